From an optimization exercise on the open Yosys and OpenROAD flow, aimed at small area and a short achievable clock period; shortcuts taken in it are not production practice. Where RTL was checked, it was by simulation tests only, not by an equivalence proof against the original. Runs are listed by start time; runs that overlapped did not see each other's results, and the first one shown may already differ from the original design. Some runs may be left out. An edit can pass the tests and still lose a function that they never use. Function not checked in runs 5, 7, 17 to 21, 26 to 28, 36 and 38: the RTL went through the layout flow alone. No activity file was given, so power comes from the tool's default toggle rates.

## flow/run.sh

```bash
#!/bin/bash
# synth_recipe.tcl (not shown) runs the flow's synth.tcl, then flattens the netlist and writes it again
# the make line also repeats each setting of config.mk as NAME=value (left out here)
make -C /OpenROAD-flow-scripts/flow DESIGN_CONFIG=/design/flow/config.mk WORK_HOME=/design/flow/orfs CLKGATE_MAP_FILE= SYNTH_SCRIPT=/design/flow/synth_recipe.tcl finish
```

## flow/config.mk

```make
export PLATFORM = sky130hd
export DESIGN_NAME = DataPath16BitCpu_Clean
export DESIGN_NICKNAME = DataPath16BitCpu_Clean
export VERILOG_FILES = /design/flow/design.v
export SDC_FILE = /design/flow/constraint.sdc
export NUM_CORES = 4
export LEC_CHECK = 0
export CAP_MARGIN = 20
export CORE_MARGIN = 2
export CORE_UTILIZATION = 40
export PLACE_DENSITY = 0.6
export SLEW_MARGIN = 20
```

## flow/constraint.sdc

```tcl
create_clock -name core_clock -period 14.0 [get_ports {Clk}]
set_input_delay 2.8000 -clock core_clock [delete_from_list [all_inputs] [get_ports {Clk}]]
set_output_delay 2.8000 -clock core_clock [all_outputs]
set_load 0.01 [all_outputs]
```

## flow/design.v

```verilog
`timescale 1ns / 1ps
module D_FF(Clk  , reset, D    , Q);
    input D, Clk, reset;
    output reg Q;
    always @(posedge Clk or negedge reset)
        if (~reset)
            begin
                Q <= 1'b0;
            end 
        else
            begin
                Q <= D;
            end
endmodule 
`timescale 1ns / 1ps
module Register16b(Clk  ,     reset,      In,Out);
    input [15:0] In;
    input Clk, reset;
    output [15:0] Out;
    D_FF     DFF [15:0] (Clk  , reset, In    , Out);
endmodule
`timescale 1ns / 1ps
module Decoder_3to8(E     ,X        ,Z);
    input E;
    input [2:0] X;
    output [7:0] Z;
    and A0(Z[0],E,~X[2],~X[1],~X[0]);
    and A1(Z[1],E,~X[2],~X[1], X[0]);
    and A2(Z[2],E,~X[2], X[1],~X[0]);
    and A3(Z[3],E,~X[2], X[1], X[0]);
    and A4(Z[4],E, X[2],~X[1],~X[0]);
    and A5(Z[5],E, X[2],~X[1], X[0]);
    and A6(Z[6],E, X[2], X[1],~X[0]);
    and A7(Z[7],E, X[2], X[1], X[0]);
endmodule
`timescale 1ns / 1ps
module Decoder_4to16(E,X,Z);
    input E;
    input [3:0] X;
    output [15:0] Z;  
    not(X3not,X[3]);
    and(E1,X3not,E);
    and(E2,X[3],E);
    Decoder_3to8        DEC1        (E1     ,X[2:0]        ,Z[7:0]);
    Decoder_3to8        DEC2        (E2      ,X[2:0]        ,Z[15:8]);
endmodule
`timescale 1ns / 1ps
module Mux16bit_2to1(E     ,   S  , X1   , X0   , Z);
    input E, S;
    input [15:0] X1;
    input [15:0] X0;
    output [15:0] Z;
    wire Snot; 
    wire [15:0] A1;
    wire [15:0] A2; 
    not            n1(Snot,S);
    genvar i_a2;
    generate for (i_a2 = 0; i_a2 <= 15; i_a2 = i_a2 + 1) begin : a2
        and g (A2[i_a2], E, Snot, X0[i_a2]);
    end endgenerate
    genvar i_a1;
    generate for (i_a1 = 0; i_a1 <= 15; i_a1 = i_a1 + 1) begin : a1
        and g (A1[i_a1], E, S, X1[i_a1]);
    end endgenerate
    genvar i_o1;
    generate for (i_o1 = 0; i_o1 <= 15; i_o1 = i_o1 + 1) begin : o1
        or g (Z[i_o1], A1[i_o1], A2[i_o1]);
    end endgenerate
endmodule
`timescale 1ns / 1ps
module Mux16bit_8to1(E     ,   S  , X0,X1,X2,X3,X4,X5,X6,X7, Z);
    input E;
    input [2:0] S;
    input [15:0] X0,X1,X2,X3,X4,X5,X6,X7;
    output [15:0] Z;
    wire [15:0] Z0,Z1, Z2, Z3, Z4,Z5;
    Mux16bit_2to1       MUX4        (E     ,   S[0]  , X1   , X0   , Z0); 
    Mux16bit_2to1       MUX3        (E     ,   S[0]  , X3   , X2   , Z1);
    Mux16bit_2to1       MUX2        (E     ,   S[0]  , X5   , X4   , Z2);     
    Mux16bit_2to1       MUX1        (E     ,   S[0]  , X7   , X6   , Z3);
    Mux16bit_2to1       MUX6        (E     ,   S[1]  , Z1   , Z0   , Z4);
    Mux16bit_2to1       MUX5        (E     ,   S[1]  , Z3   , Z2   , Z5);
    Mux16bit_2to1       MUX7        (E     ,   S[2]  , Z5   , Z4   , Z);        
endmodule
`timescale 1ns / 1ps
module Mux16bit_16to1(E,S,X0,X1,X2,X3,X4,X5,X6,X7,X8,X9,X10,X11,X12,X13,X14,X15,Z);
    input E;
    input [3:0] S;
    input [15:0] X0,X1,X2,X3,X4,X5,X6,X7,X8,X9,X10,X11,X12,X13,X14,X15;
    output [15:0] Z;
    wire [15:0] Z1, Z2;
    Mux16bit_8to1       MUX1        (E,S[2:0],X0,X1,X2,X3,X4,X5,X6,X7,Z1);
    Mux16bit_8to1       MUX2        (E,S[2:0],X8,X9,X10,X11,X12,X13,X14,X15,Z2);
    Mux16bit_2to1       MUX3        (E     ,   S[3]  ,  Z2  , Z1   , Z);    
endmodule
`timescale 1ns / 1ps
module Reg_File16b(A,B,C,Aaddr,Baddr,Caddr,Load,Clear,Clk);
    output [15:0] A,B;
    input [15:0] C;
    input [3:0] Aaddr,Baddr,Caddr;
    input Load,Clear,Clk;
    wire [255:0] In, Out;  
    wire [15:0] Zdec;     
    Register16b         REG0            (Clk  ,Clear      ,In[15:0]     ,Out[15:0]);
    Register16b         REG1            (Clk  ,Clear      ,In[31:16]    ,Out[31:16]);
    Register16b         REG2            (Clk  ,Clear      ,In[47:32]    ,Out[47:32]);
    Register16b         REG3            (Clk  ,Clear      ,In[63:48]    ,Out[63:48]);
    Register16b         REG4            (Clk  ,Clear      ,In[79:64]    ,Out[79:64]);
    Register16b         REG5            (Clk  ,Clear      ,In[95:80]    ,Out[95:80]);
    Register16b         REG6            (Clk  ,Clear      ,In[111:96]   ,Out[111:96]);
    Register16b         REG7            (Clk  ,Clear      ,In[127:112]  ,Out[127:112] );
    Register16b         REG8            (Clk  ,Clear      ,In[143:128]  ,Out[143:128]);
    Register16b         REG9            (Clk  ,Clear      ,In[159:144]  ,Out[159:144]);
    Register16b         REG10           (Clk  ,Clear      ,In[175:160]  ,Out[175:160]);
    Register16b         REG11           (Clk  ,Clear      ,In[191:176]  ,Out[191:176]);
    Register16b         REG12           (Clk  ,Clear      ,In[207:192]  ,Out[207:192]);
    Register16b         REG13           (Clk  ,Clear      ,In[223:208]  ,Out[223:208]);
    Register16b         REG14           (Clk  ,Clear      ,In[239:224]  ,Out[239:224]);
    Register16b         REG15           (Clk  ,Clear      ,In[255:240]  ,Out[255:240]);
    Mux16bit_16to1       MUX1        (1'b1,Aaddr,Out[15:0],Out[31:16],Out[47:32],Out[63:48],Out[79:64],Out[95:80],Out[111:96],Out[127:112],Out[143:128],Out[159:144],Out[175:160],Out[191:176],Out[207:192],Out[223:208],Out[239:224],Out[255:240],A);
    Mux16bit_16to1       MUX2        (1'b1,Baddr,Out[15:0],Out[31:16],Out[47:32],Out[63:48],Out[79:64],Out[95:80],Out[111:96],Out[127:112],Out[143:128],Out[159:144],Out[175:160],Out[191:176],Out[207:192],Out[223:208],Out[239:224],Out[255:240],B);
    Decoder_4to16         DECODER1            (Load     ,Caddr        ,Zdec);
    Mux16bit_2to1          MUX_0                (1'b1      ,Zdec[0]  ,C      , Out[15:0]    , In[15:0]);
    Mux16bit_2to1          MUX_1                (1'b1      ,Zdec[1]  ,C      , Out[31:16]   , In[31:16]);
    Mux16bit_2to1          MUX_2                (1'b1      ,Zdec[2]  ,C      , Out[47:32]   , In[47:32]);
    Mux16bit_2to1          MUX_3                (1'b1      ,Zdec[3]  ,C      , Out[63:48]   , In[63:48]);
    Mux16bit_2to1          MUX_4                (1'b1      ,Zdec[4]  ,C      , Out[79:64]   , In[79:64]);
    Mux16bit_2to1          MUX_5                (1'b1      ,Zdec[5]  ,C      , Out[95:80]   , In[95:80]);
    Mux16bit_2to1          MUX_6                (1'b1      ,Zdec[6]  ,C      , Out[111:96]  , In[111:96]);
    Mux16bit_2to1          MUX_7                (1'b1      ,Zdec[7]  ,C      , Out[127:112] , In[127:112]);
    Mux16bit_2to1          MUX_8                (1'b1      ,Zdec[8]  ,C      , Out[143:128] , In[143:128]);
    Mux16bit_2to1          MUX_9                (1'b1      ,Zdec[9]  ,C      , Out[159:144] , In[159:144]);
    Mux16bit_2to1          MUX_10               (1'b1     ,Zdec[10]  ,C      , Out[175:160] , In[175:160]);
    Mux16bit_2to1          MUX_11               (1'b1     ,Zdec[11]  ,C      , Out[191:176] , In[191:176]);
    Mux16bit_2to1          MUX_12               (1'b1     ,Zdec[12]  ,C      , Out[207:192] , In[207:192]);
    Mux16bit_2to1          MUX_13               (1'b1     ,Zdec[13]  ,C      , Out[223:208] , In[223:208]);
    Mux16bit_2to1          MUX_14               (1'b1     ,Zdec[14]  ,C      , Out[239:224] , In[239:224]);
    Mux16bit_2to1          MUX_15               (1'b1     ,Zdec[15]  ,C      , Out[255:240] , In[255:240]);
endmodule
`timescale 1ns / 1ps
module FullAdder_1Bit(x     ,y     ,Cin    ,Cout    ,s);
    input x,y,Cin;
    output Cout, s;
    wire s1,c1,c2;
    xor(s1,x,y);
    and(c1,x,y);
    xor(s,s1,Cin);
    and(c2,s1,Cin);
    or(Cout,c1,c2);
endmodule
`timescale 1ns / 1ps
module FullAdder2s_16bit(x          , y         ,Cin    ,Cout    , Ov        , s);
    input [15:0] x,y;
    input Cin;
    output [15:0]s;
    output Ov;
    output Cout;
    wire [14:0]c;
    wire [15:0]a;
    xor(a[0], y[0],Cin);
    xor(a[1], y[1],Cin);
    xor(a[2], y[2],Cin);
    xor(a[3], y[3],Cin);
    xor(a[4], y[4],Cin);
    xor(a[5], y[5],Cin);
    xor(a[6], y[6],Cin);
    xor(a[7], y[7],Cin);
    xor(a[8], y[8],Cin);
    xor(a[9], y[9],Cin);
    xor(a[10], y[10],Cin);
    xor(a[11], y[11],Cin);
    xor(a[12], y[12],Cin);
    xor(a[13], y[13],Cin);
    xor(a[14], y[14],Cin);
    xor(a[15], y[15],Cin);
    FullAdder_1Bit f1(x[0] , a[0] , Cin   , c[0]   , s[0]);
    FullAdder_1Bit f2(x[1], a[1], c[0], c[1], s[1]);
    FullAdder_1Bit f3(x[2], a[2], c[1], c[2], s[2]);
    FullAdder_1Bit f4(x[3], a[3], c[2], c[3], s[3]);
    FullAdder_1Bit f5(x[4], a[4], c[3], c[4], s[4]);
    FullAdder_1Bit f6(x[5], a[5], c[4], c[5], s[5]);
    FullAdder_1Bit f7(x[6], a[6], c[5], c[6], s[6]);
    FullAdder_1Bit f8(x[7],a[7], c[6], c[7], s[7]);
    FullAdder_1Bit f9(x[8], a[8], c[7], c[8], s[8]);
    FullAdder_1Bit f10(x[9], a[9], c[8], c[9], s[9]);
    FullAdder_1Bit f11(x[10], a[10], c[9], c[10], s[10]);
    FullAdder_1Bit f12(x[11], a[11], c[10], c[11], s[11]);
    FullAdder_1Bit f13(x[12],a[12], c[11], c[12], s[12]);
    FullAdder_1Bit f14(x[13], a[13], c[12], c[13], s[13]);
    FullAdder_1Bit f15(x[14], a[14], c[13], c[14], s[14]);
    FullAdder_1Bit f16(x[15],a[15], c[14], Cout, s[15]);
    xor(Ov,c[14],Cout);
endmodule
`timescale 1ns / 1ps
module AND_Bitwise(X          ,Y          ,Z);
    input [15:0] X, Y;
    output [15:0] Z;
    genvar i_and1;
    generate for (i_and1 = 0; i_and1 <= 15; i_and1 = i_and1 + 1) begin : and1
        and g (Z[i_and1], X[i_and1], Y[i_and1]);
    end endgenerate
endmodule
`timescale 1ns / 1ps
module OR_Bitwise(X          ,Y          ,Z);
    input [15:0] X, Y;
    output [15:0] Z;
    genvar i_or1;
    generate for (i_or1 = 0; i_or1 <= 15; i_or1 = i_or1 + 1) begin : or1
        or g (Z[i_or1], X[i_or1], Y[i_or1]);
    end endgenerate
endmodule
`timescale 1ns / 1ps
module Lt(X          ,Y          ,Z);
    input [15:0] X,Y;
    output [15:0] Z;
    wire TmpLt, nEq, TmpZ,CoutLt,OvLt;
    wire [15:0] Zeq,ZLt;
    FullAdder2s_16bit       FA_Lt           (X          ,Y          ,1'b1    ,CoutLt     , OvLt        ,ZLt);    
    or(TmpLt,1'b0,ZLt[15]);
    genvar i_AND_16flag;
    generate for (i_AND_16flag = 0; i_AND_16flag <= 15; i_AND_16flag = i_AND_16flag + 1) begin : AND_16flag
        and g (Z[i_AND_16flag], 1'b1, TmpLt);
    end endgenerate
endmodule
`timescale 1ns / 1ps
module BNE(X          ,Y          ,Z1, nEq);
    input [15:0] X,Y;
    output [15:0] Z1;
    output nEq;
    wire Cout, Ov_adders;
    FullAdder2s_16bit       Subtract_2s           (X          ,Y          ,1'b1    , Cout    ,Ov_adders ,Z1);
    or(nEq,Z1[0],Z1[1],Z1[2],Z1[3],Z1[4],Z1[5],Z1[6],Z1[7],Z1[8],Z1[9],Z1[10],Z1[11],Z1[12],Z1[13],Z1[14],Z1[15]);
endmodule
`timescale 1ns / 1ps
module ALU(X          ,Y          ,Out            ,Cout    ,Lt      ,nEq     ,Gt         ,Ov      ,Opcode);
    input [15:0] X,Y;
    input [2:0] Opcode;
    output Cout,Lt,nEq,Gt,Ov;
    output [15:0] Out;
    wire [15:0] Z0,Z1,Z2,Z3,Z4,Z5,Zeq,ZLt;  
    wire C1;  
    wire nSignBit, CoutLt,OvLt, TmpGt, TmpLt;
    wire [1:0] Ov_adders;  
    FullAdder2s_16bit         Add_2s         (X          ,Y          ,1'b0    ,C1      , Ov_adders[0] ,Z0);
    FullAdder2s_16bit       Sub_2s           (X          ,Y          ,1'b1    ,Cout     , Ov_adders[1],Z1);             
    AND_Bitwise             AND_B1          (X          ,Y          ,Z2);
    OR_Bitwise              OR_B1           (X          ,Y          ,Z3);
    Lt                      LT1             (X          ,Y          ,Z4);
    BNE                     BNE1            (X          ,Y          ,Z5, nEq);
    Mux16bit_8to1            MUX1           (1'b1,Opcode,Z0,Z1,Z2,Z3,Z4,Z5,16'b0,16'b0,Out);
endmodule
`timescale 1ns / 1ps
module Mux4bit_2to1(E     ,   S  , X1   , X0   , Z);
    input E, S;
    input [3:0] X1;
    input [3:0] X0;
    output [3:0] Z;
    wire Snot; 
    wire [3:0] A1;
    wire [3:0] A2; 
    not            n1(Snot,S);
    genvar i_a2;
    generate for (i_a2 = 0; i_a2 <= 3; i_a2 = i_a2 + 1) begin : a2
        and g (A2[i_a2], E, Snot, X0[i_a2]);
    end endgenerate
    genvar i_a1;
    generate for (i_a1 = 0; i_a1 <= 3; i_a1 = i_a1 + 1) begin : a1
        and g (A1[i_a1], E, S, X1[i_a1]);
    end endgenerate
    genvar i_o1;
    generate for (i_o1 = 0; i_o1 <= 3; i_o1 = i_o1 + 1) begin : o1
        or g (Z[i_o1], A1[i_o1], A2[i_o1]);
    end endgenerate
endmodule
`timescale 1ns / 1ps
module SignExtend_4to16(Data_In, Data_Out);
    input signed [3:0] Data_In;
    output signed [15:0] Data_Out;
    assign Data_Out = Data_In;
endmodule
`timescale 1ns / 1ps
module ControlUnit4bit(OPCODE, Control);
    input [3:0] OPCODE;
    output reg [10:0] Control;
    always @(*)
    case(OPCODE)
        0 :  Control = 11'b010_0010_0101;
        1 :  Control = 11'b010_0011_0101;
        2 :  Control = 11'b010_0000_0101;
        6 :  Control = 11'b010_0001_0101;
        7 :  Control = 11'b010_0100_0101;
        8 :  Control = 11'b011_0000_1100;
        10 :  Control = 11'b001_1000_1100;
        14 :  Control = 11'b000_0101_1110;
        15 :  Control = 11'b101_0001_1111;
        default : Control = 11'b000_0000_0000;
      endcase
endmodule
`timescale 1ns / 1ps
module DataPath16BitCpu_Clean(Clk,Reset,Restart,Ins,Mem_Out,PC,A,ALU_Out,B,MemWrite);
    input Clk;                           
    input Reset;                         
    input Restart;                       
    input [15:0] Ins;                    
    input [15:0] Mem_Out;                
    output [15:0] PC;                    
    output [15:0] A;                     
    output [15:0] ALU_Out;               
    output [15:0] B;                     
    output MemWrite;                     
    wire [15:0] PC;                          
    wire [3:0] Caddr;                        
    wire [15:0] A, B;                        
    wire [15:0] Offset;                      
    wire [15:0] ALUsrc_Out;                  
    wire [15:0] ALU_Out;                     
    wire [15:0] MemToReg_Out;                
    wire [15:0] PC_PlusONE_Out;              
    wire [15:0] PC_PlusOnePlusOFFSET_Out;    
    wire [15:0] PC_Branch_Out;               
    wire [15:0] PC_Next;                     
    wire [10:0] Control;                     
    assign MemWrite = Control[7];            
    wire BranchSelect;                       
    wire nEq;                                
    wire PlusONE_Cout,PlusONE_Ov,OFFSET_Cout,OFFSET_Ov,ALU_Cout,ALU_Lt,ALU_Gt,ALU_Ov;  
    Register16b             ProgramCounter          (Clk,Restart,PC_Next,PC);
    Mux4bit_2to1            RegDst_MUX   (1'b1,Control[0],Ins[3:0],Ins[7:4],Caddr);
    Reg_File16b             REG_FILE     (A,B,MemToReg_Out,Ins[11:8],Ins[7:4],Caddr,Control[9],Reset,Clk);
    ControlUnit4bit         ControlUnit    (Ins[15:12], Control);
    SignExtend_4to16        SIGN_EXTEND     (Ins[3:0], Offset);
    Mux16bit_2to1           ALUsrc_MUX   (1'b1,Control[8],Offset,B,ALUsrc_Out);
    ALU                     ALU1    (A ,ALUsrc_Out,ALU_Out,ALU_Cout,ALU_Lt ,nEq ,ALU_Gt ,ALU_Ov ,Control[6:4]);
    Mux16bit_2to1           MemToReg_MUX   (1'b1,Control[3],Mem_Out,ALU_Out,MemToReg_Out);
    FullAdder2s_16bit         PC_PlusONE         (PC  , 16'b0000_0000_0000_0001   ,1'b0  ,PlusONE_Cout,PlusONE_Ov , PC_PlusONE_Out);
    FullAdder2s_16bit         PC_OFFSET         (PC_PlusONE_Out  , Offset ,1'b0    ,OFFSET_Cout,OFFSET_Ov , PC_PlusOnePlusOFFSET_Out);
    and(BranchSelect,Control[1],nEq);
    Mux16bit_2to1           Branch_MUX   (1'b1,BranchSelect,PC_PlusOnePlusOFFSET_Out,PC_PlusONE_Out,PC_Branch_Out);
    Mux16bit_2to1           Jump_MUX   (1'b1,Control[10],Ins,PC_Branch_Out,PC_Next);
endmodule
```

==> reports/results.ini, run 1 <==
[outcome]
status = timing/DRC/antenna clean

[setup_path]
cp_max_fo = 8
cp_slowest_cell = fa_1
critical_path_class = input pin to output port
cp.required_ps = 11200
crit_path_start_kind = input pin
arrival_ps = 10910
cp-endpoint = ALU_Out[14]
r2r_slack_ps = 4900
r2r_cells = 26
max_stage_delay_ps = 540
end_kind = output port
crit_chain = buf_4 > mux4_2 > mux4_2 > ha_1 > fa_1 > fa_2 > fa_2 > fa_2 > fa_2 > fa_1 > fa_1 > fa_2 > fa_1 > fa_1 > fa_2 > fa_2 > fa_2 > fa_1 > inv_1 > o22ai_1 > a221oi_2 > a21oi_2 > clkdlybuf4s15_2
worst_path_most_repeated_cell = fa_2
crit_start = Ins[8]
timing.rr.end = ProgramCounter.DFF[0].Q

[synth]
async_reset_ff_share_pct = 100.0
syn-cell-area_um2 = 18260
synthAdderAreaFrac_pct = 7.893
synth.ff_latch_count = 272
yosysUniqueCellTypes = 68
synthFlopType = dfrtp_1
synth_common_cells = 272 x dfrtp_1, 176 x mux2_2, 144 x mux4_2
synth.largest_area_cell = dfrtp_1
synthSimpleGateAreaFrac_pct = 4.550
synth_cells = 1317
ys_seq_area_share_pct = 37.27
synth_top_family_by_area = multiplexers
syn_area_per_cell_um2 = 13.87
yosysWarnings = 5
synth_xor_xnor_area_share_pct = 0.2809
synth_nets = 1442
synth_compound_area_share_pct = 5.975
yosys.area.top_type_share_pct = 37.27
synthMuxAreaShare_pct = 37.99
post-synth-top-count-cell = dfrtp_1
ys_top_cells_by_area = dfrtp_1 37%, mux4_2 18%, mux2_2 11%
synth-edff-count = 0

[route]
viasPerCell = 5.760
antenna_left = 0
wirelength_um = 50700
drt-wirelength-per-cell_um = 25.04
first_pass_iters = 6
drt_iter0_markers = 868
met1_length_um = 23000
met2_length_um = 23920
met3_length_um = 2712
drc_errors = 0
highest_layer = met4
detailroute.via_count = 11660

[clock_network]
holdBufCountCts = 0
htree_num_levels = 1
cts_tree = built
cts.path.max_buffers = 3
clock-sinks = 272
clk_pin_slew_ps = 60
cts_root_buf = clkbuf_16
cts_buffers = 29
insertion_delay_ps = 560

[power]
irDropWorstVdd_mv = 0.1374
switching_share_pct = 37.75
power_frac_seq_pct = 30.4
p_sw_mw = 1.795
pwr-share-comb_pct = 54.1
pwr-share-clk_pct = 15.4
power_mw = 4.755
intPower_mw = 2.960
leakagePower_nw = 8.911
powerDensity_nw_per_um2 = 226.8

[floorplanning]
io_pins = 100
rows = 78
die_w_um = 217.7
core_area_um2 = 45190
dieArea_um2 = 47380
initial_core_util_pct = 40.41
die_h_um = 217.7

[sta]
skew_ps = 17.31
drv_slew = 0
worst_pin_slew_ps = 1066
rsz0062_at_grt = no
period_needed_ps = 13710
setup_viol = 0
hold_ws_ps = 511.7
finalHoldViolCount = 0
min_period_over_period_pct = 97.92
maxSlewHeadroom_pct = 28.54
fin_ws_ps = 290.7
fmax_mhz = 72.94

[hold_path]
hold_class = flip-flop to flip-flop

[cells_and_area]
syn_to_final_growth_pct = 14.80
final_nets = 1530
multiInputGateArea_um2 = 10530
layout-drive-gt1-share_pct = 43.19
num-fill-cells = 3952
regArea_um2 = 6807

[global_route]
grt.total_usage_pct = 22.05
grt_first_pass_wirelength_um = 79160
grt.overflow.total = 0
grt_max_degree = 113
antenna_found_initial = 1
grt_pass1_vias = 12390

[placed_design]
gp_congestion = 0.9231
io_buffers = 99
dp_slack_ps = -667.1
dp_hpwl_um = 34870

[flow_run]
maxCapViolCount = 0

[cell families after synthesis]
group,count (synthesis)
AND/OR/NAND/NOR,139
flip-flops,272
XOR/XNOR,5
buffers and inverters,204
AO/OA/AOI/OAI,160
multiplexers,447
adder cells (fa/ha/maj),90
[power by group through the flow]
stage | Clock [mW] | Combinational (mW) | Sequential, mW
floorplan | 0 | 1.76 | 1.34
global placement | 0 | 2.48 | 1.44
detailed placement | 0 | 2.53 | 1.45
CTS | 0.748 | 2.55 | 1.44
global route | 0.786 | 2.79 | 1.50
finish | 0.734 | 2.57 | 1.45
[per-stage QoR]
| step | utilization [%] | TNS [ps] | std cells | area [um^2] |
|---|---|---|---|---|
| finish | 46.39 | 0 | 2025 | 20960 |
| global route | 46.39 | 0 | 2025 | 20960 |
| CTS | 46.29 | 0 | 2023 | 20920 |
| detailed placement | 44.14 | -9020 | 1973 | 19950 |
| global placement | 44.14 | -7871 | 1973 | 19950 |
| floorplan | - | -10.64 | 1317 | 18350 |
[repair_timing]
action                     4_1_cts  5_1_grt
buffers inserted                 0        1
gates resized for setup         50       11
cloned                           0        0
pin swaps                        5        3
setup endpoints to repair       16       16
[per-layer routing]
layer | GRT usage [%] | vias to the layer above
li1 | - | 5071
met3 | 2.943 | 63
met1 | 31.86 | 6194
met2 | 35.45 | 335
met4 | 4.977 | 0
met5 | 0 | -
[cells in the final DEF (no fill, tap or decap), types with 10 or more instances in the layout]
cell	n
a21oi_1	36
buf_4	100
clkbuf_16	29
clkdlybuf4s50_1	76
dfrtp_1	272
fa_1	26
fa_2	16
ha_1	48
inv_1	59
mux2_1	34
mux2_2	176
mux2_4	72
mux2i_1	18
mux4_2	144
nand2_1	35
nand3_1	12
nor2_1	39
o21a_1	17
o21ai_0	35
o22ai_1	13
o311ai_0	10
[worst max-delay path: cells and delay by family]
kind / cells / cell delay [ps]
adders and majority gates: 15 / 6030
muxes: 2 / 1050
AOI/OAI and AO/OA: 3 / 530
buffers and inverters: 3 / 500
[how the worst min path moves through the flow]
stage	startpoint	to	slack, ps	cells past startpoint
6_report	flip-flop	flip-flop	510	1
5_1_grt	flip-flop	flip-flop	530	1
4_1_cts	flip-flop	flip-flop	510	1
3_5_place_dp	flip-flop	flip-flop	500	1
3_3_place_gp	flip-flop	flip-flop	490	1
2_1_floorplan	flip-flop	flip-flop	470	1
[cell type report]
| type | count | area share (%) |
|---|---|---|
| clock buffers | 38 | 3.766 |
| clock inverters | 12 | 0.4655 |
| repair buffers | 202 | 8.439 |
| inverters | 59 | 1.056 |
| multi-input cells | 841 | 50.21 |
| flip-flops and latches | 272 | 32.47 |
| well taps | 600 | 3.581 |
| diodes | 1 | 0.01194 |
==> inputs of run 2 (changes only) <==
==> flow/design.v (replaced) <==
`timescale 1ns / 1ps
module DataPath16BitCpu_Clean(Clk,Reset,Restart,Ins,Mem_Out,PC,A,ALU_Out,B,MemWrite);
    input Clk;                           
    input Reset;                         
    input Restart;                       
    input [15:0] Ins;                    
    input [15:0] Mem_Out;                
    output [15:0] PC;                    
    output [15:0] A;                     
    output [15:0] ALU_Out;               
    output [15:0] B;                     
    output MemWrite;                     
    wire [3:0] op = Ins[15:12];
    wire [3:0] rs = Ins[11:8];
    wire [3:0] rt = Ins[7:4];
    wire [3:0] rd = Ins[3:0];
    wire [15:0] off = {{12{Ins[3]}}, Ins[3:0]};
    wire is_lw  = (op == 4'd8);
    wire is_sw  = (op == 4'd10);
    wire is_bne = (op == 4'd14);
    wire is_jmp = (op == 4'd15);
    wire is_r   = (op == 4'd0) | (op == 4'd1) | (op == 4'd2) | (op == 4'd6) | (op == 4'd7);
    wire we     = is_r | is_lw;
    wire [3:0] wa = op[3] ? rt : rd;     
    wire use_off = op[3] & ~op[2];       
    wire sub     = op[2];                
    assign MemWrite = is_sw;
    wire [15:0] C;                       
    wire [255:0] Rf;
    reg  [15:0] V;                       
    genvar i;
    generate
        for (i = 0; i < 16; i = i + 1) begin : rf
            reg [15:0] q;
            always @(posedge Clk)
                if (we && wa == i) q <= C;
            assign Rf[i*16 +: 16] = q;
        end
    endgenerate
    always @(posedge Clk or negedge Reset)
        if (~Reset) V <= 16'd0;
        else if (we) V <= V | (16'd1 << wa);
    assign A = Rf[rs*16 +: 16] & {16{V[rs]}};
    assign B = Rf[rt*16 +: 16] & {16{V[rt]}};
    wire [15:0] Y = use_off ? off : (B ^ {16{sub}});
    wire [15:0] sum = A + Y + {15'd0, sub};
    assign ALU_Out = sum;
    reg [15:0] res;
    always @(*)
        case (op[2:0])
            3'd0: res = A & B;
            3'd1: res = A | B;
            3'd7: res = {16{sum[15]}};
            default: res = sum;          
        endcase
    assign C = op[3] ? Mem_Out : res;
    reg [15:0] PCr;
    wire ne = |sum;                      
    wire [15:0] inc = (is_bne & ne) ? off + 16'd1 : 16'd1;
    wire [15:0] PC_Next = is_jmp ? Ins : PCr + inc;
    always @(posedge Clk or negedge Restart)
        if (~Restart) PCr <= 16'd0;
        else PCr <= PC_Next;
    assign PC = PCr;
endmodule
==> run 2 against run 1 <==
Net effect: worst hold slack got worse by 27 ps; critical path depth fell by 9; synthesized area fell by 14%; still clean; clock skew fell by 2.6 ps; combinational power fell by 64%; sequential power fell by 26%; cell count fell by 19%; register-to-register slack improved by 1100 ps; global-route usage rose by 0.28 points; critical endpoint is now ALU_Out[10]; non-clock buffer count fell by 78; routed wire length fell by 11%.
==> reports/results.ini, run 2 <==
[sta]
tns_ps = 0  ; unchanged
hold_ws_ps = 484.9  ; -26.81 ps
rsz0062_at_grt = no
finalHoldViolCount = 0  ; unchanged
skew_ps = 14.71  ; -2.603 ps
setup_viol = 0  ; unchanged
worst_pin_slew_ps = 1031  ; -35.54 ps
period_needed_ps = 11310  ; -2404 ps
drv_slew = 0  ; unchanged
fmax_mhz = 88.45  ; +21%
maxSlewHeadroom_pct = 31.14  ; +2.6 points
min_period_over_period_pct = 80.75  ; -17 points

[clock_network]
clock-sinks = 288  ; +5.9%
insertion_delay_ps = 570  ; about the same
clk_pin_slew_ps = 60  ; about the same
cts_setup_buffers = 0  ; unchanged
cts_root_buf = clkbuf_16
cts_tree = built
cts.path.max_buffers = 3  ; unchanged
cts_buffers = 31  ; +6.9%
cts_resized = 0  ; -100%
htree_num_levels = 1  ; unchanged
holdBufCountCts = 0  ; unchanged

[setup_path]
crit_chain = buf_4 > mux4_2 > mux4_2 > and2_1 > mux2_2 > o21ai_0 > fa_1 > inv_1 > fa_1 > a21o_1 > a221oi_1 > a21oi_1 > o311ai_0 > clkdlybuf4s50_1
worstReg2RegStart = V[15]
r2r_cells = 24  ; -7.7%
cp_top_family = compound AO/OA/AOI/OAI gates
cp.required_ps = 11200  ; about the same
cp_num_buf_inv = 3  ; unchanged
crit_path_start_kind = input pin
r2r_slack_ps = 5960  ; +1060 ps
timing.rr.end = PCr[13]
arrival_ps = 8510  ; -2400 ps
max_stage_delay_ps = 710  ; +170 ps
end_kind = output port
cp_max_fo = 40  ; +32
critical_path_class = input pin to output port
cp_slowest_cell = mux4_2

[route]
met3_length_um = 4102  ; +51%
drc_errors = 0  ; unchanged
antenna_left = 0  ; unchanged
met1_length_um = 18950  ; -18%
drt_iter0_markers = 921  ; +6.1%
first_pass_iters = 5  ; -1
met2_length_um = 20830  ; -13%
viasPerCell = 6.117  ; +6.2%
wirelength_um = 45070  ; -11%
highest_layer = met5
drt-wirelength-per-cell_um = 27.33  ; +9.2%
detailroute.via_count = 10090  ; -14%

[power]
power_mw = 2.753  ; -42%
leakagePower_nw = 6.068  ; -32%
irDropWorstVdd_mv = 0.08931  ; -35%
powerDensity_nw_per_um2 = 150.1  ; -34%

[synth]
synth_nets = 1087  ; -25%
post-synth-top-count-cell = edfxtp_1
yosysUniqueCellTypes = 72  ; +5.9%
yosys.area.top_type_share_pct = 48.72  ; +11 points
ys_top_cells_by_area = edfxtp_1 49%, mux4_2 24%, dfrtp_1 5.1%
syn-cell-area_um2 = 15780  ; -14%
yosysWarnings = 1  ; -4
ys_seq_area_share_pct = 53.79  ; +17 points
synth-edff-count = 256  ; +256
syn_area_per_cell_um2 = 15.49  ; +12%
synth_common_cells = 256 x edfxtp_1, 168 x mux4_2, 58 x nor2_1
synth.largest_area_cell = edfxtp_1
async_reset_ff_share_pct = 11.11  ; -89 points
synth_cells = 1019  ; -23%
synth.ff_latch_count = 288  ; +5.9%
synthFlopType = edfxtp_1

[global_route]
grt.overflow.total = 0  ; unchanged
grt.total_usage_pct = 22.33  ; +0.28 points
antenna_found_initial = 2  ; +1
grt_pass1_vias = 10390  ; -16%
grt_first_pass_wirelength_um = 67900  ; -14%
grt_max_degree = 47  ; -58%

[cells_and_area]
final_cell_mix = 256 x edfxtp_1, 168 x mux4_2, 93 x clkdlybuf4s50_1
largest_reg_flops = 256
reg.largest.list = rf.q: 256 flops, PCr: 16 flops, V: 16 flops
largest_register = rf.q
syn_to_final_growth_pct = 16.24
final_nets = 1175  ; -23%
n_antenna_cell = 0  ; -1
layout-drive-gt1-share_pct = 25.73  ; -17 points
final_common_cell = edfxtp_1

[placed_design]
io_buffers = 99  ; unchanged
gp_congestion = 0.9397  ; +1.8%
dp_hpwl_um = 28120  ; -19%

[floorplanning]
die_w_um = 202.6  ; -6.9%
die_h_um = 202.6  ; -6.9%
dieArea_um2 = 41050  ; -13%
initial_core_util_pct = 40.64  ; +0.23 points
io_pins = 100  ; unchanged
core_area_um2 = 38830  ; -14%
rows = 72  ; -7.7%

[hold_path]
whs_endpoint = V[6]
hold_start = V[6]
whs_path_depth = 1  ; unchanged
hold_class = flip-flop to flip-flop

[outcome]
status = timing/DRC/antenna clean

[flow_run]
maxCapViolCount = 0  ; unchanged

[run 2: cell count changes after synthesis, moves of 34 or more]
cell,delta
dfrtp_1,-240
edfxtp_1,+256
mux2_2,-172
buf_4,-37
mux2_1,-34
fa_1,-39
mux2_4,-72
inv_1,-38
[run 2: final cells by class]
class                           instances  area (um^2)
Timing Repair Buffer                  124         1156
Inverter                               22        82.58
Tap cell                              518        648.1
Clock buffer                           42        837.1
Sequential cell                       288         8488
Multi-Input combinational cell        640         7043
Clock inverter                         15        87.58
Fill cell                            3332        20480
[run 2: layer usage]
| layer | track usage, % | vias to the layer above |
|---|---|---|
| met5 | 0 | - |
| met4 | 6.230 | 2 |
| met3 | 4.783 | 61 |
| met2 | 35.40 | 459 |
| met1 | 31.33 | 5237 |
| li1 | - | 4328 |
[run 2: power breakdown]
part           total, mW  internal (mW)  leakage, nW  switching [mW]
Combinational      0.922          0.412         2.96           0.510
Clock              0.760          0.419        0.446           0.341
Sequential          1.07           1.04         2.66          0.0296
Total               2.75           1.87         6.07           0.881
[run 2: how the worst max path moves through the flow]
stage	startpoint	to	slack [ps]	cells after the start
after floorplan	Ins[4]	ALU_Out[10]	3530	16
after global placement	Ins[4]	ALU_Out[10]	2750	14
after detailed placement	Ins[4]	ALU_Out[10]	2670	14
after CTS	Ins[4]	ALU_Out[10]	2660	14
after global routing	Ins[4]	ALU_Out[10]	2260	13
final	Ins[4]	ALU_Out[10]	2690	14
[run 2: worst reg2reg max path: stages, from the launching register on]
cell and delay (ps):
dfrtp_1 410, mux4_2 470, mux4_2 720, and2_1 300, mux2_2 270, o21ai_0 200
fa_1 240, inv_1 70, fa_1 460, a21o_1 220, a221oi_1 540, a21oi_1 200
o311ai_0 610, o21bai_1 220, nor4_1 110, a211oi_2 880, ha_1 420, or2_2 280
a21oi_1 210, a2111oi_0 130, o31a_1 320, o21a_1 180, o21ai_0 200, and3_1 170
o21ai_0 60
[run 2: cell families (layout without fill, tap and decap cells)]
| family | Yosys count | count (layout) | share of synthesized area (%) |
|---|---|---|---|
| flops | 288 | 288 | 53.79 |
| simple gates | 238 | 238 | 7.755 |
| mux | 173 | 173 | 24.33 |
| compound gates | 160 | 160 | 6.724 |
| buf+inv | 91 | 203 | 2.379 |
| fa+ha+maj | 49 | 49 | 3.774 |
| xor+xnor | 20 | 20 | 1.253 |
[run 2: through the flow]
step                worst slack, ps  std cells  instance area (um^2)  utilization [%]
floorplan                      3532       1019                 15780                -
global placement               2749       1592                 17410            44.84
detailed placement             2675       1592                 17410            44.84
CTS                            2660       1649                 18340            47.23
global route                   2259       1649                 18340            47.24
finish                         2694       1649                 18340            47.24
==> inputs of run 3 (changes only) <==
--- a/flow/config.mk
+++ b/flow/config.mk
@@ -5,8 +5,10 @@
 export SDC_FILE = /design/flow/constraint.sdc
 export NUM_CORES = 4
 export LEC_CHECK = 0
+export ABC_CLOCK_PERIOD_IN_PS = 2500
 export CAP_MARGIN = 20
 export CORE_MARGIN = 2
 export CORE_UTILIZATION = 40
 export PLACE_DENSITY = 0.6
+export SETUP_SLACK_MARGIN = 5
 export SLEW_MARGIN = 20
==> run 3 against run 2 <==
Net effect: critical path type unchanged; sequential power about the same; utilization grew 4.6 points; clock skew rose by 4.9 ps; die area unchanged; first-iteration DRC count grew 20%; synthesized area is the same; sequential share of layout area shrank 4.1 points; critical endpoint is now ALU_Out[14]; critical path depth up 2; global-route usage grew 0.98 points.
==> reports/results.ini, run 3 <==
[outcome]
status = timing/DRC/antenna clean

[setup_path]
cp.required_ps = 11200  ; about the same
worstReg2RegStart = V[7]
r2r_cells = 34  ; +42%
cp_max_fo = 6  ; -85%
cp_slowest_cell = mux4_2
critical_path_class = input pin to output port
r2r_slack_ps = 7040  ; +1080 ps
end_kind = output port
cp_num_buf_inv = 4  ; +1
cp_top_family = multiplexers
crit_chain = buf_16 > mux4_2 > mux4_2 > buf_12 > and2_4 > mux2_4 > o21ai_2 > fa_2 > inv_2 > fa_2 > a21o_4 > a221o_1 > a31oi_2 > or4b_4 > nand4_1 > buf_2
crit_path_start_kind = input pin
timing.rr.end = PCr[14]
arrival_ps = 6530  ; -1980 ps
max_stage_delay_ps = 500  ; -210 ps

[hold_path]
whs_path_depth = 1  ; unchanged
hold_class = flip-flop to flip-flop
whs_endpoint = V[6]
hold_start = V[6]

[clock_network]
htree_num_levels = 1  ; unchanged
cts.path.max_buffers = 3  ; unchanged
cts_root_buf = clkbuf_16
insertion_delay_ps = 580  ; about the same
cts_buffers = 30  ; -3.2%
clk_pin_slew_ps = 60  ; about the same
cts_tree = built
clock-sinks = 288  ; unchanged

[cells_and_area]
n_antenna_cell = 0  ; unchanged
fin_cells = 1740  ; +5.5%
final_common_cell = edfxtp_1
utilization_pct = 51.82  ; +4.6 points
num-fill-cells = 3139  ; -5.8%
final_cell_mix = 256 x edfxtp_1, 168 x mux4_2, 79 x buf_4
largest_register = rf.q
final_nets = 1267  ; +7.8%
layout-drive-gt1-share_pct = 39.36  ; +14 points
reg.largest.list = rf.q: 256 flops, PCr: 16 flops, V: 16 flops
syn_to_final_growth_pct = 27.51
largest_reg_flops = 256  ; unchanged

[placed_design]
io_buffers = 99  ; unchanged
gp_congestion = 0.9591  ; +2.1%
dp_hpwl_um = 28350  ; +0.82%
dp.cells = 1595  ; +0.19%

[route]
antenna_left = 0  ; unchanged
wirelength_um = 48240  ; +7.0%
met1_length_um = 19850  ; +4.8%
first_pass_iters = 5  ; unchanged
drt_iter0_markers = 1103  ; +20%
detailroute.via_count = 10750  ; +6.6%
drc_errors = 0  ; unchanged
drt-wirelength-per-cell_um = 27.72  ; +1.4%
met2_length_um = 22700  ; +8.9%
highest_layer = met4
viasPerCell = 6.179  ; +1.0%
met3_length_um = 4710  ; +15%

[global_route]
grt.overflow.total = 0  ; unchanged
antenna_found_initial = 1  ; -1
grt_first_pass_wirelength_um = 70810  ; +4.3%
grt_max_degree = 67  ; +43%
grt_pass1_vias = 10560  ; +1.6%
grt.total_usage_pct = 23.31  ; +0.98 points

[sta]
rsz0062_at_grt = yes
maxSlewHeadroom_pct = 34.68  ; +3.5 points
setup_viol = 0  ; unchanged
period_needed_ps = 9327  ; -1979 ps
tns_ps = 0  ; unchanged
min_period_over_period_pct = 66.62  ; -14 points
fmax_mhz = 107.2  ; +21%
skew_ps = 19.64  ; +4.932 ps
worst_pin_slew_ps = 977.5  ; -53.00 ps
finalHoldViolCount = 0  ; unchanged
drv_slew = 0  ; unchanged

[floorplanning]
initial_core_util_pct = 40.64  ; unchanged
die_w_um = 202.6  ; unchanged
rows = 72  ; unchanged
core_area_um2 = 38830  ; unchanged
die_h_um = 202.6  ; unchanged
dieArea_um2 = 41050  ; unchanged
io_pins = 100  ; unchanged

[synth]
post-synth-top-count-cell = edfxtp_1
async_reset_ff_share_pct = 11.11  ; unchanged
syn_area_per_cell_um2 = 15.49  ; unchanged
yosysUniqueCellTypes = 72  ; unchanged
synth-edff-count = 256  ; unchanged
synth_cells = 1019  ; unchanged
yosys.area.top_type_share_pct = 48.72  ; unchanged
yosysWarnings = 1  ; unchanged
synth_common_cells = 256 x edfxtp_1, 168 x mux4_2, 58 x nor2_1
synthFlopType = edfxtp_1
ys_seq_area_share_pct = 53.79  ; unchanged
ys_top_cells_by_area = edfxtp_1 49%, mux4_2 24%, dfrtp_1 5.1%
synth.largest_area_cell = edfxtp_1
synth.ff_latch_count = 288  ; unchanged
synth_nets = 1087  ; unchanged
syn-cell-area_um2 = 15780  ; unchanged

[power]
powerDensity_nw_per_um2 = 153.9  ; +2.5%
switching_share_pct = 32.14  ; +0.15 points
intPower_mw = 2.101  ; +12%
pwr-share-comb_pct = 39.3  ; +5.8 points
pwr-share-clk_pct = 26.0  ; -1.6 points
irDropWorstVdd_mv = 0.08572  ; -4.0%
p_sw_uw = 995.4  ; +13%
power_frac_seq_pct = 34.7  ; -4.2 points
leakagePower_nw = 6.892  ; +14%

[flow_run]
maxCapViolCount = 0  ; unchanged

## run 3: metrics by stage
| stage | hold slack [ps] | power, mW | instance area (um^2) | worst slack, ps |
|---|---|---|---|---|
| 3_3_place_gp | 467.1 | 2.015 | 17470 | 3006 |
| 5_1_grt | 501.5 | 3.219 | 20120 | 4552 |
| 2_1_floorplan | 451.5 | 1.638 | 15930 | 4661 |
| 6_report | 479.4 | 3.097 | 20120 | 4673 |
| 3_5_place_dp | 469.7 | 2.019 | 17470 | 2897 |
| 4_1_cts | 484.7 | 2.995 | 19690 | 4642 |
## run 3: worst max-delay path by stage
stage               slack (ps)  startpoint          end  cells after the start
CTS                       4640      Ins[4]  ALU_Out[10]                     15
finish                    4670      Ins[4]  ALU_Out[14]                     16
detailed placement        2900      Ins[4]  ALU_Out[10]                     15
global placement          3010      Ins[4]  ALU_Out[10]                     15
floorplan                 4660      Ins[4]  ALU_Out[14]                     17
global route              4550      Ins[4]  ALU_Out[14]                     16
## run 3: cell type report
type                    count  area, um^2  area share (%)
clock inverters            23       227.7           1.132
inverters                  22       85.08          0.4228
well taps                 518       648.1           3.221
clock buffers              32       758.2           3.768
repair buffers            217        2330           11.58
multi-input cells         640        7585           37.69
flip-flops and latches    288        8488           42.18
## run 3: cells by family after synthesis
kind of cell,share of synthesized area (%)
DFF,53.79
muxes,24.33
buffers and inverters,2.379
xor gates and xnor gates,1.253
adders and majority gates,3.774
AOI/OAI and AO/OA,6.724
and+or+nand+nor,7.755
## run 3: metal layers
metal	global-route usage (%)	vias to the layer above
met5	0	-
met4	4.875	0
met3	4.173	79
met2	36.79	562
met1	34.09	5569
li1	-	4541
## run 3: worst register-to-register path, delay by kind of cell (launching register included)
family	cells	cell delay, ps
AO/OA/AOI/OAI	11	2040
XOR/XNOR	1	150
AND/OR/NAND/NOR	7	980
adder cells (fa/ha/maj)	4	1170
buffers and inverters	8	870
multiplexers	3	1240
flip-flops	1	380
## run 3: repair_timing
action	CTS	global route
buffers inserted	65	15
gates resized for setup	144	69
endpoints found under the setup margin	30	23
pin swaps	44	32
gates cloned	8	2
hold buffers	0	0
## run 3: power groups by stage
stage | clock, mW | combinational (mW) | sequential [mW]
detailed placement | 0 | 0.930 | 1.09
floorplan | 0 | 0.545 | 1.09
global placement | 0 | 0.927 | 1.09
global route | 0.849 | 1.29 | 1.08
finish | 0.807 | 1.22 | 1.07
CTS | 0.817 | 1.11 | 1.07
==> inputs of run 4 (changes only) <==
--- a/flow/config.mk
+++ b/flow/config.mk
@@ -5,7 +5,6 @@
 export SDC_FILE = /design/flow/constraint.sdc
 export NUM_CORES = 4
 export LEC_CHECK = 0
-export ABC_CLOCK_PERIOD_IN_PS = 2500
 export CAP_MARGIN = 20
 export CORE_MARGIN = 2
 export CORE_UTILIZATION = 40
==> run 4 against run 3 <==
Net effect: first-iteration DRC count did not move; global-route usage did not move; non-clock buffer count did not move; combinational power barely moved; via count did not move; synthesized cell count did not move; critical path type unchanged; highest routed layer unchanged.
==> reports/results.ini, run 4 <==
[clock_network]
cts_root_buf = clkbuf_16
clk_pin_slew_ps = 60  ; about the same
clock-sinks = 288  ; unchanged
cts_tree = built
htree_num_levels = 1  ; unchanged
insertion_delay_ps = 580  ; about the same
cts.path.max_buffers = 3  ; unchanged
cts_buffers = 30  ; unchanged

[power]
power_mw = 3.097  ; unchanged
leakagePower_nw = 6.892  ; unchanged
irDropWorstVdd_mv = 0.08572  ; unchanged
power_frac_seq_pct = 34.7  ; about the same
powerDensity_nw_per_um2 = 153.9  ; unchanged
pwr-share-clk_pct = 26.0  ; about the same
switching_share_pct = 32.14  ; unchanged
pwr-share-comb_pct = 39.3  ; about the same
p_sw_uw = 995.4  ; unchanged
intPower_mw = 2.101  ; unchanged

[sta]
tns_ps = 0  ; unchanged
hold_ws_ps = 479.4  ; unchanged
rsz0062_at_grt = yes
maxSlewHeadroom_pct = 34.68  ; unchanged
fin_ws_ps = 4673  ; unchanged
skew_ps = 19.64  ; unchanged
min_period_over_period_pct = 66.62  ; unchanged
fmax_mhz = 107.2  ; unchanged
period_needed_ps = 9327  ; unchanged
finalHoldViolCount = 0  ; unchanged
worst_pin_slew_ps = 977.5  ; unchanged
setup_viol = 0  ; unchanged
drv_slew = 0  ; unchanged

[synth]
yosysWarnings = 1  ; unchanged
synth_compound_area_share_pct = 6.724  ; unchanged
synthSimpleGateAreaFrac_pct = 7.755  ; unchanged
syn-cell-area_um2 = 15780  ; unchanged
ys_seq_area_share_pct = 53.79  ; unchanged
syn_area_per_cell_um2 = 15.49  ; unchanged
synthAdderAreaFrac_pct = 3.774  ; unchanged
yosysUniqueCellTypes = 72  ; unchanged
synthFlopType = edfxtp_1
async_reset_ff_share_pct = 11.11  ; unchanged
synth_nets = 1087  ; unchanged
synth_xor_xnor_area_share_pct = 1.253  ; unchanged
synth_cells = 1019  ; unchanged
synthMuxAreaShare_pct = 24.33  ; unchanged
synth_top_family_by_area = multiplexers
ys_top_cells_by_area = edfxtp_1 49%, mux4_2 24%, dfrtp_1 5.1%
synth_common_cells = 256 x edfxtp_1, 168 x mux4_2, 58 x nor2_1
synth-edff-count = 256  ; unchanged
synth.ff_latch_count = 288  ; unchanged
yosys.area.top_type_share_pct = 48.72  ; unchanged
synth.largest_area_cell = edfxtp_1
post-synth-top-count-cell = edfxtp_1

[outcome]
status = timing/DRC/antenna clean

[cells_and_area]
n_antenna_cell = 0  ; unchanged
final_common_cell = edfxtp_1
num-fill-cells = 3139  ; unchanged
utilization_pct = 51.82  ; unchanged
largest_reg_flops = 256  ; unchanged
final_nets = 1267  ; unchanged
reg.largest.list = rf.q: 256 flops, PCr: 16 flops, V: 16 flops
layout-drive-gt1-share_pct = 39.36  ; unchanged
final_cell_mix = 256 x edfxtp_1, 168 x mux4_2, 79 x buf_4
syn_to_final_growth_pct = 27.51  ; unchanged
largest_register = rf.q

[route]
drc_errors = 0  ; unchanged
first_pass_iters = 5  ; unchanged
detailroute.via_count = 10750  ; unchanged
drt-wirelength-per-cell_um = 27.72  ; unchanged
drt_iter0_markers = 1103  ; unchanged
wirelength_um = 48240  ; unchanged
antenna_left = 0  ; unchanged
viasPerCell = 6.179  ; unchanged

[setup_path]
end_kind = output port
arrival_ps = 6530  ; about the same
cp_slowest_cell = mux4_2
crit_start = Ins[4]
max_stage_delay_ps = 500  ; about the same
crit_path_start_kind = input pin
cp.required_ps = 11200  ; about the same
cp_max_fo = 6  ; unchanged
critical_path_class = input pin to output port
crit_chain = buf_16 > mux4_2 > mux4_2 > buf_12 > and2_4 > mux2_4 > o21ai_2 > fa_2 > inv_2 > fa_2 > a21o_4 > a221o_1 > a31oi_2 > or4b_4 > nand4_1 > buf_2
worstReg2RegStart = V[7]

[placed_design]
dp_slack_ps = 2897  ; unchanged
dp_hpwl_um = 28350  ; unchanged
gp_congestion = 0.9591  ; unchanged
io_buffers = 99  ; unchanged

[floorplanning]
die_w_um = 202.6  ; unchanged
dieArea_um2 = 41050  ; unchanged
core_area_um2 = 38830  ; unchanged
initial_core_util_pct = 40.64  ; unchanged
rows = 72  ; unchanged
die_h_um = 202.6  ; unchanged
io_pins = 100  ; unchanged

[global_route]
grt_pass1_vias = 10560  ; unchanged
grt_max_degree = 67  ; unchanged
antenna_found_initial = 1  ; unchanged
grt.total_usage_pct = 23.31  ; unchanged
grt.overflow.total = 0  ; unchanged
grt_first_pass_wirelength_um = 70810  ; unchanged

[flow_run]
maxCapViolCount = 0  ; unchanged

[hold_path]
hold_start = V[6]
hold_class = flip-flop to flip-flop

[run 4: cell counts after synthesis]
No cell type changed its count.
[run 4: power by group through the flow]
stage	Combinational (mW)	Sequential (mW)	Clock, mW
CTS	1.11	1.07	0.817
floorplan	0.545	1.09	0
global route	1.29	1.08	0.849
global placement	0.927	1.09	0
finish	1.22	1.07	0.807
detailed placement	0.930	1.09	0
[run 4: cells by family (layout without fill, tap and decap cells)]
logic type      Yosys count  count (layout)
flops                   288             288
xor+xnor                 20              20
mux                     173             173
buf+inv                  91             294
fa+ha+maj                49              49
simple gates            238             238
compound gates          160             160
[run 4: layout make-up]
type	count	area, um^2	area share, %
sequential	288	8488	42.18
multi-input combinational	640	7585	37.69
timing repair buffer	217	2330	11.58
clock buffer	32	758.2	3.768
tap	518	648.1	3.221
clock inverter	23	227.7	1.132
inverter	22	85.08	0.4228
[run 4: path summary, 6_finish.rpt]
path | endpoint | slack (ps) | cells after the start
worst max-delay path | ALU_Out[14] | 4670 | 16
worst min-delay path | V[6] | 480 | 1
worst max register to register | PCr[14] | 7040 | 34
worst min register to register | V[6] | 480 | 1
max in group asynchronous | PCr[11] | 10830 | 1
min in group asynchronous | V[1] | 2670 | 1
[run 4: layer usage]
layer | part of all wire (%) | global-route usage (%)
met5 | 0 | 0
met2 | 47 | 36.79
met3 | 9.8 | 4.173
met1 | 41 | 34.09
met4 | 2.0 | 4.875
[run 4: critical path: cells and delay by family]
family	cells	cell delay [ps]
multiplexers	3	1260
AO/OA/AOI/OAI	4	930
AND/OR/NAND/NOR	3	430
buffers and inverters	4	490
adder cells (fa/ha/maj)	2	610
[run 4: what timing repair did]
action / CTS / global route
pin swaps: 44 / 32
setup endpoints to repair: 30 / 23
gates resized for setup: 144 / 69
hold buffers: 0 / 0
setup buffers: 65 / 15
cloned: 8 / 2
[run 4: per-stage QoR]
stage                     instance area [um^2]  cells
after floorplan                          15930   1019
after global placement                   17470   1595
after detailed placement                 17470   1595
after CTS                                19690   1723
after global routing                     20120   1740
final                                    20120   1740
==> inputs of run 5 (changes only) <==
--- a/flow/design.v
+++ b/flow/design.v
@@ -22,7 +22,6 @@
     wire is_r   = (op == 4'd0) | (op == 4'd1) | (op == 4'd2) | (op == 4'd6) | (op == 4'd7);
     wire we     = is_r | is_lw;
     wire [3:0] wa = op[3] ? rt : rd;     
-    wire use_off = op[3] & ~op[2];       
     wire sub     = op[2];                
     assign MemWrite = is_sw;
     wire [15:0] C;                       
@@ -40,11 +39,30 @@
     always @(posedge Clk or negedge Reset)
         if (~Reset) V <= 16'd0;
         else if (we) V <= V | (16'd1 << wa);
-    assign A = Rf[rs*16 +: 16] & {16{V[rs]}};
-    assign B = Rf[rt*16 +: 16] & {16{V[rt]}};
-    wire [15:0] Y = use_off ? off : (B ^ {16{sub}});
-    wire [15:0] sum = A + Y + {15'd0, sub};
-    assign ALU_Out = sum;
+    wire [15:0] sA, sB;
+    generate
+        for (i = 0; i < 16; i = i + 1) begin : dec
+            assign sA[i] = (rs == i) & V[i];
+            assign sB[i] = (rt == i) & V[i];
+        end
+    endgenerate
+    RdMux16 rdA (.s(sA), .d(Rf), .y(A));
+    RdMux16 rdB (.s(sB), .d(Rf), .y(B));
+    wire [4:0] lo = {1'b0, A[3:0]} + {1'b0, Ins[3:0]};
+    wire c4 = lo[4];
+    wire incr = c4 & ~Ins[3];
+    wire decr = ~c4 & Ins[3];
+    wire [15:4] ones, zeros;             
+    assign ones[4] = 1'b1;
+    assign zeros[4] = 1'b1;
+    generate
+        for (i = 5; i < 16; i = i + 1) begin : pfx
+            assign ones[i]  = &A[i-1:4];
+            assign zeros[i] = ~|A[i-1:4];
+        end
+    endgenerate
+    assign ALU_Out = {A[15:4] ^ (({12{incr}} & ones) | ({12{decr}} & zeros)), lo[3:0]};
+    wire [15:0] sum = A + (B ^ {16{sub}}) + {15'd0, sub};
     reg [15:0] res;
     always @(*)
         case (op[2:0])
@@ -63,3 +81,18 @@
         else PCr <= PC_Next;
     assign PC = PCr;
 endmodule
+module RdMux16(s, d, y);
+    input [15:0] s;
+    input [255:0] d;
+    output [15:0] y;
+    genvar b, k;
+    generate
+        for (b = 0; b < 16; b = b + 1) begin : bit_
+            wire [7:0] p;
+            for (k = 0; k < 8; k = k + 1) begin : pair
+                assign p[k] = (s[2*k] & d[(2*k)*16 + b]) | (s[2*k+1] & d[(2*k+1)*16 + b]);
+            end
+            assign y[b] = (p[0] | p[1] | p[2] | p[3]) | (p[4] | p[5] | p[6] | p[7]);
+        end
+    endgenerate
+endmodule
==> run 5 against run 4 <==
Net effect: non-clock buffer count is 81 higher; sequential power grew 6%; synthesized area is 1.3% lower; highest routed layer unchanged; sequential share of layout area down 0.83 points; cell count is 26% higher; critical path type unchanged.
==> reports/results.ini, run 5 <==
[synth]
async_reset_ff_share_pct = 11.11  ; unchanged
syn_area_per_cell_um2 = 11.07  ; -29%
yosys.area.top_type_share_pct = 49.37  ; +0.65 points
post-synth-top-count-cell = edfxtp_1
synth.ff_latch_count = 288  ; unchanged
syn-cell-area_um2 = 15570  ; -1.3%
ys_seq_area_share_pct = 54.51  ; +0.72 points
yosysUniqueCellTypes = 84  ; +17%
synth_common_cells = 256 x edfxtp_1, 196 x a22oi_1, 147 x nand2_1
synth-edff-count = 256  ; unchanged
synth_cells = 1407  ; +38%
synth.largest_area_cell = edfxtp_1
synth_nets = 1481  ; +36%
yosysWarnings = 1  ; unchanged
ys_top_cells_by_area = edfxtp_1 49%, a22oi_1 9.4%, dfrtp_1 5.1%
synthFlopType = edfxtp_1

[power]
powerDensity_nw_per_um2 = 139.6  ; -9.3%
power_mw = 2.866  ; -7.4%
leakagePower_nw = 7.869  ; +14%
irDropWorstVdd_mv = 0.09763  ; +14%

[floorplanning]
core_area_um2 = 38560  ; -0.70%
rows = 72  ; unchanged
io_pins = 100  ; unchanged
initial_core_util_pct = 40.39  ; -0.25 points
die_h_um = 201.3  ; -0.65%
dieArea_um2 = 40530  ; -1.3%
die_w_um = 201.3  ; -0.65%

[clock_network]
clk_pin_slew_ps = 60  ; about the same
clock-sinks = 288  ; unchanged
cts_root_buf = clkbuf_16
htree_num_levels = 1  ; unchanged
holdBufCountCts = 0  ; unchanged
cts_tree = built
cts_buffers = 29  ; -3.3%
cts.path.max_buffers = 3  ; unchanged
insertion_delay_ps = 580  ; about the same

[sta]
min_period_over_period_pct = 68.17  ; +1.6 points
period_needed_ps = 9544  ; +217.1 ps
fin_ws_ps = 4456  ; -217.1 ps
skew_ps = 15.25  ; -4.384 ps
setup_viol = 0  ; unchanged
drv_slew = 0  ; unchanged
maxSlewHeadroom_pct = 28.89  ; -5.8 points
tns_ps = 0  ; unchanged
worst_pin_slew_ps = 1063  ; +85.24 ps
fmax_mhz = 104.8  ; -2.3%
finalHoldViolCount = 0  ; unchanged
rsz0062_at_grt = yes

[setup_path]
worstReg2RegStart = V[2]
crit_path_start_kind = input pin
end_kind = output port
cp-endpoint = ALU_Out[15]
timing.rr.end = PCr[14]
cp_max_fo = 6  ; unchanged
cp.required_ps = 11200  ; about the same
crit_start = Ins[10]
arrival_ps = 6740  ; +210 ps
r2r_slack_ps = 6540  ; -500 ps
critical_path_class = input pin to output port
r2r_cells = 34  ; unchanged

[route]
drc_errors = 0  ; unchanged
first_pass_iters = 7  ; +2
drt-wirelength-per-cell_um = 29.96  ; +8.1%
wirelength_um = 65490  ; +36%
viasPerCell = 6.559  ; +6.2%
detailroute.via_count = 14340  ; +33%
drt_iter0_markers = 1840  ; +67%
antenna_left = 0  ; unchanged

[cells_and_area]
num-fill-cells = 3319  ; +5.7%
final_common_cell = edfxtp_1
n_antenna_cell = 0  ; unchanged
final_nets = 1721  ; +36%
largest_reg_flops = 256  ; unchanged
final_cell_mix = 256 x edfxtp_1, 179 x a22oi_1, 173 x buf_4
layout-drive-gt1-share_pct = 26.26  ; -13 points
syn_to_final_growth_pct = 31.79
multiInputGateArea_um2 = 7370  ; -2.8%
regArea_um2 = 8488  ; unchanged
largest_register = rf.q
reg.largest.list = rf.q: 256 flops, PCr: 16 flops, V: 16 flops

[hold_path]
whs_path_depth = 2  ; +1
hold_class = flip-flop to flip-flop

[placed_design]
dp_slack_ps = 2115  ; -782.1 ps
gp_congestion = 1.052  ; +9.7%
io_buffers = 99  ; unchanged
dp_hpwl_um = 40040  ; +41%

[global_route]
grt_pass1_vias = 13610  ; +29%
grt.total_usage_pct = 31.28  ; +8.0 points
antenna_found_initial = 0  ; -1
grt.overflow.total = 0  ; unchanged
grt_first_pass_wirelength_um = 93230  ; +32%
grt_max_degree = 35  ; -48%

[outcome]
status = timing/DRC/antenna clean

[flow_run]
maxCapViolCount = 0  ; unchanged

run 5: cell type report:
type | count | area share, %
sequential | 288 | 41.36
clock buffer | 33 | 3.609
timing repair buffer | 298 | 14.03
multi-input combinational | 982 | 35.91
inverter | 48 | 0.8901
tap | 518 | 3.158
clock inverter | 19 | 1.042
run 5: cell families (layout without fill, tap and decap cells):
kind of cell | Yosys count | after routing | share of synthesized area (%)
compound gates | 366 | 366 | 17.10
xor+xnor | 52 | 52 | 3.013
fa+ha+maj | 52 | 52 | 4.114
buf+inv | 137 | 398 | 3.471
flops | 288 | 288 | 54.51
mux | 10 | 10 | 0.6669
simple gates | 502 | 502 | 17.13
run 5: through the flow:
step                      std cells  utilization (%)  hold WS (ps)  cell area [um^2]
after floorplan                1407                -         552.7             15820
after global placement         1967            44.93         702.3             17320
after detailed placement       1967            44.93         711.1             17320
after CTS                      2146            51.97         714.8             20040
after global routing           2186            53.23         718.9             20520
final                          2186            53.23         695.5             20520
run 5: critical path, cell delays in order:
cell       delay (ps)
bufbuf_16         230
buf_4             120
nor4bb_4           60
and2_4            220
a22oi_2           150
nand2_1            80
or4_4             580
fa_2              390
a21o_1            180
a21o_1            190
inv_1              60
ha_2              140
and2_4            130
or4b_4            520
nor3_4            170
nand3_2           110
nor3_2            180
mux2i_1           120
xnor2_1           150
buf_2             150
run 5: repair_timing:
item                                    in CTS  in global routing
endpoints found under the setup margin     230                 18
buffers inserted                           121                 38
cloned                                       6                  2
pin swaps                                   57                 21
resized for setup                          260                 32
run 5: worst min-delay path by stage:
stage,startpoint,to,slack [ps]
CTS,PCr[0],PCr[0],710
global route,PCr[0],PCr[0],720
global placement,PCr[0],PCr[0],700
finish,PCr[0],PCr[0],700
detailed placement,PCr[0],PCr[0],710
floorplan,V[10],V[10],550
run 5: power breakdown:
| part | switching, mW | leakage [nW] | internal [mW] | total, mW |
|---|---|---|---|---|
| logic | 0.527 | 4.75 | 0.422 | 0.949 |
| registers | 0.0931 | 2.66 | 1.04 | 1.13 |
| clock network | 0.334 | 0.458 | 0.454 | 0.788 |
run 5: metal layers:
metal	global-route usage [%]	wire (um)	vias up
met2	47.01	27830	1270
met3	8.487	8662	310
met4	15.41	4147	0
met1	41.85	24850	6814
met5	0	0	-
li1	-	-	5945
==> inputs of run 6 (changes only) <==
--- a/flow/design.v
+++ b/flow/design.v
@@ -62,7 +62,9 @@
         end
     endgenerate
     assign ALU_Out = {A[15:4] ^ (({12{incr}} & ones) | ({12{decr}} & zeros)), lo[3:0]};
-    wire [15:0] sum = A + (B ^ {16{sub}}) + {15'd0, sub};
+    wire [15:0] y = B ^ {16{sub}};
+    wire [15:0] sum = A + y + {15'd0, sub};
+    wire ne = ~&(A ^ y);                 
     reg [15:0] res;
     always @(*)
         case (op[2:0])
@@ -73,9 +75,9 @@
         endcase
     assign C = op[3] ? Mem_Out : res;
     reg [15:0] PCr;
-    wire ne = |sum;                      
-    wire [15:0] inc = (is_bne & ne) ? off + 16'd1 : 16'd1;
-    wire [15:0] PC_Next = is_jmp ? Ins : PCr + inc;
+    wire [15:0] pc1 = PCr + 16'd1;
+    wire [15:0] pcb = pc1 + off;
+    wire [15:0] PC_Next = is_jmp ? Ins : (is_bne & ne) ? pcb : pc1;
     always @(posedge Clk or negedge Restart)
         if (~Restart) PCr <= 16'd0;
         else PCr <= PC_Next;
==> run 6 against run 5 <==
Net effect: still clean on timing, DRC and antenna; die area rose by 5.8%; non-clock buffer count fell by 75; synthesized area rose by 5.9%; worst hold slack got worse by 130 ps; sequential power barely moved; power rose by 4.8%; maximum frequency rose by 5.0%; cell count rose by 2.2%; global-route usage rose by 0.25 points; count of clock-buffer cells in the layout rose by 10; critical path type unchanged; critical endpoint is now ALU_Out[13]; largest cell class unchanged; largest power group unchanged.
==> reports/results.ini, run 6 <==
[outcome]
status = timing/DRC/antenna clean

[clock_network]
cts.path.max_buffers = 3  ; unchanged
cts_buffers = 31  ; +6.9%
clock-sinks = 288  ; unchanged
cts_root_buf = clkbuf_16
cts_tree = built
insertion_delay_ps = 600  ; +20 ps
clk_pin_slew_ps = 60  ; about the same
htree_num_levels = 1  ; unchanged

[synth]
synth.largest_area_cell = edfxtp_1
synthSimpleGateAreaFrac_pct = 20.07  ; +2.9 points
ys_top_cells_by_area = edfxtp_1 47%, a22oi_1 7.9%, dfrtp_1 4.9%
synth_xor_xnor_area_share_pct = 3.308  ; +0.30 points
synth_nets = 1598  ; +7.9%
synth_cells = 1524  ; +8.3%
synth_compound_area_share_pct = 16.71  ; -0.39 points
synth.ff_latch_count = 288  ; unchanged
synthAdderAreaFrac_pct = 3.703  ; -0.41 points
synthFlopType = edfxtp_1
async_reset_ff_share_pct = 11.11  ; unchanged
syn_area_per_cell_um2 = 10.82  ; -2.2%
post-synth-top-count-cell = edfxtp_1
synth_top_family_by_area = simple AND/OR/NAND/NOR gates
yosys.area.top_type_share_pct = 46.62  ; -2.7 points
synth-edff-count = 256  ; unchanged
yosysWarnings = 1  ; unchanged
synth_common_cells = 256 x edfxtp_1, 173 x a22oi_1, 144 x nand2_1
syn-cell-area_um2 = 16490  ; +5.9%
yosysUniqueCellTypes = 104  ; +24%
synthMuxAreaShare_pct = 0.7587  ; +0.092 points
ys_seq_area_share_pct = 51.47  ; -3.0 points

[power]
power_frac_seq_pct = 36.5  ; -2.9 points
intPower_mw = 1.950  ; +2.0%
pwr-share-clk_pct = 27.4  ; about the same
leakagePower_nw = 7.582  ; -3.6%
p_sw_mw = 1.053  ; +10%
irDropWorstVdd_mv = 0.1064  ; +9.0%
powerDensity_nw_per_um2 = 147.2  ; +5.4%
pwr-share-comb_pct = 36.1  ; +3.0 points
switching_share_pct = 35.08  ; +1.8 points

[setup_path]
crit_chain = buf_16 > and4b_2 > and2_4 > buf_4 > a22oi_1 > nand2_1 > nor4_4 > inv_2 > ha_4 > a21o_1 > a21o_1 > ha_2 > nor4b_4 > nor4b_4 > buf_4 > and3_4 > a31oi_4 > xnor2_1 > buf_2
end_kind = output port
cp.required_ps = 11200  ; about the same
critical_path_class = input pin to output port
r2r_slack_ps = 7490  ; +950 ps
crit_path_start_kind = input pin
max_stage_delay_ps = 320  ; -260 ps
arrival_ps = 6290  ; -450 ps
cp_max_fo = 7  ; +1
cp_slowest_cell = nor4b_4

[cells_and_area]
final_cell_mix = 256 x edfxtp_1, 163 x a22oi_1, 142 x nand2_1
largest_reg_flops = 256  ; unchanged
n_antenna_cell = 0  ; unchanged
largest_register = rf.q
reg.largest.list = rf.q: 256 flops, PCr: 16 flops, V: 16 flops
final_common_cell = edfxtp_1
layout-drive-gt1-share_pct = 19.67  ; -6.6 points
final_nets = 1752  ; +1.8%
syn_to_final_growth_pct = 23.69

[floorplanning]
die_w_um = 207.0  ; +2.8%
dieArea_um2 = 42870  ; +5.8%
initial_core_util_pct = 40.48  ; +0.091 points
io_pins = 100  ; unchanged
rows = 74  ; +2.8%
core_area_um2 = 40740  ; +5.7%
die_h_um = 207.0  ; +2.8%

[global_route]
grt.overflow.total = 0  ; unchanged
grt_max_degree = 30  ; -14%
grt_pass1_vias = 14310  ; +5.2%
antenna_found_initial = 0  ; unchanged
grt_first_pass_wirelength_um = 99790  ; +7.0%
grt.total_usage_pct = 31.53  ; +0.25 points

[sta]
drv_slew = 0  ; unchanged
maxSlewHeadroom_pct = 21.62  ; -7.3 points
rsz0062_at_grt = yes
hold_ws_ps = 561.1  ; -134.3 ps
tns_ps = 0  ; unchanged
period_needed_ps = 9087  ; -457.1 ps
fin_ws_ps = 4913  ; +457.0 ps
fmax_mhz = 110.0  ; +5.0%
setup_viol = 0  ; unchanged
skew_ps = 31.44  ; +16.19 ps
worst_pin_slew_ps = 1176  ; +112.9 ps
finalHoldViolCount = 0  ; unchanged
min_period_over_period_pct = 64.91  ; -3.3 points

[route]
wirelength_um = 70000  ; +6.9%
drt-wirelength-per-cell_um = 31.32  ; +4.5%
antenna_left = 0  ; unchanged
drt_iter0_markers = 2123  ; +15%
viasPerCell = 6.677  ; +1.8%
first_pass_iters = 9  ; +2
detailroute.via_count = 14920  ; +4.1%
drc_errors = 0  ; unchanged

[hold_path]
hold_class = flip-flop to flip-flop

[placed_design]
gp_congestion = 0.9710  ; -7.7%
dp_slack_ps = 2207  ; +91.90 ps
io_buffers = 99  ; unchanged
dp_hpwl_um = 45850  ; +15%

[flow_run]
maxCapViolCount = 0  ; unchanged

==> run 6: changes by cell type in the layout (fill, tap and decap cells not counted), moves of 12 or more <==
cell     change
nand3_1     +67
buf_4       -59
a22oi_1     -16
xnor2_1     +12
o21ai_0     +20
nand4_1     +17
a21oi_1     +16
buf_12      -12
==> run 6: final timing paths <==
check,startpoint,to,depth (start not counted)
worst max register to register,V[9],rf[3].q[5],18
worst min-delay path,V[0],V[0],1
max in group asynchronous,Reset,V[0],1
min in group asynchronous,Restart,PCr[13],1
worst max-delay path,Ins[9],ALU_Out[13],19
worst min register to register,V[0],V[0],1
==> run 6: what timing repair did <==
action,in CTS,in global routing
cloned,6,0
pin swaps,36,16
endpoints found under the setup margin,140,54
resized for setup,155,19
hold buffers,0,0
buffers inserted,56,10
==> run 6: cell type report <==
class | instances | area, um^2
clock inverters | 15 | 148.9
repair buffers | 223 | 2123
clock buffers | 43 | 860.8
flip-flops and latches | 288 | 8488
inverters | 48 | 182.7
multi-input cells | 1086 | 7929
fillers | 3647 | 20340
well taps | 532 | 665.6
==> run 6: cells by family after synthesis <==
family | Yosys count
simple gates | 595
fa+ha+maj | 49
mux | 12
flops | 288
buf+inv | 150
compound gates | 371
xor+xnor | 59
==> run 6: power groups by stage <==
stage | clock (mW) | combinational, mW | sequential [mW]
after floorplan | 0 | 0.627 | 1.09
after global placement | 0 | 1.00 | 1.11
after detailed placement | 0 | 1.02 | 1.11
after CTS | 0.825 | 1.06 | 1.09
after global routing | 0.860 | 1.16 | 1.10
final | 0.822 | 1.08 | 1.10
==> run 6: stage by stage <==
step / utilization (%) / power, mW / cells / cell area (um^2)
2_1_floorplan: - / 1.721 / 1524 / 16530
4_1_cts: 49.71 / 2.975 / 2225 / 20250
3_5_place_dp: 44.85 / 2.125 / 2105 / 18270
6_report: 50.07 / 3.003 / 2235 / 20400
3_3_place_gp: 44.82 / 2.115 / 2105 / 18260
5_1_grt: 50.07 / 3.126 / 2235 / 20400
==> run 6: metal layers <==
layer / global-route usage [%] / vias to the layer above / part of all wire, % / wire length [um]
li1: - / 6212 / - / -
met1: 42.69 / 7247 / 39 / 27470
met2: 47.32 / 1164 / 43 / 29910
met3: 7.823 / 300 / 12 / 8255
met4: 15.34 / 0 / 6.2 / 4355
met5: 0 / - / 0 / 0
==> run 6: critical path, delay by kind of cell <==
kind | cells | cell delay, ps
buffers and inverters | 5 | 710
adders and majority gates | 2 | 470
xor gates and xnor gates | 1 | 170
and+or+nand+nor | 7 | 1670
AOI/OAI and AO/OA | 4 | 460
==> inputs of run 7 (changes only) <==
--- a/flow/design.v
+++ b/flow/design.v
@@ -62,9 +62,7 @@
         end
     endgenerate
     assign ALU_Out = {A[15:4] ^ (({12{incr}} & ones) | ({12{decr}} & zeros)), lo[3:0]};
-    wire [15:0] y = B ^ {16{sub}};
-    wire [15:0] sum = A + y + {15'd0, sub};
-    wire ne = ~&(A ^ y);                 
+    wire [15:0] sum = A + (B ^ {16{sub}}) + {15'd0, sub};
     reg [15:0] res;
     always @(*)
         case (op[2:0])
@@ -75,9 +73,9 @@
         endcase
     assign C = op[3] ? Mem_Out : res;
     reg [15:0] PCr;
-    wire [15:0] pc1 = PCr + 16'd1;
-    wire [15:0] pcb = pc1 + off;
-    wire [15:0] PC_Next = is_jmp ? Ins : (is_bne & ne) ? pcb : pc1;
+    wire ne = |sum;                      
+    wire [15:0] inc = (is_bne & ne) ? off + 16'd1 : 16'd1;
+    wire [15:0] PC_Next = is_jmp ? Ins : PCr + inc;
     always @(posedge Clk or negedge Restart)
         if (~Restart) PCr <= 16'd0;
         else PCr <= PC_Next;
--- a/flow/config.mk
+++ b/flow/config.mk
@@ -5,6 +5,7 @@
 export SDC_FILE = /design/flow/constraint.sdc
 export NUM_CORES = 4
 export LEC_CHECK = 0
+export ABC_AREA = 1
 export CAP_MARGIN = 20
 export CORE_MARGIN = 2
 export CORE_UTILIZATION = 40
==> run 7 against run 6 <==
Net effect: cell count increased by 7.0%; first-iteration DRC count is 24% lower; power down 12%; synthesized area is 5.3% lower; worst hold slack worse by 76 ps; synthesized cell count rose by 9.8%; largest cell class unchanged.
==> reports/results.ini, run 7 <==
[outcome]
status = timing/DRC/antenna clean

[global_route]
grt_pass1_vias = 13930  ; -2.6%
antenna_found_initial = 3  ; +3
grt_max_degree = 28  ; -6.7%
grt_first_pass_wirelength_um = 93560  ; -6.2%
grt.overflow.total = 0  ; unchanged
grt.total_usage_pct = 31.72  ; +0.19 points

[sta]
skew_ps = 13.18  ; -18.26 ps
hold_ws_ps = 485.6  ; -75.54 ps
worst_pin_slew_ps = 1146  ; -29.31 ps
fmax_mhz = 111.0  ; +0.85%
period_needed_ps = 9010  ; -76.96 ps
min_period_over_period_pct = 64.36  ; -0.55 points
setup_viol = 0  ; unchanged
fin_ws_ps = 4990  ; +76.96 ps
maxSlewHeadroom_pct = 23.50  ; +1.9 points
tns_ps = 0  ; unchanged
drv_slew = 0  ; unchanged
rsz0062_at_grt = yes
finalHoldViolCount = 0  ; unchanged

[power]
switching_share_pct = 31.57  ; -3.5 points
powerDensity_nw_per_um2 = 136.4  ; -7.3%
power_frac_seq_pct = 40.0  ; +3.5 points
pwr-share-comb_pct = 26.9  ; -9.2 points
p_sw_uw = 838.8  ; -20%
irDropWorstVdd_mv = 0.08814  ; -17%
pwr-share-clk_pct = 33.1  ; +5.7 points
leakagePower_nw = 8.010  ; +5.6%
intPower_mw = 1.818  ; -6.8%

[cells_and_area]
utilization_pct = 50.51  ; +0.44 points
reg.largest.list = rf.q: 256 flops, PCr: 16 flops, V: 16 flops
largest_reg_flops = 256  ; unchanged
final_cell_mix = 315 x nand2_1, 256 x edfxtp_1, 228 x inv_1
final_common_cell = nand2_1
layout-drive-gt1-share_pct = 15.21  ; -4.5 points
design_area_um2 = 19470  ; -4.5%
final_nets = 1928  ; +10%
num-fill-cells = 3562  ; -2.3%
syn_to_final_growth_pct = 24.66
largest_register = rf.q
n_antenna_cell = 0  ; unchanged

[setup_path]
critical_path_depth = 18  ; -1
arrival_ps = 6210  ; -80 ps
cp_num_buf_inv = 5  ; unchanged
crit_path_start_kind = input pin
critical_path_class = input pin to output port
cp_top_family = buffers and inverters
cp_slowest_cell = clkdlybuf4s50_1
crit_chain = clkbuf_4 > nand2_4 > nor2_2 > nand2_4 > inv_4 > a22oi_1 > nand3_1 > nor4_4 > inv_2 > ha_4 > a21o_1 > a31oi_4 > inv_1 > ha_4 > nand3_1 > o21ai_0 > xor2_1 > clkdlybuf4s50_1
r2r_cells = 41  ; +23
cp.required_ps = 11200  ; about the same
cp_max_fo = 10  ; +3
max_stage_delay_ps = 560  ; +240 ps
end_kind = output port

[synth]
synth.largest_area_cell = edfxtp_1
yosysWarnings = 1  ; unchanged
syn_area_per_cell_um2 = 9.332  ; -14%
ys_top_cells_by_area = edfxtp_1 49%, nand2_1 7.9%, inv_1 5.8%
synth-edff-count = 256  ; unchanged
synthFlopType = edfxtp_1
post-synth-top-count-cell = nand2_1
syn-cell-area_um2 = 15620  ; -5.3%
async_reset_ff_share_pct = 11.11  ; unchanged
synth_common_cells = 327 x nand2_1, 256 x edfxtp_1, 242 x inv_1
ys_seq_area_share_pct = 54.34  ; +2.9 points
synth.ff_latch_count = 288  ; unchanged
yosys.area.top_type_share_pct = 49.21  ; +2.6 points
synth_nets = 1748  ; +9.4%
yosysUniqueCellTypes = 53  ; -49%
synth_cells = 1674  ; +9.8%

[floorplanning]
die_w_um = 201.6  ; -2.6%
initial_core_util_pct = 40.51  ; about the same
die_h_um = 201.6  ; -2.6%
dieArea_um2 = 40650  ; -5.2%
core_area_um2 = 38560  ; -5.4%
rows = 72  ; -2.7%
io_pins = 100  ; unchanged

[route]
wirelength_um = 65700  ; -6.1%
first_pass_iters = 7  ; -2
detailroute.via_count = 14400  ; -3.5%
drt_iter0_markers = 1614  ; -24%
viasPerCell = 6.018  ; -9.9%
antenna_left = 0  ; unchanged
drt-wirelength-per-cell_um = 27.47  ; -12%
drc_errors = 0  ; unchanged

[clock_network]
clk_pin_slew_ps = 60  ; about the same
clock-sinks = 288  ; unchanged
cts_buffers = 31  ; unchanged
cts_tree = built
cts.path.max_buffers = 3  ; unchanged
insertion_delay_ps = 580  ; -20 ps
htree_num_levels = 1  ; unchanged
holdBufCountCts = 0  ; unchanged
cts_root_buf = clkbuf_16

[flow_run]
maxCapViolCount = 0  ; unchanged

[placed_design]
dp_hpwl_um = 43060  ; -6.1%
placed_area_um2 = 17380  ; -4.9%
io_buffers = 99  ; unchanged
dp_slack_ps = 3423  ; +1216 ps
gp_congestion = 1.001  ; +3.1%

[hold_path]
hold_class = flip-flop to flip-flop
whs_path_depth = 2  ; +1

==> run 7: cell count changes after synthesis, moves of 29 or more <==
| cell | change |
|---|---|
| nand3_1 | -39 |
| nor2_1 | +69 |
| xnor2_1 | -41 |
| a22oi_1 | -156 |
| clkbuf_1 | -50 |
| inv_1 | +199 |
| and3_1 | -29 |
| o21ai_0 | +60 |
| o22ai_1 | +77 |
| nand2_1 | +183 |
==> run 7: cell type report <==
cell class / instances / area (um^2) / share of cell area, %
clock buffer: 34 / 787.0 / 4.041
tap: 518 / 648.1 / 3.328
inverter: 265 / 1064 / 5.461
clock inverter: 19 / 280.3 / 1.439
multi-input combinational: 1092 / 6586 / 33.82
sequential: 288 / 8488 / 43.59
timing repair buffer: 176 / 1620 / 8.320
==> run 7: worst paths after layout <==
kind | from | to | slack, ps
setup / recovery | Ins[9] | ALU_Out[7] | 4990
hold / removal | V[14] | V[14] | 490
setup reg to reg | V[12] | PCr[14] | 7490
hold reg to reg | V[14] | V[14] | 490
max in group asynchronous | Reset | V[13] | 10730
min in group asynchronous | Restart | PCr[1] | 2650
==> run 7: through the flow <==
step	cells	total power [mW]
2_1_floorplan	1674	1.434
3_3_place_gp	2281	1.729
3_5_place_dp	2281	1.732
4_1_cts	2370	2.618
5_1_grt	2392	2.748
6_report	2392	2.657
==> run 7: worst min-delay path: cells and delay by family (launching register included) <==
family,cells,cell delay [ps]
AO/OA/AOI/OAI,1,70
buffers and inverters,1,60
flip-flops,1,320
==> run 7: cell families (layout without fill, tap and decap cells) <==
logic type               after synthesis  count (layout)  share of synthesized area, %
XOR/XNOR                              40              40                         2.243
AO/OA/AOI/OAI                        335             335                         13.56
buffers and inverters                294             494                         7.241
flip-flops                           288             288                         54.34
adder cells (fa/ha/maj)               39              39                         3.268
AND/OR/NAND/NOR                      678             678                         19.35
==> run 7: layer usage <==
metal,GRT usage (%),part of all wire (%),routed length [um],vias to the layer above
met5,0,0.014,9,-
met2,48.78,43,28430,1097
met3,8.876,13,8833,272
met4,18.09,6.6,4311,2
li1,-,-,-,6244
met1,40.26,37,24110,6780
==> run 7: repair_timing <==
action                                 in CTS  in global routing
resized for setup                         115                 58
endpoints found under the hold margin       0                  0
pin swaps                                   6                 13
setup buffers                              36                 21
setup endpoints to repair                  40                 20
==> run 7: power groups by stage <==
stage | Sequential [mW] | Clock [mW] | Combinational [mW]
2_1_floorplan | 1.08 | 0 | 0.357
3_3_place_gp | 1.08 | 0 | 0.653
3_5_place_dp | 1.08 | 0 | 0.654
4_1_cts | 1.06 | 0.877 | 0.679
5_1_grt | 1.07 | 0.910 | 0.769
6_report | 1.06 | 0.878 | 0.715
==> inputs of run 8 (changes only) <==
--- a/flow/design.v
+++ b/flow/design.v
@@ -62,7 +62,9 @@
         end
     endgenerate
     assign ALU_Out = {A[15:4] ^ (({12{incr}} & ones) | ({12{decr}} & zeros)), lo[3:0]};
-    wire [15:0] sum = A + (B ^ {16{sub}}) + {15'd0, sub};
+    wire [15:0] y = B ^ {16{sub}};
+    wire [15:0] sum = A + y + {15'd0, sub};
+    wire ne = ~&(A ^ y);                 
     reg [15:0] res;
     always @(*)
         case (op[2:0])
@@ -73,9 +75,9 @@
         endcase
     assign C = op[3] ? Mem_Out : res;
     reg [15:0] PCr;
-    wire ne = |sum;                      
-    wire [15:0] inc = (is_bne & ne) ? off + 16'd1 : 16'd1;
-    wire [15:0] PC_Next = is_jmp ? Ins : PCr + inc;
+    wire [15:0] pc1 = PCr + 16'd1;
+    wire [15:0] pcb = pc1 + off;
+    wire [15:0] PC_Next = is_jmp ? Ins : (is_bne & ne) ? pcb : pc1;
     always @(posedge Clk or negedge Restart)
         if (~Restart) PCr <= 16'd0;
         else PCr <= PC_Next;
==> run 8 against run 7 <==
Net effect: sequential share of layout area is 0.20 points higher; synthesized area is 3.3% higher; clock skew rose by 16 ps; critical path depth fell by 8; non-clock buffer count shrank 26; worst hold slack gained 42 ps; count of clock-buffer cells in the layout rose by 1; die area grew 3.2%; combinational power increased by 12%; global-route usage decreased by 0.36 points.
==> reports/results.ini, run 8 <==
[sta]
fmax_mhz = 111.6  ; +0.58%
finalHoldViolCount = 0  ; unchanged
tns_ps = 0  ; unchanged
maxSlewHeadroom_pct = 28.39  ; +4.9 points
period_needed_ps = 8958  ; -51.87 ps
min_period_over_period_pct = 63.99  ; -0.37 points
drv_slew = 0  ; unchanged
skew_ps = 29.22  ; +16.04 ps
worst_pin_slew_ps = 1072  ; -74.77 ps
setup_viol = 0  ; unchanged
rsz0062_at_grt = no

[clock_network]
cts.path.max_buffers = 3  ; unchanged
cts_buffers = 31  ; unchanged
htree_num_levels = 1  ; unchanged
cts_tree = built
clk_pin_slew_ps = 60  ; about the same
holdBufCountCts = 0  ; unchanged
insertion_delay_ps = 590  ; about the same
cts_root_buf = clkbuf_16
clock-sinks = 288  ; unchanged

[global_route]
antenna_found_initial = 2  ; -1
grt_max_degree = 28  ; unchanged
grt_first_pass_wirelength_um = 95010  ; +1.5%
grt.total_usage_pct = 31.36  ; -0.36 points
grt.overflow.total = 0  ; unchanged
grt_pass1_vias = 14200  ; +1.9%

[synth]
synth_nets = 1856  ; +6.2%
async_reset_ff_share_pct = 11.11  ; unchanged
ys_seq_area_share_pct = 52.60  ; -1.7 points
synth_cells = 1782  ; +6.5%
yosysUniqueCellTypes = 51  ; -3.8%
synthFlopType = edfxtp_1
ys_top_cells_by_area = edfxtp_1 48%, nand2_1 9.7%, inv_1 5.5%
syn_area_per_cell_um2 = 9.056  ; -3.0%
synth.largest_area_cell = edfxtp_1
synth_common_cells = 418 x nand2_1, 256 x edfxtp_1, 235 x inv_1
syn-cell-area_um2 = 16140  ; +3.3%
yosys.area.top_type_share_pct = 47.64  ; -1.6 points
synth.ff_latch_count = 288  ; unchanged
yosysWarnings = 1  ; unchanged
synth-edff-count = 256  ; unchanged
post-synth-top-count-cell = nand2_1

[setup_path]
end_kind = output port
cp_max_fo = 8  ; -2
cp.required_ps = 11200  ; about the same
arrival_ps = 6160  ; -50 ps
critical_path_class = input pin to output port
crit_path_start_kind = input pin

[power]
powerDensity_nw_per_um2 = 143.1  ; +4.9%
irDropWorstVdd_mv = 0.1102  ; +25%
leakagePower_nw = 7.917  ; -1.2%

[placed_design]
gp_congestion = 1.044  ; +4.2%
dp_hpwl_um = 47010  ; +9.2%
io_buffers = 99  ; unchanged

[floorplanning]
dieArea_um2 = 41970  ; +3.2%
initial_core_util_pct = 40.52  ; about the same
die_w_um = 204.9  ; +1.6%
core_area_um2 = 39820  ; +3.3%
die_h_um = 204.9  ; +1.6%
io_pins = 100  ; unchanged
rows = 73  ; +1.4%

[outcome]
status = timing/DRC/antenna clean

[flow_run]
maxCapViolCount = 0  ; unchanged

[route]
wirelength_um = 66140  ; +0.67%
detailroute.via_count = 14710  ; +2.2%
antenna_left = 0  ; unchanged
first_pass_iters = 6  ; -1
drc_errors = 0  ; unchanged
drt-wirelength-per-cell_um = 26.72  ; -2.7%
drt_iter0_markers = 1778  ; +10%
viasPerCell = 5.943  ; -1.2%

[cells_and_area]
layout-drive-gt1-share_pct = 11.65  ; -3.6 points
final_common_cell = nand2_1
largest_register = rf.q
largest_reg_flops = 256  ; unchanged
reg.largest.list = rf.q: 256 flops, PCr: 16 flops, V: 16 flops
syn_to_final_growth_pct = 20.11
num-fill-cells = 3756  ; +5.4%
utilization_pct = 48.67  ; -1.8 points
final_nets = 1998  ; +3.6%
final_cell_mix = 415 x nand2_1, 256 x edfxtp_1, 230 x inv_1

[hold_path]
hold_class = flip-flop to flip-flop

-- run 8: changes by cell type after synthesis, sizes merged, moves of 9 or more --
cell,change
nand2,+95
o22ai,-21
nand3,-17
buf,+10
o211ai,+9
-- run 8: area by class of cell --
type	count	area (um^2)	area share [%]
diodes	1	2.502	0.01291
clock buffers	35	790.8	4.080
clock inverters	23	332.8	1.717
inverters	257	985.9	5.086
multi-input cells	1196	6760	34.88
flip-flops and latches	288	8488	43.79
well taps	525	656.9	3.389
repair buffers	150	1366	7.049
-- run 8: where the power goes --
part / internal (mW) / leakage, nW / switching [mW]
Sequential: 1.02 / 2.66 / 0.0467
Combinational: 0.300 / 4.71 / 0.501
Clock: 0.554 / 0.542 / 0.353
-- run 8: repair_timing --
| item | 4_1_cts | 5_1_grt |
|---|---|---|
| gates resized for setup | 58 | 28 |
| buffers inserted | 12 | 9 |
| pin swaps | 5 | 3 |
| setup endpoints to repair | 20 | 25 |
| cloned | 0 | 0 |
-- run 8: critical path, cell delays in order --
cell and delay (ps):
clkdlybuf4s50_1 730, nor2_2 210, nand2_1 530, clkinvlp_4 210
buf_4 220, a22oi_1 150, o2111ai_1 170, nor2_1 520
inv_1 100, clkdlybuf4s50_1 500
-- run 8: worst paths after layout --
| kind | from | endpoint | slack (ps) | cells past startpoint |
|---|---|---|---|---|
| setup reg to reg | V[12] | rf[1].q[14] | 8520 | 21 |
| hold reg to reg | V[13] | V[13] | 530 | 2 |
| max in group asynchronous | Restart | PCr[15] | 10870 | 1 |
| hold / removal | V[13] | V[13] | 530 | 2 |
| min in group asynchronous | Restart | PCr[9] | 2660 | 1 |
| setup / recovery | Ins[4] | B[10] | 5040 | 10 |
-- run 8: cell families after synthesis --
| kind of cell | synth area share [%] |
|---|---|
| xor gates and xnor gates | 2.985 |
| adders and majority gates | 3.163 |
| DFF | 52.60 |
| and+or+nand+nor | 20.95 |
| buffers and inverters | 7.280 |
| AOI/OAI and AO/OA | 13.03 |
-- run 8: metal layers --
layer | global-route usage [%] | routed length, um | part of all wire (%) | up-vias
li1 | - | - | - | 6477
met1 | 41.12 | 25730 | 39 | 6904
met2 | 49.11 | 28860 | 44 | 1068
met3 | 6.045 | 7405 | 11 | 261
met4 | 16.86 | 4138 | 6.3 | 0
met5 | 0 | 0 | 0 | -
-- run 8: stage by stage --
stage / hold WS (ps) / worst slack (ps) / instance area [um^2] / power (mW) / cells
2_1_floorplan: 439.5 / 5412 / 16140 / 1.550 / 1782
3_3_place_gp: 521.9 / 3528 / 17860 / 1.845 / 2395
3_5_place_dp: 525.5 / 3425 / 17860 / 1.854 / 2395
4_1_cts: 540.5 / 5004 / 19190 / 2.762 / 2465
5_1_grt: 563.6 / 5005 / 19380 / 2.900 / 2474
6_report: 527.5 / 5042 / 19380 / 2.773 / 2475
==> inputs of run 9 (changes only) <==
--- a/flow/config.mk
+++ b/flow/config.mk
@@ -8,7 +8,7 @@
 export ABC_AREA = 1
 export CAP_MARGIN = 20
 export CORE_MARGIN = 2
-export CORE_UTILIZATION = 40
-export PLACE_DENSITY = 0.6
+export CORE_UTILIZATION = 65
+export PLACE_DENSITY = 0.8
 export SETUP_SLACK_MARGIN = 5
 export SLEW_MARGIN = 20
==> run 9 against run 8 <==
Net effect: worst hold slack got worse by 6.2 ps; die area decreased by 38%; largest cell class unchanged; still clean on timing, DRC and antenna; power decreased by 3.1%; count of clock-buffer cells in the layout unchanged; setup slack got worse by 120 ps; sequential power about the same; critical path depth increased by 1; highest routed layer is now met5.
==> reports/results.ini, run 9 <==
[outcome]
status = timing/DRC/antenna clean

[route]
drt-wirelength-per-cell_um = 28.34  ; +6.0%
viasPerCell = 6.958  ; +17%
detailroute.via_count = 15700  ; +6.7%
drt_iter0_markers = 3075  ; +73%
first_pass_iters = 9  ; +3
antenna_left = 0  ; unchanged
drc_errors = 0  ; unchanged
wirelength_um = 63930  ; -3.3%

[synth]
syn_area_per_cell_um2 = 9.056  ; unchanged
synthFlopType = edfxtp_1
synth_cells = 1782  ; unchanged
synth-edff-count = 256  ; unchanged
ys_seq_area_share_pct = 52.60  ; unchanged
synth_compound_area_share_pct = 13.03  ; unchanged
synth.ff_latch_count = 288  ; unchanged
yosys.area.top_type_share_pct = 47.64  ; unchanged
async_reset_ff_share_pct = 11.11  ; unchanged
synth_top_family_by_area = simple AND/OR/NAND/NOR gates
synth.largest_area_cell = edfxtp_1
yosysWarnings = 1  ; unchanged
ys_top_cells_by_area = edfxtp_1 48%, nand2_1 9.7%, inv_1 5.5%
synth_common_cells = 418 x nand2_1, 256 x edfxtp_1, 235 x inv_1
syn-cell-area_um2 = 16140  ; unchanged
synthSimpleGateAreaFrac_pct = 20.95  ; unchanged
synthAdderAreaFrac_pct = 3.163  ; unchanged
post-synth-top-count-cell = nand2_1
synth_nets = 1856  ; unchanged
synth_xor_xnor_area_share_pct = 2.985  ; unchanged
synthMuxAreaShare_pct = 0  ; unchanged
yosysUniqueCellTypes = 51  ; unchanged

[sta]
period_needed_ps = 9080  ; +121.7 ps
fin_ws_ps = 4920  ; -121.7 ps
drv_slew = 0  ; unchanged
min_period_over_period_pct = 64.86  ; +0.87 points
skew_ps = 22.68  ; -6.544 ps
fmax_mhz = 110.1  ; -1.3%
worst_pin_slew_ps = 1106  ; +34.63 ps
maxSlewHeadroom_pct = 25.57  ; -2.8 points
setup_viol = 0  ; unchanged
rsz0062_at_grt = yes
finalHoldViolCount = 0  ; unchanged
tns_ps = 0  ; unchanged

[floorplanning]
io_pins = 100  ; unchanged
initial_core_util_pct = 66.36  ; +26 points
die_w_um = 161.6  ; -21%
die_h_um = 161.6  ; -21%
rows = 57  ; -22%
core_area_um2 = 24320  ; -39%
dieArea_um2 = 26100  ; -38%

[global_route]
met3_usage_pct = 17.23  ; +11 points
grt.total_usage_pct = 48.51  ; +17 points
antenna_found_initial = 3  ; +1
grt_util_met1_pct = 59.56  ; +18 points
grt_pass1_vias = 14840  ; +4.5%
top_usage_layer = met2
grt_first_pass_wirelength_um = 92010  ; -3.2%
grt.overflow.total = 0  ; unchanged
grt_use_met2_pct = 72.88  ; +24 points
grt_max_degree = 28  ; unchanged

[cells_and_area]
largest_reg_flops = 256  ; unchanged
largest_register = rf.q
reg.largest.list = rf.q: 256 flops, PCr: 16 flops, V: 16 flops
final_common_cell = nand2_1
regArea_um2 = 8488  ; unchanged
syn_to_final_growth_pct = 17.09
final_nets = 1983  ; -0.75%
final_cell_mix = 414 x nand2_1, 256 x edfxtp_1, 229 x inv_1
layout-drive-gt1-share_pct = 10.72  ; -0.93 points
fin_cells = 2256  ; -8.8%
multiInputGateArea_um2 = 6769  ; +0.13%
num-fill-cells = 1623  ; -57%

[setup_path]
crit_path_start_kind = input pin
cp_max_fo = 11  ; +3
critical_path_class = input pin to output port
end_kind = output port
timing.rr.end = rf[10].q[14]
max_stage_delay_ps = 600  ; -130 ps
cp.required_ps = 11200  ; about the same
worst_path_most_repeated_cell = nand2_1
crit_chain = clkdlybuf4s50_1 > nand2_1 > nor2_1 > nand2_1 > clkinvlp_4 > nand2_1 > o21ai_0 > a211oi_1 > and3_1 > inv_1 > clkdlybuf4s50_1
r2r_cells = 21  ; unchanged
r2r_slack_ps = 8370  ; -150 ps
cp_slowest_cell = clkdlybuf4s50_1
worstReg2RegStart = V[15]
arrival_ps = 6280  ; +120 ps

[power]
powerDensity_nw_per_um2 = 142.2  ; -0.61%
leakagePower_nw = 7.747  ; -2.1%
irDropWorstVdd_mv = 0.1710  ; +55%

[hold_path]
whs_endpoint = V[13]
hold_start = V[13]
hold_class = flip-flop to flip-flop
whs_path_depth = 2  ; unchanged

[placed_design]
dp_hpwl_um = 42770  ; -9.0%
gp_congestion = 1.015  ; -2.8%
dp.cells = 2191  ; -8.5%
io_buffers = 99  ; unchanged
dp_slack_ps = 3255  ; -170.7 ps

[clock_network]
clock-sinks = 288  ; unchanged
cts_buffers = 28  ; -9.7%
htree_num_levels = 1  ; unchanged
clk_pin_slew_ps = 60  ; about the same
insertion_delay_ps = 570  ; -20 ps
cts_root_buf = clkbuf_16
cts.path.max_buffers = 3  ; unchanged
cts_tree = built

[flow_run]
maxCapViolCount = 0  ; unchanged

[run 9: cell count changes in the layout (fill, tap and decap cells not counted), sizes merged]
cell | previous run | this run
clkdlybuf4s50 | 84 | 86
buf | 55 | 43
inv | 253 | 250
clkinvlp | 5 | 6
clkinv | 14 | 13
dlygate4sd2 | 6 | 8
bufinv | 8 | 5
dlymetal6s2s | 5 | 1
[run 9: worst max-delay path by stage]
stage	startpoint	endpoint
global placement	Ins[9]	ALU_Out[6]
floorplan	Ins[9]	ALU_Out[6]
global route	Ins[11]	ALU_Out[6]
detailed placement	Ins[8]	ALU_Out[6]
finish	Ins[6]	B[9]
CTS	Ins[11]	ALU_Out[6]
[run 9: cell type report]
class	count	share of cell area [%]
antenna	1	0.01324
inverter	257	5.258
sequential	288	44.92
multi-input combinational	1196	35.82
clock inverter	17	1.112
timing repair buffer	138	6.767
tap	324	2.145
clock buffer	35	3.960
[run 9: timing repair]
action,4_1_cts,5_1_grt
buffers inserted,9,3
pin swaps,7,3
gates cloned,0,0
hold buffers,0,0
setup endpoints to repair,21,21
gates resized for setup,70,19
hold endpoints to repair,0,0
[run 9: per-layer routing]
| metal | vias to the layer above | wire length [um] |
|---|---|---|
| met5 | - | 13 |
| met4 | 2 | 5875 |
| met3 | 489 | 10780 |
| met2 | 1557 | 26850 |
| met1 | 7194 | 20410 |
| li1 | 6456 | - |
[run 9: cells by family (layout without fill, tap and decap cells)]
family | after synthesis | after routing
and+or+nand+nor | 767 | 767
DFF | 288 | 288
buffers and inverters | 298 | 447
AOI/OAI and AO/OA | 335 | 335
other | 0 | 1
adders and majority gates | 39 | 39
xor gates and xnor gates | 55 | 55
[run 9: through the flow]
stage	hold slack [ps]	power (mW)	cell area [um^2]	utilization, %
2_1_floorplan	439.5	1.550	16140	-
3_3_place_gp	482.4	1.809	17580	72.28
3_5_place_dp	505.3	1.840	17580	72.31
4_1_cts	519.9	2.632	18770	77.19
5_1_grt	529.3	2.770	18890	77.69
6_report	521.3	2.687	18900	77.70
[run 9: worst max-delay path: cells and delay by family]
| kind | cells | cell delay (ps) |
|---|---|---|
| AO/OA/AOI/OAI | 2 | 350 |
| buffers and inverters | 4 | 1720 |
| AND/OR/NAND/NOR | 5 | 1410 |
[run 9: where the power goes]
part	internal, mW	total [mW]	switching, mW	leakage (nW)
logic	0.301	0.821	0.521	4.62
registers	1.02	1.06	0.0455	2.66
clock network	0.470	0.802	0.333	0.463
total	1.79	2.69	0.899	7.75
==> inputs of run 10 (changes only) <==
==> flow/flow/run.sh (new file) <==
#!/bin/bash
# Layout flow: the standard flow (standard.sh) with three changes:
#  - synthesis is the standard flow's synthesis script with an area-oriented ABC mapping
#    script (flow/area.abc) in place of ORFS's; registers are unchanged;
#  - port buffers are plain buf_4 cells;
#  - setup repair aims for a larger slack margin.
# Each step's full output goes to its own log file here.
set -euo pipefail
F=$(pwd)/flow
MY_ABC_SCRIPT=$F/area.abc bash standard.sh SYNTH_SCRIPT=$F/synth.tcl synth > synth.log 2>&1
bash standard.sh "BUFFER_PORTS_ARGS=-buffer_cell sky130_fd_sc_hd__buf_4" SETUP_SLACK_MARGIN=6  finish > layout.log 2>&1
==> flow/flow/area.abc (new file) <==
strash; dc2; &get -n; &dch -f; &nf -R 1000; &put
==> flow/flow/synth.tcl (new file) <==
proc synth {args} { yosys synth -nofsm -noshare {*}$args }
proc abc {args} {
  set i [lsearch -exact $args -script]
  if { $i >= 0 && [info exists ::env(MY_ABC_SCRIPT)] } { lset args [expr {$i + 1}] $::env(MY_ABC_SCRIPT) }
  yosys abc {*}$args
}
source $::env(SCRIPTS_DIR)/synth.tcl
# left out here: clear keep_hierarchy, flatten, clean up, hide names made inside functions, write 1_2_yosys.v
==> flow/standard.sh (new file) <==
#!/bin/bash
# synth_recipe.tcl (not shown) runs the flow's synth.tcl, then flattens the netlist and writes it again
# the make line also repeats each setting of config.mk as NAME=value (left out here)
make -C /OpenROAD-flow-scripts/flow DESIGN_CONFIG=/design/flow/config.mk WORK_HOME=/design/flow/orfs CLKGATE_MAP_FILE= SYNTH_SCRIPT=/design/flow/synth_recipe.tcl "${@:-finish}"
==> flow/config.mk (replaced) <==
export PLATFORM = sky130hd
export DESIGN_NAME = DataPath16BitCpu_Clean
export DESIGN_NICKNAME = DataPath16BitCpu_Clean
export VERILOG_FILES = /design/flow/design.v
export SDC_FILE = /design/flow/constraint.sdc
export NUM_CORES = 4
export LEC_CHECK = 0
export CAP_MARGIN = 20
export CORE_MARGIN = 2
export CORE_UTILIZATION = 40
export PLACE_DENSITY = 0.6
export SLEW_MARGIN = 20
removed: flow/run.sh
==> run 10 against run 9 <==
Net effect: setup slack worse by 510 ps; critical path depth rose by 11; routed wire length down 13%; via count shrank 23%; sequential share of layout area rose by 3.3 points; utilization down 27 points; synthesized cell count is 38% lower; combinational power about the same; flip-flop and latch count did not move; clock skew is 3.6 ps lower.
==> reports/results.ini, run 10 <==
[global_route]
grt_pass1_vias = 11580  ; -22%
grt_first_pass_wirelength_um = 77290  ; -16%
grt.overflow.total = 0  ; unchanged
grt_max_degree = 33  ; +18%
grt.total_usage_pct = 29.38  ; -19 points
antenna_found_initial = 0  ; -3

[route]
drc_errors = 0  ; unchanged
wirelength_um = 55370  ; -13%
first_pass_iters = 11  ; +2
drt_iter0_markers = 2194  ; -29%
viasPerCell = 6.797  ; -2.3%
antenna_left = 0  ; unchanged
detailroute.via_count = 12130  ; -23%
drt-wirelength-per-cell_um = 31.02  ; +9.5%

[sta]
min_period_over_period_pct = 68.48  ; +3.6 points
worst_pin_slew_ps = 1038  ; -67.75 ps
tns_ps = 0  ; unchanged
fmax_mhz = 104.3  ; -5.3%
hold_ws_ps = 520.0  ; -1.265 ps
period_needed_ps = 9588  ; +507.8 ps
fin_ws_ps = 4412  ; -507.8 ps
finalHoldViolCount = 0  ; unchanged
setup_viol = 0  ; unchanged
skew_ps = 19.11  ; -3.566 ps
drv_slew = 0  ; unchanged
rsz0062_at_grt = yes
maxSlewHeadroom_pct = 30.61  ; +5.0 points

[placed_design]
dp_slack_ps = 3955  ; +700.8 ps
dp_hpwl_um = 33220  ; -22%
io_buffers = 99  ; unchanged
placed_area_um2 = 15870  ; -9.8%
gp_congestion = 0.9031  ; -11%

[cells_and_area]
n_antenna_cell = 0  ; -1
num-fill-cells = 2905  ; +79%
syn_to_final_growth_pct = 25.19
largest_reg_flops = 256  ; unchanged
utilization_pct = 50.87  ; -27 points
final_nets = 1383  ; -30%
final_cell_mix = 256 x edfxtp_1, 172 x buf_4, 111 x a222oi_1
largest_register = rf.q
reg.largest.list = rf.q: 256 flops, PCr: 16 flops, V: 16 flops
layout-drive-gt1-share_pct = 23.98  ; +13 points
final_common_cell = edfxtp_1
design_area_um2 = 17610  ; -6.8%

[floorplanning]
initial_core_util_pct = 40.63  ; -26 points
rows = 68  ; +19%
die_w_um = 191.6  ; +19%
io_pins = 100  ; unchanged
die_h_um = 191.6  ; +19%
core_area_um2 = 34630  ; +42%
dieArea_um2 = 36690  ; +41%

[synth]
syn_area_per_cell_um2 = 12.81  ; +41%
synth_cells = 1098  ; -38%
yosysWarnings = 1  ; unchanged
syn-cell-area_um2 = 14070  ; -13%
synthFlopType = edfxtp_1
yosys.area.top_type_share_pct = 54.64  ; +7.0 points
async_reset_ff_share_pct = 11.11  ; unchanged
ys_seq_area_share_pct = 60.33  ; +7.7 points
synth.ff_latch_count = 288  ; unchanged
synth.largest_area_cell = edfxtp_1
synth_common_cells = 256 x edfxtp_1, 111 x a222oi_1, 78 x nand2_1
synth-edff-count = 256  ; unchanged
synth_nets = 1172  ; -37%
post-synth-top-count-cell = edfxtp_1
yosysUniqueCellTypes = 42  ; -18%
ys_top_cells_by_area = edfxtp_1 55%, a222oi_1 7.9%, dfrtp_1 5.7%

[setup_path]
cp.required_ps = 11200  ; about the same
critical_path_class = input pin to output port
max_stage_delay_ps = 360  ; -240 ps
crit_chain = buf_6 > and2_4 > and3_4 > a222oi_1 > nand4_1 > a211o_4 > ha_4 > fa_2 > a21o_1 > a21o_1 > clkinv_2 > ha_4 > clkinv_4 > nor4_4 > nor2b_4 > nor2b_4 > nand2b_1 > or3_4 > nor3_4 > mux2i_2 > xnor2_1 > buf_4
r2r_cells = 24  ; +14%
end_kind = output port
crit_path_start_kind = input pin
cp_slowest_cell = or3_4
arrival_ps = 6790  ; +510 ps
cp_max_fo = 5  ; -6

[clock_network]
clock-sinks = 288  ; unchanged
cts_tree = built
cts.path.max_buffers = 3  ; unchanged
insertion_delay_ps = 550  ; -20 ps
clk_pin_slew_ps = 60  ; about the same
cts_buffers = 29  ; +3.6%
htree_num_levels = 1  ; unchanged
cts_root_buf = clkbuf_16

[hold_path]
hold_class = flip-flop to flip-flop
whs_path_depth = 1  ; -1

[outcome]
status = timing/DRC/antenna clean

[power]
powerDensity_nw_per_um2 = 154.3  ; +8.5%
irDropWorstVdd_mv = 0.1054  ; -38%
leakagePower_nw = 6.238  ; -19%

[flow_run]
maxCapViolCount = 0  ; unchanged

[run 10: area by class of cell]
type / instances / area [um^2] / share of cell area [%]
Clock inverter: 21 / 272.8 / 1.549
Clock buffer: 31 / 733.2 / 4.163
Timing Repair Buffer: 179 / 1381 / 7.842
Sequential cell: 288 / 8488 / 48.19
Tap cell: 455 / 569.3 / 3.232
Inverter: 23 / 92.59 / 0.5256
Multi-Input combinational cell: 788 / 6077 / 34.50
[run 10: final timing paths]
| check | from | to | slack (ps) |
|---|---|---|---|
| max in group asynchronous | Reset | V[3] | 11730 |
| hold reg to reg | V[1] | V[1] | 520 |
| setup / recovery | Ins[8] | ALU_Out[15] | 4410 |
| setup reg to reg | V[9] | rf[8].q[5] | 8450 |
| min in group asynchronous | Restart | PCr[9] | 2100 |
| hold / removal | V[1] | V[1] | 520 |
[run 10: critical path, delay by kind of cell]
kind / cells / cell delay (ps)
buffers and inverters: 4 / 390
muxes: 1 / 110
xor gates and xnor gates: 1 / 140
adders and majority gates: 3 / 660
AOI/OAI and AO/OA: 4 / 1040
and+or+nand+nor: 9 / 1630
[run 10: repair_timing]
action | in CTS | in global routing
gates cloned | 0 | 1
setup buffers | 36 | 13
hold buffers | 0 | 0
pin swaps | 18 | 19
resized for setup | 48 | 34
setup endpoints to repair | 274 | 272
[run 10: routing by layer]
metal	up-vias	GRT usage [%]	part of all wire, %
met1	5772	37.21	36
met2	1044	43.56	42
met5	-	0	0
met4	0	17.99	7.4
li1	5021	-	-
met3	296	9.638	15
[run 10: report_power, final]
group	internal, mW	switching [mW]
Combinational	0.341	0.478
Sequential	1.03	0.0448
Clock	0.491	0.331
[run 10: stage by stage]
step | std cells | power [mW]
floorplan | 1098 | 1.539
global placement | 1682 | 1.812
detailed placement | 1683 | 1.822
CTS | 1771 | 2.665
global route | 1785 | 2.835
finish | 1785 | 2.718
[run 10: cell families after synthesis]
| logic type | after synthesis | share of synthesized area, % |
|---|---|---|
| AND/OR/NAND/NOR | 327 | 11.96 |
| multiplexers | 7 | 0.5158 |
| buffers and inverters | 23 | 0.6136 |
| XOR/XNOR | 57 | 3.548 |
| flip-flops | 288 | 60.33 |
| AO/OA/AOI/OAI | 350 | 18.91 |
| adder cells (fa/ha/maj) | 46 | 4.126 |
==> inputs of run 11 (changes only) <==
--- a/flow/flow/run.sh
+++ b/flow/flow/run.sh
@@ -8,4 +8,4 @@
 set -euo pipefail
 F=$(pwd)/flow
 MY_ABC_SCRIPT=$F/area.abc bash standard.sh SYNTH_SCRIPT=$F/synth.tcl synth > synth.log 2>&1
-bash standard.sh "BUFFER_PORTS_ARGS=-buffer_cell sky130_fd_sc_hd__buf_4" SETUP_SLACK_MARGIN=6  finish > layout.log 2>&1
+bash standard.sh "BUFFER_PORTS_ARGS=-buffer_cell sky130_fd_sc_hd__buf_4" SETUP_SLACK_MARGIN=7  finish > layout.log 2>&1
==> run 11 against run 10 <==
Net effect: worst hold slack better by 28 ps; synthesized cell count is the same; combinational power up about 30%; largest power group unchanged; highest routed layer unchanged.
==> reports/results.ini, run 11 <==
[clock_network]
cts_tree = built
insertion_delay_ps = 570  ; +20 ps
clock-sinks = 288  ; unchanged
clk_pin_slew_ps = 60  ; about the same
cts.path.max_buffers = 3  ; unchanged
htree_num_levels = 1  ; unchanged
cts_root_buf = clkbuf_16
holdBufCountCts = 0  ; unchanged
cts_buffers = 29  ; unchanged

[setup_path]
critical_path_class = input pin to output port
cp.required_ps = 11200  ; about the same
r2r_cells = 28  ; +17%
cp_max_fo = 7  ; +2
crit_start = Ins[8]
critical_path_depth = 23  ; +4.5%
crit_chain = buf_12 > and2_4 > and3_4 > buf_6 > buf_8 > a222oi_1 > and4_1 > nand3_4 > fa_2 > a21o_1 > a21o_1 > clkinv_2 > ha_4 > clkinv_4 > nor4_4 > nor2b_4 > nor2b_4 > nand2b_4 > or3_4 > nor3_4 > mux2i_1 > xnor2_1 > buf_4
arrival_ps = 6820  ; +30 ps
cp_top_family = simple AND/OR/NAND/NOR gates
r2r_slack_ps = 8730  ; +280 ps
worstReg2RegStart = V[5]
end_kind = output port
cp_slowest_cell = fa_2
cp-endpoint = ALU_Out[15]
timing.rr.end = rf[12].q[4]
crit_path_start_kind = input pin
cp_num_buf_inv = 6  ; +2
max_stage_delay_ps = 410  ; +50 ps

[global_route]
antenna_found_initial = 1  ; +1
grt_max_degree = 34  ; +3.0%
grt_pass1_vias = 12630  ; +9.1%
grt_first_pass_wirelength_um = 84890  ; +9.8%
grt.total_usage_pct = 32.08  ; +2.7 points
grt.overflow.total = 0  ; unchanged

[power]
power_mw = 2.971  ; +9.3%
irDropWorstVdd_mv = 0.1254  ; +19%
powerDensity_nw_per_um2 = 147.0  ; -4.7%
leakagePower_nw = 7.406  ; +19%

[cells_and_area]
final_nets = 1533  ; +11%
reg.largest.list = rf.q: 256 flops, PCr: 16 flops, V: 16 flops
final_common_cell = edfxtp_1
utilization_pct = 58.36  ; +7.5 points
largest_register = rf.q
design_area_um2 = 20210  ; +15%
largest_reg_flops = 256  ; unchanged
n_antenna_cell = 0  ; unchanged
final_cell_mix = 256 x edfxtp_1, 206 x buf_4, 111 x a222oi_1
layout-drive-gt1-share_pct = 36.78  ; +13 points
syn_to_final_growth_pct = 43.63

[route]
drt-wirelength-per-cell_um = 31.90  ; +2.8%
first_pass_iters = 15  ; +4
viasPerCell = 6.879  ; +1.2%
antenna_left = 0  ; unchanged
drc_errors = 0  ; unchanged
detailroute.via_count = 13300  ; +9.7%
wirelength_um = 61700  ; +11%
drt_iter0_markers = 2710  ; +24%

[synth]
synth.ff_latch_count = 288  ; unchanged
async_reset_ff_share_pct = 11.11  ; unchanged
yosysUniqueCellTypes = 42  ; unchanged
synth.largest_area_cell = edfxtp_1
synth_nets = 1172  ; unchanged
post-synth-top-count-cell = edfxtp_1
synth_common_cells = 256 x edfxtp_1, 111 x a222oi_1, 78 x nand2_1
syn-cell-area_um2 = 14070  ; unchanged
yosys.area.top_type_share_pct = 54.64  ; unchanged
ys_top_cells_by_area = edfxtp_1 55%, a222oi_1 7.9%, dfrtp_1 5.7%
syn_area_per_cell_um2 = 12.81  ; unchanged
synth_cells = 1098  ; unchanged
ys_seq_area_share_pct = 60.33  ; unchanged
synth-edff-count = 256  ; unchanged
yosysWarnings = 1  ; unchanged
synthFlopType = edfxtp_1

[placed_design]
io_buffers = 99  ; unchanged
dp_hpwl_um = 33030  ; -0.54%
placed_area_um2 = 16060  ; +1.2%
gp_congestion = 0.8984  ; -0.52%

[sta]
rsz0062_at_grt = yes
fmax_mhz = 103.9  ; -0.36%
finalHoldViolCount = 0  ; unchanged
min_period_over_period_pct = 68.73  ; +0.25 points
period_needed_ps = 9622  ; +34.61 ps
drv_slew = 0  ; unchanged
setup_viol = 0  ; unchanged
skew_ps = 19.92  ; +0.8114 ps
tns_ps = 0  ; unchanged
maxSlewHeadroom_pct = 32.14  ; +1.5 points
worst_pin_slew_ps = 1015  ; -22.98 ps

[floorplanning]
core_area_um2 = 34630  ; unchanged
initial_core_util_pct = 40.63  ; unchanged
rows = 68  ; unchanged
die_w_um = 191.6  ; unchanged
dieArea_um2 = 36690  ; unchanged
io_pins = 100  ; unchanged
die_h_um = 191.6  ; unchanged

[hold_path]
hold_class = flip-flop to flip-flop
hold_start = V[13]

[flow_run]
maxCapViolCount = 0  ; unchanged

[outcome]
status = timing/DRC/antenna clean

run 11: kinds of logic after synthesis:
logic type,share of synthesized area (%)
AO/OA/AOI/OAI,18.91
XOR/XNOR,3.548
adder cells (fa/ha/maj),4.126
buffers and inverters,0.6136
flip-flops,60.33
multiplexers,0.5158
AND/OR/NAND/NOR,11.96
run 11: area by class of cell:
cell class                 count  area [um^2]
fill                        2683        14420
sequential                   288         8488
multi-input combinational    798         6915
timing repair buffer         319         3146
clock buffer                  34        744.5
tap                          455        569.3
clock inverter                17        252.7
inverter                      23        92.59
run 11: timing repair:
action / in CTS / in global routing
buffers inserted: 161 / 39
pin swaps: 87 / 65
resized for setup: 183 / 79
setup endpoints to repair: 309 / 305
cloned: 6 / 8
run 11: worst reg2reg max path: cells and delay by family, from the launching register on:
kind                     cells  cell delay (ps)
buffers and inverters        4              540
AND/OR/NAND/NOR             10             1240
AO/OA/AOI/OAI               11             2100
XOR/XNOR                     2              310
adder cells (fa/ha/maj)      1              360
flip-flops                   1              410
run 11: report_power, final:
group / switching [mW] / leakage [nW] / internal, mW
Sequential: 0.0542 / 2.67 / 1.03
Combinational: 0.562 / 4.26 / 0.495
Clock: 0.336 / 0.480 / 0.491
run 11: worst min-delay path by stage:
stage	endpoint	slack [ps]	depth (start not counted)
global route	V[14]	560	1
finish	V[13]	550	1
CTS	V[13]	530	1
detailed placement	V[1]	490	1
global placement	V[8]	500	1
floorplan	V[0]	450	1
run 11: routing by layer:
layer	track usage, %	share of wire, %	vias up
met2	47.88	42	1314
li1	-	-	5347
met4	15.12	6.5	0
met5	0.5495	0	-
met3	12.45	15	366
met1	40.89	36	6277
run 11: per-stage QoR:
step                worst slack (ps)  hold slack (ps)  std cells
floorplan                       4794            449.3       1098
global placement                4116            497.9       1669
detailed placement              4010            491.7       1669
CTS                             4399            531.4       1887
global route                    4313            564.1       1934
finish                          4378            548.5       1934
==> inputs of run 12 (changes only) <==
==> flow/flow/run.sh (replaced) <==
#!/bin/bash
# Layout: the standard flow, with plain buffers on the ports instead of the
# default pick, and a tighter setup repair target. Synthesis is the standard one.
set -euo pipefail
bash standard.sh synth > synth.log 2>&1
bash standard.sh "BUFFER_PORTS_ARGS=-buffer_cell sky130_fd_sc_hd__buf_4" finish > layout.log 2>&1
--- a/flow/config.mk
+++ b/flow/config.mk
@@ -5,8 +5,10 @@
 export SDC_FILE = /design/flow/constraint.sdc
 export NUM_CORES = 4
 export LEC_CHECK = 0
+export ABC_AREA = 1
 export CAP_MARGIN = 20
 export CORE_MARGIN = 2
 export CORE_UTILIZATION = 40
 export PLACE_DENSITY = 0.6
+export SETUP_SLACK_MARGIN = 5
 export SLEW_MARGIN = 20
removed: flow/flow/area.abc
removed: flow/flow/synth.tcl
==> run 12 against run 11 <==
Net effect: still clean on timing, DRC and antenna; critical path depth down 5; routed wire length increased by 8.8%; synthesized cell count grew 62%; global-route usage fell by 0.22 points; flip-flop and latch count stayed put; count of clock-buffer cells in the layout increased by 1; worst hold slack lost 34 ps; clock power rose by 2%; via count rose by 9.2%; final area shrank 7.1%; highest routed layer is now met5.
==> reports/results.ini, run 12 <==
[outcome]
status = timing/DRC/antenna clean

[flow_run]
maxCapViolCount = 0  ; unchanged

[cells_and_area]
reg.largest.list = rf.q: 256 flops, PCr: 16 flops, V: 16 flops
num-fill-cells = 3868  ; +44%
n_antenna_cell = 0  ; unchanged
largest_register = rf.q
utilization_pct = 47.17  ; -11 points
syn_to_final_growth_pct = 16.39
fin_cells = 2453  ; +27%
layout-drive-gt1-share_pct = 14.63  ; -22 points
final_common_cell = nand2_1
design_area_um2 = 18780  ; -7.1%
final_cell_mix = 417 x nand2_1, 256 x edfxtp_1, 233 x inv_1
final_nets = 1977  ; +29%
largest_reg_flops = 256  ; unchanged

[synth]
ys_seq_area_share_pct = 52.60  ; -7.7 points
yosys.area.top_type_share_pct = 47.64  ; -7.0 points
syn_area_per_cell_um2 = 9.056  ; -29%
synth-edff-count = 256  ; unchanged
synth_cells = 1782  ; +62%
synthFlopType = edfxtp_1
synth.ff_latch_count = 288  ; unchanged
yosysUniqueCellTypes = 51  ; +21%
synth.largest_area_cell = edfxtp_1
yosysWarnings = 1  ; unchanged
synth_nets = 1856  ; +58%
synth_common_cells = 418 x nand2_1, 256 x edfxtp_1, 235 x inv_1
post-synth-top-count-cell = nand2_1
syn-cell-area_um2 = 16140  ; +15%
ys_top_cells_by_area = edfxtp_1 48%, nand2_1 9.7%, inv_1 5.5%
async_reset_ff_share_pct = 11.11  ; unchanged

[placed_design]
gp_congestion = 0.9896  ; +10%
io_buffers = 99  ; unchanged
dp_slack_ps = 4324  ; +314.0 ps
dp_hpwl_um = 48260  ; +46%
placed_area_um2 = 17600  ; +9.6%
dp.cells = 2392  ; +43%

[clock_network]
holdBufCountCts = 0  ; unchanged
clock-sinks = 288  ; unchanged
clk_pin_slew_ps = 60  ; about the same
cts.path.max_buffers = 3  ; unchanged
cts_buffers = 31  ; +6.9%
insertion_delay_ps = 590  ; +20 ps
cts_root_buf = clkbuf_16
cts_tree = built
htree_num_levels = 1  ; unchanged

[floorplanning]
core_area_um2 = 39820  ; +15%
die_h_um = 204.9  ; +6.9%
die_w_um = 204.9  ; +6.9%
dieArea_um2 = 41970  ; +14%
initial_core_util_pct = 40.52  ; -0.11 points
rows = 73  ; +7.4%
io_pins = 100  ; unchanged

[sta]
min_period_over_period_pct = 63.41  ; -5.3 points
fin_ws_ps = 5122  ; +744.5 ps
skew_ps = 10.99  ; -8.934 ps
tns_ps = 0  ; unchanged
drv_slew = 0  ; unchanged
worst_pin_slew_ps = 1209  ; +193.1 ps
hold_ws_ps = 514.6  ; -33.90 ps
setup_viol = 0  ; unchanged
period_needed_ps = 8878  ; -744.5 ps
finalHoldViolCount = 0  ; unchanged
fmax_mhz = 112.6  ; +8.4%
rsz0062_at_grt = no
maxSlewHeadroom_pct = 19.20  ; -13 points

[power]
leakagePower_nw = 7.795  ; +5.3%
power_mw = 2.680  ; -9.8%
irDropWorstVdd_mv = 0.09839  ; -22%
powerDensity_nw_per_um2 = 142.7  ; -2.9%

[hold_path]
hold_class = flip-flop to flip-flop

[setup_path]
crit_start = Ins[8]
cp_max_fo = 9  ; +2
end_kind = output port
arrival_ps = 6080  ; -740 ps
cp.required_ps = 11200  ; about the same
timing.rr.end = rf[2].q[14]
worstReg2RegStart = V[15]
cp-endpoint = ALU_Out[5]
r2r_slack_ps = 8060  ; -670 ps
r2r_cells = 21  ; -25%
critical_path_class = input pin to output port
crit_path_start_kind = input pin

[global_route]
grt_max_degree = 28  ; -18%
grt_first_pass_wirelength_um = 95740  ; +13%
grt.overflow.total = 0  ; unchanged
grt_pass1_vias = 14040  ; +11%
grt.total_usage_pct = 31.86  ; -0.22 points
antenna_found_initial = 3  ; +2

[route]
wirelength_um = 67100  ; +8.8%
drc_errors = 0  ; unchanged
drt_iter0_markers = 1566  ; -42%
first_pass_iters = 6  ; -9
antenna_left = 0  ; unchanged
viasPerCell = 5.925  ; -14%
drt-wirelength-per-cell_um = 27.35  ; -14%
detailroute.via_count = 14530  ; +9.2%

-- run 12: final cells by class --
type | count | area, um^2 | area share [%]
clock buffers | 35 | 790.8 | 4.210
inverters | 257 | 972.2 | 5.176
repair buffers | 129 | 972.2 | 5.176
clock inverters | 23 | 257.7 | 1.372
multi-input cells | 1196 | 6645 | 35.38
flip-flops and latches | 288 | 8488 | 45.19
well taps | 525 | 656.9 | 3.497
-- run 12: layer usage --
metal  share of wire (%)  global-route usage, %  vias up
li1                    -                      -     6433
met1                  41                  42.43     6968
met2                  44                  50.39      890
met3                 9.4                  5.075      240
met4                 6.0                  16.11        2
met5               0.019                      0        -
-- run 12: logic make-up (layout without fill, tap and decap cells) --
kind of cell / count (synthesis) / in the layout / share of synthesized area [%]
AOI/OAI and AO/OA: 335 / 335 / 13.03
xor gates and xnor gates: 55 / 55 / 2.985
adders and majority gates: 39 / 39 / 3.163
buffers and inverters: 298 / 444 / 7.280
DFF: 288 / 288 / 52.60
and+or+nand+nor: 767 / 767 / 20.95
-- run 12: power by group --
part | total (mW) | switching, mW | internal (mW) | leakage, nW
Sequential | 1.06 | 0.0462 | 1.02 | 2.66
Clock | 0.844 | 0.358 | 0.485 | 0.503
Combinational | 0.772 | 0.498 | 0.275 | 4.63
Total | 2.68 | 0.902 | 1.78 | 7.80
-- run 12: how the worst min path moves through the flow --
stage,startpoint,to,slack (ps),depth (start not counted)
CTS,V[12],V[12],520,2
finish,V[12],V[12],510,2
global route,V[13],V[13],550,2
floorplan,V[12],V[12],440,2
detailed placement,V[12],V[12],500,2
global placement,V[12],V[12],500,2
-- run 12: repair_timing --
item,4_1_cts,5_1_grt
setup buffers,2,1
pin swaps,1,2
endpoints found under the setup margin,12,11
resized for setup,9,14
-- run 12: critical path: stages --
cell       delay, ps
buf_4            160
inv_1            110
nor2_2            80
nand3_2          200
inv_2            210
nand2_1          110
o2111ai_1        190
nor4_4           470
inv_1            150
ha_2             410
a21o_1           170
a31oi_4           50
inv_1            110
ha_4             210
inv_1             70
o21ai_0          230
xor2_1           170
buf_4            140
==> inputs of run 13 (changes only) <==
==> flow/design.v (replaced) <==
`timescale 1ns / 1ps
module DataPath16BitCpu_Clean(Clk,Reset,Restart,Ins,Mem_Out,PC,A,ALU_Out,B,MemWrite);
    input Clk;                           
    input Reset;                         
    input Restart;                       
    input [15:0] Ins;                    
    input [15:0] Mem_Out;                
    output [15:0] PC;                    
    output [15:0] A;                     
    output [15:0] ALU_Out;               
    output [15:0] B;                     
    output MemWrite;                     
    wire [3:0] op = Ins[15:12];
    wire [3:0] rs = Ins[11:8];
    wire [3:0] rt = Ins[7:4];
    wire [3:0] rd = Ins[3:0];
    wire is_lw  = (op == 4'd8);
    wire is_sw  = (op == 4'd10);
    wire is_bne = (op == 4'd14);
    wire is_jmp = (op == 4'd15);
    wire is_r   = (op == 4'd0) | (op == 4'd1) | (op == 4'd2) | (op == 4'd6) | (op == 4'd7);
    wire we     = is_r | is_lw;
    wire [3:0] wa = op[3] ? rt : rd;     
    assign MemWrite = is_sw;
    wire [15:0] C;                       
    wire [15:0] wsel;                    
    wire [15:0] V;                       
    wire [255:0] Rf;
    genvar i;
    generate
        for (i = 0; i < 16; i = i + 1) begin : dec
            assign wsel[i] = we & (wa == i);
        end
    endgenerate
    genvar j;
    generate
        for (j = 0; j < 16; j = j + 1) begin : rf
            reg [15:0] q;
            always @(posedge Clk)
                if (wsel[j]) q <= C;
            assign Rf[j*16 +: 16] = q;
        end
    endgenerate
    reg [15:0] Vr;
    always @(posedge Clk or negedge Reset)
        if (~Reset) Vr <= 16'd0;
        else Vr <= Vr | wsel;
    assign V = Vr;
    RdPort    rdA  (.a(rs), .V(V), .Rf(Rf), .y(A));
    RdPort    rdB  (.a(rt), .V(V), .Rf(Rf), .y(B));
    AddrGen   agen (.A(A), .off(Ins[3:0]), .y(ALU_Out));
    wire ne;
    ALU16     alu  (.op(op), .A(A), .B(B), .Mem_Out(Mem_Out), .C(C), .ne(ne));
    reg [15:0] PCr;
    wire [15:0] PC_Next;
    PCNext    pcn  (.PC(PCr), .Ins(Ins), .taken(is_bne & ne), .jmp(is_jmp), .nxt(PC_Next));
    always @(posedge Clk or negedge Restart)
        if (~Restart) PCr <= 16'd0;
        else PCr <= PC_Next;
    assign PC = PCr;
endmodule
module RdPort(a, V, Rf, y);
    input [3:0] a;
    input [15:0] V;
    input [255:0] Rf;
    output [15:0] y;
    wire [15:0] s;
    genvar b, k;
    generate
        for (k = 0; k < 16; k = k + 1) begin : dec
            assign s[k] = (a == k) & V[k];
        end
        for (b = 0; b < 16; b = b + 1) begin : bit_
            wire [7:0] p;
            for (k = 0; k < 8; k = k + 1) begin : pair
                assign p[k] = (s[2*k] & Rf[(2*k)*16 + b]) | (s[2*k+1] & Rf[(2*k+1)*16 + b]);
            end
            assign y[b] = (p[0] | p[1] | p[2] | p[3]) | (p[4] | p[5] | p[6] | p[7]);
        end
    endgenerate
endmodule
module AddrGen(A, off, y);
    input [15:0] A;
    input [3:0] off;
    output [15:0] y;
    wire [3:0] g = A[3:0] & off;
    wire [3:0] p = A[3:0] ^ off;
    wire c1 = g[0];
    wire c2 = g[1] | (p[1] & g[0]);
    wire c3 = g[2] | (p[2] & g[1]) | (p[2] & p[1] & g[0]);
    wire c4 = g[3] | (p[3] & g[2]) | (p[3] & p[2] & g[1]) | (p[3] & p[2] & p[1] & g[0]);
    wire incr = c4 & ~off[3];
    wire decr = ~c4 & off[3];
    wire [15:4] ones, zeros;             
    assign ones[4] = 1'b1;
    assign zeros[4] = 1'b1;
    genvar i;
    generate
        for (i = 5; i < 16; i = i + 1) begin : pfx
            assign ones[i]  = &A[i-1:4];
            assign zeros[i] = ~|A[i-1:4];
        end
    endgenerate
    assign y = {A[15:4] ^ (({12{incr}} & ones) | ({12{decr}} & zeros)), p ^ {c3, c2, c1, 1'b0}};
endmodule
module ALU16(op, A, B, Mem_Out, C, ne);
    input [3:0] op;
    input [15:0] A, B, Mem_Out;
    output [15:0] C;
    output ne;
    wire sub = op[2];                    
    wire [15:0] y = B ^ {16{sub}};
    wire [15:0] sum = A + y + {15'd0, sub};
    assign ne = ~&(A ^ y);               
    reg [15:0] res;
    always @(*)
        case (op[2:0])
            3'd0: res = A & B;
            3'd1: res = A | B;
            3'd7: res = {16{sum[15]}};
            default: res = sum;          
        endcase
    assign C = op[3] ? Mem_Out : res;    
endmodule
module PCNext(PC, Ins, taken, jmp, nxt);
    input [15:0] PC;
    input [15:0] Ins;
    input taken, jmp;
    output [15:0] nxt;
    wire [15:0] pc1 = PC + 16'd1;
    wire [15:0] pcb = pc1 + {{12{Ins[3]}}, Ins[3:0]};
    assign nxt = jmp ? Ins : taken ? pcb : pc1;
endmodule
==> flow/flow/run.sh (replaced) <==
#!/bin/bash
# Layout flow: the standard flow (standard.sh) with these changes:
#  - synthesis is the standard flow's synthesis script (flow/synth.tcl) with other ABC
#    mapping scripts: modules on the input-to-output paths (RdPort AddrGen) are mapped
#    for delay (flow/fast.abc), the rest for area (flow/area.abc); the
#    half/full-adder extraction is off. Registers are unchanged.
#  - port buffers are plain buf_4 cells;
#  - setup repair aims for a slack margin of 6 ns.
# Each step's full output goes to its own log file here.
set -euo pipefail
F=$(pwd)/flow
MY_ABC_SCRIPT=$F/area.abc MY_ABC_FAST_SCRIPT=$F/fast.abc MY_ABC_FAST_MODULES="RdPort AddrGen" \
  bash standard.sh SYNTH_SCRIPT=$F/synth.tcl ADDER_MAP_FILE= SYNTH_HIERARCHICAL=1 SYNTH_MINIMUM_KEEP_SIZE=0 synth > synth.log 2>&1
bash standard.sh "BUFFER_PORTS_ARGS=-buffer_cell sky130_fd_sc_hd__buf_4" SETUP_SLACK_MARGIN=6  finish > layout.log 2>&1
==> flow/flow/area.abc (new file) <==
strash; dc2; &get -n; &dch -f; &nf -R 1000; &put
==> flow/flow/fast.abc (new file) <==
&get -n; &st; &dch; &nf; &put
==> flow/flow/synth.tcl (new file) <==
# The standard flow's synthesis script (synth_recipe.tcl) with one change: the ABC mapping
# script. MY_ABC_SCRIPT replaces ORFS's script; with SYNTH_HIERARCHICAL 1, the
# modules named in MY_ABC_FAST_MODULES are mapped with MY_ABC_FAST_SCRIPT
# instead. Registers are not touched by ABC.
proc synth {args} { yosys synth -nofsm -noshare {*}$args }
proc abc {args} {
  set i [lsearch -exact $args -script]
  if { $i < 0 || ![info exists ::env(MY_ABC_SCRIPT)] } {
    yosys abc {*}$args
    return
  }
  set fast {}
  if { [info exists ::env(MY_ABC_FAST_MODULES)] } { set fast $::env(MY_ABC_FAST_MODULES) }
  if { [llength $fast] > 0 } {
    set fargs $args
    lset fargs [expr {$i + 1}] $::env(MY_ABC_FAST_SCRIPT)
    yosys abc {*}$fargs {*}$fast
    # the rest: ABC leaves the cells mapped above alone
    lset args [expr {$i + 1}] $::env(MY_ABC_SCRIPT)
    yosys abc {*}$args
  } else {
    lset args [expr {$i + 1}] $::env(MY_ABC_SCRIPT)
    yosys abc {*}$args
  }
}
source $::env(SCRIPTS_DIR)/synth.tcl
# left out here: clear keep_hierarchy, flatten, clean up, hide names made inside functions, write 1_2_yosys.v
--- a/flow/config.mk
+++ b/flow/config.mk
@@ -5,10 +5,8 @@
 export SDC_FILE = /design/flow/constraint.sdc
 export NUM_CORES = 4
 export LEC_CHECK = 0
-export ABC_AREA = 1
 export CAP_MARGIN = 20
 export CORE_MARGIN = 2
 export CORE_UTILIZATION = 40
 export PLACE_DENSITY = 0.6
-export SETUP_SLACK_MARGIN = 5
 export SLEW_MARGIN = 20
==> run 13 against run 12 <==
Net effect: clock skew increased by 14 ps; critical path depth decreased by 2; synthesized area decreased by 12%; maximum frequency increased by 7.4%; global-route usage decreased by 4.8 points; still clean on timing, DRC and antenna; via count decreased by 16%; routed wire length decreased by 24%; sequential share of layout area decreased by 0.19 points.
==> reports/results.ini, run 13 <==
[floorplanning]
io_pins = 100  ; unchanged
dieArea_um2 = 36990  ; -12%
die_w_um = 192.3  ; -6.1%
core_area_um2 = 34710  ; -13%
rows = 68  ; -6.8%
initial_core_util_pct = 40.87  ; +0.34 points
die_h_um = 192.3  ; -6.1%

[global_route]
grt_pass1_vias = 11820  ; -16%
grt_first_pass_wirelength_um = 73930  ; -23%
antenna_found_initial = 0  ; -3
grt.overflow.total = 0  ; unchanged
grt_max_degree = 43  ; +54%
grt.total_usage_pct = 27.01  ; -4.8 points

[sta]
rsz0062_at_grt = yes
setup_viol = 0  ; unchanged
period_needed_ps = 8265  ; -612.6 ps
drv_slew = 0  ; unchanged
min_period_over_period_pct = 59.04  ; -4.4 points
skew_ps = 24.50  ; +13.51 ps
worst_pin_slew_ps = 1171  ; -37.51 ps
finalHoldViolCount = 0  ; unchanged
fmax_mhz = 121.0  ; +7.4%
maxSlewHeadroom_pct = 21.64  ; +2.4 points
tns_ps = 0  ; unchanged

[synth]
synth.ff_latch_count = 288  ; unchanged
synth_nets = 1170  ; -37%
synthFlopType = edfxtp_1
syn_area_per_cell_um2 = 12.50  ; +38%
post-synth-top-count-cell = edfxtp_1
syn-cell-area_um2 = 14190  ; -12%
async_reset_ff_share_pct = 11.11  ; unchanged
synth_cells = 1135  ; -36%
yosys.area.top_type_share_pct = 54.19  ; +6.6 points
ys_seq_area_share_pct = 59.83  ; +7.2 points
synth-edff-count = 256  ; unchanged
yosysUniqueCellTypes = 46  ; -9.8%
ys_top_cells_by_area = edfxtp_1 54%, a22oi_1 11%, dfrtp_1 5.6%
synth_common_cells = 256 x edfxtp_1, 202 x a22oi_1, 74 x nor2_1
synth.largest_area_cell = edfxtp_1
yosysWarnings = 8  ; +7

[route]
highest_layer = met4
wirelength_um = 50970  ; -24%
drt_iter0_markers = 1264  ; -19%
detailroute.via_count = 12240  ; -16%
met1_length_um = 20330  ; -25%
viasPerCell = 6.425  ; +8.4%
met2_length_um = 23140  ; -22%
first_pass_iters = 7  ; +1
met3_length_um = 5405  ; -14%
drc_errors = 0  ; unchanged
antenna_left = 0  ; unchanged
drt-wirelength-per-cell_um = 26.76  ; -2.2%

[clock_network]
cts_root_buf = clkbuf_16
htree_num_levels = 1  ; unchanged
cts.path.max_buffers = 3  ; unchanged
insertion_delay_ps = 580  ; about the same
cts_tree = built
clock-sinks = 288  ; unchanged
clk_pin_slew_ps = 60  ; about the same
cts_buffers = 30  ; -3.2%

[cells_and_area]
reg.largest.list = rf.q: 256 flops, PCr: 16 flops, Vr: 16 flops
final_cell_mix = 256 x edfxtp_1, 216 x buf_4, 181 x a22oi_1
n_antenna_cell = 0  ; unchanged
largest_reg_flops = 256  ; unchanged
layout-drive-gt1-share_pct = 29.52  ; +15 points
num-fill-cells = 2846  ; -26%
final_nets = 1462  ; -26%
utilization_pct = 54.34  ; +7.2 points
largest_register = rf.q
final_common_cell = edfxtp_1
multiInputGateArea_um2 = 6599  ; -0.70%
fin_cells = 1905  ; -22%
regArea_um2 = 8488  ; unchanged
syn_to_final_growth_pct = 32.98

[power]
power_frac_seq_pct = 39.2  ; -0.5 points
pwr-share-clk_pct = 27.2  ; -4.3 points
leakagePower_nw = 6.447  ; -17%
intPower_mw = 1.842  ; +3.6%
pwr-share-comb_pct = 33.5  ; +4.7 points
irDropWorstVdd_mv = 0.1071  ; +8.9%
switching_share_pct = 32.89  ; -0.77 points
powerDensity_nw_per_um2 = 145.5  ; +2.0%
p_sw_uw = 902.8  ; about the same

[placed_design]
dp_hpwl_um = 30250  ; -37%
dp.cells = 1716  ; -28%
gp_congestion = 0.8957  ; -9.5%
io_buffers = 99  ; unchanged

[setup_path]
arrival_ps = 5470  ; -610 ps
cp_max_fo = 6  ; -3
critical_path_depth = 16  ; -2
crit_path_start_kind = input pin
cp.required_ps = 11200  ; about the same
cp_top_family = simple AND/OR/NAND/NOR gates
crit_chain = buf_6 > nor2b_4 > and3_4 > buf_6 > a22oi_1 > and4_1 > nand4_1 > buf_6 > xor2_4 > nand4_1 > a31oi_4 > buf_12 > buf_16 > o22ai_4 > xnor2_1 > buf_4
cp_slowest_cell = a31oi_4
worst_path_most_repeated_cell = buf_6
end_kind = output port
critical_path_class = input pin to output port
max_stage_delay_ps = 300  ; -170 ps
r2r_cells = 27  ; +29%
cp_num_buf_inv = 6  ; -1

[hold_path]
hold_class = flip-flop to flip-flop
whs_path_depth = 1  ; -1

[outcome]
status = timing/DRC/antenna clean

[flow_run]
maxCapViolCount = 0  ; unchanged

[run 13: cell count changes after synthesis, moves of 36 or more]
cell / previous run / this run
nand2_1: 418 / 63
inv_1: 235 / 0
a22oi_1: 25 / 202
nand3_1: 82 / 12
o21ai_0: 103 / 34
o22ai_1: 59 / 1
nor2_1: 129 / 74
and4_1: 0 / 38
and3_1: 3 / 39
ha_1: 36 / 0
[run 13: area by class of cell]
class	instances	area share, %
Clock inverter	18	0.7694
Clock buffer	37	4.119
Inverter	13	0.2587
Timing Repair Buffer	253	11.86
Sequential cell	288	45.00
Multi-Input combinational cell	841	34.98
Tap cell	455	3.018
[run 13: worst register-to-register path, cell delays in order (launching register included)]
cell	delay, ps
dfrtp_1	420
and3_4	220
a22oi_1	210
and4_1	260
nand4_1	230
xor2_2	270
xnor2_2	200
a21oi_2	190
a21oi_2	70
or2_1	240
a21o_1	190
a31oi_2	200
nand2b_1	80
a31o_1	200
o211a_1	240
or2_0	220
a31o_1	240
or2_1	240
a31oi_2	230
nand2_1	80
nand3_1	90
o21ai_1	80
xor2_1	170
and2_4	210
nor2_4	110
buf_12	150
o21ai_2	90
a22o_2	320
[run 13: through the flow]
step	hold slack, ps	total power, mW	instance area, um^2	setup slack [ps]
floorplan	449.3	1.533	14300	5915
global placement	491.4	1.801	15820	4579
detailed placement	486.1	1.804	15820	4384
CTS	502.7	2.654	18270	5814
global route	534.8	2.861	18860	5632
finish	506.2	2.745	18860	5735
[run 13: logic make-up after synthesis]
kind of cell / synth area share [%]
AO/OA/AOI/OAI: 20.39
XOR/XNOR: 5.001
adder cells (fa/ha/maj): 0.6351
buffers and inverters: 0.3440
flip-flops: 59.83
multiplexers: 0.6615
AND/OR/NAND/NOR: 13.13
[run 13: power by group through the flow]
stage | logic [mW] | clock network, mW | registers (mW)
2_1_floorplan | 0.443 | 0 | 1.09
3_3_place_gp | 0.708 | 0 | 1.09
3_5_place_dp | 0.712 | 0 | 1.09
4_1_cts | 0.823 | 0.755 | 1.08
5_1_grt | 0.986 | 0.791 | 1.08
6_report | 0.921 | 0.747 | 1.08
[run 13: modules after synthesis (local to each module, per instance)]
module / cell area [um^2] / cells inside
PCNext: 900.9 / 152
RdPort: 1386 / 184
DataPath16BitCpu_Clean: 8835 / 348
AddrGen: 452.9 / 65
ALU16: 1225 / 202
[run 13: layer usage]
layer	vias up	global-route usage, %
met5	-	0
met4	0	9.953
met3	172	6.110
met2	755	43.17
met1	5992	36.05
li1	5320	-
[run 13: path summary, 6_finish.rpt]
path,start,end,slack [ps]
setup / recovery,Ins[8],ALU_Out[6],5730
hold / removal,Vr[6],Vr[6],510
setup reg to reg,Vr[11],rf[14].q[7],8310
hold reg to reg,Vr[6],Vr[6],510
max in group asynchronous,Restart,PCr[15],11710
min in group asynchronous,Reset,Vr[12],2080
[run 13: timing repair]
action                     CTS  global route
resized for setup          129            71
gates cloned                 5             3
setup buffers              106            20
setup endpoints to repair  272           269
hold buffers                 0             0
pin swaps                   71            48
==> inputs of run 14 (changes only) <==
--- a/flow/flow/run.sh
+++ b/flow/flow/run.sh
@@ -5,10 +5,10 @@
 #    for delay (flow/fast.abc), the rest for area (flow/area.abc); the
 #    half/full-adder extraction is off. Registers are unchanged.
 #  - port buffers are plain buf_4 cells;
-#  - setup repair aims for a slack margin of 6 ns.
+#  - setup repair aims for a slack margin of 5 ns.
 # Each step's full output goes to its own log file here.
 set -euo pipefail
 F=$(pwd)/flow
 MY_ABC_SCRIPT=$F/area.abc MY_ABC_FAST_SCRIPT=$F/fast.abc MY_ABC_FAST_MODULES="RdPort AddrGen" \
   bash standard.sh SYNTH_SCRIPT=$F/synth.tcl ADDER_MAP_FILE= SYNTH_HIERARCHICAL=1 SYNTH_MINIMUM_KEEP_SIZE=0 synth > synth.log 2>&1
-bash standard.sh "BUFFER_PORTS_ARGS=-buffer_cell sky130_fd_sc_hd__buf_4" SETUP_SLACK_MARGIN=6  finish > layout.log 2>&1
+bash standard.sh "BUFFER_PORTS_ARGS=-buffer_cell sky130_fd_sc_hd__buf_4" SETUP_SLACK_MARGIN=5  "CTS_ARGS=-sink_clustering_enable -repair_clock_nets -dont_use_dummy_load -buf_list {sky130_fd_sc_hd__clkbuf_4 sky130_fd_sc_hd__clkbuf_8}" "BUFFER_PORTS_ARGS=-buffer_cell sky130_fd_sc_hd__buf_2" finish > layout.log 2>&1
==> run 14 against run 13 <==
Net effect: worst hold slack lost 7.4 ps; final area shrank 12%; clock skew grew 52 ps; routed wire length shrank 9.8%; register-to-register slack lost 540 ps; first-iteration DRC count shrank 21%; setup slack lost 510 ps; sequential power is essentially flat; utilization shrank 6.7 points; synthesized area is the same; critical endpoint is now ALU_Out[14]; highest routed layer unchanged.
==> reports/results.ini, run 14 <==
[route]
wirelength_um = 45960  ; -9.8%
first_pass_iters = 6  ; -1
viasPerCell = 6.377  ; -0.75%
drc_errors = 0  ; unchanged
detailroute.via_count = 11470  ; -6.3%
drt_iter0_markers = 996  ; -21%
drt-wirelength-per-cell_um = 25.56  ; -4.5%
antenna_left = 0  ; unchanged

[setup_path]
cp.required_ps = 11200  ; about the same
cp_slowest_cell = and3_2
timing.rr.end = rf[14].q[4]
r2r_cells = 27  ; unchanged
arrival_ps = 5970  ; +500 ps
worstReg2RegStart = Vr[2]
r2r_slack_ps = 7770  ; -540 ps
max_stage_delay_ps = 400  ; +100 ps
cp_num_buf_inv = 2  ; -4
critical_path_class = input pin to output port
cp_top_family = simple AND/OR/NAND/NOR gates
crit_chain = buf_2 > and2_0 > and3_2 > a22oi_1 > and4_1 > nand4_1 > xnor2_1 > o21a_1 > and4_2 > a32o_1 > xor2_1 > buf_2
cp_max_fo = 16  ; +10
worst_path_most_repeated_cell = buf_2
end_kind = output port
crit_path_start_kind = input pin

[global_route]
grt_first_pass_wirelength_um = 66810  ; -9.6%
grt.total_usage_pct = 24.38  ; -2.6 points
antenna_found_initial = 0  ; unchanged
grt.overflow.total = 0  ; unchanged
grt_max_degree = 40  ; -7.0%
grt_pass1_vias = 10900  ; -7.8%

[cells_and_area]
largest_reg_flops = 256  ; unchanged
final_cell_mix = 256 x edfxtp_1, 202 x a22oi_1, 99 x buf_2
layout-drive-gt1-share_pct = 18.62  ; -11 points
n_antenna_cell = 0  ; unchanged
syn_to_final_growth_pct = 16.54
reg.largest.list = rf.q: 256 flops, PCr: 16 flops, Vr: 16 flops
final_common_cell = edfxtp_1
final_nets = 1380  ; -5.6%
fin_cells = 1798  ; -5.6%
largest_register = rf.q

[synth]
yosysWarnings = 8  ; unchanged
yosys.area.top_type_share_pct = 54.19  ; unchanged
yosysUniqueCellTypes = 46  ; unchanged
synth.ff_latch_count = 288  ; unchanged
synth.largest_area_cell = edfxtp_1
syn-cell-area_um2 = 14190  ; unchanged
synth_cells = 1135  ; unchanged
ys_top_cells_by_area = edfxtp_1 54%, a22oi_1 11%, dfrtp_1 5.6%
synth_nets = 1170  ; unchanged
post-synth-top-count-cell = edfxtp_1
synthFlopType = edfxtp_1
async_reset_ff_share_pct = 11.11  ; unchanged
synth-edff-count = 256  ; unchanged
ys_seq_area_share_pct = 59.83  ; unchanged
syn_area_per_cell_um2 = 12.50  ; unchanged
synth_common_cells = 256 x edfxtp_1, 202 x a22oi_1, 74 x nor2_1

[sta]
worst_pin_slew_ps = 976.4  ; -194.7 ps
min_period_over_period_pct = 62.66  ; +3.6 points
tns_ps = 0  ; unchanged
maxSlewHeadroom_pct = 34.67  ; +13 points
fin_ws_ps = 5228  ; -506.8 ps
rsz0062_at_grt = no
setup_viol = 0  ; unchanged
hold_ws_ps = 498.8  ; -7.388 ps
fmax_mhz = 114.0  ; -5.8%
finalHoldViolCount = 0  ; unchanged
period_needed_ps = 8772  ; +506.8 ps
skew_ps = 76.52  ; +52.02 ps
drv_slew = 0  ; unchanged

[clock_network]
insertion_delay_ps = 600  ; +20 ps
cts.path.max_buffers = 3  ; unchanged
holdBufCountCts = 0  ; unchanged
cts_tree = built
clock-sinks = 288  ; unchanged
cts_buffers = 47  ; +57%
clk_pin_slew_ps = 50  ; about the same
htree_num_levels = 2  ; +1
cts_root_buf = clkbuf_8

[power]
powerDensity_nw_per_um2 = 144.4  ; -0.75%
irDropWorstVdd_mv = 0.07001  ; -35%
p_sw_uw = 782.9  ; -13%
switching_share_pct = 32.80  ; -0.098 points
pwr-share-clk_pct = 24.7  ; -2.5 points
pwr-share-comb_pct = 30.3  ; -3.2 points
intPower_mw = 1.604  ; -13%
power_frac_seq_pct = 45.0  ; +5.8 points
leakagePower_nw = 5.483  ; -15%

[hold_path]
whs_endpoint = Vr[12]
hold_class = flip-flop to flip-flop
hold_start = Vr[12]
whs_path_depth = 1  ; unchanged

[floorplanning]
io_pins = 100  ; unchanged
die_h_um = 192.3  ; unchanged
dieArea_um2 = 36990  ; unchanged
core_area_um2 = 34710  ; unchanged
rows = 68  ; unchanged
die_w_um = 192.3  ; unchanged
initial_core_util_pct = 40.87  ; unchanged

[placed_design]
io_buffers = 99  ; unchanged
dp.cells = 1721  ; +0.29%
dp_slack_ps = 4089  ; -294.7 ps
dp_hpwl_um = 29560  ; -2.3%
gp_congestion = 0.8711  ; -2.7%

[flow_run]
maxCapViolCount = 0  ; unchanged

[outcome]
status = timing/DRC/antenna clean

[run 14: metrics by stage]
stage	utilization (%)	area [um^2]	power, mW
3_3_place_gp	44.63	15490	1.753
2_1_floorplan	-	14190	1.526
5_1_grt	47.62	16530	2.505
4_1_cts	46.71	16210	2.355
3_5_place_dp	44.66	15500	1.764
6_report	47.62	16530	2.387
[run 14: worst max path at each step]
stage | start | end | slack (ps) | depth (start not counted)
3_3_place_gp | Ins[4] | rf[14].q[13] | 4410 | 27
2_1_floorplan | Ins[9] | ALU_Out[14] | 5540 | 10
4_1_cts | Ins[9] | ALU_Out[14] | 4990 | 12
5_1_grt | Ins[10] | ALU_Out[13] | 4960 | 12
3_5_place_dp | Ins[4] | rf[8].q[13] | 4090 | 27
6_report | Ins[10] | ALU_Out[14] | 5230 | 12
[run 14: per-layer routing]
layer	wire, um	part of all wire (%)	vias to the layer above	track usage [%]
met5	0	0	-	0
met4	1471	3.2	0	10.13
met3	4396	9.6	104	4.965
met2	21220	46	623	38.61
met1	18880	41	5652	32.74
li1	-	-	5086	-
[run 14: layout make-up]
class                           instances  area, um^2
Tap cell                              455       569.3
Clock buffer                           47       646.9
Inverter                               13       48.80
Timing Repair Buffer                  161       964.7
Sequential cell                       288        8488
Multi-Input combinational cell        834        5814
Fill cell                            3067       18180
[run 14: logic make-up (layout without fill, tap and decap cells)]
logic type                 after synthesis  count (layout)  share of synthesized area (%)
adders and majority gates                9               9                         0.6351
DFF                                    288             288                          59.83
AOI/OAI and AO/OA                      395             395                          20.39
xor gates and xnor gates                81              81                          5.001
and+or+nand+nor                        340             340                          13.13
muxes                                    9               9                         0.6615
buffers and inverters                   13             221                         0.3440
[run 14: power by group through the flow]
stage	Sequential, mW	Clock [mW]	Combinational [mW]
2_1_floorplan	1.09	0	0.436
3_3_place_gp	1.09	0	0.664
3_5_place_dp	1.09	0	0.674
4_1_cts	1.07	0.600	0.682
5_1_grt	1.08	0.633	0.793
6_report	1.07	0.590	0.724
[run 14: modules after synthesis (local to each module, per instance)]
module / cells / times used / cell area [um^2]
ALU16: 202 / 1 / 1225
PCNext: 152 / 1 / 900.9
AddrGen: 65 / 1 / 452.9
RdPort: 184 / 2 / 1386
DataPath16BitCpu_Clean: 348 / 1 / 8835
[run 14: what timing repair did]
| item | CTS | global route |
|---|---|---|
| pin swaps | 1 | 8 |
| resized for setup | 18 | 34 |
| setup buffers | 2 | 28 |
| setup endpoints to repair | 56 | 252 |
==> inputs of run 15 (changes only) <==
--- a/flow/flow/run.sh
+++ b/flow/flow/run.sh
@@ -11,4 +11,4 @@
 F=$(pwd)/flow
 MY_ABC_SCRIPT=$F/area.abc MY_ABC_FAST_SCRIPT=$F/fast.abc MY_ABC_FAST_MODULES="RdPort AddrGen" \
   bash standard.sh SYNTH_SCRIPT=$F/synth.tcl ADDER_MAP_FILE= SYNTH_HIERARCHICAL=1 SYNTH_MINIMUM_KEEP_SIZE=0 synth > synth.log 2>&1
-bash standard.sh "BUFFER_PORTS_ARGS=-buffer_cell sky130_fd_sc_hd__buf_4" SETUP_SLACK_MARGIN=5  "CTS_ARGS=-sink_clustering_enable -repair_clock_nets -dont_use_dummy_load -buf_list {sky130_fd_sc_hd__clkbuf_4 sky130_fd_sc_hd__clkbuf_8}" "BUFFER_PORTS_ARGS=-buffer_cell sky130_fd_sc_hd__buf_2" finish > layout.log 2>&1
+bash standard.sh "BUFFER_PORTS_ARGS=-buffer_cell sky130_fd_sc_hd__buf_4" SETUP_SLACK_MARGIN=5  "CTS_ARGS=-sink_clustering_enable -repair_clock_nets -dont_use_dummy_load -buf_list {sky130_fd_sc_hd__clkbuf_8}" finish > layout.log 2>&1
==> run 15 against run 14 <==
Net effect: still clean; final area grew 1.0%; first-iteration DRC count grew 0.60%; via count shrank 0.32%; routed wire length shrank 2.3%; flip-flop and latch count is the same; global-route usage shrank 0.38 points; cell count is the same; worst hold slack lost 3.5 ps; combinational power grew 5.4%; critical path depth is the same; critical path type unchanged; critical endpoint unchanged; highest routed layer unchanged.
==> reports/results.ini, run 15 <==
[cells_and_area]
layout-drive-gt1-share_pct = 18.17  ; -0.45 points
reg.largest.list = rf.q: 256 flops, PCr: 16 flops, Vr: 16 flops
final_nets = 1380  ; unchanged
largest_reg_flops = 256  ; unchanged
largest_register = rf.q
final_common_cell = edfxtp_1
syn_to_final_growth_pct = 17.74
n_antenna_cell = 0  ; unchanged
final_cell_mix = 256 x edfxtp_1, 202 x a22oi_1, 161 x buf_4
num-fill-cells = 3096  ; +0.95%

[clock_network]
htree_num_levels = 2  ; unchanged
clock-sinks = 288  ; unchanged
cts_tree = built
cts_buffers = 45  ; -4.3%
holdBufCountCts = 0  ; unchanged
cts.path.max_buffers = 3  ; unchanged
cts_root_buf = clkbuf_8
clk_pin_slew_ps = 50  ; about the same
insertion_delay_ps = 590  ; about the same

[synth]
synth.ff_latch_count = 288  ; unchanged
syn_area_per_cell_um2 = 12.50  ; unchanged
yosysWarnings = 8  ; unchanged
async_reset_ff_share_pct = 11.11  ; unchanged
synthMuxAreaShare_pct = 0.6615  ; unchanged
synth.largest_area_cell = edfxtp_1
synthFlopType = edfxtp_1
synth_xor_xnor_area_share_pct = 5.001  ; unchanged
post-synth-top-count-cell = edfxtp_1
syn-cell-area_um2 = 14190  ; unchanged
yosysUniqueCellTypes = 46  ; unchanged
yosys.area.top_type_share_pct = 54.19  ; unchanged
synth_cells = 1135  ; unchanged
synthAdderAreaFrac_pct = 0.6350  ; unchanged
ys_top_cells_by_area = edfxtp_1 54%, a22oi_1 11%, dfrtp_1 5.6%
synthSimpleGateAreaFrac_pct = 13.13  ; unchanged
ys_seq_area_share_pct = 59.83  ; unchanged
synth-edff-count = 256  ; unchanged
synth_nets = 1170  ; unchanged
synth_compound_area_share_pct = 20.39  ; unchanged
synth_top_family_by_area = compound AO/OA/AOI/OAI gates
synth_common_cells = 256 x edfxtp_1, 202 x a22oi_1, 74 x nor2_1

[setup_path]
crit_chain = buf_4 > nor2_1 > and3_1 > a22oi_1 > nand4_1 > buf_4 > xor2_1 > nand4_1 > and4_2 > a32o_1 > xor2_1 > buf_4
cp.required_ps = 11200  ; about the same
max_stage_delay_ps = 810  ; +410 ps
cp_slowest_cell = and3_1
worstReg2RegStart = Vr[3]
r2r_slack_ps = 7520  ; -250 ps
crit_path_start_kind = input pin
r2r_cells = 26  ; -3.7%
end_kind = output port
cp_max_fo = 16  ; unchanged
arrival_ps = 6070  ; +100 ps
crit_start = Ins[8]
critical_path_class = input pin to output port
worst_path_most_repeated_cell = buf_4
cp-endpoint = ALU_Out[14]
timing.rr.end = rf[14].q[4]

[global_route]
grt.overflow.total = 0  ; unchanged
antenna_found_initial = 0  ; unchanged
grt.total_usage_pct = 24.00  ; -0.38 points
grt_pass1_vias = 10940  ; +0.29%
grt_first_pass_wirelength_um = 65610  ; -1.8%
grt_max_degree = 40  ; unchanged

[placed_design]
gp_congestion = 0.9031  ; +3.7%
dp_hpwl_um = 29850  ; +0.98%
io_buffers = 99  ; unchanged
dp_slack_ps = 4212  ; +123.5 ps

[sta]
worst_pin_slew_ps = 1009  ; +32.91 ps
skew_ps = 108.6  ; +32.05 ps
drv_slew = 0  ; unchanged
tns_ps = 0  ; unchanged
fmax_mhz = 112.7  ; -1.2%
maxSlewHeadroom_pct = 32.47  ; -2.2 points
rsz0062_at_grt = yes
setup_viol = 0  ; unchanged
fin_ws_ps = 5125  ; -102.9 ps
period_needed_ps = 8875  ; +102.9 ps
finalHoldViolCount = 0  ; unchanged
min_period_over_period_pct = 63.39  ; +0.74 points

[route]
antenna_left = 0  ; unchanged
drt-wirelength-per-cell_um = 24.98  ; -2.3%
first_pass_iters = 6  ; unchanged
wirelength_um = 44910  ; -2.3%
detailroute.via_count = 11430  ; -0.32%
viasPerCell = 6.356  ; -0.32%
drc_errors = 0  ; unchanged
drt_iter0_markers = 1002  ; +0.60%

[floorplanning]
dieArea_um2 = 36990  ; unchanged
die_w_um = 192.3  ; unchanged
core_area_um2 = 34710  ; unchanged
rows = 68  ; unchanged
initial_core_util_pct = 40.87  ; unchanged
die_h_um = 192.3  ; unchanged
io_pins = 100  ; unchanged

[outcome]
status = timing/DRC/antenna clean

[hold_path]
hold_start = Vr[13]
hold_class = flip-flop to flip-flop
whs_path_depth = 1  ; unchanged

[power]
leakagePower_nw = 5.555  ; +1.3%
powerDensity_nw_per_um2 = 144.2  ; -0.17%
irDropWorstVdd_mv = 0.06572  ; -6.1%

[flow_run]
maxCapViolCount = 0  ; unchanged

run 15: power breakdown:
group / internal (mW) / leakage, nW / switching (mW) / total [mW]
clock: 0.283 / 0.324 / 0.288 / 0.571
sequential: 1.04 / 2.67 / 0.0387 / 1.07
combinational: 0.309 / 2.56 / 0.454 / 0.763
run 15: through the flow:
stage	power [mW]	std cells	hold WS, ps	area (um^2)	utilization, %
floorplan	1.526	1135	449.3	14190	-
global placement	1.792	1718	482.4	15720	45.27
detailed placement	1.801	1719	483.5	15720	45.29
CTS	2.370	1764	496.5	16390	47.21
global route	2.524	1798	514.9	16700	48.11
finish	2.408	1798	495.3	16700	48.11
run 15: worst min path at each step:
stage / endpoint
2_1_floorplan: Vr[0]
3_3_place_gp: Vr[12]
3_5_place_dp: Vr[13]
4_1_cts: Vr[13]
5_1_grt: Vr[4]
6_report: Vr[13]
run 15: cells by family (layout without fill, tap and decap cells):
logic type / count (synthesis) / count (layout)
AND/OR/NAND/NOR: 340 / 340
flip-flops: 288 / 288
adder cells (fa/ha/maj): 9 / 9
AO/OA/AOI/OAI: 395 / 395
buffers and inverters: 13 / 221
multiplexers: 9 / 9
XOR/XNOR: 81 / 81
run 15: per-module statistics from Yosys, one instance, submodules excluded:
module | copies in the design | cells inside | flops+latches
AddrGen | 1 | 65 | 0
RdPort | 2 | 184 | 0
PCNext | 1 | 152 | 0
DataPath16BitCpu_Clean | 1 | 348 | 288
ALU16 | 1 | 202 | 0
run 15: per-layer routing:
metal  share of wire (%)  vias up  GRT usage, %
met2                  47      593         39.37
met5                   0        -             0
met1                  40     5594         30.48
met3                 9.2      147         5.619
li1                    -     5094             -
met4                 4.2        0         10.16
run 15: layout make-up:
cell class | count | area [um^2] | area share [%]
inverters | 13 | 48.80 | 0.2922
multi-input cells | 834 | 5743 | 34.38
flip-flops and latches | 288 | 8488 | 50.82
well taps | 455 | 569.3 | 3.408
clock buffers | 45 | 619.3 | 3.708
repair buffers | 163 | 1234 | 7.386
run 15: what timing repair did:
| action | in CTS | in global routing |
|---|---|---|
| endpoints found under the setup margin | 63 | 194 |
| pin swaps | 0 | 11 |
| gates resized for setup | 15 | 24 |
| setup buffers | 0 | 34 |
run 15: critical path, delay by kind of cell:
kind / cells / cell delay [ps]
xor+xnor: 2 / 350
compound gates: 2 / 450
simple gates: 5 / 1950
buf+inv: 3 / 490
==> inputs of run 16 (changes only) <==
--- a/flow/flow/run.sh
+++ b/flow/flow/run.sh
@@ -11,4 +11,4 @@
 F=$(pwd)/flow
 MY_ABC_SCRIPT=$F/area.abc MY_ABC_FAST_SCRIPT=$F/fast.abc MY_ABC_FAST_MODULES="RdPort AddrGen" \
   bash standard.sh SYNTH_SCRIPT=$F/synth.tcl ADDER_MAP_FILE= SYNTH_HIERARCHICAL=1 SYNTH_MINIMUM_KEEP_SIZE=0 synth > synth.log 2>&1
-bash standard.sh "BUFFER_PORTS_ARGS=-buffer_cell sky130_fd_sc_hd__buf_4" SETUP_SLACK_MARGIN=5  "CTS_ARGS=-sink_clustering_enable -repair_clock_nets -dont_use_dummy_load -buf_list {sky130_fd_sc_hd__clkbuf_8}" finish > layout.log 2>&1
+bash standard.sh "BUFFER_PORTS_ARGS=-buffer_cell sky130_fd_sc_hd__buf_4" SETUP_SLACK_MARGIN=5  finish > layout.log 2>&1
==> run 16 against run 15 <==
Net effect: synthesized cell count unchanged; still clean on timing, DRC and antenna; clock skew is 88 ps lower; register-to-register slack about the same; global-route usage shrank 0.18 points; maximum frequency increased by 0.20%; worst hold slack better by 1.2 ps; sequential share of layout area is 0.92 points lower; power up 8.5%; synthesized area is the same; routed wire length barely moved; die area unchanged; clock power rose by 36%.
==> reports/results.ini, run 16 <==
[synth]
synth_nets = 1170  ; unchanged
synthFlopType = edfxtp_1
synth-edff-count = 256  ; unchanged
synth_common_cells = 256 x edfxtp_1, 202 x a22oi_1, 74 x nor2_1
syn-cell-area_um2 = 14190  ; unchanged
async_reset_ff_share_pct = 11.11  ; unchanged
syn_area_per_cell_um2 = 12.50  ; unchanged
yosysUniqueCellTypes = 46  ; unchanged
synth_cells = 1135  ; unchanged
yosysWarnings = 8  ; unchanged
post-synth-top-count-cell = edfxtp_1
ys_top_cells_by_area = edfxtp_1 54%, a22oi_1 11%, dfrtp_1 5.6%
synth.largest_area_cell = edfxtp_1
ys_seq_area_share_pct = 59.83  ; unchanged
yosys.area.top_type_share_pct = 54.19  ; unchanged
synth.ff_latch_count = 288  ; unchanged

[sta]
setup_viol = 0  ; unchanged
tns_ps = 0  ; unchanged
min_period_over_period_pct = 63.26  ; -0.13 points
finalHoldViolCount = 0  ; unchanged
skew_ps = 20.27  ; -88.29 ps
hold_ws_ps = 496.5  ; +1.216 ps
rsz0062_at_grt = yes
worst_pin_slew_ps = 1050  ; +40.55 ps
period_needed_ps = 8857  ; -17.89 ps
maxSlewHeadroom_pct = 29.75  ; -2.7 points
fmax_mhz = 112.9  ; +0.20%
drv_slew = 0  ; unchanged
fin_ws_ps = 5143  ; +17.89 ps

[cells_and_area]
largest_register = rf.q
num-fill-cells = 3042  ; -1.7%
largest_reg_flops = 256  ; unchanged
final_common_cell = edfxtp_1
n_antenna_cell = 0  ; unchanged
final_cell_mix = 256 x edfxtp_1, 202 x a22oi_1, 157 x buf_4
multiInputGateArea_um2 = 5743  ; unchanged
layout-drive-gt1-share_pct = 17.74  ; -0.43 points
final_nets = 1360  ; -1.4%
syn_to_final_growth_pct = 19.90
regArea_um2 = 8488  ; unchanged
reg.largest.list = rf.q: 256 flops, PCr: 16 flops, Vr: 16 flops
design_area_um2 = 17010  ; +1.8%

[setup_path]
r2r_cells = 25  ; -3.8%
crit_path_start_kind = input pin
cp_max_fo = 16  ; unchanged
cp_num_buf_inv = 3  ; unchanged
worstReg2RegStart = Vr[3]
cp_top_family = simple AND/OR/NAND/NOR gates
arrival_ps = 6060  ; about the same
r2r_slack_ps = 7520  ; about the same
end_kind = output port
max_stage_delay_ps = 820  ; about the same
cp_slowest_cell = and3_1
critical_path_class = input pin to output port
crit_chain = buf_4 > nor2b_1 > and3_1 > a22oi_1 > nand4_1 > buf_4 > xor2_1 > nand4_1 > and4_2 > a32o_1 > xor2_1 > buf_4
cp.required_ps = 11200  ; about the same
timing.rr.end = rf[14].q[4]
worst_path_most_repeated_cell = buf_4

[outcome]
status = timing/DRC/antenna clean

[floorplanning]
initial_core_util_pct = 40.87  ; unchanged
die_h_um = 192.3  ; unchanged
die_w_um = 192.3  ; unchanged
rows = 68  ; unchanged
dieArea_um2 = 36990  ; unchanged
io_pins = 100  ; unchanged
core_area_um2 = 34710  ; unchanged

[clock_network]
cts_root_buf = clkbuf_16
holdBufCountCts = 0  ; unchanged
cts_buffers = 29  ; -36%
cts_tree = built
insertion_delay_ps = 560  ; -30 ps
htree_num_levels = 1  ; -1
clock-sinks = 288  ; unchanged
clk_pin_slew_ps = 60  ; about the same
cts.path.max_buffers = 3  ; unchanged

[power]
leakagePower_nw = 5.682  ; +2.3%
power_frac_seq_pct = 41.1  ; -3.5 points
intPower_mw = 1.795  ; +10%
pwr-share-clk_pct = 29.8  ; +6.1 points
p_sw_uw = 818.1  ; +4.8%
irDropWorstVdd_mv = 0.1055  ; +61%
power_mw = 2.613  ; +8.5%
pwr-share-comb_pct = 29.1  ; -2.6 points
powerDensity_nw_per_um2 = 153.6  ; +6.6%
switching_share_pct = 31.31  ; -1.1 points

[global_route]
grt_max_degree = 40  ; unchanged
grt.overflow.total = 0  ; unchanged
grt_util_met1_pct = 30.57  ; +0.087 points
grt_pass1_vias = 10820  ; -1.1%
antenna_found_initial = 0  ; unchanged
met3_usage_pct = 5.146  ; -0.47 points
grt.total_usage_pct = 23.82  ; -0.18 points
top_usage_layer = met2
grt_first_pass_wirelength_um = 65400  ; -0.32%
grt_use_met2_pct = 39.85  ; +0.47 points

[placed_design]
placed_area_um2 = 15720  ; unchanged
gp_congestion = 0.9031  ; unchanged
dp_slack_ps = 4212  ; unchanged
dp_hpwl_um = 29850  ; unchanged
io_buffers = 99  ; unchanged

[route]
antenna_left = 0  ; unchanged
detailroute.via_count = 11490  ; +0.58%
viasPerCell = 6.378  ; +0.35%
drc_errors = 0  ; unchanged
first_pass_iters = 5  ; -1
drt-wirelength-per-cell_um = 24.93  ; -0.20%
drt_iter0_markers = 1067  ; +6.5%
wirelength_um = 44920  ; about the same

[flow_run]
maxCapViolCount = 0  ; unchanged

[hold_path]
whs_endpoint = Vr[13]
whs_path_depth = 1  ; unchanged
hold_start = Vr[13]
hold_class = flip-flop to flip-flop

run 16: cell counts after synthesis:
No cell type changed its count.
run 16: worst max path at each step:
stage / from / to / slack [ps] / cells after the start
finish: Ins[9] / ALU_Out[14] / 5140 / 12
global route: Ins[5] / rf[14].q[4] / 4990 / 27
CTS: Ins[9] / ALU_Out[11] / 5010 / 12
detailed placement: Ins[4] / rf[11].q[1] / 4210 / 27
global placement: Ins[4] / rf[8].q[13] / 4430 / 27
floorplan: Ins[9] / ALU_Out[14] / 5540 / 10
run 16: metal layers:
layer	wire, um	share of wire (%)
met1	17800	40
met2	21250	47
met5	0	0
met4	1568	3.5
met3	4307	9.6
run 16: modules after synthesis, one instance, submodules excluded:
module | copies in the design | area [um^2] | flip-flops and latches | cells inside
AddrGen | 1 | 452.9 | 0 | 65
RdPort | 2 | 1386 | 0 | 184
DataPath16BitCpu_Clean | 1 | 8835 | 288 | 348
PCNext | 1 | 900.9 | 0 | 152
ALU16 | 1 | 1225 | 0 | 202
run 16: kinds of logic after synthesis:
family          share of synthesized area [%]
compound gates                          20.39
xor+xnor                                5.001
fa+ha+maj                              0.6351
buf+inv                                0.3440
flops                                   59.83
mux                                    0.6615
simple gates                            13.13
run 16: stage by stage:
| step | instances | util [%] |
|---|---|---|
| after floorplan | 1135 | - |
| after global placement | 1718 | 45.27 |
| after detailed placement | 1719 | 45.29 |
| after CTS | 1772 | 48.18 |
| after global routing | 1802 | 49.00 |
| final | 1802 | 49.00 |
run 16: final cells by class:
type	count	share of cell area, %
sequential	288	49.90
multi-input combinational	834	33.76
timing repair buffer	159	7.077
clock buffer	33	4.355
tap	455	3.347
clock inverter	20	1.265
inverter	13	0.2869
run 16: what timing repair did:
action                                  CTS  global route
buffers inserted                          0            30
gates resized for setup                  15            24
pin swaps                                 0             9
endpoints found under the setup margin   44           179
run 16: power by group through the flow:
stage	registers, mW	logic (mW)	clock network, mW
after floorplan	1.09	0.436	0
after global placement	1.09	0.704	0
after detailed placement	1.09	0.712	0
after CTS	1.07	0.718	0.786
after global routing	1.08	0.827	0.820
final	1.07	0.760	0.779
==> inputs of run 17 (changes only) <==
--- a/flow/design.v
+++ b/flow/design.v
@@ -89,8 +89,6 @@
     wire c2 = g[1] | (p[1] & g[0]);
     wire c3 = g[2] | (p[2] & g[1]) | (p[2] & p[1] & g[0]);
     wire c4 = g[3] | (p[3] & g[2]) | (p[3] & p[2] & g[1]) | (p[3] & p[2] & p[1] & g[0]);
-    wire incr = c4 & ~off[3];
-    wire decr = ~c4 & off[3];
     wire [15:4] ones, zeros;             
     assign ones[4] = 1'b1;
     assign zeros[4] = 1'b1;
@@ -101,7 +99,9 @@
             assign zeros[i] = ~|A[i-1:4];
         end
     endgenerate
-    assign y = {A[15:4] ^ (({12{incr}} & ones) | ({12{decr}} & zeros)), p ^ {c3, c2, c1, 1'b0}};
+    wire [15:4] hi1 = off[3] ? A[15:4] : A[15:4] ^ ones;     
+    wire [15:4] hi0 = off[3] ? A[15:4] ^ zeros : A[15:4];    
+    assign y = {c4 ? hi1 : hi0, p ^ {c3, c2, c1, 1'b0}};
 endmodule
 module ALU16(op, A, B, Mem_Out, C, ne);
     input [3:0] op;
@@ -110,7 +110,8 @@
     output ne;
     wire sub = op[2];                    
     wire [15:0] y = B ^ {16{sub}};
-    wire [15:0] sum = A + y + {15'd0, sub};
+    wire [15:0] sum;
+    Add16 add (.a(A), .b(y), .ci(sub), .s(sum));
     assign ne = ~&(A ^ y);               
     reg [15:0] res;
     always @(*)
@@ -131,3 +132,9 @@
     wire [15:0] pcb = pc1 + {{12{Ins[3]}}, Ins[3:0]};
     assign nxt = jmp ? Ins : taken ? pcb : pc1;
 endmodule
+module Add16(a, b, ci, s);
+    input [15:0] a, b;
+    input ci;
+    output [15:0] s;
+    assign s = a + b + {15'd0, ci};
+endmodule
==> flow/flow/run.sh (replaced) <==
#!/bin/bash
# Layout flow: the standard flow (standard.sh) with these changes:
#  - synthesis is the standard flow's synthesis script (flow/synth.tcl) with other ABC
#    mapping scripts: modules on the input-to-output paths (RdPort AddrGen Add16) are mapped
#    for delay (flow/fast.abc), the rest for area (flow/area.abc); the
#    half/full-adder extraction is off. Registers are unchanged.
#  - port buffers are plain buf_4 cells;
#  - setup repair aims for a slack margin of 5 ns.
# Each step's full output goes to its own log file here.
set -euo pipefail
F=$(pwd)/flow
MY_ABC_SCRIPT=$F/area.abc MY_ABC_FAST_SCRIPT=$F/fast.abc MY_ABC_FAST_MODULES="RdPort AddrGen Add16" \
  bash standard.sh SYNTH_SCRIPT=$F/synth.tcl ADDER_MAP_FILE= SYNTH_HIERARCHICAL=1 SYNTH_MINIMUM_KEEP_SIZE=0 synth > synth.log 2>&1
bash standard.sh "BUFFER_PORTS_ARGS=-buffer_cell sky130_fd_sc_hd__buf_4" SETUP_SLACK_MARGIN=5  "CTS_ARGS=-sink_clustering_enable -repair_clock_nets -dont_use_dummy_load -buf_list {sky130_fd_sc_hd__clkbuf_4 sky130_fd_sc_hd__clkbuf_8}" "BUFFER_PORTS_ARGS=-buffer_cell sky130_fd_sc_hd__buf_2" finish > layout.log 2>&1
==> run 17 against run 16 <==
Net effect: sequential power about the same; via count up 1.5%; sequential share of layout area up 0.76 points; maximum frequency up 0.63%; die area up 2.2%; routed wire length up 2.7%; clock power down 24%; final area down 1.5%; power down 3.3%; first-iteration DRC count up 6.5%; largest cell class unchanged.
==> reports/results.ini, run 17 <==
[clock_network]
cts_buffers = 48  ; +66%
clock-sinks = 288  ; unchanged
htree_num_levels = 2  ; +1
cts_root_buf = clkbuf_8
clk_pin_slew_ps = 50  ; about the same
holdBufCountCts = 0  ; unchanged
cts_tree = built
cts.path.max_buffers = 3  ; unchanged
insertion_delay_ps = 570  ; about the same

[synth]
syn_area_per_cell_um2 = 12.33  ; -1.3%
synth_common_cells = 256 x edfxtp_1, 197 x a22oi_1, 87 x nand2_1
async_reset_ff_share_pct = 11.11  ; unchanged
yosysUniqueCellTypes = 44  ; -4.3%
post-synth-top-count-cell = edfxtp_1
ys_seq_area_share_pct = 58.53  ; -1.3 points
yosysWarnings = 8  ; unchanged
syn-cell-area_um2 = 14500  ; +2.2%
synth-edff-count = 256  ; unchanged
synth_cells = 1176  ; +3.6%
yosys.area.top_type_share_pct = 53.01  ; -1.2 points
synthFlopType = edfxtp_1
synth_nets = 1211  ; +3.5%
synth.largest_area_cell = edfxtp_1
ys_top_cells_by_area = edfxtp_1 53%, a22oi_1 10%, dfrtp_1 5.5%
synth.ff_latch_count = 288  ; unchanged

[cells_and_area]
final_cell_mix = 256 x edfxtp_1, 197 x a22oi_1, 99 x buf_2
final_common_cell = edfxtp_1
syn_to_final_growth_pct = 15.53
layout-drive-gt1-share_pct = 16.52  ; -1.2 points
largest_register = rf.q
n_antenna_cell = 0  ; unchanged
reg.largest.list = rf.q: 256 flops, PCr: 16 flops, Vr: 16 flops
final_nets = 1417  ; +4.2%
num-fill-cells = 3210  ; +5.5%
largest_reg_flops = 256  ; unchanged

[sta]
skew_ps = 69.12  ; +48.86 ps
hold_ws_ps = 502.5  ; +5.987 ps
tns_ps = 0  ; unchanged
fin_ws_ps = 5198  ; +55.17 ps
drv_slew = 0  ; unchanged
setup_viol = 0  ; unchanged
worst_pin_slew_ps = 1101  ; +50.95 ps
maxSlewHeadroom_pct = 26.53  ; -3.2 points
min_period_over_period_pct = 62.87  ; -0.39 points
fmax_mhz = 113.6  ; +0.63%
finalHoldViolCount = 0  ; unchanged
period_needed_ps = 8802  ; -55.17 ps
rsz0062_at_grt = no

[setup_path]
critical_path_class = input pin to output port
end_kind = output port
cp_max_fo = 16  ; unchanged
r2r_slack_ps = 8350  ; +830 ps
arrival_ps = 6000  ; -60 ps
crit_path_start_kind = input pin
cp.required_ps = 11200  ; about the same

[route]
wirelength_um = 46150  ; +2.7%
drt-wirelength-per-cell_um = 25.07  ; +0.55%
antenna_left = 0  ; unchanged
first_pass_iters = 25  ; +20
drt_iter0_markers = 1136  ; +6.5%
detailroute.via_count = 11660  ; +1.5%
drc_errors = 0  ; unchanged
viasPerCell = 6.335  ; -0.68%

[power]
power_frac_seq_pct = 43.3  ; +2.2 points
powerDensity_nw_per_um2 = 150.8  ; -1.9%
intPower_mw = 1.670  ; -6.9%
leakagePower_nw = 5.543  ; -2.4%
pwr-share-comb_pct = 33.2  ; +4.1 points
switching_share_pct = 33.88  ; +2.6 points
p_sw_uw = 855.8  ; +4.6%
pwr-share-clk_pct = 23.5  ; -6.3 points
irDropWorstVdd_mv = 0.06237  ; -41%

[global_route]
grt_pass1_vias = 11310  ; +4.6%
grt_max_degree = 45  ; +13%
grt.overflow.total = 0  ; unchanged
grt.total_usage_pct = 23.87  ; +0.049 points
antenna_found_initial = 1  ; +1
grt_first_pass_wirelength_um = 68030  ; +4.0%

[floorplanning]
initial_core_util_pct = 40.67  ; -0.20 points
dieArea_um2 = 37790  ; +2.2%
die_w_um = 194.4  ; +1.1%
core_area_um2 = 35660  ; +2.7%
io_pins = 100  ; unchanged
rows = 69  ; +1.5%
die_h_um = 194.4  ; +1.1%

[outcome]
status = timing/DRC/antenna clean

[placed_design]
dp_slack_ps = 4596  ; +383.6 ps
dp_hpwl_um = 30490  ; +2.1%
gp_congestion = 0.8927  ; -1.2%
io_buffers = 99  ; unchanged

[hold_path]
hold_class = flip-flop to flip-flop

[flow_run]
maxCapViolCount = 0  ; unchanged

==> run 17: power by group through the flow <==
stage	registers [mW]	logic [mW]	clock network (mW)
CTS	1.09	0.803	0.604
global placement	1.11	0.788	0
finish	1.09	0.839	0.592
floorplan	1.11	0.519	0
global route	1.10	0.915	0.640
detailed placement	1.11	0.797	0
==> run 17: worst paths after layout <==
kind,start,endpoint,cells after the start
setup / recovery,Ins[9],ALU_Out[13],12
hold / removal,Vr[5],Vr[5],1
setup reg to reg,Vr[12],rf[13].q[3],16
hold reg to reg,Vr[5],Vr[5],1
max in group asynchronous,Reset,Vr[5],1
min in group asynchronous,Reset,Vr[4],1
==> run 17: stage by stage <==
step / instances / utilization (%) / total power [mW] / instance area, um^2
floorplan: 1176 / - / 1.630 / 14500
global placement: 1769 / 44.39 / 1.897 / 15830
detailed placement: 1769 / 44.41 / 1.907 / 15830
CTS: 1818 / 46.36 / 2.501 / 16530
global route: 1841 / 46.99 / 2.655 / 16750
finish: 1841 / 46.99 / 2.526 / 16750
==> run 17: cells by family (layout without fill, tap and decap cells) <==
logic type	Yosys count	after routing	share of synthesized area (%)
AO/OA/AOI/OAI	382	382	19.17
XOR/XNOR	110	110	6.644
adder cells (fa/ha/maj)	18	18	1.242
buffers and inverters	10	214	0.2589
flip-flops	288	288	58.53
multiplexers	19	19	1.363
AND/OR/NAND/NOR	349	349	12.79
==> run 17: cell type report <==
class	count	area (um^2)	area share, %
clock buffer	48	660.6	3.943
sequential	288	8488	50.66
multi-input combinational	878	6067	36.21
tap	461	576.8	3.443
timing repair buffer	156	923.4	5.512
inverter	10	37.54	0.2240
==> run 17: per-layer routing <==
metal	GRT usage [%]	up-vias	part of all wire [%]
met5	0	-	0.028
met4	10.68	2	3.7
met3	5.882	125	8.9
met2	38.74	583	47
met1	30.34	5752	41
li1	-	5201	-
==> run 17: per-module statistics from Yosys, one instance, submodules excluded <==
module / times used / area (um^2) / flops+latches
DataPath16BitCpu_Clean: 1 / 8835 / 288
RdPort: 2 / 1386 / 0
PCNext: 1 / 900.9 / 0
ALU16: 1 / 810.8 / 0
Add16: 1 / 670.6 / 0
AddrGen: 1 / 511.7 / 0
==> run 17: timing repair <==
item                                    CTS  global route
gates resized for setup                  14            16
pin swaps                                 1             7
setup buffers                             1            23
endpoints found under the setup margin   10            11
==> run 17: worst max-delay path, stage by stage <==
cell and delay [ps]:
buf_2 160, and2_0 240, and3_2 500, a22oi_1 160
and4_1 260, nand4_1 340, nand2_1 140, o21ai_1 370
a21o_2 360, mux2_1 370, xnor2_1 130, buf_2 160
==> inputs of run 18 (changes only) <==
==> flow/flow/run.sh (replaced) <==
#!/bin/bash
# Layout flow: the standard flow (standard.sh) with these changes:
#  - synthesis is the standard flow's synthesis script (flow/synth.tcl) with other ABC
#    mapping scripts: modules on the input-to-output paths (RdPort AddrGen Add16) are mapped
#    for delay (flow/fast.abc), the rest for area (flow/area.abc); the
#    half/full-adder extraction is off. Registers are unchanged.
#  - port buffers are plain buf_4 cells;
#  - setup repair aims for a slack margin of 6 ns.
# Each step's full output goes to its own log file here.
set -euo pipefail
F=$(pwd)/flow
MY_ABC_SCRIPT=$F/area.abc MY_ABC_FAST_SCRIPT=$F/fast.abc MY_ABC_FAST_MODULES="RdPort AddrGen Add16" \
  bash standard.sh SYNTH_SCRIPT=$F/synth.tcl ADDER_MAP_FILE= SYNTH_HIERARCHICAL=1 SYNTH_MINIMUM_KEEP_SIZE=0 synth > synth.log 2>&1
bash standard.sh "BUFFER_PORTS_ARGS=-buffer_cell sky130_fd_sc_hd__buf_4" SETUP_SLACK_MARGIN=6  "CTS_ARGS=-sink_clustering_enable -repair_clock_nets -dont_use_dummy_load -buf_list {sky130_fd_sc_hd__clkbuf_4 sky130_fd_sc_hd__clkbuf_8}" "BUFFER_PORTS_ARGS=-buffer_cell sky130_fd_sc_hd__buf_2" finish > layout.log 2>&1
==> run 18 against run 17 <==
Net effect: die area unchanged; maximum frequency grew 6.3%; sequential power about the same; global-route usage rose by 1.0 points; cell count increased by 4.5%; critical path type unchanged; largest cell class unchanged; highest routed layer is now met4.
==> reports/results.ini, run 18 <==
[outcome]
status = timing/DRC/antenna clean

[setup_path]
crit_path_start_kind = input pin
timing.rr.end = rf[7].q[7]
cp_max_fo = 16  ; unchanged
arrival_ps = 5480  ; -520 ps
max_stage_delay_ps = 390  ; -110 ps
cp.required_ps = 11200  ; about the same
critical_path_class = input pin to output port
r2r_slack_ps = 8680  ; +330 ps
worstReg2RegStart = Vr[15]
end_kind = output port
r2r_cells = 21  ; +5
crit_chain = buf_12 > buf_12 > nor2_4 > and3_4 > a22oi_1 > and4_1 > nand4_1 > buf_4 > nand2_1 > nor4_4 > nand2_1 > mux2_4 > xnor2_2 > buf_2
cp_slowest_cell = and3_4
cp_top_family = simple AND/OR/NAND/NOR gates
cp_num_buf_inv = 4  ; +2

[synth]
synth_common_cells = 256 x edfxtp_1, 197 x a22oi_1, 87 x nand2_1
synth_compound_area_share_pct = 19.17  ; unchanged
ys_top_cells_by_area = edfxtp_1 53%, a22oi_1 10%, dfrtp_1 5.5%
synth_cells = 1176  ; unchanged
synth_xor_xnor_area_share_pct = 6.644  ; unchanged
yosysUniqueCellTypes = 44  ; unchanged
synth_top_family_by_area = compound AO/OA/AOI/OAI gates
syn-cell-area_um2 = 14500  ; unchanged
post-synth-top-count-cell = edfxtp_1
ys_seq_area_share_pct = 58.53  ; unchanged
synthAdderAreaFrac_pct = 1.242  ; unchanged
synthFlopType = edfxtp_1
syn_area_per_cell_um2 = 12.33  ; unchanged
synthMuxAreaShare_pct = 1.363  ; unchanged
synth.largest_area_cell = edfxtp_1
synth.ff_latch_count = 288  ; unchanged
yosysWarnings = 8  ; unchanged
yosys.area.top_type_share_pct = 53.01  ; unchanged
synth-edff-count = 256  ; unchanged
synthSimpleGateAreaFrac_pct = 12.79  ; unchanged
async_reset_ff_share_pct = 11.11  ; unchanged
synth_nets = 1211  ; unchanged

[power]
leakagePower_nw = 6.155  ; +11%
irDropWorstVdd_mv = 0.05838  ; -6.4%
powerDensity_nw_per_um2 = 144.6  ; -4.1%

[cells_and_area]
layout-drive-gt1-share_pct = 26.21  ; +9.7 points
final_nets = 1498  ; +5.7%
largest_reg_flops = 256  ; unchanged
final_cell_mix = 256 x edfxtp_1, 178 x a22oi_1, 98 x buf_4
reg.largest.list = rf.q: 256 flops, PCr: 16 flops, Vr: 16 flops
fin_cells = 1923  ; +4.5%
largest_register = rf.q
syn_to_final_growth_pct = 24.52
final_common_cell = edfxtp_1
design_area_um2 = 18060  ; +7.8%

[clock_network]
cts_root_buf = clkbuf_8
htree_num_levels = 2  ; unchanged
clock-sinks = 288  ; unchanged
cts.path.max_buffers = 3  ; unchanged
holdBufCountCts = 0  ; unchanged
clk_pin_slew_ps = 50  ; about the same
cts_tree = built
insertion_delay_ps = 590  ; +20 ps
cts_buffers = 48  ; unchanged

[sta]
skew_ps = 88.76  ; +19.63 ps
min_period_over_period_pct = 59.17  ; -3.7 points
fmax_mhz = 120.7  ; +6.3%
setup_viol = 0  ; unchanged
finalHoldViolCount = 0  ; unchanged
worst_pin_slew_ps = 994.5  ; -106.3 ps
period_needed_ps = 8284  ; -517.7 ps
fin_ws_ps = 5716  ; +517.8 ps
maxSlewHeadroom_pct = 33.70  ; +7.2 points
rsz0062_at_grt = yes
tns_ps = 0  ; unchanged
drv_slew = 0  ; unchanged

[floorplanning]
initial_core_util_pct = 40.67  ; unchanged
rows = 69  ; unchanged
dieArea_um2 = 37790  ; unchanged
core_area_um2 = 35660  ; unchanged
die_w_um = 194.4  ; unchanged
io_pins = 100  ; unchanged
die_h_um = 194.4  ; unchanged

[route]
detailroute.via_count = 12160  ; +4.3%
drt-wirelength-per-cell_um = 24.99  ; -0.29%
antenna_left = 0  ; unchanged
viasPerCell = 6.323  ; -0.19%
first_pass_iters = 23  ; -8.0%
wirelength_um = 48060  ; +4.2%
drt_iter0_markers = 1128  ; -0.70%
drc_errors = 0  ; unchanged

[global_route]
antenna_found_initial = 0  ; -1
grt_first_pass_wirelength_um = 71560  ; +5.2%
grt_pass1_vias = 11960  ; +5.8%
grt.total_usage_pct = 24.91  ; +1.0 points
grt.overflow.total = 0  ; unchanged
grt_max_degree = 45  ; unchanged

[hold_path]
hold_start = Vr[3]
whs_path_depth = 1  ; unchanged
whs_endpoint = Vr[3]
hold_class = flip-flop to flip-flop

[placed_design]
dp_hpwl_um = 30510  ; about the same
placed_area_um2 = 15920  ; +0.56%
io_buffers = 99  ; unchanged
gp_congestion = 0.9397  ; +5.3%
dp.cells = 1763  ; -0.34%
dp_slack_ps = 5047  ; +451.1 ps

[flow_run]
maxCapViolCount = 0  ; unchanged

[run 18: cell counts after synthesis]
Identical to the previous run, type by type.
[run 18: what timing repair did]
action,4_1_cts,5_1_grt
setup endpoints to repair,15,253
resized for setup,90,52
pin swaps,51,36
setup buffers,84,23
gates cloned,1,0
[run 18: worst max-delay path by stage]
stage | from | slack (ps) | cells after the start | end
2_1_floorplan | Ins[10] | 5960 | 10 | ALU_Out[13]
3_3_place_gp | Ins[8] | 5180 | 11 | ALU_Out[13]
3_5_place_dp | Ins[8] | 5050 | 11 | ALU_Out[13]
4_1_cts | Ins[11] | 5690 | 13 | ALU_Out[13]
5_1_grt | Ins[8] | 5590 | 14 | ALU_Out[13]
6_report | Ins[8] | 5720 | 14 | ALU_Out[13]
[run 18: stage by stage]
step / total power [mW] / util [%] / hold WS, ps
2_1_floorplan: 1.637 / - / 448.8
3_3_place_gp: 1.908 / 44.63 / 482.7
3_5_place_dp: 1.917 / 44.66 / 487.1
4_1_cts: 2.582 / 49.52 / 502.6
5_1_grt: 2.741 / 50.64 / 512.3
6_report: 2.612 / 50.64 / 504.7
[run 18: where the power goes]
part           total [mW]  switching (mW)  internal, mW
clock               0.595           0.294         0.301
sequential           1.10          0.0419          1.06
combinational       0.919           0.553         0.367
[run 18: worst register-to-register path: cells and delay by family, from the launching register on]
family / cells / cell delay [ps]
simple gates: 4 / 1030
compound gates: 8 / 2030
flops: 1 / 450
xor+xnor: 2 / 510
buf+inv: 7 / 1120
[run 18: Yosys stat by module (local to each module, per instance)]
module / copies in the design / cells / flops+latches / cell area (um^2)
ALU16: 1 / 123 / 0 / 810.8
Add16: 1 / 110 / 0 / 670.6
AddrGen: 1 / 75 / 0 / 511.7
DataPath16BitCpu_Clean: 1 / 348 / 288 / 8835
PCNext: 1 / 152 / 0 / 900.9
RdPort: 2 / 184 / 0 / 1386
[run 18: final cells by class]
cell class,count,area [um^2]
Fill cell,3069,17600
Timing Repair Buffer,236,1784
Clock buffer,48,660.6
Tap cell,461,576.8
Sequential cell,288,8488
Inverter,10,37.54
Multi-Input combinational cell,879,6507
Antenna cell,1,2.502
[run 18: layer usage]
metal  vias up  global-route usage (%)  wire [um]
met2       667                   40.19      22240
met5         -                       0          0
met4         0                   8.689       1195
li1       5360                       -          -
met1      6033                   33.66      19940
met3        99                   4.911       4694
[run 18: cell families after synthesis]
family	after synthesis
fa+ha+maj	18
mux	19
compound gates	382
simple gates	349
buf+inv	10
flops	288
xor+xnor	110
==> inputs of run 19 (changes only) <==
--- a/flow/design.v
+++ b/flow/design.v
@@ -111,8 +111,7 @@
     wire sub = op[2];                    
     wire [15:0] y = B ^ {16{sub}};
     wire [15:0] sum;
-    Add16 add (.a(A), .b(y), .ci(sub), .s(sum));
-    assign ne = ~&(A ^ y);               
+    Add16 add (.a(A), .b(y), .ci(sub), .s(sum), .ne(ne));   
     reg [15:0] res;
     always @(*)
         case (op[2:0])
@@ -128,13 +127,14 @@
     input [15:0] Ins;
     input taken, jmp;
     output [15:0] nxt;
-    wire [15:0] pc1 = PC + 16'd1;
-    wire [15:0] pcb = pc1 + {{12{Ins[3]}}, Ins[3:0]};
-    assign nxt = jmp ? Ins : taken ? pcb : pc1;
+    wire [4:0] k = taken ? {Ins[3], Ins[3:0]} + 5'd1 : 5'd1;    
+    assign nxt = jmp ? Ins : PC + {{11{k[4]}}, k};
 endmodule
-module Add16(a, b, ci, s);
+module Add16(a, b, ci, s, ne);
     input [15:0] a, b;
     input ci;
     output [15:0] s;
+    output ne;                           
     assign s = a + b + {15'd0, ci};
+    assign ne = ~&(a ^ b);
 endmodule
==> flow/flow/run.sh (replaced) <==
#!/bin/bash
# Layout flow: the standard flow (standard.sh) with these changes:
#  - synthesis is the standard flow's synthesis script (flow/synth.tcl) with other ABC
#    mapping scripts: modules on the input-to-output paths (RdPort AddrGen Add16) are mapped
#    for delay (flow/fast.abc), the rest for area (flow/area.abc); the
#    half/full-adder extraction is off. Registers are unchanged.
#  - port buffers are plain buf_4 cells;
#  - setup repair aims for a slack margin of 5 ns.
# Each step's full output goes to its own log file here.
set -euo pipefail
F=$(pwd)/flow
MY_ABC_SCRIPT=$F/area.abc MY_ABC_FAST_SCRIPT=$F/fast.abc MY_ABC_FAST_MODULES="RdPort AddrGen Add16" \
  bash standard.sh SYNTH_SCRIPT=$F/synth.tcl ADDER_MAP_FILE= SYNTH_HIERARCHICAL=1 SYNTH_MINIMUM_KEEP_SIZE=0 synth > synth.log 2>&1
bash standard.sh "BUFFER_PORTS_ARGS=-buffer_cell sky130_fd_sc_hd__buf_4" SETUP_SLACK_MARGIN=5  "CTS_ARGS=-sink_clustering_enable -repair_clock_nets -dont_use_dummy_load -buf_list {sky130_fd_sc_hd__clkbuf_4 sky130_fd_sc_hd__clkbuf_8} -sink_clustering_size 20 -sink_clustering_max_diameter 50" "BUFFER_PORTS_ARGS=-buffer_cell sky130_fd_sc_hd__buf_2" finish > layout.log 2>&1
==> run 19 against run 18 <==
Net effect: power is 12% lower; register-to-register slack worse by 1100 ps; routed wire length is 5.3% lower; highest routed layer is now met5; sequential power hardly changed; utilization is 2.9 points lower; synthesized area is 2.5% lower; final area is 8.3% lower; worst hold slack better by 7.2 ps; cell count is 6.9% lower; flip-flop and latch count stayed put; combinational power is 18% lower; still clean on timing, DRC and antenna.
==> reports/results.ini, run 19 <==
[outcome]
status = timing/DRC/antenna clean

[route]
wirelength_um = 45520  ; -5.3%
detailroute.via_count = 11400  ; -6.3%
drt-wirelength-per-cell_um = 25.43  ; +1.8%
drc_errors = 0  ; unchanged
first_pass_iters = 5  ; -78%
drt_iter0_markers = 1455  ; +29%
viasPerCell = 6.367  ; +0.70%
antenna_left = 0  ; unchanged

[floorplanning]
die_w_um = 192.0  ; -1.2%
initial_core_util_pct = 40.73  ; +0.062 points
die_h_um = 192.0  ; -1.2%
core_area_um2 = 34710  ; -2.6%
rows = 68  ; -1.4%
io_pins = 100  ; unchanged
dieArea_um2 = 36870  ; -2.4%

[cells_and_area]
final_cell_mix = 256 x edfxtp_1, 192 x a22oi_1, 99 x buf_2
n_antenna_cell = 0  ; -1
reg.largest.list = rf.q: 256 flops, PCr: 16 flops, Vr: 16 flops
fin_cells = 1790  ; -6.9%
final_common_cell = edfxtp_1
largest_register = rf.q
largest_reg_flops = 256  ; unchanged
utilization_pct = 47.71  ; -2.9 points
final_nets = 1372  ; -8.4%
layout-drive-gt1-share_pct = 20.45  ; -5.8 points
syn_to_final_growth_pct = 17.12

[setup_path]
crit_path_start_kind = input pin
worstReg2RegStart = Vr[9]
timing.rr.end = PCr[14]
cp.required_ps = 11200  ; about the same
end_kind = output port
r2r_slack_ps = 7610  ; -1070 ps
r2r_cells = 30  ; +43%
arrival_ps = 6020  ; +540 ps
critical_path_class = input pin to output port
crit_start = Ins[11]
cp_max_fo = 16  ; unchanged

[power]
irDropWorstVdd_mv = 0.06970  ; +19%
leakagePower_nw = 5.435  ; -12%
pwr-share-clk_pct = 19.3  ; -3.5 points
pwr-share-comb_pct = 32.9  ; -2.3 points
powerDensity_nw_per_um2 = 138.7  ; -4.1%
intPower_mw = 1.530  ; -11%
power_mw = 2.297  ; -12%
switching_share_pct = 33.40  ; -0.62 points
power_frac_seq_pct = 47.8  ; +5.8 points
p_sw_uw = 767.1  ; -14%

[sta]
worst_pin_slew_ps = 985.2  ; -9.386 ps
drv_slew = 0  ; unchanged
rsz0062_at_grt = yes
period_needed_ps = 8815  ; +530.9 ps
fin_ws_ps = 5185  ; -530.9 ps
min_period_over_period_pct = 62.96  ; +3.8 points
skew_ps = 51.33  ; -37.43 ps
tns_ps = 0  ; unchanged
fmax_mhz = 113.4  ; -6.0%
maxSlewHeadroom_pct = 34.32  ; +0.63 points
setup_viol = 0  ; unchanged
finalHoldViolCount = 0  ; unchanged

[global_route]
grt_first_pass_wirelength_um = 65630  ; -8.3%
grt_max_degree = 45  ; unchanged
grt.overflow.total = 0  ; unchanged
grt_pass1_vias = 10670  ; -11%
grt.total_usage_pct = 23.91  ; -1.0 points
antenna_found_initial = 1  ; +1

[placed_design]
gp_congestion = 0.9266  ; -1.4%
dp_hpwl_um = 29060  ; -4.8%
io_buffers = 99  ; unchanged
dp.cells = 1714  ; -2.8%
dp_slack_ps = 4003  ; -1044 ps

[synth]
ys_seq_area_share_pct = 60.03  ; +1.5 points
synth_cells = 1129  ; -4.0%
yosysUniqueCellTypes = 43  ; -2.3%
synth_common_cells = 256 x edfxtp_1, 192 x a22oi_1, 88 x nand2_1
synth.largest_area_cell = edfxtp_1
ys_top_cells_by_area = edfxtp_1 54%, a22oi_1 10%, dfrtp_1 5.7%
yosys.area.top_type_share_pct = 54.37  ; +1.4 points
yosysWarnings = 8  ; unchanged
synth.ff_latch_count = 288  ; unchanged
syn_area_per_cell_um2 = 12.52  ; +1.6%
synth-edff-count = 256  ; unchanged
synthFlopType = edfxtp_1
syn-cell-area_um2 = 14140  ; -2.5%
post-synth-top-count-cell = edfxtp_1
async_reset_ff_share_pct = 11.11  ; unchanged
synth_nets = 1164  ; -3.9%

[clock_network]
cts_buffers = 29  ; -40%
cts_root_buf = clkbuf_8
clock-sinks = 288  ; unchanged
htree_num_levels = 1  ; -1
cts.path.max_buffers = 3  ; unchanged
clk_pin_slew_ps = 60  ; about the same
cts_tree = built
insertion_delay_ps = 600  ; about the same

[hold_path]
hold_class = flip-flop to flip-flop
hold_start = Vr[2]
whs_endpoint = Vr[2]
whs_path_depth = 1  ; unchanged

[flow_run]
maxCapViolCount = 0  ; unchanged

[run 19: worst max-delay path, stage by stage]
cell,delay [ps]
buf_2,120
nor2b_1,330
and3_4,460
a22oi_1,140
and4_1,260
nand4_1,410
nor2_1,70
o21ai_1,370
a21o_2,370
mux2_1,380
xnor2_1,130
buf_2,150
[run 19: Yosys stat by module (local to each module, per instance)]
module                  copies in the design  cells  flops+latches
DataPath16BitCpu_Clean                     1    348            288
RdPort                                     2    184              0
PCNext                                     1    125              0
Add16                                      1    111              0
ALU16                                      1    102              0
AddrGen                                    1     75              0
[run 19: kinds of logic (layout without fill, tap and decap cells)]
kind of cell / after synthesis / in the layout / share of synthesized area [%]
AO/OA/AOI/OAI: 372 / 372 / 19.00
adder cells (fa/ha/maj): 17 / 17 / 1.203
flip-flops: 288 / 288 / 60.03
multiplexers: 21 / 21 / 1.566
AND/OR/NAND/NOR: 343 / 344 / 12.86
buffers and inverters: 3 / 208 / 0.07963
XOR/XNOR: 85 / 85 / 5.265
[run 19: final cells by class]
class / count / area, um^2
inverters: 3 / 11.26
clock buffers: 29 / 399.1
well taps: 455 / 569.3
fillers: 3158 / 18150
repair buffers: 176 / 1102
multi-input cells: 839 / 5991
flip-flops and latches: 288 / 8488
[run 19: how the worst max path moves through the flow]
stage | depth (start not counted) | to | slack, ps
2_1_floorplan | 31 | PCr[14] | 5320
3_3_place_gp | 32 | PCr[14] | 4100
3_5_place_dp | 33 | PCr[14] | 4000
4_1_cts | 32 | PCr[14] | 5040
5_1_grt | 33 | PCr[14] | 4920
6_report | 12 | ALU_Out[13] | 5180
[run 19: power by group through the flow]
stage,combinational (mW),clock (mW),sequential [mW]
2_1_floorplan,0.414,0,1.12
3_3_place_gp,0.663,0,1.11
3_5_place_dp,0.670,0,1.11
4_1_cts,0.694,0.453,1.09
5_1_grt,0.814,0.489,1.11
6_report,0.756,0.444,1.10
[run 19: what timing repair did]
item | 4_1_cts | 5_1_grt
hold buffers | 0 | 0
gates cloned | 0 | 1
setup buffers | 11 | 35
pin swaps | 4 | 23
setup endpoints to repair | 16 | 13
gates resized for setup | 41 | 47
[run 19: metal layers]
metal  GRT usage (%)  share of wire [%]
met5               0              0.020
met4           6.958                2.5
met3           3.581                9.7
met2           39.60                 47
met1           32.67                 41
[run 19: through the flow]
step                      area, um^2  hold WS (ps)
after CTS                      16070         494.1
final                          16560         511.9
after floorplan                14140         449.3
after global routing           16560         529.4
after detailed placement       15460         476.8
after global placement         15440         473.7
==> inputs of run 20 (changes only) <==
--- a/flow/flow/run.sh
+++ b/flow/flow/run.sh
@@ -11,4 +11,4 @@
 F=$(pwd)/flow
 MY_ABC_SCRIPT=$F/area.abc MY_ABC_FAST_SCRIPT=$F/fast.abc MY_ABC_FAST_MODULES="RdPort AddrGen Add16" \
   bash standard.sh SYNTH_SCRIPT=$F/synth.tcl ADDER_MAP_FILE= SYNTH_HIERARCHICAL=1 SYNTH_MINIMUM_KEEP_SIZE=0 synth > synth.log 2>&1
-bash standard.sh "BUFFER_PORTS_ARGS=-buffer_cell sky130_fd_sc_hd__buf_4" SETUP_SLACK_MARGIN=5  "CTS_ARGS=-sink_clustering_enable -repair_clock_nets -dont_use_dummy_load -buf_list {sky130_fd_sc_hd__clkbuf_4 sky130_fd_sc_hd__clkbuf_8} -sink_clustering_size 20 -sink_clustering_max_diameter 50" "BUFFER_PORTS_ARGS=-buffer_cell sky130_fd_sc_hd__buf_2" finish > layout.log 2>&1
+bash standard.sh "BUFFER_PORTS_ARGS=-buffer_cell sky130_fd_sc_hd__buf_4" SETUP_SLACK_MARGIN=5  "CTS_ARGS=-sink_clustering_enable -repair_clock_nets -dont_use_dummy_load -buf_list {sky130_fd_sc_hd__clkbuf_4 sky130_fd_sc_hd__clkbuf_8} -sink_clustering_size 16 -sink_clustering_max_diameter 40" "BUFFER_PORTS_ARGS=-buffer_cell sky130_fd_sc_hd__buf_2" finish > layout.log 2>&1
==> run 20 against run 19 <==
Net effect: final area rose by 1.5%; via count rose by 0.59%; critical endpoint unchanged; count of clock-buffer cells in the layout grew 6; non-clock buffer count increased by 17; register-to-register slack is essentially flat; sequential power is essentially flat; synthesized area stayed put; still clean on timing, DRC and antenna; first-iteration DRC count is 5.3% lower; setup slack improved by 22 ps; critical path depth stayed put; cell count increased by 1.4%.
==> reports/results.ini, run 20 <==
[cells_and_area]
final_cell_mix = 256 x edfxtp_1, 192 x a22oi_1, 99 x buf_2
largest_reg_flops = 256  ; unchanged
utilization_pct = 48.44  ; +0.73 points
largest_register = rf.q
final_nets = 1397  ; +1.8%
reg.largest.list = rf.q: 256 flops, PCr: 16 flops, Vr: 16 flops
final_common_cell = edfxtp_1
n_antenna_cell = 0  ; unchanged
layout-drive-gt1-share_pct = 22.13  ; +1.7 points
fin_cells = 1815  ; +1.4%
syn_to_final_growth_pct = 18.92

[synth]
synth_nets = 1164  ; unchanged
yosysUniqueCellTypes = 43  ; unchanged
syn-cell-area_um2 = 14140  ; unchanged
syn_area_per_cell_um2 = 12.52  ; unchanged
synth.largest_area_cell = edfxtp_1
synthFlopType = edfxtp_1
yosys.area.top_type_share_pct = 54.37  ; unchanged
post-synth-top-count-cell = edfxtp_1
ys_top_cells_by_area = edfxtp_1 54%, a22oi_1 10%, dfrtp_1 5.7%
synth_common_cells = 256 x edfxtp_1, 192 x a22oi_1, 88 x nand2_1
ys_seq_area_share_pct = 60.03  ; unchanged
yosysWarnings = 8  ; unchanged
async_reset_ff_share_pct = 11.11  ; unchanged
synth.ff_latch_count = 288  ; unchanged
synth_cells = 1129  ; unchanged
synth-edff-count = 256  ; unchanged

[clock_network]
cts_tree = built
holdBufCountCts = 0  ; unchanged
clk_pin_slew_ps = 60  ; about the same
insertion_delay_ps = 570  ; -30 ps
htree_num_levels = 2  ; +1
cts_root_buf = clkbuf_8
cts_buffers = 35  ; +21%
cts.path.max_buffers = 3  ; unchanged
clock-sinks = 288  ; unchanged

[global_route]
grt.overflow.total = 0  ; unchanged
grt_max_degree = 45  ; unchanged
antenna_found_initial = 2  ; +1
grt_pass1_vias = 10730  ; +0.57%
grt.total_usage_pct = 24.08  ; +0.17 points
grt_first_pass_wirelength_um = 65980  ; +0.53%

[sta]
min_period_over_period_pct = 62.81  ; -0.16 points
finalHoldViolCount = 0  ; unchanged
worst_pin_slew_ps = 951.7  ; -33.44 ps
maxSlewHeadroom_pct = 36.55  ; +2.2 points
skew_ps = 81.69  ; +30.37 ps
drv_slew = 0  ; unchanged
fmax_mhz = 113.7  ; +0.25%
tns_ps = 0  ; unchanged
hold_ws_ps = 510.1  ; -1.750 ps
setup_viol = 0  ; unchanged
period_needed_ps = 8793  ; -21.94 ps
rsz0062_at_grt = yes

[setup_path]
worst_path_most_repeated_cell = buf_2
max_stage_delay_ps = 430  ; -30 ps
r2r_cells = 29  ; -3.3%
critical_path_class = input pin to output port
cp_max_fo = 16  ; unchanged
crit_path_start_kind = input pin
cp.required_ps = 11200  ; about the same
worstReg2RegStart = Vr[13]
cp_num_buf_inv = 2  ; unchanged
crit_chain = buf_2 > nor2b_1 > and3_4 > a22oi_1 > and4_1 > nand4_1 > nor2_1 > o21ai_1 > a21o_2 > mux2_1 > xnor2_1 > buf_2
timing.rr.end = PCr[14]
r2r_slack_ps = 7600  ; about the same
arrival_ps = 5990  ; -30 ps
cp_slowest_cell = and3_4
cp_top_family = simple AND/OR/NAND/NOR gates
end_kind = output port

[floorplanning]
die_w_um = 192.0  ; unchanged
rows = 68  ; unchanged
dieArea_um2 = 36870  ; unchanged
io_pins = 100  ; unchanged
die_h_um = 192.0  ; unchanged
initial_core_util_pct = 40.73  ; unchanged
core_area_um2 = 34710  ; unchanged

[power]
pwr-share-comb_pct = 32.6  ; -0.3 points
intPower_mw = 1.581  ; +3.4%
switching_share_pct = 33.19  ; -0.22 points
pwr-share-clk_pct = 20.9  ; +1.6 points
leakagePower_nw = 5.585  ; +2.8%
irDropWorstVdd_mv = 0.06330  ; -9.2%
p_sw_uw = 785.2  ; +2.4%
power_frac_seq_pct = 46.5  ; -1.3 points
powerDensity_nw_per_um2 = 140.7  ; +1.5%

[placed_design]
io_buffers = 99  ; unchanged
dp.cells = 1714  ; unchanged
gp_congestion = 0.9266  ; unchanged
dp_hpwl_um = 29060  ; unchanged

[hold_path]
hold_class = flip-flop to flip-flop
whs_endpoint = Vr[2]
hold_start = Vr[2]
whs_path_depth = 1  ; unchanged

[outcome]
status = timing/DRC/antenna clean

[route]
viasPerCell = 6.316  ; -0.80%
detailroute.via_count = 11460  ; +0.59%
drc_errors = 0  ; unchanged
antenna_left = 0  ; unchanged
drt-wirelength-per-cell_um = 25.56  ; +0.51%
drt_iter0_markers = 1378  ; -5.3%
first_pass_iters = 6  ; +1
wirelength_um = 46400  ; +1.9%

[flow_run]
maxCapViolCount = 0  ; unchanged

==> run 20: cell counts after synthesis <==
Identical to the previous run, type by type.
==> run 20: power by group through the flow <==
stage / Combinational (mW) / Sequential [mW] / Clock, mW
CTS: 0.697 / 1.09 / 0.503
detailed placement: 0.670 / 1.11 / 0
global route: 0.830 / 1.11 / 0.537
finish: 0.772 / 1.10 / 0.494
floorplan: 0.414 / 1.12 / 0
global placement: 0.663 / 1.11 / 0
==> run 20: Yosys stat by module (local to each module, per instance) <==
module | cells inside | cell area (um^2)
RdPort | 184 | 1386
DataPath16BitCpu_Clean | 348 | 8835
ALU16 | 102 | 641.9
PCNext | 125 | 694.4
AddrGen | 75 | 511.7
Add16 | 111 | 684.4
==> run 20: per-layer routing <==
layer	part of all wire, %	vias to the layer above	global-route usage, %
met4	2.7	2	7.193
met5	0.019	-	0
met3	11	113	4.623
met2	47	660	39.71
met1	40	5608	32.30
li1	-	5081	-
==> run 20: layout make-up <==
type,instances,area (um^2)
sequential,288,8488
clock buffer,35,481.7
multi-input combinational,841,6022
timing repair buffer,193,1242
tap,455,569.3
fill,3133,17900
inverter,3,11.26
==> run 20: stage by stage <==
step                cell area (um^2)  power [mW]  setup slack, ps
floorplan                      14140       1.529             5320
global placement               15440       1.775             4104
detailed placement             15460       1.783             4003
CTS                            16160       2.294             5015
global route                   16810       2.474             4892
finish                         16810       2.366             5207
==> run 20: worst max path at each step <==
stage           start     endpoint  slack [ps]  depth (start not counted)
6_report       Ins[8]  ALU_Out[13]        5210                         12
5_1_grt        Ins[6]      PCr[14]        4890                         33
4_1_cts        Ins[5]      PCr[14]        5020                         33
3_5_place_dp   Ins[4]      PCr[14]        4000                         33
3_3_place_gp   Ins[9]      PCr[14]        4100                         32
2_1_floorplan  Ins[9]      PCr[14]        5320                         31
==> run 20: logic make-up (layout without fill, tap and decap cells) <==
| group | count (synthesis) | after routing | synth area share, % |
|---|---|---|---|
| AO/OA/AOI/OAI | 372 | 372 | 19.00 |
| buffers and inverters | 3 | 231 | 0.07963 |
| AND/OR/NAND/NOR | 343 | 346 | 12.86 |
| adder cells (fa/ha/maj) | 17 | 17 | 1.203 |
| multiplexers | 21 | 21 | 1.566 |
| XOR/XNOR | 85 | 85 | 5.265 |
| flip-flops | 288 | 288 | 60.03 |
==> run 20: what timing repair did <==
action,CTS,global route
cloned,0,3
buffers inserted,13,50
endpoints found under the setup margin,16,13
gates resized for setup,40,53
pin swaps,5,32
==> inputs of run 21 (changes only) <==
--- a/flow/flow/run.sh
+++ b/flow/flow/run.sh
@@ -11,4 +11,4 @@
 F=$(pwd)/flow
 MY_ABC_SCRIPT=$F/area.abc MY_ABC_FAST_SCRIPT=$F/fast.abc MY_ABC_FAST_MODULES="RdPort AddrGen Add16" \
   bash standard.sh SYNTH_SCRIPT=$F/synth.tcl ADDER_MAP_FILE= SYNTH_HIERARCHICAL=1 SYNTH_MINIMUM_KEEP_SIZE=0 synth > synth.log 2>&1
-bash standard.sh "BUFFER_PORTS_ARGS=-buffer_cell sky130_fd_sc_hd__buf_4" SETUP_SLACK_MARGIN=5  "CTS_ARGS=-sink_clustering_enable -repair_clock_nets -dont_use_dummy_load -buf_list {sky130_fd_sc_hd__clkbuf_4 sky130_fd_sc_hd__clkbuf_8} -sink_clustering_size 16 -sink_clustering_max_diameter 40" "BUFFER_PORTS_ARGS=-buffer_cell sky130_fd_sc_hd__buf_2" finish > layout.log 2>&1
+bash standard.sh "BUFFER_PORTS_ARGS=-buffer_cell sky130_fd_sc_hd__buf_4" SETUP_SLACK_MARGIN=5  "CTS_ARGS=-sink_clustering_enable -repair_clock_nets -dont_use_dummy_load -buf_list {sky130_fd_sc_hd__clkbuf_4 sky130_fd_sc_hd__clkbuf_8} -sink_clustering_size 12 -sink_clustering_max_diameter 40" "BUFFER_PORTS_ARGS=-buffer_cell sky130_fd_sc_hd__buf_2" finish > layout.log 2>&1
==> run 21 against run 20 <==
Net effect: maximum frequency decreased by 0.19%; critical path depth unchanged; sequential share of layout area increased by 0.17 points; sequential power about the same; worst hold slack about the same; cell count decreased by 0.28%; routed wire length decreased by 0.74%; critical endpoint unchanged; largest cell class unchanged; highest routed layer unchanged.
==> reports/results.ini, run 21 <==
[outcome]
status = timing/DRC/antenna clean

[synth]
yosysUniqueCellTypes = 43  ; unchanged
yosys.area.top_type_share_pct = 54.37  ; unchanged
syn-cell-area_um2 = 14140  ; unchanged
synth-edff-count = 256  ; unchanged
ys_seq_area_share_pct = 60.03  ; unchanged
synthFlopType = edfxtp_1
syn_area_per_cell_um2 = 12.52  ; unchanged
ys_top_cells_by_area = edfxtp_1 54%, a22oi_1 10%, dfrtp_1 5.7%
yosysWarnings = 8  ; unchanged
synth_common_cells = 256 x edfxtp_1, 192 x a22oi_1, 88 x nand2_1
post-synth-top-count-cell = edfxtp_1
synth_nets = 1164  ; unchanged
synth.ff_latch_count = 288  ; unchanged
async_reset_ff_share_pct = 11.11  ; unchanged
synth_cells = 1129  ; unchanged
synth.largest_area_cell = edfxtp_1

[power]
leakagePower_nw = 5.555  ; -0.53%
irDropWorstVdd_mv = 0.06325  ; about the same
powerDensity_nw_per_um2 = 142.2  ; +1.0%
power_mw = 2.383  ; +0.71%

[sta]
min_period_over_period_pct = 62.93  ; +0.12 points
maxSlewHeadroom_pct = 35.83  ; -0.72 points
period_needed_ps = 8810  ; +16.90 ps
setup_viol = 0  ; unchanged
drv_slew = 0  ; unchanged
tns_ps = 0  ; unchanged
worst_pin_slew_ps = 962.5  ; +10.77 ps
rsz0062_at_grt = yes
fmax_mhz = 113.5  ; -0.19%
finalHoldViolCount = 0  ; unchanged
skew_ps = 70.44  ; -11.25 ps

[setup_path]
max_stage_delay_ps = 460  ; +30 ps
end_kind = output port
cp.required_ps = 11200  ; about the same
cp_slowest_cell = and3_4
critical_path_class = input pin to output port
worst_path_most_repeated_cell = buf_2
cp_max_fo = 16  ; unchanged
crit_chain = buf_2 > nor2b_1 > and3_4 > a22oi_1 > and4_1 > nand4_1 > nor2_1 > o21ai_1 > a21o_2 > mux2_1 > xnor2_1 > buf_2
crit_start = Ins[11]
crit_path_start_kind = input pin
arrival_ps = 6010  ; +20 ps
worstReg2RegStart = Vr[13]

[clock_network]
cts.path.max_buffers = 3  ; unchanged
clock-sinks = 288  ; unchanged
cts_buffers = 39  ; +11%
cts_tree = built
clk_pin_slew_ps = 70  ; about the same
holdBufCountCts = 0  ; unchanged
cts_root_buf = clkbuf_8
htree_num_levels = 2  ; unchanged
insertion_delay_ps = 560  ; about the same

[cells_and_area]
layout-drive-gt1-share_pct = 21.55  ; -0.58 points
final_nets = 1392  ; -0.36%
largest_reg_flops = 256  ; unchanged
largest_register = rf.q
reg.largest.list = rf.q: 256 flops, PCr: 16 flops, Vr: 16 flops
n_antenna_cell = 0  ; unchanged
syn_to_final_growth_pct = 18.53
final_common_cell = edfxtp_1
final_cell_mix = 256 x edfxtp_1, 192 x a22oi_1, 99 x buf_2

[flow_run]
maxCapViolCount = 0  ; unchanged

[route]
drt_iter0_markers = 1344  ; -2.5%
drt-wirelength-per-cell_um = 25.44  ; -0.47%
detailroute.via_count = 11440  ; -0.20%
first_pass_iters = 7  ; +1
antenna_left = 0  ; unchanged
drc_errors = 0  ; unchanged
wirelength_um = 46050  ; -0.74%
viasPerCell = 6.321  ; about the same

[placed_design]
gp_congestion = 0.9266  ; unchanged
io_buffers = 99  ; unchanged
dp_hpwl_um = 29060  ; unchanged

[floorplanning]
rows = 68  ; unchanged
die_h_um = 192.0  ; unchanged
dieArea_um2 = 36870  ; unchanged
die_w_um = 192.0  ; unchanged
io_pins = 100  ; unchanged
initial_core_util_pct = 40.73  ; unchanged
core_area_um2 = 34710  ; unchanged

[global_route]
grt_first_pass_wirelength_um = 66090  ; +0.17%
grt.overflow.total = 0  ; unchanged
grt_pass1_vias = 10740  ; +0.11%
grt_max_degree = 45  ; unchanged
grt.total_usage_pct = 24.12  ; +0.036 points
antenna_found_initial = 2  ; unchanged

[hold_path]
hold_start = Vr[1]
hold_class = flip-flop to flip-flop

run 21: cell counts after synthesis:
No cell type changed its count.
run 21: kinds of logic (layout without fill, tap and decap cells):
family	Yosys count	in the layout	share of synthesized area, %
fa+ha+maj	17	17	1.203
xor+xnor	85	85	5.265
simple gates	343	345	12.86
buf+inv	3	227	0.07963
mux	21	21	1.566
flops	288	288	60.03
compound gates	372	372	19.00
run 21: critical path: cells and delay by family:
kind            cells  cell delay (ps)
compound gates      3              880
xor+xnor            1              130
mux                 1              380
simple gates        5             1530
buf+inv             2              270
run 21: final timing paths:
| kind | to | slack [ps] | cells after the start |
|---|---|---|---|
| min in group asynchronous | Vr[7] | 2170 | 1 |
| max in group asynchronous | Vr[15] | 11490 | 1 |
| hold reg to reg | Vr[1] | 510 | 1 |
| setup / recovery | ALU_Out[13] | 5190 | 12 |
| hold / removal | Vr[1] | 510 | 1 |
| setup reg to reg | PCr[14] | 7560 | 29 |
run 21: stage by stage:
stage	utilization, %	area, um^2	hold WS, ps	cells	setup slack (ps)
6_report	48.28	16760	509.8	1810	5190
3_3_place_gp	44.48	15440	473.7	1713	4104
4_1_cts	46.75	16230	493.5	1768	5025
5_1_grt	48.28	16760	526.0	1810	4897
3_5_place_dp	44.54	15460	476.8	1714	4003
2_1_floorplan	-	14140	449.3	1129	5320
run 21: report_power, final:
group | switching (mW) | internal, mW
logic | 0.464 | 0.294
registers | 0.0430 | 1.06
clock network | 0.278 | 0.247
total | 0.786 | 1.60
run 21: timing repair:
action | 4_1_cts | 5_1_grt
setup endpoints to repair | 16 | 12
cloned | 0 | 2
buffers inserted | 15 | 40
pin swaps | 5 | 26
endpoints found under the hold margin | 0 | 0
resized for setup | 40 | 48
run 21: layout make-up:
type / instances / area, um^2
tap: 455 / 569.3
clock buffer: 39 / 536.8
multi-input combinational: 840 / 5997
fill: 3158 / 17950
sequential: 288 / 8488
timing repair buffer: 185 / 1157
inverter: 3 / 11.26
run 21: Yosys stat by module (local to each module, per instance):
| module | times used | flops+latches | cell area (um^2) |
|---|---|---|---|
| DataPath16BitCpu_Clean | 1 | 288 | 8835 |
| AddrGen | 1 | 0 | 511.7 |
| Add16 | 1 | 0 | 684.4 |
| ALU16 | 1 | 0 | 641.9 |
| PCNext | 1 | 0 | 694.4 |
| RdPort | 2 | 0 | 1386 |
run 21: metal layers:
layer,track usage [%],vias up,part of all wire (%)
met5,0,-,0.020
met4,7.193,2,2.6
met3,4.129,104,10
met2,39.70,627,47
met1,32.75,5642,40
li1,-,5066,-
==> inputs of run 22 (changes only) <==
--- a/flow/design.v
+++ b/flow/design.v
@@ -89,6 +89,8 @@
     wire c2 = g[1] | (p[1] & g[0]);
     wire c3 = g[2] | (p[2] & g[1]) | (p[2] & p[1] & g[0]);
     wire c4 = g[3] | (p[3] & g[2]) | (p[3] & p[2] & g[1]) | (p[3] & p[2] & p[1] & g[0]);
+    wire incr = c4 & ~off[3];
+    wire decr = ~c4 & off[3];
     wire [15:4] ones, zeros;             
     assign ones[4] = 1'b1;
     assign zeros[4] = 1'b1;
@@ -99,9 +101,7 @@
             assign zeros[i] = ~|A[i-1:4];
         end
     endgenerate
-    wire [15:4] hi1 = off[3] ? A[15:4] : A[15:4] ^ ones;     
-    wire [15:4] hi0 = off[3] ? A[15:4] ^ zeros : A[15:4];    
-    assign y = {c4 ? hi1 : hi0, p ^ {c3, c2, c1, 1'b0}};
+    assign y = {A[15:4] ^ (({12{incr}} & ones) | ({12{decr}} & zeros)), p ^ {c3, c2, c1, 1'b0}};
 endmodule
 module ALU16(op, A, B, Mem_Out, C, ne);
     input [3:0] op;
@@ -110,8 +110,8 @@
     output ne;
     wire sub = op[2];                    
     wire [15:0] y = B ^ {16{sub}};
-    wire [15:0] sum;
-    Add16 add (.a(A), .b(y), .ci(sub), .s(sum), .ne(ne));   
+    wire [15:0] sum = A + y + {15'd0, sub};
+    assign ne = ~&(A ^ y);               
     reg [15:0] res;
     always @(*)
         case (op[2:0])
@@ -127,14 +127,7 @@
     input [15:0] Ins;
     input taken, jmp;
     output [15:0] nxt;
-    wire [4:0] k = taken ? {Ins[3], Ins[3:0]} + 5'd1 : 5'd1;    
-    assign nxt = jmp ? Ins : PC + {{11{k[4]}}, k};
+    wire [15:0] pc1 = PC + 16'd1;
+    wire [15:0] pcb = pc1 + {{12{Ins[3]}}, Ins[3:0]};
+    assign nxt = jmp ? Ins : taken ? pcb : pc1;
 endmodule
-module Add16(a, b, ci, s, ne);
-    input [15:0] a, b;
-    input ci;
-    output [15:0] s;
-    output ne;                           
-    assign s = a + b + {15'd0, ci};
-    assign ne = ~&(a ^ b);
-endmodule
==> flow/flow/run.sh (replaced) <==
#!/bin/bash
# Layout flow: the standard flow (standard.sh) with these changes:
#  - synthesis is the standard flow's synthesis script (flow/synth.tcl) with other ABC
#    mapping scripts: modules on the input-to-output paths (RdPort AddrGen) are mapped
#    for delay (flow/fast.abc), the rest for area (flow/area.abc); the
#    half/full-adder extraction is off. Registers are unchanged.
#  - port buffers are plain buf_4 cells;
#  - setup repair aims for a slack margin of 5 ns.
# Each step's full output goes to its own log file here.
set -euo pipefail
F=$(pwd)/flow
MY_ABC_SCRIPT=$F/area.abc MY_ABC_FAST_SCRIPT=$F/fast.abc MY_ABC_FAST_MODULES="RdPort AddrGen" \
  bash standard.sh SYNTH_SCRIPT=$F/synth.tcl ADDER_MAP_FILE= SYNTH_HIERARCHICAL=1 SYNTH_MINIMUM_KEEP_SIZE=0 synth > synth.log 2>&1
bash standard.sh "BUFFER_PORTS_ARGS=-buffer_cell sky130_fd_sc_hd__buf_4" SETUP_SLACK_MARGIN=5  "CTS_ARGS=-sink_clustering_enable -repair_clock_nets -dont_use_dummy_load -buf_list {sky130_fd_sc_hd__clkbuf_4 sky130_fd_sc_hd__clkbuf_8} -sink_clustering_size 20 -sink_clustering_max_diameter 50" "BUFFER_PORTS_ARGS=-buffer_cell sky130_fd_sc_hd__buf_2" finish > layout.log 2>&1
==> run 22 against run 21 <==
Net effect: synthesized area increased by 0.33%; maximum frequency barely moved; clock skew shrank 14 ps; still clean.
==> reports/results.ini, run 22 <==
[route]
wirelength_um = 45330  ; -1.6%
viasPerCell = 6.364  ; +0.69%
first_pass_iters = 5  ; -2
drc_errors = 0  ; unchanged
drt_iter0_markers = 993  ; -26%
drt-wirelength-per-cell_um = 25.52  ; +0.31%
detailroute.via_count = 11300  ; -1.2%
antenna_left = 0  ; unchanged

[floorplanning]
rows = 68  ; unchanged
io_pins = 100  ; unchanged
core_area_um2 = 34710  ; unchanged
dieArea_um2 = 36990  ; +0.32%
initial_core_util_pct = 40.87  ; +0.13 points
die_h_um = 192.3  ; +0.16%
die_w_um = 192.3  ; +0.16%

[cells_and_area]
utilization_pct = 46.70  ; -1.6 points
final_cell_mix = 256 x edfxtp_1, 202 x a22oi_1, 99 x buf_2
syn_to_final_growth_pct = 14.27
n_antenna_cell = 0  ; unchanged
regArea_um2 = 8488  ; unchanged
layout-drive-gt1-share_pct = 17.18  ; -4.4 points
reg.largest.list = rf.q: 256 flops, PCr: 16 flops, Vr: 16 flops
largest_register = rf.q
largest_reg_flops = 256  ; unchanged
final_common_cell = edfxtp_1
multiInputGateArea_um2 = 5783  ; -3.6%
num-fill-cells = 3108  ; -1.6%
final_nets = 1358  ; -2.4%

[setup_path]
end_kind = output port
worstReg2RegStart = Vr[9]
crit_chain = buf_2 > nor2_1 > and3_1 > a221oi_1 > nand4_1 > buf_4 > xor2_1 > nand4_1 > a31oi_4 > a32o_1 > xor2_1 > buf_2
crit_path_start_kind = input pin
cp_num_buf_inv = 3  ; +1
arrival_ps = 6010  ; about the same
cp.required_ps = 11200  ; about the same
cp_slowest_cell = and3_1
r2r_slack_ps = 7690  ; +130 ps
critical_path_class = input pin to output port
cp_max_fo = 16  ; unchanged
r2r_cells = 24  ; -17%
cp_top_family = simple AND/OR/NAND/NOR gates
timing.rr.end = rf[10].q[13]
max_stage_delay_ps = 800  ; +340 ps

[sta]
tns_ps = 0  ; unchanged
worst_pin_slew_ps = 982.7  ; +20.23 ps
min_period_over_period_pct = 62.92  ; about the same
finalHoldViolCount = 0  ; unchanged
maxSlewHeadroom_pct = 34.24  ; -1.6 points
period_needed_ps = 8809  ; -1.360 ps
rsz0062_at_grt = yes
fmax_mhz = 113.5  ; about the same
setup_viol = 0  ; unchanged
skew_ps = 56.88  ; -13.56 ps
drv_slew = 0  ; unchanged

[global_route]
grt_pass1_vias = 10760  ; +0.20%
grt_util_met1_pct = 32.69  ; -0.059 points
antenna_found_initial = 0  ; -2
grt.overflow.total = 0  ; unchanged
grt.total_usage_pct = 24.12  ; about the same
grt_max_degree = 40  ; -11%
grt_use_met2_pct = 38.42  ; -1.3 points
met3_usage_pct = 4.801  ; +0.67 points
grt_first_pass_wirelength_um = 66310  ; +0.33%
top_usage_layer = met2

[power]
powerDensity_nw_per_um2 = 137.3  ; -3.4%
power_frac_seq_pct = 48.1  ; +2.0 points
intPower_mw = 1.476  ; -7.6%
leakagePower_nw = 5.340  ; -3.9%
pwr-share-clk_pct = 19.6  ; -2.4 points
switching_share_pct = 33.67  ; +0.70 points
irDropWorstVdd_mv = 0.07416  ; +17%
pwr-share-comb_pct = 32.3  ; +0.5 points
p_sw_uw = 749.3  ; -4.6%

[outcome]
status = timing/DRC/antenna clean

[placed_design]
io_buffers = 99  ; unchanged
gp_congestion = 0.8711  ; -6.0%
dp_hpwl_um = 29560  ; +1.7%

[synth]
post-synth-top-count-cell = edfxtp_1
yosys.area.top_type_share_pct = 54.19  ; -0.18 points
syn-cell-area_um2 = 14190  ; +0.33%
synth_nets = 1170  ; +0.52%
async_reset_ff_share_pct = 11.11  ; unchanged
ys_seq_area_share_pct = 59.83  ; -0.20 points
yosysWarnings = 8  ; unchanged
yosysUniqueCellTypes = 46  ; +7.0%
synth.largest_area_cell = edfxtp_1
ys_top_cells_by_area = edfxtp_1 54%, a22oi_1 11%, dfrtp_1 5.6%
synthFlopType = edfxtp_1
synth_cells = 1135  ; +0.53%
syn_area_per_cell_um2 = 12.50  ; -0.20%
synth_common_cells = 256 x edfxtp_1, 202 x a22oi_1, 74 x nor2_1
synth-edff-count = 256  ; unchanged
synth.ff_latch_count = 288  ; unchanged

[hold_path]
whs_endpoint = Vr[12]
hold_class = flip-flop to flip-flop
whs_path_depth = 1  ; unchanged
hold_start = Vr[12]

[clock_network]
clock-sinks = 288  ; unchanged
cts_tree = built
insertion_delay_ps = 590  ; +30 ps
cts_root_buf = clkbuf_8
htree_num_levels = 1  ; -1
cts_buffers = 27  ; -31%
cts.path.max_buffers = 3  ; unchanged
clk_pin_slew_ps = 80  ; about the same

[flow_run]
maxCapViolCount = 0  ; unchanged

[run 22: layer usage]
layer | up-vias | part of all wire, %
li1 | 5042 | -
met1 | 5586 | 41
met2 | 583 | 46
met3 | 92 | 11
met4 | 0 | 2.8
met5 | - | 0
[run 22: area by class of cell]
class	count	area share, %
timing repair buffer	159	5.858
sequential	288	52.36
inverter	13	0.3010
tap	455	3.512
multi-input combinational	834	35.67
clock buffer	27	2.292
[run 22: logic make-up (layout without fill, tap and decap cells)]
group / Yosys count / after routing / share of synthesized area [%]
buf+inv: 13 / 199 / 0.3440
simple gates: 340 / 340 / 13.13
flops: 288 / 288 / 59.83
compound gates: 395 / 395 / 20.39
xor+xnor: 81 / 81 / 5.001
fa+ha+maj: 9 / 9 / 0.6351
mux: 9 / 9 / 0.6615
[run 22: power groups by stage]
stage	logic, mW	clock network (mW)	registers, mW
final	0.718	0.436	1.07
after CTS	0.682	0.445	1.07
after global placement	0.664	0	1.09
after global routing	0.789	0.476	1.08
after detailed placement	0.674	0	1.09
after floorplan	0.436	0	1.09
[run 22: worst max path at each step]
stage          startpoint            to  depth (start not counted)
6_report           Ins[8]   ALU_Out[14]                         12
5_1_grt            Ins[9]   ALU_Out[14]                         12
4_1_cts            Ins[9]   ALU_Out[14]                         12
2_1_floorplan      Ins[9]   ALU_Out[14]                         10
3_3_place_gp       Ins[4]  rf[14].q[13]                         27
3_5_place_dp       Ins[4]   rf[8].q[13]                         27
[run 22: per-module statistics from Yosys (local to each module, per instance)]
module                  flops+latches  times used
ALU16                               0           1
DataPath16BitCpu_Clean            288           1
PCNext                              0           1
RdPort                              0           2
AddrGen                             0           1
[run 22: repair_timing]
action                                  4_1_cts  5_1_grt
cloned                                        0        0
buffers inserted                              2       26
hold buffers                                  0        0
gates resized for setup                      19       24
endpoints found under the setup margin       44      252
pin swaps                                     1        8
[run 22: through the flow]
stage / setup WS, ps / hold WS [ps] / total power, mW / cell area [um^2] / cells
floorplan: 5544 / 449.3 / 1.526 / 14190 / 1135
global placement: 4407 / 474.5 / 1.753 / 15490 / 1720
detailed placement: 4089 / 483.1 / 1.764 / 15500 / 1721
CTS: 4990 / 502.9 / 2.198 / 15940 / 1750
global route: 4964 / 515.9 / 2.343 / 16210 / 1776
finish: 5191 / 506.7 / 2.225 / 16210 / 1776
==> inputs of run 23 (changes only) <==
--- a/flow/design.v
+++ b/flow/design.v
@@ -71,11 +71,13 @@
             assign s[k] = (a == k) & V[k];
         end
         for (b = 0; b < 16; b = b + 1) begin : bit_
-            wire [7:0] p;
-            for (k = 0; k < 8; k = k + 1) begin : pair
-                assign p[k] = (s[2*k] & Rf[(2*k)*16 + b]) | (s[2*k+1] & Rf[(2*k+1)*16 + b]);
+            wire [5:0] p;
+            for (k = 0; k < 5; k = k + 1) begin : grp
+                assign p[k] = (s[3*k] & Rf[(3*k)*16 + b]) | (s[3*k+1] & Rf[(3*k+1)*16 + b])
+                            | (s[3*k+2] & Rf[(3*k+2)*16 + b]);
             end
-            assign y[b] = (p[0] | p[1] | p[2] | p[3]) | (p[4] | p[5] | p[6] | p[7]);
+            assign p[5] = s[15] & Rf[15*16 + b];
+            assign y[b] = (p[0] | p[1] | p[2]) | (p[3] | p[4] | p[5]);
         end
     endgenerate
 endmodule
@@ -89,8 +91,6 @@
     wire c2 = g[1] | (p[1] & g[0]);
     wire c3 = g[2] | (p[2] & g[1]) | (p[2] & p[1] & g[0]);
     wire c4 = g[3] | (p[3] & g[2]) | (p[3] & p[2] & g[1]) | (p[3] & p[2] & p[1] & g[0]);
-    wire incr = c4 & ~off[3];
-    wire decr = ~c4 & off[3];
     wire [15:4] ones, zeros;             
     assign ones[4] = 1'b1;
     assign zeros[4] = 1'b1;
@@ -101,7 +101,9 @@
             assign zeros[i] = ~|A[i-1:4];
         end
     endgenerate
-    assign y = {A[15:4] ^ (({12{incr}} & ones) | ({12{decr}} & zeros)), p ^ {c3, c2, c1, 1'b0}};
+    wire [15:4] hi1 = off[3] ? A[15:4] : A[15:4] ^ ones;     
+    wire [15:4] hi0 = off[3] ? A[15:4] ^ zeros : A[15:4];    
+    assign y = {c4 ? hi1 : hi0, p ^ {c3, c2, c1, 1'b0}};
 endmodule
 module ALU16(op, A, B, Mem_Out, C, ne);
     input [3:0] op;
@@ -110,8 +112,8 @@
     output ne;
     wire sub = op[2];                    
     wire [15:0] y = B ^ {16{sub}};
-    wire [15:0] sum = A + y + {15'd0, sub};
-    assign ne = ~&(A ^ y);               
+    wire [15:0] sum;
+    Add16 add (.a(A), .b(y), .ci(sub), .s(sum), .ne(ne));   
     reg [15:0] res;
     always @(*)
         case (op[2:0])
@@ -127,7 +129,14 @@
     input [15:0] Ins;
     input taken, jmp;
     output [15:0] nxt;
-    wire [15:0] pc1 = PC + 16'd1;
-    wire [15:0] pcb = pc1 + {{12{Ins[3]}}, Ins[3:0]};
-    assign nxt = jmp ? Ins : taken ? pcb : pc1;
+    wire [4:0] k = taken ? {Ins[3], Ins[3:0]} + 5'd1 : 5'd1;    
+    assign nxt = jmp ? Ins : PC + {{11{k[4]}}, k};
 endmodule
+module Add16(a, b, ci, s, ne);
+    input [15:0] a, b;
+    input ci;
+    output [15:0] s;
+    output ne;                           
+    assign s = a + b + {15'd0, ci};
+    assign ne = ~&(a ^ b);
+endmodule
==> flow/flow/run.sh (replaced) <==
#!/bin/bash
# Layout flow: the standard flow (standard.sh) with these changes:
#  - synthesis is the standard flow's synthesis script (flow/synth.tcl) with other ABC
#    mapping scripts: modules on the input-to-output paths (RdPort AddrGen Add16) are mapped
#    for delay (flow/fast.abc), the rest for area (flow/area.abc); the
#    half/full-adder extraction is off. Registers are unchanged.
#  - port buffers are plain buf_4 cells;
#  - setup repair aims for a slack margin of 5.5 ns.
# Each step's full output goes to its own log file here.
set -euo pipefail
F=$(pwd)/flow
MY_ABC_SCRIPT=$F/area.abc MY_ABC_FAST_SCRIPT=$F/fast.abc MY_ABC_FAST_MODULES="RdPort AddrGen Add16" \
  bash standard.sh SYNTH_SCRIPT=$F/synth.tcl ADDER_MAP_FILE= SYNTH_HIERARCHICAL=1 SYNTH_MINIMUM_KEEP_SIZE=0 synth > synth.log 2>&1
bash standard.sh "BUFFER_PORTS_ARGS=-buffer_cell sky130_fd_sc_hd__buf_4" SETUP_SLACK_MARGIN=5.5  "CTS_ARGS=-sink_clustering_enable -repair_clock_nets -dont_use_dummy_load -buf_list {sky130_fd_sc_hd__clkbuf_4 sky130_fd_sc_hd__clkbuf_8} -sink_clustering_size 20 -sink_clustering_max_diameter 50" "BUFFER_PORTS_ARGS=-buffer_cell sky130_fd_sc_hd__buf_2" finish > layout.log 2>&1
==> run 23 against run 22 <==
Net effect: synthesized area down 2.0%; combinational power is 17% higher; flip-flop and latch count did not move; setup slack better by 230 ps; cell count fell by 0.62%; maximum frequency is 2.7% higher; sequential share of layout area decreased by 2.0 points; die area down 2.0%.
==> reports/results.ini, run 23 <==
[global_route]
grt_first_pass_wirelength_um = 69480  ; +4.8%
antenna_found_initial = 0  ; unchanged
grt.total_usage_pct = 26.05  ; +1.9 points
grt_pass1_vias = 10840  ; +0.73%
grt.overflow.total = 0  ; unchanged
grt_max_degree = 45  ; +13%

[setup_path]
cp_max_fo = 8  ; -8
end_kind = output port
critical_path_class = input pin to output port
cp.required_ps = 11200  ; about the same
crit_path_start_kind = input pin
arrival_ps = 5780  ; -230 ps

[sta]
worst_pin_slew_ps = 1092  ; +109.0 ps
tns_ps = 0  ; unchanged
period_needed_ps = 8578  ; -230.3 ps
skew_ps = 82.47  ; +25.59 ps
fmax_mhz = 116.6  ; +2.7%
setup_viol = 0  ; unchanged
fin_ws_ps = 5422  ; +230.3 ps
maxSlewHeadroom_pct = 27.22  ; -7.0 points
finalHoldViolCount = 0  ; unchanged
rsz0062_at_grt = yes
min_period_over_period_pct = 61.27  ; -1.6 points
drv_slew = 0  ; unchanged

[power]
leakagePower_nw = 5.848  ; +9.5%
powerDensity_nw_per_um2 = 141.1  ; +2.8%
irDropWorstVdd_mv = 0.07270  ; -2.0%

[cells_and_area]
final_common_cell = edfxtp_1
num-fill-cells = 3054  ; -1.7%
largest_reg_flops = 256  ; unchanged
largest_register = rf.q
final_cell_mix = 256 x edfxtp_1, 160 x a222oi_1, 119 x nand2_1
reg.largest.list = rf.q: 256 flops, PCr: 16 flops, Vr: 16 flops
syn_to_final_growth_pct = 21.26
final_nets = 1346  ; -0.88%
layout-drive-gt1-share_pct = 25.52  ; +8.3 points

[synth]
synth_cells = 1097  ; -3.3%
syn_area_per_cell_um2 = 12.67  ; +1.4%
synthFlopType = edfxtp_1
synth.largest_area_cell = edfxtp_1
post-synth-top-count-cell = edfxtp_1
synth.ff_latch_count = 288  ; unchanged
synth_common_cells = 256 x edfxtp_1, 160 x a222oi_1, 120 x nand2_1
yosysUniqueCellTypes = 43  ; -6.5%
yosys.area.top_type_share_pct = 55.31  ; +1.1 points
yosysWarnings = 8  ; unchanged
async_reset_ff_share_pct = 11.11  ; unchanged
syn-cell-area_um2 = 13900  ; -2.0%
synth_nets = 1132  ; -3.2%
synth-edff-count = 256  ; unchanged
ys_top_cells_by_area = edfxtp_1 55%, a222oi_1 12%, dfrtp_1 5.8%
ys_seq_area_share_pct = 61.07  ; +1.2 points

[route]
drc_errors = 0  ; unchanged
detailroute.via_count = 11660  ; +3.2%
viasPerCell = 6.608  ; +3.8%
drt_iter0_markers = 2155  ; +120%
drt-wirelength-per-cell_um = 28.08  ; +10%
first_pass_iters = 10  ; +5
wirelength_um = 49570  ; +9.3%
antenna_left = 0  ; unchanged

[floorplanning]
core_area_um2 = 34370  ; -0.98%
rows = 68  ; unchanged
die_h_um = 190.4  ; -0.99%
initial_core_util_pct = 40.44  ; -0.43 points
dieArea_um2 = 36260  ; -2.0%
die_w_um = 190.4  ; -0.99%
io_pins = 100  ; unchanged

[clock_network]
htree_num_levels = 1  ; unchanged
cts_root_buf = clkbuf_8
cts.path.max_buffers = 3  ; unchanged
insertion_delay_ps = 620  ; +30 ps
clock-sinks = 288  ; unchanged
holdBufCountCts = 0  ; unchanged
cts_buffers = 28  ; +3.7%
clk_pin_slew_ps = 90  ; about the same
cts_tree = built

[placed_design]
io_buffers = 99  ; unchanged
dp_slack_ps = 4033  ; -56.05 ps
dp_hpwl_um = 31280  ; +5.8%
gp_congestion = 0.9518  ; +9.3%

[hold_path]
hold_class = flip-flop to flip-flop

[flow_run]
maxCapViolCount = 0  ; unchanged

[outcome]
status = timing/DRC/antenna clean

[run 23: timing repair]
item / CTS / global route
setup buffers: 24 / 15
cloned: 1 / 2
resized for setup: 121 / 89
pin swaps: 29 / 48
hold endpoints to repair: 0 / 0
setup endpoints to repair: 20 / 33
[run 23: path summary, 6_finish.rpt]
path,slack (ps),start,cells after the start,end
max,5420,Ins[9],14,ALU_Out[13]
min,520,Vr[4],1,Vr[4]
max in group asynchronous,11540,Reset,1,Vr[7]
min in group asynchronous,2140,Reset,1,Vr[1]
min reg2reg,520,Vr[4],1,Vr[4]
max reg2reg,7650,Vr[3],33,PCr[14]
[run 23: through the flow]
stage	instances	cell area [um^2]	hold slack [ps]	util, %	total power, mW
2_1_floorplan	1097	13910	449.3	-	1.533
3_3_place_gp	1692	15320	474.6	44.58	1.810
3_5_place_dp	1693	15350	490.6	44.66	1.816
4_1_cts	1746	16350	510.3	47.58	2.312
5_1_grt	1764	16850	536.0	49.03	2.479
6_report	1765	16850	521.4	49.04	2.378
[run 23: power by group]
group,internal [mW],leakage [nW],switching (mW)
Clock,0.177,0.201,0.259
Sequential,1.06,2.67,0.0461
Combinational,0.334,2.97,0.506
Total,1.57,5.85,0.811
[run 23: metal layers]
| layer | global-route usage, % | up-vias | wire length [um] |
|---|---|---|---|
| met5 | 0 | - | 0 |
| met4 | 10.52 | 0 | 2162 |
| met3 | 4.012 | 118 | 5475 |
| met2 | 42.24 | 792 | 22730 |
| met1 | 35.11 | 5775 | 19200 |
| li1 | - | 4978 | - |
[run 23: kinds of logic (layout without fill, tap and decap cells)]
| family | count (synthesis) | after routing | share of synthesized area, % |
|---|---|---|---|
| AOI/OAI and AO/OA | 276 | 276 | 16.45 |
| xor gates and xnor gates | 85 | 85 | 5.356 |
| adders and majority gates | 17 | 17 | 1.224 |
| buffers and inverters | 3 | 213 | 0.08101 |
| DFF | 288 | 288 | 61.07 |
| muxes | 21 | 21 | 1.593 |
| other | 0 | 1 | 0 |
| and+or+nand+nor | 407 | 409 | 14.23 |
[run 23: area by class of cell]
cell class	count	area (um^2)	share of cell area [%]
Inverter	3	11.26	0.06681
Antenna cell	1	2.502	0.01485
Sequential cell	288	8488	50.36
Timing Repair Buffer	182	1261	7.483
Clock buffer	28	385.4	2.286
Multi-Input combinational cell	808	6137	36.41
Tap cell	455	569.3	3.378
[run 23: modules after synthesis (local to each module, per instance)]
module | cells | copies in the design
AddrGen | 75 | 1
ALU16 | 102 | 1
RdPort | 168 | 2
Add16 | 111 | 1
DataPath16BitCpu_Clean | 348 | 1
PCNext | 125 | 1
[run 23: critical path: stages]
cell	delay, ps
buf_8	100
and2_4	160
and3_4	190
buf_12	150
a222oi_1	410
nand3_1	240
or2_0	270
buf_6	150
nor4b_4	290
nor4bb_4	370
nand2b_1	90
mux2_4	290
xnor2_2	130
buf_2	140
==> inputs of run 24 (changes only) <==
==> flow/flow/run.sh (replaced) <==
#!/bin/bash
# Layout flow: the standard flow (standard.sh) with these changes:
#  - synthesis is the standard flow's synthesis script (flow/synth.tcl) with other ABC
#    mapping scripts: modules on the input-to-output paths (RdPort AddrGen Add16) are mapped
#    for delay (flow/fast.abc), the rest for area (flow/area.abc); the
#    half/full-adder extraction is off. Registers are unchanged.
#  - port buffers are plain buf_4 cells;
#  - setup repair aims for a slack margin of 5 ns.
# Each step's full output goes to its own log file here.
set -euo pipefail
F=$(pwd)/flow
MY_ABC_SCRIPT=$F/area.abc MY_ABC_FAST_SCRIPT=$F/fast.abc MY_ABC_FAST_MODULES="RdPort AddrGen Add16" \
  bash standard.sh SYNTH_SCRIPT=$F/synth.tcl ADDER_MAP_FILE= SYNTH_HIERARCHICAL=1 SYNTH_MINIMUM_KEEP_SIZE=0 synth > synth.log 2>&1
bash standard.sh "BUFFER_PORTS_ARGS=-buffer_cell sky130_fd_sc_hd__buf_4" SETUP_SLACK_MARGIN=5  "CTS_ARGS=-sink_clustering_enable -repair_clock_nets -dont_use_dummy_load -buf_list {sky130_fd_sc_hd__clkbuf_4 sky130_fd_sc_hd__clkbuf_8} -sink_clustering_size 20 -sink_clustering_max_diameter 50" "BUFFER_PORTS_ARGS=-buffer_cell sky130_fd_sc_hd__buf_2" finish > layout.log 2>&1
==> run 24 against run 23 <==
Net effect: still clean; critical path depth did not move; clock power is 14% higher; count of clock-buffer cells in the layout rose by 6; via count shrank 1.6%; clock skew is 7.6 ps higher; first-iteration DRC count is 1.8% higher; synthesized area stayed put; highest routed layer unchanged.
==> reports/results.ini, run 24 <==
[outcome]
status = timing/DRC/antenna clean

[clock_network]
htree_num_levels = 2  ; +1
cts_tree = built
clock-sinks = 288  ; unchanged
cts_root_buf = clkbuf_8
cts_buffers = 34  ; +21%
cts.path.max_buffers = 3  ; unchanged
clk_pin_slew_ps = 50  ; -40 ps
insertion_delay_ps = 580  ; -40 ps

[global_route]
antenna_found_initial = 0  ; unchanged
grt_pass1_vias = 10920  ; +0.71%
grt.overflow.total = 0  ; unchanged
grt.total_usage_pct = 26.38  ; +0.34 points
grt_max_degree = 45  ; unchanged
met3_usage_pct = 5.337  ; +1.3 points
grt_use_met2_pct = 41.08  ; -1.2 points
top_usage_layer = met2
grt_util_met1_pct = 35.76  ; +0.65 points
grt_first_pass_wirelength_um = 70110  ; +0.91%

[sta]
period_needed_ps = 8823  ; +245.1 ps
finalHoldViolCount = 0  ; unchanged
drv_slew = 0  ; unchanged
skew_ps = 90.07  ; +7.602 ps
worst_pin_slew_ps = 1161  ; +69.18 ps
maxSlewHeadroom_pct = 22.52  ; -4.7 points
setup_viol = 0  ; unchanged
fmax_mhz = 113.3  ; -2.8%
tns_ps = 0  ; unchanged
min_period_over_period_pct = 63.02  ; +1.8 points
rsz0062_at_grt = no

[cells_and_area]
final_nets = 1331  ; -1.1%
largest_register = rf.q
design_area_um2 = 16220  ; -3.8%
regArea_um2 = 8488  ; unchanged
reg.largest.list = rf.q: 256 flops, PCr: 16 flops, Vr: 16 flops
num-fill-cells = 3108  ; +1.8%
syn_to_final_growth_pct = 16.68
largest_reg_flops = 256  ; unchanged
final_common_cell = edfxtp_1
final_cell_mix = 256 x edfxtp_1, 160 x a222oi_1, 120 x nand2_1
multiInputGateArea_um2 = 5699  ; -7.1%
layout-drive-gt1-share_pct = 19.94  ; -5.6 points

[route]
first_pass_iters = 10  ; unchanged
antenna_left = 0  ; unchanged
detailroute.via_count = 11480  ; -1.6%
viasPerCell = 6.558  ; -0.76%
drt_iter0_markers = 2194  ; +1.8%
drt-wirelength-per-cell_um = 27.98  ; -0.37%
wirelength_um = 48960  ; -1.2%
drc_errors = 0  ; unchanged

[synth]
synth_common_cells = 256 x edfxtp_1, 160 x a222oi_1, 120 x nand2_1
ys_seq_area_share_pct = 61.07  ; unchanged
synth.ff_latch_count = 288  ; unchanged
yosys.area.top_type_share_pct = 55.31  ; unchanged
yosysUniqueCellTypes = 43  ; unchanged
synthFlopType = edfxtp_1
post-synth-top-count-cell = edfxtp_1
synth_nets = 1132  ; unchanged
synth-edff-count = 256  ; unchanged
ys_top_cells_by_area = edfxtp_1 55%, a222oi_1 12%, dfrtp_1 5.8%
synth_cells = 1097  ; unchanged
syn-cell-area_um2 = 13900  ; unchanged
yosysWarnings = 8  ; unchanged
async_reset_ff_share_pct = 11.11  ; unchanged
synth.largest_area_cell = edfxtp_1
syn_area_per_cell_um2 = 12.67  ; unchanged

[setup_path]
end_kind = output port
timing.rr.end = PCr[14]
arrival_ps = 6020  ; +240 ps
critical_path_class = input pin to output port
r2r_cells = 31  ; -6.1%
worstReg2RegStart = Vr[1]
crit_path_start_kind = input pin
r2r_slack_ps = 7550  ; -100 ps
cp.required_ps = 11200  ; about the same
cp_max_fo = 16  ; +8

[floorplanning]
dieArea_um2 = 36260  ; unchanged
die_h_um = 190.4  ; unchanged
io_pins = 100  ; unchanged
die_w_um = 190.4  ; unchanged
core_area_um2 = 34370  ; unchanged
rows = 68  ; unchanged
initial_core_util_pct = 40.44  ; unchanged

[placed_design]
io_buffers = 99  ; unchanged
gp_congestion = 0.9340  ; -1.9%
placed_area_um2 = 15350  ; about the same
dp_hpwl_um = 31490  ; +0.69%

[hold_path]
hold_start = Vr[9]
whs_endpoint = Vr[9]
whs_path_depth = 1  ; unchanged
hold_class = flip-flop to flip-flop

[power]
power_mw = 2.361  ; -0.71%
leakagePower_nw = 5.635  ; -3.6%
irDropWorstVdd_mv = 0.06035  ; -17%
powerDensity_nw_per_um2 = 145.6  ; +3.2%

[flow_run]
maxCapViolCount = 0  ; unchanged

-- run 24: worst max-delay path by stage --
stage	startpoint	end	slack, ps	cells after the start
3_5_place_dp	Ins[5]	PCr[14]	3860	33
5_1_grt	Ins[4]	PCr[14]	4950	34
4_1_cts	Ins[8]	ALU_Out[15]	4970	12
3_3_place_gp	Ins[6]	PCr[14]	4010	33
2_1_floorplan	Ins[6]	PCr[14]	5350	32
6_report	Ins[8]	ALU_Out[13]	5180	14
-- run 24: what timing repair did --
action                     4_1_cts  5_1_grt
hold buffers                     0        0
pin swaps                        1       21
resized for setup               39       45
setup endpoints to repair       16       14
setup buffers                    2       14
-- run 24: Yosys stat by module (local to each module, per instance) --
module	times used	flops+latches
PCNext	1	0
ALU16	1	0
AddrGen	1	0
DataPath16BitCpu_Clean	1	288
RdPort	2	0
Add16	1	0
-- run 24: kinds of logic (layout without fill, tap and decap cells) --
logic type	Yosys count	in the layout	share of synthesized area [%]
and+or+nand+nor	407	407	14.23
DFF	288	288	61.07
AOI/OAI and AO/OA	276	276	16.45
xor gates and xnor gates	85	85	5.356
muxes	21	21	1.593
adders and majority gates	17	17	1.224
buffers and inverters	3	200	0.08101
other	0	1	0
-- run 24: layout make-up --
type | count | area share [%]
Multi-Input combinational cell | 806 | 35.14
Timing Repair Buffer | 163 | 6.041
Antenna cell | 1 | 0.01543
Tap cell | 455 | 3.510
Sequential cell | 288 | 52.34
Inverter | 3 | 0.06943
Clock buffer | 34 | 2.885
-- run 24: power by group --
part / internal, mW / leakage (nW) / switching (mW)
logic: 0.281 / 2.72 / 0.484
clock network: 0.216 / 0.244 / 0.282
registers: 1.06 / 2.67 / 0.0426
-- run 24: routing by layer --
metal  wire, um  vias to the layer above  share of wire (%)
met4       2236                        0                4.6
met5          0                        -                  0
met2      21900                      721                 45
met3       5292                      113                 11
met1      19530                     5688                 40
li1           -                     4954                  -
-- run 24: critical path: stages --
cell	delay (ps)
buf_2	140
and2_0	220
and3_4	290
a222oi_1	490
nand3_1	250
or2_0	250
buf_4	190
nor4b_4	290
nor4bb_4	240
buf_4	190
nand2b_1	50
mux2_1	300
xnor2_1	140
buf_2	170
-- run 24: metrics by stage --
| step | hold slack, ps | util [%] | instances | setup WS [ps] |
|---|---|---|---|---|
| after floorplan | 449.3 | - | 1097 | 5346 |
| after detailed placement | 476.8 | 44.66 | 1698 | 3861 |
| after global placement | 486.9 | 44.63 | 1698 | 4013 |
| after global routing | 515.0 | 47.18 | 1749 | 4949 |
| final | 495.7 | 47.18 | 1750 | 5177 |
| after CTS | 483.3 | 46.40 | 1734 | 4975 |
==> inputs of run 25 (changes only) <==
--- a/flow/config.mk
+++ b/flow/config.mk
@@ -5,8 +5,8 @@
 export SDC_FILE = /design/flow/constraint.sdc
 export NUM_CORES = 4
 export LEC_CHECK = 0
-export CAP_MARGIN = 20
+export CAP_MARGIN = 5
 export CORE_MARGIN = 2
 export CORE_UTILIZATION = 40
 export PLACE_DENSITY = 0.6
-export SLEW_MARGIN = 20
+export SLEW_MARGIN = 5
==> run 25 against run 24 <==
Net effect: count of clock-buffer cells in the layout did not move; via count decreased by 0.52%; die area unchanged; power barely moved; first-iteration DRC count is 8.9% lower; critical path type unchanged; largest power group unchanged.
==> reports/results.ini, run 25 <==
[global_route]
antenna_found_initial = 0  ; unchanged
grt.overflow.total = 0  ; unchanged
grt_pass1_vias = 10970  ; +0.50%
grt_first_pass_wirelength_um = 69700  ; -0.58%
grt_max_degree = 45  ; unchanged
grt.total_usage_pct = 26.24  ; -0.14 points

[hold_path]
hold_class = flip-flop to flip-flop

[sta]
skew_ps = 102.0  ; +11.91 ps
tns_ps = 0  ; unchanged
min_period_over_period_pct = 63.37  ; +0.34 points
setup_viol = 0  ; unchanged
drv_slew = 0  ; unchanged
fmax_mhz = 112.7  ; -0.54%
worst_pin_slew_ps = 1245  ; +83.70 ps
finalHoldViolCount = 0  ; unchanged
rsz0062_at_grt = yes
fin_ws_ps = 5128  ; -48.20 ps
period_needed_ps = 8872  ; +48.20 ps
maxSlewHeadroom_pct = 16.93  ; -5.6 points

[floorplanning]
io_pins = 100  ; unchanged
core_area_um2 = 34370  ; unchanged
die_h_um = 190.4  ; unchanged
rows = 68  ; unchanged
die_w_um = 190.4  ; unchanged
initial_core_util_pct = 40.44  ; unchanged
dieArea_um2 = 36260  ; unchanged

[clock_network]
clock-sinks = 288  ; unchanged
clk_pin_slew_ps = 50  ; about the same
cts_tree = built
holdBufCountCts = 0  ; unchanged
cts_buffers = 34  ; unchanged
cts.path.max_buffers = 3  ; unchanged
htree_num_levels = 2  ; unchanged
cts_root_buf = clkbuf_8
insertion_delay_ps = 580  ; about the same

[power]
irDropWorstVdd_mv = 0.06200  ; +2.7%
power_frac_seq_pct = 46.5  ; about the same
p_sw_uw = 808.1  ; about the same
switching_share_pct = 34.24  ; about the same
pwr-share-clk_pct = 21.0  ; about the same
pwr-share-comb_pct = 32.5  ; about the same
intPower_mw = 1.552  ; about the same
leakagePower_nw = 5.621  ; -0.24%
power_mw = 2.360  ; about the same
powerDensity_nw_per_um2 = 145.8  ; +0.16%

[cells_and_area]
utilization_pct = 47.10  ; -0.084 points
layout-drive-gt1-share_pct = 19.83  ; -0.11 points
syn_to_final_growth_pct = 16.47
final_cell_mix = 256 x edfxtp_1, 160 x a222oi_1, 120 x nand2_1
final_nets = 1328  ; -0.23%
final_common_cell = edfxtp_1
largest_reg_flops = 256  ; unchanged
largest_register = rf.q
reg.largest.list = rf.q: 256 flops, PCr: 16 flops, Vr: 16 flops

[synth]
synthAdderAreaFrac_pct = 1.224  ; unchanged
async_reset_ff_share_pct = 11.11  ; unchanged
synth_top_family_by_area = compound AO/OA/AOI/OAI gates
synth-edff-count = 256  ; unchanged
synth_common_cells = 256 x edfxtp_1, 160 x a222oi_1, 120 x nand2_1
synth_cells = 1097  ; unchanged
post-synth-top-count-cell = edfxtp_1
synth.ff_latch_count = 288  ; unchanged
synth_nets = 1132  ; unchanged
yosysWarnings = 8  ; unchanged
yosys.area.top_type_share_pct = 55.31  ; unchanged
yosysUniqueCellTypes = 43  ; unchanged
synthFlopType = edfxtp_1
synth.largest_area_cell = edfxtp_1
ys_top_cells_by_area = edfxtp_1 55%, a222oi_1 12%, dfrtp_1 5.8%
synth_xor_xnor_area_share_pct = 5.356  ; unchanged
synthMuxAreaShare_pct = 1.593  ; unchanged
synth_compound_area_share_pct = 16.45  ; unchanged
syn-cell-area_um2 = 13900  ; unchanged
synthSimpleGateAreaFrac_pct = 14.23  ; unchanged
syn_area_per_cell_um2 = 12.67  ; unchanged
ys_seq_area_share_pct = 61.07  ; unchanged

[route]
first_pass_iters = 12  ; +2
antenna_left = 0  ; unchanged
viasPerCell = 6.535  ; -0.35%
drt-wirelength-per-cell_um = 27.91  ; -0.24%
drt_iter0_markers = 1999  ; -8.9%
detailroute.via_count = 11420  ; -0.52%
wirelength_um = 48760  ; -0.41%
drc_errors = 0  ; unchanged

[setup_path]
cp.required_ps = 11200  ; about the same
r2r_slack_ps = 7480  ; -70 ps
critical_path_class = input pin to output port
crit_path_start_kind = input pin
arrival_ps = 6070  ; +50 ps
end_kind = output port
cp_max_fo = 16  ; unchanged

[placed_design]
dp_hpwl_um = 31450  ; -0.12%
dp_slack_ps = 3825  ; -35.99 ps
gp_congestion = 0.9340  ; unchanged
io_buffers = 99  ; unchanged

[flow_run]
maxCapViolCount = 0  ; unchanged

[outcome]
status = timing/DRC/antenna clean

## run 25: final timing paths
check                      startpoint     endpoint  cells past startpoint
max                           Ins[10]  ALU_Out[15]                     12
min in group asynchronous       Reset        Vr[8]                      1
min                             Vr[9]        Vr[9]                      1
max reg2reg                     Vr[8]      PCr[14]                     32
max in group asynchronous     Restart       PCr[1]                      1
min reg2reg                     Vr[9]        Vr[9]                      1
## run 25: cell type report
class	count	area (um^2)
well taps	455	569.3
fillers	3123	18180
inverters	3	11.26
clock buffers	34	467.9
multi-input cells	806	5697
flip-flops and latches	288	8488
diodes	1	2.502
repair buffers	160	953.4
## run 25: repair_timing
item | 4_1_cts | 5_1_grt
setup buffers | 3 | 11
pin swaps | 2 | 17
gates resized for setup | 44 | 41
endpoints found under the hold margin | 0 | 0
setup endpoints to repair | 16 | 14
gates cloned | 0 | 0
## run 25: critical path, cell delays in order
cell,delay [ps]
buf_2,130
nor2b_1,280
and3_2,540
a222oi_1,160
nand3_1,200
or2_1,470
nand4_1,190
nor4_2,500
nand4_1,190
mux2i_2,250
xor2_1,170
buf_2,170
## run 25: layer usage
| metal | up-vias | GRT usage, % | wire length [um] |
|---|---|---|---|
| li1 | 4940 | - | - |
| met1 | 5598 | 35.35 | 19250 |
| met2 | 776 | 40.76 | 21850 |
| met3 | 102 | 5.116 | 5387 |
| met4 | 0 | 12.73 | 2278 |
| met5 | - | 0 | 0 |
## run 25: metrics by stage
step	cell area [um^2]	instances	hold slack [ps]
floorplan	13900	1097	449.3
global placement	15340	1698	486.9
detailed placement	15340	1698	482.7
CTS	15970	1735	491.4
global route	16190	1746	517.6
finish	16190	1747	500.8
## run 25: logic make-up (layout without fill, tap and decap cells)
family | after synthesis | count (layout)
AND/OR/NAND/NOR | 407 | 407
flip-flops | 288 | 288
AO/OA/AOI/OAI | 276 | 276
XOR/XNOR | 85 | 85
multiplexers | 21 | 21
adder cells (fa/ha/maj) | 17 | 17
buffers and inverters | 3 | 197
other | 0 | 1
## run 25: Yosys stat by module, one instance, submodules excluded
module,copies in the design,flip-flops and latches
ALU16,1,0
Add16,1,0
AddrGen,1,0
DataPath16BitCpu_Clean,1,288
PCNext,1,0
RdPort,2,0
## run 25: power by group through the flow
stage	Sequential, mW	Combinational, mW	Clock (mW)
detailed placement	1.11	0.708	0
finish	1.10	0.767	0.495
global placement	1.11	0.701	0
CTS	1.10	0.729	0.502
floorplan	1.11	0.417	0
global route	1.10	0.828	0.536
==> inputs of run 26 (changes only) <==
--- a/flow/design.v
+++ b/flow/design.v
@@ -37,7 +37,7 @@
         for (j = 0; j < 16; j = j + 1) begin : rf
             reg [15:0] q;
             always @(posedge Clk)
-                if (wsel[j]) q <= C;
+                if (wsel[j]) q <= ~C;      
             assign Rf[j*16 +: 16] = q;
         end
     endgenerate
@@ -71,13 +71,11 @@
             assign s[k] = (a == k) & V[k];
         end
         for (b = 0; b < 16; b = b + 1) begin : bit_
-            wire [5:0] p;
-            for (k = 0; k < 5; k = k + 1) begin : grp
-                assign p[k] = (s[3*k] & Rf[(3*k)*16 + b]) | (s[3*k+1] & Rf[(3*k+1)*16 + b])
-                            | (s[3*k+2] & Rf[(3*k+2)*16 + b]);
+            wire [7:0] p;
+            for (k = 0; k < 8; k = k + 1) begin : pair
+                assign p[k] = ~((~s[2*k] | Rf[(2*k)*16 + b]) & (~s[2*k+1] | Rf[(2*k+1)*16 + b]));
             end
-            assign p[5] = s[15] & Rf[15*16 + b];
-            assign y[b] = (p[0] | p[1] | p[2]) | (p[3] | p[4] | p[5]);
+            assign y[b] = (p[0] | p[1] | p[2] | p[3]) | (p[4] | p[5] | p[6] | p[7]);
         end
     endgenerate
 endmodule
==> flow/config.mk (replaced) <==
export PLATFORM = sky130hd
export DESIGN_NAME = DataPath16BitCpu_Clean
export DESIGN_NICKNAME = DataPath16BitCpu_Clean
export VERILOG_FILES = /design/flow/design.v
export SDC_FILE = /design/flow/constraint.sdc
export NUM_CORES = 4
export LEC_CHECK = 0
export CAP_MARGIN = 20
export CORE_MARGIN = 2
export CORE_UTILIZATION = 65
export PLACE_DENSITY = 0.8
export SLEW_MARGIN = 20
==> run 26 against run 25 <==
Net effect: maximum frequency down 2.7%; flip-flop and latch count unchanged; via count grew 9.1%; sequential power barely moved; utilization is 31 points higher; register-to-register slack lost 140 ps; final area up 1.2%; clock skew is 3.6 ps lower; first-iteration DRC count rose by 11%; critical endpoint unchanged; largest cell class unchanged.
==> reports/results.ini, run 26 <==
[cells_and_area]
final_cell_mix = 256 x edfxtp_1, 255 x o22ai_1, 106 x nand2_1
largest_reg_flops = 256  ; unchanged
reg.largest.list = rf.q: 256 flops, PCr: 16 flops, Vr: 16 flops
syn_to_final_growth_pct = 18.72
final_common_cell = edfxtp_1
n_antenna_cell = 0  ; -1
layout-drive-gt1-share_pct = 22.21  ; +2.4 points
largest_register = rf.q
fin_cells = 1635  ; -6.4%
final_nets = 1397  ; +5.2%
utilization_pct = 78.16  ; +31 points
num-fill-cells = 1284  ; -59%

[setup_path]
cp.required_ps = 11200  ; about the same
crit_path_start_kind = input pin
crit_start = Ins[10]
worstReg2RegStart = Vr[5]
critical_path_class = input pin to output port
timing.rr.end = PCr[14]
arrival_ps = 6310  ; +240 ps
worst_path_most_repeated_cell = buf_2
cp_slowest_cell = nor4_1
r2r_cells = 29  ; -9.4%
end_kind = output port
r2r_slack_ps = 7340  ; -140 ps
crit_chain = buf_2 > nor2b_1 > nand3_1 > buf_4 > o22ai_1 > nor4_1 > nand2_2 > xnor2_1 > nor2_1 > a21oi_2 > mux2i_1 > xor2_1 > buf_2
max_stage_delay_ps = 740  ; +200 ps
cp_max_fo = 16  ; unchanged

[synth]
synth_nets = 1210  ; +6.9%
synth_common_cells = 256 x edfxtp_1, 256 x o22ai_1, 120 x nand2_1
ys_seq_area_share_pct = 61.52  ; +0.45 points
synthFlopType = edfxtp_1
syn-cell-area_um2 = 13800  ; -0.74%
synth.largest_area_cell = edfxtp_1
syn_area_per_cell_um2 = 11.74  ; -7.3%
yosys.area.top_type_share_pct = 55.72  ; +0.41 points
synth.ff_latch_count = 288  ; unchanged
async_reset_ff_share_pct = 11.11  ; unchanged
yosysWarnings = 8  ; unchanged
synth_cells = 1175  ; +7.1%
ys_top_cells_by_area = edfxtp_1 56%, o22ai_1 12%, dfrtp_1 5.8%
yosysUniqueCellTypes = 43  ; unchanged
synth-edff-count = 256  ; unchanged

[sta]
setup_viol = 0  ; unchanged
worst_pin_slew_ps = 1159  ; -85.92 ps
finalHoldViolCount = 0  ; unchanged
tns_ps = 0  ; unchanged
min_period_over_period_pct = 65.10  ; +1.7 points
drv_slew = 0  ; unchanged
skew_ps = 98.43  ; -3.560 ps
rsz0062_at_grt = yes
period_needed_ps = 9114  ; +242.3 ps
maxSlewHeadroom_pct = 22.67  ; +5.7 points
fmax_mhz = 109.7  ; -2.7%

[power]
irDropWorstVdd_mv = 0.1324  ; +110%
powerDensity_nw_per_um2 = 140.8  ; -3.4%
leakagePower_nw = 5.473  ; -2.6%
power_mw = 2.307  ; -2.3%

[placed_design]
gp_congestion = 1.015  ; +8.7%
dp_hpwl_um = 29450  ; -6.4%
io_buffers = 99  ; unchanged
dp.cells = 1566  ; -7.8%

[clock_network]
clk_pin_slew_ps = 60  ; about the same
cts_root_buf = clkbuf_8
cts_tree = built
holdBufCountCts = 0  ; unchanged
cts.path.max_buffers = 3  ; unchanged
insertion_delay_ps = 610  ; +30 ps
cts_buffers = 26  ; -24%
htree_num_levels = 1  ; -1
clock-sinks = 288  ; unchanged

[hold_path]
whs_path_depth = 1  ; unchanged
hold_class = flip-flop to flip-flop
whs_endpoint = Vr[15]
hold_start = Vr[15]

[route]
detailroute.via_count = 12460  ; +9.1%
wirelength_um = 47910  ; -1.7%
drt_iter0_markers = 2224  ; +11%
viasPerCell = 7.621  ; +17%
antenna_left = 0  ; unchanged
drc_errors = 0  ; unchanged
first_pass_iters = 6  ; -6
drt-wirelength-per-cell_um = 29.30  ; +5.0%

[global_route]
grt.total_usage_pct = 40.50  ; +14 points
grt_pass1_vias = 11380  ; +3.7%
grt.overflow.total = 0  ; unchanged
grt_first_pass_wirelength_um = 67170  ; -3.6%
antenna_found_initial = 0  ; unchanged
grt_max_degree = 45  ; unchanged

[floorplanning]
dieArea_um2 = 22410  ; -38%
core_area_um2 = 20960  ; -39%
rows = 53  ; -22%
die_w_um = 149.7  ; -21%
io_pins = 100  ; unchanged
initial_core_util_pct = 65.84  ; +25 points
die_h_um = 149.7  ; -21%

[flow_run]
maxCapViolCount = 0  ; unchanged

[outcome]
status = timing/DRC/antenna clean

## run 26: worst max path at each step
stage,endpoint,slack [ps],depth (start not counted)
6_report,ALU_Out[15],4890,13
5_1_grt,PCr[14],4750,31
4_1_cts,ALU_Out[15],4940,12
3_5_place_dp,PCr[14],3610,32
3_3_place_gp,PCr[14],3750,32
2_1_floorplan,PCr[14],5480,32
## run 26: where the power goes
part	internal [mW]	total [mW]	switching, mW
registers	1.06	1.11	0.0537
logic	0.269	0.765	0.496
clock network	0.165	0.431	0.266
## run 26: per-layer routing
| metal | up-vias | GRT usage [%] | share of wire [%] |
|---|---|---|---|
| li1 | 5107 | - | - |
| met1 | 5823 | 56.45 | 34 |
| met2 | 1272 | 60.18 | 44 |
| met3 | 258 | 8.811 | 16 |
| met4 | 0 | 21.75 | 6.2 |
| met5 | - | 0 | 0 |
## run 26: metrics by stage
step	area, um^2	hold WS [ps]	setup slack (ps)
finish	16380	556.2	4886
floorplan	13800	465.1	5485
global route	16380	581.7	4750
global placement	14780	488.5	3751
detailed placement	14790	492.2	3615
CTS	15680	522.2	4940
## run 26: area by class of cell
class                           count  area, um^2  area share [%]
Clock buffer                       26       357.8           2.185
Inverter                           19       71.32          0.4354
Timing Repair Buffer              157       968.4           5.912
Multi-Input combinational cell    870        6150           37.54
Tap cell                          275       344.1           2.101
Sequential cell                   288        8488           51.82
## run 26: per-module statistics from Yosys, one instance, submodules excluded
module | area [um^2] | cells inside | flops+latches | times used
ALU16 | 641.9 | 102 | 0 | 1
Add16 | 684.4 | 111 | 0 | 1
AddrGen | 511.7 | 75 | 0 | 1
DataPath16BitCpu_Clean | 8895 | 364 | 288 | 1
PCNext | 694.4 | 125 | 0 | 1
RdPort | 1185 | 199 | 0 | 2
## run 26: cells by family (layout without fill, tap and decap cells)
logic type	after synthesis	in the layout	synth area share (%)
and+or+nand+nor	373	375	13.16
AOI/OAI and AO/OA	372	372	16.57
muxes	21	21	1.605
buffers and inverters	19	202	0.5169
DFF	288	288	61.52
adders and majority gates	17	17	1.233
xor gates and xnor gates	85	85	5.396
## run 26: repair_timing
action,in CTS,in global routing
pin swaps,7,24
endpoints found under the setup margin,18,18
buffers inserted,20,21
cloned,0,2
resized for setup,63,85
## run 26: worst max-delay path: cells and delay by family
kind	cells	cell delay, ps
buf+inv	3	610
simple gates	5	1560
mux	1	290
compound gates	2	490
xor+xnor	2	540
==> inputs of run 27 (changes only) <==
--- a/flow/config.mk
+++ b/flow/config.mk
@@ -7,6 +7,6 @@
 export LEC_CHECK = 0
 export CAP_MARGIN = 20
 export CORE_MARGIN = 2
-export CORE_UTILIZATION = 65
-export PLACE_DENSITY = 0.8
+export CORE_UTILIZATION = 55
+export PLACE_DENSITY = 0.7
 export SLEW_MARGIN = 20
==> run 27 against run 26 <==
Net effect: still clean; die area grew 18%; first-iteration DRC count shrank 23%; clock power grew 3%; cell count grew 2.5%; synthesized area is the same; combinational power shrank 1%; largest power group unchanged; highest routed layer unchanged.
==> reports/results.ini, run 27 <==
[power]
powerDensity_nw_per_um2 = 140.8  ; about the same
intPower_mw = 1.507  ; +1.0%
power_mw = 2.310  ; +0.13%
leakagePower_nw = 5.482  ; +0.17%
power_frac_seq_pct = 47.9  ; -0.3 points
switching_share_pct = 34.75  ; -0.58 points
pwr-share-comb_pct = 32.8  ; -0.4 points
pwr-share-clk_pct = 19.3  ; +0.6 points
p_sw_uw = 802.6  ; -1.5%
irDropWorstVdd_mv = 0.08607  ; -35%

[floorplanning]
die_w_um = 162.4  ; +8.5%
rows = 57  ; +7.5%
initial_core_util_pct = 56.40  ; -9.4 points
dieArea_um2 = 26370  ; +18%
die_h_um = 162.4  ; +8.5%
core_area_um2 = 24460  ; +17%
io_pins = 100  ; unchanged

[global_route]
antenna_found_initial = 0  ; unchanged
grt_first_pass_wirelength_um = 67500  ; +0.49%
grt.overflow.total = 0  ; unchanged
grt_max_degree = 45  ; unchanged
grt_pass1_vias = 11130  ; -2.2%
grt.total_usage_pct = 34.72  ; -5.8 points

[sta]
setup_viol = 0  ; unchanged
tns_ps = 0  ; unchanged
min_period_over_period_pct = 63.18  ; -1.9 points
drv_slew = 0  ; unchanged
rsz0062_at_grt = yes
skew_ps = 114.3  ; +15.89 ps
fmax_mhz = 113.1  ; +3.0%
finalHoldViolCount = 0  ; unchanged
worst_pin_slew_ps = 949.7  ; -209.0 ps
maxSlewHeadroom_pct = 36.68  ; +14 points
period_needed_ps = 8845  ; -269.0 ps

[clock_network]
insertion_delay_ps = 640  ; +30 ps
cts_buffers = 28  ; +7.7%
cts.path.max_buffers = 3  ; unchanged
htree_num_levels = 1  ; unchanged
holdBufCountCts = 0  ; unchanged
clk_pin_slew_ps = 70  ; about the same
cts_tree = built
cts_root_buf = clkbuf_8
clock-sinks = 288  ; unchanged

[setup_path]
critical_path_class = input pin to output port
r2r_cells = 30  ; +3.4%
cp_slowest_cell = nor2_1
worstReg2RegStart = Vr[14]
arrival_ps = 6040  ; -270 ps
cp_max_fo = 16  ; unchanged
cp_num_buf_inv = 2  ; -1
timing.rr.end = PCr[14]
r2r_slack_ps = 7650  ; +310 ps
cp.required_ps = 11200  ; about the same
end_kind = output port
crit_start = Ins[8]
crit_chain = buf_2 > nor2_1 > nand3_4 > o22ai_1 > nor4_1 > nand2_1 > nand2_1 > o21ai_1 > a21o_2 > mux2_1 > xnor2_1 > buf_2
critical_path_depth = 12  ; -1
crit_path_start_kind = input pin
max_stage_delay_ps = 500  ; -240 ps
cp_top_family = simple AND/OR/NAND/NOR gates
cp-endpoint = ALU_Out[13]

[synth]
synthAdderAreaFrac_pct = 1.233  ; unchanged
synth.largest_area_cell = edfxtp_1
syn-cell-area_um2 = 13800  ; unchanged
synth_top_family_by_area = compound AO/OA/AOI/OAI gates
synth_compound_area_share_pct = 16.57  ; unchanged
synth_common_cells = 256 x edfxtp_1, 256 x o22ai_1, 120 x nand2_1
synth.ff_latch_count = 288  ; unchanged
yosysWarnings = 8  ; unchanged
async_reset_ff_share_pct = 11.11  ; unchanged
yosysUniqueCellTypes = 43  ; unchanged
synth_xor_xnor_area_share_pct = 5.396  ; unchanged
ys_top_cells_by_area = edfxtp_1 56%, o22ai_1 12%, dfrtp_1 5.8%
synthSimpleGateAreaFrac_pct = 13.16  ; unchanged
syn_area_per_cell_um2 = 11.74  ; unchanged
synthFlopType = edfxtp_1
synth_cells = 1175  ; unchanged
synth_nets = 1210  ; unchanged
synthMuxAreaShare_pct = 1.605  ; unchanged
synth-edff-count = 256  ; unchanged
ys_seq_area_share_pct = 61.52  ; unchanged
yosys.area.top_type_share_pct = 55.72  ; unchanged

[outcome]
status = timing/DRC/antenna clean

[route]
antenna_left = 0  ; unchanged
viasPerCell = 7.213  ; -5.4%
wirelength_um = 47070  ; -1.8%
drt-wirelength-per-cell_um = 28.09  ; -4.2%
drc_errors = 0  ; unchanged
drt_iter0_markers = 1722  ; -23%
detailroute.via_count = 12090  ; -3.0%
first_pass_iters = 6  ; unchanged

[cells_and_area]
layout-drive-gt1-share_pct = 21.52  ; -0.68 points
syn_to_final_growth_pct = 18.90
reg.largest.list = rf.q: 256 flops, PCr: 16 flops, Vr: 16 flops
num-fill-cells = 1802  ; +40%
n_antenna_cell = 0  ; unchanged
final_cell_mix = 256 x o22ai_1, 256 x edfxtp_1, 105 x nand2_1
largest_register = rf.q
final_nets = 1389  ; -0.57%
largest_reg_flops = 256  ; unchanged

[hold_path]
hold_class = flip-flop to flip-flop

[placed_design]
dp_hpwl_um = 29070  ; -1.3%
io_buffers = 99  ; unchanged
gp_congestion = 0.9743  ; -4.0%

[flow_run]
maxCapViolCount = 0  ; unchanged

[run 27: modules after synthesis (local to each module, per instance)]
| module | flip-flops and latches | cells | cell area, um^2 |
|---|---|---|---|
| DataPath16BitCpu_Clean | 288 | 364 | 8895 |
| AddrGen | 0 | 75 | 511.7 |
| Add16 | 0 | 111 | 684.4 |
| RdPort | 0 | 199 | 1185 |
| PCNext | 0 | 125 | 694.4 |
| ALU16 | 0 | 102 | 641.9 |
[run 27: how the worst min path moves through the flow]
stage               startpoint  endpoint  slack, ps  depth (start not counted)
floorplan                Vr[0]     Vr[0]        470                          1
global placement         Vr[6]     Vr[6]        480                          1
detailed placement       Vr[6]     Vr[6]        490                          1
CTS                      Vr[8]     Vr[8]        520                          1
global route             Vr[9]     Vr[9]        530                          1
finish                  Vr[14]    Vr[14]        520                          1
[run 27: area by class of cell]
cell class,count,area [um^2],share of cell area [%]
Sequential cell,288,8488,51.74
Multi-Input combinational cell,868,6140,37.43
Timing Repair Buffer,149,914.6,5.575
Tap cell,324,405.4,2.471
Clock buffer,28,385.4,2.349
Inverter,19,71.32,0.4347
[run 27: logic make-up after synthesis]
| group | Yosys count |
|---|---|
| AND/OR/NAND/NOR | 373 |
| AO/OA/AOI/OAI | 372 |
| flip-flops | 288 |
| XOR/XNOR | 85 |
| multiplexers | 21 |
| buffers and inverters | 19 |
| adder cells (fa/ha/maj) | 17 |
[run 27: per-layer routing]
| metal | global-route usage, % | routed length [um] | vias to the layer above |
|---|---|---|---|
| met5 | 0 | 0 | - |
| met3 | 7.079 | 6272 | 193 |
| li1 | - | - | 5108 |
| met4 | 17.18 | 2912 | 0 |
| met2 | 53.46 | 21160 | 996 |
| met1 | 47.51 | 16730 | 5792 |
[run 27: metrics by stage]
stage          hold slack (ps)  worst slack (ps)  instance area, um^2  cells  utilization (%)
6_report                 519.2              5155                16400   1676            67.06
5_1_grt                  534.8              4860                16400   1676            67.06
4_1_cts                  524.5              4937                15800   1655            64.57
3_5_place_dp             490.2              3560                14940   1625            61.09
3_3_place_gp             481.7              3729                14920   1624            60.98
2_1_floorplan            465.1              5485                13800   1175                -
[run 27: what timing repair did]
| action | 4_1_cts | 5_1_grt |
|---|---|---|
| endpoints found under the setup margin | 18 | 14 |
| setup buffers | 2 | 21 |
| resized for setup | 79 | 72 |
| pin swaps | 1 | 17 |
[run 27: power groups by stage]
stage | clock network (mW) | registers [mW] | logic (mW)
floorplan | 0 | 1.12 | 0.417
CTS | 0.445 | 1.11 | 0.687
detailed placement | 0 | 1.12 | 0.662
global placement | 0 | 1.12 | 0.651
global route | 0.473 | 1.11 | 0.811
finish | 0.446 | 1.11 | 0.757
==> inputs of run 28 (changes only) <==
==> flow/flow/run.sh (replaced) <==
#!/bin/bash
# Layout flow: the standard flow (standard.sh) with these changes:
#  - synthesis is the standard flow's synthesis script (flow/synth.tcl) with other ABC
#    mapping scripts: modules on the input-to-output paths (RdPort AddrGen Add16) are mapped
#    for delay (flow/fast.abc), the rest for area (flow/area.abc); the
#    half/full-adder extraction is off. Registers are unchanged.
#  - port buffers are plain buf_4 cells;
#  - setup repair aims for a slack margin of 5.5 ns.
# Each step's full output goes to its own log file here.
set -euo pipefail
F=$(pwd)/flow
MY_ABC_SCRIPT=$F/area.abc MY_ABC_FAST_SCRIPT=$F/fast.abc MY_ABC_FAST_MODULES="RdPort AddrGen Add16" \
  bash standard.sh SYNTH_SCRIPT=$F/synth.tcl ADDER_MAP_FILE= SYNTH_HIERARCHICAL=1 SYNTH_MINIMUM_KEEP_SIZE=0 synth > synth.log 2>&1
bash standard.sh "BUFFER_PORTS_ARGS=-buffer_cell sky130_fd_sc_hd__buf_4" SETUP_SLACK_MARGIN=5.5  "CTS_ARGS=-sink_clustering_enable -repair_clock_nets -dont_use_dummy_load -buf_list {sky130_fd_sc_hd__clkbuf_4 sky130_fd_sc_hd__clkbuf_8} -sink_clustering_size 20 -sink_clustering_max_diameter 50" "BUFFER_PORTS_ARGS=-buffer_cell sky130_fd_sc_hd__buf_2" finish > layout.log 2>&1
==> run 28 against run 27 <==
Net effect: clock power fell by 4%; maximum frequency increased by 4.2%; critical path depth is 3 higher; worst hold slack better by 26 ps; cell count rose by 4.2%; die area unchanged; synthesized area unchanged; routed wire length grew 7.5%; clock skew fell by 27 ps; sequential share of layout area is 3.4 points lower; register-to-register slack gained 80 ps; count of clock-buffer cells in the layout fell by 1; largest power group unchanged.
==> reports/results.ini, run 28 <==
[sta]
finalHoldViolCount = 0  ; unchanged
rsz0062_at_grt = yes
worst_pin_slew_ps = 1194  ; +244.4 ps
drv_slew = 0  ; unchanged
setup_viol = 0  ; unchanged
min_period_over_period_pct = 60.65  ; -2.5 points
tns_ps = 0  ; unchanged
hold_ws_ps = 545.2  ; +26.01 ps
period_needed_ps = 8490  ; -354.6 ps
skew_ps = 87.71  ; -26.61 ps
maxSlewHeadroom_pct = 20.30  ; -16 points
fmax_mhz = 117.8  ; +4.2%

[synth]
syn_area_per_cell_um2 = 11.74  ; unchanged
synth_common_cells = 256 x edfxtp_1, 256 x o22ai_1, 120 x nand2_1
ys_seq_area_share_pct = 61.52  ; unchanged
yosysUniqueCellTypes = 43  ; unchanged
synth_cells = 1175  ; unchanged
synth_nets = 1210  ; unchanged
syn-cell-area_um2 = 13800  ; unchanged
yosys.area.top_type_share_pct = 55.72  ; unchanged
synth.largest_area_cell = edfxtp_1
ys_top_cells_by_area = edfxtp_1 56%, o22ai_1 12%, dfrtp_1 5.8%
yosysWarnings = 8  ; unchanged
synth.ff_latch_count = 288  ; unchanged
synth-edff-count = 256  ; unchanged
async_reset_ff_share_pct = 11.11  ; unchanged
synthFlopType = edfxtp_1

[clock_network]
cts.path.max_buffers = 3  ; unchanged
htree_num_levels = 1  ; unchanged
clock-sinks = 288  ; unchanged
clk_pin_slew_ps = 100  ; +30 ps
cts_tree = built
cts_root_buf = clkbuf_8
insertion_delay_ps = 600  ; -40 ps
holdBufCountCts = 0  ; unchanged
cts_buffers = 27  ; -3.6%

[floorplanning]
die_w_um = 162.4  ; unchanged
dieArea_um2 = 26370  ; unchanged
die_h_um = 162.4  ; unchanged
io_pins = 100  ; unchanged
rows = 57  ; unchanged
initial_core_util_pct = 56.40  ; unchanged
core_area_um2 = 24460  ; unchanged

[global_route]
grt.total_usage_pct = 35.93  ; +1.2 points
grt_first_pass_wirelength_um = 70250  ; +4.1%
antenna_found_initial = 0  ; unchanged
grt.overflow.total = 0  ; unchanged
grt_max_degree = 45  ; unchanged
grt_pass1_vias = 11560  ; +3.9%

[power]
switching_share_pct = 34.80  ; +0.056 points
power_frac_seq_pct = 46.9  ; -1.0 points
p_sw_uw = 824.3  ; +2.7%
pwr-share-clk_pct = 18.1  ; -1.2 points
pwr-share-comb_pct = 34.9  ; +2.1 points
leakagePower_nw = 6.016  ; +9.7%
intPower_mw = 1.544  ; +2.5%
powerDensity_nw_per_um2 = 134.8  ; -4.3%
irDropWorstVdd_mv = 0.1103  ; +28%

[setup_path]
cp_num_buf_inv = 5  ; +3
worstReg2RegStart = Vr[2]
critical_path_class = input pin to output port
crit_path_start_kind = input pin
arrival_ps = 5690  ; -350 ps
cp_max_fo = 5  ; -11
end_kind = output port
timing.rr.end = PCr[14]
r2r_slack_ps = 7730  ; +80 ps
cp_top_family = simple AND/OR/NAND/NOR gates
max_stage_delay_ps = 380  ; -120 ps
worst_path_most_repeated_cell = buf_6
cp_slowest_cell = nor4bb_4
r2r_cells = 30  ; unchanged
crit_chain = buf_6 > and2_4 > nand4_1 > buf_6 > buf_8 > o22ai_2 > nor4_4 > nand2_2 > buf_12 > nor4b_4 > nor4bb_4 > nand2b_1 > mux2_4 > xnor2_2 > buf_2
cp.required_ps = 11200  ; about the same

[route]
detailroute.via_count = 12490  ; +3.3%
wirelength_um = 50620  ; +7.5%
drc_errors = 0  ; unchanged
antenna_left = 0  ; unchanged
viasPerCell = 7.154  ; -0.82%
first_pass_iters = 7  ; +1
drt-wirelength-per-cell_um = 28.99  ; +3.2%
drt_iter0_markers = 1683  ; -2.3%

[cells_and_area]
layout-drive-gt1-share_pct = 29.11  ; +7.6 points
reg.largest.list = rf.q: 256 flops, PCr: 16 flops, Vr: 16 flops
final_common_cell = edfxtp_1
fin_cells = 1746  ; +4.2%
final_nets = 1459  ; +5.0%
syn_to_final_growth_pct = 27.33
largest_reg_flops = 256  ; unchanged
final_cell_mix = 256 x edfxtp_1, 248 x o22ai_1, 98 x nand2_1
n_antenna_cell = 0  ; unchanged
design_area_um2 = 17570  ; +7.1%
largest_register = rf.q

[hold_path]
whs_endpoint = Vr[12]
hold_class = flip-flop to flip-flop
whs_path_depth = 1  ; unchanged
hold_start = Vr[12]

[placed_design]
gp_congestion = 1.020  ; +4.7%
placed_area_um2 = 14960  ; +0.13%
dp_hpwl_um = 30010  ; +3.2%
dp.cells = 1622  ; -0.18%
io_buffers = 99  ; unchanged

[flow_run]
maxCapViolCount = 0  ; unchanged

[outcome]
status = timing/DRC/antenna clean

run 28: how the worst max path moves through the flow:
stage	to	depth (start not counted)	start
2_1_floorplan	PCr[14]	32	Ins[5]
3_3_place_gp	PCr[14]	32	Ins[11]
3_5_place_dp	PCr[14]	33	Ins[7]
4_1_cts	ALU_Out[13]	12	Ins[9]
5_1_grt	PCr[14]	32	Ins[7]
6_report	ALU_Out[13]	15	Ins[8]
run 28: layer usage:
layer	GRT usage [%]	up-vias	wire (um)
met1	48.37	5966	18030
met4	22.04	0	3762
met2	54.99	1059	22370
met3	6.188	233	6460
li1	-	5233	-
met5	0	-	0
run 28: area by class of cell:
type / instances / area (um^2)
Sequential cell: 288 / 8488
Fill cell: 1684 / 6894
Multi-Input combinational cell: 871 / 6605
Timing Repair Buffer: 217 / 1627
Tap cell: 324 / 405.4
Clock buffer: 27 / 371.6
Inverter: 19 / 71.32
run 28: what timing repair did:
item | 4_1_cts | 5_1_grt
setup buffers | 19 | 72
endpoints found under the hold margin | 0 | 0
resized for setup | 170 | 95
pin swaps | 33 | 40
endpoints found under the setup margin | 22 | 14
gates cloned | 1 | 5
run 28: logic make-up after synthesis:
group / Yosys count / synth area share [%]
adder cells (fa/ha/maj): 17 / 1.233
AO/OA/AOI/OAI: 372 / 16.57
XOR/XNOR: 85 / 5.396
flip-flops: 288 / 61.52
multiplexers: 21 / 1.605
buffers and inverters: 19 / 0.5169
AND/OR/NAND/NOR: 373 / 13.16
run 28: metrics by stage:
stage | total power [mW] | util [%] | setup WS (ps)
2_1_floorplan | 1.534 | - | 5506
3_3_place_gp | 1.774 | 60.99 | 3803
3_5_place_dp | 1.783 | 61.16 | 3682
4_1_cts | 2.291 | 67.46 | 5512
5_1_grt | 2.461 | 71.82 | 5243
6_report | 2.369 | 71.82 | 5510
run 28: worst reg2reg max path: cells and delay by family, from the launching register on:
family / cells / cell delay (ps)
DFF: 1 / 450
xor gates and xnor gates: 3 / 480
AOI/OAI and AO/OA: 12 / 1680
muxes: 1 / 280
and+or+nand+nor: 12 / 2860
buffers and inverters: 2 / 420
run 28: per-module statistics from Yosys (local to each module, per instance):
module                  cells inside  flip-flops and latches  times used  cell area, um^2
ALU16                            102                       0           1            641.9
Add16                            111                       0           1            684.4
AddrGen                           75                       0           1            511.7
DataPath16BitCpu_Clean           364                     288           1             8895
PCNext                           125                       0           1            694.4
RdPort                           199                       0           2             1185
run 28: power by group through the flow:
stage	clock network (mW)	logic [mW]	registers [mW]
CTS	0.428	0.755	1.11
floorplan	0	0.418	1.12
global route	0.457	0.886	1.12
global placement	0	0.657	1.12
detailed placement	0	0.665	1.12
finish	0.429	0.827	1.11
==> inputs of run 29 (changes only) <==
--- a/flow/design.v
+++ b/flow/design.v
@@ -37,7 +37,7 @@
         for (j = 0; j < 16; j = j + 1) begin : rf
             reg [15:0] q;
             always @(posedge Clk)
-                if (wsel[j]) q <= ~C;      
+                if (wsel[j]) q <= C;
             assign Rf[j*16 +: 16] = q;
         end
     endgenerate
@@ -71,11 +71,13 @@
             assign s[k] = (a == k) & V[k];
         end
         for (b = 0; b < 16; b = b + 1) begin : bit_
-            wire [7:0] p;
-            for (k = 0; k < 8; k = k + 1) begin : pair
-                assign p[k] = ~((~s[2*k] | Rf[(2*k)*16 + b]) & (~s[2*k+1] | Rf[(2*k+1)*16 + b]));
+            wire [5:0] p;
+            for (k = 0; k < 5; k = k + 1) begin : grp
+                assign p[k] = (s[3*k] & Rf[(3*k)*16 + b]) | (s[3*k+1] & Rf[(3*k+1)*16 + b])
+                            | (s[3*k+2] & Rf[(3*k+2)*16 + b]);
             end
-            assign y[b] = (p[0] | p[1] | p[2] | p[3]) | (p[4] | p[5] | p[6] | p[7]);
+            assign p[5] = s[15] & Rf[15*16 + b];
+            assign y[b] = (p[0] | p[1] | p[2]) | (p[3] | p[4] | p[5]);
         end
     endgenerate
 endmodule
==> flow/flow/run.sh (replaced) <==
#!/bin/bash
# Layout flow: the standard flow (standard.sh) with these changes:
#  - synthesis is the standard flow's synthesis script (flow/synth.tcl) with other ABC
#    mapping scripts: modules on the input-to-output paths (RdPort AddrGen Add16) are mapped
#    for delay (flow/fast.abc), the rest for area (flow/area.abc); the
#    half/full-adder extraction is off. Registers are unchanged.
#  - port buffers are plain buf_4 cells;
#  - setup repair aims for a slack margin of 5 ns.
# Each step's full output goes to its own log file here.
set -euo pipefail
F=$(pwd)/flow
MY_ABC_SCRIPT=$F/area.abc MY_ABC_FAST_SCRIPT=$F/fast.abc MY_ABC_FAST_MODULES="RdPort AddrGen Add16" \
  bash standard.sh SYNTH_SCRIPT=$F/synth.tcl ADDER_MAP_FILE= SYNTH_HIERARCHICAL=1 SYNTH_MINIMUM_KEEP_SIZE=0 synth > synth.log 2>&1
bash standard.sh "BUFFER_PORTS_ARGS=-buffer_cell sky130_fd_sc_hd__buf_4" SETUP_SLACK_MARGIN=5  "CTS_ARGS=-sink_clustering_enable -repair_clock_nets -dont_use_dummy_load -buf_list {sky130_fd_sc_hd__clkbuf_4 sky130_fd_sc_hd__clkbuf_8} -sink_clustering_size 20 -sink_clustering_max_diameter 50" "BUFFER_PORTS_ARGS=-buffer_cell sky130_fd_sc_hd__buf_2" finish > layout.log 2>&1
==> run 29 against run 28 <==
Net effect: clock power increased by 2%; setup slack got worse by 390 ps; non-clock buffer count decreased by 79; routed wire length decreased by 10%; highest routed layer unchanged; sequential share of layout area increased by 5.1 points; flip-flop and latch count unchanged; count of clock-buffer cells in the layout increased by 1; synthesized cell count decreased by 6.6%; largest cell class unchanged; via count decreased by 7.9%; critical path type unchanged; combinational power decreased by 7.4%; power decreased by 2.9%.
==> reports/results.ini, run 29 <==
[synth]
ys_seq_area_share_pct = 61.07  ; -0.45 points
post-synth-top-count-cell = edfxtp_1
yosysWarnings = 8  ; unchanged
async_reset_ff_share_pct = 11.11  ; unchanged
synth_cells = 1097  ; -6.6%
syn-cell-area_um2 = 13900  ; +0.74%
yosys.area.top_type_share_pct = 55.31  ; -0.41 points
syn_area_per_cell_um2 = 12.67  ; +7.9%
synth-edff-count = 256  ; unchanged
synth.largest_area_cell = edfxtp_1
synthFlopType = edfxtp_1
synth_common_cells = 256 x edfxtp_1, 160 x a222oi_1, 120 x nand2_1
ys_top_cells_by_area = edfxtp_1 55%, a222oi_1 12%, dfrtp_1 5.8%
synth_nets = 1132  ; -6.4%
synth.ff_latch_count = 288  ; unchanged
yosysUniqueCellTypes = 43  ; unchanged

[placed_design]
dp_hpwl_um = 29250  ; -2.5%
dp_slack_ps = 3959  ; +277.3 ps
io_buffers = 99  ; unchanged
placed_area_um2 = 15080  ; +0.81%
gp_congestion = 0.9666  ; -5.2%
dp.cells = 1554  ; -4.2%

[power]
leakagePower_nw = 5.484  ; -8.8%
p_sw_uw = 785.9  ; -4.7%
irDropWorstVdd_mv = 0.08944  ; -19%
pwr-share-comb_pct = 33.3  ; -1.6 points
power_mw = 2.300  ; -2.9%
power_frac_seq_pct = 47.7  ; +0.8 points
pwr-share-clk_pct = 19.0  ; +0.9 points
powerDensity_nw_per_um2 = 144.6  ; +7.3%
switching_share_pct = 34.17  ; -0.63 points
intPower_mw = 1.514  ; -2.0%

[cells_and_area]
largest_register = rf.q
design_area_um2 = 15900  ; -9.5%
final_nets = 1300  ; -11%
regArea_um2 = 8488  ; unchanged
multiInputGateArea_um2 = 5797  ; -12%
final_common_cell = edfxtp_1
largest_reg_flops = 256  ; unchanged
utilization_pct = 63.71  ; -8.1 points
num-fill-cells = 1943  ; +15%
fin_cells = 1594  ; -8.7%
reg.largest.list = rf.q: 256 flops, PCr: 16 flops, Vr: 16 flops
syn_to_final_growth_pct = 14.42
layout-drive-gt1-share_pct = 19.64  ; -9.5 points
final_cell_mix = 256 x edfxtp_1, 160 x a222oi_1, 120 x nand2_1

[setup_path]
r2r_cells = 31  ; +3.3%
cp_slowest_cell = a222oi_1
end_kind = output port
arrival_ps = 6080  ; +390 ps
critical_path_class = input pin to output port
cp.required_ps = 11200  ; about the same
max_stage_delay_ps = 430  ; +50 ps
cp_max_fo = 16  ; +11
crit_chain = buf_2 > and2_0 > and3_2 > a222oi_1 > nand3_1 > or2_1 > xnor2_1 > o21ai_1 > a21o_2 > mux2_1 > xnor2_1 > buf_2
crit_path_start_kind = input pin

[hold_path]
hold_class = flip-flop to flip-flop
whs_path_depth = 1  ; unchanged

[floorplanning]
core_area_um2 = 24960  ; +2.1%
die_w_um = 163.0  ; +0.36%
rows = 58  ; +1.8%
dieArea_um2 = 26560  ; +0.72%
io_pins = 100  ; unchanged
die_h_um = 163.0  ; +0.36%
initial_core_util_pct = 55.68  ; -0.72 points

[global_route]
grt_first_pass_wirelength_um = 65900  ; -6.2%
grt.total_usage_pct = 33.75  ; -2.2 points
grt.overflow.total = 0  ; unchanged
antenna_found_initial = 0  ; unchanged
grt_max_degree = 45  ; unchanged
grt_pass1_vias = 10660  ; -7.8%

[clock_network]
insertion_delay_ps = 600  ; about the same
cts.path.max_buffers = 3  ; unchanged
clk_pin_slew_ps = 80  ; -20 ps
holdBufCountCts = 0  ; unchanged
cts_buffers = 28  ; +3.7%
htree_num_levels = 1  ; unchanged
cts_root_buf = clkbuf_8
clock-sinks = 288  ; unchanged
cts_tree = built

[sta]
tns_ps = 0  ; unchanged
skew_ps = 73.05  ; -14.66 ps
setup_viol = 0  ; unchanged
fin_ws_ps = 5115  ; -394.4 ps
maxSlewHeadroom_pct = 18.25  ; -2.1 points
rsz0062_at_grt = yes
period_needed_ps = 8885  ; +394.4 ps
fmax_mhz = 112.6  ; -4.4%
min_period_over_period_pct = 63.46  ; +2.8 points
hold_ws_ps = 507.5  ; -37.73 ps
drv_slew = 0  ; unchanged
finalHoldViolCount = 0  ; unchanged
worst_pin_slew_ps = 1225  ; +30.76 ps

[flow_run]
maxCapViolCount = 0  ; unchanged

[route]
detailroute.via_count = 11510  ; -7.9%
antenna_left = 0  ; unchanged
first_pass_iters = 10  ; +3
drt-wirelength-per-cell_um = 28.42  ; -2.0%
wirelength_um = 45310  ; -10%
viasPerCell = 7.218  ; +0.90%
drc_errors = 0  ; unchanged
drt_iter0_markers = 2182  ; +30%

[outcome]
status = timing/DRC/antenna clean

run 29: changes by cell type in the layout (fill, tap and decap cells not counted), moves of 21 or more:
cell      delta
nand2_1     +22
buf_4       -52
a222oi_1   +160
or2_0       +22
nand3_4     -21
and3_2      +23
nand3_1     +60
nor4_2      -26
o22ai_1    -248
run 29: area by class of cell:
type	count	share of cell area, %
Timing Repair Buffer	138	5.074
Multi-Input combinational cell	806	36.45
Sequential cell	288	53.37
Tap cell	330	2.596
Clock buffer	28	2.423
Antenna cell	1	0.01573
Inverter	3	0.07080
run 29: per-layer routing:
metal  global-route usage (%)  vias to the layer above  share of wire [%]
met1                    46.83                     5609                 38
met3                    7.665                      125                 13
li1                         -                     4889                  -
met5                        0                        -                  0
met2                    51.33                      883                 44
met4                    14.84                        0                4.6
run 29: timing repair:
action / 4_1_cts / 5_1_grt
resized for setup: 46 / 47
setup buffers: 0 / 10
pin swaps: 0 / 18
endpoints found under the setup margin: 14 / 13
gates cloned: 0 / 0
run 29: power groups by stage:
stage,Sequential [mW],Combinational [mW],Clock (mW)
floorplan,1.11,0.417,0
global placement,1.11,0.692,0
detailed placement,1.11,0.699,0
CTS,1.09,0.715,0.440
global route,1.10,0.828,0.473
finish,1.10,0.766,0.437
run 29: logic make-up (layout without fill, tap and decap cells):
| kind of cell | after synthesis | in the layout | synth area share (%) |
|---|---|---|---|
| simple gates | 407 | 407 | 14.23 |
| flops | 288 | 288 | 61.07 |
| compound gates | 276 | 276 | 16.45 |
| xor+xnor | 85 | 85 | 5.356 |
| mux | 21 | 21 | 1.593 |
| fa+ha+maj | 17 | 17 | 1.224 |
| buf+inv | 3 | 169 | 0.08101 |
| other cells | 0 | 1 | 0 |
run 29: Yosys stat by module, one instance, submodules excluded:
| module | cell area, um^2 | flops+latches |
|---|---|---|
| RdPort | 1266 | 0 |
| ALU16 | 641.9 | 0 |
| PCNext | 694.4 | 0 |
| Add16 | 684.4 | 0 |
| DataPath16BitCpu_Clean | 8835 | 288 |
| AddrGen | 511.7 | 0 |
run 29: worst max-delay path, delay by kind of cell:
family,cells,cell delay [ps]
multiplexers,1,350
XOR/XNOR,2,450
AO/OA/AOI/OAI,3,870
AND/OR/NAND/NOR,4,1310
buffers and inverters,2,300
run 29: final timing paths:
kind,start,slack [ps],endpoint
min in group asynchronous,Reset,2120,Vr[1]
worst min-delay path,Vr[13],510,Vr[13]
worst max-delay path,Ins[8],5120,ALU_Out[13]
worst min register to register,Vr[13],510,Vr[13]
max in group asynchronous,Reset,11570,Vr[12]
worst max register to register,Vr[0],7500,PCr[14]
==> inputs of run 30 (changes only) <==
==> flow/flow/run.sh (replaced) <==
#!/bin/bash
# Layout flow: the standard flow (standard.sh) with these changes:
#  - synthesis is the standard flow's synthesis script (flow/synth.tcl) with other ABC
#    mapping scripts: modules on the input-to-output paths (RdPort AddrGen Add16) are mapped
#    for delay (flow/fast.abc), the rest for area (flow/area.abc); the
#    half/full-adder extraction is off. Registers are unchanged.
#  - port buffers are plain buf_4 cells;
#  - setup repair aims for a slack margin of 5.25 ns.
# Each step's full output goes to its own log file here.
set -euo pipefail
F=$(pwd)/flow
MY_ABC_SCRIPT=$F/area.abc MY_ABC_FAST_SCRIPT=$F/fast.abc MY_ABC_FAST_MODULES="RdPort AddrGen Add16" \
  bash standard.sh SYNTH_SCRIPT=$F/synth.tcl ADDER_MAP_FILE= SYNTH_HIERARCHICAL=1 SYNTH_MINIMUM_KEEP_SIZE=0 synth > synth.log 2>&1
bash standard.sh "BUFFER_PORTS_ARGS=-buffer_cell sky130_fd_sc_hd__buf_4" SETUP_SLACK_MARGIN=5.25  "CTS_ARGS=-sink_clustering_enable -repair_clock_nets -dont_use_dummy_load -buf_list {sky130_fd_sc_hd__clkbuf_4 sky130_fd_sc_hd__clkbuf_8} -sink_clustering_size 20 -sink_clustering_max_diameter 50" "BUFFER_PORTS_ARGS=-buffer_cell sky130_fd_sc_hd__buf_2" finish > layout.log 2>&1
==> run 30 against run 29 <==
Net effect: critical path depth grew 1; utilization rose by 2.1 points; power rose by 2.2%; largest cell class unchanged; largest power group unchanged; critical endpoint unchanged; flip-flop and latch count is the same.
==> reports/results.ini, run 30 <==
[route]
drt-wirelength-per-cell_um = 29.80  ; +4.8%
detailroute.via_count = 12030  ; +4.5%
antenna_left = 0  ; unchanged
drc_errors = 0  ; unchanged
wirelength_um = 48750  ; +7.6%
first_pass_iters = 13  ; +3
viasPerCell = 7.351  ; +1.8%
drt_iter0_markers = 2493  ; +14%

[power]
irDropWorstVdd_mv = 0.09050  ; +1.2%
powerDensity_nw_per_um2 = 143.0  ; -1.1%
leakagePower_nw = 5.745  ; +4.8%

[floorplanning]
rows = 58  ; unchanged
initial_core_util_pct = 55.68  ; unchanged
die_w_um = 163.0  ; unchanged
core_area_um2 = 24960  ; unchanged
die_h_um = 163.0  ; unchanged
io_pins = 100  ; unchanged
dieArea_um2 = 26560  ; unchanged

[sta]
tns_ps = 0  ; unchanged
setup_viol = 0  ; unchanged
skew_ps = 80.83  ; +7.785 ps
worst_pin_slew_ps = 1211  ; -14.11 ps
rsz0062_at_grt = yes
drv_slew = 0  ; unchanged
maxSlewHeadroom_pct = 19.19  ; +0.94 points
fin_ws_ps = 5299  ; +183.9 ps
min_period_over_period_pct = 62.15  ; -1.3 points
fmax_mhz = 114.9  ; +2.1%
finalHoldViolCount = 0  ; unchanged
period_needed_ps = 8701  ; -183.9 ps

[global_route]
grt_use_met2_pct = 52.47  ; +1.1 points
grt_util_met1_pct = 46.08  ; -0.75 points
grt.total_usage_pct = 33.98  ; +0.23 points
met3_usage_pct = 8.862  ; +1.2 points
grt_pass1_vias = 10700  ; +0.33%
top_usage_layer = met2
grt_max_degree = 45  ; unchanged
antenna_found_initial = 0  ; unchanged
grt_first_pass_wirelength_um = 66300  ; +0.61%
grt.overflow.total = 0  ; unchanged

[placed_design]
dp_slack_ps = 3959  ; unchanged
dp_hpwl_um = 29250  ; unchanged
gp_congestion = 0.9666  ; unchanged
io_buffers = 99  ; unchanged

[setup_path]
arrival_ps = 5900  ; -180 ps
end_kind = output port
cp_max_fo = 9  ; -7
crit_path_start_kind = input pin
cp.required_ps = 11200  ; about the same
critical_path_class = input pin to output port

[clock_network]
cts_root_buf = clkbuf_8
htree_num_levels = 1  ; unchanged
cts_buffers = 28  ; unchanged
clk_pin_slew_ps = 80  ; about the same
cts_tree = built
cts.path.max_buffers = 3  ; unchanged
holdBufCountCts = 0  ; unchanged
insertion_delay_ps = 610  ; about the same
clock-sinks = 288  ; unchanged

[hold_path]
hold_class = flip-flop to flip-flop

[cells_and_area]
regArea_um2 = 8488  ; unchanged
final_nets = 1343  ; +3.3%
reg.largest.list = rf.q: 256 flops, PCr: 16 flops, Vr: 16 flops
syn_to_final_growth_pct = 18.26
n_antenna_cell = 0  ; -1
largest_register = rf.q
num-fill-cells = 1863  ; -4.1%
final_cell_mix = 256 x edfxtp_1, 160 x a222oi_1, 120 x nand2_1
largest_reg_flops = 256  ; unchanged
final_common_cell = edfxtp_1
layout-drive-gt1-share_pct = 24.27  ; +4.6 points
multiInputGateArea_um2 = 6057  ; +4.5%

[synth]
synth.ff_latch_count = 288  ; unchanged
synth.largest_area_cell = edfxtp_1
yosysUniqueCellTypes = 43  ; unchanged
ys_seq_area_share_pct = 61.07  ; unchanged
synth_nets = 1132  ; unchanged
synth-edff-count = 256  ; unchanged
synth_cells = 1097  ; unchanged
syn_area_per_cell_um2 = 12.67  ; unchanged
async_reset_ff_share_pct = 11.11  ; unchanged
ys_top_cells_by_area = edfxtp_1 55%, a222oi_1 12%, dfrtp_1 5.8%
syn-cell-area_um2 = 13900  ; unchanged
yosysWarnings = 8  ; unchanged
synth_common_cells = 256 x edfxtp_1, 160 x a222oi_1, 120 x nand2_1
yosys.area.top_type_share_pct = 55.31  ; unchanged
synthFlopType = edfxtp_1
post-synth-top-count-cell = edfxtp_1

[flow_run]
maxCapViolCount = 0  ; unchanged

[outcome]
status = timing/DRC/antenna clean

-- run 30: per-stage QoR --
stage	std cells	hold slack (ps)	cell area (um^2)	util, %	power (mW)
6_report	1636	530.8	16440	65.85	2.351
5_1_grt	1636	549.0	16440	65.85	2.446
4_1_cts	1589	498.4	15780	63.22	2.270
3_5_place_dp	1554	478.7	15080	60.42	1.813
3_3_place_gp	1552	476.6	15040	60.26	1.804
2_1_floorplan	1097	449.3	13900	-	1.532
-- run 30: logic make-up (layout without fill, tap and decap cells) --
group	count (synthesis)	after routing	synth area share, %
AND/OR/NAND/NOR	407	416	14.23
flip-flops	288	288	61.07
AO/OA/AOI/OAI	276	277	16.45
XOR/XNOR	85	85	5.356
multiplexers	21	21	1.593
adder cells (fa/ha/maj)	17	17	1.224
buffers and inverters	3	202	0.08101
-- run 30: final timing paths --
| kind | from | end | slack [ps] | cells past startpoint |
|---|---|---|---|---|
| hold reg to reg | Vr[13] | Vr[13] | 530 | 1 |
| hold / removal | Vr[13] | Vr[13] | 530 | 1 |
| min in group asynchronous | Reset | Vr[1] | 2090 | 1 |
| setup reg to reg | Vr[3] | PCr[14] | 7560 | 30 |
| setup / recovery | Ins[11] | ALU_Out[13] | 5300 | 13 |
| max in group asynchronous | Reset | Vr[12] | 11570 | 1 |
-- run 30: cell type report --
type | instances | area share [%]
clock buffer | 28 | 2.344
timing repair buffer | 171 | 6.592
inverter | 3 | 0.06850
sequential | 288 | 51.64
tap | 330 | 2.512
multi-input combinational | 816 | 36.85
-- run 30: power breakdown --
part           total, mW  internal, mW  switching, mW
Combinational      0.806         0.302          0.504
Sequential          1.10          1.06         0.0488
Clock              0.441         0.177          0.264
-- run 30: per-layer routing --
layer	share of wire (%)	up-vias	routed length (um)
li1	-	5007	-
met1	36	5762	17560
met2	43	1076	21070
met3	15	182	7543
met4	5.3	0	2579
met5	0	-	0
-- run 30: worst max-delay path, stage by stage --
cell and delay, ps:
buf_2 150, nor2_2 350, and3_4 390, clkbuf_4 260, a222oi_1 130, nand3_1 220, or2_2 340, nand2_1 140
nor4_2 400, nand2_1 90, mux2_1 320, xnor2_1 140, buf_2 160
-- run 30: repair_timing --
item	in CTS	in global routing
resized for setup	84	82
pin swaps	11	55
setup endpoints to repair	16	14
setup buffers	6	37
cloned	1	9
-- run 30: modules after synthesis, one instance, submodules excluded --
module | cells inside | cell area, um^2
DataPath16BitCpu_Clean | 348 | 8835
PCNext | 125 | 694.4
AddrGen | 75 | 511.7
RdPort | 168 | 1266
ALU16 | 102 | 641.9
Add16 | 111 | 684.4
==> inputs of run 31 (changes only) <==
==> flow/flow/run.sh (replaced) <==
#!/bin/bash
# Layout flow: the standard flow (standard.sh) with these changes:
#  - synthesis is the standard flow's synthesis script (flow/synth.tcl) with other ABC
#    mapping scripts: modules on the input-to-output paths (RdPort AddrGen) are mapped
#    for delay (flow/fast.abc), the rest for area (flow/area.abc); the
#    half/full-adder extraction is off. Registers are unchanged.
#  - port buffers are plain buf_4 cells;
#  - setup repair aims for a slack margin of 5 ns.
# Each step's full output goes to its own log file here.
set -euo pipefail
F=$(pwd)/flow
MY_ABC_SCRIPT=$F/area.abc MY_ABC_FAST_SCRIPT=$F/fast.abc MY_ABC_FAST_MODULES="RdPort AddrGen" \
  bash standard.sh SYNTH_SCRIPT=$F/synth.tcl ADDER_MAP_FILE= SYNTH_HIERARCHICAL=1 SYNTH_MINIMUM_KEEP_SIZE=0 synth > synth.log 2>&1
bash standard.sh "BUFFER_PORTS_ARGS=-buffer_cell sky130_fd_sc_hd__buf_4" SETUP_SLACK_MARGIN=5  "CTS_ARGS=-sink_clustering_enable -repair_clock_nets -dont_use_dummy_load -buf_list {sky130_fd_sc_hd__clkbuf_4 sky130_fd_sc_hd__clkbuf_8} -sink_clustering_size 20 -sink_clustering_max_diameter 50" "BUFFER_PORTS_ARGS=-buffer_cell sky130_fd_sc_hd__buf_2" finish > layout.log 2>&1
==> run 31 against run 30 <==
Net effect: still clean; sequential power about the same; via count decreased by 5.5%; final area decreased by 4.4%; critical endpoint is now ALU_Out[8].
==> reports/results.ini, run 31 <==
[setup_path]
critical_path_class = input pin to output port
timing.rr.end = PCr[14]
cp-endpoint = ALU_Out[8]
cp_max_fo = 16  ; +7
arrival_ps = 6100  ; +200 ps
r2r_cells = 31  ; +3.3%
crit_path_start_kind = input pin
crit_start = Ins[8]
cp.required_ps = 11200  ; about the same
r2r_slack_ps = 7520  ; -40 ps
worstReg2RegStart = Vr[8]
end_kind = output port
crit_chain = buf_2 > and2_0 > and3_4 > a222oi_1 > nand3_1 > or2_4 > xnor2_1 > o21ai_0 > a21o_2 > mux2i_1 > xnor2_1 > buf_2
cp_slowest_cell = a222oi_1
max_stage_delay_ps = 450  ; +50 ps

[sta]
hold_ws_ps = 518.1  ; -12.74 ps
finalHoldViolCount = 0  ; unchanged
skew_ps = 56.36  ; -24.47 ps
min_period_over_period_pct = 63.55  ; +1.4 points
worst_pin_slew_ps = 1112  ; -98.61 ps
period_needed_ps = 8898  ; +196.7 ps
drv_slew = 0  ; unchanged
setup_viol = 0  ; unchanged
rsz0062_at_grt = yes
tns_ps = 0  ; unchanged
fmax_mhz = 112.4  ; -2.2%
maxSlewHeadroom_pct = 25.77  ; +6.6 points

[placed_design]
io_buffers = 99  ; unchanged
gp_congestion = 0.9281  ; -4.0%
dp_hpwl_um = 28810  ; -1.5%
placed_area_um2 = 14950  ; -0.88%
dp.cells = 1533  ; -1.4%

[synth]
syn-cell-area_um2 = 13790  ; -0.79%
yosysWarnings = 8  ; unchanged
synth.ff_latch_count = 288  ; unchanged
syn_area_per_cell_um2 = 12.77  ; +0.77%
synth-edff-count = 256  ; unchanged
ys_top_cells_by_area = edfxtp_1 56%, a222oi_1 12%, dfrtp_1 5.8%
synth.largest_area_cell = edfxtp_1
async_reset_ff_share_pct = 11.11  ; unchanged
post-synth-top-count-cell = edfxtp_1
synth_cells = 1080  ; -1.5%
synth_nets = 1115  ; -1.5%
synthFlopType = edfxtp_1
ys_seq_area_share_pct = 61.56  ; +0.49 points
synth_common_cells = 256 x edfxtp_1, 160 x a222oi_1, 116 x nand2_1
yosysUniqueCellTypes = 39  ; -9.3%
yosys.area.top_type_share_pct = 55.75  ; +0.44 points

[cells_and_area]
multiInputGateArea_um2 = 5617  ; -7.3%
reg.largest.list = rf.q: 256 flops, PCr: 16 flops, Vr: 16 flops
num-fill-cells = 1852  ; -0.59%
largest_register = rf.q
final_nets = 1283  ; -4.5%
fin_cells = 1570  ; -4.0%
n_antenna_cell = 0  ; unchanged
largest_reg_flops = 256  ; unchanged
syn_to_final_growth_pct = 14.01
final_cell_mix = 256 x edfxtp_1, 160 x a222oi_1, 115 x nand2_1
final_common_cell = edfxtp_1
regArea_um2 = 8488  ; unchanged
design_area_um2 = 15720  ; -4.4%
layout-drive-gt1-share_pct = 18.78  ; -5.5 points

[route]
drt_iter0_markers = 2375  ; -4.7%
first_pass_iters = 10  ; -3
antenna_left = 0  ; unchanged
drt-wirelength-per-cell_um = 28.86  ; -3.2%
detailroute.via_count = 11370  ; -5.5%
drc_errors = 0  ; unchanged
wirelength_um = 45300  ; -7.1%
viasPerCell = 7.242  ; -1.5%

[clock_network]
holdBufCountCts = 0  ; unchanged
cts_root_buf = clkbuf_8
htree_num_levels = 1  ; unchanged
insertion_delay_ps = 600  ; about the same
cts_buffers = 28  ; unchanged
cts_tree = built
clock-sinks = 288  ; unchanged
clk_pin_slew_ps = 70  ; about the same
cts.path.max_buffers = 3  ; unchanged

[global_route]
antenna_found_initial = 0  ; unchanged
grt_max_degree = 45  ; unchanged
grt.overflow.total = 0  ; unchanged
grt_pass1_vias = 10890  ; +1.8%
grt_first_pass_wirelength_um = 66220  ; -0.13%
grt.total_usage_pct = 33.89  ; -0.095 points

[floorplanning]
io_pins = 100  ; unchanged
dieArea_um2 = 26350  ; -0.77%
initial_core_util_pct = 56.37  ; +0.69 points
rows = 57  ; -1.7%
core_area_um2 = 24460  ; -2.0%
die_w_um = 162.3  ; -0.39%
die_h_um = 162.3  ; -0.39%

[outcome]
status = timing/DRC/antenna clean

[power]
powerDensity_nw_per_um2 = 141.2  ; -1.2%
power_mw = 2.220  ; -5.6%
leakagePower_nw = 5.435  ; -5.4%
irDropWorstVdd_mv = 0.09011  ; -0.43%

[hold_path]
hold_class = flip-flop to flip-flop

[flow_run]
maxCapViolCount = 0  ; unchanged

==> run 31: how the worst min path moves through the flow <==
| stage | to | start | slack [ps] | depth (start not counted) |
|---|---|---|---|---|
| finish | Vr[15] | Vr[15] | 520 | 1 |
| global route | Vr[12] | Vr[12] | 530 | 1 |
| CTS | Vr[0] | Vr[0] | 490 | 1 |
| detailed placement | Vr[0] | Vr[0] | 480 | 1 |
| global placement | Vr[2] | Vr[2] | 470 | 1 |
| floorplan | Vr[0] | Vr[0] | 450 | 1 |
==> run 31: through the flow <==
stage               util [%]  setup WS [ps]
floorplan                  -           5536
global placement       60.99           4036
detailed placement     61.12           3868
CTS                    63.04           5004
global route           64.27           4843
finish                 64.27           5102
==> run 31: worst max-delay path, delay by kind of cell <==
family | cells | cell delay [ps]
xor gates and xnor gates | 2 | 390
AOI/OAI and AO/OA | 3 | 1050
buffers and inverters | 2 | 330
and+or+nand+nor | 4 | 1220
muxes | 1 | 300
==> run 31: what timing repair did <==
action / 4_1_cts / 5_1_grt
pin swaps: 0 / 18
endpoints found under the setup margin: 17 / 255
buffers inserted: 0 / 8
resized for setup: 47 / 64
cloned: 0 / 0
==> run 31: layout make-up <==
cell class	instances	area share (%)
clock buffer	28	2.451
inverter	5	0.1194
sequential	288	53.99
multi-input combinational	787	35.73
tap	324	2.579
timing repair buffer	138	5.133
==> run 31: routing by layer <==
metal  vias to the layer above  global-route usage [%]  wire length (um)
met5                         -                   1.136                 0
met4                         0                   15.49              1984
met3                       116                   7.716              6039
met2                       914                   52.26             20330
met1                      5533                   46.16             16940
li1                       4807                       -                 -
==> run 31: Yosys stat by module (local to each module, per instance) <==
module                  cells inside  flip-flops and latches  times used  area [um^2]
DataPath16BitCpu_Clean           348                     288           1         8835
PCNext                           125                       0           1        694.4
ALU16                            102                       0           1        641.9
Add16                             94                       0           1        574.3
RdPort                           168                       0           2         1266
AddrGen                           75                       0           1        511.7
==> run 31: cells by family (layout without fill, tap and decap cells) <==
| kind of cell | count (synthesis) | count (layout) | share of synthesized area, % |
|---|---|---|---|
| mux | 21 | 21 | 1.606 |
| xor+xnor | 80 | 80 | 5.081 |
| flops | 288 | 288 | 61.56 |
| simple gates | 413 | 413 | 14.62 |
| fa+ha+maj | 16 | 16 | 1.161 |
| compound gates | 257 | 257 | 15.84 |
| buf+inv | 5 | 171 | 0.1361 |
==> run 31: power breakdown <==
part / total [mW] / internal [mW] / switching [mW]
combinational: 0.686 / 0.254 / 0.432
sequential: 1.09 / 1.05 / 0.0425
clock: 0.441 / 0.177 / 0.264
==> inputs of run 32 (changes only) <==
==> flow/flow/run.sh (replaced) <==
#!/bin/bash
# Layout flow: the standard flow (standard.sh) with these changes:
#  - synthesis is the standard flow's synthesis script (flow/synth.tcl) with other ABC
#    mapping scripts: modules on the input-to-output paths (RdPort AddrGen) are mapped
#    for delay (flow/fast.abc), the rest for area (flow/area.abc); the
#    half/full-adder extraction is off. Registers are unchanged.
#  - port buffers are plain buf_4 cells;
#  - setup repair aims for a slack margin of 4.75 ns.
# Each step's full output goes to its own log file here.
set -euo pipefail
F=$(pwd)/flow
MY_ABC_SCRIPT=$F/area.abc MY_ABC_FAST_SCRIPT=$F/fast.abc MY_ABC_FAST_MODULES="RdPort AddrGen" \
  bash standard.sh SYNTH_SCRIPT=$F/synth.tcl ADDER_MAP_FILE= SYNTH_HIERARCHICAL=1 SYNTH_MINIMUM_KEEP_SIZE=0 synth > synth.log 2>&1
bash standard.sh "BUFFER_PORTS_ARGS=-buffer_cell sky130_fd_sc_hd__buf_4" SETUP_SLACK_MARGIN=4.75  "CTS_ARGS=-sink_clustering_enable -repair_clock_nets -dont_use_dummy_load -buf_list {sky130_fd_sc_hd__clkbuf_4 sky130_fd_sc_hd__clkbuf_8} -sink_clustering_size 20 -sink_clustering_max_diameter 50" "BUFFER_PORTS_ARGS=-buffer_cell sky130_fd_sc_hd__buf_2" finish > layout.log 2>&1
==> run 32 against run 31 <==
Net effect: still clean; routed wire length down 0.31%; non-clock buffer count decreased by 5; synthesized cell count did not move; critical path type unchanged.
==> reports/results.ini, run 32 <==
[outcome]
status = timing/DRC/antenna clean

[route]
detailroute.via_count = 11350  ; -0.15%
drt-wirelength-per-cell_um = 28.86  ; about the same
drc_errors = 0  ; unchanged
drt_iter0_markers = 2248  ; -5.3%
viasPerCell = 7.254  ; +0.17%
wirelength_um = 45160  ; -0.31%
antenna_left = 0  ; unchanged
first_pass_iters = 9  ; -1

[synth]
synth_cells = 1080  ; unchanged
yosysWarnings = 8  ; unchanged
synth.ff_latch_count = 288  ; unchanged
synth_nets = 1115  ; unchanged
synth.largest_area_cell = edfxtp_1
yosys.area.top_type_share_pct = 55.75  ; unchanged
post-synth-top-count-cell = edfxtp_1
ys_top_cells_by_area = edfxtp_1 56%, a222oi_1 12%, dfrtp_1 5.8%
ys_seq_area_share_pct = 61.56  ; unchanged
synth-edff-count = 256  ; unchanged
yosysUniqueCellTypes = 39  ; unchanged
async_reset_ff_share_pct = 11.11  ; unchanged
syn-cell-area_um2 = 13790  ; unchanged
synth_common_cells = 256 x edfxtp_1, 160 x a222oi_1, 116 x nand2_1
syn_area_per_cell_um2 = 12.77  ; unchanged
synthFlopType = edfxtp_1

[global_route]
grt_first_pass_wirelength_um = 66150  ; -0.10%
grt.total_usage_pct = 33.80  ; -0.084 points
grt_max_degree = 45  ; unchanged
grt_pass1_vias = 10880  ; -0.073%
antenna_found_initial = 0  ; unchanged
grt.overflow.total = 0  ; unchanged

[floorplanning]
rows = 57  ; unchanged
die_h_um = 162.3  ; unchanged
initial_core_util_pct = 56.37  ; unchanged
io_pins = 100  ; unchanged
dieArea_um2 = 26350  ; unchanged
die_w_um = 162.3  ; unchanged
core_area_um2 = 24460  ; unchanged

[setup_path]
cp_slowest_cell = and3_2
arrival_ps = 6300  ; +200 ps
critical_path_class = input pin to output port
crit_chain = buf_2 > nor2b_1 > and3_2 > a222oi_1 > nand3_1 > or2_1 > nand2_1 > o21ai_1 > a21o_2 > mux2i_1 > xnor2_1 > buf_2
crit_path_start_kind = input pin
cp.required_ps = 11200  ; about the same
max_stage_delay_ps = 570  ; +120 ps
worst_path_most_repeated_cell = buf_2
cp_max_fo = 16  ; unchanged
end_kind = output port

[sta]
finalHoldViolCount = 0  ; unchanged
tns_ps = 0  ; unchanged
fin_ws_ps = 4900  ; -202.8 ps
period_needed_ps = 9100  ; +202.8 ps
min_period_over_period_pct = 65.00  ; +1.4 points
skew_ps = 52.07  ; -4.294 ps
drv_slew = 0  ; unchanged
hold_ws_ps = 496.8  ; -21.28 ps
setup_viol = 0  ; unchanged
worst_pin_slew_ps = 1135  ; +23.14 ps
rsz0062_at_grt = no
maxSlewHeadroom_pct = 24.23  ; -1.5 points
fmax_mhz = 109.9  ; -2.2%

[clock_network]
htree_num_levels = 1  ; unchanged
clk_pin_slew_ps = 60  ; about the same
cts_tree = built
cts_buffers = 28  ; unchanged
cts_root_buf = clkbuf_8
cts.path.max_buffers = 3  ; unchanged
insertion_delay_ps = 600  ; about the same
clock-sinks = 288  ; unchanged

[power]
pwr-share-clk_pct = 20.0  ; +0.2 points
leakagePower_nw = 5.409  ; -0.49%
powerDensity_nw_per_um2 = 141.3  ; about the same
intPower_mw = 1.474  ; -0.58%
irDropWorstVdd_mv = 0.08955  ; -0.61%
pwr-share-comb_pct = 30.5  ; -0.4 points
switching_share_pct = 33.13  ; -0.095 points
power_frac_seq_pct = 49.6  ; +0.3 points
p_sw_uw = 730.4  ; -1.0%

[cells_and_area]
syn_to_final_growth_pct = 13.11
final_cell_mix = 256 x edfxtp_1, 160 x a222oi_1, 116 x nand2_1
utilization_pct = 63.76  ; -0.51 points
multiInputGateArea_um2 = 5530  ; -1.5%
final_nets = 1278  ; -0.39%
layout-drive-gt1-share_pct = 17.41  ; -1.4 points
largest_reg_flops = 256  ; unchanged
reg.largest.list = rf.q: 256 flops, PCr: 16 flops, Vr: 16 flops
regArea_um2 = 8488  ; unchanged
fin_cells = 1565  ; -0.32%
num-fill-cells = 1876  ; +1.3%
n_antenna_cell = 0  ; unchanged
final_common_cell = edfxtp_1
largest_register = rf.q

[placed_design]
dp.cells = 1533  ; unchanged
dp_hpwl_um = 28810  ; unchanged
io_buffers = 99  ; unchanged
gp_congestion = 0.9281  ; unchanged
dp_slack_ps = 3868  ; unchanged

[hold_path]
hold_class = flip-flop to flip-flop

[flow_run]
maxCapViolCount = 0  ; unchanged

-- run 32: cell types whose count changed in the layout (fill, tap and decap cells not counted), sizes merged --
cell	before	now
buf	138	133
-- run 32: metal layers --
metal	vias up	global-route usage [%]	part of all wire [%]
met5	-	1.136	0
met4	0	15.53	5.0
met3	138	7.792	14
met2	926	52.05	44
met1	5492	46.02	37
li1	4797	-	-
-- run 32: final timing paths --
check                        start         end  slack [ps]  cells past startpoint
max                         Ins[8]  ALU_Out[8]        4900                     12
max reg2reg                  Vr[5]     PCr[14]        7400                     28
min                          Vr[0]       Vr[0]         500                      1
max in group asynchronous  Restart     PCr[10]       11540                      1
min reg2reg                  Vr[0]       Vr[0]         500                      1
min in group asynchronous    Reset       Vr[4]        2110                      1
-- run 32: cell type report --
type | instances | share of cell area [%]
tap | 324 | 2.599
timing repair buffer | 133 | 4.933
multi-input combinational | 787 | 35.46
inverter | 5 | 0.1203
clock buffer | 28 | 2.471
sequential | 288 | 54.42
-- run 32: power groups by stage --
stage	Sequential, mW	Clock, mW	Combinational (mW)
floorplan	1.11	0	0.389
global placement	1.11	0	0.631
detailed placement	1.11	0	0.639
CTS	1.09	0.442	0.644
global route	1.10	0.474	0.725
finish	1.09	0.440	0.671
-- run 32: Yosys stat by module (local to each module, per instance) --
module / flops+latches / times used
DataPath16BitCpu_Clean: 288 / 1
ALU16: 0 / 1
RdPort: 0 / 2
Add16: 0 / 1
AddrGen: 0 / 1
PCNext: 0 / 1
-- run 32: worst max-delay path: cells and delay by family --
kind                      cells  cell delay [ps]
AOI/OAI and AO/OA             3              970
xor gates and xnor gates      1              190
buffers and inverters         2              320
muxes                         1              310
and+or+nand+nor               5             1690
-- run 32: what timing repair did --
action                     4_1_cts  5_1_grt
hold endpoints to repair         0        0
pin swaps                        0       12
setup buffers                    0        3
setup endpoints to repair       14       27
hold buffers                     0        0
gates resized for setup         35       54
-- run 32: metrics by stage --
step | power [mW] | cell area, um^2
2_1_floorplan | 1.500 | 13790
3_3_place_gp | 1.738 | 14920
3_5_place_dp | 1.748 | 14950
4_1_cts | 2.176 | 15390
5_1_grt | 2.298 | 15600
6_report | 2.204 | 15600
-- run 32: kinds of logic after synthesis --
| family | after synthesis | synth area share (%) |
|---|---|---|
| and+or+nand+nor | 413 | 14.62 |
| DFF | 288 | 61.56 |
| AOI/OAI and AO/OA | 257 | 15.84 |
| xor gates and xnor gates | 80 | 5.081 |
| muxes | 21 | 1.606 |
| adders and majority gates | 16 | 1.161 |
| buffers and inverters | 5 | 0.1361 |
==> inputs of run 33 (changes only) <==
==> flow/flow/run.sh (replaced) <==
#!/bin/bash
# Layout flow: the standard flow (standard.sh) with these changes:
#  - synthesis is the standard flow's synthesis script (flow/synth.tcl) with other ABC
#    mapping scripts: modules on the input-to-output paths (RdPort AddrGen) are mapped
#    for delay (flow/fast.abc), the rest for area (flow/area.abc); the
#    half/full-adder extraction is off. Registers are unchanged.
#  - port buffers are plain buf_4 cells;
#  - setup repair aims for a slack margin of 5 ns.
# Each step's full output goes to its own log file here.
set -euo pipefail
F=$(pwd)/flow
MY_ABC_SCRIPT=$F/area.abc MY_ABC_FAST_SCRIPT=$F/fast.abc MY_ABC_FAST_MODULES="RdPort AddrGen" \
  bash standard.sh SYNTH_SCRIPT=$F/synth.tcl ADDER_MAP_FILE= SYNTH_HIERARCHICAL=1 SYNTH_MINIMUM_KEEP_SIZE=0 synth > synth.log 2>&1
bash standard.sh "BUFFER_PORTS_ARGS=-buffer_cell sky130_fd_sc_hd__buf_4" SETUP_SLACK_MARGIN=5  "CTS_ARGS=-sink_clustering_enable -repair_clock_nets -dont_use_dummy_load -buf_list {sky130_fd_sc_hd__clkbuf_4 sky130_fd_sc_hd__clkbuf_8} -sink_clustering_size 20 -sink_clustering_max_diameter 50" "BUFFER_PORTS_ARGS=-buffer_cell sky130_fd_sc_hd__buf_2" finish > layout.log 2>&1
==> flow/flow/area.abc (replaced) <==
strash; dc2; &get -n; &dch -f; &nf -R 1000; &put; mfs2 -W 4; strash; dc2; &get -n; &dch -f; &nf -R 1000; &put
==> run 33 against run 32 <==
Net effect: non-clock buffer count up 33; critical path depth up 1; via count up 3.7%; power up 4.3%; still clean; critical path type unchanged; combinational power up 13%; first-iteration DRC count up 15%; worst hold slack better by 21 ps; global-route usage up 1.5 points; count of clock-buffer cells in the layout unchanged; highest routed layer unchanged; final area up 5.6%.
==> reports/results.ini, run 33 <==
[sta]
finalHoldViolCount = 0  ; unchanged
fmax_mhz = 113.0  ; +2.9%
period_needed_ps = 8847  ; -253.2 ps
min_period_over_period_pct = 63.19  ; -1.8 points
skew_ps = 80.59  ; +28.52 ps
worst_pin_slew_ps = 1206  ; +70.78 ps
drv_slew = 0  ; unchanged
maxSlewHeadroom_pct = 19.29  ; -4.9 points
tns_ps = 0  ; unchanged
setup_viol = 0  ; unchanged
rsz0062_at_grt = yes

[placed_design]
dp_hpwl_um = 28770  ; -0.14%
gp_congestion = 0.9052  ; -2.5%
io_buffers = 99  ; unchanged
dp.cells = 1503  ; -2.0%

[route]
drt_iter0_markers = 2586  ; +15%
first_pass_iters = 10  ; +1
wirelength_um = 49830  ; +10%
antenna_left = 0  ; unchanged
viasPerCell = 7.479  ; +3.1%
drt-wirelength-per-cell_um = 31.66  ; +9.7%
detailroute.via_count = 11770  ; +3.7%
drc_errors = 0  ; unchanged

[global_route]
grt_first_pass_wirelength_um = 67990  ; +2.8%
grt.total_usage_pct = 35.32  ; +1.5 points
antenna_found_initial = 0  ; unchanged
grt.overflow.total = 0  ; unchanged
grt_pass1_vias = 10920  ; +0.41%
grt_max_degree = 44  ; -2.2%

[cells_and_area]
final_common_cell = edfxtp_1
final_cell_mix = 256 x edfxtp_1, 160 x a222oi_1, 102 x nand2_1
final_nets = 1287  ; +0.70%
n_antenna_cell = 0  ; unchanged
largest_register = rf.q
syn_to_final_growth_pct = 20.31
layout-drive-gt1-share_pct = 24.16  ; +6.8 points
fin_cells = 1574  ; +0.58%
reg.largest.list = rf.q: 256 flops, PCr: 16 flops, Vr: 16 flops
largest_reg_flops = 256  ; unchanged

[floorplanning]
die_w_um = 161.8  ; -0.34%
rows = 57  ; unchanged
initial_core_util_pct = 56.14  ; -0.24 points
core_area_um2 = 24390  ; -0.29%
dieArea_um2 = 26170  ; -0.69%
die_h_um = 161.8  ; -0.34%
io_pins = 100  ; unchanged

[synth]
synth_nets = 1085  ; -2.7%
synth_top_family_by_area = compound AO/OA/AOI/OAI gates
synth.largest_area_cell = edfxtp_1
synth_common_cells = 256 x edfxtp_1, 160 x a222oi_1, 103 x nand2_1
ys_top_cells_by_area = edfxtp_1 56%, a222oi_1 12%, dfrtp_1 5.8%
yosys.area.top_type_share_pct = 56.15  ; +0.40 points
synthFlopType = edfxtp_1
synthSimpleGateAreaFrac_pct = 13.41  ; -1.2 points
synth-edff-count = 256  ; unchanged
synthAdderAreaFrac_pct = 1.535  ; +0.37 points
synth_cells = 1050  ; -2.8%
synthMuxAreaShare_pct = 1.608  ; +0.0023 points
synth_xor_xnor_area_share_pct = 5.474  ; +0.39 points
synth.ff_latch_count = 288  ; unchanged
syn_area_per_cell_um2 = 13.04  ; +2.1%
synth_compound_area_share_pct = 15.84  ; about the same
async_reset_ff_share_pct = 11.11  ; unchanged
syn-cell-area_um2 = 13690  ; -0.71%
ys_seq_area_share_pct = 61.99  ; +0.44 points
post-synth-top-count-cell = edfxtp_1
yosysUniqueCellTypes = 38  ; -2.6%
yosysWarnings = 8  ; unchanged

[setup_path]
end_kind = output port
critical_path_class = input pin to output port
r2r_cells = 28  ; unchanged
timing.rr.end = PCr[15]
r2r_slack_ps = 7330  ; -70 ps
worstReg2RegStart = Vr[11]
arrival_ps = 6050  ; -250 ps
cp_max_fo = 16  ; unchanged
crit_start = Ins[10]
cp-endpoint = ALU_Out[15]
crit_path_start_kind = input pin
cp.required_ps = 11200  ; about the same

[clock_network]
insertion_delay_ps = 620  ; +20 ps
holdBufCountCts = 0  ; unchanged
cts_root_buf = clkbuf_8
cts_tree = built
cts.path.max_buffers = 3  ; unchanged
cts_buffers = 28  ; unchanged
htree_num_levels = 1  ; unchanged
clock-sinks = 288  ; unchanged
clk_pin_slew_ps = 50  ; about the same

[power]
leakagePower_nw = 5.711  ; +5.6%
irDropWorstVdd_mv = 0.1014  ; +13%
powerDensity_nw_per_um2 = 139.5  ; -1.3%
power_mw = 2.299  ; +4.3%

[outcome]
status = timing/DRC/antenna clean

[hold_path]
hold_class = flip-flop to flip-flop

[flow_run]
maxCapViolCount = 0  ; unchanged

## run 33: changes by cell type in the layout (fill, tap and decap cells not counted), moves of 10 or more
| cell | before | now |
|---|---|---|
| o31ai_4 | 0 | 15 |
| and3_4 | 19 | 33 |
| a21oi_2 | 1 | 11 |
| buf_12 | 0 | 25 |
| o31ai_1 | 16 | 0 |
| nand2_1 | 116 | 102 |
| a21oi_1 | 33 | 20 |
| o21ai_0 | 26 | 36 |
| and3_2 | 13 | 1 |
| buf_4 | 31 | 42 |
| nor2_1 | 71 | 51 |
## run 33: logic make-up after synthesis
| kind of cell | Yosys count |
|---|---|
| AO/OA/AOI/OAI | 259 |
| XOR/XNOR | 84 |
| adder cells (fa/ha/maj) | 21 |
| buffers and inverters | 5 |
| flip-flops | 288 |
| multiplexers | 21 |
| AND/OR/NAND/NOR | 372 |
## run 33: layer usage
layer | global-route usage, % | routed length (um) | up-vias
li1 | - | - | 4776
met1 | 48.42 | 17290 | 5605
met2 | 52.77 | 20960 | 1175
met3 | 10.09 | 8651 | 216
met4 | 16.01 | 2930 | 0
met5 | 0 | 0 | -
## run 33: where the power goes
| part | internal, mW | switching [mW] |
|---|---|---|
| combinational | 0.307 | 0.448 |
| sequential | 1.05 | 0.0538 |
| clock | 0.177 | 0.266 |
## run 33: worst min path at each step
| stage | startpoint | slack [ps] | end | cells past startpoint |
|---|---|---|---|---|
| floorplan | Vr[0] | 450 | Vr[0] | 1 |
| global placement | Vr[10] | 490 | Vr[10] | 1 |
| detailed placement | Vr[10] | 490 | Vr[10] | 1 |
| CTS | Vr[10] | 510 | Vr[10] | 1 |
| global route | Vr[10] | 540 | Vr[10] | 1 |
| finish | Vr[10] | 520 | Vr[10] | 1 |
## run 33: through the flow
step / setup slack (ps) / utilization (%) / hold slack, ps / instance area, um^2
finish: 5153 / 67.54 / 518.0 / 16470
global route: 4851 / 67.54 / 542.7 / 16470
CTS: 4983 / 65.12 / 511.2 / 15880
detailed placement: 3286 / 61.17 / 486.1 / 14920
global placement: 3465 / 61.16 / 489.9 / 14920
floorplan: 5074 / - / 449.3 / 13770
## run 33: timing repair
| action | CTS | global route |
|---|---|---|
| endpoints found under the hold margin | 0 | 0 |
| setup buffers | 16 | 21 |
| gates cloned | 0 | 6 |
| setup endpoints to repair | 276 | 267 |
| pin swaps | 17 | 36 |
| resized for setup | 77 | 81 |
## run 33: critical path, stage by stage
cell	delay [ps]
buf_2	130
and2_0	220
and3_4	330
a222oi_1	440
nand3_1	140
or2_0	250
buf_4	210
nor4b_2	320
nor4bb_4	370
nand3b_1	130
mux2i_2	320
xor2_1	200
buf_2	160
## run 33: cell type report
type / count / area (um^2)
clock buffers: 28 / 385.4
well taps: 324 / 405.4
flip-flops and latches: 288 / 8488
repair buffers: 166 / 1311
inverters: 5 / 18.77
fillers: 1792 / 7918
multi-input cells: 763 / 5864
## run 33: per-module statistics from Yosys, one instance, submodules excluded
| module | area (um^2) | cells inside | flip-flops and latches |
|---|---|---|---|
| DataPath16BitCpu_Clean | 8830 | 350 | 288 |
| RdPort | 1266 | 168 | 0 |
| PCNext | 670.6 | 110 | 0 |
| ALU16 | 641.9 | 102 | 0 |
| AddrGen | 511.7 | 75 | 0 |
| Add16 | 505.5 | 77 | 0 |
==> inputs of run 34 (changes only) <==
--- a/flow/flow/run.sh
+++ b/flow/flow/run.sh
@@ -11,4 +11,4 @@
 F=$(pwd)/flow
 MY_ABC_SCRIPT=$F/area.abc MY_ABC_FAST_SCRIPT=$F/fast.abc MY_ABC_FAST_MODULES="RdPort AddrGen" \
   bash standard.sh SYNTH_SCRIPT=$F/synth.tcl ADDER_MAP_FILE= SYNTH_HIERARCHICAL=1 SYNTH_MINIMUM_KEEP_SIZE=0 synth > synth.log 2>&1
-bash standard.sh "BUFFER_PORTS_ARGS=-buffer_cell sky130_fd_sc_hd__buf_4" SETUP_SLACK_MARGIN=5  "CTS_ARGS=-sink_clustering_enable -repair_clock_nets -dont_use_dummy_load -buf_list {sky130_fd_sc_hd__clkbuf_4 sky130_fd_sc_hd__clkbuf_8} -sink_clustering_size 20 -sink_clustering_max_diameter 50" "BUFFER_PORTS_ARGS=-buffer_cell sky130_fd_sc_hd__buf_2" finish > layout.log 2>&1
+bash standard.sh "BUFFER_PORTS_ARGS=-buffer_cell sky130_fd_sc_hd__buf_4" SETUP_SLACK_MARGIN=5  "CTS_ARGS=-sink_clustering_enable -repair_clock_nets -dont_use_dummy_load -buf_list {sky130_fd_sc_hd__clkbuf_4 sky130_fd_sc_hd__clkbuf_8} -sink_clustering_size 20 -sink_clustering_max_diameter 50" "BUFFER_PORTS_ARGS=-buffer_cell sky130_fd_sc_hd__buf_1" finish > layout.log 2>&1
==> run 34 against run 33 <==
Net effect: non-clock buffer count down 10; synthesized cell count unchanged; setup slack worse by 92 ps; sequential power about the same; global-route usage down 0.53 points; largest power group unchanged; still clean; first-iteration DRC count up 1.2%.
==> reports/results.ini, run 34 <==
[synth]
ys_seq_area_share_pct = 61.99  ; unchanged
syn-cell-area_um2 = 13690  ; unchanged
ys_top_cells_by_area = edfxtp_1 56%, a222oi_1 12%, dfrtp_1 5.8%
yosys.area.top_type_share_pct = 56.15  ; unchanged
synth.ff_latch_count = 288  ; unchanged
synthFlopType = edfxtp_1
synth_cells = 1050  ; unchanged
yosysWarnings = 8  ; unchanged
yosysUniqueCellTypes = 38  ; unchanged
post-synth-top-count-cell = edfxtp_1
synth.largest_area_cell = edfxtp_1
synth-edff-count = 256  ; unchanged
synth_nets = 1085  ; unchanged
async_reset_ff_share_pct = 11.11  ; unchanged
syn_area_per_cell_um2 = 13.04  ; unchanged
synth_common_cells = 256 x edfxtp_1, 160 x a222oi_1, 103 x nand2_1

[sta]
hold_ws_ps = 534.3  ; +16.31 ps
period_needed_ps = 8939  ; +92.35 ps
maxSlewHeadroom_pct = 33.30  ; +14 points
fin_ws_ps = 5061  ; -92.35 ps
skew_ps = 103.1  ; +22.49 ps
rsz0062_at_grt = yes
drv_slew = 0  ; unchanged
worst_pin_slew_ps = 1000  ; -205.7 ps
finalHoldViolCount = 0  ; unchanged
tns_ps = 0  ; unchanged
setup_viol = 0  ; unchanged
min_period_over_period_pct = 63.85  ; +0.66 points
fmax_mhz = 111.9  ; -1.0%

[cells_and_area]
design_area_um2 = 16230  ; -1.5%
final_cell_mix = 256 x edfxtp_1, 160 x a222oi_1, 101 x nand2_1
final_nets = 1281  ; -0.47%
syn_to_final_growth_pct = 18.55
num-fill-cells = 1805  ; +0.73%
layout-drive-gt1-share_pct = 16.80  ; -7.4 points
final_common_cell = edfxtp_1
reg.largest.list = rf.q: 256 flops, PCr: 16 flops, Vr: 16 flops
largest_reg_flops = 256  ; unchanged
largest_register = rf.q

[setup_path]
crit_chain = buf_1 > nor2b_1 > and3_1 > buf_4 > a222oi_1 > nand3_1 > or2_0 > buf_4 > nand4_1 > nor4_1 > nand4_1 > mux2i_2 > xor2_1 > buf_1
r2r_slack_ps = 7280  ; -50 ps
end_kind = output port
cp_top_family = simple AND/OR/NAND/NOR gates
critical_path_class = input pin to output port
crit_path_start_kind = input pin
worstReg2RegStart = Vr[2]
timing.rr.end = PCr[15]
cp_max_fo = 16  ; unchanged
critical_path_depth = 14  ; +1
cp-endpoint = ALU_Out[15]
cp.required_ps = 11200  ; about the same
cp_num_buf_inv = 4  ; +1
max_stage_delay_ps = 640  ; +200 ps
crit_start = Ins[11]
cp_slowest_cell = nor4_1
arrival_ps = 6140  ; +90 ps
r2r_cells = 29  ; +3.6%

[global_route]
grt_first_pass_wirelength_um = 66740  ; -1.8%
grt_max_degree = 44  ; unchanged
antenna_found_initial = 1  ; +1
grt_pass1_vias = 10750  ; -1.6%
grt.total_usage_pct = 34.79  ; -0.53 points
grt.overflow.total = 0  ; unchanged

[hold_path]
hold_class = flip-flop to flip-flop

[route]
antenna_left = 0  ; unchanged
wirelength_um = 49870  ; about the same
drc_errors = 0  ; unchanged
drt_iter0_markers = 2617  ; +1.2%
first_pass_iters = 12  ; +2
detailroute.via_count = 11700  ; -0.65%
viasPerCell = 7.454  ; -0.34%
highest_layer = met4
drt-wirelength-per-cell_um = 31.78  ; +0.39%
met2_length_um = 21280  ; +1.5%
met1_length_um = 16980  ; -1.8%
met3_length_um = 8025  ; -7.2%

[outcome]
status = timing/DRC/antenna clean

[clock_network]
cts_root_buf = clkbuf_8
clock-sinks = 288  ; unchanged
insertion_delay_ps = 630  ; about the same
htree_num_levels = 1  ; unchanged
clk_pin_slew_ps = 50  ; about the same
cts_tree = built
cts_buffers = 29  ; +3.6%
cts.path.max_buffers = 3  ; unchanged
holdBufCountCts = 0  ; unchanged

[placed_design]
io_buffers = 99  ; unchanged
dp_slack_ps = 3252  ; -33.98 ps
gp_congestion = 0.8823  ; -2.5%
dp_hpwl_um = 28400  ; -1.3%
placed_area_um2 = 14800  ; -0.80%

[floorplanning]
dieArea_um2 = 26170  ; unchanged
die_w_um = 161.8  ; unchanged
die_h_um = 161.8  ; unchanged
rows = 57  ; unchanged
initial_core_util_pct = 56.14  ; unchanged
io_pins = 100  ; unchanged
core_area_um2 = 24390  ; unchanged

[power]
irDropWorstVdd_mv = 0.09741  ; -4.0%
leakagePower_nw = 5.363  ; -6.1%
powerDensity_nw_per_um2 = 140.6  ; +0.74%

[flow_run]
maxCapViolCount = 0  ; unchanged

[run 34: metrics by stage]
stage,power [mW],std cells,utilization (%)
floorplan,1.488,1050,-
global placement,1.689,1504,60.69
detailed placement,1.698,1504,60.69
CTS,2.183,1543,64.13
global route,2.367,1568,66.54
finish,2.282,1569,66.55
[run 34: layer usage]
layer	up-vias	GRT usage (%)
met5	-	0.5682
met2	1124	53.85
met1	5495	44.66
met3	296	9.831
met4	0	19.03
li1	4780	-
[run 34: cell type report]
cell class              instances  area [um^2]  area share, %
diodes                          1        2.502        0.01542
multi-input cells             766         5919          36.47
inverters                       5        18.77         0.1156
flip-flops and latches        288         8488          52.29
repair buffers                156        998.5          6.151
well taps                     324        405.4          2.497
clock buffers                  29        399.1          2.459
[run 34: per-module statistics from Yosys, one instance, submodules excluded]
module / copies in the design / area [um^2] / cells / flip-flops and latches
ALU16: 1 / 641.9 / 102 / 0
DataPath16BitCpu_Clean: 1 / 8830 / 350 / 288
PCNext: 1 / 670.6 / 110 / 0
Add16: 1 / 505.5 / 77 / 0
RdPort: 2 / 1266 / 168 / 0
AddrGen: 1 / 511.7 / 75 / 0
[run 34: worst min-delay path by stage]
stage                  to  cells after the start  startpoint  slack (ps)
CTS                 Vr[9]                      1       Vr[9]         510
finish              Vr[9]                      1       Vr[9]         530
detailed placement  Vr[9]                      1       Vr[9]         490
floorplan           Vr[0]                      1       Vr[0]         450
global route        Vr[9]                      1       Vr[9]         540
global placement    Vr[9]                      1       Vr[9]         490
[run 34: cell families after synthesis]
group	share of synthesized area, %
buffers and inverters	0.1371
DFF	61.99
adders and majority gates	1.535
xor gates and xnor gates	5.474
AOI/OAI and AO/OA	15.84
muxes	1.608
and+or+nand+nor	13.41
[run 34: repair_timing]
| action | in CTS | in global routing |
|---|---|---|
| gates resized for setup | 82 | 101 |
| pin swaps | 14 | 45 |
| buffers inserted | 10 | 16 |
| hold endpoints to repair | 0 | 0 |
| cloned | 0 | 9 |
| endpoints found under the setup margin | 275 | 270 |
[run 34: power by group]
group	internal, mW	switching, mW
clock	0.183	0.259
combinational	0.287	0.446
sequential	1.05	0.0592
total	1.52	0.765
==> inputs of run 35 (changes only) <==
==> flow/flow/area.abc (replaced) <==
strash; dc2; &get -n; &dch -f; &nf -R 1000; &put
==> run 35 against run 34 <==
Net effect: still clean on timing, DRC and antenna; global-route usage shrank 1.9 points; routed wire length shrank 9.6%; cell count is essentially flat; power shrank 4.1%; count of clock-buffer cells in the layout shrank 2; worst hold slack lost 20 ps; utilization shrank 3.0 points; clock power shrank 2%; register-to-register slack gained 170 ps; critical path depth shrank 2; clock skew shrank 18 ps; non-clock buffer count shrank 21; critical path type unchanged; largest power group unchanged.
==> reports/results.ini, run 35 <==
[setup_path]
cp.required_ps = 11200  ; about the same
r2r_cells = 30  ; +3.4%
arrival_ps = 6090  ; -50 ps
worst_path_most_repeated_cell = buf_1
cp_slowest_cell = and3_4
end_kind = output port
critical_path_class = input pin to output port
cp_max_fo = 16  ; unchanged
max_stage_delay_ps = 440  ; -200 ps
crit_path_start_kind = input pin
crit_chain = buf_1 > nor2b_1 > and3_4 > a222oi_1 > nand3_1 > or2_1 > nand2_1 > o21ai_2 > a21o_2 > mux2i_1 > xnor2_1 > buf_1

[synth]
synth.ff_latch_count = 288  ; unchanged
yosysUniqueCellTypes = 39  ; +2.6%
async_reset_ff_share_pct = 11.11  ; unchanged
synth.largest_area_cell = edfxtp_1
syn-cell-area_um2 = 13790  ; +0.71%
synth_cells = 1080  ; +2.9%
post-synth-top-count-cell = edfxtp_1
yosys.area.top_type_share_pct = 55.75  ; -0.40 points
synth-edff-count = 256  ; unchanged
yosysWarnings = 8  ; unchanged
synthFlopType = edfxtp_1
ys_seq_area_share_pct = 61.56  ; -0.44 points
synth_common_cells = 256 x edfxtp_1, 160 x a222oi_1, 116 x nand2_1
syn_area_per_cell_um2 = 12.77  ; -2.1%
synth_nets = 1115  ; +2.8%
ys_top_cells_by_area = edfxtp_1 56%, a222oi_1 12%, dfrtp_1 5.8%

[sta]
skew_ps = 84.69  ; -18.40 ps
drv_slew = 0  ; unchanged
finalHoldViolCount = 0  ; unchanged
hold_ws_ps = 513.9  ; -20.40 ps
rsz0062_at_grt = yes
worst_pin_slew_ps = 1157  ; +156.2 ps
min_period_over_period_pct = 63.48  ; -0.37 points
tns_ps = 0  ; unchanged
maxSlewHeadroom_pct = 22.81  ; -10 points
setup_viol = 0  ; unchanged
period_needed_ps = 8887  ; -52.24 ps
fmax_mhz = 112.5  ; +0.59%

[route]
antenna_left = 0  ; unchanged
viasPerCell = 7.183  ; -3.6%
first_pass_iters = 11  ; -1
drc_errors = 0  ; unchanged
drt-wirelength-per-cell_um = 28.71  ; -9.7%
wirelength_um = 45070  ; -9.6%
drt_iter0_markers = 2128  ; -19%
detailroute.via_count = 11280  ; -3.6%

[clock_network]
cts_tree = built
clk_pin_slew_ps = 60  ; about the same
clock-sinks = 288  ; unchanged
cts_root_buf = clkbuf_8
holdBufCountCts = 0  ; unchanged
htree_num_levels = 1  ; unchanged
cts.path.max_buffers = 3  ; unchanged
insertion_delay_ps = 610  ; -20 ps
cts_buffers = 27  ; -6.9%

[cells_and_area]
final_cell_mix = 256 x edfxtp_1, 160 x a222oi_1, 115 x nand2_1
layout-drive-gt1-share_pct = 10.85  ; -5.9 points
fin_cells = 1570  ; +0.064%
final_common_cell = edfxtp_1
design_area_um2 = 15560  ; -4.2%
final_nets = 1281  ; unchanged
largest_register = rf.q
syn_to_final_growth_pct = 12.82
num-fill-cells = 1905  ; +5.5%
largest_reg_flops = 256  ; unchanged
reg.largest.list = rf.q: 256 flops, PCr: 16 flops, Vr: 16 flops

[flow_run]
maxCapViolCount = 0  ; unchanged

[placed_design]
dp_hpwl_um = 28620  ; +0.80%
gp_congestion = 0.9533  ; +8.0%
placed_area_um2 = 14820  ; +0.14%
dp.cells = 1534  ; +2.0%
io_buffers = 99  ; unchanged

[power]
irDropWorstVdd_mv = 0.1056  ; +8.4%
powerDensity_nw_per_um2 = 140.7  ; about the same
power_mw = 2.189  ; -4.1%
leakagePower_nw = 5.125  ; -4.4%

[floorplanning]
die_w_um = 162.3  ; +0.35%
dieArea_um2 = 26350  ; +0.69%
rows = 57  ; unchanged
io_pins = 100  ; unchanged
die_h_um = 162.3  ; +0.35%
core_area_um2 = 24460  ; +0.29%
initial_core_util_pct = 56.37  ; +0.24 points

[outcome]
status = timing/DRC/antenna clean

[global_route]
grt.total_usage_pct = 32.87  ; -1.9 points
grt_first_pass_wirelength_um = 64200  ; -3.8%
grt_max_degree = 45  ; +2.3%
antenna_found_initial = 1  ; unchanged
grt_pass1_vias = 10610  ; -1.4%
grt.overflow.total = 0  ; unchanged

[hold_path]
whs_path_depth = 1  ; unchanged
hold_class = flip-flop to flip-flop

## run 35: changes by cell type after synthesis, sizes merged, moves of 3 or more
cell    previous run  this run
xor2              33        38
a31oi              1         4
nand2b             4         8
nor2              63        79
xnor2             50        42
and2               7        12
o21ai             42        29
a21oi             31        34
nand2            103       116
maj3              21        16
o221ai             0         3
## run 35: path summary, 6_finish.rpt
| check | from | slack [ps] | to |
|---|---|---|---|
| setup / recovery | Ins[9] | 5110 | ALU_Out[8] |
| hold / removal | Vr[2] | 510 | Vr[2] |
| setup reg to reg | Vr[8] | 7450 | PCr[14] |
| hold reg to reg | Vr[2] | 510 | Vr[2] |
| max in group asynchronous | Restart | 11030 | PCr[10] |
| min in group asynchronous | Reset | 2330 | Vr[8] |
## run 35: cell type report
class	instances	area [um^2]	share of cell area, %
diodes	2	5.005	0.03217
clock buffers	27	371.6	2.389
inverters	5	18.77	0.1206
multi-input cells	789	5619	36.12
flip-flops and latches	288	8488	54.56
well taps	324	405.4	2.606
repair buffers	135	649.4	4.174
## run 35: metrics by stage
stage,worst slack (ps),util (%)
final,5113,63.60
after floorplan,5536,-
after global placement,4019,60.57
after detailed placement,3892,60.59
after global routing,4867,63.58
after CTS,5020,62.54
## run 35: per-layer routing
layer / part of all wire [%] / GRT usage (%) / up-vias / wire length (um)
met5: 0.029 / 0 / - / 13
met4: 5.7 / 17.38 / 2 / 2572
met3: 13 / 5.882 / 143 / 5694
met2: 45 / 50.68 / 861 / 20190
met1: 37 / 45.01 / 5466 / 16600
li1: - / - / 4805 / -
## run 35: worst max-delay path: cells and delay by family
kind / cells / cell delay, ps
compound gates: 3 / 780
mux: 1 / 320
buf+inv: 2 / 400
xor+xnor: 1 / 210
simple gates: 5 / 1550
## run 35: modules after synthesis, one instance, submodules excluded
module	flip-flops and latches	times used	area, um^2
PCNext	0	1	694.4
AddrGen	0	1	511.7
Add16	0	1	574.3
RdPort	0	2	1266
DataPath16BitCpu_Clean	288	1	8835
ALU16	0	1	641.9
## run 35: where the power goes
group	internal [mW]	total, mW	switching [mW]
Sequential	1.05	1.10	0.0446
Clock	0.171	0.433	0.262
Combinational	0.234	0.661	0.427
Total	1.46	2.19	0.734
## run 35: logic make-up (layout without fill, tap and decap cells)
| family | count (synthesis) | after routing | share of synthesized area, % |
|---|---|---|---|
| flip-flops | 288 | 288 | 61.56 |
| multiplexers | 21 | 21 | 1.606 |
| AO/OA/AOI/OAI | 257 | 257 | 15.84 |
| buffers and inverters | 5 | 167 | 0.1361 |
| adder cells (fa/ha/maj) | 16 | 16 | 1.161 |
| AND/OR/NAND/NOR | 413 | 415 | 14.62 |
| XOR/XNOR | 80 | 80 | 5.081 |
| other | 0 | 2 | 0 |
## run 35: repair_timing
| item | CTS | global route |
|---|---|---|
| endpoints found under the setup margin | 195 | 254 |
| pin swaps | 0 | 19 |
| resized for setup | 53 | 67 |
| gates cloned | 0 | 2 |
| buffers inserted | 0 | 5 |
==> inputs of run 36 (changes only) <==
--- a/flow/design.v
+++ b/flow/design.v
@@ -48,9 +48,8 @@
     assign V = Vr;
     RdPort    rdA  (.a(rs), .V(V), .Rf(Rf), .y(A));
     RdPort    rdB  (.a(rt), .V(V), .Rf(Rf), .y(B));
-    AddrGen   agen (.A(A), .off(Ins[3:0]), .y(ALU_Out));
     wire ne;
-    ALU16     alu  (.op(op), .A(A), .B(B), .Mem_Out(Mem_Out), .C(C), .ne(ne));
+    ALU16     alu  (.op(op), .off(Ins[3:0]), .A(A), .B(B), .Mem_Out(Mem_Out), .C(C), .sum(ALU_Out), .ne(ne));
     reg [15:0] PCr;
     wire [15:0] PC_Next;
     PCNext    pcn  (.PC(PCr), .Ins(Ins), .taken(is_bne & ne), .jmp(is_jmp), .nxt(PC_Next));
@@ -81,38 +80,16 @@
         end
     endgenerate
 endmodule
-module AddrGen(A, off, y);
-    input [15:0] A;
+module ALU16(op, off, A, B, Mem_Out, C, sum, ne);
+    input [3:0] op;
     input [3:0] off;
-    output [15:0] y;
-    wire [3:0] g = A[3:0] & off;
-    wire [3:0] p = A[3:0] ^ off;
-    wire c1 = g[0];
-    wire c2 = g[1] | (p[1] & g[0]);
-    wire c3 = g[2] | (p[2] & g[1]) | (p[2] & p[1] & g[0]);
-    wire c4 = g[3] | (p[3] & g[2]) | (p[3] & p[2] & g[1]) | (p[3] & p[2] & p[1] & g[0]);
-    wire [15:4] ones, zeros;             
-    assign ones[4] = 1'b1;
-    assign zeros[4] = 1'b1;
-    genvar i;
-    generate
-        for (i = 5; i < 16; i = i + 1) begin : pfx
-            assign ones[i]  = &A[i-1:4];
-            assign zeros[i] = ~|A[i-1:4];
-        end
-    endgenerate
-    wire [15:4] hi1 = off[3] ? A[15:4] : A[15:4] ^ ones;     
-    wire [15:4] hi0 = off[3] ? A[15:4] ^ zeros : A[15:4];    
-    assign y = {c4 ? hi1 : hi0, p ^ {c3, c2, c1, 1'b0}};
-endmodule
-module ALU16(op, A, B, Mem_Out, C, ne);
-    input [3:0] op;
     input [15:0] A, B, Mem_Out;
     output [15:0] C;
+    output [15:0] sum;                   
     output ne;
     wire sub = op[2];                    
-    wire [15:0] y = B ^ {16{sub}};
-    wire [15:0] sum;
+    wire use_off = op[3] & ~op[2];       
+    wire [15:0] y = use_off ? {{12{off[3]}}, off} : B ^ {16{sub}};
     Add16 add (.a(A), .b(y), .ci(sub), .s(sum), .ne(ne));   
     reg [15:0] res;
     always @(*)
==> flow/flow/run.sh (replaced) <==
#!/bin/bash
# Layout flow: the standard flow (standard.sh) with these changes:
#  - synthesis is the standard flow's synthesis script (flow/synth.tcl) with other ABC
#    mapping scripts: modules on the input-to-output paths (RdPort Add16) are mapped
#    for delay (flow/fast.abc), the rest for area (flow/area.abc); the
#    half/full-adder extraction is off. Registers are unchanged.
#  - port buffers are plain buf_4 cells;
#  - setup repair aims for a slack margin of 5 ns.
# Each step's full output goes to its own log file here.
set -euo pipefail
F=$(pwd)/flow
MY_ABC_SCRIPT=$F/area.abc MY_ABC_FAST_SCRIPT=$F/fast.abc MY_ABC_FAST_MODULES="RdPort Add16" \
  bash standard.sh SYNTH_SCRIPT=$F/synth.tcl ADDER_MAP_FILE= SYNTH_HIERARCHICAL=1 SYNTH_MINIMUM_KEEP_SIZE=0 synth > synth.log 2>&1
bash standard.sh "BUFFER_PORTS_ARGS=-buffer_cell sky130_fd_sc_hd__buf_4" SETUP_SLACK_MARGIN=5  "CTS_ARGS=-sink_clustering_enable -repair_clock_nets -dont_use_dummy_load -buf_list {sky130_fd_sc_hd__clkbuf_4 sky130_fd_sc_hd__clkbuf_8} -sink_clustering_size 20 -sink_clustering_max_diameter 50" "BUFFER_PORTS_ARGS=-buffer_cell sky130_fd_sc_hd__buf_1" finish > layout.log 2>&1
==> run 36 against run 35 <==
Net effect: largest power group unchanged; count of clock-buffer cells in the layout stayed put; first-iteration DRC count is 2.8% higher; setup slack worse by 320 ps; critical endpoint is now ALU_Out[12]; still clean on timing, DRC and antenna; via count is 2.0% higher; sequential share of layout area is 2.0 points lower.
==> reports/results.ini, run 36 <==
[synth]
ys_top_cells_by_area = edfxtp_1 57%, a222oi_1 12%, dfrtp_1 5.9%
synth.ff_latch_count = 288  ; unchanged
yosysWarnings = 8  ; unchanged
syn_area_per_cell_um2 = 12.96  ; +1.5%
synth_common_cells = 256 x edfxtp_1, 160 x a222oi_1, 110 x nand2_1
synth.largest_area_cell = edfxtp_1
synth-edff-count = 256  ; unchanged
synth_nets = 1077  ; -3.4%
syn-cell-area_um2 = 13500  ; -2.1%
ys_seq_area_share_pct = 62.88  ; +1.3 points
async_reset_ff_share_pct = 11.11  ; unchanged
post-synth-top-count-cell = edfxtp_1
yosysUniqueCellTypes = 42  ; +7.7%
synthFlopType = edfxtp_1
yosys.area.top_type_share_pct = 56.95  ; +1.2 points
synth_cells = 1042  ; -3.5%

[placed_design]
dp_hpwl_um = 27760  ; -3.0%
placed_area_um2 = 14530  ; -2.0%
io_buffers = 99  ; unchanged
gp_congestion = 0.9964  ; +4.5%

[power]
leakagePower_nw = 5.397  ; +5.3%
p_sw_uw = 769.6  ; +4.9%
irDropWorstVdd_mv = 0.1025  ; -2.9%
power_frac_seq_pct = 47.3  ; -2.8 points
power_mw = 2.267  ; +3.6%
powerDensity_nw_per_um2 = 140.5  ; -0.16%
pwr-share-clk_pct = 19.0  ; -0.8 points
intPower_mw = 1.498  ; +2.9%
switching_share_pct = 33.94  ; +0.43 points
pwr-share-comb_pct = 33.7  ; +3.5 points

[cells_and_area]
largest_reg_flops = 256  ; unchanged
reg.largest.list = rf.q: 256 flops, PCr: 16 flops, Vr: 16 flops
design_area_um2 = 16140  ; +3.7%
syn_to_final_growth_pct = 19.57
final_common_cell = edfxtp_1
layout-drive-gt1-share_pct = 20.35  ; +9.5 points
final_nets = 1305  ; +1.9%
largest_register = rf.q
final_cell_mix = 256 x edfxtp_1, 160 x a222oi_1, 110 x nand2_1

[setup_path]
arrival_ps = 6410  ; +320 ps
cp_max_fo = 7  ; -9
r2r_cells = 34  ; +13%
critical_path_class = input pin to output port
end_kind = output port
crit_chain = buf_12 > nor2b_1 > and3_4 > buf_4 > a222oi_1 > nand3_1 > or2_0 > xnor2_1 > o21ai_2 > xnor2_2 > o21ai_0 > a21oi_1 > nor2_1 > a2111oi_2 > xor2_1 > buf_2
max_stage_delay_ps = 420  ; -20 ps
cp_num_buf_inv = 3  ; +1
cp_slowest_cell = a2111oi_2
cp.required_ps = 11200  ; about the same
cp_top_family = compound AO/OA/AOI/OAI gates
crit_path_start_kind = input pin
r2r_slack_ps = 7320  ; -130 ps
critical_path_depth = 16  ; +4

[clock_network]
cts_tree = built
htree_num_levels = 1  ; unchanged
holdBufCountCts = 0  ; unchanged
cts.path.max_buffers = 3  ; unchanged
clock-sinks = 288  ; unchanged
clk_pin_slew_ps = 40  ; -20 ps
cts_buffers = 27  ; unchanged
insertion_delay_ps = 600  ; about the same
cts_root_buf = clkbuf_8

[global_route]
antenna_found_initial = 0  ; -1
grt_max_degree = 52  ; +16%
grt.total_usage_pct = 34.05  ; +1.2 points
grt_first_pass_wirelength_um = 65260  ; +1.6%
grt_pass1_vias = 10720  ; +1.0%
grt.overflow.total = 0  ; unchanged

[sta]
setup_viol = 0  ; unchanged
worst_pin_slew_ps = 1132  ; -25.04 ps
period_needed_ps = 9211  ; +323.4 ps
tns_ps = 0  ; unchanged
min_period_over_period_pct = 65.79  ; +2.3 points
maxSlewHeadroom_pct = 24.48  ; +1.7 points
finalHoldViolCount = 0  ; unchanged
skew_ps = 62.49  ; -22.19 ps
drv_slew = 0  ; unchanged
fmax_mhz = 108.6  ; -3.5%
rsz0062_at_grt = yes

[floorplanning]
initial_core_util_pct = 55.84  ; -0.54 points
rows = 57  ; unchanged
die_w_um = 160.7  ; -1.0%
die_h_um = 160.7  ; -1.0%
io_pins = 100  ; unchanged
core_area_um2 = 24180  ; -1.2%
dieArea_um2 = 25810  ; -2.1%

[flow_run]
maxCapViolCount = 0  ; unchanged

[hold_path]
whs_path_depth = 1  ; unchanged
hold_class = flip-flop to flip-flop

[route]
first_pass_iters = 10  ; -1
drc_errors = 0  ; unchanged
drt_iter0_markers = 2188  ; +2.8%
wirelength_um = 45540  ; +1.0%
drt-wirelength-per-cell_um = 28.58  ; -0.43%
detailroute.via_count = 11500  ; +2.0%
antenna_left = 0  ; unchanged
viasPerCell = 7.220  ; +0.52%

[outcome]
status = timing/DRC/antenna clean

[run 36: cell types whose count changed after synthesis, moves of 3 or more]
cell      change
nand4_1       -3
nor2_1       -13
and2_0        -3
xor2_1       -25
xnor2_1       +8
a21oi_1       +4
mux2i_1       -8
a211oi_1      +3
a31oi_1       -3
o21ai_0      +20
nand2_1       -6
nand2b_1      -3
[run 36: final cells by class]
class	instances	area, um^2
Timing Repair Buffer	198	1217
Multi-Input combinational cell	752	5644
Sequential cell	288	8488
Antenna cell	1	2.502
Fill cell	1763	8036
Tap cell	324	405.4
Clock buffer	27	371.6
Inverter	3	11.26
[run 36: timing repair]
action / 4_1_cts / 5_1_grt
setup buffers: 52 / 19
resized for setup: 123 / 77
setup endpoints to repair: 20 / 17
cloned: 1 / 0
pin swaps: 42 / 46
[run 36: per-module statistics from Yosys (local to each module, per instance)]
| module | area (um^2) | flops+latches |
|---|---|---|
| ALU16 | 753.2 | 0 |
| DataPath16BitCpu_Clean | 8835 | 288 |
| Add16 | 684.4 | 0 |
| RdPort | 1266 | 0 |
| PCNext | 694.4 | 0 |
[run 36: cell families (layout without fill, tap and decap cells)]
logic type | count (synthesis) | after routing | share of synthesized area, %
other | 0 | 1 | 0
flip-flops | 288 | 288 | 62.88
XOR/XNOR | 63 | 63 | 4.088
multiplexers | 11 | 11 | 0.8806
AND/OR/NAND/NOR | 375 | 376 | 13.50
AO/OA/AOI/OAI | 285 | 285 | 17.31
adder cells (fa/ha/maj) | 17 | 17 | 1.261
buffers and inverters | 3 | 228 | 0.08341
[run 36: worst reg2reg max path, delay by kind of cell (launching register included)]
kind | cells | cell delay (ps)
and+or+nand+nor | 13 | 2470
DFF | 1 | 420
xor gates and xnor gates | 3 | 480
buffers and inverters | 4 | 540
AOI/OAI and AO/OA | 14 | 2650
[run 36: per-layer routing]
metal | track usage, % | wire length (um) | part of all wire [%]
met2 | 52.27 | 20210 | 44
met1 | 46.77 | 16580 | 36
met4 | 16.75 | 2491 | 5.5
met5 | 0 | 0 | 0
met3 | 6.947 | 6258 | 14
[run 36: worst paths after layout]
path / end / from
min in group asynchronous: Vr[9] / Reset
setup reg to reg: PCr[15] / Vr[3]
max in group asynchronous: PCr[12] / Restart
setup / recovery: ALU_Out[12] / Ins[5]
hold / removal: Vr[4] / Vr[4]
hold reg to reg: Vr[4] / Vr[4]
[run 36: through the flow]
stage | setup slack (ps) | hold WS (ps) | instances | util (%)
after floorplan | 5000 | 448.8 | 1042 | -
after global placement | 3723 | 468.8 | 1493 | 60.09
after detailed placement | 3664 | 475.4 | 1493 | 60.09
after CTS | 4929 | 496.2 | 1573 | 64.92
after global routing | 4637 | 509.7 | 1592 | 66.75
final | 4789 | 498.5 | 1593 | 66.76
[run 36: power by group through the flow]
stage                     clock (mW)  combinational (mW)  sequential [mW]
after detailed placement           0               0.596             1.09
after floorplan                    0               0.361             1.09
after CTS                      0.434               0.668             1.07
after global routing           0.459               0.807             1.08
after global placement             0               0.590             1.09
final                          0.431               0.763             1.07
==> inputs of run 37 (changes only) <==
--- a/flow/design.v
+++ b/flow/design.v
@@ -48,8 +48,9 @@
     assign V = Vr;
     RdPort    rdA  (.a(rs), .V(V), .Rf(Rf), .y(A));
     RdPort    rdB  (.a(rt), .V(V), .Rf(Rf), .y(B));
+    AddrGen   agen (.A(A), .off(Ins[3:0]), .y(ALU_Out));
     wire ne;
-    ALU16     alu  (.op(op), .off(Ins[3:0]), .A(A), .B(B), .Mem_Out(Mem_Out), .C(C), .sum(ALU_Out), .ne(ne));
+    ALU16     alu  (.op(op), .A(A), .B(B), .Mem_Out(Mem_Out), .C(C), .ne(ne));
     reg [15:0] PCr;
     wire [15:0] PC_Next;
     PCNext    pcn  (.PC(PCr), .Ins(Ins), .taken(is_bne & ne), .jmp(is_jmp), .nxt(PC_Next));
@@ -80,16 +81,38 @@
         end
     endgenerate
 endmodule
-module ALU16(op, off, A, B, Mem_Out, C, sum, ne);
+module AddrGen(A, off, y);
+    input [15:0] A;
+    input [3:0] off;
+    output [15:0] y;
+    wire [3:0] g = A[3:0] & off;
+    wire [3:0] p = A[3:0] ^ off;
+    wire c1 = g[0];
+    wire c2 = g[1] | (p[1] & g[0]);
+    wire c3 = g[2] | (p[2] & g[1]) | (p[2] & p[1] & g[0]);
+    wire c4 = g[3] | (p[3] & g[2]) | (p[3] & p[2] & g[1]) | (p[3] & p[2] & p[1] & g[0]);
+    wire [15:4] ones, zeros;             
+    assign ones[4] = 1'b1;
+    assign zeros[4] = 1'b1;
+    genvar i;
+    generate
+        for (i = 5; i < 16; i = i + 1) begin : pfx
+            assign ones[i]  = &A[i-1:4];
+            assign zeros[i] = ~|A[i-1:4];
+        end
+    endgenerate
+    wire [15:4] hi1 = off[3] ? A[15:4] : A[15:4] ^ ones;     
+    wire [15:4] hi0 = off[3] ? A[15:4] ^ zeros : A[15:4];    
+    assign y = {c4 ? hi1 : hi0, p ^ {c3, c2, c1, 1'b0}};
+endmodule
+module ALU16(op, A, B, Mem_Out, C, ne);
     input [3:0] op;
-    input [3:0] off;
     input [15:0] A, B, Mem_Out;
     output [15:0] C;
-    output [15:0] sum;                   
     output ne;
     wire sub = op[2];                    
-    wire use_off = op[3] & ~op[2];       
-    wire [15:0] y = use_off ? {{12{off[3]}}, off} : B ^ {16{sub}};
+    wire [15:0] y = B ^ {16{sub}};
+    wire [15:0] sum;
     Add16 add (.a(A), .b(y), .ci(sub), .s(sum), .ne(ne));   
     reg [15:0] res;
     always @(*)
==> flow/flow/run.sh (replaced) <==
#!/bin/bash
# Layout flow: the standard flow (standard.sh) with these changes:
#  - synthesis is the standard flow's synthesis script (flow/synth.tcl) with other ABC
#    mapping scripts: modules on the input-to-output paths (RdPort AddrGen) are mapped
#    for delay (flow/fast.abc), the rest for area (flow/area.abc); the
#    half/full-adder extraction is off. Registers are unchanged.
#  - port buffers are plain buf_4 cells;
#  - setup repair aims for a slack margin of 5 ns.
# Each step's full output goes to its own log file here.
set -euo pipefail
F=$(pwd)/flow
MY_ABC_SCRIPT=$F/area.abc MY_ABC_FAST_SCRIPT=$F/fast.abc MY_ABC_FAST_MODULES="RdPort AddrGen" \
  bash standard.sh SYNTH_SCRIPT=$F/synth.tcl ADDER_MAP_FILE= SYNTH_HIERARCHICAL=1 SYNTH_MINIMUM_KEEP_SIZE=0 synth > synth.log 2>&1
bash standard.sh "BUFFER_PORTS_ARGS=-buffer_cell sky130_fd_sc_hd__buf_4" SETUP_SLACK_MARGIN=5  "CTS_ARGS=-sink_clustering_enable -repair_clock_nets -dont_use_dummy_load -buf_list {sky130_fd_sc_hd__clkbuf_4 sky130_fd_sc_hd__clkbuf_8} -sink_clustering_size 20 -sink_clustering_max_diameter 50" "BUFFER_PORTS_ARGS=-buffer_cell sky130_fd_sc_hd__buf_1" finish > layout.log 2>&1
--- a/flow/config.mk
+++ b/flow/config.mk
@@ -7,6 +7,6 @@
 export LEC_CHECK = 0
 export CAP_MARGIN = 20
 export CORE_MARGIN = 2
-export CORE_UTILIZATION = 55
-export PLACE_DENSITY = 0.7
+export CORE_UTILIZATION = 60
+export PLACE_DENSITY = 0.75
 export SLEW_MARGIN = 20
==> run 37 against run 36 <==
Net effect: flip-flop and latch count unchanged; first-iteration DRC count up 5.7%; routed wire length down 1.2%; count of clock-buffer cells in the layout down 1; final area down 3.1%; critical endpoint is now ALU_Out[13].
==> reports/results.ini, run 37 <==
[setup_path]
cp.required_ps = 11200  ; about the same
max_stage_delay_ps = 440  ; +20 ps
worst_path_most_repeated_cell = buf_1
crit_chain = buf_1 > nor2b_1 > and3_4 > a222oi_1 > nand3_1 > or2_1 > nand2_1 > o21ai_2 > a21o_2 > mux2_1 > xnor2_1 > buf_1
critical_path_class = input pin to output port
worstReg2RegStart = Vr[3]
arrival_ps = 6110  ; -300 ps
crit_start = Ins[10]
crit_path_start_kind = input pin
end_kind = output port
cp_max_fo = 16  ; +9
cp_slowest_cell = and3_4

[global_route]
grt_pass1_vias = 10800  ; +0.81%
grt_max_degree = 45  ; -13%
antenna_found_initial = 0  ; unchanged
grt_first_pass_wirelength_um = 64540  ; -1.1%
grt.total_usage_pct = 35.88  ; +1.8 points
grt.overflow.total = 0  ; unchanged

[route]
drt_iter0_markers = 2313  ; +5.7%
wirelength_um = 44980  ; -1.2%
first_pass_iters = 9  ; -1
detailroute.via_count = 11400  ; -0.91%
viasPerCell = 7.420  ; +2.8%
drc_errors = 0  ; unchanged
drt-wirelength-per-cell_um = 29.28  ; +2.4%
antenna_left = 0  ; unchanged

[synth]
synthMuxAreaShare_pct = 1.606  ; +0.73 points
synth.largest_area_cell = edfxtp_1
synth_nets = 1115  ; +3.5%
syn-cell-area_um2 = 13790  ; +2.2%
ys_top_cells_by_area = edfxtp_1 56%, a222oi_1 12%, dfrtp_1 5.8%
synth-edff-count = 256  ; unchanged
synthSimpleGateAreaFrac_pct = 14.62  ; +1.1 points
yosys.area.top_type_share_pct = 55.75  ; -1.2 points
synth_xor_xnor_area_share_pct = 5.081  ; +0.99 points
synthFlopType = edfxtp_1
synth.ff_latch_count = 288  ; unchanged
synth_common_cells = 256 x edfxtp_1, 160 x a222oi_1, 116 x nand2_1
ys_seq_area_share_pct = 61.56  ; -1.3 points
synth_top_family_by_area = compound AO/OA/AOI/OAI gates
async_reset_ff_share_pct = 11.11  ; unchanged
syn_area_per_cell_um2 = 12.77  ; -1.4%
yosysWarnings = 8  ; unchanged
synth_compound_area_share_pct = 15.84  ; -1.5 points
synthAdderAreaFrac_pct = 1.161  ; -0.099 points
post-synth-top-count-cell = edfxtp_1
synth_cells = 1080  ; +3.6%
yosysUniqueCellTypes = 39  ; -7.1%

[clock_network]
clock-sinks = 288  ; unchanged
cts_buffers = 26  ; -3.7%
cts.path.max_buffers = 3  ; unchanged
insertion_delay_ps = 610  ; about the same
holdBufCountCts = 0  ; unchanged
cts_tree = built
cts_root_buf = clkbuf_8
htree_num_levels = 1  ; unchanged
clk_pin_slew_ps = 60  ; +20 ps

[sta]
maxSlewHeadroom_pct = 22.04  ; -2.4 points
rsz0062_at_grt = yes
tns_ps = 0  ; unchanged
fmax_mhz = 112.2  ; +3.3%
drv_slew = 0  ; unchanged
finalHoldViolCount = 0  ; unchanged
setup_viol = 0  ; unchanged
skew_ps = 100.8  ; +38.32 ps
hold_ws_ps = 507.0  ; +8.497 ps
min_period_over_period_pct = 63.67  ; -2.1 points
period_needed_ps = 8914  ; -297.1 ps
worst_pin_slew_ps = 1168  ; +36.53 ps
fin_ws_ps = 5086  ; +297.1 ps

[placed_design]
placed_area_um2 = 14800  ; +1.9%
dp_hpwl_um = 28050  ; +1.0%
dp.cells = 1499  ; +0.40%
io_buffers = 99  ; unchanged
dp_slack_ps = 3896  ; +231.5 ps
gp_congestion = 0.9573  ; -3.9%

[cells_and_area]
num-fill-cells = 1651  ; -6.4%
largest_register = rf.q
final_nets = 1288  ; -1.3%
final_common_cell = edfxtp_1
syn_to_final_growth_pct = 13.40
design_area_um2 = 15640  ; -3.1%
final_cell_mix = 256 x edfxtp_1, 160 x a222oi_1, 115 x nand2_1
layout-drive-gt1-share_pct = 12.07  ; -8.3 points
reg.largest.list = rf.q: 256 flops, PCr: 16 flops, Vr: 16 flops
n_antenna_cell = 0  ; -1
utilization_pct = 69.28  ; +2.5 points
largest_reg_flops = 256  ; unchanged
regArea_um2 = 8488  ; unchanged
multiInputGateArea_um2 = 5665  ; +0.38%
fin_cells = 1536  ; -3.6%

[power]
power_mw = 2.202  ; -2.9%
powerDensity_nw_per_um2 = 140.8  ; +0.25%
leakagePower_nw = 5.180  ; -4.0%
irDropWorstVdd_mv = 0.09873  ; -3.6%

[floorplanning]
core_area_um2 = 22570  ; -6.6%
dieArea_um2 = 24210  ; -6.2%
die_h_um = 155.6  ; -3.2%
initial_core_util_pct = 61.09  ; +5.3 points
io_pins = 100  ; unchanged
die_w_um = 155.6  ; -3.2%
rows = 55  ; -3.5%

[hold_path]
hold_class = flip-flop to flip-flop
hold_start = Vr[2]

[flow_run]
maxCapViolCount = 0  ; unchanged

[outcome]
status = timing/DRC/antenna clean

[run 37: cell count changes after synthesis, sizes merged, moves of 4 or more]
cell	delta
xor2	+25
o21ai	-20
nor2	+13
mux2i	+8
xnor2	-8
nand2	+6
a21oi	-4
[run 37: cell type report]
| type | count | share of cell area, % |
|---|---|---|
| Inverter | 5 | 0.1200 |
| Multi-Input combinational cell | 787 | 36.23 |
| Timing Repair Buffer | 145 | 4.801 |
| Sequential cell | 288 | 54.28 |
| Tap cell | 285 | 2.280 |
| Clock buffer | 26 | 2.288 |
[run 37: kinds of logic after synthesis]
group           Yosys count
simple gates            413
flops                   288
compound gates          257
xor+xnor                 80
mux                      21
fa+ha+maj                16
buf+inv                   5
[run 37: path summary, 6_finish.rpt]
check	to	slack (ps)	cells past startpoint
setup / recovery	ALU_Out[13]	5090	12
max in group asynchronous	PCr[12]	11010	1
setup reg to reg	PCr[14]	7530	30
min in group asynchronous	Vr[8]	2350	1
hold / removal	Vr[2]	510	1
hold reg to reg	Vr[2]	510	1
[run 37: worst max-delay path, delay by kind of cell]
| kind | cells | cell delay, ps |
|---|---|---|
| buf+inv | 2 | 370 |
| simple gates | 5 | 1610 |
| compound gates | 3 | 810 |
| mux | 1 | 370 |
| xor+xnor | 1 | 130 |
[run 37: report_power, final]
| group | switching [mW] | internal, mW |
|---|---|---|
| clock network | 0.257 | 0.165 |
| logic | 0.441 | 0.245 |
| registers | 0.0427 | 1.05 |
[run 37: modules after synthesis (local to each module, per instance)]
module | flops+latches | cell area [um^2]
DataPath16BitCpu_Clean | 288 | 8835
ALU16 | 0 | 641.9
AddrGen | 0 | 511.7
Add16 | 0 | 574.3
RdPort | 0 | 1266
PCNext | 0 | 694.4
[run 37: repair_timing]
| item | in CTS | in global routing |
|---|---|---|
| pin swaps | 1 | 25 |
| setup buffers | 0 | 11 |
| resized for setup | 45 | 84 |
| setup endpoints to repair | 257 | 255 |
[run 37: per-layer routing]
metal / vias to the layer above / GRT usage, % / wire (um)
met2: 991 / 54.95 / 20040
met1: 5414 / 46.68 / 15750
li1: 4813 / - / -
met4: 0 / 21.28 / 2942
met3: 179 / 9.111 / 6245
met5: - / 0 / 0
==> inputs of run 38 (changes only) <==
--- a/flow/design.v
+++ b/flow/design.v
@@ -37,7 +37,7 @@
         for (j = 0; j < 16; j = j + 1) begin : rf
             reg [15:0] q;
             always @(posedge Clk)
-                if (wsel[j]) q <= C;
+                if (wsel[j]) q <= ~C;      
             assign Rf[j*16 +: 16] = q;
         end
     endgenerate
@@ -71,13 +71,11 @@
             assign s[k] = (a == k) & V[k];
         end
         for (b = 0; b < 16; b = b + 1) begin : bit_
-            wire [5:0] p;
-            for (k = 0; k < 5; k = k + 1) begin : grp
-                assign p[k] = (s[3*k] & Rf[(3*k)*16 + b]) | (s[3*k+1] & Rf[(3*k+1)*16 + b])
-                            | (s[3*k+2] & Rf[(3*k+2)*16 + b]);
+            wire [7:0] p;
+            for (k = 0; k < 8; k = k + 1) begin : pair
+                assign p[k] = ~((~s[2*k] | Rf[(2*k)*16 + b]) & (~s[2*k+1] | Rf[(2*k+1)*16 + b]));
             end
-            assign p[5] = s[15] & Rf[15*16 + b];
-            assign y[b] = (p[0] | p[1] | p[2]) | (p[3] | p[4] | p[5]);
+            assign y[b] = (p[0] | p[1] | p[2] | p[3]) | (p[4] | p[5] | p[6] | p[7]);
         end
     endgenerate
 endmodule
--- a/flow/config.mk
+++ b/flow/config.mk
@@ -7,6 +7,6 @@
 export LEC_CHECK = 0
 export CAP_MARGIN = 20
 export CORE_MARGIN = 2
-export CORE_UTILIZATION = 60
-export PLACE_DENSITY = 0.75
+export CORE_UTILIZATION = 55
+export PLACE_DENSITY = 0.7
 export SLEW_MARGIN = 20
==> run 38 against run 37 <==
Net effect: count of clock-buffer cells in the layout up 4; register-to-register slack got worse by 440 ps; sequential share of layout area shrank 1.6 points; non-clock buffer count up 2; global-route usage is 0.79 points lower; combinational power is 2% lower; power rose by 1.8%; setup slack got worse by 170 ps; routed wire length grew 6.3%.
==> reports/results.ini, run 38 <==
[outcome]
status = timing/DRC/antenna clean

[clock_network]
holdBufCountCts = 0  ; unchanged
insertion_delay_ps = 620  ; about the same
cts_root_buf = clkbuf_8
cts_tree = built
clock-sinks = 288  ; unchanged
htree_num_levels = 1  ; unchanged
clk_pin_slew_ps = 80  ; +20 ps
cts_buffers = 30  ; +15%
cts.path.max_buffers = 3  ; unchanged

[flow_run]
maxCapViolCount = 0  ; unchanged

[synth]
synth.largest_area_cell = edfxtp_1
synth_common_cells = 256 x edfxtp_1, 256 x o22ai_1, 116 x nand2_1
yosysUniqueCellTypes = 39  ; unchanged
synthAdderAreaFrac_pct = 1.170  ; +0.0087 points
synth.ff_latch_count = 288  ; unchanged
ys_top_cells_by_area = edfxtp_1 56%, o22ai_1 12%, dfrtp_1 5.9%
synth_compound_area_share_pct = 15.96  ; +0.12 points
synth_top_family_by_area = compound AO/OA/AOI/OAI gates
syn-cell-area_um2 = 13690  ; -0.74%
synth_cells = 1158  ; +7.2%
synthSimpleGateAreaFrac_pct = 13.54  ; -1.1 points
synth_xor_xnor_area_share_pct = 5.119  ; +0.038 points
synth_nets = 1193  ; +7.0%
synthMuxAreaShare_pct = 1.618  ; +0.012 points
synthFlopType = edfxtp_1
synth-edff-count = 256  ; unchanged
yosysWarnings = 8  ; unchanged
async_reset_ff_share_pct = 11.11  ; unchanged
syn_area_per_cell_um2 = 11.82  ; -7.4%
ys_seq_area_share_pct = 62.02  ; +0.46 points
yosys.area.top_type_share_pct = 56.17  ; +0.42 points

[route]
antenna_left = 0  ; unchanged
detailroute.via_count = 11930  ; +4.7%
drt_iter0_markers = 1703  ; -26%
wirelength_um = 47810  ; +6.3%
drt-wirelength-per-cell_um = 28.82  ; -1.6%
first_pass_iters = 6  ; -3
viasPerCell = 7.190  ; -3.1%
drc_errors = 0  ; unchanged

[global_route]
grt_first_pass_wirelength_um = 68020  ; +5.4%
grt_pass1_vias = 11040  ; +2.2%
grt_max_degree = 45  ; unchanged
grt_util_met1_pct = 48.60  ; +1.9 points
met3_usage_pct = 7.048  ; -2.1 points
antenna_found_initial = 0  ; unchanged
grt_use_met2_pct = 53.09  ; -1.9 points
grt.total_usage_pct = 35.09  ; -0.79 points
grt.overflow.total = 0  ; unchanged
top_usage_layer = met2

[power]
p_sw_uw = 776.0  ; +4.7%
powerDensity_nw_per_um2 = 139.1  ; -1.2%
irDropWorstVdd_mv = 0.09118  ; -7.6%
switching_share_pct = 34.60  ; +0.93 points
pwr-share-comb_pct = 30.0  ; -1.1 points
intPower_mw = 1.467  ; +0.41%
power_frac_seq_pct = 49.2  ; -0.5 points
pwr-share-clk_pct = 20.8  ; +1.6 points
leakagePower_nw = 5.217  ; +0.71%

[floorplanning]
die_w_um = 161.8  ; +4.0%
io_pins = 100  ; unchanged
initial_core_util_pct = 56.11  ; -5.0 points
die_h_um = 161.8  ; +4.0%
core_area_um2 = 24390  ; +8.1%
dieArea_um2 = 26160  ; +8.1%
rows = 57  ; +3.6%

[hold_path]
hold_class = flip-flop to flip-flop

[sta]
rsz0062_at_grt = yes
maxSlewHeadroom_pct = 26.41  ; +4.4 points
drv_slew = 0  ; unchanged
finalHoldViolCount = 0  ; unchanged
worst_pin_slew_ps = 1104  ; -64.18 ps
tns_ps = 0  ; unchanged
fmax_mhz = 110.1  ; -1.9%
hold_ws_ps = 522.8  ; +15.86 ps
setup_viol = 0  ; unchanged
min_period_over_period_pct = 64.87  ; +1.2 points
skew_ps = 49.02  ; -51.79 ps
period_needed_ps = 9082  ; +168.6 ps

[cells_and_area]
largest_reg_flops = 256  ; unchanged
largest_register = rf.q
reg.largest.list = rf.q: 256 flops, PCr: 16 flops, Vr: 16 flops
layout-drive-gt1-share_pct = 15.96  ; +3.9 points
utilization_pct = 66.09  ; -3.2 points
syn_to_final_growth_pct = 17.78
fin_cells = 1659  ; +8.0%
n_antenna_cell = 0  ; unchanged
final_nets = 1372  ; +6.5%
final_cell_mix = 256 x o22ai_1, 256 x edfxtp_1, 96 x nand2_1

[placed_design]
dp_hpwl_um = 28760  ; +2.5%
gp_congestion = 0.9491  ; -0.86%
dp.cells = 1615  ; +7.7%
io_buffers = 99  ; unchanged

[setup_path]
arrival_ps = 9300  ; +3190 ps
cp_max_fo = 16  ; unchanged
critical_path_class = input pin to flip-flop
end_kind = flip-flop
cp.required_ps = 14220  ; +3020 ps
crit_path_start_kind = input pin

[run 38: cell count changes after synthesis, sizes merged]
cell,change
nor4,+64
or2,-32
a222oi,-160
nand3,-40
clkinv,+16
and3,-32
nand4,+8
o22ai,+256
and2,-2
[run 38: power groups by stage]
stage          Combinational [mW]  Clock [mW]  Sequential, mW
2_1_floorplan               0.389           0            1.11
3_3_place_gp                0.593           0            1.11
3_5_place_dp                0.603           0            1.11
4_1_cts                     0.620       0.461            1.10
5_1_grt                     0.720       0.490            1.11
6_report                    0.673       0.468            1.10
[run 38: timing repair]
action / in CTS / in global routing
setup buffers: 2 / 12
pin swaps: 1 / 16
setup endpoints to repair: 260 / 273
endpoints found under the hold margin: 0 / 0
gates resized for setup: 68 / 108
[run 38: worst paths after layout]
path | start | end | slack [ps] | cells after the start
max | Ins[7] | rf[2].q[12] | 4920 | 28
min | Vr[14] | Vr[14] | 520 | 1
max reg2reg | Vr[9] | rf[2].q[12] | 7090 | 26
min reg2reg | Vr[14] | Vr[14] | 520 | 1
max in group asynchronous | Restart | PCr[13] | 11070 | 1
min in group asynchronous | Reset | Vr[10] | 2300 | 1
[run 38: cell families after synthesis]
family	Yosys count
adder cells (fa/ha/maj)	16
AO/OA/AOI/OAI	353
XOR/XNOR	80
AND/OR/NAND/NOR	379
flip-flops	288
buffers and inverters	21
multiplexers	21
[run 38: worst max-delay path: stages]
cell	delay [ps]
clkbuf_2	200
nor2b_4	210
nand3_1	130
buf_4	280
o22ai_1	130
nor4_2	560
nand2_1	320
xor2_1	260
maj3_1	460
nor2b_1	150
a21oi_1	290
a21oi_1	160
nand2b_1	110
a31oi_1	110
and2_0	190
a21oi_1	290
o21ai_0	200
nand3b_1	120
a31oi_1	120
a31oi_1	260
o221a_1	300
o221ai_1	150
xor2_1	160
o21ai_0	170
nand2_2	400
a21oi_1	80
o31ai_1	260
clkinv_1	410
[run 38: metal layers]
layer | share of wire (%) | vias up
met5 | 0 | -
met4 | 5.9 | 0
met3 | 14 | 208
met2 | 45 | 1026
met1 | 36 | 5678
li1 | - | 5016
[run 38: per-stage QoR]
stage          instance area (um^2)  setup slack (ps)  power [mW]
6_report                      16120              4918       2.243
3_3_place_gp                  14740              3579       1.703
3_5_place_dp                  14740              3301       1.716
2_1_floorplan                 13690              5687       1.501
4_1_cts                       15540              4859       2.182
5_1_grt                       16120              4694       2.319
[run 38: layout make-up]
cell class / count / area (um^2)
Inverter: 21 / 78.83
Tap cell: 324 / 405.4
Clock buffer: 30 / 412.9
Multi-Input combinational cell: 849 / 5966
Sequential cell: 288 / 8488
Timing Repair Buffer: 147 / 769.5
Fill cell: 1857 / 8270
[run 38: modules after synthesis (local to each module, per instance)]
module | cell area (um^2) | times used | cells | flops+latches
DataPath16BitCpu_Clean | 8895 | 1 | 364 | 288
RdPort | 1185 | 2 | 199 | 0
PCNext | 694.4 | 1 | 125 | 0
ALU16 | 641.9 | 1 | 102 | 0
Add16 | 574.3 | 1 | 94 | 0
AddrGen | 511.7 | 1 | 75 | 0
==> inputs of run 39 (changes only) <==
--- a/flow/design.v
+++ b/flow/design.v
@@ -37,7 +37,7 @@
         for (j = 0; j < 16; j = j + 1) begin : rf
             reg [15:0] q;
             always @(posedge Clk)
-                if (wsel[j]) q <= ~C;      
+                if (wsel[j]) q <= C;
             assign Rf[j*16 +: 16] = q;
         end
     endgenerate
@@ -71,11 +71,13 @@
             assign s[k] = (a == k) & V[k];
         end
         for (b = 0; b < 16; b = b + 1) begin : bit_
-            wire [7:0] p;
-            for (k = 0; k < 8; k = k + 1) begin : pair
-                assign p[k] = ~((~s[2*k] | Rf[(2*k)*16 + b]) & (~s[2*k+1] | Rf[(2*k+1)*16 + b]));
+            wire [5:0] p;
+            for (k = 0; k < 5; k = k + 1) begin : grp
+                assign p[k] = (s[3*k] & Rf[(3*k)*16 + b]) | (s[3*k+1] & Rf[(3*k+1)*16 + b])
+                            | (s[3*k+2] & Rf[(3*k+2)*16 + b]);
             end
-            assign y[b] = (p[0] | p[1] | p[2] | p[3]) | (p[4] | p[5] | p[6] | p[7]);
+            assign p[5] = s[15] & Rf[15*16 + b];
+            assign y[b] = (p[0] | p[1] | p[2]) | (p[3] | p[4] | p[5]);
         end
     endgenerate
 endmodule
==> flow/flow/run.sh (replaced) <==
#!/bin/bash
# Layout flow: the standard flow (standard.sh), with these changes.
#  Synthesis: the standard flow's synthesis script (flow/synth.tcl = synth_recipe.tcl plus
#    a wrapper around ABC). Modules on the input-to-output paths (RdPort,
#    AddrGen) are mapped for delay with flow/fast.abc; the rest is mapped for
#    area with flow/area.abc. Yosys's half/full-adder extraction is off.
#    Registers, their names and cell types are as in the standard synthesis.
#  Layout:
#    - port buffers are buf_1 cells (repair resizes them as needed);
#    - setup repair aims for a 5 ns slack margin;
#    - CTS uses clkbuf_4/clkbuf_8, sink clusters of up to 20 within 50 um,
#      and no dummy loads.
# Each step's full output goes to its own log file here.
set -euo pipefail
F=$(pwd)/flow
MY_ABC_SCRIPT=$F/area.abc MY_ABC_FAST_SCRIPT=$F/fast.abc MY_ABC_FAST_MODULES="RdPort AddrGen" \
  bash standard.sh SYNTH_SCRIPT=$F/synth.tcl ADDER_MAP_FILE= SYNTH_HIERARCHICAL=1 SYNTH_MINIMUM_KEEP_SIZE=0 \
  synth > synth.log 2>&1
bash standard.sh \
  "BUFFER_PORTS_ARGS=-buffer_cell sky130_fd_sc_hd__buf_1" \
  SETUP_SLACK_MARGIN=5 \
  "CTS_ARGS=-sink_clustering_enable -repair_clock_nets -dont_use_dummy_load -buf_list {sky130_fd_sc_hd__clkbuf_4 sky130_fd_sc_hd__clkbuf_8} -sink_clustering_size 20 -sink_clustering_max_diameter 50" \
  finish > layout.log 2>&1
==> run 39 against run 38 <==
Net effect: cell count fell by 5.4%; maximum frequency rose by 2.2%; setup slack improved by 190 ps; register-to-register slack improved by 360 ps; sequential power barely moved.
==> reports/results.ini, run 39 <==
[synth]
ys_seq_area_share_pct = 61.56  ; -0.46 points
async_reset_ff_share_pct = 11.11  ; unchanged
syn_area_per_cell_um2 = 12.77  ; +8.0%
synth_common_cells = 256 x edfxtp_1, 160 x a222oi_1, 116 x nand2_1
yosysUniqueCellTypes = 39  ; unchanged
synth_cells = 1080  ; -6.7%
yosys.area.top_type_share_pct = 55.75  ; -0.42 points
post-synth-top-count-cell = edfxtp_1
yosysWarnings = 8  ; unchanged
synth.largest_area_cell = edfxtp_1
ys_top_cells_by_area = edfxtp_1 56%, a222oi_1 12%, dfrtp_1 5.8%
synthFlopType = edfxtp_1
synth-edff-count = 256  ; unchanged
syn-cell-area_um2 = 13790  ; +0.75%
synth_nets = 1115  ; -6.5%
synth.ff_latch_count = 288  ; unchanged

[sta]
min_period_over_period_pct = 63.48  ; -1.4 points
finalHoldViolCount = 0  ; unchanged
skew_ps = 84.69  ; +35.67 ps
setup_viol = 0  ; unchanged
hold_ws_ps = 513.9  ; -8.962 ps
tns_ps = 0  ; unchanged
fmax_mhz = 112.5  ; +2.2%
rsz0062_at_grt = yes
maxSlewHeadroom_pct = 22.81  ; -3.6 points
drv_slew = 0  ; unchanged
period_needed_ps = 8887  ; -195.0 ps
worst_pin_slew_ps = 1157  ; +52.69 ps

[power]
power_frac_seq_pct = 50.1  ; +0.9 points
pwr-share-comb_pct = 30.2  ; +0.2 points
powerDensity_nw_per_um2 = 140.7  ; +1.1%
intPower_mw = 1.455  ; -0.77%
power_mw = 2.189  ; -2.4%
irDropWorstVdd_mv = 0.1056  ; +16%
p_sw_uw = 733.6  ; -5.5%
leakagePower_nw = 5.125  ; -1.8%
pwr-share-clk_pct = 19.8  ; -1.0 points
switching_share_pct = 33.51  ; -1.1 points

[cells_and_area]
fin_cells = 1570  ; -5.4%
num-fill-cells = 1905  ; +2.6%
final_nets = 1281  ; -6.6%
layout-drive-gt1-share_pct = 10.85  ; -5.1 points
largest_reg_flops = 256  ; unchanged
reg.largest.list = rf.q: 256 flops, PCr: 16 flops, Vr: 16 flops
syn_to_final_growth_pct = 12.82
final_cell_mix = 256 x edfxtp_1, 160 x a222oi_1, 115 x nand2_1
largest_register = rf.q
regArea_um2 = 8488  ; unchanged
utilization_pct = 63.60  ; -2.5 points
final_common_cell = edfxtp_1
multiInputGateArea_um2 = 5619  ; -5.8%

[route]
wirelength_um = 45070  ; -5.7%
drc_errors = 0  ; unchanged
detailroute.via_count = 11280  ; -5.5%
drt_iter0_markers = 2128  ; +25%
viasPerCell = 7.183  ; about the same
drt-wirelength-per-cell_um = 28.71  ; -0.40%
first_pass_iters = 11  ; +5
antenna_left = 0  ; unchanged

[global_route]
grt_first_pass_wirelength_um = 64200  ; -5.6%
grt.total_usage_pct = 32.87  ; -2.2 points
grt_pass1_vias = 10610  ; -3.9%
grt.overflow.total = 0  ; unchanged
antenna_found_initial = 1  ; +1
grt_max_degree = 45  ; unchanged

[floorplanning]
die_w_um = 162.3  ; +0.36%
dieArea_um2 = 26350  ; +0.73%
rows = 57  ; unchanged
die_h_um = 162.3  ; +0.36%
core_area_um2 = 24460  ; +0.29%
initial_core_util_pct = 56.37  ; +0.26 points
io_pins = 100  ; unchanged

[clock_network]
clk_pin_slew_ps = 60  ; -20 ps
holdBufCountCts = 0  ; unchanged
clock-sinks = 288  ; unchanged
cts_root_buf = clkbuf_8
insertion_delay_ps = 610  ; about the same
htree_num_levels = 1  ; unchanged
cts_buffers = 27  ; -10%
cts_tree = built
cts.path.max_buffers = 3  ; unchanged

[outcome]
status = timing/DRC/antenna clean

[setup_path]
cp_slowest_cell = and3_4
crit_chain = buf_1 > nor2b_1 > and3_4 > a222oi_1 > nand3_1 > or2_1 > nand2_1 > o21ai_2 > a21o_2 > mux2i_1 > xnor2_1 > buf_1
cp_top_family = simple AND/OR/NAND/NOR gates
critical_path_class = input pin to output port
cp.required_ps = 11200  ; -3020 ps
max_stage_delay_ps = 440  ; -120 ps
cp_max_fo = 16  ; unchanged
end_kind = output port
cp_num_buf_inv = 2  ; -1
crit_path_start_kind = input pin
worst_path_most_repeated_cell = buf_1
arrival_ps = 6090  ; -3210 ps

[placed_design]
dp.cells = 1534  ; -5.0%
io_buffers = 99  ; unchanged
dp_hpwl_um = 28620  ; -0.47%
gp_congestion = 0.9533  ; +0.44%

[hold_path]
hold_class = flip-flop to flip-flop

[flow_run]
maxCapViolCount = 0  ; unchanged

## run 39: through the flow
stage          instance area (um^2)  setup WS [ps]
2_1_floorplan                 13790           5536
3_3_place_gp                  14820           4019
3_5_place_dp                  14820           3892
4_1_cts                       15300           5020
5_1_grt                       15550           4867
6_report                      15560           5113
## run 39: kinds of logic (layout without fill, tap and decap cells)
group,count (synthesis),in the layout,synth area share [%]
AOI/OAI and AO/OA,257,257,15.84
DFF,288,288,61.56
and+or+nand+nor,413,415,14.62
buffers and inverters,5,167,0.1361
other,0,2,0
adders and majority gates,16,16,1.161
xor gates and xnor gates,80,80,5.081
muxes,21,21,1.606
## run 39: power by group through the flow
stage                     clock (mW)  sequential, mW  combinational, mW
after floorplan                    0            1.11              0.389
after global placement             0            1.11              0.613
after detailed placement           0            1.11              0.622
after CTS                      0.435            1.09              0.630
after global routing           0.465            1.10              0.715
final                          0.433            1.10              0.661
## run 39: worst paths after layout
check	slack (ps)	from	cells after the start	endpoint
hold reg to reg	510	Vr[2]	1	Vr[2]
setup reg to reg	7450	Vr[8]	30	PCr[14]
min in group asynchronous	2330	Reset	1	Vr[8]
setup / recovery	5110	Ins[9]	12	ALU_Out[8]
max in group asynchronous	11030	Restart	1	PCr[10]
hold / removal	510	Vr[2]	1	Vr[2]
## run 39: layer usage
metal	up-vias	wire (um)	track usage (%)
met5	-	13	0
met2	861	20190	50.68
met3	143	5694	5.882
li1	4805	-	-
met1	5466	16600	45.01
met4	2	2572	17.38
## run 39: repair_timing
item | 4_1_cts | 5_1_grt
endpoints found under the setup margin | 195 | 254
gates cloned | 0 | 2
pin swaps | 0 | 19
gates resized for setup | 53 | 67
setup buffers | 0 | 5
endpoints found under the hold margin | 0 | 0
## run 39: Yosys stat by module (local to each module, per instance)
module                  times used  flip-flops and latches
PCNext                           1                       0
ALU16                            1                       0
RdPort                           2                       0
Add16                            1                       0
DataPath16BitCpu_Clean           1                     288
AddrGen                          1                       0
## run 39: layout make-up
cell class	count	area share (%)
flip-flops and latches	288	54.56
well taps	324	2.606
multi-input cells	789	36.12
inverters	5	0.1206
clock buffers	27	2.389
diodes	2	0.03217
repair buffers	135	4.174

## afterwards: timing with drivers on the ports
Ports are ideal in the flow. The routed layouts listed here were re-timed in OpenROAD. Step 1 (the two cells are an assumption about what drives the block):
set clk [get_ports {Clk}]
set_driving_cell -lib_cell sky130_fd_sc_hd__clkbuf_16 $clk
set_driving_cell -lib_cell sky130_fd_sc_hd__buf_2 [delete_from_list [all_inputs] $clk]
Step 2 times the ports against the registers' clock, not the clock port: input delays grow and output delays shrink by t, the midpoint of the rising clock arrivals with the driver on. Slacks: ideal / step 1 / step 2; pairs: ideal / step 1.
run	shift t [ns]	setup slack, ns	worst setup path after step 2	worst data-port slew with drivers (ns)	cell pins on the clock port's net
run 1	0.615	0.291 / 0.202 / 0.202	input to output	0.10	1
run 2	0.617	2.694 / 2.664 / 2.664	input to output	0.05	1
run 3	0.621	4.673 / 4.436 / 4.249	input to register	0.25	1
run 4	0.621	4.673 / 4.436 / 4.249	input to register	0.25	1
run 5	0.635	4.456 / 4.250 / 3.885	input to register	0.23	1
run 6	0.635	4.913 / 4.703 / 4.581	input to register	0.27	1
run 7	0.633	4.990 / 4.920 / 4.749	input to register	0.07	1
run 8	0.633	5.042 / 5.014 / 5.014	input to output	0.05	1
run 9	0.606	4.920 / 4.890 / 4.890	input to output	0.06	1
run 10	0.587	4.412 / 4.358 / 4.358	input to output	0.07	1
run 11	0.617	4.378 / 4.329 / 4.329	input to output	0.06	1
run 12	0.639	5.122 / 5.078 / 5.078	input to output	0.07	1
run 13	0.619	5.735 / 5.700 / 5.590	input to register	0.05	1
run 14	0.603	5.228 / 5.207 / 4.941	input to register	0.05	1
run 15	0.584	5.125 / 5.103 / 4.695	input to register	0.05	1
run 16	0.602	5.143 / 5.119 / 4.699	input to register	0.05	1
run 17	0.583	5.198 / 5.178 / 5.178	input to output	0.04	1
run 18	0.596	5.716 / 5.670 / 5.670	input to output	0.06	1
run 19	0.623	5.185 / 5.164 / 4.779	input to register	0.03	1
run 20	0.580	5.207 / 5.181 / 4.754	input to register	0.03	1
run 21	0.576	5.190 / 5.169 / 4.749	input to register	0.03	1
run 22	0.611	5.191 / 5.171 / 4.895	input to register	0.05	1
run 23	0.633	5.422 / 5.381 / 4.942	input to register	0.05	1
run 24	0.580	5.177 / 5.154 / 4.766	input to register	0.06	1
run 25	0.567	5.128 / 5.102 / 4.667	input to register	0.06	1
run 26	0.608	4.886 / 4.866 / 4.633	input to register	0.04	1
run 27	0.621	5.155 / 5.135 / 4.752	input to register	0.05	1
run 28	0.604	5.510 / 5.475 / 5.053	input to register	0.04	1
run 29	0.613	5.115 / 5.092 / 4.774	input to register	0.04	1
run 30	0.617	5.299 / 5.280 / 4.921	input to register	0.04	1
run 31	0.617	5.102 / 5.081 / 4.638	input to register	0.05	1
run 32	0.619	4.900 / 4.875 / 4.548	input to register	0.06	1
run 33	0.623	5.153 / 5.134 / 4.636	input to register	0.04	1
run 34	0.623	5.061 / 5.031 / 4.575	input to register	0.04	1
run 35	0.619	5.113 / 5.090 / 4.567	input to register	0.05	1
run 36	0.610	4.789 / 4.736 / 4.619	input to register	0.07	1
run 37	0.601	5.086 / 5.056 / 4.733	input to register	0.05	1
run 38	0.639	4.918 / 4.924 / 4.286	input to register	0.06	1
run 39	0.619	5.113 / 5.090 / 4.567	input to register	0.05	1
After both steps setup and hold are still met in every run listed. The setup slack of run 38, which loses most, moves by +0.006 ns with the drivers and by -0.632 ns with both steps.
